Context: an optimization exercise on an open-source flow, tuned for small area, a short achievable clock period and few clock cycles per item. The choices shown serve that exercise and are no tape-out recipe. At most, simulation tests tie the RTL to the original design; equivalence was not proved. Order is by start time. A run may have started before the one above it ended, and the first run may already hold edits. The series may have gaps, and a smaller design here may also do less where the tests do not look. Function not checked in runs 2 to 19, 21, 22, 29 to 31, 33 to 36 and 39: the RTL went through the layout flow alone. No activity file was given, so power comes from the tool's default toggle rates.

--- flow/run.sh ---
#!/bin/bash
# synth_recipe.tcl (not shown) runs the flow's synth.tcl, then flattens the netlist and writes it again
# the make line also repeats each setting of config.mk as NAME=value (left out here)
make -C /OpenROAD-flow-scripts/flow DESIGN_CONFIG=/design/flow/config.mk WORK_HOME=/design/flow/orfs CLKGATE_MAP_FILE= SYNTH_SCRIPT=/design/flow/synth_recipe.tcl finish
--- flow/config.mk ---
export PLATFORM = sky130hd
export DESIGN_NAME = fp_sqrt
export DESIGN_NICKNAME = fp_sqrt
export VERILOG_FILES = /design/flow/design.v
export SDC_FILE = /design/flow/constraint.sdc
export NUM_CORES = 4
export LEC_CHECK = 0
export CAP_MARGIN = 20
export CORE_MARGIN = 2
export CORE_UTILIZATION = 40
export SLEW_MARGIN = 20
--- flow/constraint.sdc ---
create_clock -name core_clock -period 11.0 [get_ports {clk}]
set_input_delay 2.2000 -clock core_clock [delete_from_list [all_inputs] [get_ports {clk}]]
set_output_delay 2.2000 -clock core_clock [all_outputs]
set_load 0.01 [all_outputs]
--- flow/design.v ---
module integer_sqrt #(parameter WIDTH = 32, parameter CYCLES = 14)(stall, clk, data_in, quotient, remainder, ready);
    output reg signed [WIDTH-1: 0] quotient;
    output reg signed [WIDTH-1: 0] remainder;
    output reg ready;
    input wire unsigned [WIDTH-1: 0] data_in;
    input clk;
    input stall;
    parameter s_IDLE = 1'b0;
    parameter s_CALC = 1'b1;
    reg unsigned [6:0] c;
    reg state;
    reg signed [WIDTH-1: 0] q;
    reg signed [WIDTH-1: 0] rem;
    reg rdy;
    always @(posedge clk) begin
        q = quotient;
        rem = remainder;
        rdy = ready;
        if(stall == 1)begin
            state = s_IDLE;
            q = 0;
            rem = 0;
            rdy = 0;
            c = CYCLES;
        end 
        case(state)
            s_IDLE:
                begin
                    if(rdy == 1) begin
                        state = s_IDLE;
                    end
                    else begin
                        state = s_CALC;
                    end
                end
            s_CALC:
                begin
                    if (rem >= 0) begin                                                        
                        rem = (rem << 2) | ((data_in >> (c << 1)) & 3);
                        rem = rem - ((q << 2) | 1);
                    end
                    else begin
                        rem = (rem << 2) | ((data_in >> (c + 1)) & 3);
                        rem = rem + ((q << 2) | 3);
                    end
                    if (rem >= 0) begin                                                        
                        q = ((q << 1) | 1);
                    end
                    else begin
                        q = (q << 1);
                    end
                    if (rem < 0) begin                                                        
                        rem = rem + ((q << 1) | 1);
                    end
                    if (c == 0) begin
                        rdy = 1;
                        state = s_IDLE;
                    end
                    c = c - 1;
                end
        endcase
        quotient <= q;
        remainder <= rem;
        ready <= rdy;
    end
endmodule
module fp_sqrt(reset, clk, i_sign, i_exp, i_frac, ready, o_sign, o_exp, o_frac);
    parameter WIDTH = 64;
    parameter EXP_WIDTH = 11;
    parameter FRAC_WIDTH = 52;
    parameter BIAS = 1023;
    parameter CYCLES = 28;
input reset;
input clk;
input i_sign;
input wire unsigned [EXP_WIDTH-1: 0] i_exp;
input wire unsigned [FRAC_WIDTH-1: 0] i_frac;
output reg ready;
output reg o_sign;
output reg unsigned [EXP_WIDTH-1: 0] o_exp;
output reg unsigned [FRAC_WIDTH-1: 0] o_frac;
reg unsigned [WIDTH-1: 0] temp_frac;
wire unsigned [WIDTH-1: 0] temp_frac2;
reg stall;
wire signed [WIDTH-1: 0] remainder;
wire r;
parameter s_IDLE = 2'b00;
parameter s_INIT = 2'b01;
parameter s_CALC = 2'b10;
reg[1:0] state;
defparam rooter.CYCLES = CYCLES;
defparam rooter.WIDTH = WIDTH;
integer_sqrt rooter(stall, clk, temp_frac, temp_frac2, remainder, r);
always @(posedge clk) begin
    if(reset == 1'b1) begin
        state = s_IDLE;
        ready = 1'b0;
        o_sign = 1'b0;
        o_exp = 0;
        o_frac = 0;
        stall <= 1;
    end
    case(state)
        s_IDLE: begin
            if(ready == 1)begin
                state = s_IDLE;
            end
            else begin
                state = s_INIT;
            end
        end
        s_INIT: begin
            o_sign = i_sign;
            o_exp[EXP_WIDTH-1: 0] = (i_exp >> 1) + (BIAS >> 1) + i_exp[0];
            if(i_exp[0] == 1'b0) begin
                    temp_frac[4:0] <= 0;
                    temp_frac[56:5] <= i_frac[51:0];
                    temp_frac[57] <= 1;
                    temp_frac[63:58] <= 0;
            end
            else begin
                    temp_frac[3:0] <= 0;
                    temp_frac[55:4] <= i_frac[51:0];
                    temp_frac[56] <= 1;
                    temp_frac[63:57] <= 0;
            end
            stall <= 0;                                          
            state = s_CALC;
        end
        s_CALC: begin
            if(r == 1'b1) begin
                ready = 1'b1;
                    o_frac[23:0] = 0;
                    o_frac[51:24] = temp_frac2[27:0];
                state = s_IDLE;
            end 
        end
    endcase
end
endmodule
==> results.py, run 1 <==
metrics = {
    "outcome": {
        "status": "complete, no violations",
    },
    "route": {
        "drt_first_iter_violations": 2158,
        "drc": 0,
        "viasPerCell": 6.09,
        "wl_per_cell_um": 22.4,
        "vias": 23900,
        "dr.pass1.iters": 10,
        "ant_nets": 0,
        "routed_wl_um": 87700,
    },
    "die": {
        "initial_core_util": 0.404,
        "dieWidth_um": 248,
        "num_rows": 89,
        "num_io_pins": 131,
        "die_area_um2": 61300,
        "core_area_um2": 58800,
        "die_y_um": 248,
    },
    "global_routing": {
        "grt_max_degree": 85,
        "grt_pass1_wl_um": 136000,
        "antenna_found_initial": 0,
        "grt_pass1_vias": 23000,
        "grt-ovfl-total": 0,
        "grt_usage": 0.282,
    },
    "clocking": {
        "cts_hold_buf": 0,
        "cts_max_level": 2,
        "path_clk_slew_ns": 0.06,
        "clock_latency_ns": 0.59,
        "cts.sinks": 256,
        "cts_root_buf": "clkbuf_16",
        "ctsResizeCount": 0,
        "numCtsBuffers": 35,
        "cts_tree": "built",
        "post_cts_buffers": 0,
        "cts_max_path_buffers": 3,
    },
    "pwr": {
        "p_int_mw": 3.16,
        "seqPwrFrac": 0.189,
        "peakVddDrop_mv": 0.178,
        "p_sw_mw": 2.93,
        "swShare": 0.481,
        "clkPwrFrac": 0.204,
        "powerDensity_nw_per_um2": 229,
        "comb_power_share": 0.608,
        "cellLeakagePower_nw": 11.3,
    },
    "setup_path": {
        "critPathArrivalTime_ns": 9.84,
        "r2r_cells": 29,
        "max_stage_delay_ns": 0.79,
        "r2r-start": "stall",
        "path_class": "reg2reg",
        "rrSetupSlack_ns": 1.61,
        "r2r-end": "rooter.remainder[56]",
        "crit_path_end_kind": "flop",
        "slowest_stage": "inv_2",
        "required_ns": 11.45,
        "crit_fanout": 65,
        "startpoint_type": "flop",
    },
    "hold_path": {
        "whs_endpoint": "o_frac[19]",
        "min_from": "o_frac[19]",
        "hold_depth": 1,
        "hold_class": "reg2reg",
    },
    "synth": {
        "syn_area_per_cell_um2": 7.62,
        "synth_cell_types": 102,
        "synth_ff_type": "dfxtp_1",
        "seq_area_frac_synth": 0.244,
        "synth_area_um2": 23700,
        "synth_edf_count": 66,
        "ys.warnings.count": 2,
        "syn_inst": 3114,
        "ys_ff_latch": 256,
        "async_flop_share": 0,
    },
    "timing": {
        "rsz0062_at_grt": "no",
        "timing.slew.headroom": 0.255,
        "hold_viol": 0,
        "setup_viol": 0,
        "period_share": 0.854,
        "fin_skew_ns": 0.0382,
        "max_freq_ghz": 0.106,
        "period_needed_ns": 9.39,
        "final.setup.tns_ns": 0,
        "worst_slew_pin_slew_ns": 1.11,
        "finalMaxSlewViolations": 0,
    },
    "layout": {
        "mostFrequentLayoutCell": "nand2_1",
        "stdcell_area_um2": 26600,
        "syn_to_final_growth_pct": 11.9,
        "fillers": 5994,
        "multiInputGateArea_um2": 16400,
        "seq_area_um2": 5800,
        "layout.nets": 3371,
        "final_cell_mix": "nand2_1, a21oi_1, o21ai_0, nor2_1, ha_1",
        "drive_gt1_frac": 0.0662,
    },
    "place": {
        "place.port_buffers": 130,
        "hpwlAfterDp_um": 68200,
        "postPlaceCellArea_um2": 25300,
        "gp_congestion": 0.981,
    },
    "run": {
        "maxCapViolations": 0,
    },
}
[kinds of logic (layout without fill, tap and decap cells)]
group / after synthesis / count (layout) / synth area share
AOI/OAI and AO/OA: 1036 / 1036 / 0.282
xor gates and xnor gates: 128 / 128 / 0.0476
adders and majority gates: 189 / 189 / 0.100
buffers and inverters: 369 / 398 / 0.0682
DFF: 256 / 256 / 0.244
muxes: 108 / 108 / 0.0510
other: 0 / 1 / 0
and+or+nand+nor: 1028 / 1028 / 0.207
[sequential cells by signal (all words and copies together), names as in the netlist]
signal            cells
rooter.c              7
o_exp                11
rooter.remainder     63
state                 2
rooter.state          1
o_frac               52
rooter.data_in       54
stall                 1
ready                 1
rooter.ready          1
rooter.quotient      62
o_sign                1
[cell usage after synthesis (8+ instances only)]
cell type    n  share of area
a211oi_1    33          0.010
a21boi_0    10         0.0032
a21o_1      77          0.024
a21oi_1    299          0.063
a221o_1     19         0.0080
a221oi_1    12         0.0044
a22oi_1      9         0.0028
a311oi_1    31          0.011
a31oi_1     34         0.0090
a41oi_1      9         0.0033
and2_1      45          0.012
and3_1      19         0.0050
buf_1       13         0.0021
buf_2        8         0.0017
buf_4        8         0.0025
buf_6       22          0.010
clkbuf_1   141          0.022
dfxtp_1    190           0.16
edfxtp_1    66          0.084
ha_1       188          0.099
inv_1      167          0.026
mux2_2      61          0.029
mux2i_1     41          0.017
nand2_1    370          0.059
nand2b_1    22         0.0058
nand3_1     46         0.0097
nand4_1     56          0.015
nor2_1     218          0.034
nor2b_1     90          0.024
nor3_1      48          0.010
nor3b_1      9         0.0028
nor4_1      47          0.012
o211ai_1    28         0.0089
o21a_1      22         0.0070
o21ai_0    236          0.050
o21bai_1    58          0.018
o22ai_1     12         0.0032
o31ai_1     42          0.013
or2_2       10         0.0026
or3_1       17         0.0045
xnor2_1     96          0.035
xor2_1      31          0.011
[metal layers]
| layer | global-route usage | wire length [µm] | up-vias |
|---|---|---|---|
| li1 | - | - | 11300 |
| met1 | 0.376 | 39000 | 11500 |
| met2 | 0.461 | 39900 | 951 |
| met3 | 0.0408 | 5660 | 151 |
| met4 | 0.103 | 3140 | 0 |
| met5 | 0 | 0 | - |
[cell type report]
class | count | area share
Inverter | 174 | 0.0247
Tap cell | 773 | 0.0364
Antenna cell | 1 | 0.0000943
Multi-Input combinational cell | 2489 | 0.616
Timing Repair Buffer | 160 | 0.0573
Clock buffer | 45 | 0.0363
Clock inverter | 19 | 0.0106
Sequential cell | 256 | 0.218
[power by group through the flow]
| stage | combinational (mW) | clock (mW) | sequential, mW |
|---|---|---|---|
| global route | 3.99 | 1.30 | 1.16 |
| floorplan | 2.66 | 0 | 1.12 |
| CTS | 3.63 | 1.26 | 1.15 |
| detailed placement | 3.61 | 0 | 1.16 |
| global placement | 3.63 | 0 | 1.16 |
| finish | 3.70 | 1.24 | 1.15 |
[worst max-delay path by stage]
| stage | slack, ns | endpoint | start |
|---|---|---|---|
| after detailed placement | 1.84 | rooter.remainder[56] | stall |
| after floorplan | 3.57 | rooter.remainder[56] | stall |
| after global routing | 0.92 | rooter.remainder[56] | stall |
| final | 1.61 | rooter.remainder[56] | stall |
| after CTS | 1.74 | rooter.remainder[56] | stall |
| after global placement | 1.77 | rooter.remainder[54] | rooter.c[1] |
[worst max-delay path: cells and delay by family, from the launching register on]
kind,cells,cell delay (ns)
compound gates,12,3.74
simple gates,9,2.00
buf+inv,4,1.55
fa+ha+maj,2,0.93
flops,1,0.58
xor+xnor,2,0.34
[per-stage QoR]
step / total power [mW] / setup slack, ns / util / hold slack [ns] / instances
2_1_floorplan: 3.77 / 3.57 / - / 0.415 / 3114
3_3_place_gp: 4.79 / 1.77 / 0.430 / 0.442 / 3852
3_5_place_dp: 4.77 / 1.84 / 0.430 / 0.444 / 3852
4_1_cts: 6.04 / 1.74 / 0.451 / 0.459 / 3916
5_1_grt: 6.45 / 0.920 / 0.452 / 0.475 / 3916
6_report: 6.08 / 1.61 / 0.452 / 0.458 / 3917
Testbench counts, summed over its fixed seeds: cycles 61,440, items 1,920.
==> run 2: changes to the inputs <==
==> flow/design.v (replaced) <==
module integer_sqrt #(parameter K = 1) (clk, start, odd, frac, root, done);
    input clk;
    input start;
    input odd;
    input [51:0] frac;
    output [27:0] root;
    output done;
    localparam C  = 28 / K;          
    localparam CW = $clog2(C + 1);
    reg [28:0] q;                    
    reg signed [30:0] rem;           
    reg [CW-1:0] cnt;                
    reg [2*K-1:0] p;                 
    assign root = q[27:0];
    assign done = q[28];
    wire [56:0] fe = {frac, 5'd0};
    function [2*K-1:0] window;
        input [CW-1:0] c;
        input e0;
        reg [2*K:0] w;
        integer i;
        begin
            w = 0;
            for (i = 0; i < C; i = i + 1)
                if (c == i) w = fe[56 - 2*i*K -: 2*K+1];
            window = e0 ? w[2*K:1] : w[2*K-1:0];
        end
    endfunction
    reg signed [30:0] r;
    reg [28:0] qq;
    reg signed [30:0] t;
    integer s;
    always @(*) begin
        r = rem;
        qq = q;
        for (s = 0; s < K; s = s + 1) begin
            if (!r[30])
                t = {r[28:0], p[2*K-1-2*s -: 2]} - {qq[27:0], 2'b01};
            else
                t = {r[28:0], p[2*K-1-2*s -: 2]} + {qq[27:0], 2'b11};
            qq = {qq[27:0], ~t[30]};
            r = t;
        end
    end
    always @(posedge clk) begin
        if (start) begin
            q   <= 29'd1;
            rem <= odd ? 31'd0 : {29'd0, frac[51], ~frac[51]};
            cnt <= 1;
            p   <= window(0, odd);
        end else begin
            if (!q[28]) q <= qq;
            rem <= r;
            cnt <= cnt + 1'b1;
            p   <= window(cnt, odd);
        end
    end
endmodule
module fp_sqrt(reset, clk, i_sign, i_exp, i_frac, ready, o_sign, o_exp, o_frac);
    input reset;
    input clk;
    input i_sign;
    input wire [10:0] i_exp;
    input wire [51:0] i_frac;
    output wire ready;
    output reg o_sign;
    output reg [10:0] o_exp;
    output wire [51:0] o_frac;
    wire [27:0] root;
    always @(posedge clk) begin
        if (reset) begin
            o_sign <= i_sign;
            o_exp  <= (i_exp >> 1) + 11'd511 + i_exp[0];
        end
    end
    integer_sqrt rooter(.clk(clk), .start(reset), .odd(i_exp[0]), .frac(i_frac),
                        .root(root), .done(ready));
    assign o_frac = {root, 24'd0};
endmodule
==> results.py, run 2 <==
metrics = {
    "outcome": {
        "status": "complete, no violations",
    },
    "pwr": {
        "cellLeakagePower_nw": 2.55,
        "seqPwrFrac": 0.230,
        "p_int_uw": 987,
        "powerDensity_nw_per_um2": 239,
        "comb_power_share": 0.574,
        "clkPwrFrac": 0.196,
        "p_sw_uw": 646,
        "swShare": 0.395,
        "peakVddDrop_mv": 0.144,
    },
    "setup_path": {
        "r2r-start": "rooter.cnt[1]",
        "cp_cell_sequence": "clkdlybuf4s50_1",
        "crit_fanout": 33,
        "crit_path_end_kind": "primary output",
        "max_stage_delay_ns": 0.98,
        "crit_path_start": "rooter.q[28]",
        "crit_family": "flip-flops",
        "slowest_stage": "dfxtp_2",
        "required_ns": 8.80,
        "worst-path-buf-inv": 1,
        "path_class": "reg2out",
        "startpoint_type": "flop",
        "critPathArrivalTime_ns": 2.04,
    },
    "clocking": {
        "path_clk_slew_ns": 0.06,
        "cts_hold_buf": 0,
        "ctsResizeCount": 0,
        "post_cts_buffers": 0,
        "cts_root_buf": "clkbuf_16",
        "clock_latency_ns": 0.34,
        "numCtsBuffers": 9,
        "cts.sinks": 78,
        "cts_tree": "built",
        "cts_max_path_buffers": 2,
        "cts_max_level": 3,
    },
    "timing": {
        "worst_slew_pin_slew_ns": 0.987,
        "timing.slew.headroom": 0.342,
        "hold_viol": 0,
        "final.setup.tns_ns": 0,
        "period_needed_ns": 4.24,
        "setup_viol": 0,
        "finalMaxSlewViolations": 0,
        "period_share": 0.385,
        "fin_skew_ns": 0.00631,
        "rsz0062_at_grt": "no",
        "max_freq_ghz": 0.236,
    },
    "synth": {
        "seq_area_frac_synth": 0.299,
        "synth_top_area_share": 0.235,
        "synth_cell_types": 62,
        "ys.warnings.count": 2,
        "synth_edf_count": 12,
        "syn_area_per_cell_um2": 8.23,
        "ys_ff_latch": 78,
        "yosysTopAreaCell": "dfxtp_1",
        "yosysMostFrequentCell": "nor2_1",
        "synth_ff_type": "dfxtp_1",
        "synth_area_um2": 5630,
        "synthTopCellsByCount": "nor2_1, dfxtp_1, buf_4",
        "syn_inst": 684,
        "async_flop_share": 0,
        "synth.area.top_cells": "dfxtp_1, ha_1, buf_4",
    },
    "die": {
        "num_io_pins": 131,
        "die_y_um": 123,
        "die_area_um2": 15000,
        "core_area_um2": 13800,
        "num_rows": 43,
        "initial_core_util": 0.407,
        "dieWidth_um": 123,
    },
    "layout": {
        "stdcell_area_um2": 6820,
        "final_cell_mix": "clkdlybuf4s50_1, nor2_1, dfxtp_1, xnor2_1, a21oi_1",
        "fin_cells": 928,
        "syn_to_final_growth_pct": 21.2,
        "largest_reg_flops": 30,
        "largest-register": "rooter.rem",
        "layout.nets": 845,
        "n_antenna_cell": 0,
        "drive_gt1_frac": 0.0307,
        "mostFrequentLayoutCell": "clkdlybuf4s50_1",
    },
    "global_routing": {
        "antenna_found_initial": 0,
        "grt-ovfl-total": 0,
        "grt_pass1_wl_um": 22100,
        "grt_max_degree": 84,
        "grt_pass1_vias": 4581,
        "grt_usage": 0.184,
    },
    "place": {
        "dp_cells": 912,
        "gp_congestion": 0.831,
        "hpwlAfterDp_um": 9740,
        "place.port_buffers": 106,
        "postPlaceCellArea_um2": 6510,
    },
    "route": {
        "dr.pass1.iters": 5,
        "ant_nets": 0,
        "viasPerCell": 5.31,
        "routed_wl_um": 13500,
        "wl_per_cell_um": 14.6,
        "drt_first_iter_violations": 385,
        "drc": 0,
        "vias": 4932,
    },
    "hold_path": {
        "min_from": "rooter.cnt[0]",
        "hold_class": "reg2reg",
    },
    "run": {
        "maxCapViolations": 0,
    },
}
-- run 2: cell count changes after synthesis, sizes merged, moves of 119 or more --
cell / change
a21oi: -259
o21ai: -206
clkbuf: -119
nand2: -334
nor2: -134
inv: -150
dfxtp: -124
ha: -152
-- run 2: per-layer routing --
layer  part of all wire  track usage  vias to the layer above
met1               0.47        0.249                     2282
met3              0.077       0.0534                       10
met4             0.0066       0.0517                        0
met5                  0            0                        -
met2               0.45        0.285                      177
li1                   -            -                     2463
-- run 2: cells by family after synthesis --
group                    share of synthesized area
buffers and inverters                        0.106
other                                     0.000666
multiplexers                                0.0535
XOR/XNOR                                    0.0902
AND/OR/NAND/NOR                              0.187
AO/OA/AOI/OAI                                0.184
adder cells (fa/ha/maj)                     0.0800
flip-flops                                   0.299
-- run 2: worst paths after layout --
| kind | to | slack [ns] | cells after the start |
|---|---|---|---|
| worst max register to register | rooter.p[1] | 7.48 | 11 |
| worst min register to register | rooter.cnt[0] | 0.46 | 1 |
| worst min-delay path | rooter.cnt[0] | 0.46 | 1 |
| worst max-delay path | ready | 6.76 | 1 |
-- run 2: per-stage QoR --
| step | setup WS, ns | utilization | total power [mW] | hold WS, ns |
|---|---|---|---|---|
| 2_1_floorplan | 7.34 | - | 1.13 | 0.404 |
| 3_3_place_gp | 6.62 | 0.471 | 1.30 | 0.422 |
| 3_5_place_dp | 6.61 | 0.471 | 1.31 | 0.438 |
| 4_1_cts | 6.70 | 0.494 | 1.65 | 0.453 |
| 5_1_grt | 6.66 | 0.494 | 1.79 | 0.475 |
| 6_report | 6.76 | 0.494 | 1.63 | 0.455 |
-- run 2: power groups by stage --
stage | sequential, mW | combinational, mW | clock, mW
2_1_floorplan | 0.378 | 0.754 | 0
3_3_place_gp | 0.381 | 0.916 | 0
3_5_place_dp | 0.382 | 0.932 | 0
4_1_cts | 0.376 | 0.939 | 0.331
5_1_grt | 0.381 | 1.06 | 0.342
6_report | 0.375 | 0.937 | 0.321
-- run 2: final cells by class --
type                       instances  area [µm²]
fill                            1344        7000
clock buffer                      12         246
timing repair buffer             109        1080
clock inverter                     4        70.1
inverter                          21        78.8
multi-input combinational        524        3440
tap                              180         225
sequential                        78        1680
==> run 3: changes to the inputs <==
--- a/flow/design.v
+++ b/flow/design.v
@@ -74,5 +74,5 @@
         end
     end
-    integer_sqrt rooter(.clk(clk), .start(reset), .odd(i_exp[0]), .frac(i_frac),
+    integer_sqrt #(.K(2)) rooter(.clk(clk), .start(reset), .odd(i_exp[0]), .frac(i_frac),
                         .root(root), .done(ready));
     assign o_frac = {root, 24'd0};
==> results.py, run 3 <==
metrics = {
    "layout": {
        "stdcell_area_um2": 7980,
        "largest_reg_flops": 30,
        "final_cell_mix": "clkdlybuf4s50_1, nor2_1, xnor2_1, ha_1, dfxtp_1",
        "fin_util": 0.483,
        "mostFrequentLayoutCell": "clkdlybuf4s50_1",
        "largest-register": "rooter.rem",
        "seq_area_um2": 1700,
        "multiInputGateArea_um2": 4550,
        "syn_to_final_growth_pct": 18.2,
        "drive_gt1_frac": 0.0384,
        "layout.nets": 985,
        "fillers": 1629,
        "n_antenna_cell": 0,
    },
    "die": {
        "num_rows": 47,
        "dieWidth_um": 134,
        "num_io_pins": 131,
        "core_area_um2": 16500,
        "die_y_um": 134,
        "die_area_um2": 17900,
        "initial_core_util": 0.409,
    },
    "global_routing": {
        "grt_max_degree": 85,
        "grt_pass1_vias": 5456,
        "grt_usage": 0.187,
        "grt_pass1_wl_um": 27000,
        "grt-ovfl-total": 0,
        "antenna_found_initial": 0,
    },
    "synth": {
        "syn_inst": 790,
        "ys.warnings.count": 2,
        "yosysTopAreaCell": "dfxtp_1",
        "synthTopCellsByCount": "nor2_1, xnor2_1, dfxtp_1",
        "syn_area_per_cell_um2": 8.55,
        "ys_ff_latch": 79,
        "synth_edf_count": 12,
        "synth_area_um2": 6750,
        "synth_top_area_share": 0.199,
        "async_flop_share": 0,
        "synth_cell_types": 64,
        "yosysMostFrequentCell": "nor2_1",
        "synth_ff_type": "dfxtp_1",
        "synth.area.top_cells": "dfxtp_1, xnor2_1, ha_1",
        "seq_area_frac_synth": 0.252,
    },
    "timing": {
        "timing.slew.headroom": 0.339,
        "worst_slew_pin_slew_ns": 0.991,
        "max_freq_ghz": 0.144,
        "period_share": 0.633,
        "period_needed_ns": 6.97,
        "rsz0062_at_grt": "no",
        "hold_viol": 0,
        "fin_ws_ns": 4.03,
        "fin_skew_ns": 0.00581,
        "final.setup.tns_ns": 0,
        "finalMaxSlewViolations": 0,
        "setup_viol": 0,
    },
    "route": {
        "routed.top_layer": "met4",
        "routed_wl_um": 16300,
        "dr.pass1.iters": 4,
        "drt_first_iter_violations": 254,
        "dr_wl_met3_um": 978,
        "wl_met2_um": 7660,
        "viasPerCell": 5.18,
        "ant_nets": 0,
        "met1_length_um": 7510,
        "drc": 0,
        "vias": 5592,
        "wl_per_cell_um": 15.1,
    },
    "setup_path": {
        "cp_cell_sequence": "xnor2_1, ha_1, o211ai_1, a21oi_1, o41ai_4, o31ai_2, a211oi_2, o21ai_1, a31oi_1, xnor2_2, buf_4, xnor2_1, ha_1, a21o_1, a2111oi_2, a2111oi_0, a211oi_2, nor2b_1, or4b_4, a31oi_4, o21ai_1, xnor3_1, mux2i_1, nand2b_1",
        "crit_family": "compound AO/OA/AOI/OAI gates",
        "startpoint_type": "flop",
        "slowest_stage": "dfxtp_2",
        "critPathArrivalTime_ns": 7.20,
        "worst-path-buf-inv": 1,
        "crit_fanout": 29,
        "crit_path_end_kind": "flop",
        "path_class": "reg2reg",
        "required_ns": 11.23,
        "max_stage_delay_ns": 0.98,
    },
    "clocking": {
        "cts_tree": "built",
        "clock_latency_ns": 0.35,
        "cts_hold_buf": 0,
        "numCtsBuffers": 9,
        "post_cts_buffers": 0,
        "cts_max_path_buffers": 2,
        "cts.sinks": 79,
        "cts_max_level": 3,
        "cts_root_buf": "clkbuf_16",
        "ctsResizeCount": 0,
        "path_clk_slew_ns": 0.06,
    },
    "run": {
        "maxCapViolations": 0,
    },
    "hold_path": {
        "hold_class": "reg2reg",
    },
    "place": {
        "postPlaceCellArea_um2": 7700,
        "gp_congestion": 0.856,
        "dp_slack_ns": 4.03,
        "hpwlAfterDp_um": 12300,
        "place.port_buffers": 106,
    },
    "outcome": {
        "status": "complete, no violations",
    },
}
## run 3: area by class of cell
cell class | instances | area share
multi-input cells | 629 | 0.570
inverters | 27 | 0.0127
flip-flops and latches | 79 | 0.213
well taps | 220 | 0.0345
clock inverters | 6 | 0.00643
repair buffers | 108 | 0.134
clock buffers | 10 | 0.0287
## run 3: final timing paths
path	from	to	slack (ns)	cells past startpoint
setup / recovery	rooter.rem[30]	rooter.q[0]	4.03	24
hold / removal	rooter.cnt[0]	rooter.cnt[0]	0.45	1
setup reg to reg	rooter.rem[30]	rooter.q[0]	4.03	24
hold reg to reg	rooter.cnt[0]	rooter.cnt[0]	0.45	1
## run 3: cell families after synthesis
kind of cell,share of synthesized area
buffers and inverters,0.0880
adders and majority gates,0.120
AOI/OAI and AO/OA,0.213
other,0.000555
muxes,0.0415
and+or+nand+nor,0.128
xor gates and xnor gates,0.156
DFF,0.252
## run 3: metrics by stage
| stage | instances | hold slack, ns |
|---|---|---|
| detailed placement | 1063 | 0.444 |
| finish | 1079 | 0.455 |
| CTS | 1079 | 0.459 |
| floorplan | 813 | 0.416 |
| global placement | 1063 | 0.436 |
| global route | 1079 | 0.476 |
## run 3: routing by layer
metal | vias to the layer above | global-route usage
li1 | 2867 | -
met1 | 2579 | 0.235
met2 | 134 | 0.314
met3 | 12 | 0.0518
met4 | 0 | 0.0520
met5 | - | 0
Power of run 3 is not shown: default switching activity piles up to over one toggle a cycle in this logic, so the estimate is an artifact.
==> run 4: changes to the inputs <==
--- a/flow/design.v
+++ b/flow/design.v
@@ -1,3 +1,3 @@
-module integer_sqrt #(parameter K = 1) (clk, start, odd, frac, root, done);
+module integer_sqrt #(parameter K = 1, parameter S = 0) (clk, start, odd, frac, root, done);
     input clk;
     input start;
@@ -6,5 +6,5 @@
     output [27:0] root;
     output done;
-    localparam C  = 28 / K;          
+    localparam C  = (28 - S) / K;    
     localparam CW = $clog2(C + 1);
     reg [28:0] q;                    
@@ -14,17 +14,44 @@
     assign root = q[27:0];
     assign done = q[28];
-    wire [56:0] fe = {frac, 5'd0};
-    function [2*K-1:0] window;
+    function [2*K-1:0] fetch;
         input [CW-1:0] c;
         input e0;
-        reg [2*K:0] w;
-        integer i;
+        reg [K-1:0] ev;              
+        reg [K:0]   od;              
+        integer n, k, i;
         begin
-            w = 0;
-            for (i = 0; i < C; i = i + 1)
-                if (c == i) w = fe[56 - 2*i*K -: 2*K+1];
-            window = e0 ? w[2*K:1] : w[2*K-1:0];
+            ev = 0;
+            od = 0;
+            for (n = 0; n < C; n = n + 1)
+                if (c == n)
+                    for (k = 0; k <= K; k = k + 1) begin
+                        i = 25 - S - K*n - k;
+                        if (k < K && i >= 0) ev[K-1-k] = frac[2*i];
+                        if (i >= 0) od[K-k] = frac[2*i+1];
+                    end
+            for (k = 0; k < K; k = k + 1)
+                fetch[2*K-1-2*k -: 2] = e0 ? {od[K-k], ev[K-1-k]} : {ev[K-1-k], od[K-1-k]};
         end
     endfunction
+    localparam TW = 2*S + 2;
+    wire [TW-1:0] mtop = odd ? {2'b01, frac[51 -: 2*S]} : {1'b1, frac[51 -: 2*S+1]};
+    reg [S:0] r0;
+    reg [S+1:0] m0;
+    reg [S+3:0] tt;
+    integer u;
+    always @(*) begin
+        r0 = 1;
+        m0 = mtop[TW-1:TW-2] - 1'b1;
+        for (u = 0; u < S; u = u + 1) begin
+            tt = {m0, mtop[2*S-1-2*u -: 2]} - {r0, 2'b01};
+            if (!tt[S+3]) begin
+                m0 = tt;
+                r0 = {r0, 1'b1};
+            end else begin
+                m0 = {m0, mtop[2*S-1-2*u -: 2]};
+                r0 = {r0, 1'b0};
+            end
+        end
+    end
     reg signed [30:0] r;
     reg [28:0] qq;
@@ -45,13 +72,13 @@
     always @(posedge clk) begin
         if (start) begin
-            q   <= 29'd1;
-            rem <= odd ? 31'd0 : {29'd0, frac[51], ~frac[51]};
+            q   <= r0;
+            rem <= m0;
             cnt <= 1;
-            p   <= window(0, odd);
+            p   <= fetch(0, odd);
         end else begin
             if (!q[28]) q <= qq;
             rem <= r;
             cnt <= cnt + 1'b1;
-            p   <= window(cnt, odd);
+            p   <= fetch(cnt, odd);
         end
     end
@@ -74,6 +101,6 @@
         end
     end
-    integer_sqrt #(.K(2)) rooter(.clk(clk), .start(reset), .odd(i_exp[0]), .frac(i_frac),
-                        .root(root), .done(ready));
+    integer_sqrt #(.K(1), .S(2)) rooter(.clk(clk), .start(reset), .odd(i_exp[0]),
+                        .frac(i_frac), .root(root), .done(ready));
     assign o_frac = {root, 24'd0};
 endmodule
--- a/flow/config.mk
+++ b/flow/config.mk
@@ -6,6 +6,8 @@
 export NUM_CORES = 4
 export LEC_CHECK = 0
+export ABC_CLOCK_PERIOD_IN_PS = 2500
 export CAP_MARGIN = 20
 export CORE_MARGIN = 2
 export CORE_UTILIZATION = 40
+export SETUP_SLACK_MARGIN = 5
 export SLEW_MARGIN = 20
==> results.py, run 4 <==
metrics = {
    "timing": {
        "finalMaxSlewViolations": 0,
        "period_share": 0.419,
        "hold_viol": 0,
        "worst_slew_pin_slew_ns": 0.986,
        "setup_viol": 0,
        "final.setup.tns_ns": 0,
        "rsz0062_at_grt": "no",
        "max_freq_ghz": 0.217,
        "period_needed_ns": 4.60,
        "fin_ws_ns": 6.40,
        "timing.slew.headroom": 0.343,
        "fin_skew_ns": 0.00587,
    },
    "clocking": {
        "cts.sinks": 78,
        "ctsResizeCount": 0,
        "post_cts_buffers": 0,
        "clock_latency_ns": 0.34,
        "cts_max_level": 3,
        "path_clk_slew_ns": 0.06,
        "cts_max_path_buffers": 2,
        "cts_root_buf": "clkbuf_16",
        "cts_tree": "built",
        "cts_hold_buf": 0,
        "numCtsBuffers": 9,
    },
    "route": {
        "wl_per_cell_um": 14.6,
        "ant_nets": 0,
        "drt_first_iter_violations": 309,
        "viasPerCell": 5.33,
        "vias": 5028,
        "routed_wl_um": 13800,
        "dr.pass1.iters": 4,
        "drc": 0,
    },
    "layout": {
        "final_cell_mix": "clkdlybuf4s50_1, nor2_1, dfxtp_1, a21oi_1, xnor2_1",
        "stdcell_area_um2": 7100,
        "largest_reg_flops": 30,
        "syn_to_final_growth_pct": 25.5,
        "fillers": 1334,
        "n_antenna_cell": 0,
        "layout.nets": 863,
        "mostFrequentLayoutCell": "clkdlybuf4s50_1",
        "largest-register": "rooter.rem",
        "fin_cells": 944,
        "drive_gt1_frac": 0.0458,
        "fin_util": 0.514,
    },
    "synth": {
        "syn_area_per_cell_um2": 8.40,
        "synth_top_area_share": 0.223,
        "synth.area.top_cells": "dfxtp_1, ha_1, edfxtp_1",
        "seq_area_frac_synth": 0.302,
        "synth_cell_types": 73,
        "async_flop_share": 0,
        "ys_ff_latch": 78,
        "synth_area_um2": 5660,
        "ys.warnings.count": 137,
        "yosysTopAreaCell": "dfxtp_1",
        "synth_edf_count": 15,
        "syn_inst": 674,
        "yosysMostFrequentCell": "nor2_1",
        "synthTopCellsByCount": "nor2_1, dfxtp_1, a21oi_1",
        "synth_ff_type": "dfxtp_1",
    },
    "pwr": {
        "cellLeakagePower_nw": 2.73,
        "powerDensity_nw_per_um2": 242,
        "peakVddDrop_mv": 0.126,
    },
    "die": {
        "die_area_um2": 15100,
        "die_y_um": 123,
        "dieWidth_um": 123,
        "num_io_pins": 131,
        "num_rows": 43,
        "core_area_um2": 13800,
        "initial_core_util": 0.409,
    },
    "place": {
        "dp_cells": 928,
        "hpwlAfterDp_um": 10200,
        "dp_slack_ns": 6.03,
        "place.port_buffers": 106,
        "gp_congestion": 0.843,
        "postPlaceCellArea_um2": 6750,
    },
    "global_routing": {
        "grt-ovfl-total": 0,
        "grt_pass1_wl_um": 22600,
        "grt_usage": 0.188,
        "grt_pass1_vias": 4677,
        "antenna_found_initial": 0,
        "grt_max_degree": 93,
    },
    "setup_path": {
        "required_ns": 11.25,
        "critPathArrivalTime_ns": 4.85,
        "path_class": "in2reg",
        "cpMostUsedCell": "o21ai_0",
        "max_stage_delay_ns": 0.82,
        "crit_path_end_kind": "flop",
        "crit_fanout": 16,
        "cp_cell_sequence": "clkdlybuf4s50_1, inv_1, a21boi_0, ha_1, nand3b_1, o31ai_1, o21ai_0, o21ai_1, nor2_1, xnor2_1, o21ai_0, o32ai_1",
        "startpoint_type": "input pin",
        "slowest_stage": "clkdlybuf4s50_1",
    },
    "run": {
        "maxCapViolations": 0,
    },
    "hold_path": {
        "hold_class": "reg2reg",
    },
    "outcome": {
        "status": "complete, no violations",
    },
}
## run 4: cell types whose count changed in the layout (fill, tap and decap cells not counted), moves of 6 or more
cell	before	now
a21boi_0	0	6
a21o_1	30	11
a21oi_1	57	45
ha_1	65	38
nand2_1	25	39
nor2_1	96	81
nor3_1	9	17
nor3b_1	0	6
o21bai_1	9	2
xnor2_1	93	43
## run 4: path summary, 6_finish.rpt
| kind | start | to | slack (ns) | cells past startpoint |
|---|---|---|---|---|
| worst max-delay path | i_exp[0] | rooter.rem[2] | 6.40 | 12 |
| worst min-delay path | rooter.cnt[0] | rooter.cnt[0] | 0.44 | 1 |
| worst max register to register | rooter.rem[30] | rooter.rem[25] | 7.51 | 11 |
| worst min register to register | rooter.cnt[0] | rooter.cnt[0] | 0.44 | 1 |
## run 4: cells by family (layout without fill, tap and decap cells)
family	count (synthesis)	count (layout)	share of synthesized area
flip-flops	78	78	0.302
adder cells (fa/ha/maj)	38	38	0.0840
AND/OR/NAND/NOR	201	201	0.168
other	1	24	0.000662
multiplexers	34	34	0.0612
AO/OA/AOI/OAI	177	177	0.216
buffers and inverters	83	150	0.0720
XOR/XNOR	62	62	0.0959
## run 4: layout make-up
type / instances / area, µm² / share of cell area
inverters: 23 / 86.3 / 0.0122
clock buffers: 11 / 254 / 0.0358
well taps: 180 / 225 / 0.0317
flip-flops and latches: 78 / 1710 / 0.241
multi-input cells: 536 / 3630 / 0.511
clock inverters: 5 / 104 / 0.0146
repair buffers: 111 / 1090 / 0.154
## run 4: where the power goes
| group | switching (mW) | internal (mW) |
|---|---|---|
| logic | 0.526 | 0.452 |
| registers | 0.0312 | 0.357 |
| clock network | 0.116 | 0.235 |
| total | 0.674 | 1.04 |
## run 4: critical path, delay by kind of cell
kind / cells / cell delay, ns
XOR/XNOR: 1 / 0.15
buffers and inverters: 2 / 1.02
AO/OA/AOI/OAI: 6 / 1.05
AND/OR/NAND/NOR: 2 / 0.20
adder cells (fa/ha/maj): 1 / 0.23
## run 4: metrics by stage
step,power (mW),hold slack (ns)
5_1_grt,1.87,0.470
6_report,1.72,0.444
4_1_cts,1.73,0.446
3_3_place_gp,1.35,0.419
2_1_floorplan,1.17,0.404
3_5_place_dp,1.36,0.435
## run 4: layer usage
layer	global-route usage	share of wire
met3	0.0392	0.050
met4	0.0511	0.015
met2	0.319	0.48
met1	0.242	0.45
met5	0	0
==> run 5: changes to the inputs <==
--- a/flow/design.v
+++ b/flow/design.v
@@ -101,5 +101,5 @@
         end
     end
-    integer_sqrt #(.K(1), .S(2)) rooter(.clk(clk), .start(reset), .odd(i_exp[0]),
+    integer_sqrt #(.K(2), .S(2)) rooter(.clk(clk), .start(reset), .odd(i_exp[0]),
                         .frac(i_frac), .root(root), .done(ready));
     assign o_frac = {root, 24'd0};
--- a/flow/config.mk
+++ b/flow/config.mk
@@ -6,5 +6,5 @@
 export NUM_CORES = 4
 export LEC_CHECK = 0
-export ABC_CLOCK_PERIOD_IN_PS = 2500
+export ABC_CLOCK_PERIOD_IN_PS = 3500
 export CAP_MARGIN = 20
 export CORE_MARGIN = 2
==> results.py, run 5 <==
metrics = {
    "layout": {
        "n_antenna_cell": 0,
        "largest-register": "rooter.rem",
        "final_cell_mix": "clkdlybuf4s50_1, nor2_1, xnor2_1, a21oi_1, ha_1",
        "fillers": 1596,
        "largest_reg_flops": 30,
        "drive_gt1_frac": 0.0393,
        "layout.nets": 1018,
        "mostFrequentLayoutCell": "clkdlybuf4s50_1",
        "syn_to_final_growth_pct": 23.3,
    },
    "run": {
        "maxCapViolations": 0,
    },
    "place": {
        "place.port_buffers": 106,
        "hpwlAfterDp_um": 12800,
        "gp_congestion": 0.846,
    },
    "global_routing": {
        "grt_pass1_wl_um": 27300,
        "grt_usage": 0.188,
        "antenna_found_initial": 0,
        "grt_max_degree": 45,
        "grt_pass1_vias": 5456,
        "grt-ovfl-total": 0,
    },
    "setup_path": {
        "critPathArrivalTime_ns": 5.54,
        "cp_cell_sequence": "xnor2_1, ha_1, o211ai_2, a21oi_1, nor2_1, o31ai_4, a211oi_2, a21oi_1, xnor2_4, buf_12, buf_4, xnor2_1, ha_1, and2_1, and3_1, a221oi_1, nor2_1, a21oi_1, a31oi_1, xor2_1, xnor3_1, a31o_1",
        "crit_family": "compound AO/OA/AOI/OAI gates",
        "startpoint_type": "flop",
        "path_class": "reg2reg",
        "r2r-start": "rooter.q[1]",
        "cpMostUsedCell": "a21oi_1",
        "max_stage_delay_ns": 0.52,
        "crit_fanout": 18,
        "slowest_stage": "edfxtp_1",
        "required_ns": 11.09,
        "worst-path-buf-inv": 2,
        "crit_path_end_kind": "flop",
        "crit_path_start": "rooter.q[1]",
    },
    "synth": {
        "yosysTopAreaCell": "dfxtp_1",
        "synth_cell_types": 62,
        "synth_area_um2": 6700,
        "seq_area_frac_synth": 0.258,
        "synth_edf_count": 15,
        "synth_ff_type": "dfxtp_1",
        "synthTopCellsByCount": "nor2_1, xnor2_1, a21oi_1, ha_1, dfxtp_1",
        "syn_area_per_cell_um2": 8.38,
        "ys_ff_latch": 79,
        "async_flop_share": 0,
        "ys.warnings.count": 72,
        "synth.area.top_cells": "dfxtp_1, ha_1, xnor2_1",
        "synth_top_area_share": 0.191,
        "syn_inst": 799,
    },
    "clocking": {
        "numCtsBuffers": 9,
        "cts.sinks": 79,
        "cts_hold_buf": 0,
        "cts_max_path_buffers": 2,
        "cts_tree": "built",
        "cts_max_level": 3,
        "cts_root_buf": "clkbuf_16",
        "path_clk_slew_ns": 0.07,
        "clock_latency_ns": 0.35,
    },
    "route": {
        "drt_first_iter_violations": 277,
        "ant_nets": 0,
        "viasPerCell": 5.27,
        "wl_per_cell_um": 15.3,
        "routed_wl_um": 16900,
        "dr.pass1.iters": 4,
        "drc": 0,
        "vias": 5845,
    },
    "hold_path": {
        "min_from": "rooter.cnt[0]",
        "hold_class": "reg2reg",
    },
    "timing": {
        "fin_skew_ns": 0.0114,
        "finalMaxSlewViolations": 0,
        "max_freq_ghz": 0.184,
        "setup_viol": 0,
        "final.setup.tns_ns": 0,
        "rsz0062_at_grt": "no",
        "period_share": 0.495,
        "period_needed_ns": 5.45,
        "hold_viol": 0,
        "timing.slew.headroom": 0.374,
        "worst_slew_pin_slew_ns": 0.939,
    },
    "die": {
        "num_rows": 47,
        "initial_core_util": 0.407,
        "die_y_um": 133,
        "dieWidth_um": 133,
        "core_area_um2": 16500,
        "num_io_pins": 131,
        "die_area_um2": 17800,
    },
    "outcome": {
        "status": "complete, no violations",
    },
}
==> run 5: cell types whose count changed after synthesis, moves of 7 or more <==
cell and delta:
a221oi_1 +9, xor2_1 +13, ha_1 +29, nand2_1 +9, xnor2_1 +45, a21oi_1 +22, nor2_1 +7, inv_1 +9
==> run 5: metal layers <==
metal / track usage / routed length [µm] / up-vias
li1: - / - / 2960
met1: 0.239 / 7740 / 2710
met2: 0.322 / 8070 / 152
met3: 0.0358 / 832 / 23
met4: 0.0585 / 306 / 0
met5: 0 / 0 / -
==> run 5: area by class of cell <==
cell class,count,area [µm²],share of cell area
clock buffer,9,225,0.0273
timing repair buffer,112,1130,0.137
clock inverter,7,145,0.0176
multi-input combinational,652,4620,0.560
sequential,79,1740,0.210
inverter,31,116,0.0141
tap,220,275,0.0333
==> run 5: per-stage QoR <==
step,setup slack [ns],hold slack (ns),util,cells,area (µm²)
finish,5.55,0.449,0.501,1110,8260
global route,5.11,0.482,0.501,1110,8260
CTS,5.07,0.449,0.497,1106,8180
detailed placement,4.80,0.434,0.474,1090,7810
global placement,4.94,0.426,0.474,1090,7810
floorplan,5.33,0.404,-,822,6790
==> run 5: final timing paths <==
kind,slack [ns],depth (start not counted),to
worst max-delay path,5.55,22,rooter.q[0]
worst min-delay path,0.45,1,rooter.cnt[0]
worst max register to register,5.55,22,rooter.q[0]
worst min register to register,0.45,1,rooter.cnt[0]
==> run 5: cells by family after synthesis <==
family / share of synthesized area
other: 0.000560
DFF: 0.258
xor gates and xnor gates: 0.160
adders and majority gates: 0.125
AOI/OAI and AO/OA: 0.199
buffers and inverters: 0.0669
and+or+nand+nor: 0.141
muxes: 0.0478
==> run 5: timing repair <==
item                                   in CTS  in global routing
setup endpoints to repair                   3                  5
resized for setup                           1                  1
pin swaps                                   0                  1
endpoints found under the hold margin       0                  0
buffers inserted                            0                  4
==> run 5: worst register-to-register path, delay by kind of cell, from the launching register on <==
family          cells  cell delay, ns
flops               1            0.52
simple gates        4            0.59
buf+inv             2            0.47
xor+xnor            5            0.89
fa+ha+maj           2            0.75
compound gates      9            1.98
Power of run 5 is left out: the tool's default activity adds up to more than one toggle a clock period on the data nets, which glitch-free logic cannot reach.
==> run 6: changes to the inputs <==
--- a/flow/design.v
+++ b/flow/design.v
@@ -101,5 +101,5 @@
         end
     end
-    integer_sqrt #(.K(2), .S(2)) rooter(.clk(clk), .start(reset), .odd(i_exp[0]),
+    integer_sqrt #(.K(4), .S(4)) rooter(.clk(clk), .start(reset), .odd(i_exp[0]),
                         .frac(i_frac), .root(root), .done(ready));
     assign o_frac = {root, 24'd0};
--- a/flow/config.mk
+++ b/flow/config.mk
@@ -6,5 +6,5 @@
 export NUM_CORES = 4
 export LEC_CHECK = 0
-export ABC_CLOCK_PERIOD_IN_PS = 3500
+export ABC_CLOCK_PERIOD_IN_PS = 6000
 export CAP_MARGIN = 20
 export CORE_MARGIN = 2
==> results.py, run 6 <==
metrics = {
    "outcome": {
        "status": "complete, no violations",
    },
    "synth": {
        "synth_ff_type": "dfxtp_1",
        "synth_area_um2": 10400,
        "syn_area_per_cell_um2": 7.93,
        "yosysMostFrequentCell": "nor2_1",
        "synth_cell_types": 72,
        "synthTopCellsByCount": "nor2_1, ha_1, xnor2_1",
        "synth_top_area_share": 0.157,
        "ys_ff_latch": 82,
        "synth_edf_count": 17,
        "yosysTopAreaCell": "ha_1",
        "synth.area.top_cells": "ha_1, dfxtp_1, xnor2_1",
        "seq_area_frac_synth": 0.173,
        "syn_inst": 1317,
        "ys.warnings.count": 37,
        "async_flop_share": 0,
    },
    "place": {
        "hpwlAfterDp_um": 24600,
        "gp_congestion": 0.951,
        "postPlaceCellArea_um2": 12100,
        "place.port_buffers": 106,
        "dp_cells": 1739,
    },
    "route": {
        "viasPerCell": 5.55,
        "routed_wl_um": 34100,
        "ant_nets": 0,
        "vias": 10400,
        "drc": 0,
        "dr.pass1.iters": 5,
        "drt_first_iter_violations": 654,
        "wl_per_cell_um": 18.3,
    },
    "clocking": {
        "cts_max_level": 3,
        "numCtsBuffers": 9,
        "cts_max_path_buffers": 2,
        "clock_latency_ns": 0.37,
        "cts.sinks": 82,
        "cts_hold_buf": 0,
        "cts_tree": "built",
        "cts_root_buf": "clkbuf_16",
        "path_clk_slew_ns": 0.08,
    },
    "global_routing": {
        "grt_max_degree": 49,
        "grt_pass1_wl_um": 51600,
        "grt_usage": 0.233,
        "antenna_found_initial": 1,
        "grt_pass1_vias": 9824,
        "grt-ovfl-total": 0,
    },
    "setup_path": {
        "r2r-start": "rooter.rem[30]",
        "crit_path_end_kind": "flop",
        "required_ns": 11.12,
        "r2r_cells": 47,
        "r2r-end": "rooter.q[0]",
        "rrSetupSlack_ns": 0.90,
        "critPathArrivalTime_ns": 10.22,
        "max_stage_delay_ns": 0.44,
        "startpoint_type": "flop",
        "path_class": "reg2reg",
        "slowest_stage": "a221o_2",
        "crit_fanout": 9,
    },
    "timing": {
        "finalMaxSlewViolations": 0,
        "hold_viol": 0,
        "setup_viol": 0,
        "timing.slew.headroom": 0.307,
        "rsz0062_at_grt": "yes",
        "fin_skew_ns": 0.0106,
        "max_freq_ghz": 0.0990,
        "worst_slew_pin_slew_ns": 1.04,
        "period_needed_ns": 10.10,
        "period_share": 0.918,
    },
    "hold_path": {
        "min_from": "rooter.cnt[0]",
        "whs_endpoint": "rooter.cnt[0]",
        "hold_depth": 1,
        "hold_class": "reg2reg",
    },
    "layout": {
        "stdcell_area_um2": 14200,
        "fillers": 2376,
        "fin_cells": 1866,
        "drive_gt1_frac": 0.216,
        "n_antenna_cell": 0,
        "syn_to_final_growth_pct": 35.6,
        "largest-register": "rooter.rem",
        "final_cell_mix": "buf_4, nor2_1, xnor2_1, ha_1, clkdlybuf4s50_1",
        "largest_reg_flops": 30,
        "mostFrequentLayoutCell": "buf_4",
        "layout.nets": 1723,
    },
    "die": {
        "num_rows": 59,
        "num_io_pins": 131,
        "die_area_um2": 27400,
        "die_y_um": 166,
        "dieWidth_um": 166,
        "initial_core_util": 0.404,
        "core_area_um2": 25800,
    },
    "run": {
        "maxCapViolations": 0,
    },
}
run 6: cell types whose count changed after synthesis, moves of 16 or more:
cell     previous run  this run
xor2_1             32        97
ha_1               67       131
nor2_1             88       135
o21ai_0            29        76
a21oi_1            67       108
xnor2_1            88       129
nand2_1            48        85
a21o_1             17        42
buf_1               6        30
inv_1              30        46
run 6: what timing repair did:
| action | 4_1_cts | 5_1_grt |
|---|---|---|
| setup buffers | 49 | 57 |
| setup endpoints to repair | 33 | 33 |
| gates resized for setup | 84 | 99 |
| gates cloned | 4 | 1 |
| pin swaps | 66 | 90 |
run 6: worst max-delay path: cells and delay by family (launching register included):
kind / cells / cell delay, ns
and+or+nand+nor: 9 / 1.62
AOI/OAI and AO/OA: 18 / 3.50
adders and majority gates: 4 / 1.24
buffers and inverters: 7 / 1.25
xor gates and xnor gates: 9 / 1.78
DFF: 1 / 0.40
run 6: worst max-delay path by stage:
| stage | startpoint | end | slack [ns] | depth (start not counted) |
|---|---|---|---|---|
| 2_1_floorplan | rooter.rem[30] | rooter.q[0] | 1.01 | 50 |
| 3_3_place_gp | rooter.rem[30] | rooter.q[0] | 0.28 | 45 |
| 3_5_place_dp | rooter.rem[30] | rooter.q[0] | -0.03 | 43 |
| 4_1_cts | rooter.rem[30] | rooter.q[0] | 0.65 | 45 |
| 5_1_grt | rooter.rem[30] | rooter.q[0] | 0.55 | 49 |
| 6_report | rooter.rem[30] | rooter.q[0] | 0.90 | 47 |
run 6: final cells by class:
type                       instances  area, µm²  area share
timing repair buffer             259       2370       0.168
clock buffer                       9        225      0.0159
multi-input combinational       1127       9060       0.640
inverter                          47        181      0.0128
sequential                        82       1820       0.128
clock inverter                     7       86.3     0.00609
tap                              335        419      0.0296
run 6: kinds of logic (layout without fill, tap and decap cells):
logic type / count (synthesis) / after routing / synth area share
and+or+nand+nor: 335 / 335 / 0.148
adders and majority gates: 131 / 131 / 0.157
buffers and inverters: 131 / 322 / 0.0574
muxes: 44 / 44 / 0.0428
DFF: 82 / 82 / 0.173
AOI/OAI and AO/OA: 363 / 363 / 0.224
other: 1 / 24 / 0.000359
xor gates and xnor gates: 230 / 230 / 0.197
run 6: metrics by stage:
stage          hold slack [ns]  setup TNS, ns  utilization  worst slack [ns]
4_1_cts                  0.431              0        0.513             0.653
5_1_grt                  0.437              0        0.548             0.548
2_1_floorplan            0.392              0            -              1.01
6_report                 0.428              0        0.548             0.902
3_3_place_gp             0.405              0        0.469             0.280
3_5_place_dp             0.414        -0.0286        0.469           -0.0286
run 6: metal layers:
layer / GRT usage / part of all wire
met5: 0 / 0.00038
met4: 0.0934 / 0.035
met1: 0.303 / 0.44
met3: 0.0432 / 0.065
met2: 0.380 / 0.46
Power of run 6 is left out for the same reason.
==> run 7: changes to the inputs <==
--- a/flow/design.v
+++ b/flow/design.v
@@ -56,5 +56,6 @@
     reg signed [30:0] r;
     reg [28:0] qq;
-    reg signed [30:0] t;
+    reg [1:0] pp;
+    reg sg;
     integer s;
     always @(*) begin
@@ -62,10 +63,8 @@
         qq = q;
         for (s = 0; s < K; s = s + 1) begin
-            if (!r[30])
-                t = {r[28:0], p[2*K-1-2*s -: 2]} - {qq[27:0], 2'b01};
-            else
-                t = {r[28:0], p[2*K-1-2*s -: 2]} + {qq[27:0], 2'b11};
-            qq = {qq[27:0], ~t[30]};
-            r = t;
+            pp = p[2*K-1-2*s -: 2];
+            sg = r[30];
+            r = {r[28:0] + (qq ^ {29{~sg}}) + (pp != 2'b00), pp - 2'b01};
+            qq = {qq[27:0], ~r[30]};
         end
     end
@@ -101,5 +100,5 @@
         end
     end
-    integer_sqrt #(.K(4), .S(4)) rooter(.clk(clk), .start(reset), .odd(i_exp[0]),
+    integer_sqrt #(.K(1), .S(2)) rooter(.clk(clk), .start(reset), .odd(i_exp[0]),
                         .frac(i_frac), .root(root), .done(ready));
     assign o_frac = {root, 24'd0};
==> flow/flow/run.sh (new file) <==
#!/bin/bash
# The standard layout (standard.sh, standard synthesis unchanged) with
# two changes to how the layout is made: the port buffers use the smallest
# buffer cell, and timing repair aims for 8 ns of setup slack.
set -o pipefail
bash standard.sh "BUFFER_PORTS_ARGS=-buffer_cell sky130_fd_sc_hd__buf_1" SETUP_SLACK_MARGIN=8  finish > flow_make.log 2>&1
==> flow/standard.sh (new file) <==
#!/bin/bash
# synth_recipe.tcl (not shown) runs the flow's synth.tcl, then flattens the netlist and writes it again
# the make line also repeats each setting of config.mk as NAME=value (left out here)
make -C /OpenROAD-flow-scripts/flow DESIGN_CONFIG=/design/flow/config.mk WORK_HOME=/design/flow/orfs CLKGATE_MAP_FILE= SYNTH_SCRIPT=/design/flow/synth_recipe.tcl "${@:-finish}"
--- a/flow/config.mk
+++ b/flow/config.mk
@@ -6,5 +6,5 @@
 export NUM_CORES = 4
 export LEC_CHECK = 0
-export ABC_CLOCK_PERIOD_IN_PS = 6000
+export ABC_CLOCK_PERIOD_IN_PS = 2500
 export CAP_MARGIN = 20
 export CORE_MARGIN = 2
removed: flow/run.sh
==> results.py, run 7 <==
metrics = {
    "outcome": {
        "status": "complete, no violations",
    },
    "synth": {
        "synth_cell_types": 70,
        "seq_area_frac_synth": 0.304,
        "synth.area.top_cells": "dfxtp_1, ha_1, edfxtp_1",
        "yosysMostFrequentCell": "nor2_1",
        "synthTopCellsByCount": "nor2_1, dfxtp_1, nand2_1",
        "yosysTopAreaCell": "dfxtp_1",
        "syn_inst": 674,
        "synth_edf_count": 15,
        "synth_area_um2": 5630,
        "async_flop_share": 0,
        "syn_area_per_cell_um2": 8.35,
        "ys.warnings.count": 137,
        "synth_top_area_share": 0.224,
        "ys_ff_latch": 78,
        "synth_ff_type": "dfxtp_1",
    },
    "setup_path": {
        "critPathArrivalTime_ns": 3.73,
        "crit_path_end_kind": "flop",
        "required_ns": 11.26,
        "crit_fanout": 2,
        "startpoint_type": "input pin",
        "path_class": "in2reg",
    },
    "place": {
        "hpwlAfterDp_um": 10100,
        "postPlaceCellArea_um2": 6130,
        "place.port_buffers": 106,
        "gp_congestion": 0.883,
    },
    "layout": {
        "n_antenna_cell": 0,
        "layout.nets": 924,
        "largest_reg_flops": 30,
        "final_cell_mix": "nor2_1, buf_1, buf_4, nand2_1, buf_6",
        "stdcell_area_um2": 7730,
        "mostFrequentLayoutCell": "nor2_1",
        "largest-register": "rooter.rem",
        "drive_gt1_frac": 0.265,
        "syn_to_final_growth_pct": 37.4,
    },
    "timing": {
        "finalMaxSlewViolations": 0,
        "setup_viol": 0,
        "max_freq_ghz": 0.288,
        "hold-worst-slack_ns": 0.439,
        "period_needed_ns": 3.47,
        "rsz0062_at_grt": "yes",
        "final.setup.tns_ns": 0,
        "worst_slew_pin_slew_ns": 1.14,
        "hold_viol": 0,
        "fin_skew_ns": 0.00754,
        "period_share": 0.315,
        "timing.slew.headroom": 0.242,
    },
    "route": {
        "ant_nets": 0,
        "wl_per_cell_um": 16.1,
        "drc": 0,
        "vias": 5458,
        "drt_first_iter_violations": 294,
        "dr.pass1.iters": 5,
        "routed_wl_um": 16200,
        "viasPerCell": 5.44,
    },
    "global_routing": {
        "grt-ovfl-total": 0,
        "grt_max_degree": 43,
        "grt_pass1_vias": 5078,
        "antenna_found_initial": 0,
        "grt_pass1_wl_um": 24700,
        "grt_usage": 0.208,
    },
    "clocking": {
        "cts.sinks": 78,
        "path_clk_slew_ns": 0.05,
        "cts_max_path_buffers": 2,
        "cts_tree": "built",
        "cts_max_level": 3,
        "cts_root_buf": "clkbuf_16",
        "cts_hold_buf": 0,
        "clock_latency_ns": 0.34,
        "numCtsBuffers": 9,
    },
    "die": {
        "initial_core_util": 0.407,
        "dieWidth_um": 123,
        "die_y_um": 123,
        "num_io_pins": 131,
        "num_rows": 43,
        "core_area_um2": 13800,
        "die_area_um2": 15000,
    },
    "pwr": {
        "peakVddDrop_mv": 0.119,
        "cellLeakagePower_nw": 3.15,
        "powerDensity_nw_per_um2": 230,
    },
    "run": {
        "maxCapViolations": 0,
    },
    "hold_path": {
        "hold_class": "reg2reg",
    },
}
run 7: changes by cell type after synthesis, sizes merged, moves of 12 or more:
cell	change
a21o	-28
a21oi	-71
a31oi	-13
buf	-29
ha	-94
inv	-26
nand2	-35
nor2	-44
o21a	-15
o21ai	-43
o21bai	-12
xnor2	-91
xor2	-82
run 7: per-layer routing:
metal	share of wire	up-vias	GRT usage
met5	0	-	0
met2	0.49	184	0.339
li1	-	2651	-
met3	0.053	30	0.0409
met4	0.023	0	0.0833
met1	0.43	2593	0.270
run 7: critical path: stages:
cell and delay [ns]:
buf_6 0.07, nand2b_4 0.12, o31ai_4 0.08, a32oi_1 0.21, o221ai_1 0.17, a2111oi_2 0.37, o211ai_1 0.15, and3_1 0.20
o221ai_2 0.14
run 7: kinds of logic after synthesis:
family	count (synthesis)	synth area share
xor+xnor	57	0.0911
flops	78	0.304
other cells	1	0.000666
fa+ha+maj	39	0.0894
buf+inv	79	0.0696
mux	30	0.0536
compound gates	171	0.211
simple gates	219	0.180
run 7: worst paths after layout:
| kind | startpoint | end | slack (ns) | cells after the start |
|---|---|---|---|---|
| setup / recovery | i_frac[41] | rooter.p[1] | 7.53 | 9 |
| hold / removal | rooter.p[0] | rooter.rem[0] | 0.44 | 1 |
| setup reg to reg | rooter.cnt[0] | rooter.p[1] | 7.87 | 10 |
| hold reg to reg | rooter.p[0] | rooter.rem[0] | 0.44 | 1 |
run 7: stage by stage:
step | instances | setup WS [ns] | util | power [mW]
3_3_place_gp | 928 | 6.38 | 0.443 | 1.28
4_1_cts | 993 | 7.44 | 0.531 | 1.69
3_5_place_dp | 928 | 6.27 | 0.443 | 1.29
6_report | 1004 | 7.53 | 0.559 | 1.78
2_1_floorplan | 697 | 7.11 | - | 1.13
5_1_grt | 1004 | 7.43 | 0.559 | 1.92
run 7: what timing repair did:
action,4_1_cts,5_1_grt
gates resized for setup,144,66
setup buffers,45,10
pin swaps,27,23
setup endpoints to repair,88,67
gates cloned,4,1
run 7: cell type report:
type                            instances  area [µm²]
Tap cell                              180         225
Clock inverter                          5        65.1
Timing Repair Buffer                  169        1340
Sequential cell                        78        1760
Inverter                               21        85.1
Multi-Input combinational cell        540        4000
Fill cell                            1226        6090
Clock buffer                           11         253
run 7: report_power, final:
group / switching (mW) / internal (mW)
logic: 0.581 / 0.498
registers: 0.0294 / 0.356
clock network: 0.122 / 0.190
total: 0.733 / 1.04
==> run 8: changes to the inputs <==
--- a/flow/design.v
+++ b/flow/design.v
@@ -100,5 +100,5 @@
         end
     end
-    integer_sqrt #(.K(1), .S(2)) rooter(.clk(clk), .start(reset), .odd(i_exp[0]),
+    integer_sqrt #(.K(2), .S(2)) rooter(.clk(clk), .start(reset), .odd(i_exp[0]),
                         .frac(i_frac), .root(root), .done(ready));
     assign o_frac = {root, 24'd0};
==> flow/flow/run.sh (replaced) <==
#!/bin/bash
# The standard layout (standard.sh, standard synthesis unchanged) with
# two changes to how the layout is made: the port buffers use the smallest
# buffer cell, and timing repair aims for 7 ns of setup slack.
set -o pipefail
bash standard.sh "BUFFER_PORTS_ARGS=-buffer_cell sky130_fd_sc_hd__buf_1" SETUP_SLACK_MARGIN=7  finish > flow_make.log 2>&1
--- a/flow/config.mk
+++ b/flow/config.mk
@@ -6,5 +6,5 @@
 export NUM_CORES = 4
 export LEC_CHECK = 0
-export ABC_CLOCK_PERIOD_IN_PS = 2500
+export ABC_CLOCK_PERIOD_IN_PS = 3500
 export CAP_MARGIN = 20
 export CORE_MARGIN = 2
==> results.py, run 8 <==
metrics = {
    "synth": {
        "synth_top_area_share": 0.189,
        "async_flop_share": 0,
        "synth_ff_type": "dfxtp_1",
        "yosysTopAreaCell": "dfxtp_1",
        "synthTopCellsByCount": "xnor2_1, nor2_1, ha_1",
        "seq_area_frac_synth": 0.256,
        "ys_ff_latch": 79,
        "synth_edf_count": 15,
        "synth.area.top_cells": "dfxtp_1, xnor2_1, ha_1",
        "ys.warnings.count": 72,
        "syn_area_per_cell_um2": 8.39,
        "synth_cell_types": 67,
        "yosysMostFrequentCell": "xnor2_1",
        "syn_inst": 806,
        "synth_area_um2": 6770,
    },
    "setup_path": {
        "path_class": "reg2reg",
        "crit_fanout": 10,
        "slowest_stage": "edfxtp_1",
        "crit_family": "compound AO/OA/AOI/OAI gates",
        "max_stage_delay_ns": 0.46,
        "startpoint_type": "flop",
        "critPathArrivalTime_ns": 5.62,
        "cp_cell_sequence": "xnor2_2, fa_2, fa_2, a211oi_4, o211ai_2, a31oi_4, o31ai_4, a311o_1, a31oi_2, xnor2_2, buf_12, buf_12, xnor2_1, ha_1, inv_1, nor2_1, nand2_1, nor3_2, a21oi_2, a311o_1, o21ai_1, xnor3_1, a22o_1",
        "rrSetupSlack_ns": 5.49,
        "required_ns": 11.11,
        "r2r-start": "rooter.q[0]",
        "crit_path_end_kind": "flop",
        "r2r-end": "rooter.q[0]",
        "worst-path-buf-inv": 3,
        "r2r_cells": 23,
    },
    "layout": {
        "largest-register": "rooter.rem",
        "largest_reg_flops": 30,
        "drive_gt1_frac": 0.161,
        "fin_cells": 1168,
        "layout.nets": 1077,
        "n_antenna_cell": 0,
        "syn_to_final_growth_pct": 25.1,
        "stdcell_area_um2": 8460,
        "final_cell_mix": "buf_1, nor2_1, xnor2_1, dfxtp_1, ha_1",
        "mostFrequentLayoutCell": "buf_1",
    },
    "die": {
        "dieWidth_um": 134,
        "num_rows": 47,
        "num_io_pins": 131,
        "die_area_um2": 18000,
        "core_area_um2": 16600,
        "initial_core_util": 0.408,
        "die_y_um": 134,
    },
    "place": {
        "hpwlAfterDp_um": 12200,
        "gp_congestion": 0.855,
        "postPlaceCellArea_um2": 7380,
        "place.port_buffers": 106,
        "dp_cells": 1100,
        "dp_slack_ns": 4.50,
    },
    "clocking": {
        "numCtsBuffers": 9,
        "cts_max_level": 3,
        "clock_latency_ns": 0.36,
        "cts_hold_buf": 0,
        "path_clk_slew_ns": 0.06,
        "cts.sinks": 79,
        "cts_max_path_buffers": 2,
        "cts_tree": "built",
        "cts_root_buf": "clkbuf_16",
    },
    "global_routing": {
        "grt-ovfl-total": 0,
        "antenna_found_initial": 0,
        "grt_pass1_wl_um": 28100,
        "grt_pass1_vias": 5749,
        "grt_usage": 0.195,
        "grt_max_degree": 49,
    },
    "route": {
        "viasPerCell": 5.14,
        "dr.pass1.iters": 5,
        "vias": 6007,
        "wl_per_cell_um": 15.0,
        "drt_first_iter_violations": 212,
        "drc": 0,
        "routed_wl_um": 17500,
        "ant_nets": 0,
    },
    "timing": {
        "setup_viol": 0,
        "worst_slew_pin_slew_ns": 0.800,
        "period_needed_ns": 5.51,
        "max_freq_ghz": 0.182,
        "final.setup.tns_ns": 0,
        "timing.slew.headroom": 0.467,
        "finalMaxSlewViolations": 0,
        "rsz0062_at_grt": "yes",
        "hold_viol": 0,
        "fin_ws_ns": 5.49,
        "fin_skew_ns": 0.0102,
        "period_share": 0.501,
    },
    "hold_path": {
        "hold_depth": 1,
        "min_from": "rooter.cnt[0]",
        "hold_class": "reg2reg",
        "whs_endpoint": "rooter.cnt[0]",
    },
    "outcome": {
        "status": "complete, no violations",
    },
    "run": {
        "maxCapViolations": 0,
    },
}
[run 8: cell count changes in the layout (fill, tap and decap cells not counted), sizes merged, moves of 5 or more]
cell,delta
nor2b,-6
o22ai,-5
clkbuf,-9
xor2,+6
a31oi,+7
a21oi,+27
xnor2,+56
inv,+17
o21ai,+6
nand4,+6
o21bai,+5
ha,+28
[run 8: layer usage]
layer / up-vias / global-route usage / part of all wire
met5: - / 0 / 0
met4: 0 / 0.0749 / 0.027
met3: 34 / 0.0393 / 0.042
met2: 138 / 0.326 / 0.48
met1: 2749 / 0.248 / 0.45
li1: 3086 / - / -
[run 8: metrics by stage]
| stage | hold WS [ns] | util |
|---|---|---|
| after floorplan | 0.416 | - |
| after global placement | 0.435 | 0.445 |
| after detailed placement | 0.451 | 0.445 |
| after CTS | 0.461 | 0.492 |
| after global routing | 0.477 | 0.510 |
| final | 0.461 | 0.510 |
[run 8: how the worst max path moves through the flow]
stage | cells after the start | end | slack (ns) | start
floorplan | 23 | rooter.q[0] | 5.63 | rooter.q[0]
global placement | 23 | rooter.q[0] | 4.60 | rooter.rem[30]
detailed placement | 23 | rooter.q[0] | 4.50 | rooter.rem[30]
CTS | 23 | rooter.q[0] | 5.54 | rooter.q[0]
global route | 23 | rooter.q[0] | 5.23 | rooter.q[0]
finish | 23 | rooter.q[0] | 5.49 | rooter.q[0]
[run 8: timing repair]
item                                    CTS  global route
setup buffers                            34            16
resized for setup                        38            39
endpoints found under the setup margin   32            29
endpoints found under the hold margin     0             0
gates cloned                              2             0
pin swaps                                41            39
[run 8: kinds of logic (layout without fill, tap and decap cells)]
group                      count (synthesis)  count (layout)  share of synthesized area
AOI/OAI and AO/OA                        206             206                      0.204
xor gates and xnor gates                 119             119                      0.156
adders and majority gates                 68              68                      0.129
buffers and inverters                     91             210                     0.0666
DFF                                       79              79                      0.256
muxes                                     32              32                     0.0475
other                                      1              24                   0.000554
and+or+nand+nor                          210             210                      0.140
[run 8: cell type report]
class | instances | area [µm²]
multi-input cells | 659 | 5100
clock buffers | 9 | 225
repair buffers | 161 | 933
fillers | 1612 | 8120
clock inverters | 7 | 61.3
inverters | 33 | 126
flip-flops and latches | 79 | 1740
well taps | 220 | 275
[run 8: worst register-to-register path, stage by stage, from the launching register on]
cell and delay (ns):
edfxtp_1 0.46, xnor2_2 0.17, fa_2 0.35, fa_2 0.39, a211oi_4 0.28, o211ai_2 0.16
a31oi_4 0.28, o31ai_4 0.10, a311o_1 0.30, a31oi_2 0.17, xnor2_2 0.18, buf_12 0.18
buf_12 0.15, xnor2_1 0.08, ha_1 0.32, inv_1 0.06, nor2_1 0.21, nand2_1 0.16
nor3_2 0.20, a21oi_2 0.09, a311o_1 0.35, o21ai_1 0.15, xnor3_1 0.24, a22o_1 0.22
Power of run 8 is left out: the tool's default activity adds up to more than one toggle a clock period on the data nets, which glitch-free logic cannot reach.
==> run 9: changes to the inputs <==
--- a/flow/design.v
+++ b/flow/design.v
@@ -1,3 +1,3 @@
-module integer_sqrt #(parameter K = 1, parameter S = 0) (clk, start, odd, frac, root, done);
+module integer_sqrt #(parameter K = 1, parameter S = 1) (clk, start, odd, frac, root, done);
     input clk;
     input start;
@@ -9,5 +9,5 @@
     localparam CW = $clog2(C + 1);
     reg [28:0] q;                    
-    reg signed [30:0] rem;           
+    reg [29:0] rem;                  
     reg [CW-1:0] cnt;                
     reg [2*K-1:0] p;                 
@@ -54,19 +54,19 @@
         end
     end
-    reg signed [30:0] r;
-    reg [28:0] qq;
-    reg [1:0] pp;
-    reg sg;
-    integer s;
-    always @(*) begin
-        r = rem;
-        qq = q;
-        for (s = 0; s < K; s = s + 1) begin
-            pp = p[2*K-1-2*s -: 2];
-            sg = r[30];
-            r = {r[28:0] + (qq ^ {29{~sg}}) + (pp != 2'b00), pp - 2'b01};
-            qq = {qq[27:0], ~r[30]};
+    wire [29:0] rs [0:K];
+    wire [28:0] qs [0:K];
+    assign rs[0] = rem;
+    assign qs[0] = q;
+    genvar g;
+    generate
+        for (g = 0; g < K; g = g + 1) begin : step
+            wire [1:0] pp = p[2*K-1-2*g -: 2];
+            wire sg = rs[g][29];
+            wire [28:0] sum;
+            ksadd #(.N(29)) add(.a(rs[g][28:0]), .b(qs[g] ^ {29{~sg}}), .ci(pp != 2'b00), .s(sum));
+            assign rs[g+1] = {sum[28], sum[26:0], pp - 2'b01};
+            assign qs[g+1] = {qs[g][27:0], ~sum[28]};
         end
-    end
+    endgenerate
     always @(posedge clk) begin
         if (start) begin
@@ -76,10 +76,28 @@
             p   <= fetch(0, odd);
         end else begin
-            if (!q[28]) q <= qq;
-            rem <= r;
+            if (!q[28]) q <= qs[K];
+            rem <= rs[K];
             cnt <= cnt + 1'b1;
             p   <= fetch(cnt, odd);
         end
     end
+endmodule
+module ksadd #(parameter N = 29) (input [N-1:0] a, input [N-1:0] b, input ci, output [N-1:0] s);
+    wire [N-1:0] p0 = a ^ b;
+    reg [N-1:0] g, p, gn, pn;
+    integer i, d;
+    always @(*) begin
+        g = a & b; p = p0;
+        g[0] = g[0] | (p0[0] & ci);
+        for (d = 1; d < N; d = d * 2) begin
+            gn = g; pn = p;
+            for (i = d; i < N; i = i + 1) begin
+                gn[i] = g[i] | (p[i] & g[i-d]);
+                pn[i] = p[i] & p[i-d];
+            end
+            g = gn; p = pn;
+        end
+    end
+    assign s = p0 ^ {g[N-2:0], ci};
 endmodule
 module fp_sqrt(reset, clk, i_sign, i_exp, i_frac, ready, o_sign, o_exp, o_frac);
==> flow/flow/run.sh (replaced) <==
#!/bin/bash
# The standard layout (standard.sh, standard synthesis unchanged) with
# two changes to how the layout is made: the port buffers use the smallest
# buffer cell, and timing repair aims for 5 ns of setup slack.
set -o pipefail
bash standard.sh "BUFFER_PORTS_ARGS=-buffer_cell sky130_fd_sc_hd__buf_1" SETUP_SLACK_MARGIN=5  finish > flow_make.log 2>&1
--- a/flow/config.mk
+++ b/flow/config.mk
@@ -6,5 +6,5 @@
 export NUM_CORES = 4
 export LEC_CHECK = 0
-export ABC_CLOCK_PERIOD_IN_PS = 3500
+export ABC_CLOCK_PERIOD_IN_PS = 2500
 export CAP_MARGIN = 20
 export CORE_MARGIN = 2
==> results.py, run 9 <==
metrics = {
    "outcome": {
        "status": "complete, no violations",
    },
    "clocking": {
        "path_clk_slew_ns": 0.06,
        "cts_tree": "built",
        "cts_max_level": 3,
        "clock_latency_ns": 0.35,
        "cts.sinks": 79,
        "cts_max_path_buffers": 2,
        "numCtsBuffers": 9,
        "cts_root_buf": "clkbuf_16",
    },
    "setup_path": {
        "startpoint_type": "flop",
        "critPathArrivalTime_ns": 5.83,
        "worst-path-buf-inv": 1,
        "required_ns": 11.10,
        "crit_family": "compound AO/OA/AOI/OAI gates",
        "cp_cell_sequence": "xnor2_1, fa_1, fa_1, a211oi_1, o21ai_1, o211ai_1, buf_4, a211oi_2, o21ai_1, a31o_2, and3_4, xnor2_1, ha_1, nor2b_1, o31a_1, o311ai_1, nand3_1, a211oi_4, o31ai_1, xor2_1, xor2_1, a22o_1",
        "max_stage_delay_ns": 0.47,
        "crit_fanout": 6,
        "crit_path_end_kind": "flop",
        "slowest_stage": "fa_1",
        "path_class": "reg2reg",
    },
    "route": {
        "vias": 5780,
        "drc": 0,
        "dr.pass1.iters": 5,
        "routed_wl_um": 16400,
        "drt_first_iter_violations": 245,
        "ant_nets": 0,
        "wl_per_cell_um": 14.6,
        "viasPerCell": 5.14,
    },
    "timing": {
        "rsz0062_at_grt": "no",
        "hold_viol": 0,
        "fin_skew_ns": 0.00604,
        "max_freq_ghz": 0.175,
        "timing.slew.headroom": 0.296,
        "period_share": 0.521,
        "finalMaxSlewViolations": 0,
        "period_needed_ns": 5.73,
        "final.setup.tns_ns": 0,
        "setup_viol": 0,
        "worst_slew_pin_slew_ns": 1.06,
    },
    "global_routing": {
        "antenna_found_initial": 0,
        "grt-ovfl-total": 0,
        "grt_pass1_wl_um": 25900,
        "grt_max_degree": 93,
        "grt_usage": 0.179,
        "grt_pass1_vias": 5284,
    },
    "place": {
        "place.port_buffers": 106,
        "gp_congestion": 0.842,
        "hpwlAfterDp_um": 11800,
    },
    "layout": {
        "mostFrequentLayoutCell": "buf_1",
        "multiInputGateArea_um2": 4750,
        "drive_gt1_frac": 0.0808,
        "syn_to_final_growth_pct": 15.0,
        "largest_reg_flops": 30,
        "n_antenna_cell": 0,
        "seq_area_um2": 1740,
        "layout.nets": 1033,
        "final_cell_mix": "buf_1, nor2_1, xnor2_1, ha_1, dfxtp_1",
        "fillers": 1692,
        "largest-register": "rooter.rem",
    },
    "hold_path": {
        "hold_class": "reg2reg",
    },
    "synth": {
        "ys_ff_latch": 79,
        "ys.warnings.count": 143,
        "synth_top_area_share": 0.189,
        "yosysTopAreaCell": "dfxtp_1",
        "synth_cell_types": 66,
        "syn_inst": 784,
        "synth.area.top_cells": "dfxtp_1, ha_1, xnor2_1",
        "async_flop_share": 0,
        "syn_area_per_cell_um2": 8.63,
        "synthTopCellsByCount": "nor2_1, xnor2_1, ha_1",
        "synth_edf_count": 15,
        "synth_ff_type": "dfxtp_1",
        "synth_area_um2": 6760,
        "seq_area_frac_synth": 0.256,
        "yosysMostFrequentCell": "nor2_1",
    },
    "die": {
        "num_rows": 47,
        "dieWidth_um": 134,
        "die_area_um2": 18000,
        "core_area_um2": 16600,
        "die_y_um": 134,
        "initial_core_util": 0.408,
        "num_io_pins": 131,
    },
    "run": {
        "maxCapViolations": 0,
    },
}
run 9: cell types whose count changed in the layout (fill, tap and decap cells not counted), sizes merged, moves of 7 or more:
cell / delta
inv: -9
o21ai: -8
a31oi: -7
buf: -31
a21o: +17
xnor2: -12
run 9: cells by family (layout without fill, tap and decap cells):
| group | count (synthesis) | count (layout) | share of synthesized area |
|---|---|---|---|
| adder cells (fa/ha/maj) | 68 | 68 | 0.129 |
| XOR/XNOR | 108 | 108 | 0.140 |
| multiplexers | 44 | 44 | 0.0701 |
| AND/OR/NAND/NOR | 205 | 207 | 0.137 |
| buffers and inverters | 80 | 175 | 0.0611 |
| other | 1 | 24 | 0.000555 |
| AO/OA/AOI/OAI | 199 | 199 | 0.206 |
| flip-flops | 79 | 79 | 0.256 |
run 9: per-layer routing:
metal | vias to the layer above | wire, µm | GRT usage
met5 | - | 0 | 0
met1 | 2653 | 7740 | 0.233
met2 | 137 | 7740 | 0.302
li1 | 2972 | - | -
met4 | 0 | 265 | 0.0573
met3 | 18 | 668 | 0.0325
run 9: worst paths after layout:
path,start,endpoint,slack [ns],cells after the start
min,rooter.p[0],rooter.rem[0],0.45,1
max,rooter.q[0],rooter.q[0],5.27,22
min reg2reg,rooter.p[0],rooter.rem[0],0.45,1
max reg2reg,rooter.q[0],rooter.q[0],5.27,22
run 9: repair_timing:
item                                    CTS  global route
gates cloned                              1             1
buffers inserted                          2            19
endpoints found under the setup margin   22            11
pin swaps                                 0             7
gates resized for setup                   2             4
hold buffers                              0             0
hold endpoints to repair                  0             0
run 9: layout make-up:
cell class / instances / share of cell area
sequential: 79 / 0.223
clock inverter: 6 / 0.0109
tap: 220 / 0.0354
inverter: 30 / 0.0145
multi-input combinational: 650 / 0.612
clock buffer: 10 / 0.0294
timing repair buffer: 129 / 0.0748
run 9: stage by stage:
stage	area (µm²)	cells	worst slack, ns	utilization	hold WS, ns
3_3_place_gp	7240	1085	4.22	0.437	0.444
5_1_grt	7770	1124	4.93	0.469	0.479
6_report	7770	1124	5.27	0.469	0.448
4_1_cts	7590	1104	5.03	0.458	0.447
2_1_floorplan	6850	807	5.45	-	0.416
3_5_place_dp	7240	1085	4.12	0.437	0.439
Power of run 9 is left out for the same reason.
==> run 10: changes to the inputs <==
==> flow/flow/run.sh (replaced) <==
#!/bin/bash
# The standard layout (standard.sh, standard synthesis unchanged) with
# two changes to how the layout is made: the port buffers use the smallest
# buffer cell, and timing repair aims for 6.5 ns of setup slack.
set -o pipefail
bash standard.sh "BUFFER_PORTS_ARGS=-buffer_cell sky130_fd_sc_hd__buf_1" SETUP_SLACK_MARGIN=6.5  finish > flow_make.log 2>&1
==> results.py, run 10 <==
metrics = {
    "outcome": {
        "status": "complete, no violations",
    },
    "layout": {
        "largest-register": "rooter.rem",
        "layout.nets": 1059,
        "drive_gt1_frac": 0.167,
        "syn_to_final_growth_pct": 21.6,
        "largest_reg_flops": 30,
        "fin_util": 0.496,
        "n_antenna_cell": 0,
        "mostFrequentLayoutCell": "buf_1",
        "final_cell_mix": "buf_1, nor2_1, xnor2_1, dfxtp_1, ha_1",
        "fillers": 1629,
    },
    "route": {
        "drc": 0,
        "vias": 5967,
        "routed_wl_um": 16900,
        "ant_nets": 0,
        "dr.pass1.iters": 5,
        "drt_first_iter_violations": 276,
        "viasPerCell": 5.19,
        "wl_per_cell_um": 14.7,
    },
    "synth": {
        "yosysMostFrequentCell": "nor2_1",
        "syn_inst": 784,
        "syn_area_per_cell_um2": 8.63,
        "synth_ff_type": "dfxtp_1",
        "ys.warnings.count": 143,
        "synth.area.top_cells": "dfxtp_1, ha_1, xnor2_1",
        "yosysTopAreaCell": "dfxtp_1",
        "synthTopCellsByCount": "nor2_1, xnor2_1, ha_1",
        "synth_top_area_share": 0.189,
        "synth_cell_types": 66,
        "seq_area_frac_synth": 0.256,
        "synth_edf_count": 15,
        "ys_ff_latch": 79,
        "synth_area_um2": 6760,
        "async_flop_share": 0,
    },
    "setup_path": {
        "startpoint_type": "flop",
        "crit_path_end_kind": "flop",
        "crit_fanout": 7,
        "critPathArrivalTime_ns": 5.11,
        "required_ns": 11.10,
        "path_class": "reg2reg",
    },
    "global_routing": {
        "grt_pass1_wl_um": 27400,
        "gr-max-usage-layer": "met2",
        "grtUsageMet1": 0.247,
        "grt_max_degree": 93,
        "use_met3": 0.0272,
        "grt_use_met2": 0.323,
        "grt_pass1_vias": 5526,
        "grt_usage": 0.189,
        "grt-ovfl-total": 0,
        "antenna_found_initial": 0,
    },
    "timing": {
        "hold_viol": 0,
        "fin_ws_ns": 5.99,
        "worst_slew_pin_slew_ns": 1.04,
        "period_needed_ns": 5.01,
        "fin_skew_ns": 0.00891,
        "setup_viol": 0,
        "rsz0062_at_grt": "yes",
        "timing.slew.headroom": 0.304,
        "final.setup.tns_ns": 0,
        "finalMaxSlewViolations": 0,
        "max_freq_ghz": 0.200,
        "period_share": 0.455,
    },
    "die": {
        "core_area_um2": 16600,
        "dieWidth_um": 134,
        "initial_core_util": 0.408,
        "die_y_um": 134,
        "num_io_pins": 131,
        "die_area_um2": 18000,
        "num_rows": 47,
    },
    "place": {
        "gp_congestion": 0.875,
        "dp_slack_ns": 4.59,
        "place.port_buffers": 106,
        "hpwlAfterDp_um": 11800,
    },
    "clocking": {
        "cts_tree": "built",
        "cts_root_buf": "clkbuf_16",
        "path_clk_slew_ns": 0.06,
        "cts_max_path_buffers": 2,
        "numCtsBuffers": 9,
        "clock_latency_ns": 0.35,
        "cts.sinks": 79,
        "cts_max_level": 3,
    },
    "run": {
        "maxCapViolations": 0,
    },
    "hold_path": {
        "hold_class": "reg2reg",
    },
}
## run 10: logic make-up after synthesis
kind of cell,synth area share
mux,0.0701
flops,0.256
xor+xnor,0.140
buf+inv,0.0611
fa+ha+maj,0.129
other cells,0.000555
compound gates,0.206
simple gates,0.137
## run 10: critical path, stage by stage, from the launching register on
cell	delay, ns
edfxtp_1	0.43
xnor2_2	0.16
fa_2	0.35
fa_2	0.38
a211oi_2	0.22
o21ai_2	0.09
o211ai_1	0.15
buf_4	0.16
a211oi_4	0.06
o21ai_2	0.14
a31o_2	0.17
buf_4	0.10
buf_4	0.09
and3_4	0.27
xnor2_1	0.14
ha_2	0.32
o21ai_0	0.20
nor2_1	0.11
o311ai_2	0.10
nand3_2	0.15
a211oi_2	0.30
o31ai_1	0.11
xor2_1	0.16
xor2_1	0.18
a22o_1	0.20
## run 10: final cells by class
class	instances	area, µm²	share of cell area
Multi-Input combinational cell	649	5000	0.608
Clock inverter	7	50.0	0.00609
Sequential cell	79	1740	0.211
Clock buffer	9	225	0.0274
Inverter	30	113	0.0137
Timing Repair Buffer	156	821	0.0998
Tap cell	220	275	0.0335
## run 10: through the flow
| stage | hold slack [ns] | cells | instance area (µm²) |
|---|---|---|---|
| after global placement | 0.442 | 1085 | 7300 |
| final | 0.464 | 1150 | 8220 |
| after global routing | 0.495 | 1150 | 8220 |
| after floorplan | 0.416 | 807 | 6920 |
| after detailed placement | 0.451 | 1085 | 7300 |
| after CTS | 0.461 | 1130 | 7900 |
## run 10: layer usage
metal  up-vias  wire [µm]
li1       3040          -
met1      2777       7860
met2       133       8130
met3        17        662
met4         0        260
met5         -          0
## run 10: worst paths after layout
kind,depth (start not counted),startpoint,slack [ns],endpoint
max,24,rooter.q[0],5.99,rooter.q[0]
max reg2reg,24,rooter.q[0],5.99,rooter.q[0]
min reg2reg,1,rooter.cnt[0],0.46,rooter.cnt[0]
min,1,rooter.cnt[0],0.46,rooter.cnt[0]
## run 10: what timing repair did
item	4_1_cts	5_1_grt
resized for setup	19	39
gates cloned	1	0
endpoints found under the hold margin	0	0
pin swaps	36	38
setup endpoints to repair	28	24
hold buffers	0	0
setup buffers	28	20
Power of run 10 is left out for the same reason.
==> run 11: changes to the inputs <==
--- a/flow/design.v
+++ b/flow/design.v
@@ -118,5 +118,5 @@
         end
     end
-    integer_sqrt #(.K(2), .S(2)) rooter(.clk(clk), .start(reset), .odd(i_exp[0]),
+    integer_sqrt #(.K(1), .S(3)) rooter(.clk(clk), .start(reset), .odd(i_exp[0]),
                         .frac(i_frac), .root(root), .done(ready));
     assign o_frac = {root, 24'd0};
==> flow/flow/run.sh (replaced) <==
#!/bin/bash
# The standard layout (standard.sh, standard synthesis unchanged) with
# two changes to how the layout is made: the port buffers use the smallest
# buffer cell, and timing repair aims for 7.5 ns of setup slack.
set -o pipefail
bash standard.sh "BUFFER_PORTS_ARGS=-buffer_cell sky130_fd_sc_hd__buf_1" SETUP_SLACK_MARGIN=7.5  finish > flow_make.log 2>&1
==> results.py, run 11 <==
metrics = {
    "layout": {
        "largest-register": "rooter.rem",
        "final_cell_mix": "buf_1, nor2_1, dfxtp_1, xnor2_1, ha_1",
        "mostFrequentLayoutCell": "buf_1",
        "syn_to_final_growth_pct": 19.2,
        "drive_gt1_frac": 0.107,
        "largest_reg_flops": 30,
        "stdcell_area_um2": 6910,
        "n_antenna_cell": 0,
        "layout.nets": 893,
    },
    "timing": {
        "period_share": 0.413,
        "final.setup.tns_ns": 0,
        "timing.slew.headroom": 0.412,
        "worst_slew_pin_slew_ns": 0.883,
        "rsz0062_at_grt": "yes",
        "hold_viol": 0,
        "period_needed_ns": 4.55,
        "setup_viol": 0,
        "max_freq_ghz": 0.220,
        "fin_skew_ns": 0.00639,
        "finalMaxSlewViolations": 0,
    },
    "setup_path": {
        "critPathArrivalTime_ns": 4.64,
        "r2r_cells": 11,
        "required_ns": 11.10,
        "startpoint_type": "input pin",
        "r2r-end": "rooter.rem[29]",
        "path_class": "in2reg",
        "rrSetupSlack_ns": 7.72,
        "r2r-start": "rooter.q[0]",
        "crit_fanout": 5,
        "crit_path_end_kind": "flop",
    },
    "synth": {
        "yosysMostFrequentCell": "nor2_1",
        "ys_ff_latch": 78,
        "seq_area_frac_synth": 0.297,
        "synth_cell_types": 75,
        "synth.area.top_cells": "dfxtp_1, ha_1, edfxtp_1",
        "syn_inst": 677,
        "yosysTopAreaCell": "dfxtp_1",
        "synthTopCellsByCount": "nor2_1, dfxtp_1, xnor2_1",
        "synth_edf_count": 16,
        "ys.warnings.count": 263,
        "async_flop_share": 0,
        "syn_area_per_cell_um2": 8.57,
        "synth_top_area_share": 0.214,
        "synth_ff_type": "dfxtp_1",
        "synth_area_um2": 5800,
    },
    "pwr": {
        "seqPwrFrac": 0.231,
        "clkPwrFrac": 0.165,
        "p_int_uw": 995,
        "p_sw_uw": 690,
        "power_mw": 1.68,
        "peakVddDrop_mv": 0.120,
        "comb_power_share": 0.605,
        "powerDensity_nw_per_um2": 244,
        "swShare": 0.410,
        "cellLeakagePower_nw": 2.65,
    },
    "die": {
        "core_area_um2": 14400,
        "die_y_um": 124,
        "initial_core_util": 0.404,
        "dieWidth_um": 124,
        "die_area_um2": 15500,
        "num_rows": 44,
        "num_io_pins": 131,
    },
    "global_routing": {
        "grt_pass1_vias": 5006,
        "grt-ovfl-total": 0,
        "grt_max_degree": 81,
        "grt_pass1_wl_um": 23300,
        "antenna_found_initial": 0,
        "grt_usage": 0.180,
    },
    "clocking": {
        "path_clk_slew_ns": 0.05,
        "cts_root_buf": "clkbuf_16",
        "cts_max_level": 3,
        "cts_hold_buf": 0,
        "cts_max_path_buffers": 2,
        "cts.sinks": 78,
        "clock_latency_ns": 0.34,
        "numCtsBuffers": 9,
        "cts_tree": "built",
    },
    "route": {
        "drc": 0,
        "vias": 5095,
        "ant_nets": 0,
        "wl_per_cell_um": 14.2,
        "viasPerCell": 5.24,
        "drt_first_iter_violations": 288,
        "dr.pass1.iters": 5,
        "routed_wl_um": 13800,
    },
    "place": {
        "gp_congestion": 0.886,
        "place.port_buffers": 106,
        "postPlaceCellArea_um2": 6290,
        "hpwlAfterDp_um": 9900,
    },
    "hold_path": {
        "hold_class": "reg2reg",
        "min_from": "rooter.p[0]",
        "whs_endpoint": "rooter.rem[0]",
        "hold_depth": 1,
    },
    "run": {
        "maxCapViolations": 0,
    },
    "outcome": {
        "status": "complete, no violations",
    },
}
run 11: worst max-delay path by stage:
stage | endpoint | startpoint
finish | rooter.q[0] | i_exp[0]
global route | rooter.rem[2] | i_frac[50]
floorplan | rooter.rem[1] | i_exp[0]
global placement | rooter.rem[2] | i_exp[0]
CTS | rooter.rem[1] | i_exp[0]
detailed placement | rooter.rem[1] | i_exp[0]
run 11: kinds of logic after synthesis:
kind of cell | synth area share
buf+inv | 0.0720
flops | 0.297
xor+xnor | 0.0917
simple gates | 0.181
fa+ha+maj | 0.0953
compound gates | 0.191
other cells | 0.000646
mux | 0.0716
run 11: final cells by class:
type	instances	area [µm²]
fillers	1412	7450
multi-input cells	538	3940
flip-flops and latches	78	1720
repair buffers	127	643
clock buffers	14	264
well taps	184	230
inverters	30	113
clock inverters	1	5.00
run 11: power groups by stage:
| stage | Sequential, mW | Combinational [mW] | Clock [mW] |
|---|---|---|---|
| floorplan | 0.388 | 0.804 | 0 |
| global placement | 0.393 | 0.954 | 0 |
| detailed placement | 0.395 | 0.964 | 0 |
| CTS | 0.389 | 0.994 | 0.285 |
| global route | 0.395 | 1.15 | 0.296 |
| finish | 0.389 | 1.02 | 0.278 |
run 11: per-layer routing:
layer / global-route usage / wire length (µm)
met5: 0 / 0
met4: 0.0701 / 271
met3: 0.0378 / 614
met2: 0.299 / 6570
met1: 0.228 / 6350
run 11: timing repair:
item	CTS	global route
gates resized for setup	27	23
pin swaps	14	13
cloned	1	0
setup endpoints to repair	23	14
buffers inserted	12	3
run 11: worst max-delay path, stage by stage:
cell      delay [ns]
buf_12          0.09
mux2i_4         0.22
ha_2            0.20
inv_2           0.04
ha_4            0.15
or2_4           0.27
o211ai_4        0.22
o22ai_4         0.12
mux2i_2         0.18
ha_1            0.35
a21oi_4         0.18
o21ai_4         0.10
buf_4           0.16
a22o_1          0.16
run 11: through the flow:
stage | hold slack, ns | setup WS, ns | utilization | std cells
2_1_floorplan | 0.404 | 6.16 | - | 700
3_3_place_gp | 0.425 | 5.46 | 0.438 | 941
3_5_place_dp | 0.437 | 5.32 | 0.438 | 941
4_1_cts | 0.444 | 6.49 | 0.472 | 969
5_1_grt | 0.453 | 6.32 | 0.481 | 972
6_report | 0.440 | 6.45 | 0.481 | 972
==> run 12: changes to the inputs <==
--- a/flow/design.v
+++ b/flow/design.v
@@ -54,17 +54,23 @@
         end
     end
-    wire [29:0] rs [0:K];
-    wire [28:0] qs [0:K];
+    wire [29:0] rs [0:K/2];
+    wire [28:0] qs [0:K/2];
     assign rs[0] = rem;
     assign qs[0] = q;
     genvar g;
     generate
-        for (g = 0; g < K; g = g + 1) begin : step
-            wire [1:0] pp = p[2*K-1-2*g -: 2];
+        for (g = 0; g < K/2; g = g + 1) begin : stage
+            wire [1:0] p1 = p[2*K-1-4*g -: 2];
+            wire [1:0] p2 = p[2*K-3-4*g -: 2];
             wire sg = rs[g][29];
-            wire [28:0] sum;
-            ksadd #(.N(29)) add(.a(rs[g][28:0]), .b(qs[g] ^ {29{~sg}}), .ci(pp != 2'b00), .s(sum));
-            assign rs[g+1] = {sum[28], sum[26:0], pp - 2'b01};
-            assign qs[g+1] = {qs[g][27:0], ~sum[28]};
+            wire [28:0] qn = qs[g] ^ {29{~sg}};
+            wire [30:0] t1 = {rs[g][28:0], p1} + {qn, 2'b11};
+            wire [30:0] x = {rs[g][26:0], p1, p2};
+            wire [30:0] t2s = x + {qn, 3'b111};
+            wire [30:0] t2b = x + {qn, 4'b1111} + {qn, 3'b000};
+            wire s1 = t1[30];
+            wire [30:0] t2 = (s1 == sg) ? t2b : t2s;
+            assign rs[g+1] = {t2[30], t2[28:0]};
+            assign qs[g+1] = {qs[g][26:0], ~s1, ~t2[30]};
         end
     endgenerate
@@ -76,28 +82,10 @@
             p   <= fetch(0, odd);
         end else begin
-            if (!q[28]) q <= qs[K];
-            rem <= rs[K];
+            if (!q[28]) q <= qs[K/2];
+            rem <= rs[K/2];
             cnt <= cnt + 1'b1;
             p   <= fetch(cnt, odd);
         end
     end
-endmodule
-module ksadd #(parameter N = 29) (input [N-1:0] a, input [N-1:0] b, input ci, output [N-1:0] s);
-    wire [N-1:0] p0 = a ^ b;
-    reg [N-1:0] g, p, gn, pn;
-    integer i, d;
-    always @(*) begin
-        g = a & b; p = p0;
-        g[0] = g[0] | (p0[0] & ci);
-        for (d = 1; d < N; d = d * 2) begin
-            gn = g; pn = p;
-            for (i = d; i < N; i = i + 1) begin
-                gn[i] = g[i] | (p[i] & g[i-d]);
-                pn[i] = p[i] & p[i-d];
-            end
-            g = gn; p = pn;
-        end
-    end
-    assign s = p0 ^ {g[N-2:0], ci};
 endmodule
 module fp_sqrt(reset, clk, i_sign, i_exp, i_frac, ready, o_sign, o_exp, o_frac);
@@ -118,5 +106,5 @@
         end
     end
-    integer_sqrt #(.K(1), .S(3)) rooter(.clk(clk), .start(reset), .odd(i_exp[0]),
+    integer_sqrt #(.K(2), .S(2)) rooter(.clk(clk), .start(reset), .odd(i_exp[0]),
                         .frac(i_frac), .root(root), .done(ready));
     assign o_frac = {root, 24'd0};
==> results.py, run 12 <==
metrics = {
    "timing": {
        "finalMaxSlewViolations": 0,
        "period_share": 0.321,
        "period_needed_ns": 3.54,
        "rsz0062_at_grt": "yes",
        "fin_skew_ns": 0.0110,
        "hold_viol": 0,
        "setup_viol": 0,
        "worst_slew_pin_slew_ns": 0.797,
        "max_freq_ghz": 0.283,
        "timing.slew.headroom": 0.469,
        "final.setup.tns_ns": 0,
        "fin_ws_ns": 7.46,
    },
    "global_routing": {
        "grt_max_degree": 83,
        "antenna_found_initial": 0,
        "grt_pass1_vias": 7694,
        "grt-ovfl-total": 0,
        "grt_usage": 0.206,
        "grt_pass1_wl_um": 39700,
    },
    "setup_path": {
        "crit_family": "compound AO/OA/AOI/OAI gates",
        "path_class": "in2reg",
        "max_stage_delay_ns": 0.23,
        "worst-path-buf-inv": 1,
        "required_ns": 11.29,
        "startpoint_type": "input pin",
        "slowest_stage": "ha_4",
        "crit_fanout": 5,
        "cp_cell_sequence": "buf_12, nand2_4, a21boi_4, ha_4, a221oi_4, a2bb2oi_4, nand2_2, a21oi_2, o22ai_1, a211o_1, o21ai_1",
        "critical_path_depth": 11,
        "r2r_cells": 12,
        "critPathArrivalTime_ns": 3.83,
        "crit_path_end_kind": "flop",
    },
    "die": {
        "core_area_um2": 21700,
        "die_area_um2": 23200,
        "num_rows": 54,
        "initial_core_util": 0.406,
        "die_y_um": 152,
        "dieWidth_um": 152,
        "num_io_pins": 131,
    },
    "clocking": {
        "cts_root_buf": "clkbuf_16",
        "clock_latency_ns": 0.36,
        "cts_max_level": 3,
        "numCtsBuffers": 9,
        "path_clk_slew_ns": 0.07,
        "cts_hold_buf": 0,
        "cts_tree": "built",
        "cts.sinks": 79,
        "cts_max_path_buffers": 2,
    },
    "layout": {
        "n_antenna_cell": 0,
        "fillers": 2126,
        "drive_gt1_frac": 0.0974,
        "layout.nets": 1356,
        "final_cell_mix": "ha_1, buf_1, nor2_1, a21oi_1, nand2_1",
        "mostFrequentLayoutCell": "ha_1",
        "largest-register": "rooter.rem",
        "syn_to_final_growth_pct": 14.8,
        "largest_reg_flops": 30,
        "fin_util": 0.466,
    },
    "hold_path": {
        "hold_class": "reg2reg",
        "hold_depth": 1,
    },
    "synth": {
        "synthTopCellsByCount": "ha_1, nor2_1, a21oi_1",
        "seq_area_frac_synth": 0.197,
        "yosysTopAreaCell": "ha_1",
        "synth.area.top_cells": "ha_1, dfxtp_1, xnor2_1",
        "syn_area_per_cell_um2": 8.21,
        "synth_top_area_share": 0.173,
        "yosysMostFrequentCell": "ha_1",
        "syn_inst": 1073,
        "synth_edf_count": 15,
        "synth_ff_type": "dfxtp_1",
        "ys_ff_latch": 79,
        "async_flop_share": 0,
        "synth_cell_types": 90,
        "ys.warnings.count": 72,
        "synth_area_um2": 8810,
    },
    "run": {
        "maxCapViolations": 0,
    },
    "place": {
        "hpwlAfterDp_um": 18900,
        "dp_slack_ns": 6.53,
        "place.port_buffers": 106,
        "gp_congestion": 0.881,
    },
    "route": {
        "drc": 0,
        "drt_first_iter_violations": 616,
        "wl_per_cell_um": 17.2,
        "routed_wl_um": 25000,
        "viasPerCell": 5.69,
        "ant_nets": 0,
        "dr.pass1.iters": 5,
        "vias": 8262,
    },
    "outcome": {
        "status": "complete, no violations",
    },
}
run 12: changes by cell type after synthesis, moves of 13 or more:
cell,change
ha_1,+81
a21oi_1,+47
xor2_1,+35
nand2_1,+34
a21o_1,+29
nand3_1,+20
o21ai_0,+18
clkbuf_1,+14
xnor2_1,+13
run 12: per-layer routing:
layer,GRT usage,wire length [µm],vias to the layer above
met4,0.0538,465,0
met3,0.0282,1050,36
met2,0.342,11600,213
met1,0.282,11900,3903
li1,-,-,4110
met5,0,0,-
run 12: timing repair:
action,4_1_cts,5_1_grt
resized for setup,27,38
pin swaps,4,12
buffers inserted,6,11
gates cloned,0,1
endpoints found under the hold margin,0,0
endpoints found under the setup margin,34,22
run 12: worst register-to-register path, delay by kind of cell, from the launching register on:
| family | cells | cell delay [ns] |
|---|---|---|
| XOR/XNOR | 1 | 0.19 |
| AND/OR/NAND/NOR | 5 | 0.85 |
| flip-flops | 1 | 0.38 |
| buffers and inverters | 1 | 0.20 |
| AO/OA/AOI/OAI | 4 | 1.18 |
| adder cells (fa/ha/maj) | 1 | 0.46 |
run 12: stage by stage:
step,cell area (µm²),hold slack (ns),cells
3_3_place_gp,9380,0.422,1417
5_1_grt,10100,0.472,1451
4_1_cts,9820,0.447,1439
6_report,10100,0.447,1451
2_1_floorplan,9000,0.404,1096
3_5_place_dp,9380,0.429,1417
run 12: kinds of logic after synthesis:
logic type	count (synthesis)	share of synthesized area
buffers and inverters	104	0.0573
AND/OR/NAND/NOR	298	0.165
XOR/XNOR	106	0.105
flip-flops	79	0.197
AO/OA/AOI/OAI	322	0.251
multiplexers	38	0.0449
other	1	0.000426
adder cells (fa/ha/maj)	125	0.179
run 12: final cells by class:
cell class | count | area (µm²) | area share
inverter | 34 | 136 | 0.0135
tap | 280 | 350 | 0.0347
clock buffer | 9 | 225 | 0.0223
multi-input combinational | 913 | 6930 | 0.686
sequential | 79 | 1750 | 0.173
timing repair buffer | 129 | 648 | 0.0641
clock inverter | 7 | 68.8 | 0.00681
run 12: final timing paths:
| check | from | slack, ns | to |
|---|---|---|---|
| worst max-delay path | i_exp[0] | 7.46 | rooter.rem[2] |
| worst min-delay path | rooter.cnt[0] | 0.45 | rooter.cnt[0] |
| worst max register to register | rooter.rem[29] | 7.50 | rooter.q[0] |
| worst min register to register | rooter.cnt[0] | 0.45 | rooter.cnt[0] |
Power of run 12 is not shown: the default activity estimate is doubtful for this run.
==> run 13: changes to the inputs <==
==> flow/flow/run.sh (replaced) <==
#!/bin/bash
# The standard layout (standard.sh, standard synthesis unchanged) with
# two changes to how the layout is made: the port buffers use the smallest
# buffer cell, and timing repair aims for 6 ns of setup slack.
set -o pipefail
bash standard.sh "BUFFER_PORTS_ARGS=-buffer_cell sky130_fd_sc_hd__buf_1" SETUP_SLACK_MARGIN=6  finish > flow_make.log 2>&1
==> results.py, run 13 <==
metrics = {
    "synth": {
        "seq_area_frac_synth": 0.197,
        "synth_top_area_share": 0.173,
        "synth_ff_type": "dfxtp_1",
        "ys_ff_latch": 79,
        "synthSimpleGateAreaFrac": 0.165,
        "syn_inst": 1073,
        "synth_area_um2": 8810,
        "synth_fa_ha_area_frac": 0.179,
        "synthTopCellsByCount": "ha_1, nor2_1, a21oi_1",
        "yosysTopAreaCell": "ha_1",
        "syn_area_per_cell_um2": 8.21,
        "async_flop_share": 0,
        "synth.area.top_cells": "ha_1, dfxtp_1, xnor2_1",
        "synth_compound_area_frac": 0.251,
        "yosysMostFrequentCell": "ha_1",
        "synth_edf_count": 15,
        "synth_top_family_by_area": "compound AO/OA/AOI/OAI gates",
        "ys.warnings.count": 72,
        "synth_xor_xnor_area_share": 0.105,
        "synth_cell_types": 90,
        "synth_mux_area_frac": 0.0449,
    },
    "layout": {
        "largest_reg_flops": 30,
        "layout.nets": 1337,
        "n_antenna_cell": 0,
        "final_cell_mix": "ha_1, buf_1, nor2_1, a21oi_1, nand2_1",
        "multiInputGateArea_um2": 6660,
        "fillers": 2210,
        "largest-register": "rooter.rem",
        "mostFrequentLayoutCell": "ha_1",
        "seq_area_um2": 1730,
        "syn_to_final_growth_pct": 9.38,
        "drive_gt1_frac": 0.0382,
    },
    "timing": {
        "max_freq_ghz": 0.219,
        "rsz0062_at_grt": "no",
        "worst_slew_pin_slew_ns": 1.04,
        "hold_viol": 0,
        "setup_viol": 0,
        "fin_ws_ns": 6.43,
        "final.setup.tns_ns": 0,
        "timing.slew.headroom": 0.306,
        "period_needed_ns": 4.57,
        "finalMaxSlewViolations": 0,
        "fin_skew_ns": 0.0122,
        "period_share": 0.415,
    },
    "clocking": {
        "cts_root_buf": "clkbuf_16",
        "cts_hold_buf": 0,
        "ctsResizeCount": 0,
        "cts_max_path_buffers": 2,
        "cts.sinks": 79,
        "path_clk_slew_ns": 0.07,
        "cts_max_level": 3,
        "clock_latency_ns": 0.36,
        "numCtsBuffers": 9,
        "cts_tree": "built",
        "post_cts_buffers": 0,
    },
    "hold_path": {
        "hold_class": "reg2reg",
        "whs_endpoint": "rooter.cnt[0]",
        "hold_depth": 1,
        "min_from": "rooter.cnt[0]",
    },
    "setup_path": {
        "crit_fanout": 11,
        "r2r-start": "rooter.rem[29]",
        "worst-path-buf-inv": 2,
        "slowest_stage": "buf_1",
        "path_class": "in2reg",
        "startpoint_type": "input pin",
        "rrSetupSlack_ns": 6.92,
        "cp_cell_sequence": "buf_1, inv_1, a21boi_0, ha_1, a221oi_1, a2bb2oi_2, nand2_1, a21oi_1, o22ai_1, a211o_1, o21ai_1",
        "r2r_cells": 12,
        "r2r-end": "rooter.rem[11]",
        "crit_family": "compound AO/OA/AOI/OAI gates",
        "required_ns": 11.29,
        "crit_path_end_kind": "flop",
        "max_stage_delay_ns": 0.39,
        "critPathArrivalTime_ns": 4.85,
    },
    "global_routing": {
        "antenna_found_initial": 0,
        "grt_pass1_vias": 7780,
        "grt_usage": 0.208,
        "grt_pass1_wl_um": 40000,
        "grt_max_degree": 83,
        "grt-ovfl-total": 0,
    },
    "route": {
        "drc": 0,
        "wl_per_cell_um": 17.0,
        "dr.pass1.iters": 5,
        "routed_wl_um": 24400,
        "vias": 8197,
        "ant_nets": 0,
        "drt_first_iter_violations": 530,
        "viasPerCell": 5.72,
    },
    "die": {
        "die_area_um2": 23200,
        "num_rows": 54,
        "initial_core_util": 0.406,
        "num_io_pins": 131,
        "dieWidth_um": 152,
        "die_y_um": 152,
        "core_area_um2": 21700,
    },
    "place": {
        "hpwlAfterDp_um": 18500,
        "dp_slack_ns": 6.13,
        "gp_congestion": 0.882,
        "place.port_buffers": 106,
    },
    "run": {
        "maxCapViolations": 0,
    },
    "outcome": {
        "status": "complete, no violations",
    },
}
run 13: how the worst max path moves through the flow:
stage / from / end / slack [ns] / cells after the start
after detailed placement: i_exp[0] / rooter.rem[2] / 6.13 / 11
final: i_exp[0] / rooter.rem[2] / 6.43 / 11
after global placement: i_exp[0] / rooter.rem[2] / 6.24 / 11
after CTS: i_exp[0] / rooter.rem[2] / 6.50 / 11
after floorplan: i_exp[0] / rooter.rem[2] / 6.53 / 12
after global routing: i_exp[0] / rooter.rem[2] / 6.16 / 11
run 13: layout make-up:
| class | count | share of cell area |
|---|---|---|
| Sequential cell | 79 | 0.180 |
| Clock inverter | 7 | 0.0113 |
| Clock buffer | 9 | 0.0234 |
| Timing Repair Buffer | 110 | 0.0446 |
| Tap cell | 280 | 0.0364 |
| Inverter | 34 | 0.0133 |
| Multi-Input combinational cell | 913 | 0.691 |
run 13: metal layers:
metal | up-vias | global-route usage | wire, µm
met2 | 191 | 0.345 | 11300
li1 | 4067 | - | -
met4 | 0 | 0.0534 | 382
met5 | - | 0 | 0
met3 | 27 | 0.0230 | 985
met1 | 3912 | 0.289 | 11700
run 13: cells by family (layout without fill, tap and decap cells):
kind of cell	Yosys count	in the layout
adders and majority gates	125	125
xor gates and xnor gates	106	106
and+or+nand+nor	298	298
AOI/OAI and AO/OA	322	322
muxes	38	38
DFF	79	79
other	1	24
buffers and inverters	104	160
run 13: worst register-to-register path: stages, from the launching register on:
cell,delay (ns)
dfxtp_2,0.31
buf_4,0.47
xnor2_1,0.26
ha_1,0.37
a21oi_1,0.14
o21ai_1,0.21
nor4_2,0.43
o22ai_1,0.19
o21ai_2,0.21
nand2_1,0.46
buf_4,0.39
or3_1,0.38
a21oi_1,0.18
run 13: metrics by stage:
| stage | utilization | instance area, µm² | instances | hold slack (ns) |
|---|---|---|---|---|
| final | 0.444 | 9630 | 1432 | 0.453 |
| after global routing | 0.444 | 9630 | 1432 | 0.464 |
| after CTS | 0.444 | 9630 | 1432 | 0.451 |
| after detailed placement | 0.429 | 9300 | 1416 | 0.434 |
| after global placement | 0.429 | 9300 | 1416 | 0.424 |
| after floorplan | - | 8890 | 1096 | 0.404 |
Power of run 13 is not shown: the default activity estimate is doubtful for this run.
==> run 14: changes to the inputs <==
==> flow/flow/run.sh (replaced) <==
#!/bin/bash
# The standard layout (standard.sh, standard synthesis unchanged) with
# two changes to how the layout is made: the port buffers use the smallest
# buffer cell, and timing repair aims for 8 ns of setup slack.
set -o pipefail
bash standard.sh "BUFFER_PORTS_ARGS=-buffer_cell sky130_fd_sc_hd__buf_1" SETUP_SLACK_MARGIN=8  finish > flow_make.log 2>&1
==> results.py, run 14 <==
metrics = {
    "outcome": {
        "status": "complete, no violations",
    },
    "timing": {
        "timing.slew.headroom": 0.435,
        "period_needed_ns": 3.53,
        "finalMaxSlewViolations": 0,
        "setup_viol": 0,
        "rsz0062_at_grt": "yes",
        "hold_viol": 0,
        "max_freq_ghz": 0.283,
        "period_share": 0.321,
        "fin_ws_ns": 7.47,
        "fin_skew_ns": 0.0126,
        "final.setup.tns_ns": 0,
        "worst_slew_pin_slew_ns": 0.848,
    },
    "setup_path": {
        "r2r_cells": 11,
        "crit_path_start": "i_exp[0]",
        "r2r-start": "rooter.q[0]",
        "crit_fanout": 11,
        "r2r-end": "rooter.q[0]",
        "startpoint_type": "input pin",
        "crit_path_end_kind": "flop",
        "cp_cell_sequence": "buf_12, inv_6, a21boi_4, ha_4, o31a_1, a2bb2oi_4, buf_4, o21a_1, o211a_1",
        "rrSetupSlack_ns": 7.71,
        "path_class": "in2reg",
        "required_ns": 11.10,
        "slowest_stage": "o31a_1",
        "critPathArrivalTime_ns": 3.64,
        "max_stage_delay_ns": 0.28,
    },
    "hold_path": {
        "whs_endpoint": "rooter.cnt[0]",
        "min_from": "rooter.cnt[0]",
        "hold_depth": 1,
        "hold_class": "reg2reg",
    },
    "route": {
        "dr.pass1.iters": 5,
        "ant_nets": 0,
        "wl_per_cell_um": 18.8,
        "routed_wl_um": 29500,
        "drt_first_iter_violations": 535,
        "vias": 9040,
        "drc": 0,
        "viasPerCell": 5.77,
    },
    "layout": {
        "fillers": 1827,
        "largest_reg_flops": 30,
        "final_cell_mix": "buf_4, nor2_1, ha_1, nand2_1, buf_1",
        "largest-register": "rooter.rem",
        "layout.nets": 1472,
        "mostFrequentLayoutCell": "buf_4",
        "n_antenna_cell": 0,
        "fin_cells": 1567,
        "drive_gt1_frac": 0.336,
        "syn_to_final_growth_pct": 47.9,
    },
    "die": {
        "num_rows": 54,
        "dieWidth_um": 152,
        "die_y_um": 152,
        "initial_core_util": 0.406,
        "die_area_um2": 23200,
        "core_area_um2": 21700,
        "num_io_pins": 131,
    },
    "synth": {
        "async_flop_share": 0,
        "yosysTopAreaCell": "ha_1",
        "ys.warnings.count": 72,
        "synth_cell_types": 90,
        "ys_ff_latch": 79,
        "synth_edf_count": 15,
        "yosysMostFrequentCell": "ha_1",
        "synth_area_um2": 8810,
        "syn_area_per_cell_um2": 8.21,
        "synth_top_area_share": 0.173,
        "synth_ff_type": "dfxtp_1",
        "synthTopCellsByCount": "ha_1, nor2_1, a21oi_1",
        "syn_inst": 1073,
        "seq_area_frac_synth": 0.197,
        "synth.area.top_cells": "ha_1, dfxtp_1, xnor2_1",
    },
    "clocking": {
        "clock_latency_ns": 0.36,
        "cts.sinks": 79,
        "cts_root_buf": "clkbuf_16",
        "cts_max_path_buffers": 2,
        "path_clk_slew_ns": 0.06,
        "cts_hold_buf": 0,
        "numCtsBuffers": 9,
        "cts_tree": "built",
        "cts_max_level": 3,
    },
    "place": {
        "place.port_buffers": 106,
        "gp_congestion": 0.851,
        "dp_cells": 1417,
        "dp_slack_ns": 6.49,
        "hpwlAfterDp_um": 19000,
    },
    "global_routing": {
        "grt_max_degree": 37,
        "grt-ovfl-total": 0,
        "grt_usage": 0.236,
        "antenna_found_initial": 0,
        "grt_pass1_wl_um": 45100,
        "grt_pass1_vias": 8679,
    },
    "run": {
        "maxCapViolations": 0,
    },
}
run 14: cell types whose count changed in the layout (fill, tap and decap cells not counted), moves of 24 or more:
cell     previous run  this run
dfxtp_4             0        24
xnor2_1            59        30
buf_6               0        57
dfxtp_1            62        37
buf_4               4        90
buf_1             105        58
ha_1              122        82
ha_4                0        31
run 14: worst max-delay path by stage:
| stage | endpoint | slack (ns) |
|---|---|---|
| 5_1_grt | rooter.rem[2] | 7.40 |
| 4_1_cts | rooter.rem[2] | 7.48 |
| 2_1_floorplan | rooter.rem[2] | 7.09 |
| 3_5_place_dp | rooter.rem[2] | 6.49 |
| 6_report | rooter.q[0] | 7.47 |
| 3_3_place_gp | rooter.rem[2] | 6.52 |
run 14: through the flow:
| step | utilization | instance area [µm²] | hold slack (ns) |
|---|---|---|---|
| 3_3_place_gp | 0.437 | 9480 | 0.435 |
| 6_report | 0.601 | 13000 | 0.450 |
| 2_1_floorplan | - | 9170 | 0.404 |
| 4_1_cts | 0.549 | 11900 | 0.454 |
| 3_5_place_dp | 0.437 | 9480 | 0.442 |
| 5_1_grt | 0.601 | 13000 | 0.468 |
run 14: cell families (layout without fill, tap and decap cells):
family	after synthesis	after routing	share of synthesized area
other	1	24	0.000426
AND/OR/NAND/NOR	298	298	0.165
XOR/XNOR	106	106	0.105
multiplexers	38	38	0.0449
buffers and inverters	104	295	0.0573
flip-flops	79	79	0.197
adder cells (fa/ha/maj)	125	125	0.179
AO/OA/AOI/OAI	322	322	0.251
run 14: layout make-up:
type | count | area (µm²) | area share
Timing Repair Buffer | 245 | 2100 | 0.161
Tap cell | 280 | 350 | 0.0269
Clock buffer | 9 | 225 | 0.0173
Clock inverter | 7 | 121 | 0.00932
Multi-Input combinational cell | 913 | 8270 | 0.635
Sequential cell | 79 | 1830 | 0.140
Inverter | 34 | 136 | 0.0105
run 14: metal layers:
metal,share of wire,GRT usage
met1,0.44,0.304
met2,0.48,0.394
met3,0.055,0.0424
met4,0.030,0.0895
met5,0,0
run 14: what timing repair did:
| item | in CTS | in global routing |
|---|---|---|
| cloned | 3 | 2 |
| endpoints found under the setup margin | 118 | 85 |
| buffers inserted | 82 | 47 |
| resized for setup | 291 | 143 |
| pin swaps | 83 | 97 |
run 14: worst max-delay path: cells and delay by family:
| kind | cells | cell delay (ns) |
|---|---|---|
| buf+inv | 3 | 0.41 |
| fa+ha+maj | 1 | 0.17 |
| compound gates | 5 | 0.85 |
Power of run 14 is not shown: the default activity estimate is doubtful for this run.
==> run 15: changes to the inputs <==
==> flow/flow/run.sh (replaced) <==
#!/bin/bash
# The standard layout (standard.sh, standard synthesis unchanged) with
# two changes to how the layout is made: the port buffers use the smallest
# buffer cell, and timing repair aims for 8.5 ns of setup slack.
set -o pipefail
bash standard.sh "BUFFER_PORTS_ARGS=-buffer_cell sky130_fd_sc_hd__buf_1" SETUP_SLACK_MARGIN=8.5  finish > flow_make.log 2>&1
==> results.py, run 15 <==
metrics = {
    "outcome": {
        "status": "complete, no violations",
    },
    "layout": {
        "n_antenna_cell": 0,
        "largest_reg_flops": 30,
        "final_cell_mix": "buf_4, ha_1, nor2_1, nand2_1, buf_1",
        "stdcell_area_um2": 13400,
        "fin_cells": 1586,
        "layout.nets": 1491,
        "syn_to_final_growth_pct": 51.6,
        "drive_gt1_frac": 0.362,
        "largest-register": "rooter.rem",
        "mostFrequentLayoutCell": "buf_4",
    },
    "global_routing": {
        "antenna_found_initial": 0,
        "grt_usage": 0.249,
        "use_met3": 0.0356,
        "grt_pass1_wl_um": 47300,
        "gr-max-usage-layer": "met2",
        "grt_max_degree": 32,
        "grt-ovfl-total": 0,
        "grt_use_met2": 0.440,
        "grt_pass1_vias": 9110,
        "grtUsageMet1": 0.311,
    },
    "setup_path": {
        "cp_cell_sequence": "buf_12, inv_6, a21boi_4, ha_4, o31a_1, a2bb2oi_4, buf_4, o21a_1, o211a_1",
        "max_stage_delay_ns": 0.28,
        "crit_path_end_kind": "flop",
        "r2r-end": "rooter.q[0]",
        "startpoint_type": "input pin",
        "rrSetupSlack_ns": 7.62,
        "crit_fanout": 11,
        "worst-path-buf-inv": 3,
        "critPathArrivalTime_ns": 3.67,
        "slowest_stage": "o31a_1",
        "required_ns": 11.12,
        "r2r_cells": 13,
        "path_class": "in2reg",
        "crit_family": "compound AO/OA/AOI/OAI gates",
        "r2r-start": "rooter.rem[29]",
    },
    "timing": {
        "period_needed_ns": 3.56,
        "period_share": 0.323,
        "worst_slew_pin_slew_ns": 0.849,
        "setup_viol": 0,
        "fin_skew_ns": 0.0127,
        "hold_viol": 0,
        "fin_ws_ns": 7.44,
        "max_freq_ghz": 0.281,
        "final.setup.tns_ns": 0,
        "finalMaxSlewViolations": 0,
        "timing.slew.headroom": 0.434,
        "rsz0062_at_grt": "yes",
    },
    "route": {
        "drc": 0,
        "wl_per_cell_um": 19.5,
        "dr.pass1.iters": 5,
        "viasPerCell": 5.82,
        "vias": 9231,
        "ant_nets": 0,
        "drt_first_iter_violations": 594,
        "routed_wl_um": 30900,
    },
    "synth": {
        "synthTopCellsByCount": "ha_1, nor2_1, a21oi_1",
        "async_flop_share": 0,
        "ys.warnings.count": 72,
        "syn_area_per_cell_um2": 8.21,
        "syn_inst": 1073,
        "seq_area_frac_synth": 0.197,
        "synth_cell_types": 90,
        "yosysTopAreaCell": "ha_1",
        "synth_ff_type": "dfxtp_1",
        "synth_area_um2": 8810,
        "synth_top_area_share": 0.173,
        "synth_edf_count": 15,
        "synth.area.top_cells": "ha_1, dfxtp_1, xnor2_1",
        "ys_ff_latch": 79,
        "yosysMostFrequentCell": "ha_1",
    },
    "clocking": {
        "numCtsBuffers": 9,
        "cts_root_buf": "clkbuf_16",
        "clock_latency_ns": 0.36,
        "cts_hold_buf": 0,
        "cts_tree": "built",
        "path_clk_slew_ns": 0.07,
        "cts_max_path_buffers": 2,
        "cts.sinks": 79,
        "cts_max_level": 3,
    },
    "hold_path": {
        "hold_class": "reg2reg",
        "hold_depth": 1,
        "whs_endpoint": "rooter.cnt[0]",
        "min_from": "rooter.cnt[0]",
    },
    "die": {
        "initial_core_util": 0.406,
        "core_area_um2": 21700,
        "die_y_um": 152,
        "num_rows": 54,
        "die_area_um2": 23200,
        "dieWidth_um": 152,
        "num_io_pins": 131,
    },
    "run": {
        "maxCapViolations": 0,
    },
    "place": {
        "place.port_buffers": 106,
        "dp_cells": 1417,
        "postPlaceCellArea_um2": 9780,
        "gp_congestion": 0.877,
        "dp_slack_ns": 6.50,
        "hpwlAfterDp_um": 19200,
    },
}
[run 15: cells by family (layout without fill, tap and decap cells)]
logic type | after synthesis | count (layout) | share of synthesized area
AO/OA/AOI/OAI | 322 | 322 | 0.251
buffers and inverters | 104 | 314 | 0.0573
multiplexers | 38 | 38 | 0.0449
XOR/XNOR | 106 | 106 | 0.105
AND/OR/NAND/NOR | 298 | 298 | 0.165
other | 1 | 24 | 0.000426
flip-flops | 79 | 79 | 0.197
adder cells (fa/ha/maj) | 125 | 125 | 0.179
[run 15: worst max-delay path by stage]
stage | endpoint | cells past startpoint | slack [ns] | startpoint
final | rooter.q[0] | 9 | 7.44 | i_exp[0]
after global routing | rooter.rem[2] | 11 | 7.37 | i_frac[50]
after CTS | rooter.rem[2] | 11 | 7.49 | i_frac[50]
after detailed placement | rooter.rem[2] | 11 | 6.50 | i_exp[0]
after global placement | rooter.rem[2] | 11 | 6.55 | i_exp[0]
after floorplan | rooter.rem[2] | 12 | 7.09 | i_exp[0]
[run 15: through the flow]
| step | hold WS (ns) | utilization |
|---|---|---|
| global route | 0.474 | 0.616 |
| global placement | 0.424 | 0.451 |
| detailed placement | 0.445 | 0.451 |
| finish | 0.455 | 0.616 |
| floorplan | 0.404 | - |
| CTS | 0.462 | 0.578 |
[run 15: what timing repair did]
item / 4_1_cts / 5_1_grt
endpoints found under the setup margin: 118 / 96
cloned: 8 / 2
gates resized for setup: 275 / 106
setup buffers: 113 / 30
pin swaps: 71 / 71
[run 15: area by class of cell]
type	instances	area, µm²
Multi-Input combinational cell	913	8380
Clock inverter	7	70.1
Timing Repair inverter	1	16.3
Inverter	34	159
Tap cell	280	350
Sequential cell	79	1830
Fill cell	1744	8330
Clock buffer	9	225
Timing Repair Buffer	263	2330
[run 15: routing by layer]
layer,up-vias,share of wire
met5,-,0
met4,0,0.031
met3,76,0.055
met2,367,0.49
met1,4391,0.42
li1,4397,-
Power of run 15 is not shown: the default activity estimate is doubtful for this run.
==> run 16: changes to the inputs <==
--- a/flow/design.v
+++ b/flow/design.v
@@ -35,23 +35,30 @@
     endfunction
     localparam TW = 2*S + 2;
-    wire [TW-1:0] mtop = odd ? {2'b01, frac[51 -: 2*S]} : {1'b1, frac[51 -: 2*S+1]};
-    reg [S:0] r0;
-    reg [S+1:0] m0;
-    reg [S+3:0] tt;
-    integer u;
-    always @(*) begin
-        r0 = 1;
-        m0 = mtop[TW-1:TW-2] - 1'b1;
-        for (u = 0; u < S; u = u + 1) begin
-            tt = {m0, mtop[2*S-1-2*u -: 2]} - {r0, 2'b01};
-            if (!tt[S+3]) begin
-                m0 = tt;
-                r0 = {r0, 1'b1};
-            end else begin
-                m0 = {m0, mtop[2*S-1-2*u -: 2]};
-                r0 = {r0, 1'b0};
+    function [2*S+2:0] topsqrt;      
+        input [TW-1:0] mt;
+        reg [S:0] r;
+        reg [S+1:0] m;
+        reg [S+3:0] t;
+        integer u;
+        begin
+            r = 1;
+            m = mt[TW-1:TW-2] - 1'b1;
+            for (u = 0; u < S; u = u + 1) begin
+                t = {m, mt[2*S-1-2*u -: 2]} - {r, 2'b01};
+                if (!t[S+3]) begin
+                    m = t;
+                    r = {r, 1'b1};
+                end else begin
+                    m = {m, mt[2*S-1-2*u -: 2]};
+                    r = {r, 1'b0};
+                end
             end
+            topsqrt = {r, m};
         end
-    end
+    endfunction
+    wire [2*S+2:0] top_odd  = topsqrt({2'b01, frac[51 -: 2*S]});
+    wire [2*S+2:0] top_even = topsqrt({1'b1, frac[51 -: 2*S+1]});
+    wire [S:0] r0 = odd ? top_odd[2*S+2 -: S+1] : top_even[2*S+2 -: S+1];
+    wire [S+1:0] m0 = odd ? top_odd[S+1:0] : top_even[S+1:0];
     wire [29:0] rs [0:K/2];
     wire [28:0] qs [0:K/2];
==> flow/flow/run.sh (replaced) <==
#!/bin/bash
# The standard layout (standard.sh, standard synthesis unchanged) with
# two changes to how the layout is made: the port buffers use the smallest
# buffer cell, and timing repair aims for 8 ns of setup slack.
set -o pipefail
bash standard.sh "BUFFER_PORTS_ARGS=-buffer_cell sky130_fd_sc_hd__buf_1" SETUP_SLACK_MARGIN=8  finish > flow_make.log 2>&1
==> results.py, run 16 <==
metrics = {
    "synth": {
        "synthTopCellsByCount": "ha_1, nor2_1, a21oi_1",
        "synth_fa_ha_area_frac": 0.192,
        "seq_area_frac_synth": 0.205,
        "synthSimpleGateAreaFrac": 0.144,
        "synth_ff_type": "dfxtp_1",
        "syn_inst": 1016,
        "synth_cell_types": 69,
        "syn_area_per_cell_um2": 8.33,
        "synth_area_um2": 8470,
        "async_flop_share": 0,
        "synth_mux_area_frac": 0.0497,
        "synth_xor_xnor_area_share": 0.117,
        "ys.warnings.count": 72,
        "synth_edf_count": 15,
        "synth_top_family_by_area": "compound AO/OA/AOI/OAI gates",
        "synth_compound_area_frac": 0.235,
        "yosysMostFrequentCell": "ha_1",
        "synth_top_area_share": 0.186,
        "ys_ff_latch": 79,
        "synth.area.top_cells": "ha_1, dfxtp_1, xnor2_1",
        "yosysTopAreaCell": "ha_1",
    },
    "timing": {
        "period_share": 0.319,
        "max_freq_ghz": 0.285,
        "final.setup.tns_ns": 0,
        "rsz0062_at_grt": "yes",
        "hold_viol": 0,
        "worst_slew_pin_slew_ns": 0.732,
        "fin_skew_ns": 0.0124,
        "setup_viol": 0,
        "period_needed_ns": 3.51,
        "timing.slew.headroom": 0.512,
        "finalMaxSlewViolations": 0,
    },
    "clocking": {
        "numCtsBuffers": 9,
        "cts_tree": "built",
        "cts_max_level": 3,
        "cts_hold_buf": 0,
        "clock_latency_ns": 0.36,
        "path_clk_slew_ns": 0.07,
        "cts.sinks": 79,
        "cts_max_path_buffers": 2,
        "cts_root_buf": "clkbuf_16",
    },
    "layout": {
        "final_cell_mix": "ha_1, nor2_1, a21oi_1, buf_1, nand2_1",
        "largest-register": "rooter.rem",
        "drive_gt1_frac": 0.268,
        "fin_cells": 1451,
        "layout.nets": 1365,
        "stdcell_area_um2": 11500,
        "n_antenna_cell": 0,
        "largest_reg_flops": 30,
        "mostFrequentLayoutCell": "ha_1",
        "fin_util": 0.551,
        "syn_to_final_growth_pct": 36.0,
    },
    "setup_path": {
        "path_class": "in2reg",
        "crit_fanout": 2,
        "required_ns": 11.23,
        "crit_path_end_kind": "flop",
        "critPathArrivalTime_ns": 3.74,
        "startpoint_type": "input pin",
    },
    "global_routing": {
        "grtUsageMet1": 0.305,
        "grt_use_met2": 0.376,
        "grt_pass1_wl_um": 40200,
        "antenna_found_initial": 0,
        "grt_usage": 0.226,
        "grt_pass1_vias": 7696,
        "grt_max_degree": 75,
        "grt-ovfl-total": 0,
        "gr-max-usage-layer": "met2",
        "use_met3": 0.0338,
    },
    "route": {
        "wl_per_cell_um": 17.3,
        "drc": 0,
        "dr.pass1.iters": 5,
        "routed_wl_um": 25100,
        "drt_first_iter_violations": 486,
        "vias": 7997,
        "ant_nets": 0,
        "viasPerCell": 5.51,
    },
    "die": {
        "initial_core_util": 0.405,
        "die_area_um2": 22300,
        "num_rows": 53,
        "core_area_um2": 20900,
        "die_y_um": 149,
        "dieWidth_um": 149,
        "num_io_pins": 131,
    },
    "outcome": {
        "status": "complete, no violations",
    },
    "place": {
        "hpwlAfterDp_um": 17300,
        "postPlaceCellArea_um2": 9340,
        "gp_congestion": 0.881,
        "place.port_buffers": 106,
        "dp_cells": 1364,
    },
    "run": {
        "maxCapViolations": 0,
    },
    "hold_path": {
        "hold_class": "reg2reg",
    },
}
-- run 16: changes by cell type after synthesis, moves of 11 or more --
cell	change
nand3_1	-15
o21ai_0	+14
inv_1	+11
o21ai_1	-11
xnor2_1	+11
-- run 16: cells by family (layout without fill, tap and decap cells) --
logic type               Yosys count  in the layout
AO/OA/AOI/OAI                    297            298
XOR/XNOR                         113            113
adder cells (fa/ha/maj)          129            129
buffers and inverters            102            238
flip-flops                        79             79
multiplexers                      37             37
other                              1             24
AND/OR/NAND/NOR                  258            258
-- run 16: path summary, 6_finish.rpt --
path | startpoint | to | slack (ns) | cells past startpoint
setup / recovery | i_frac[39] | rooter.p[0] | 7.49 | 8
hold / removal | rooter.cnt[0] | rooter.cnt[0] | 0.45 | 1
setup reg to reg | rooter.rem[29] | rooter.q[0] | 7.50 | 13
hold reg to reg | rooter.cnt[0] | rooter.cnt[0] | 0.45 | 1
-- run 16: per-layer routing --
| layer | up-vias | share of wire |
|---|---|---|
| met5 | - | 0 |
| met4 | 0 | 0.019 |
| met3 | 30 | 0.048 |
| met2 | 225 | 0.48 |
| met1 | 3766 | 0.46 |
| li1 | 3976 | - |
-- run 16: layout make-up --
class	count	area (µm²)
Tap cell	275	344
Fill cell	1938	9370
Timing Repair Buffer	180	1540
Inverter	42	168
Clock buffer	9	225
Sequential cell	79	1830
Clock inverter	7	61.3
Multi-Input combinational cell	859	7350
-- run 16: worst max-delay path: stages --
cell and delay, ns:
buf_6 0.10, a221oi_2 0.23, o31ai_1 0.09, a222oi_1 0.31, o311ai_1 0.16, o21ai_1 0.10
o21ai_1 0.08, mux4_2 0.46
-- run 16: per-stage QoR --
| stage | worst slack (ns) | hold WS (ns) |
|---|---|---|
| 6_report | 7.49 | 0.446 |
| 5_1_grt | 7.38 | 0.474 |
| 4_1_cts | 7.48 | 0.450 |
| 3_5_place_dp | 6.45 | 0.431 |
| 3_3_place_gp | 6.52 | 0.426 |
| 2_1_floorplan | 7.39 | 0.404 |
-- run 16: timing repair --
item / CTS / global route
pin swaps: 46 / 25
gates resized for setup: 248 / 50
buffers inserted: 54 / 11
gates cloned: 6 / 0
endpoints found under the setup margin: 101 / 82
Power of run 16 is not shown: the default activity estimate is doubtful for this run.
==> run 17: changes to the inputs <==
==> flow/flow/run.sh (replaced) <==
#!/bin/bash
# The standard layout (standard.sh, standard synthesis unchanged) with
# two changes to how the layout is made: the port buffers use the smallest
# buffer cell, and timing repair aims for 7.5 ns of setup slack.
set -o pipefail
bash standard.sh "BUFFER_PORTS_ARGS=-buffer_cell sky130_fd_sc_hd__buf_1" SETUP_SLACK_MARGIN=7.5  finish > flow_make.log 2>&1
==> results.py, run 17 <==
metrics = {
    "synth": {
        "async_flop_share": 0,
        "syn_inst": 1016,
        "yosysTopAreaCell": "ha_1",
        "synthTopCellsByCount": "ha_1, nor2_1, a21oi_1",
        "synth_area_um2": 8470,
        "ys.warnings.count": 72,
        "yosysMostFrequentCell": "ha_1",
        "synth.area.top_cells": "ha_1, dfxtp_1, xnor2_1",
        "synth_edf_count": 15,
        "syn_area_per_cell_um2": 8.33,
        "synth_cell_types": 69,
        "ys_ff_latch": 79,
        "synth_top_area_share": 0.186,
        "seq_area_frac_synth": 0.205,
        "synth_ff_type": "dfxtp_1",
    },
    "route": {
        "drc": 0,
        "drt_first_iter_violations": 476,
        "routed_wl_um": 24000,
        "dr.pass1.iters": 8,
        "wl_per_cell_um": 17.1,
        "ant_nets": 0,
        "viasPerCell": 5.57,
        "vias": 7816,
    },
    "die": {
        "core_area_um2": 20900,
        "initial_core_util": 0.405,
        "dieWidth_um": 149,
        "die_area_um2": 22300,
        "num_rows": 53,
        "num_io_pins": 131,
        "die_y_um": 149,
    },
    "layout": {
        "stdcell_area_um2": 10100,
        "syn_to_final_growth_pct": 19.1,
        "layout.nets": 1318,
        "n_antenna_cell": 0,
        "final_cell_mix": "ha_1, buf_1, nor2_1, a21oi_1, nand2_1",
        "mostFrequentLayoutCell": "ha_1",
        "fillers": 2075,
        "drive_gt1_frac": 0.121,
        "largest_reg_flops": 30,
        "fin_util": 0.482,
        "largest-register": "rooter.rem",
    },
    "global_routing": {
        "grt_pass1_vias": 7313,
        "grt_max_degree": 53,
        "antenna_found_initial": 0,
        "grt-ovfl-total": 0,
        "grt_usage": 0.210,
        "grt_pass1_wl_um": 37300,
    },
    "run": {
        "maxCapViolations": 0,
    },
    "timing": {
        "worst_slew_pin_slew_ns": 0.724,
        "fin_ws_ns": 7.46,
        "final.setup.tns_ns": 0,
        "timing.slew.headroom": 0.517,
        "max_freq_ghz": 0.282,
        "fin_skew_ns": 0.0136,
        "finalMaxSlewViolations": 0,
        "period_needed_ns": 3.54,
        "rsz0062_at_grt": "yes",
        "hold_viol": 0,
        "setup_viol": 0,
        "period_share": 0.322,
    },
    "setup_path": {
        "required_ns": 11.24,
        "crit_fanout": 2,
        "path_class": "in2reg",
        "critPathArrivalTime_ns": 3.78,
        "crit_path_end_kind": "flop",
        "startpoint_type": "input pin",
    },
    "clocking": {
        "path_clk_slew_ns": 0.07,
        "cts.sinks": 79,
        "cts_hold_buf": 0,
        "cts_max_path_buffers": 2,
        "cts_tree": "built",
        "numCtsBuffers": 9,
        "cts_root_buf": "clkbuf_16",
        "clock_latency_ns": 0.36,
        "cts_max_level": 3,
    },
    "place": {
        "place.port_buffers": 106,
        "gp_congestion": 0.881,
        "dp_slack_ns": 6.75,
        "hpwlAfterDp_um": 17300,
        "postPlaceCellArea_um2": 9020,
    },
    "hold_path": {
        "hold_class": "reg2reg",
    },
    "outcome": {
        "status": "complete, no violations",
    },
}
[run 17: cell counts after synthesis]
No cell type changed its count.
[run 17: stage by stage]
step | hold slack, ns | cells
2_1_floorplan | 0.404 | 1039
3_3_place_gp | 0.427 | 1363
3_5_place_dp | 0.425 | 1363
4_1_cts | 0.442 | 1390
5_1_grt | 0.481 | 1404
6_report | 0.448 | 1404
[run 17: cell type report]
| cell class | count | area, µm² | share of cell area |
|---|---|---|---|
| clock buffers | 9 | 225 | 0.0223 |
| clock inverters | 7 | 85.1 | 0.00844 |
| inverters | 42 | 165 | 0.0164 |
| multi-input cells | 858 | 6800 | 0.675 |
| flip-flops and latches | 79 | 1740 | 0.173 |
| well taps | 275 | 344 | 0.0341 |
| repair buffers | 134 | 717 | 0.0711 |
[run 17: cells by family (layout without fill, tap and decap cells)]
| group | count (synthesis) | in the layout | synth area share |
|---|---|---|---|
| DFF | 79 | 79 | 0.205 |
| AOI/OAI and AO/OA | 297 | 297 | 0.235 |
| buffers and inverters | 102 | 192 | 0.0578 |
| and+or+nand+nor | 258 | 258 | 0.144 |
| other | 1 | 24 | 0.000443 |
| adders and majority gates | 129 | 129 | 0.192 |
| xor gates and xnor gates | 113 | 113 | 0.117 |
| muxes | 37 | 37 | 0.0497 |
[run 17: per-layer routing]
metal | wire, µm | global-route usage | up-vias
li1 | - | - | 3882
met1 | 10900 | 0.275 | 3659
met2 | 11200 | 0.352 | 235
met3 | 1140 | 0.0305 | 40
met4 | 681 | 0.0752 | 0
met5 | 0 | 0 | -
[run 17: worst max-delay path, cell delays in order]
cell,delay [ns]
buf_6,0.09
a221oi_2,0.24
o31ai_1,0.09
a222oi_1,0.40
o311ai_1,0.13
o21ai_1,0.09
o21ai_1,0.08
mux4_2,0.46
[run 17: final timing paths]
kind / start / end / slack, ns / cells past startpoint
hold reg to reg: rooter.cnt[0] / rooter.cnt[0] / 0.45 / 1
setup / recovery: i_frac[39] / rooter.p[0] / 7.46 / 8
setup reg to reg: rooter.q[0] / rooter.q[0] / 7.53 / 12
hold / removal: rooter.cnt[0] / rooter.cnt[0] / 0.45 / 1
[run 17: what timing repair did]
action / in CTS / in global routing
buffers inserted: 10 / 13
gates resized for setup: 41 / 65
endpoints found under the setup margin: 38 / 36
cloned: 1 / 1
pin swaps: 8 / 23
Power of run 17 is not shown: the default activity estimate is doubtful for this run.
==> run 18: changes to the inputs <==
==> flow/flow/run.sh (replaced) <==
#!/bin/bash
# The standard layout (standard.sh, standard synthesis unchanged) with
# two changes to how the layout is made: the port buffers use the smallest
# buffer cell, and timing repair aims for 7 ns of setup slack.
set -o pipefail
bash standard.sh "BUFFER_PORTS_ARGS=-buffer_cell sky130_fd_sc_hd__buf_1" SETUP_SLACK_MARGIN=7  finish > flow_make.log 2>&1
==> results.py, run 18 <==
metrics = {
    "outcome": {
        "status": "complete, no violations",
    },
    "timing": {
        "finalMaxSlewViolations": 0,
        "period_share": 0.349,
        "timing.slew.headroom": 0.309,
        "final.setup.tns_ns": 0,
        "worst_slew_pin_slew_ns": 1.04,
        "rsz0062_at_grt": "no",
        "hold_viol": 0,
        "max_freq_ghz": 0.261,
        "setup_viol": 0,
        "fin_skew_ns": 0.0112,
        "period_needed_ns": 3.83,
    },
    "clocking": {
        "cts_tree": "built",
        "cts_max_level": 3,
        "cts_root_buf": "clkbuf_16",
        "cts.sinks": 79,
        "numCtsBuffers": 9,
        "cts_max_path_buffers": 2,
        "path_clk_slew_ns": 0.07,
        "clock_latency_ns": 0.36,
        "cts_hold_buf": 0,
    },
    "layout": {
        "layout.nets": 1299,
        "fin_util": 0.449,
        "n_antenna_cell": 0,
        "syn_to_final_growth_pct": 10.8,
        "mostFrequentLayoutCell": "ha_1",
        "fillers": 2163,
        "final_cell_mix": "ha_1, buf_1, nor2_1, a21oi_1, xnor2_1",
        "multiInputGateArea_um2": 6360,
        "drive_gt1_frac": 0.0441,
        "largest-register": "rooter.rem",
        "largest_reg_flops": 30,
        "seq_area_um2": 1740,
    },
    "run": {
        "maxCapViolations": 0,
    },
    "route": {
        "drt_first_iter_violations": 478,
        "viasPerCell": 5.48,
        "vias": 7586,
        "routed_wl_um": 22500,
        "dr.pass1.iters": 5,
        "drc": 0,
        "ant_nets": 0,
        "wl_per_cell_um": 16.2,
    },
    "synth": {
        "synth_cell_types": 69,
        "ys.warnings.count": 72,
        "synth_top_area_share": 0.186,
        "synth_ff_type": "dfxtp_1",
        "synth_xor_xnor_area_share": 0.117,
        "synthTopCellsByCount": "ha_1, nor2_1, a21oi_1",
        "synth_edf_count": 15,
        "synth_compound_area_frac": 0.235,
        "synth_mux_area_frac": 0.0497,
        "syn_area_per_cell_um2": 8.33,
        "seq_area_frac_synth": 0.205,
        "yosysTopAreaCell": "ha_1",
        "async_flop_share": 0,
        "synth.area.top_cells": "ha_1, dfxtp_1, xnor2_1",
        "synth_area_um2": 8470,
        "synth_fa_ha_area_frac": 0.192,
        "yosysMostFrequentCell": "ha_1",
        "syn_inst": 1016,
        "ys_ff_latch": 79,
        "synthSimpleGateAreaFrac": 0.144,
        "synth_top_family_by_area": "compound AO/OA/AOI/OAI gates",
    },
    "setup_path": {
        "slowest_stage": "dfxtp_2",
        "required_ns": 8.80,
        "critPathArrivalTime_ns": 1.63,
        "crit_path_end_kind": "primary output",
        "crit_family": "flip-flops",
        "startpoint_type": "flop",
        "path_class": "reg2out",
        "worst-path-buf-inv": 1,
        "cp_cell_sequence": "buf_1",
        "max_stage_delay_ns": 1.01,
        "crit_fanout": 32,
    },
    "die": {
        "die_area_um2": 22300,
        "core_area_um2": 20900,
        "num_rows": 53,
        "num_io_pins": 131,
        "die_y_um": 149,
        "dieWidth_um": 149,
        "initial_core_util": 0.405,
    },
    "global_routing": {
        "grt_max_degree": 75,
        "grt_pass1_vias": 7221,
        "grt_pass1_wl_um": 36800,
        "grt-ovfl-total": 0,
        "antenna_found_initial": 0,
        "grt_usage": 0.205,
    },
    "place": {
        "hpwlAfterDp_um": 17300,
        "gp_congestion": 0.895,
        "place.port_buffers": 106,
    },
    "hold_path": {
        "hold_class": "reg2reg",
    },
}
-- run 18: changes by cell type in the layout (fill, tap and decap cells not counted), moves of 4 or more --
cell / change
xnor2_1: +19
buf_4: -16
o21ai_0: +15
xnor2_2: -15
o21ai_1: -11
buf_1: +8
ha_1: +7
a21oi_1: +5
a21oi_2: -5
ha_4: -5
buf_2: -4
xnor2_4: -4
-- run 18: logic make-up after synthesis --
kind of cell / count (synthesis)
flip-flops: 79
other: 1
adder cells (fa/ha/maj): 129
XOR/XNOR: 113
multiplexers: 37
AND/OR/NAND/NOR: 258
buffers and inverters: 102
AO/OA/AOI/OAI: 297
-- run 18: final cells by class --
class | count | share of cell area
Multi-Input combinational cell | 858 | 0.677
Sequential cell | 79 | 0.185
Timing Repair Buffer | 115 | 0.0515
Tap cell | 275 | 0.0367
Clock buffer | 9 | 0.0240
Inverter | 42 | 0.0168
Clock inverter | 7 | 0.00867
-- run 18: metrics by stage --
stage	hold WS [ns]	cells	worst slack [ns]	cell area, µm²
after floorplan	0.404	1039	7.17	8550
after global placement	0.424	1363	6.62	8990
after detailed placement	0.432	1363	6.52	8990
after CTS	0.449	1383	7.04	9350
after global routing	0.482	1385	7.00	9380
final	0.449	1385	7.17	9380
-- run 18: final timing paths --
check / end / slack, ns / cells after the start / start
max reg2reg: rooter.q[0] / 7.22 / 13 / rooter.rem[29]
min reg2reg: rooter.cnt[0] / 0.45 / 1 / rooter.cnt[0]
max: ready / 7.17 / 1 / rooter.q[28]
min: rooter.cnt[0] / 0.45 / 1 / rooter.cnt[0]
-- run 18: metal layers --
layer	vias up	part of all wire	global-route usage
li1	3834	-	-
met1	3539	0.47	0.274
met2	184	0.46	0.342
met3	29	0.045	0.0308
met4	0	0.021	0.0619
met5	-	0	0
-- run 18: what timing repair did --
| action | 4_1_cts | 5_1_grt |
|---|---|---|
| setup endpoints to repair | 30 | 23 |
| pin swaps | 0 | 1 |
| gates resized for setup | 5 | 5 |
| buffers inserted | 4 | 2 |
Power of run 18 is not shown: the default activity estimate is doubtful for this run.
==> run 19: changes to the inputs <==
==> flow/flow/run.sh (replaced) <==
#!/bin/bash
# The standard layout (standard.sh, standard synthesis unchanged) with
# two changes to how the layout is made: the port buffers use the smallest
# buffer cell, and timing repair aims for 7.5 ns of setup slack.
set -o pipefail
bash standard.sh "BUFFER_PORTS_ARGS=-buffer_cell sky130_fd_sc_hd__buf_1" SETUP_SLACK_MARGIN=7.5  finish > flow_make.log 2>&1
--- a/flow/config.mk
+++ b/flow/config.mk
@@ -9,5 +9,5 @@
 export CAP_MARGIN = 20
 export CORE_MARGIN = 2
-export CORE_UTILIZATION = 40
+export CORE_UTILIZATION = 60
 export SETUP_SLACK_MARGIN = 5
 export SLEW_MARGIN = 20
==> results.py, run 19 <==
metrics = {
    "layout": {
        "largest-register": "rooter.rem",
        "n_antenna_cell": 0,
        "final_cell_mix": "ha_1, buf_1, nor2_1, a21oi_1, nand2_1",
        "drive_gt1_frac": 0.130,
        "layout.nets": 1324,
        "mostFrequentLayoutCell": "ha_1",
        "fin_cells": 1315,
        "largest_reg_flops": 30,
        "syn_to_final_growth_pct": 18.4,
    },
    "route": {
        "dr.pass1.iters": 6,
        "routed_wl_um": 22300,
        "vias": 7760,
        "drt_first_iter_violations": 451,
        "wl_per_cell_um": 17.0,
        "ant_nets": 0,
        "viasPerCell": 5.90,
        "drc": 0,
    },
    "global_routing": {
        "grt_pass1_vias": 7155,
        "grt_pass1_wl_um": 34700,
        "antenna_found_initial": 0,
        "grt_max_degree": 76,
        "grt-ovfl-total": 0,
        "grt_usage": 0.291,
    },
    "clocking": {
        "cts_tree": "built",
        "clock_latency_ns": 0.35,
        "numCtsBuffers": 9,
        "cts_root_buf": "clkbuf_16",
        "cts_max_level": 3,
        "path_clk_slew_ns": 0.07,
        "cts_max_path_buffers": 2,
        "cts_hold_buf": 0,
        "cts.sinks": 79,
    },
    "synth": {
        "synth_xor_xnor_area_share": 0.117,
        "synth_edf_count": 15,
        "synth_mux_area_frac": 0.0497,
        "synth_top_area_share": 0.186,
        "syn_inst": 1016,
        "synthTopCellsByCount": "ha_1, nor2_1, a21oi_1",
        "synth_area_um2": 8470,
        "synth_fa_ha_area_frac": 0.192,
        "seq_area_frac_synth": 0.205,
        "synthSimpleGateAreaFrac": 0.144,
        "syn_area_per_cell_um2": 8.33,
        "synth_compound_area_frac": 0.235,
        "synth.area.top_cells": "ha_1, dfxtp_1, xnor2_1",
        "yosysMostFrequentCell": "ha_1",
        "synth_top_family_by_area": "compound AO/OA/AOI/OAI gates",
        "ys.warnings.count": 72,
        "yosysTopAreaCell": "ha_1",
        "ys_ff_latch": 79,
        "async_flop_share": 0,
        "synth_ff_type": "dfxtp_1",
        "synth_cell_types": 69,
    },
    "timing": {
        "period_share": 0.322,
        "setup_viol": 0,
        "finalMaxSlewViolations": 0,
        "worst_slew_pin_slew_ns": 0.759,
        "hold_viol": 0,
        "fin_skew_ns": 0.00739,
        "timing.slew.headroom": 0.489,
        "rsz0062_at_grt": "yes",
        "period_needed_ns": 3.55,
        "final.setup.tns_ns": 0,
        "max_freq_ghz": 0.282,
    },
    "die": {
        "num_rows": 43,
        "initial_core_util": 0.612,
        "dieWidth_um": 123,
        "num_io_pins": 131,
        "die_area_um2": 15100,
        "core_area_um2": 13800,
        "die_y_um": 123,
    },
    "place": {
        "hpwlAfterDp_um": 16100,
        "dp_cells": 1268,
        "place.port_buffers": 106,
        "gp_congestion": 0.934,
    },
    "run": {
        "maxCapViolations": 0,
    },
    "setup_path": {
        "startpoint_type": "input pin",
        "crit_path_end_kind": "flop",
        "critPathArrivalTime_ns": 3.77,
        "path_class": "in2reg",
        "required_ns": 11.23,
        "crit_fanout": 2,
    },
    "outcome": {
        "status": "complete, no violations",
    },
    "hold_path": {
        "hold_class": "reg2reg",
    },
}
-- run 19: cell counts after synthesis --
Identical to the previous run, type by type.
-- run 19: kinds of logic after synthesis --
kind of cell,after synthesis
adder cells (fa/ha/maj),129
other,1
AND/OR/NAND/NOR,258
AO/OA/AOI/OAI,297
buffers and inverters,102
multiplexers,37
flip-flops,79
XOR/XNOR,113
-- run 19: area by class of cell --
type | instances | area (µm²)
clock buffers | 9 | 225
well taps | 180 | 225
clock inverters | 7 | 86.3
repair buffers | 140 | 782
inverters | 42 | 171
multi-input cells | 858 | 6780
flip-flops and latches | 79 | 1750
fillers | 1141 | 3800
-- run 19: stage by stage --
step | worst slack, ns | util | instance area (µm²) | hold slack [ns]
2_1_floorplan | 7.38 | - | 8590 | 0.404
6_report | 7.45 | 0.725 | 10000 | 0.436
3_5_place_dp | 6.29 | 0.643 | 8900 | 0.419
4_1_cts | 7.41 | 0.683 | 9440 | 0.435
5_1_grt | 7.35 | 0.725 | 10000 | 0.466
3_3_place_gp | 6.38 | 0.643 | 8900 | 0.420
-- run 19: repair_timing --
item                                    4_1_cts  5_1_grt
buffers inserted                             10       20
endpoints found under the setup margin       42       26
gates resized for setup                      33       78
pin swaps                                     8       23
gates cloned                                  0        1
-- run 19: critical path, stage by stage --
cell and delay [ns]:
buf_6 0.09, buf_4 0.12, nor2b_1 0.10, a311oi_1 0.06
a21oi_1 0.15, o311ai_1 0.10, o21ai_1 0.11, a21oi_1 0.09
o22ai_1 0.20, o21ai_1 0.10, mux4_2 0.46
-- run 19: routing by layer --
layer,wire length (µm),track usage,up-vias,share of wire
met2,10800,0.496,244,0.48
met4,446,0.0841,0,0.020
met3,1170,0.0418,27,0.052
li1,-,-,3890,-
met5,0,0,-,0
met1,9940,0.380,3599,0.45
-- run 19: worst paths after layout --
path                        from            end  slack, ns  cells past startpoint
hold / removal     rooter.cnt[0]  rooter.cnt[0]       0.44                      1
hold reg to reg    rooter.cnt[0]  rooter.cnt[0]       0.44                      1
setup / recovery      i_frac[39]    rooter.p[3]       7.45                     11
setup reg to reg  rooter.rem[29]    rooter.q[0]       7.53                     12
Power of run 19 is not shown: the default activity estimate is doubtful for this run.
==> run 20: changes to the inputs <==
--- a/flow/design.v
+++ b/flow/design.v
@@ -7,5 +7,5 @@
     output done;
     localparam C  = (28 - S) / K;    
-    localparam CW = $clog2(C + 1);
+    localparam CW = (C < 16) ? 4 : 5;
     reg [28:0] q;                    
     reg [29:0] rem;                  
==> flow/flow/run.sh (replaced) <==
#!/bin/bash
# The standard layout (standard.sh, standard synthesis unchanged) with
# two changes to how the layout is made: the port buffers use the smallest
# buffer cell, and timing repair aims for 7 ns of setup slack.
set -o pipefail
bash standard.sh "BUFFER_PORTS_ARGS=-buffer_cell sky130_fd_sc_hd__buf_1" SETUP_SLACK_MARGIN=7  finish > flow_make.log 2>&1
--- a/flow/config.mk
+++ b/flow/config.mk
@@ -9,5 +9,5 @@
 export CAP_MARGIN = 20
 export CORE_MARGIN = 2
-export CORE_UTILIZATION = 60
+export CORE_UTILIZATION = 40
 export SETUP_SLACK_MARGIN = 5
 export SLEW_MARGIN = 20
==> results.py, run 20 <==
metrics = {
    "clocking": {
        "cts.sinks": 79,
        "cts_max_level": 3,
        "path_clk_slew_ns": 0.07,
        "cts_max_path_buffers": 2,
        "numCtsBuffers": 9,
        "cts_hold_buf": 0,
        "clock_latency_ns": 0.36,
        "cts_root_buf": "clkbuf_16",
        "cts_tree": "built",
    },
    "die": {
        "dieWidth_um": 149,
        "initial_core_util": 0.405,
        "num_io_pins": 131,
        "die_y_um": 149,
        "core_area_um2": 20900,
        "die_area_um2": 22300,
        "num_rows": 53,
    },
    "layout": {
        "n_antenna_cell": 0,
        "largest_reg_flops": 30,
        "seq_area_um2": 1740,
        "fin_cells": 1385,
        "fillers": 2163,
        "multiInputGateArea_um2": 6360,
        "mostFrequentLayoutCell": "ha_1",
        "syn_to_final_growth_pct": 10.8,
        "fin_util": 0.449,
        "drive_gt1_frac": 0.0441,
        "largest-register": "rooter.rem",
        "final_cell_mix": "ha_1, buf_1, nor2_1, a21oi_1, xnor2_1",
        "layout.nets": 1299,
    },
    "setup_path": {
        "r2r-start": "rooter.rem[29]",
        "worst-path-buf-inv": 1,
        "cp_cell_sequence": "buf_1",
        "rrSetupSlack_ns": 7.22,
        "path_class": "reg2out",
        "crit_path_end_kind": "primary output",
        "crit_fanout": 32,
        "crit_family": "flip-flops",
        "r2r_cells": 13,
        "slowest_stage": "dfxtp_2",
        "r2r-end": "rooter.q[0]",
        "startpoint_type": "flop",
        "required_ns": 8.80,
        "max_stage_delay_ns": 1.01,
        "critPathArrivalTime_ns": 1.63,
    },
    "synth": {
        "synth_cell_types": 69,
        "synth_edf_count": 15,
        "syn_inst": 1016,
        "synth_area_um2": 8470,
        "seq_area_frac_synth": 0.205,
        "synth_ff_type": "dfxtp_1",
        "async_flop_share": 0,
        "yosysTopAreaCell": "ha_1",
        "syn_area_per_cell_um2": 8.33,
        "yosysMostFrequentCell": "ha_1",
        "synth.area.top_cells": "ha_1, dfxtp_1, xnor2_1",
        "synth_top_area_share": 0.186,
        "ys.warnings.count": 72,
        "synthTopCellsByCount": "ha_1, nor2_1, a21oi_1",
        "ys_ff_latch": 79,
    },
    "route": {
        "dr.pass1.iters": 5,
        "drc": 0,
        "viasPerCell": 5.48,
        "wl_per_cell_um": 16.2,
        "ant_nets": 0,
        "routed_wl_um": 22500,
        "vias": 7586,
        "drt_first_iter_violations": 478,
    },
    "run": {
        "maxCapViolations": 0,
    },
    "timing": {
        "max_freq_ghz": 0.261,
        "fin_skew_ns": 0.0112,
        "setup_viol": 0,
        "worst_slew_pin_slew_ns": 1.04,
        "timing.slew.headroom": 0.309,
        "finalMaxSlewViolations": 0,
        "rsz0062_at_grt": "no",
        "period_share": 0.349,
        "final.setup.tns_ns": 0,
        "period_needed_ns": 3.83,
        "hold_viol": 0,
    },
    "place": {
        "gp_congestion": 0.895,
        "place.port_buffers": 106,
        "dp_cells": 1363,
        "hpwlAfterDp_um": 17300,
    },
    "global_routing": {
        "grt_usage": 0.205,
        "antenna_found_initial": 0,
        "grt_pass1_wl_um": 36800,
        "grt_max_degree": 75,
        "grt-ovfl-total": 0,
        "grt_pass1_vias": 7221,
    },
    "outcome": {
        "status": "complete, no violations",
    },
    "hold_path": {
        "hold_depth": 1,
        "hold_class": "reg2reg",
        "whs_endpoint": "rooter.cnt[0]",
        "min_from": "rooter.cnt[0]",
    },
}
==> run 20: changes by cell type in the layout (fill, tap and decap cells not counted), moves of 5 or more <==
cell | before | now
o21ai_1 | 15 | 6
o21ai_0 | 41 | 54
xnor2_1 | 53 | 69
dfxtp_2 | 6 | 1
xnor2_4 | 6 | 0
ha_1 | 118 | 126
buf_4 | 26 | 7
dfxtp_1 | 55 | 62
buf_1 | 97 | 105
inv_1 | 36 | 42
xnor2_2 | 11 | 1
==> run 20: worst max-delay path by stage <==
stage,slack [ns],start,depth (start not counted),end
after floorplan,7.17,rooter.rem[29],15,rooter.rem[27]
after global placement,6.62,rooter.rem[29],13,rooter.rem[27]
after detailed placement,6.52,rooter.rem[29],13,rooter.rem[27]
after CTS,7.04,rooter.rem[29],13,rooter.rem[27]
after global routing,7.00,rooter.rem[29],13,rooter.q[0]
final,7.17,rooter.q[28],1,ready
==> run 20: kinds of logic (layout without fill, tap and decap cells) <==
logic type / after synthesis / count (layout) / synth area share
AO/OA/AOI/OAI: 297 / 297 / 0.235
XOR/XNOR: 113 / 113 / 0.117
adder cells (fa/ha/maj): 129 / 129 / 0.192
buffers and inverters: 102 / 173 / 0.0578
flip-flops: 79 / 79 / 0.205
multiplexers: 37 / 37 / 0.0497
other: 1 / 24 / 0.000443
AND/OR/NAND/NOR: 258 / 258 / 0.144
==> run 20: repair_timing <==
action / in CTS / in global routing
setup endpoints to repair: 30 / 23
gates resized for setup: 5 / 5
setup buffers: 4 / 2
pin swaps: 0 / 1
gates cloned: 0 / 0
==> run 20: final cells by class <==
cell class	instances	share of cell area
inverters	42	0.0168
clock inverters	7	0.00867
clock buffers	9	0.0240
repair buffers	115	0.0515
flip-flops and latches	79	0.185
multi-input cells	858	0.677
well taps	275	0.0367
==> run 20: stage by stage <==
stage	cell area [µm²]	setup slack, ns	hold slack, ns
after floorplan	8550	7.17	0.404
after global placement	8990	6.62	0.424
after detailed placement	8990	6.52	0.432
after CTS	9350	7.04	0.449
after global routing	9380	7.00	0.482
final	9380	7.17	0.449
==> run 20: metal layers <==
| metal | track usage | wire [µm] | up-vias |
|---|---|---|---|
| li1 | - | - | 3834 |
| met1 | 0.274 | 10600 | 3539 |
| met2 | 0.342 | 10400 | 184 |
| met3 | 0.0308 | 1010 | 29 |
| met4 | 0.0619 | 474 | 0 |
| met5 | 0 | 0 | - |
Testbench counts for the RTL of run 20, summed over its fixed seeds: cycles 26,880, items 1,920.
Power of run 20 is not shown: the default activity estimate is doubtful for this run.
==> run 21: changes to the inputs <==
--- a/flow/design.v
+++ b/flow/design.v
@@ -9,9 +9,10 @@
     localparam CW = (C < 16) ? 4 : 5;
     reg [28:0] q;                    
+    reg rdy;                         
     reg [29:0] rem;                  
     reg [CW-1:0] cnt;                
     reg [2*K-1:0] p;                 
     assign root = q[27:0];
-    assign done = q[28];
+    assign done = rdy;
     function [2*K-1:0] fetch;
         input [CW-1:0] c;
@@ -85,4 +86,5 @@
         if (start) begin
             q   <= r0;
+            rdy <= 1'b0;
             rem <= m0;
             cnt <= 1;
@@ -90,4 +92,5 @@
         end else begin
             if (!q[28]) q <= qs[K/2];
+            rdy <= rdy | q[28-K];
             rem <= rs[K/2];
             cnt <= cnt + 1'b1;
==> flow/flow/run.sh (replaced) <==
#!/bin/bash
# The standard layout (standard.sh, standard synthesis unchanged) with
# two changes to how the layout is made: the port buffers use the smallest
# buffer cell, and timing repair aims for 7.5 ns of setup slack.
set -o pipefail
bash standard.sh "BUFFER_PORTS_ARGS=-buffer_cell sky130_fd_sc_hd__buf_1" SETUP_SLACK_MARGIN=7.5  finish > flow_make.log 2>&1
==> results.py, run 21 <==
metrics = {
    "outcome": {
        "status": "complete, no violations",
    },
    "timing": {
        "setup_viol": 0,
        "rsz0062_at_grt": "yes",
        "period_needed_ns": 3.57,
        "timing.slew.headroom": 0.331,
        "fin_skew_ns": 0.00921,
        "period_share": 0.324,
        "worst_slew_pin_slew_ns": 1.00,
        "final.setup.tns_ns": 0,
        "hold_viol": 0,
        "finalMaxSlewViolations": 0,
        "max_freq_ghz": 0.280,
    },
    "die": {
        "die_y_um": 150,
        "initial_core_util": 0.407,
        "dieWidth_um": 150,
        "num_io_pins": 131,
        "core_area_um2": 21000,
        "die_area_um2": 22500,
        "num_rows": 53,
    },
    "global_routing": {
        "antenna_found_initial": 0,
        "grt-ovfl-total": 0,
        "grt_pass1_wl_um": 37100,
        "grt_usage": 0.206,
        "grt_pass1_vias": 7417,
        "grt_max_degree": 44,
    },
    "layout": {
        "seq_area_um2": 1770,
        "largest_reg_flops": 30,
        "layout.nets": 1314,
        "final_cell_mix": "ha_1, buf_1, nor2_1, nand2_1, a21oi_1",
        "mostFrequentLayoutCell": "ha_1",
        "drive_gt1_frac": 0.130,
        "n_antenna_cell": 0,
        "largest-register": "rooter.rem",
        "stdcell_area_um2": 10100,
        "fin_util": 0.481,
        "fillers": 2076,
        "multiInputGateArea_um2": 6790,
        "syn_to_final_growth_pct": 18.1,
    },
    "synth": {
        "synth_fa_ha_area_frac": 0.191,
        "synthSimpleGateAreaFrac": 0.142,
        "ys.warnings.count": 72,
        "seq_area_frac_synth": 0.205,
        "yosysMostFrequentCell": "ha_1",
        "synth_xor_xnor_area_share": 0.119,
        "synth_ff_type": "dfxtp_1",
        "async_flop_share": 0,
        "syn_area_per_cell_um2": 8.24,
        "synth_cell_types": 75,
        "syn_inst": 1036,
        "synth_edf_count": 15,
        "ys_ff_latch": 80,
        "yosysTopAreaCell": "ha_1",
        "synth_area_um2": 8540,
        "synth_top_area_share": 0.185,
        "synthTopCellsByCount": "ha_1, nor2_1, a21oi_1",
        "synth_top_family_by_area": "compound AO/OA/AOI/OAI gates",
        "synth_mux_area_frac": 0.0422,
        "synth_compound_area_frac": 0.220,
        "synth.area.top_cells": "ha_1, dfxtp_1, xnor2_1",
    },
    "setup_path": {
        "startpoint_type": "flop",
        "path_class": "reg2reg",
        "rrSetupSlack_ns": 7.43,
        "r2r-start": "rooter.q[1]",
        "crit_fanout": 5,
        "critPathArrivalTime_ns": 3.67,
        "required_ns": 11.11,
        "max_stage_delay_ns": 0.42,
        "r2r-end": "rooter.q[0]",
        "cp_cell_sequence": "buf_4, xor2_1, ha_1, ha_4, a21o_1, a21oi_1, a21oi_2, o211ai_1, o31ai_4, a31oi_4, o311a_1, o32a_1, nor3b_1",
        "r2r_cells": 13,
        "crit_path_end_kind": "flop",
        "slowest_stage": "edfxtp_1",
        "crit_family": "compound AO/OA/AOI/OAI gates",
        "worst-path-buf-inv": 1,
        "critical_path_depth": 13,
    },
    "clocking": {
        "cts.sinks": 80,
        "cts_max_level": 3,
        "cts_tree": "built",
        "path_clk_slew_ns": 0.07,
        "clock_latency_ns": 0.35,
        "cts_root_buf": "clkbuf_16",
        "cts_max_path_buffers": 2,
        "numCtsBuffers": 9,
    },
    "hold_path": {
        "min_from": "rooter.cnt[0]",
        "whs_endpoint": "rooter.cnt[0]",
        "hold_depth": 1,
        "hold_class": "reg2reg",
    },
    "route": {
        "wl_per_cell_um": 16.5,
        "routed_wl_um": 23100,
        "vias": 7582,
        "viasPerCell": 5.42,
        "drc": 0,
        "ant_nets": 0,
        "dr.pass1.iters": 5,
        "drt_first_iter_violations": 392,
    },
    "place": {
        "place.port_buffers": 106,
        "gp_congestion": 0.851,
        "hpwlAfterDp_um": 16800,
        "postPlaceCellArea_um2": 8960,
    },
    "run": {
        "maxCapViolations": 0,
    },
}
run 21: what timing repair did:
action / CTS / global route
setup buffers: 10 / 16
pin swaps: 6 / 25
gates cloned: 2 / 1
hold buffers: 0 / 0
resized for setup: 51 / 50
setup endpoints to repair: 35 / 29
run 21: area by class of cell:
type	count	share of cell area
flip-flops and latches	80	0.175
clock inverters	7	0.00831
clock buffers	9	0.0223
repair buffers	137	0.0709
inverters	41	0.0159
well taps	275	0.0341
multi-input cells	851	0.673
run 21: worst max path at each step:
stage                       end  slack (ns)      startpoint
finish              rooter.q[0]        7.43     rooter.q[1]
global placement    rooter.q[0]        6.87  rooter.rem[29]
global route        rooter.q[0]        7.28  rooter.rem[29]
CTS                 rooter.q[0]        7.44  rooter.rem[29]
floorplan           rooter.q[0]        7.50      i_frac[49]
detailed placement  rooter.q[0]        6.80  rooter.rem[29]
run 21: per-layer routing:
layer	part of all wire	vias up	wire length, µm	global-route usage
li1	-	3845	-	-
met1	0.47	3551	10800	0.266
met2	0.48	168	11100	0.360
met3	0.040	18	927	0.0336
met4	0.012	0	281	0.0434
met5	0	-	0	0
run 21: cells by family (layout without fill, tap and decap cells):
group                      Yosys count  after routing
AOI/OAI and AO/OA                  285            285
and+or+nand+nor                    260            261
adders and majority gates          129            129
buffers and inverters              129            194
xor gates and xnor gates           116            116
DFF                                 80             80
muxes                               36             36
other                                1             24
run 21: stage by stage:
| step | setup slack [ns] | hold slack [ns] | instances |
|---|---|---|---|
| 5_1_grt | 7.28 | 0.459 | 1400 |
| 6_report | 7.43 | 0.445 | 1400 |
| 2_1_floorplan | 7.50 | 0.404 | 1059 |
| 3_3_place_gp | 6.87 | 0.421 | 1355 |
| 3_5_place_dp | 6.80 | 0.436 | 1355 |
| 4_1_cts | 7.44 | 0.451 | 1383 |
Power of run 21 is not shown: the default activity estimate is doubtful for this run.
==> run 22: changes to the inputs <==
--- a/flow/config.mk
+++ b/flow/config.mk
@@ -6,4 +6,5 @@
 export NUM_CORES = 4
 export LEC_CHECK = 0
+export ABC_AREA = 1
 export ABC_CLOCK_PERIOD_IN_PS = 2500
 export CAP_MARGIN = 20
==> results.py, run 22 <==
metrics = {
    "outcome": {
        "status": "complete, no violations",
    },
    "place": {
        "hpwlAfterDp_um": 21700,
        "place.port_buffers": 106,
        "dp_cells": 1741,
        "gp_congestion": 0.955,
        "postPlaceCellArea_um2": 9740,
    },
    "synth": {
        "yosysMostFrequentCell": "nand2_1",
        "synth_edf_count": 15,
        "synth_area_um2": 9320,
        "synth_top_area_share": 0.169,
        "async_flop_share": 0,
        "synth_cell_types": 44,
        "yosysTopAreaCell": "ha_1",
        "synthTopCellsByCount": "nand2_1, inv_1, nor2_1",
        "syn_area_per_cell_um2": 6.80,
        "syn_inst": 1372,
        "synth_ff_type": "dfxtp_1",
        "synth.area.top_cells": "ha_1, dfxtp_1, nand2_1",
        "ys.warnings.count": 72,
        "ys_ff_latch": 80,
        "seq_area_frac_synth": 0.188,
    },
    "route": {
        "dr.pass1.iters": 5,
        "viasPerCell": 5.17,
        "routed_wl_um": 27600,
        "wl_met2_um": 12700,
        "drc": 0,
        "wl_per_cell_um": 15.6,
        "ant_nets": 0,
        "dr_wl_met3_um": 1680,
        "vias": 9148,
        "routed.top_layer": "met4",
        "met1_length_um": 12600,
        "drt_first_iter_violations": 625,
    },
    "clocking": {
        "path_clk_slew_ns": 0.07,
        "cts_max_path_buffers": 2,
        "clock_latency_ns": 0.36,
        "cts_root_buf": "clkbuf_16",
        "cts_hold_buf": 0,
        "numCtsBuffers": 9,
        "cts_tree": "built",
        "cts.sinks": 80,
        "cts_max_level": 3,
    },
    "global_routing": {
        "grt_pass1_wl_um": 43800,
        "antenna_found_initial": 0,
        "grt_usage": 0.226,
        "grt_pass1_vias": 8765,
        "grt-ovfl-total": 0,
        "grt_max_degree": 32,
    },
    "die": {
        "num_io_pins": 131,
        "num_rows": 55,
        "core_area_um2": 22800,
        "die_y_um": 157,
        "initial_core_util": 0.409,
        "die_area_um2": 24500,
        "dieWidth_um": 157,
    },
    "layout": {
        "final_cell_mix": "nand2_1, nor2_1, inv_1, ha_1, buf_1",
        "layout.nets": 1647,
        "multiInputGateArea_um2": 6670,
        "drive_gt1_frac": 0.0439,
        "mostFrequentLayoutCell": "nand2_1",
        "syn_to_final_growth_pct": 10.2,
        "n_antenna_cell": 0,
        "fin_util": 0.451,
        "seq_area_um2": 1760,
        "fillers": 2462,
        "largest-register": "rooter.rem",
        "stdcell_area_um2": 10300,
        "largest_reg_flops": 30,
        "fin_cells": 1771,
    },
    "setup_path": {
        "crit_path_end_kind": "flop",
        "startpoint_type": "input pin",
        "crit_fanout": 8,
        "slowest_stage": "o21ai_0",
        "cpMostUsedCell": "nand2_1",
        "critPathArrivalTime_ns": 3.65,
        "required_ns": 11.24,
        "max_stage_delay_ns": 0.25,
        "path_class": "in2reg",
        "cp_cell_sequence": "clkbuf_4, clkinvlp_4, ha_2, inv_1, ha_1, inv_1, nand2_2, nand2_1, o21ai_0, o22ai_2, nand2_1, nand2_1",
    },
    "timing": {
        "period_needed_ns": 3.40,
        "final.setup.tns_ns": 0,
        "setup_viol": 0,
        "hold_viol": 0,
        "max_freq_ghz": 0.294,
        "rsz0062_at_grt": "yes",
        "fin_skew_ns": 0.0123,
        "timing.slew.headroom": 0.594,
        "period_share": 0.309,
        "finalMaxSlewViolations": 0,
        "worst_slew_pin_slew_ns": 0.604,
    },
    "run": {
        "maxCapViolations": 0,
    },
    "hold_path": {
        "hold_class": "reg2reg",
    },
}
## run 22: cell count changes after synthesis, sizes merged, moves of 12 or more
cell	before	now
nor2b	16	0
nor2	82	151
mux2i	36	0
clkbuf	22	10
nand2	78	267
xnor2	69	43
o21ai	46	90
a211oi	22	3
o22ai	7	25
xor2	47	69
inv	39	153
nand3	17	77
## run 22: worst paths after layout
kind | startpoint | endpoint | slack (ns) | cells past startpoint
hold reg to reg | rooter.cnt[0] | rooter.cnt[0] | 0.47 | 1
hold / removal | rooter.cnt[0] | rooter.cnt[0] | 0.47 | 1
setup reg to reg | rooter.rem[29] | rooter.rem[16] | 7.75 | 13
setup / recovery | i_frac[49] | rooter.rem[2] | 7.60 | 12
## run 22: worst max-delay path, delay by kind of cell
family | cells | cell delay (ns)
AO/OA/AOI/OAI | 2 | 0.36
adder cells (fa/ha/maj) | 2 | 0.37
buffers and inverters | 4 | 0.41
AND/OR/NAND/NOR | 4 | 0.31
## run 22: kinds of logic (layout without fill, tap and decap cells)
group                      Yosys count  after routing  synth area share
and+or+nand+nor                    546            546             0.246
AOI/OAI and AO/OA                  278            278             0.173
buffers and inverters              227            290             0.115
adders and majority gates          128            128             0.173
xor gates and xnor gates           112            112             0.105
DFF                                 80             80             0.188
other                                1             24          0.000402
## run 22: cell type report
cell class / count / area share
Clock buffer: 9 / 0.0219
Clock inverter: 7 / 0.00840
Inverter: 153 / 0.0578
Multi-Input combinational cell: 1088 / 0.649
Sequential cell: 80 / 0.171
Tap cell: 313 / 0.0381
Timing Repair Buffer: 118 / 0.0516
Timing Repair inverter: 3 / 0.00195
## run 22: through the flow
stage | worst slack (ns) | hold slack [ns]
CTS | 7.54 | 0.465
global placement | 6.09 | 0.445
finish | 7.60 | 0.469
floorplan | 7.50 | 0.413
global route | 7.46 | 0.483
detailed placement | 6.40 | 0.450
## run 22: timing repair
action,CTS,global route
cloned,2,1
resized for setup,10,18
pin swaps,0,2
buffers inserted,4,7
setup endpoints to repair,72,47
## run 22: metal layers
| layer | track usage | up-vias |
|---|---|---|
| li1 | - | 4670 |
| met5 | 0 | - |
| met2 | 0.381 | 264 |
| met1 | 0.300 | 4181 |
| met4 | 0.0655 | 0 |
| met3 | 0.0313 | 33 |
Power of run 22 is not shown: the default activity estimate is doubtful for this run.
==> run 23: changes to the inputs <==
--- a/flow/design.v
+++ b/flow/design.v
@@ -58,6 +58,17 @@
         end
     endfunction
-    wire [2*S+2:0] top_odd  = topsqrt({2'b01, frac[51 -: 2*S]});
-    wire [2*S+2:0] top_even = topsqrt({1'b1, frac[51 -: 2*S+1]});
+    wire [2*S+2:0] tab_odd  [0:(1 << 2*S) - 1];
+    wire [2*S+2:0] tab_even [0:(1 << 2*S+1) - 1];
+    genvar v;
+    generate
+        for (v = 0; v < (1 << 2*S); v = v + 1) begin : todd
+            assign tab_odd[v] = topsqrt({2'b01, v[2*S-1:0]});
+        end
+        for (v = 0; v < (1 << 2*S+1); v = v + 1) begin : teven
+            assign tab_even[v] = topsqrt({1'b1, v[2*S:0]});
+        end
+    endgenerate
+    wire [2*S+2:0] top_odd  = tab_odd[frac[51 -: 2*S]];
+    wire [2*S+2:0] top_even = tab_even[frac[51 -: 2*S+1]];
     wire [S:0] r0 = odd ? top_odd[2*S+2 -: S+1] : top_even[2*S+2 -: S+1];
     wire [S+1:0] m0 = odd ? top_odd[S+1:0] : top_even[S+1:0];
==> results.py, run 23 <==
metrics = {
    "outcome": {
        "status": "complete, no violations",
    },
    "run": {
        "maxCapViolations": 0,
    },
    "setup_path": {
        "crit_path_end_kind": "flop",
        "path_class": "in2reg",
        "crit_fanout": 14,
        "critPathArrivalTime_ns": 3.53,
        "startpoint_type": "input pin",
        "required_ns": 11.11,
        "r2r_cells": 14,
    },
    "layout": {
        "final_cell_mix": "nand2_1, nor2_1, inv_1, ha_1, buf_1",
        "mostFrequentLayoutCell": "nand2_1",
        "drive_gt1_frac": 0.0596,
        "fillers": 2421,
        "syn_to_final_growth_pct": 9.05,
        "largest_reg_flops": 30,
        "n_antenna_cell": 0,
        "largest-register": "rooter.rem",
        "layout.nets": 1575,
    },
    "synth": {
        "syn_inst": 1315,
        "seq_area_frac_synth": 0.190,
        "synth_area_um2": 9220,
        "synth_cell_types": 55,
        "yosysTopAreaCell": "ha_1",
        "synth_edf_count": 15,
        "async_flop_share": 0,
        "synth_top_area_share": 0.163,
        "synth_ff_type": "dfxtp_1",
        "syn_area_per_cell_um2": 7.01,
        "yosysMostFrequentCell": "nand2_1",
        "ys_ff_latch": 80,
        "synth.area.top_cells": "ha_1, dfxtp_1, nand2_1",
        "ys.warnings.count": 72,
        "synthTopCellsByCount": "nand2_1, nor2_1, inv_1",
    },
    "timing": {
        "period_needed_ns": 3.42,
        "finalMaxSlewViolations": 0,
        "max_freq_ghz": 0.293,
        "worst_slew_pin_slew_ns": 0.560,
        "hold_viol": 0,
        "setup_viol": 0,
        "rsz0062_at_grt": "yes",
        "period_share": 0.311,
        "timing.slew.headroom": 0.624,
        "fin_skew_ns": 0.0146,
        "final.setup.tns_ns": 0,
    },
    "clocking": {
        "cts_hold_buf": 0,
        "cts_max_level": 3,
        "cts_max_path_buffers": 2,
        "path_clk_slew_ns": 0.07,
        "cts.sinks": 80,
        "numCtsBuffers": 9,
        "cts_root_buf": "clkbuf_16",
        "clock_latency_ns": 0.36,
        "cts_tree": "built",
    },
    "route": {
        "routed_wl_um": 26100,
        "dr.pass1.iters": 5,
        "ant_nets": 0,
        "vias": 8712,
        "viasPerCell": 5.19,
        "drc": 0,
        "wl_per_cell_um": 15.6,
        "drt_first_iter_violations": 563,
    },
    "global_routing": {
        "grt_pass1_vias": 8329,
        "grt_max_degree": 37,
        "antenna_found_initial": 0,
        "grt-ovfl-total": 0,
        "grt_usage": 0.214,
        "grt_pass1_wl_um": 41700,
    },
    "hold_path": {
        "hold_depth": 1,
        "hold_class": "reg2reg",
    },
    "die": {
        "dieWidth_um": 156,
        "num_io_pins": 131,
        "die_y_um": 156,
        "num_rows": 55,
        "core_area_um2": 22600,
        "initial_core_util": 0.407,
        "die_area_um2": 24300,
    },
    "place": {
        "place.port_buffers": 106,
        "hpwlAfterDp_um": 20900,
        "gp_congestion": 0.922,
    },
}
## run 23: cell types whose count changed in the layout (fill, tap and decap cells not counted), sizes merged, moves of 6 or more
cell      delta
nand3       +13
a21oi        +6
nand2        -6
o21ai       -16
nand3b       -9
ha           -6
xor2         -6
nor2        -12
inv         -23
buf          -8
xnor2        +8
clkinvlp     -6
## run 23: path summary, 6_finish.rpt
check	from	endpoint	slack, ns
hold / removal	rooter.cnt[0]	rooter.cnt[0]	0.46
setup reg to reg	rooter.rem[29]	rooter.q[0]	7.66
setup / recovery	i_exp[0]	o_exp[8]	7.58
hold reg to reg	rooter.cnt[0]	rooter.cnt[0]	0.46
## run 23: through the flow
step / area [µm²] / hold WS (ns) / util / cells / setup slack [ns]
6_report: 10100 / 0.459 / 0.444 / 1677 / 7.58
5_1_grt: 10100 / 0.495 / 0.444 / 1677 / 7.47
4_1_cts: 9970 / 0.459 / 0.441 / 1674 / 7.44
3_5_place_dp: 9610 / 0.445 / 0.424 / 1658 / 5.64
3_3_place_gp: 9610 / 0.435 / 0.424 / 1658 / 5.69
2_1_floorplan: 9370 / 0.412 / - / 1338 / 7.35
## run 23: cells by family after synthesis
logic type,share of synthesized area
AND/OR/NAND/NOR,0.252
AO/OA/AOI/OAI,0.171
buffers and inverters,0.110
adder cells (fa/ha/maj),0.167
XOR/XNOR,0.110
flip-flops,0.190
other,0.000407
## run 23: worst max-delay path, cell delays in order
cell,delay (ns)
buf_4,0.18
inv_12,0.10
ha_4,0.14
ha_4,0.14
nand2_2,0.05
or3_4,0.38
nor2_4,0.12
inv_2,0.04
o21ai_1,0.11
nand2_1,0.06
## run 23: cell type report
cell class	count	area [µm²]	area share
Clock buffer	9	225	0.0224
Clock inverter	7	109	0.0108
Inverter	129	520	0.0518
Multi-Input combinational cell	1057	6630	0.659
Sequential cell	80	1760	0.175
Tap cell	285	357	0.0355
Timing Repair Buffer	109	452	0.0449
Timing Repair inverter	1	7.51	0.000747
## run 23: layer usage
metal | vias up | track usage | wire, µm
li1 | 4474 | - | -
met5 | - | 0 | 0
met4 | 0 | 0.0511 | 434
met1 | 3995 | 0.282 | 12000
met2 | 218 | 0.370 | 12400
met3 | 25 | 0.0300 | 1310
## run 23: repair_timing
item,in CTS,in global routing
gates cloned,0,2
resized for setup,9,11
endpoints found under the setup margin,68,50
setup buffers,0,1
pin swaps,0,2
Testbench counts for the RTL of run 23, summed over its fixed seeds: cycles 26,880, items 1,920.
Power of run 23 is not shown: the default activity estimate is doubtful for this run.
==> run 24: changes to the inputs <==
==> flow/flow/run.sh (replaced) <==
#!/bin/bash
# The standard layout (standard.sh, standard synthesis unchanged) with
# two changes to how the layout is made: the port buffers use the smallest
# buffer cell, and timing repair aims for 8 ns of setup slack.
set -o pipefail
bash standard.sh "BUFFER_PORTS_ARGS=-buffer_cell sky130_fd_sc_hd__buf_1" SETUP_SLACK_MARGIN=8  finish > flow_make.log 2>&1
==> results.py, run 24 <==
metrics = {
    "timing": {
        "timing.slew.headroom": 0.585,
        "worst_slew_pin_slew_ns": 0.622,
        "hold_viol": 0,
        "finalMaxSlewViolations": 0,
        "period_needed_ns": 3.22,
        "fin_skew_ns": 0.0116,
        "period_share": 0.293,
        "max_freq_ghz": 0.310,
        "final.setup.tns_ns": 0,
        "setup_viol": 0,
        "rsz0062_at_grt": "yes",
    },
    "synth": {
        "syn_inst": 1315,
        "synth_ff_type": "dfxtp_1",
        "synth_xor_xnor_area_share": 0.110,
        "ys.warnings.count": 72,
        "synth_mux_area_frac": 0,
        "synth_edf_count": 15,
        "synth_area_um2": 9220,
        "syn_area_per_cell_um2": 7.01,
        "synth_compound_area_frac": 0.171,
        "synth.area.top_cells": "ha_1, dfxtp_1, nand2_1",
        "synthTopCellsByCount": "nand2_1, nor2_1, inv_1",
        "synth_cell_types": 55,
        "synth_fa_ha_area_frac": 0.167,
        "async_flop_share": 0,
        "synth_top_area_share": 0.163,
        "synth_top_family_by_area": "simple AND/OR/NAND/NOR gates",
        "ys_ff_latch": 80,
        "yosysTopAreaCell": "ha_1",
        "seq_area_frac_synth": 0.190,
        "yosysMostFrequentCell": "nand2_1",
        "synthSimpleGateAreaFrac": 0.252,
    },
    "global_routing": {
        "grt-ovfl-total": 0,
        "antenna_found_initial": 0,
        "grt_usage": 0.241,
        "grt_pass1_vias": 9242,
        "grt_max_degree": 37,
        "grt_pass1_wl_um": 46500,
    },
    "layout": {
        "largest-register": "rooter.rem",
        "layout.nets": 1656,
        "fillers": 2241,
        "syn_to_final_growth_pct": 28.8,
        "n_antenna_cell": 0,
        "seq_area_um2": 1850,
        "mostFrequentLayoutCell": "nand2_1",
        "largest_reg_flops": 30,
        "drive_gt1_frac": 0.238,
        "final_cell_mix": "nand2_1, nor2_1, inv_1, ha_1, a21oi_1",
        "fin_util": 0.524,
        "multiInputGateArea_um2": 7340,
    },
    "clocking": {
        "cts_root_buf": "clkbuf_16",
        "path_clk_slew_ns": 0.07,
        "cts_tree": "built",
        "cts_hold_buf": 0,
        "cts.sinks": 80,
        "cts_max_path_buffers": 2,
        "cts_max_level": 3,
        "numCtsBuffers": 9,
        "clock_latency_ns": 0.36,
    },
    "place": {
        "gp_congestion": 0.928,
        "hpwlAfterDp_um": 21300,
        "place.port_buffers": 106,
    },
    "die": {
        "die_area_um2": 24300,
        "num_rows": 55,
        "num_io_pins": 131,
        "core_area_um2": 22600,
        "dieWidth_um": 156,
        "initial_core_util": 0.407,
        "die_y_um": 156,
    },
    "hold_path": {
        "whs_endpoint": "rooter.cnt[0]",
        "min_from": "rooter.cnt[0]",
        "hold_depth": 1,
        "hold_class": "reg2reg",
    },
    "route": {
        "vias": 9330,
        "dr.pass1.iters": 5,
        "wl_per_cell_um": 16.5,
        "viasPerCell": 5.31,
        "drt_first_iter_violations": 527,
        "routed_wl_um": 29100,
        "drc": 0,
        "ant_nets": 0,
    },
    "setup_path": {
        "crit_fanout": 2,
        "slowest_stage": "edfxtp_1",
        "path_class": "reg2out",
        "critPathArrivalTime_ns": 1.02,
        "rrSetupSlack_ns": 7.85,
        "r2r-end": "rooter.q[0]",
        "cp_cell_sequence": "buf_4, buf_6",
        "max_stage_delay_ns": 0.40,
        "crit_path_end_kind": "primary output",
        "crit_path_start": "rooter.q[1]",
        "required_ns": 8.80,
        "r2r-start": "rooter.q[2]",
        "r2r_cells": 19,
        "startpoint_type": "flop",
    },
    "run": {
        "maxCapViolations": 0,
    },
    "outcome": {
        "status": "complete, no violations",
    },
}
-- run 24: through the flow --
step | area (µm²) | setup WS, ns | hold WS, ns | std cells
after CTS | 11400 | 7.79 | 0.455 | 1743
after global routing | 11900 | 7.71 | 0.501 | 1758
after floorplan | 9410 | 7.36 | 0.412 | 1338
after global placement | 9630 | 6.91 | 0.438 | 1657
final | 11900 | 7.78 | 0.452 | 1758
after detailed placement | 9630 | 6.85 | 0.443 | 1657
-- run 24: logic make-up (layout without fill, tap and decap cells) --
kind of cell / Yosys count / count (layout)
fa+ha+maj: 122 / 122
xor+xnor: 114 / 114
compound gates: 262 / 262
flops: 80 / 80
other cells: 1 / 24
buf+inv: 202 / 335
simple gates: 534 / 536
-- run 24: worst max-delay path: cells and delay by family, from the launching register on --
kind / cells / cell delay, ns
buffers and inverters: 2 / 0.28
flip-flops: 1 / 0.40
-- run 24: how the worst max path moves through the flow --
stage                     slack [ns]  depth (start not counted)           to
after floorplan                 7.36                         10     o_exp[8]
after global placement          6.91                         10     o_exp[8]
after detailed placement        6.85                         10     o_exp[8]
after CTS                       7.79                          1   o_frac[26]
after global routing            7.71                         15  rooter.q[0]
final                           7.78                          2   o_frac[25]
-- run 24: metal layers --
layer,track usage,share of wire
met5,0,0
met4,0.113,0.037
met3,0.0317,0.054
met2,0.408,0.48
met1,0.304,0.43
-- run 24: cell type report --
class                      instances  area share
timing repair inverter             1    0.000632
tap                              285      0.0300
clock buffer                       9      0.0190
clock inverter                     7     0.00896
multi-input combinational       1058       0.618
sequential                        80       0.156
inverter                         129      0.0448
timing repair buffer             189       0.123
-- run 24: timing repair --
item / in CTS / in global routing
resized for setup: 225 / 97
gates cloned: 2 / 1
setup endpoints to repair: 120 / 81
pin swaps: 56 / 44
buffers inserted: 68 / 14
Power of run 24 is not shown: the default activity estimate is doubtful for this run.
==> run 25: changes to the inputs <==
--- a/flow/config.mk
+++ b/flow/config.mk
@@ -13,2 +13,3 @@
 export SETUP_SLACK_MARGIN = 5
 export SLEW_MARGIN = 20
+export TNS_END_PERCENT = 10
==> results.py, run 25 <==
metrics = {
    "synth": {
        "async_flop_share": 0,
        "synth_area_um2": 9220,
        "synth.area.top_cells": "ha_1, dfxtp_1, nand2_1",
        "seq_area_frac_synth": 0.190,
        "synth_top_area_share": 0.163,
        "synth_cell_types": 55,
        "synth_edf_count": 15,
        "ys.warnings.count": 72,
        "yosysMostFrequentCell": "nand2_1",
        "ys_ff_latch": 80,
        "synth_ff_type": "dfxtp_1",
        "syn_area_per_cell_um2": 7.01,
        "yosysTopAreaCell": "ha_1",
        "synthTopCellsByCount": "nand2_1, nor2_1, inv_1",
        "syn_inst": 1315,
    },
    "hold_path": {
        "hold_class": "reg2reg",
    },
    "timing": {
        "setup_viol": 0,
        "rsz0062_at_grt": "yes",
        "max_freq_ghz": 0.306,
        "period_needed_ns": 3.26,
        "period_share": 0.297,
        "hold_viol": 0,
        "finalMaxSlewViolations": 0,
        "final.setup.tns_ns": 0,
        "fin_skew_ns": 0.0122,
    },
    "outcome": {
        "status": "complete, no violations",
    },
    "global_routing": {
        "grt-ovfl-total": 0,
        "grt_pass1_vias": 8419,
        "grt_max_degree": 37,
        "antenna_found_initial": 0,
        "grt_usage": 0.217,
        "grt_pass1_wl_um": 42100,
    },
    "die": {
        "dieWidth_um": 156,
        "initial_core_util": 0.407,
        "core_area_um2": 22600,
        "die_y_um": 156,
        "num_io_pins": 131,
        "num_rows": 55,
        "die_area_um2": 24300,
    },
    "clocking": {
        "clock_latency_ns": 0.36,
        "cts.sinks": 80,
        "path_clk_slew_ns": 0.07,
        "cts_root_buf": "clkbuf_16",
        "cts_tree": "built",
        "cts_max_level": 3,
        "numCtsBuffers": 9,
        "cts_hold_buf": 0,
        "cts_max_path_buffers": 2,
    },
    "route": {
        "dr.pass1.iters": 5,
        "drt_first_iter_violations": 558,
        "wl_per_cell_um": 16.0,
        "drc": 0,
        "vias": 8943,
        "routed_wl_um": 27300,
        "ant_nets": 0,
        "viasPerCell": 5.24,
    },
    "layout": {
        "mostFrequentLayoutCell": "nand2_1",
        "fin_util": 0.481,
        "syn_to_final_growth_pct": 18.1,
        "final_cell_mix": "nand2_1, nor2_1, inv_1, ha_1, buf_1",
        "stdcell_area_um2": 10900,
        "layout.nets": 1605,
        "largest-register": "rooter.rem",
        "fillers": 2365,
        "drive_gt1_frac": 0.130,
        "largest_reg_flops": 30,
        "n_antenna_cell": 0,
    },
    "setup_path": {
        "critPathArrivalTime_ns": 3.38,
        "required_ns": 11.12,
        "startpoint_type": "input pin",
        "crit_fanout": 14,
        "path_class": "in2reg",
        "crit_path_end_kind": "flop",
    },
    "place": {
        "gp_congestion": 0.887,
        "hpwlAfterDp_um": 21100,
        "place.port_buffers": 106,
        "postPlaceCellArea_um2": 9620,
    },
    "run": {
        "maxCapViolations": 0,
    },
}
[run 25: cell counts after synthesis]
Identical to the previous run, type by type.
[run 25: cell families after synthesis]
kind of cell / count (synthesis) / synth area share
and+or+nand+nor: 534 / 0.252
other: 1 / 0.000407
AOI/OAI and AO/OA: 262 / 0.171
adders and majority gates: 122 / 0.167
DFF: 80 / 0.190
buffers and inverters: 202 / 0.110
xor gates and xnor gates: 114 / 0.110
[run 25: per-stage QoR]
step                      instances  hold slack (ns)  setup slack (ns)
final                          1707            0.457              7.74
after global routing           1707            0.470              7.68
after CTS                      1685            0.456              7.73
after detailed placement       1658            0.446              5.61
after global placement         1658            0.432              5.68
after floorplan                1338            0.412              7.35
[run 25: critical path: stages]
cell	delay [ns]
buf_8	0.13
inv_12	0.05
ha_4	0.13
ha_4	0.14
nand2_2	0.05
or3_4	0.35
nor2_4	0.10
inv_2	0.04
o21ai_1	0.12
nand2_1	0.06
[run 25: timing repair]
item | CTS | global route
cloned | 1 | 2
resized for setup | 28 | 94
setup endpoints to repair | 120 | 92
pin swaps | 3 | 16
setup buffers | 10 | 20
[run 25: area by class of cell]
type                            instances  area (µm²)  area share
Timing Repair inverter                  1        7.51    0.000690
Timing Repair Buffer                  138         761      0.0699
Tap cell                              285         357      0.0328
Multi-Input combinational cell       1058        7130       0.655
Sequential cell                        80        1770       0.162
Clock buffer                            9         225      0.0207
Clock inverter                          7         109      0.0100
Inverter                              129         534      0.0491
[run 25: worst paths after layout]
path,start,to,slack [ns],cells after the start
worst min-delay path,rooter.cnt[0],rooter.cnt[0],0.46,1
worst max register to register,rooter.q[2],rooter.q[0],7.97,15
worst min register to register,rooter.cnt[0],rooter.cnt[0],0.46,1
worst max-delay path,i_exp[0],o_exp[8],7.74,10
[run 25: per-layer routing]
layer,track usage,up-vias,routed length [µm]
met5,0,-,0
li1,-,4551,-
met3,0.0328,33,1440
met4,0.0384,0,504
met2,0.385,267,13200
met1,0.282,4092,12200
Power of run 25 is not shown: the default activity estimate is doubtful for this run.
==> run 26: changes to the inputs <==
==> flow/flow/run.sh (replaced) <==
#!/bin/bash
# The standard layout (standard.sh, standard synthesis unchanged) with
# two changes to how the layout is made: the port buffers use the smallest
# buffer cell, and timing repair aims for 7.75 ns of setup slack.
set -o pipefail
bash standard.sh "BUFFER_PORTS_ARGS=-buffer_cell sky130_fd_sc_hd__buf_1" SETUP_SLACK_MARGIN=7.75  finish > flow_make.log 2>&1
==> results.py, run 26 <==
metrics = {
    "global_routing": {
        "grt_max_degree": 37,
        "grt_pass1_wl_um": 42000,
        "grt_pass1_vias": 8347,
        "grt-ovfl-total": 0,
        "antenna_found_initial": 0,
        "grt_usage": 0.216,
    },
    "synth": {
        "synth_top_area_share": 0.163,
        "syn_inst": 1315,
        "ys.warnings.count": 72,
        "synth.area.top_cells": "ha_1, dfxtp_1, nand2_1",
        "yosysMostFrequentCell": "nand2_1",
        "async_flop_share": 0,
        "ys_ff_latch": 80,
        "synth_edf_count": 15,
        "synthTopCellsByCount": "nand2_1, nor2_1, inv_1",
        "synth_area_um2": 9220,
        "synth_ff_type": "dfxtp_1",
        "yosysTopAreaCell": "ha_1",
        "syn_area_per_cell_um2": 7.01,
        "seq_area_frac_synth": 0.190,
        "synth_cell_types": 55,
    },
    "outcome": {
        "status": "complete, no violations",
    },
    "layout": {
        "final_cell_mix": "nand2_1, nor2_1, inv_1, ha_1, buf_1",
        "largest_reg_flops": 30,
        "drive_gt1_frac": 0.0820,
        "largest-register": "rooter.rem",
        "mostFrequentLayoutCell": "nand2_1",
        "n_antenna_cell": 0,
        "syn_to_final_growth_pct": 11.7,
        "layout.nets": 1585,
    },
    "route": {
        "dr.pass1.iters": 5,
        "drc": 0,
        "wl_per_cell_um": 15.7,
        "viasPerCell": 5.19,
        "vias": 8756,
        "drt_first_iter_violations": 600,
        "routed_wl_um": 26400,
        "ant_nets": 0,
    },
    "timing": {
        "setup_viol": 0,
        "final.setup.tns_ns": 0,
        "hold_viol": 0,
        "worst_slew_pin_slew_ns": 0.509,
        "period_needed_ns": 3.26,
        "max_freq_ghz": 0.306,
        "rsz0062_at_grt": "yes",
        "period_share": 0.297,
        "fin_skew_ns": 0.0126,
        "timing.slew.headroom": 0.658,
        "finalMaxSlewViolations": 0,
    },
    "clocking": {
        "cts_root_buf": "clkbuf_16",
        "path_clk_slew_ns": 0.07,
        "cts.sinks": 80,
        "cts_hold_buf": 0,
        "cts_max_level": 3,
        "cts_tree": "built",
        "cts_max_path_buffers": 2,
        "clock_latency_ns": 0.36,
        "numCtsBuffers": 9,
    },
    "setup_path": {
        "crit_family": "flip-flops",
        "slowest_stage": "edfxtp_1",
        "worst-path-buf-inv": 1,
        "startpoint_type": "flop",
        "crit_path_start": "rooter.q[2]",
        "cp_cell_sequence": "buf_1",
        "required_ns": 8.80,
        "max_stage_delay_ns": 0.52,
        "path_class": "reg2out",
        "critPathArrivalTime_ns": 1.06,
        "r2r-start": "rooter.rem[29]",
        "crit_path_end_kind": "primary output",
        "crit_fanout": 5,
    },
    "hold_path": {
        "hold_class": "reg2reg",
        "min_from": "rooter.cnt[0]",
    },
    "run": {
        "maxCapViolations": 0,
    },
    "die": {
        "die_y_um": 156,
        "core_area_um2": 22600,
        "initial_core_util": 0.407,
        "num_io_pins": 131,
        "dieWidth_um": 156,
        "die_area_um2": 24300,
        "num_rows": 55,
    },
    "place": {
        "hpwlAfterDp_um": 20900,
        "gp_congestion": 0.922,
        "place.port_buffers": 106,
    },
}
run 26: cell counts after synthesis:
No cell type changed its count.
run 26: cell families after synthesis:
family,count (synthesis),synth area share
compound gates,262,0.171
xor+xnor,114,0.110
fa+ha+maj,122,0.167
buf+inv,202,0.110
flops,80,0.190
other cells,1,0.000407
simple gates,534,0.252
run 26: final cells by class:
type / instances / area, µm²
clock buffer: 9 / 225
multi-input combinational: 1057 / 6770
clock inverter: 7 / 109
tap: 285 / 357
timing repair buffer: 119 / 551
timing repair inverter: 1 / 7.51
sequential: 80 / 1760
fill: 2404 / 12300
inverter: 129 / 520
run 26: worst paths after layout:
| kind | to | slack [ns] | cells after the start |
|---|---|---|---|
| max | o_frac[26] | 7.74 | 1 |
| min | rooter.cnt[0] | 0.46 | 1 |
| max reg2reg | rooter.rem[16] | 7.82 | 15 |
| min reg2reg | rooter.cnt[0] | 0.46 | 1 |
run 26: metal layers:
layer / GRT usage / vias up / routed length [µm]
li1: - / 4487 / -
met1: 0.286 / 4010 / 12100
met2: 0.374 / 229 / 12500
met3: 0.0294 / 30 / 1300
met4: 0.0516 / 0 / 452
met5: 0 / - / 0
run 26: per-stage QoR:
| step | instance area [µm²] | hold WS (ns) | instances | setup slack, ns | util |
|---|---|---|---|---|---|
| 3_5_place_dp | 9610 | 0.445 | 1658 | 5.64 | 0.424 |
| 5_1_grt | 10300 | 0.495 | 1687 | 7.66 | 0.455 |
| 4_1_cts | 10000 | 0.459 | 1677 | 7.68 | 0.443 |
| 3_3_place_gp | 9610 | 0.435 | 1658 | 5.69 | 0.424 |
| 2_1_floorplan | 9370 | 0.412 | 1338 | 7.35 | - |
| 6_report | 10300 | 0.459 | 1687 | 7.74 | 0.455 |
run 26: what timing repair did:
item | CTS | global route
pin swaps | 1 | 9
setup buffers | 2 | 9
endpoints found under the setup margin | 78 | 41
cloned | 1 | 1
gates resized for setup | 19 | 38
Power of run 26 is not shown: the default activity estimate is doubtful for this run.
==> run 27: changes to the inputs <==
--- a/flow/config.mk
+++ b/flow/config.mk
@@ -11,5 +11,6 @@
 export CORE_MARGIN = 2
 export CORE_UTILIZATION = 40
+export CTS_BUF_LIST = sky130_fd_sc_hd__clkbuf_4 sky130_fd_sc_hd__clkbuf_8
 export SETUP_SLACK_MARGIN = 5
 export SLEW_MARGIN = 20
-export TNS_END_PERCENT = 10
+export TNS_END_PERCENT = 30
==> results.py, run 27 <==
metrics = {
    "timing": {
        "max_freq_ghz": 0.305,
        "setup_viol": 0,
        "rsz0062_at_grt": "yes",
        "final.setup.tns_ns": 0,
        "fin_skew_ns": 0.0237,
        "period_share": 0.298,
        "fin_ws_ns": 7.73,
        "hold-worst-slack_ns": 0.465,
        "finalMaxSlewViolations": 0,
        "hold_viol": 0,
        "period_needed_ns": 3.27,
    },
    "hold_path": {
        "min_from": "rooter.cnt[0]",
        "hold_class": "reg2reg",
    },
    "layout": {
        "layout.nets": 1586,
        "final_cell_mix": "nand2_1, nor2_1, inv_1, ha_1, buf_1",
        "drive_gt1_frac": 0.0898,
        "n_antenna_cell": 0,
        "largest_reg_flops": 30,
        "syn_to_final_growth_pct": 11.1,
        "mostFrequentLayoutCell": "nand2_1",
        "fin_util": 0.453,
        "largest-register": "rooter.rem",
    },
    "synth": {
        "ys.warnings.count": 72,
        "synth_edf_count": 15,
        "ys_ff_latch": 80,
        "synth_area_um2": 9220,
        "seq_area_frac_synth": 0.190,
        "syn_area_per_cell_um2": 7.01,
        "synth_top_area_share": 0.163,
        "synthTopCellsByCount": "nand2_1, nor2_1, inv_1",
        "yosysMostFrequentCell": "nand2_1",
        "synth_ff_type": "dfxtp_1",
        "synth_cell_types": 55,
        "yosysTopAreaCell": "ha_1",
        "synth.area.top_cells": "ha_1, dfxtp_1, nand2_1",
        "syn_inst": 1315,
        "async_flop_share": 0,
    },
    "die": {
        "die_area_um2": 24300,
        "num_io_pins": 131,
        "core_area_um2": 22600,
        "dieWidth_um": 156,
        "die_y_um": 156,
        "initial_core_util": 0.407,
        "num_rows": 55,
    },
    "route": {
        "dr.pass1.iters": 6,
        "drt_first_iter_violations": 635,
        "routed_wl_um": 26600,
        "ant_nets": 0,
        "drc": 0,
        "vias": 8825,
        "wl_per_cell_um": 15.7,
        "viasPerCell": 5.23,
    },
    "clocking": {
        "cts_max_level": 3,
        "numCtsBuffers": 9,
        "clock_latency_ns": 0.39,
        "cts.sinks": 80,
        "path_clk_slew_ns": 0.11,
        "cts_root_buf": "clkbuf_8",
        "cts_max_path_buffers": 2,
        "cts_tree": "built",
    },
    "setup_path": {
        "cp_cell_sequence": "buf_1",
        "crit_family": "flip-flops",
        "slowest_stage": "dfxtp_1",
        "required_ns": 8.80,
        "critPathArrivalTime_ns": 1.07,
        "rrSetupSlack_ns": 7.79,
        "crit_path_start": "rooter.q[16]",
        "path_class": "reg2out",
        "crit_fanout": 5,
        "crit_path_end_kind": "primary output",
        "r2r-start": "rooter.q[0]",
        "worst-path-buf-inv": 1,
        "max_stage_delay_ns": 0.50,
        "startpoint_type": "flop",
    },
    "place": {
        "place.port_buffers": 106,
        "hpwlAfterDp_um": 20900,
        "dp_slack_ns": 5.75,
        "gp_congestion": 0.903,
    },
    "outcome": {
        "status": "complete, no violations",
    },
    "global_routing": {
        "grt-ovfl-total": 0,
        "antenna_found_initial": 0,
        "grt_usage": 0.218,
        "grt_pass1_wl_um": 42200,
        "grt_pass1_vias": 8317,
        "grt_max_degree": 37,
    },
    "run": {
        "maxCapViolations": 0,
    },
}
==> run 27: layout make-up <==
class	count	area, µm²
repair inverters	1	7.51
inverters	129	515
well taps	285	357
multi-input cells	1056	6810
fillers	2369	12400
clock buffers	9	124
flip-flops and latches	80	1750
clock inverters	7	108
repair buffers	121	568
==> run 27: per-layer routing <==
metal  GRT usage  share of wire
met2       0.371           0.47
met5           0              0
met3      0.0364          0.058
met1       0.286           0.45
met4      0.0572          0.018
==> run 27: worst paths after layout <==
kind,cells after the start,endpoint
max,1,o_frac[40]
min,1,rooter.cnt[0]
max reg2reg,14,rooter.q[0]
min reg2reg,1,rooter.cnt[0]
==> run 27: cells by family after synthesis <==
logic type | after synthesis | share of synthesized area
flip-flops | 80 | 0.190
other | 1 | 0.000407
AND/OR/NAND/NOR | 534 | 0.252
AO/OA/AOI/OAI | 262 | 0.171
buffers and inverters | 202 | 0.110
XOR/XNOR | 114 | 0.110
adder cells (fa/ha/maj) | 122 | 0.167
==> run 27: per-stage QoR <==
| step | cells | area [µm²] |
|---|---|---|
| finish | 1688 | 10200 |
| global route | 1688 | 10200 |
| CTS | 1676 | 9920 |
| detailed placement | 1657 | 9620 |
| global placement | 1657 | 9620 |
| floorplan | 1338 | 9380 |
==> run 27: timing repair <==
| action | in CTS | in global routing |
|---|---|---|
| gates resized for setup | 18 | 44 |
| pin swaps | 0 | 9 |
| cloned | 1 | 1 |
| setup endpoints to repair | 89 | 75 |
| hold buffers | 0 | 0 |
| setup buffers | 2 | 11 |
| endpoints found under the hold margin | 0 | 0 |
Power of run 27 is not shown: the default activity estimate is doubtful for this run.
==> run 28: changes to the inputs <==
--- a/flow/config.mk
+++ b/flow/config.mk
@@ -11,5 +11,4 @@
 export CORE_MARGIN = 2
 export CORE_UTILIZATION = 40
-export CTS_BUF_LIST = sky130_fd_sc_hd__clkbuf_4 sky130_fd_sc_hd__clkbuf_8
 export SETUP_SLACK_MARGIN = 5
 export SLEW_MARGIN = 20
==> results.py, run 28 <==
metrics = {
    "outcome": {
        "status": "complete, no violations",
    },
    "setup_path": {
        "critPathArrivalTime_ns": 1.07,
        "slowest_stage": "edfxtp_1",
        "max_stage_delay_ns": 0.52,
        "cp_cell_sequence": "buf_6",
        "path_class": "reg2out",
        "r2r_cells": 14,
        "crit_path_end_kind": "primary output",
        "crit_family": "flip-flops",
        "crit_fanout": 4,
        "worst-path-buf-inv": 1,
        "required_ns": 8.80,
        "startpoint_type": "flop",
        "critical_path_depth": 1,
    },
    "global_routing": {
        "grt_usage": 0.219,
        "grt_pass1_wl_um": 42400,
        "grt_max_degree": 37,
        "grt_pass1_vias": 8345,
        "grt-ovfl-total": 0,
        "antenna_found_initial": 0,
    },
    "synth": {
        "syn_inst": 1315,
        "ys_ff_latch": 80,
        "async_flop_share": 0,
        "synthTopCellsByCount": "nand2_1, nor2_1, inv_1",
        "ys.warnings.count": 72,
        "synth_top_area_share": 0.163,
        "seq_area_frac_synth": 0.190,
        "syn_area_per_cell_um2": 7.01,
        "synth_ff_type": "dfxtp_1",
        "synth.area.top_cells": "ha_1, dfxtp_1, nand2_1",
        "yosysMostFrequentCell": "nand2_1",
        "synth_cell_types": 55,
        "yosysTopAreaCell": "ha_1",
        "synth_edf_count": 15,
        "synth_area_um2": 9220,
    },
    "clocking": {
        "cts_root_buf": "clkbuf_16",
        "numCtsBuffers": 9,
        "clock_latency_ns": 0.36,
        "cts_tree": "built",
        "path_clk_slew_ns": 0.08,
        "cts.sinks": 80,
        "cts_max_path_buffers": 2,
        "cts_max_level": 3,
    },
    "die": {
        "core_area_um2": 22600,
        "num_rows": 55,
        "die_y_um": 156,
        "dieWidth_um": 156,
        "num_io_pins": 131,
        "initial_core_util": 0.407,
        "die_area_um2": 24300,
    },
    "layout": {
        "drive_gt1_frac": 0.0814,
        "layout.nets": 1583,
        "largest-register": "rooter.rem",
        "seq_area_um2": 1750,
        "fillers": 2369,
        "fin_cells": 1685,
        "syn_to_final_growth_pct": 11.3,
        "largest_reg_flops": 30,
        "n_antenna_cell": 0,
        "mostFrequentLayoutCell": "nand2_1",
        "multiInputGateArea_um2": 6750,
        "final_cell_mix": "nand2_1, nor2_1, inv_1, ha_1, buf_1",
        "stdcell_area_um2": 10300,
    },
    "route": {
        "routed_wl_um": 26400,
        "drt_first_iter_violations": 720,
        "vias": 8865,
        "wl_per_cell_um": 15.7,
        "ant_nets": 0,
        "drc": 0,
        "viasPerCell": 5.26,
        "dr.pass1.iters": 5,
    },
    "timing": {
        "period_needed_ns": 3.27,
        "setup_viol": 0,
        "max_freq_ghz": 0.306,
        "hold_viol": 0,
        "period_share": 0.297,
        "rsz0062_at_grt": "yes",
        "final.setup.tns_ns": 0,
        "timing.slew.headroom": 0.654,
        "finalMaxSlewViolations": 0,
        "worst_slew_pin_slew_ns": 0.516,
        "fin_skew_ns": 0.0146,
    },
    "place": {
        "place.port_buffers": 106,
        "gp_congestion": 0.903,
        "dp_cells": 1657,
        "hpwlAfterDp_um": 20900,
        "postPlaceCellArea_um2": 9620,
    },
    "hold_path": {
        "hold_class": "reg2reg",
        "hold_depth": 1,
    },
    "run": {
        "maxCapViolations": 0,
    },
}
-- run 28: cell counts after synthesis --
Identical to the previous run, type by type.
-- run 28: path summary, 6_finish.rpt --
| check | slack [ns] | from | to |
|---|---|---|---|
| max | 7.73 | rooter.q[0] | o_frac[24] |
| max reg2reg | 7.79 | rooter.rem[29] | rooter.q[0] |
| min | 0.46 | rooter.cnt[0] | rooter.cnt[0] |
| min reg2reg | 0.46 | rooter.cnt[0] | rooter.cnt[0] |
-- run 28: what timing repair did --
action	4_1_cts	5_1_grt
buffers inserted	3	7
pin swaps	1	9
gates cloned	1	1
gates resized for setup	20	33
hold buffers	0	0
setup endpoints to repair	77	61
-- run 28: layout make-up --
cell class,count,area share
multi-input combinational,1056,0.658
clock inverter,7,0.0105
sequential,80,0.171
inverter,129,0.0502
clock buffer,9,0.0219
timing repair inverter,1,0.000731
timing repair buffer,118,0.0535
tap,285,0.0347
-- run 28: cell families after synthesis --
kind of cell | after synthesis | share of synthesized area
AO/OA/AOI/OAI | 262 | 0.171
flip-flops | 80 | 0.190
AND/OR/NAND/NOR | 534 | 0.252
other | 1 | 0.000407
XOR/XNOR | 114 | 0.110
buffers and inverters | 202 | 0.110
adder cells (fa/ha/maj) | 122 | 0.167
-- run 28: per-layer routing --
metal | wire length, µm | up-vias | share of wire | track usage
li1 | - | 4507 | - | -
met1 | 12100 | 4083 | 0.46 | 0.285
met2 | 12400 | 244 | 0.47 | 0.378
met3 | 1410 | 31 | 0.053 | 0.0358
met4 | 478 | 0 | 0.018 | 0.0537
met5 | 0 | - | 0 | 0
-- run 28: through the flow --
stage,setup slack (ns),hold WS [ns],utilization
global route,7.62,0.479,0.453
CTS,7.67,0.457,0.444
detailed placement,5.75,0.444,0.425
finish,7.73,0.459,0.453
global placement,5.79,0.433,0.425
floorplan,7.35,0.412,-
Power of run 28 is not shown: the default activity estimate is doubtful for this run.
==> run 29: changes to the inputs <==
--- a/flow/design.v
+++ b/flow/design.v
@@ -84,8 +84,13 @@
             wire sg = rs[g][29];
             wire [28:0] qn = qs[g] ^ {29{~sg}};
-            wire [30:0] t1 = {rs[g][28:0], p1} + {qn, 2'b11};
+            wire [30:0] t1, t2s, t2b;
+            pfadd #(31) a1(.a({rs[g][28:0], p1}), .b({qn, 2'b11}), .s(t1));
             wire [30:0] x = {rs[g][26:0], p1, p2};
-            wire [30:0] t2s = x + {qn, 3'b111};
-            wire [30:0] t2b = x + {qn, 4'b1111} + {qn, 3'b000};
+            pfadd #(31) a2(.a(x), .b({qn[27:0], 3'b111}), .s(t2s));
+            wire [30:0] ca = {qn[26:0], 4'b1111};
+            wire [30:0] cb = {qn[27:0], 3'b000};
+            wire [30:0] cs = x ^ ca ^ cb;
+            wire [30:0] cc = (x & ca) | (x & cb) | (ca & cb);
+            pfadd #(31) a3(.a(cs), .b({cc[29:0], 1'b0}), .s(t2b));
             wire s1 = t1[30];
             wire [30:0] t2 = (s1 == sg) ? t2b : t2s;
@@ -110,4 +115,28 @@
     end
 endmodule
+module pfadd #(parameter N = 31) (a, b, s);
+    input [N-1:0] a;
+    input [N-1:0] b;
+    output [N-1:0] s;
+    wire [N-1:0] p0 = a ^ b;
+    reg [N-1:0] g, p, gn, pn;
+    integer i, d;
+    always @(*) begin
+        g = a & b;
+        p = p0;
+        for (d = 1; d < N; d = d * 2) begin
+            gn = g;
+            pn = p;
+            for (i = 0; i < N; i = i + 1)
+                if (i & d) begin
+                    gn[i] = g[i] | (p[i] & g[(i & ~(d-1)) - 1]);
+                    pn[i] = p[i] & p[(i & ~(d-1)) - 1];
+                end
+            g = gn;
+            p = pn;
+        end
+    end
+    assign s = p0 ^ {g[N-2:0], 1'b0};
+endmodule
 module fp_sqrt(reset, clk, i_sign, i_exp, i_frac, ready, o_sign, o_exp, o_frac);
     input reset;
==> results.py, run 29 <==
metrics = {
    "synth": {
        "ys.warnings.count": 73,
        "synth_ff_type": "dfxtp_1",
        "synth_top_area_share": 0.154,
        "seq_area_frac_synth": 0.208,
        "yosysTopAreaCell": "dfxtp_1",
        "synth.area.top_cells": "dfxtp_1, ha_1, nand2_1",
        "ys_ff_latch": 80,
        "synth_cell_types": 45,
        "synth_edf_count": 15,
        "syn_inst": 1206,
        "synth_area_um2": 8420,
        "async_flop_share": 0,
        "synthTopCellsByCount": "nand2_1, inv_1, nor2_1",
        "yosysMostFrequentCell": "nand2_1",
        "syn_area_per_cell_um2": 6.99,
    },
    "layout": {
        "layout.nets": 1516,
        "multiInputGateArea_um2": 6610,
        "largest_reg_flops": 30,
        "syn_to_final_growth_pct": 26.8,
        "final_cell_mix": "nand2_1, inv_1, buf_1, nor2_1, nand3_1",
        "n_antenna_cell": 0,
        "drive_gt1_frac": 0.174,
        "fillers": 2005,
        "largest-register": "rooter.rem",
        "mostFrequentLayoutCell": "nand2_1",
        "seq_area_um2": 1760,
    },
    "die": {
        "num_io_pins": 131,
        "dieWidth_um": 149,
        "num_rows": 53,
        "initial_core_util": 0.405,
        "core_area_um2": 20800,
        "die_area_um2": 22200,
        "die_y_um": 149,
    },
    "timing": {
        "rsz0062_at_grt": "yes",
        "period_share": 0.307,
        "hold_viol": 0,
        "finalMaxSlewViolations": 0,
        "max_freq_ghz": 0.297,
        "timing.slew.headroom": 0.568,
        "period_needed_ns": 3.37,
        "final.setup.tns_ns": 0,
        "worst_slew_pin_slew_ns": 0.646,
        "setup_viol": 0,
        "fin_skew_ns": 0.00939,
    },
    "clocking": {
        "cts_root_buf": "clkbuf_16",
        "path_clk_slew_ns": 0.06,
        "cts_tree": "built",
        "cts.sinks": 80,
        "numCtsBuffers": 9,
        "clock_latency_ns": 0.36,
        "cts_max_level": 3,
        "cts_max_path_buffers": 2,
    },
    "route": {
        "viasPerCell": 4.92,
        "vias": 7979,
        "dr.pass1.iters": 7,
        "routed_wl_um": 23700,
        "drc": 0,
        "ant_nets": 0,
        "drt_first_iter_violations": 460,
        "wl_per_cell_um": 14.6,
    },
    "setup_path": {
        "r2r_cells": 16,
        "crit_path_end_kind": "primary output",
        "startpoint_type": "flop",
        "required_ns": 8.80,
        "rrSetupSlack_ns": 7.72,
        "path_class": "reg2out",
        "crit_fanout": 2,
        "r2r-end": "rooter.q[0]",
        "critPathArrivalTime_ns": 1.17,
        "r2r-start": "rooter.rem[29]",
    },
    "global_routing": {
        "grt-ovfl-total": 0,
        "grt_pass1_vias": 7450,
        "antenna_found_initial": 0,
        "grt_usage": 0.202,
        "grt_max_degree": 33,
        "grt_pass1_wl_um": 35900,
    },
    "outcome": {
        "status": "complete, no violations",
    },
    "hold_path": {
        "hold_class": "reg2reg",
        "hold_depth": 1,
        "whs_endpoint": "rooter.cnt[0]",
        "min_from": "rooter.cnt[0]",
    },
    "place": {
        "hpwlAfterDp_um": 16600,
        "gp_congestion": 0.874,
        "place.port_buffers": 106,
    },
    "run": {
        "maxCapViolations": 0,
    },
}
==> run 29: critical path, cell delays in order, from the launching register on <==
cell	delay, ns
edfxtp_1	0.49
buf_4	0.20
buf_1	0.13
==> run 29: cell families after synthesis <==
family,synth area share
DFF,0.208
adders and majority gates,0.179
AOI/OAI and AO/OA,0.131
and+or+nand+nor,0.261
buffers and inverters,0.136
xor gates and xnor gates,0.0853
other,0.000445
==> run 29: worst max path at each step <==
stage,startpoint,end,slack [ns]
global placement,rooter.rem[29],rooter.q[0],6.97
finish,rooter.q[1],o_frac[25],7.63
floorplan,i_exp[0],o_exp[10],7.71
global route,rooter.rem[29],rooter.rem[25],7.54
CTS,i_exp[0],o_exp[10],7.61
detailed placement,rooter.rem[29],rooter.q[0],6.90
==> run 29: area by class of cell <==
type | count | share of cell area
Multi-Input combinational cell | 912 | 0.619
Timing Repair Buffer | 165 | 0.0914
Clock inverter | 6 | 0.00633
Clock buffer | 10 | 0.0224
Tap cell | 275 | 0.0322
Timing Repair inverter | 1 | 0.000703
Inverter | 172 | 0.0635
Sequential cell | 80 | 0.164
==> run 29: routing by layer <==
layer | global-route usage | routed length (µm) | up-vias
li1 | - | - | 4099
met1 | 0.267 | 10500 | 3630
met2 | 0.343 | 11300 | 218
met3 | 0.0251 | 1300 | 32
met4 | 0.0671 | 529 | 0
met5 | 0 | 0 | -
==> run 29: through the flow <==
| step | hold WS [ns] | cells | util | setup WS [ns] | cell area, µm² |
|---|---|---|---|---|---|
| 6_report | 0.461 | 1621 | 0.513 | 7.63 | 10700 |
| 3_5_place_dp | 0.446 | 1544 | 0.428 | 6.90 | 8910 |
| 4_1_cts | 0.461 | 1587 | 0.478 | 7.61 | 9960 |
| 5_1_grt | 0.486 | 1621 | 0.513 | 7.54 | 10700 |
| 2_1_floorplan | 0.412 | 1229 | - | 7.71 | 8670 |
| 3_3_place_gp | 0.432 | 1544 | 0.428 | 6.97 | 8910 |
==> run 29: timing repair <==
item	CTS	global route
setup buffers	26	30
resized for setup	80	93
pin swaps	15	55
gates cloned	1	4
setup endpoints to repair	69	71
hold buffers	0	0
Power of run 29 is left out: the tool's default activity adds up to more than one toggle a clock period on the data nets, which glitch-free logic cannot reach.
==> run 30: changes to the inputs <==
--- a/flow/config.mk
+++ b/flow/config.mk
@@ -6,5 +6,4 @@
 export NUM_CORES = 4
 export LEC_CHECK = 0
-export ABC_AREA = 1
 export ABC_CLOCK_PERIOD_IN_PS = 2500
 export CAP_MARGIN = 20
==> results.py, run 30 <==
metrics = {
    "outcome": {
        "status": "complete, no violations",
    },
    "route": {
        "wl_met2_um": 11600,
        "viasPerCell": 5.41,
        "dr_wl_met3_um": 960,
        "drc": 0,
        "drt_first_iter_violations": 410,
        "met1_length_um": 10400,
        "dr.pass1.iters": 5,
        "routed_wl_um": 23800,
        "wl_per_cell_um": 17.3,
        "vias": 7443,
        "ant_nets": 0,
        "routed.top_layer": "met4",
    },
    "timing": {
        "timing.slew.headroom": 0.460,
        "max_freq_ghz": 0.290,
        "period_share": 0.314,
        "final.setup.tns_ns": 0,
        "rsz0062_at_grt": "yes",
        "hold_viol": 0,
        "worst_slew_pin_slew_ns": 0.809,
        "fin_skew_ns": 0.00587,
        "period_needed_ns": 3.45,
        "finalMaxSlewViolations": 0,
        "setup_viol": 0,
    },
    "global_routing": {
        "grt_pass1_vias": 7292,
        "grt_max_degree": 76,
        "grt_usage": 0.219,
        "grt_pass1_wl_um": 37800,
        "grt-ovfl-total": 0,
        "antenna_found_initial": 0,
    },
    "synth": {
        "async_flop_share": 0,
        "ys_ff_latch": 80,
        "yosysMostFrequentCell": "nor2_1",
        "synth_area_um2": 8150,
        "synth.area.top_cells": "dfxtp_1, ha_1, xnor2_1",
        "yosysTopAreaCell": "dfxtp_1",
        "syn_inst": 963,
        "syn_area_per_cell_um2": 8.46,
        "synthTopCellsByCount": "nor2_1, ha_1, dfxtp_1",
        "seq_area_frac_synth": 0.215,
        "synth_ff_type": "dfxtp_1",
        "synth_edf_count": 15,
        "synth_top_area_share": 0.160,
        "ys.warnings.count": 73,
        "synth_cell_types": 66,
    },
    "layout": {
        "mostFrequentLayoutCell": "buf_1",
        "largest-register": "rooter.rem",
        "drive_gt1_frac": 0.207,
        "layout.nets": 1276,
        "largest_reg_flops": 30,
        "fillers": 1821,
        "syn_to_final_growth_pct": 30.3,
        "final_cell_mix": "buf_1, nor2_1, dfxtp_1, ha_1, buf_4",
        "n_antenna_cell": 0,
    },
    "clocking": {
        "cts_max_level": 3,
        "cts_max_path_buffers": 2,
        "cts.sinks": 80,
        "numCtsBuffers": 9,
        "cts_hold_buf": 0,
        "clock_latency_ns": 0.36,
        "cts_root_buf": "clkbuf_16",
        "cts_tree": "built",
        "path_clk_slew_ns": 0.07,
    },
    "setup_path": {
        "r2r-end": "rooter.q[0]",
        "r2r-start": "rooter.rem[29]",
        "critPathArrivalTime_ns": 3.57,
        "slowest_stage": "fa_1",
        "required_ns": 11.12,
        "crit_path_end_kind": "flop",
        "cp_cell_sequence": "buf_12, buf_12, xnor2_4, fa_1, ha_4, a211oi_4, o21ai_2, a22oi_2, o21ai_2, or2_4, a211oi_2, xnor2_1, a211o_1",
        "crit_end": "rooter.q[0]",
        "path_class": "reg2reg",
        "r2r_cells": 13,
        "rrSetupSlack_ns": 7.55,
        "crit_path_start": "rooter.rem[29]",
        "max_stage_delay_ns": 0.49,
        "startpoint_type": "flop",
        "crit_fanout": 7,
    },
    "place": {
        "place.port_buffers": 106,
        "hpwlAfterDp_um": 16600,
        "gp_congestion": 0.857,
    },
    "die": {
        "core_area_um2": 20100,
        "num_rows": 52,
        "die_area_um2": 21500,
        "num_io_pins": 131,
        "dieWidth_um": 147,
        "initial_core_util": 0.405,
        "die_y_um": 147,
    },
    "hold_path": {
        "hold_class": "reg2reg",
    },
    "run": {
        "maxCapViolations": 0,
    },
}
[run 30: worst min path at each step]
stage / start / end / slack (ns) / cells past startpoint
finish: rooter.cnt[0] / rooter.cnt[0] / 0.44 / 1
global route: rooter.cnt[0] / rooter.cnt[0] / 0.47 / 1
CTS: rooter.cnt[0] / rooter.cnt[0] / 0.45 / 1
detailed placement: rooter.cnt[0] / rooter.cnt[0] / 0.43 / 1
global placement: rooter.cnt[0] / rooter.cnt[0] / 0.43 / 1
floorplan: rooter.cnt[0] / rooter.cnt[0] / 0.40 / 1
[run 30: critical path, delay by kind of cell (launching register included)]
kind            cells  cell delay [ns]
buf+inv             2             0.31
xor+xnor            2             0.35
flops               1             0.38
compound gates      6             1.12
fa+ha+maj           2             0.76
simple gates        1             0.27
[run 30: cells by family after synthesis]
family                     Yosys count  share of synthesized area
other                                1                   0.000460
xor gates and xnor gates           111                      0.123
AOI/OAI and AO/OA                  239                      0.192
muxes                               44                     0.0544
DFF                                 80                      0.215
buffers and inverters              125                     0.0831
adders and majority gates          113                      0.190
and+or+nand+nor                    250                      0.142
[run 30: cell type report]
class / count / area (µm²) / share of cell area
repair buffers: 183 / 1160 / 0.110
well taps: 270 / 338 / 0.0318
clock inverters: 7 / 70.1 / 0.00660
multi-input cells: 781 / 6880 / 0.648
inverters: 46 / 183 / 0.0172
flip-flops and latches: 80 / 1760 / 0.166
clock buffers: 9 / 225 / 0.0212
[run 30: stage by stage]
step	utilization	std cells	cell area, µm²	setup WS (ns)	hold slack, ns
3_3_place_gp	0.438	1286	8800	6.58	0.428
6_report	0.528	1376	10600	7.55	0.444
5_1_grt	0.528	1376	10600	7.45	0.471
3_5_place_dp	0.438	1286	8800	6.50	0.429
2_1_floorplan	-	986	8600	7.60	0.404
4_1_cts	0.513	1363	10300	7.62	0.446
[run 30: metal layers]
metal	up-vias	GRT usage
li1	3648	-
met1	3520	0.281
met2	223	0.369
met3	52	0.0311
met4	0	0.0951
met5	-	0
[run 30: what timing repair did]
item / in CTS / in global routing
cloned: 2 / 0
buffers inserted: 59 / 13
pin swaps: 46 / 24
endpoints found under the setup margin: 60 / 67
resized for setup: 115 / 31
Power of run 30 is left out for the same reason.
==> run 31: changes to the inputs <==
--- a/flow/design.v
+++ b/flow/design.v
@@ -85,5 +85,5 @@
             wire [28:0] qn = qs[g] ^ {29{~sg}};
             wire [30:0] t1, t2s, t2b;
-            pfadd #(31) a1(.a({rs[g][28:0], p1}), .b({qn, 2'b11}), .s(t1));
+            assign t1 = {rs[g][28:0], p1} + {qn, 2'b11};
             wire [30:0] x = {rs[g][26:0], p1, p2};
             pfadd #(31) a2(.a(x), .b({qn[27:0], 3'b111}), .s(t2s));
@@ -120,20 +120,19 @@
     output [N-1:0] s;
     wire [N-1:0] p0 = a ^ b;
-    reg [N-1:0] g, p, gn, pn;
+    reg [N-1:0] g, p;
     integer i, d;
     always @(*) begin
         g = a & b;
         p = p0;
-        for (d = 1; d < N; d = d * 2) begin
-            gn = g;
-            pn = p;
-            for (i = 0; i < N; i = i + 1)
-                if (i & d) begin
-                    gn[i] = g[i] | (p[i] & g[(i & ~(d-1)) - 1]);
-                    pn[i] = p[i] & p[(i & ~(d-1)) - 1];
-                end
-            g = gn;
-            p = pn;
-        end
+        for (d = 1; d < N; d = d * 2)
+            for (i = 2*d - 1; i < N; i = i + 2*d) begin
+                g[i] = g[i] | (p[i] & g[i-d]);
+                p[i] = p[i] & p[i-d];
+            end
+        for (d = 16; d >= 1; d = d / 2)
+            for (i = 3*d - 1; i < N; i = i + 2*d) begin
+                g[i] = g[i] | (p[i] & g[i-d]);
+                p[i] = p[i] & p[i-d];
+            end
     end
     assign s = p0 ^ {g[N-2:0], 1'b0};
--- a/flow/config.mk
+++ b/flow/config.mk
@@ -6,4 +6,5 @@
 export NUM_CORES = 4
 export LEC_CHECK = 0
+export ABC_AREA = 1
 export ABC_CLOCK_PERIOD_IN_PS = 2500
 export CAP_MARGIN = 20
==> results.py, run 31 <==
metrics = {
    "layout": {
        "largest-register": "rooter.rem",
        "layout.nets": 1448,
        "fin_util": 0.501,
        "fillers": 1974,
        "stdcell_area_um2": 10200,
        "drive_gt1_frac": 0.177,
        "final_cell_mix": "nand2_1, inv_1, buf_1, nor2_1, ha_1",
        "syn_to_final_growth_pct": 22.1,
        "mostFrequentLayoutCell": "nand2_1",
        "seq_area_um2": 1760,
        "largest_reg_flops": 30,
        "multiInputGateArea_um2": 6210,
        "n_antenna_cell": 0,
    },
    "synth": {
        "synth.area.top_cells": "dfxtp_1, ha_1, nand2_1",
        "synth_cell_types": 46,
        "seq_area_frac_synth": 0.210,
        "yosysTopAreaCell": "dfxtp_1",
        "synth_ff_type": "dfxtp_1",
        "yosysMostFrequentCell": "nand2_1",
        "syn_inst": 1125,
        "synth_edf_count": 15,
        "ys.warnings.count": 73,
        "synth_top_area_share": 0.156,
        "async_flop_share": 0,
        "synth_area_um2": 8350,
        "ys_ff_latch": 80,
        "synthTopCellsByCount": "nand2_1, inv_1, ha_1",
        "syn_area_per_cell_um2": 7.42,
    },
    "setup_path": {
        "crit_path_end_kind": "flop",
        "cp_cell_sequence": "buf_12, buf_6, nand2_1, nand2_4, ha_1, a21oi_1, nand2_1, ha_4, nand2_1, nand2_1, nand2_1, nand2_1, a21oi_2, nand2_4, inv_2, o21bai_1, a31o_2, fa_2, xor2_1, o21ai_1, nor2_1",
        "critical_path_depth": 21,
        "cpMostUsedCell": "nand2_1",
        "crit_family": "adder cells",
        "r2r-end": "rooter.rem[23]",
        "r2r-start": "rooter.rem[29]",
        "rrSetupSlack_ns": 7.65,
        "crit_fanout": 7,
        "startpoint_type": "flop",
        "slowest_stage": "dfxtp_4",
        "path_class": "reg2reg",
        "max_stage_delay_ns": 0.38,
        "r2r_cells": 21,
        "critPathArrivalTime_ns": 3.60,
        "worst-path-buf-inv": 3,
        "required_ns": 11.25,
    },
    "die": {
        "die_y_um": 148,
        "num_rows": 52,
        "initial_core_util": 0.410,
        "core_area_um2": 20400,
        "dieWidth_um": 148,
        "die_area_um2": 22000,
        "num_io_pins": 131,
    },
    "route": {
        "routed_wl_um": 22300,
        "wl_met2_um": 10800,
        "met1_length_um": 10000,
        "viasPerCell": 4.83,
        "routed.top_layer": "met4",
        "dr.pass1.iters": 5,
        "ant_nets": 0,
        "vias": 7352,
        "wl_per_cell_um": 14.6,
        "drt_first_iter_violations": 341,
        "dr_wl_met3_um": 1100,
        "drc": 0,
    },
    "global_routing": {
        "grt_max_degree": 38,
        "grt-ovfl-total": 0,
        "antenna_found_initial": 0,
        "grt_pass1_wl_um": 34700,
        "grt_usage": 0.198,
        "grt_pass1_vias": 7141,
    },
    "run": {
        "maxCapViolations": 0,
    },
    "place": {
        "dp_slack_ns": 7.01,
        "postPlaceCellArea_um2": 8910,
        "hpwlAfterDp_um": 16200,
        "gp_congestion": 0.842,
        "place.port_buffers": 106,
    },
    "hold_path": {
        "hold_class": "reg2reg",
        "hold_depth": 1,
        "min_from": "rooter.cnt[0]",
        "whs_endpoint": "rooter.cnt[0]",
    },
    "timing": {
        "max_freq_ghz": 0.298,
        "final.setup.tns_ns": 0,
        "hold_viol": 0,
        "setup_viol": 0,
        "timing.slew.headroom": 0.624,
        "fin_skew_ns": 0.0128,
        "fin_ws_ns": 7.65,
        "rsz0062_at_grt": "yes",
        "finalMaxSlewViolations": 0,
        "period_share": 0.305,
        "worst_slew_pin_slew_ns": 0.562,
        "period_needed_ns": 3.35,
    },
    "clocking": {
        "clock_latency_ns": 0.35,
        "cts_max_path_buffers": 2,
        "cts_max_level": 3,
        "cts_tree": "built",
        "path_clk_slew_ns": 0.07,
        "cts_root_buf": "clkbuf_16",
        "cts_hold_buf": 0,
        "cts.sinks": 80,
        "numCtsBuffers": 9,
    },
    "outcome": {
        "status": "complete, no violations",
    },
}
==> run 31: cell count changes after synthesis, moves of 25 or more <==
cell	change
nand2_1	+190
inv_1	+129
mux2i_1	-42
nand3_1	+39
xnor2_1	-33
o21ai_0	-32
fa_1	+26
nand2_2	+25
==> run 31: worst max path at each step <==
stage                              start        endpoint
after floorplan                 i_exp[0]       o_exp[10]
after global placement    rooter.rem[29]  rooter.rem[12]
after detailed placement  rooter.rem[29]   rooter.rem[3]
after CTS                          reset     rooter.q[1]
after global routing      rooter.rem[29]  rooter.rem[23]
final                     rooter.rem[29]  rooter.rem[23]
==> run 31: repair_timing <==
action,in CTS,in global routing
resized for setup,67,42
endpoints found under the hold margin,0,0
cloned,0,3
pin swaps,38,22
buffers inserted,31,16
setup endpoints to repair,70,68
==> run 31: logic make-up (layout without fill, tap and decap cells) <==
logic type      after synthesis  in the layout  synth area share
compound gates              137            137            0.0973
xor+xnor                     73             73            0.0766
fa+ha+maj                   135            135             0.243
buf+inv                     246            348             0.140
flops                        80             80             0.210
other cells                   1             24          0.000449
simple gates                453            455             0.233
==> run 31: worst register-to-register path, delay by kind of cell, from the launching register on <==
family | cells | cell delay [ns]
xor gates and xnor gates | 1 | 0.15
and+or+nand+nor | 9 | 0.77
AOI/OAI and AO/OA | 5 | 0.74
DFF | 1 | 0.38
buffers and inverters | 3 | 0.38
adders and majority gates | 3 | 0.82
==> run 31: metal layers <==
metal | track usage | vias up
li1 | - | 3742
met1 | 0.256 | 3386
met2 | 0.341 | 200
met3 | 0.0368 | 24
met4 | 0.0519 | 0
met5 | 0 | -
==> run 31: metrics by stage <==
stage	std cells	hold slack, ns
final	1522	0.453
after global routing	1522	0.482
after CTS	1503	0.457
after detailed placement	1456	0.440
after global placement	1456	0.432
after floorplan	1148	0.411
==> run 31: area by class of cell <==
| type | count | area share |
|---|---|---|
| Timing Repair Buffer | 155 | 0.0851 |
| Timing Repair inverter | 1 | 0.000736 |
| Clock buffer | 10 | 0.0225 |
| Clock inverter | 6 | 0.0106 |
| Sequential cell | 80 | 0.172 |
| Multi-Input combinational cell | 824 | 0.609 |
| Inverter | 176 | 0.0666 |
| Tap cell | 270 | 0.0331 |
Power of run 31 is not shown: the default activity estimate is doubtful for this run.
==> run 32: changes to the inputs <==
--- a/flow/design.v
+++ b/flow/design.v
@@ -84,13 +84,8 @@
             wire sg = rs[g][29];
             wire [28:0] qn = qs[g] ^ {29{~sg}};
-            wire [30:0] t1, t2s, t2b;
-            assign t1 = {rs[g][28:0], p1} + {qn, 2'b11};
+            wire [30:0] t1 = {rs[g][28:0], p1} + {qn, 2'b11};
             wire [30:0] x = {rs[g][26:0], p1, p2};
-            pfadd #(31) a2(.a(x), .b({qn[27:0], 3'b111}), .s(t2s));
-            wire [30:0] ca = {qn[26:0], 4'b1111};
-            wire [30:0] cb = {qn[27:0], 3'b000};
-            wire [30:0] cs = x ^ ca ^ cb;
-            wire [30:0] cc = (x & ca) | (x & cb) | (ca & cb);
-            pfadd #(31) a3(.a(cs), .b({cc[29:0], 1'b0}), .s(t2b));
+            wire [30:0] t2s = x + {qn, 3'b111};
+            wire [30:0] t2b = x + {qn, 4'b1111} + {qn, 3'b000};
             wire s1 = t1[30];
             wire [30:0] t2 = (s1 == sg) ? t2b : t2s;
@@ -115,27 +110,4 @@
     end
 endmodule
-module pfadd #(parameter N = 31) (a, b, s);
-    input [N-1:0] a;
-    input [N-1:0] b;
-    output [N-1:0] s;
-    wire [N-1:0] p0 = a ^ b;
-    reg [N-1:0] g, p;
-    integer i, d;
-    always @(*) begin
-        g = a & b;
-        p = p0;
-        for (d = 1; d < N; d = d * 2)
-            for (i = 2*d - 1; i < N; i = i + 2*d) begin
-                g[i] = g[i] | (p[i] & g[i-d]);
-                p[i] = p[i] & p[i-d];
-            end
-        for (d = 16; d >= 1; d = d / 2)
-            for (i = 3*d - 1; i < N; i = i + 2*d) begin
-                g[i] = g[i] | (p[i] & g[i-d]);
-                p[i] = p[i] & p[i-d];
-            end
-    end
-    assign s = p0 ^ {g[N-2:0], 1'b0};
-endmodule
 module fp_sqrt(reset, clk, i_sign, i_exp, i_frac, ready, o_sign, o_exp, o_frac);
     input reset;
--- a/flow/config.mk
+++ b/flow/config.mk
@@ -11,4 +11,5 @@
 export CORE_MARGIN = 2
 export CORE_UTILIZATION = 40
+export PLACE_DENSITY = 0.75
 export SETUP_SLACK_MARGIN = 5
 export SLEW_MARGIN = 20
==> results.py, run 32 <==
metrics = {
    "synth": {
        "ys_ff_latch": 80,
        "syn_area_per_cell_um2": 7.01,
        "seq_area_frac_synth": 0.190,
        "synth_ff_type": "dfxtp_1",
        "yosysTopAreaCell": "ha_1",
        "synthTopCellsByCount": "nand2_1, nor2_1, inv_1",
        "synth_top_area_share": 0.163,
        "ys.warnings.count": 72,
        "synth_cell_types": 55,
        "yosysMostFrequentCell": "nand2_1",
        "synth_area_um2": 9220,
        "syn_inst": 1315,
        "synth_edf_count": 15,
        "async_flop_share": 0,
        "synth.area.top_cells": "ha_1, dfxtp_1, nand2_1",
    },
    "setup_path": {
        "crit_fanout": 4,
        "crit_path_end_kind": "primary output",
        "critPathArrivalTime_ns": 1.09,
        "startpoint_type": "flop",
        "required_ns": 8.80,
        "path_class": "reg2out",
        "r2r_cells": 14,
    },
    "timing": {
        "period_share": 0.299,
        "timing.slew.headroom": 0.667,
        "fin_ws_ns": 7.71,
        "period_needed_ns": 3.29,
        "rsz0062_at_grt": "yes",
        "fin_skew_ns": 0.0120,
        "worst_slew_pin_slew_ns": 0.496,
        "final.setup.tns_ns": 0,
        "setup_viol": 0,
        "finalMaxSlewViolations": 0,
        "hold_viol": 0,
        "max_freq_ghz": 0.304,
    },
    "layout": {
        "n_antenna_cell": 0,
        "drive_gt1_frac": 0.101,
        "multiInputGateArea_um2": 6900,
        "layout.nets": 1590,
        "seq_area_um2": 1760,
        "largest_reg_flops": 30,
        "fin_cells": 1692,
        "fillers": 2265,
        "largest-register": "rooter.rem",
        "stdcell_area_um2": 10500,
        "mostFrequentLayoutCell": "nand2_1",
        "syn_to_final_growth_pct": 13.9,
        "final_cell_mix": "nand2_1, nor2_1, inv_1, ha_1, buf_1",
    },
    "place": {
        "dp_cells": 1657,
        "gp_congestion": 0.946,
        "place.port_buffers": 106,
        "postPlaceCellArea_um2": 9620,
        "hpwlAfterDp_um": 20600,
        "dp_slack_ns": 5.82,
    },
    "die": {
        "dieWidth_um": 156,
        "initial_core_util": 0.407,
        "die_area_um2": 24300,
        "core_area_um2": 22600,
        "num_rows": 55,
        "die_y_um": 156,
        "num_io_pins": 131,
    },
    "clocking": {
        "cts_tree": "built",
        "clock_latency_ns": 0.36,
        "cts_max_path_buffers": 2,
        "numCtsBuffers": 9,
        "cts_root_buf": "clkbuf_16",
        "path_clk_slew_ns": 0.07,
        "cts_max_level": 3,
        "cts.sinks": 80,
    },
    "global_routing": {
        "grt_pass1_vias": 8439,
        "grt_pass1_wl_um": 41500,
        "antenna_found_initial": 0,
        "grt_usage": 0.215,
        "grt_max_degree": 37,
        "grt-ovfl-total": 0,
    },
    "route": {
        "ant_nets": 0,
        "drc": 0,
        "dr.pass1.iters": 5,
        "vias": 9058,
        "viasPerCell": 5.35,
        "drt_first_iter_violations": 632,
        "wl_per_cell_um": 16.0,
        "routed_wl_um": 27100,
    },
    "outcome": {
        "status": "complete, no violations",
    },
    "run": {
        "maxCapViolations": 0,
    },
    "hold_path": {
        "hold_class": "reg2reg",
        "hold_depth": 1,
    },
}
## run 32: changes by cell type after synthesis, sizes merged, moves of 21 or more
cell	delta
a21oi	+48
xnor2	+21
o21ai	+41
a21o	+30
nor2	+39
inv	-48
fa	-43
nand3	+34
ha	+30
## run 32: critical path, cell delays in order (launching register included)
cell,delay (ns)
edfxtp_1,0.46
buf_6,0.16
buf_6,0.11
## run 32: path summary, 6_finish.rpt
| check | slack, ns | endpoint | startpoint |
|---|---|---|---|
| max | 7.71 | o_frac[25] | rooter.q[1] |
| min | 0.47 | rooter.cnt[0] | rooter.cnt[0] |
| max reg2reg | 7.86 | rooter.q[0] | rooter.rem[29] |
| min reg2reg | 0.47 | rooter.cnt[0] | rooter.cnt[0] |
## run 32: timing repair
action	in CTS	in global routing
pin swaps	2	14
gates cloned	1	3
hold buffers	0	0
gates resized for setup	25	58
setup endpoints to repair	77	35
setup buffers	7	8
## run 32: kinds of logic (layout without fill, tap and decap cells)
kind of cell | after synthesis | after routing | share of synthesized area
adder cells (fa/ha/maj) | 122 | 122 | 0.167
other | 1 | 24 | 0.000407
AO/OA/AOI/OAI | 262 | 262 | 0.171
XOR/XNOR | 114 | 114 | 0.110
AND/OR/NAND/NOR | 534 | 535 | 0.252
flip-flops | 80 | 80 | 0.190
buffers and inverters | 202 | 270 | 0.110
## run 32: through the flow
step            util  hold WS (ns)
3_5_place_dp   0.425         0.449
6_report       0.464         0.465
5_1_grt        0.464         0.491
2_1_floorplan      -         0.412
4_1_cts        0.446         0.464
3_3_place_gp   0.425         0.428
## run 32: area by class of cell
class                      count  share of cell area
tap                          285              0.0340
clock inverter                 7              0.0104
multi-input combinational   1057               0.657
clock buffer                   9              0.0215
timing repair inverter         1            0.000715
inverter                     129              0.0496
sequential                    80               0.168
timing repair buffer         124              0.0590
## run 32: metal layers
layer,vias up,part of all wire,track usage,routed length [µm]
li1,4514,-,-,-
met1,4152,0.44,0.279,11900
met2,342,0.46,0.363,12600
met3,50,0.071,0.0358,1920
met4,0,0.025,0.0703,691
met5,-,0,0,0
Testbench counts for the RTL of run 32, summed over its fixed seeds: cycles 26,880, items 1,920.
Power of run 32 is not shown: the default activity estimate is doubtful for this run.
==> run 33: changes to the inputs <==
--- a/flow/design.v
+++ b/flow/design.v
@@ -7,14 +7,14 @@
     output done;
     localparam C  = (28 - S) / K;    
-    localparam CW = (C < 16) ? 4 : 5;
+    localparam JW = (C + 1) / 2;     
     reg [28:0] q;                    
     reg rdy;                         
     reg [29:0] rem;                  
-    reg [CW-1:0] cnt;                
+    reg [JW-1:0] jc;                 
     reg [2*K-1:0] p;                 
     assign root = q[27:0];
     assign done = rdy;
     function [2*K-1:0] fetch;
-        input [CW-1:0] c;
+        input [C-1:0] c;             
         input e0;
         reg [K-1:0] ev;              
@@ -25,5 +25,5 @@
             od = 0;
             for (n = 0; n < C; n = n + 1)
-                if (c == n)
+                if (c[n])
                     for (k = 0; k <= K; k = k + 1) begin
                         i = 25 - S - K*n - k;
@@ -33,4 +33,19 @@
             for (k = 0; k < K; k = k + 1)
                 fetch[2*K-1-2*k -: 2] = e0 ? {od[K-k], ev[K-1-k]} : {ev[K-1-k], od[K-1-k]};
+        end
+    endfunction
+    function [C-1:0] jdec;
+        input [JW-1:0] j;
+        integer n;
+        begin
+            for (n = 0; n < C; n = n + 1)
+                if (n == 0)
+                    jdec[n] = ~j[0] & ~j[JW-1];
+                else if (n < JW)
+                    jdec[n] = j[n-1] & ~j[n];
+                else if (n == JW)
+                    jdec[n] = j[JW-1] & j[0];
+                else
+                    jdec[n] = ~j[n-JW-1] & j[n-JW];
         end
     endfunction
@@ -99,12 +114,12 @@
             rdy <= 1'b0;
             rem <= m0;
-            cnt <= 1;
-            p   <= fetch(0, odd);
+            jc  <= 1;
+            p   <= fetch(1, odd);
         end else begin
             if (!q[28]) q <= qs[K/2];
             rdy <= rdy | q[28-K];
             rem <= rs[K/2];
-            cnt <= cnt + 1'b1;
-            p   <= fetch(cnt, odd);
+            jc  <= {jc[JW-2:0], ~jc[JW-1]};
+            p   <= fetch(jdec(jc), odd);
         end
     end
--- a/flow/config.mk
+++ b/flow/config.mk
@@ -11,5 +11,4 @@
 export CORE_MARGIN = 2
 export CORE_UTILIZATION = 40
-export PLACE_DENSITY = 0.75
 export SETUP_SLACK_MARGIN = 5
 export SLEW_MARGIN = 20
==> results.py, run 33 <==
metrics = {
    "timing": {
        "finalMaxSlewViolations": 0,
        "fin_ws_ns": 7.67,
        "hold-worst-slack_ns": 0.451,
        "timing.slew.headroom": 0.648,
        "max_freq_ghz": 0.300,
        "final.setup.tns_ns": 0,
        "fin_skew_ns": 0.0157,
        "setup_viol": 0,
        "hold_viol": 0,
        "period_share": 0.303,
        "worst_slew_pin_slew_ns": 0.522,
        "period_needed_ns": 3.33,
        "rsz0062_at_grt": "yes",
    },
    "global_routing": {
        "grt-ovfl-total": 0,
        "grt_max_degree": 37,
        "grt_pass1_wl_um": 42000,
        "grt_usage": 0.220,
        "antenna_found_initial": 0,
        "grt_pass1_vias": 8200,
    },
    "route": {
        "ant_nets": 0,
        "dr_wl_met3_um": 1190,
        "wl_met2_um": 12600,
        "wl_per_cell_um": 15.8,
        "routed_wl_um": 27000,
        "viasPerCell": 5.15,
        "drt_first_iter_violations": 654,
        "routed.top_layer": "met4",
        "drc": 0,
        "dr.pass1.iters": 5,
        "vias": 8799,
        "met1_length_um": 12400,
    },
    "synth": {
        "async_flop_share": 0,
        "synth_ff_type": "dfxtp_1",
        "yosysMostFrequentCell": "nand2_1",
        "synthTopCellsByCount": "nand2_1, inv_1, ha_1, nor2_1, a21oi_1",
        "seq_area_frac_synth": 0.197,
        "synth_top_area_share": 0.158,
        "ys.warnings.count": 72,
        "syn_area_per_cell_um2": 6.93,
        "synth_edf_count": 15,
        "ys_ff_latch": 83,
        "syn_inst": 1326,
        "synth_area_um2": 9190,
        "synth_cell_types": 50,
        "synth.area.top_cells": "ha_1, dfxtp_1, nand2_1",
        "yosysTopAreaCell": "ha_1",
    },
    "layout": {
        "syn_to_final_growth_pct": 12.4,
        "stdcell_area_um2": 10300,
        "fillers": 2450,
        "drive_gt1_frac": 0.0696,
        "largest-register": "rooter.rem",
        "layout.nets": 1601,
        "largest_reg_flops": 30,
        "n_antenna_cell": 0,
        "final_cell_mix": "nand2_1, inv_1, ha_1, nor2_1, buf_1",
        "mostFrequentLayoutCell": "nand2_1",
    },
    "place": {
        "hpwlAfterDp_um": 20900,
        "postPlaceCellArea_um2": 9610,
        "gp_congestion": 0.909,
        "dp_slack_ns": 6.78,
        "place.port_buffers": 106,
    },
    "die": {
        "dieWidth_um": 156,
        "die_area_um2": 24200,
        "num_rows": 55,
        "die_y_um": 156,
        "initial_core_util": 0.407,
        "core_area_um2": 22600,
        "num_io_pins": 131,
    },
    "clocking": {
        "cts_hold_buf": 0,
        "path_clk_slew_ns": 0.07,
        "cts_tree": "built",
        "numCtsBuffers": 9,
        "cts_root_buf": "clkbuf_16",
        "cts_max_level": 3,
        "cts_max_path_buffers": 2,
        "cts.sinks": 83,
        "clock_latency_ns": 0.37,
    },
    "setup_path": {
        "r2r_cells": 15,
        "startpoint_type": "flop",
        "rrSetupSlack_ns": 7.81,
        "path_class": "reg2out",
        "crit_path_start": "rooter.q[0]",
        "crit_end": "o_frac[24]",
        "crit_path_end_kind": "primary output",
        "r2r-start": "rooter.rem[29]",
        "r2r-end": "rooter.q[0]",
        "crit_fanout": 2,
        "required_ns": 8.80,
        "critPathArrivalTime_ns": 1.13,
    },
    "run": {
        "maxCapViolations": 0,
    },
    "outcome": {
        "status": "complete, no violations",
    },
    "hold_path": {
        "hold_class": "reg2reg",
    },
}
run 33: critical path: stages, from the launching register on:
cell	delay, ns
edfxtp_1	0.40
buf_4	0.16
buf_6	0.11
buf_6	0.11
run 33: routing by layer:
layer  up-vias  global-route usage
met5         -                   0
met4         0              0.0834
met2       199               0.367
met3        37              0.0233
li1       4550                   -
met1      4013               0.293
run 33: metrics by stage:
stage                     std cells   util
final                          1707  0.457
after global routing           1707  0.457
after CTS                      1690  0.443
after detailed placement       1668  0.426
after global placement         1668  0.426
after floorplan                1349      -
run 33: cell type report:
| class | instances | area, µm² | area share |
|---|---|---|---|
| flip-flops and latches | 83 | 1810 | 0.176 |
| clock buffers | 9 | 225 | 0.0218 |
| repair inverters | 1 | 7.51 | 0.000727 |
| multi-input cells | 1038 | 6580 | 0.637 |
| well taps | 285 | 357 | 0.0345 |
| clock inverters | 7 | 51.3 | 0.00497 |
| inverters | 155 | 637 | 0.0617 |
| repair buffers | 129 | 656 | 0.0635 |
run 33: cell families (layout without fill, tap and decap cells):
| logic type | after synthesis | after routing | share of synthesized area |
|---|---|---|---|
| compound gates | 278 | 278 | 0.177 |
| xor+xnor | 118 | 118 | 0.113 |
| fa+ha+maj | 118 | 118 | 0.162 |
| buf+inv | 229 | 301 | 0.121 |
| flops | 83 | 83 | 0.197 |
| other cells | 1 | 24 | 0.000408 |
| simple gates | 499 | 500 | 0.230 |
run 33: repair_timing:
| action | 4_1_cts | 5_1_grt |
|---|---|---|
| setup buffers | 4 | 16 |
| cloned | 2 | 1 |
| pin swaps | 2 | 7 |
| gates resized for setup | 15 | 37 |
| setup endpoints to repair | 75 | 58 |
run 33: worst min path at each step:
stage	endpoint	start	cells past startpoint
6_report	rooter.jc[6]	rooter.jc[5]	2
5_1_grt	rooter.rdy	rooter.rdy	2
4_1_cts	rooter.jc[6]	rooter.jc[5]	2
3_5_place_dp	rooter.jc[6]	rooter.jc[5]	2
3_3_place_gp	rooter.jc[6]	rooter.jc[5]	2
2_1_floorplan	rooter.jc[0]	rooter.jc[6]	1
Power of run 33 is not shown: the default activity estimate is doubtful for this run.
==> run 34: changes to the inputs <==
==> flow/flow/run.sh (replaced) <==
#!/bin/bash
# The standard layout (standard.sh, standard synthesis unchanged) with
# two changes to how the layout is made: the port buffers use the smallest
# buffer cell, and timing repair aims for 7.9 ns of setup slack.
set -o pipefail
bash standard.sh "BUFFER_PORTS_ARGS=-buffer_cell sky130_fd_sc_hd__buf_1" SETUP_SLACK_MARGIN=7.9  finish > flow_make.log 2>&1
==> results.py, run 34 <==
metrics = {
    "timing": {
        "worst_slew_pin_slew_ns": 0.538,
        "fin_skew_ns": 0.00900,
        "timing.slew.headroom": 0.638,
        "max_freq_ghz": 0.304,
        "period_share": 0.299,
        "hold_viol": 0,
        "period_needed_ns": 3.29,
        "finalMaxSlewViolations": 0,
        "rsz0062_at_grt": "yes",
        "final.setup.tns_ns": 0,
        "setup_viol": 0,
    },
    "layout": {
        "layout.nets": 1618,
        "fin_cells": 1724,
        "n_antenna_cell": 0,
        "final_cell_mix": "nand2_1, inv_1, nor2_1, ha_1, buf_1",
        "largest-register": "rooter.rem",
        "mostFrequentLayoutCell": "nand2_1",
        "fin_util": 0.479,
        "drive_gt1_frac": 0.110,
        "largest_reg_flops": 30,
        "syn_to_final_growth_pct": 17.7,
    },
    "outcome": {
        "status": "complete, no violations",
    },
    "setup_path": {
        "crit_end": "o_exp[8]",
        "path_class": "in2reg",
        "critPathArrivalTime_ns": 3.40,
        "crit_path_start": "i_exp[0]",
        "crit_fanout": 2,
        "r2r_cells": 13,
        "r2r-end": "rooter.q[0]",
        "required_ns": 11.10,
        "rrSetupSlack_ns": 7.98,
        "startpoint_type": "input pin",
        "crit_path_end_kind": "flop",
        "r2r-start": "rooter.rem[29]",
    },
    "route": {
        "dr_wl_met3_um": 974,
        "wl_per_cell_um": 15.6,
        "routed_wl_um": 27000,
        "viasPerCell": 5.18,
        "met1_length_um": 12600,
        "routed.top_layer": "met4",
        "drc": 0,
        "drt_first_iter_violations": 598,
        "wl_met2_um": 12700,
        "vias": 8926,
        "ant_nets": 0,
        "dr.pass1.iters": 5,
    },
    "place": {
        "hpwlAfterDp_um": 20900,
        "dp_cells": 1668,
        "gp_congestion": 0.926,
        "place.port_buffers": 106,
    },
    "synth": {
        "synthTopCellsByCount": "nand2_1, inv_1, ha_1, nor2_1, a21oi_1",
        "synth_ff_type": "dfxtp_1",
        "async_flop_share": 0,
        "syn_area_per_cell_um2": 6.93,
        "syn_inst": 1326,
        "ys_ff_latch": 83,
        "synth_edf_count": 15,
        "synth.area.top_cells": "ha_1, dfxtp_1, nand2_1",
        "yosysMostFrequentCell": "nand2_1",
        "synth_area_um2": 9190,
        "synth_cell_types": 50,
        "seq_area_frac_synth": 0.197,
        "ys.warnings.count": 72,
        "synth_top_area_share": 0.158,
        "yosysTopAreaCell": "ha_1",
    },
    "die": {
        "dieWidth_um": 156,
        "num_rows": 55,
        "die_y_um": 156,
        "initial_core_util": 0.407,
        "die_area_um2": 24200,
        "num_io_pins": 131,
        "core_area_um2": 22600,
    },
    "clocking": {
        "cts_tree": "built",
        "clock_latency_ns": 0.35,
        "cts.sinks": 83,
        "cts_root_buf": "clkbuf_16",
        "path_clk_slew_ns": 0.07,
        "cts_max_path_buffers": 2,
        "cts_max_level": 3,
        "numCtsBuffers": 9,
    },
    "global_routing": {
        "grt_pass1_vias": 8332,
        "grt-ovfl-total": 0,
        "grt_usage": 0.218,
        "antenna_found_initial": 0,
        "grt_pass1_wl_um": 42100,
        "grt_max_degree": 37,
    },
    "hold_path": {
        "hold_depth": 2,
        "hold_class": "reg2reg",
    },
    "run": {
        "maxCapViolations": 0,
    },
}
## run 34: cell counts after synthesis
No cell type changed its count.
## run 34: metal layers
layer	up-vias	track usage
met5	-	0
met4	0	0.0747
met3	36	0.0261
met2	196	0.367
met1	4113	0.290
li1	4581	-
## run 34: how the worst min path moves through the flow
stage                      start      endpoint
detailed placement  rooter.jc[5]  rooter.jc[6]
global route          rooter.rdy    rooter.rdy
global placement    rooter.jc[5]  rooter.jc[6]
floorplan           rooter.jc[6]  rooter.jc[0]
finish              rooter.jc[5]  rooter.jc[6]
CTS                 rooter.jc[5]  rooter.jc[6]
## run 34: cell type report
class	instances	area, µm²
well taps	285	357
clock inverters	6	65.1
multi-input cells	1038	6900
fillers	2339	11800
flip-flops and latches	83	1820
repair inverters	1	7.51
inverters	155	649
repair buffers	146	782
clock buffers	10	229
## run 34: logic make-up (layout without fill, tap and decap cells)
group / after synthesis / count (layout) / synth area share
other: 1 / 24 / 0.000408
adder cells (fa/ha/maj): 118 / 118 / 0.162
buffers and inverters: 229 / 318 / 0.121
XOR/XNOR: 118 / 118 / 0.113
AO/OA/AOI/OAI: 278 / 278 / 0.177
flip-flops: 83 / 83 / 0.197
AND/OR/NAND/NOR: 499 / 500 / 0.230
## run 34: worst max-delay path, stage by stage
cell and delay (ns):
buf_12 0.12, clkinv_16 0.04, ha_4 0.13, ha_4 0.14, nand2_4 0.04, or3_4 0.38, nor2_4 0.12, inv_2 0.05
nor2_2 0.10, xor2_1 0.06
## run 34: metrics by stage
step	worst slack [ns]	hold slack [ns]	cell area, µm²
6_report	7.71	0.442	10800
3_5_place_dp	6.74	0.434	9610
5_1_grt	7.66	0.488	10800
2_1_floorplan	7.48	0.400	9360
3_3_place_gp	6.77	0.434	9610
4_1_cts	7.69	0.444	10100
## run 34: timing repair
action / 4_1_cts / 5_1_grt
endpoints found under the setup margin: 103 / 70
buffers inserted: 13 / 25
hold buffers: 0 / 0
gates resized for setup: 25 / 88
cloned: 1 / 1
pin swaps: 6 / 17
Power of run 34 is not shown: the default activity estimate is doubtful for this run.
==> run 35: changes to the inputs <==
--- a/flow/design.v
+++ b/flow/design.v
@@ -7,14 +7,14 @@
     output done;
     localparam C  = (28 - S) / K;    
-    localparam JW = (C + 1) / 2;     
+    localparam CW = (C < 16) ? 4 : 5;
     reg [28:0] q;                    
     reg rdy;                         
     reg [29:0] rem;                  
-    reg [JW-1:0] jc;                 
+    reg [CW-1:0] cnt;                
     reg [2*K-1:0] p;                 
     assign root = q[27:0];
     assign done = rdy;
     function [2*K-1:0] fetch;
-        input [C-1:0] c;             
+        input [CW-1:0] c;
         input e0;
         reg [K-1:0] ev;              
@@ -25,5 +25,5 @@
             od = 0;
             for (n = 0; n < C; n = n + 1)
-                if (c[n])
+                if (c == n)
                     for (k = 0; k <= K; k = k + 1) begin
                         i = 25 - S - K*n - k;
@@ -33,19 +33,4 @@
             for (k = 0; k < K; k = k + 1)
                 fetch[2*K-1-2*k -: 2] = e0 ? {od[K-k], ev[K-1-k]} : {ev[K-1-k], od[K-1-k]};
-        end
-    endfunction
-    function [C-1:0] jdec;
-        input [JW-1:0] j;
-        integer n;
-        begin
-            for (n = 0; n < C; n = n + 1)
-                if (n == 0)
-                    jdec[n] = ~j[0] & ~j[JW-1];
-                else if (n < JW)
-                    jdec[n] = j[n-1] & ~j[n];
-                else if (n == JW)
-                    jdec[n] = j[JW-1] & j[0];
-                else
-                    jdec[n] = ~j[n-JW-1] & j[n-JW];
         end
     endfunction
@@ -101,6 +86,12 @@
             wire [30:0] t1 = {rs[g][28:0], p1} + {qn, 2'b11};
             wire [30:0] x = {rs[g][26:0], p1, p2};
-            wire [30:0] t2s = x + {qn, 3'b111};
-            wire [30:0] t2b = x + {qn, 4'b1111} + {qn, 3'b000};
+            wire [30:0] a = {qn[27:0], 3'b111};
+            wire [30:0] b = {qn[26:0], 4'b1000};
+            wire [30:0] t2s = x + a;
+            wire [30:0] hp = x ^ a;
+            wire [30:0] hg = x & a;
+            wire [30:0] cs = hp ^ b;
+            wire [30:0] cc = hg | (hp & b);
+            wire [30:0] t2b = cs + {cc[29:0], 1'b0};
             wire s1 = t1[30];
             wire [30:0] t2 = (s1 == sg) ? t2b : t2s;
@@ -114,12 +105,12 @@
             rdy <= 1'b0;
             rem <= m0;
-            jc  <= 1;
-            p   <= fetch(1, odd);
+            cnt <= 1;
+            p   <= fetch(0, odd);
         end else begin
             if (!q[28]) q <= qs[K/2];
             rdy <= rdy | q[28-K];
             rem <= rs[K/2];
-            jc  <= {jc[JW-2:0], ~jc[JW-1]};
-            p   <= fetch(jdec(jc), odd);
+            cnt <= cnt + 1'b1;
+            p   <= fetch(cnt, odd);
         end
     end
==> flow/flow/run.sh (replaced) <==
#!/bin/bash
# The standard layout (standard.sh, standard synthesis unchanged) with
# two changes to how the layout is made: the port buffers use the smallest
# buffer cell, and timing repair aims for 7.75 ns of setup slack.
set -o pipefail
bash standard.sh "BUFFER_PORTS_ARGS=-buffer_cell sky130_fd_sc_hd__buf_1" SETUP_SLACK_MARGIN=7.75  finish > flow_make.log 2>&1
==> results.py, run 35 <==
metrics = {
    "timing": {
        "fin_ws_ns": 7.64,
        "hold-worst-slack_ns": 0.458,
        "max_freq_ghz": 0.297,
        "hold_viol": 0,
        "fin_skew_ns": 0.0122,
        "rsz0062_at_grt": "yes",
        "period_needed_ns": 3.36,
        "period_share": 0.306,
        "setup_viol": 0,
        "final.setup.tns_ns": 0,
        "timing.slew.headroom": 0.525,
        "worst_slew_pin_slew_ns": 0.713,
        "finalMaxSlewViolations": 0,
    },
    "synth": {
        "synth_top_area_share": 0.139,
        "syn_area_per_cell_um2": 6.72,
        "seq_area_frac_synth": 0.187,
        "async_flop_share": 0,
        "synth_ff_type": "dfxtp_1",
        "ys_ff_latch": 80,
        "synthTopCellsByCount": "nand2_1, inv_1, nor2_1",
        "synth_cell_types": 54,
        "yosysMostFrequentCell": "nand2_1",
        "yosysTopAreaCell": "dfxtp_1",
        "synth_area_um2": 9360,
        "synth_edf_count": 15,
        "synth.area.top_cells": "dfxtp_1, ha_1, nand2_1",
        "syn_inst": 1394,
        "ys.warnings.count": 72,
    },
    "route": {
        "routed_wl_um": 28800,
        "dr.pass1.iters": 5,
        "vias": 9154,
        "ant_nets": 0,
        "viasPerCell": 5.05,
        "drc": 0,
        "drt_first_iter_violations": 553,
        "wl_per_cell_um": 15.9,
    },
    "setup_path": {
        "required_ns": 11.30,
        "crit_fanout": 7,
        "path_class": "reg2reg",
        "critPathArrivalTime_ns": 3.66,
        "startpoint_type": "flop",
        "crit_path_end_kind": "flop",
    },
    "global_routing": {
        "grt_max_degree": 34,
        "grt-ovfl-total": 0,
        "grt_pass1_vias": 8870,
        "grt_usage": 0.229,
        "grt_pass1_wl_um": 44500,
        "antenna_found_initial": 0,
    },
    "run": {
        "maxCapViolations": 0,
    },
    "layout": {
        "drive_gt1_frac": 0.121,
        "layout.nets": 1681,
        "syn_to_final_growth_pct": 20.1,
        "mostFrequentLayoutCell": "nand2_1",
        "n_antenna_cell": 0,
        "largest_reg_flops": 30,
        "final_cell_mix": "nand2_1, inv_1, nor2_1, buf_1, ha_1",
        "largest-register": "rooter.rem",
    },
    "clocking": {
        "clock_latency_ns": 0.36,
        "cts_max_level": 3,
        "cts_max_path_buffers": 2,
        "cts_tree": "built",
        "numCtsBuffers": 9,
        "cts_root_buf": "clkbuf_16",
        "path_clk_slew_ns": 0.07,
        "cts.sinks": 80,
    },
    "place": {
        "place.port_buffers": 106,
        "gp_congestion": 1.01,
        "hpwlAfterDp_um": 22600,
        "dp_slack_ns": 6.68,
    },
    "die": {
        "num_io_pins": 131,
        "dieWidth_um": 157,
        "num_rows": 55,
        "initial_core_util": 0.411,
        "core_area_um2": 22800,
        "die_area_um2": 24600,
        "die_y_um": 157,
    },
    "outcome": {
        "status": "complete, no violations",
    },
    "hold_path": {
        "hold_class": "reg2reg",
    },
}
==> run 35: cell types whose count changed after synthesis, moves of 8 or more <==
cell     before  now
inv_1       151  249
xor2_1       66   58
ha_1        116   95
o21ai_0      71   62
xnor2_1      52   24
nand3_1      73   81
nand2_1     262  277
a21o_1       35   15
a21oi_1      90  101
fa_1          2   27
==> run 35: through the flow <==
stage                     cell area, µm²  cells  utilization
after floorplan                     9540   1417            -
after global placement              9840   1766        0.432
after detailed placement            9840   1766        0.432
after CTS                          10500   1792        0.461
after global routing               11200   1811        0.494
final                              11200   1811        0.494
==> run 35: final timing paths <==
| kind | startpoint | to | slack (ns) | cells after the start |
|---|---|---|---|---|
| worst max-delay path | rooter.rem[29] | rooter.rem[28] | 7.64 | 14 |
| worst min-delay path | rooter.cnt[0] | rooter.cnt[0] | 0.46 | 1 |
| worst min register to register | rooter.cnt[0] | rooter.cnt[0] | 0.46 | 1 |
| worst max register to register | rooter.rem[29] | rooter.rem[28] | 7.64 | 14 |
==> run 35: final cells by class <==
cell class                      count  area (µm²)
Clock buffer                        9         225
Timing Repair Buffer              137         737
Clock inverter                      7        72.6
Inverter                          251         966
Timing Repair inverter              1        7.51
Tap cell                          313         392
Sequential cell                    80        1760
Fill cell                        2325       11500
Multi-Input combinational cell   1013        7090
==> run 35: routing by layer <==
metal  track usage  wire (µm)  vias up
li1              -          -     4615
met1         0.306      12900     4192
met2         0.376      13200      295
met3        0.0319       1680       52
met4        0.0878        923        0
met5             0          0        -
==> run 35: worst max-delay path: stages (launching register included) <==
cell and delay (ns):
dfxtp_4 0.48, clkbuf_16 0.24, xor2_4 0.10, fa_1 0.54, inv_1 0.04, ha_1 0.36, nand2_1 0.10, nand2_1 0.12
a21oi_1 0.34, o221ai_1 0.25, a21oi_1 0.16, nand2_1 0.12, xor2_2 0.22, nand2_1 0.09, a21oi_2 0.13
==> run 35: what timing repair did <==
action	in CTS	in global routing
hold buffers	0	0
buffers inserted	9	16
pin swaps	3	17
endpoints found under the setup margin	70	48
gates resized for setup	50	107
cloned	1	3
==> run 35: kinds of logic (layout without fill, tap and decap cells) <==
family                     Yosys count  after routing  synth area share
adders and majority gates          122            122             0.185
and+or+nand+nor                    528            529             0.235
buffers and inverters              325            405             0.153
AOI/OAI and AO/OA                  254            254             0.159
xor gates and xnor gates            84             84            0.0802
other                                1             24          0.000401
DFF                                 80             80             0.187
Power of run 35 is left out: the tool's default activity adds up to more than one toggle a clock period on the data nets, which glitch-free logic cannot reach.
==> run 36: changes to the inputs <==
==> flow/flow/run.sh (replaced) <==
#!/bin/bash
# The standard layout (standard.sh, standard synthesis unchanged) with
# two changes to how the layout is made: the port buffers use the smallest
# buffer cell, and timing repair aims for 7.6 ns of setup slack.
set -o pipefail
bash standard.sh "BUFFER_PORTS_ARGS=-buffer_cell sky130_fd_sc_hd__buf_1" SETUP_SLACK_MARGIN=7.6  finish > flow_make.log 2>&1
==> results.py, run 36 <==
metrics = {
    "route": {
        "vias": 8968,
        "dr.pass1.iters": 5,
        "met1_length_um": 11800,
        "dr_wl_met3_um": 1240,
        "wl_per_cell_um": 15.1,
        "wl_met2_um": 13200,
        "routed.top_layer": "met4",
        "drt_first_iter_violations": 499,
        "ant_nets": 0,
        "routed_wl_um": 27200,
        "drc": 0,
        "viasPerCell": 4.97,
    },
    "clocking": {
        "numCtsBuffers": 9,
        "path_clk_slew_ns": 0.07,
        "clock_latency_ns": 0.35,
        "cts_root_buf": "clkbuf_16",
        "cts.sinks": 80,
        "cts_max_path_buffers": 2,
        "cts_tree": "built",
        "cts_max_level": 3,
    },
    "layout": {
        "drive_gt1_frac": 0.0859,
        "fillers": 2389,
        "final_cell_mix": "nand2_1, inv_1, nor2_1, buf_1, a21oi_1",
        "layout.nets": 1673,
        "mostFrequentLayoutCell": "nand2_1",
        "syn_to_final_growth_pct": 15.1,
        "n_antenna_cell": 0,
        "largest-register": "rooter.rem",
        "largest_reg_flops": 30,
    },
    "synth": {
        "synth_xor_xnor_area_share": 0.0802,
        "synth_top_family_by_area": "simple AND/OR/NAND/NOR gates",
        "seq_area_frac_synth": 0.187,
        "synth_top_area_share": 0.139,
        "synth_mux_area_frac": 0,
        "yosysMostFrequentCell": "nand2_1",
        "synthTopCellsByCount": "nand2_1, inv_1, nor2_1",
        "ys_ff_latch": 80,
        "async_flop_share": 0,
        "synth_area_um2": 9360,
        "synth_ff_type": "dfxtp_1",
        "syn_area_per_cell_um2": 6.72,
        "syn_inst": 1394,
        "synth_compound_area_frac": 0.159,
        "synth_fa_ha_area_frac": 0.185,
        "ys.warnings.count": 72,
        "synth_edf_count": 15,
        "yosysTopAreaCell": "dfxtp_1",
        "synthSimpleGateAreaFrac": 0.235,
        "synth_cell_types": 54,
        "synth.area.top_cells": "dfxtp_1, ha_1, nand2_1",
    },
    "hold_path": {
        "hold_class": "reg2reg",
    },
    "timing": {
        "period_share": 0.303,
        "setup_viol": 0,
        "timing.slew.headroom": 0.545,
        "period_needed_ns": 3.33,
        "fin_ws_ns": 7.67,
        "hold_viol": 0,
        "final.setup.tns_ns": 0,
        "max_freq_ghz": 0.300,
        "worst_slew_pin_slew_ns": 0.680,
        "fin_skew_ns": 0.0104,
        "rsz0062_at_grt": "yes",
        "finalMaxSlewViolations": 0,
    },
    "global_routing": {
        "grt_pass1_vias": 8606,
        "grt-ovfl-total": 0,
        "antenna_found_initial": 0,
        "grt_usage": 0.219,
        "grt_max_degree": 34,
        "grt_pass1_wl_um": 42600,
    },
    "place": {
        "hpwlAfterDp_um": 21700,
        "dp_slack_ns": 6.64,
        "gp_congestion": 0.953,
        "place.port_buffers": 106,
    },
    "run": {
        "maxCapViolations": 0,
    },
    "setup_path": {
        "required_ns": 11.11,
        "crit_fanout": 11,
        "crit_path_end_kind": "flop",
        "path_class": "in2reg",
        "critPathArrivalTime_ns": 3.45,
        "startpoint_type": "input pin",
    },
    "die": {
        "die_area_um2": 24600,
        "dieWidth_um": 157,
        "die_y_um": 157,
        "num_io_pins": 131,
        "num_rows": 55,
        "core_area_um2": 22800,
        "initial_core_util": 0.411,
    },
    "outcome": {
        "status": "complete, no violations",
    },
}
==> run 36: what timing repair did <==
| item | 4_1_cts | 5_1_grt |
|---|---|---|
| endpoints found under the setup margin | 65 | 56 |
| buffers inserted | 4 | 16 |
| pin swaps | 0 | 9 |
| gates cloned | 0 | 3 |
| resized for setup | 14 | 71 |
| hold buffers | 0 | 0 |
==> run 36: area by class of cell <==
class / instances / area (µm²) / area share
well taps: 313 / 392 / 0.0363
multi-input cells: 1013 / 6740 / 0.625
repair buffers: 129 / 638 / 0.0592
clock inverters: 7 / 71.3 / 0.00662
flip-flops and latches: 80 / 1760 / 0.163
clock buffers: 9 / 225 / 0.0209
inverters: 251 / 953 / 0.0884
repair inverters: 1 / 7.51 / 0.000696
==> run 36: final timing paths <==
path / start / endpoint / slack, ns / cells after the start
worst max-delay path: i_exp[0] / o_exp[9] / 7.67 / 8
worst min-delay path: rooter.cnt[0] / rooter.cnt[0] / 0.46 / 1
worst max register to register: rooter.rem[29] / rooter.q[0] / 7.71 / 17
worst min register to register: rooter.cnt[0] / rooter.cnt[0] / 0.46 / 1
==> run 36: worst max-delay path, cell delays in order <==
cell	delay [ns]
buf_1	0.42
inv_4	0.11
ha_4	0.20
nand2_1	0.11
nor3_2	0.06
nand3b_1	0.14
nor3_2	0.06
xor2_1	0.14
==> run 36: metal layers <==
| metal | track usage | vias up |
|---|---|---|
| li1 | - | 4598 |
| met1 | 0.270 | 4060 |
| met2 | 0.384 | 255 |
| met3 | 0.0295 | 55 |
| met4 | 0.0878 | 0 |
| met5 | 0 | - |
==> run 36: logic make-up after synthesis <==
logic type | count (synthesis)
adder cells (fa/ha/maj) | 122
AO/OA/AOI/OAI | 254
XOR/XNOR | 84
flip-flops | 80
AND/OR/NAND/NOR | 528
buffers and inverters | 325
other | 1
==> run 36: stage by stage <==
| step | cells | area [µm²] | hold WS, ns | util |
|---|---|---|---|---|
| CTS | 1784 | 10200 | 0.460 | 0.448 |
| global placement | 1764 | 9810 | 0.437 | 0.430 |
| finish | 1803 | 10800 | 0.458 | 0.473 |
| floorplan | 1417 | 9500 | 0.413 | - |
| global route | 1803 | 10800 | 0.475 | 0.473 |
| detailed placement | 1764 | 9810 | 0.450 | 0.430 |
Power of run 36 is left out for the same reason.
==> run 37: changes to the inputs <==
--- a/flow/design.v
+++ b/flow/design.v
@@ -86,12 +86,6 @@
             wire [30:0] t1 = {rs[g][28:0], p1} + {qn, 2'b11};
             wire [30:0] x = {rs[g][26:0], p1, p2};
-            wire [30:0] a = {qn[27:0], 3'b111};
-            wire [30:0] b = {qn[26:0], 4'b1000};
-            wire [30:0] t2s = x + a;
-            wire [30:0] hp = x ^ a;
-            wire [30:0] hg = x & a;
-            wire [30:0] cs = hp ^ b;
-            wire [30:0] cc = hg | (hp & b);
-            wire [30:0] t2b = cs + {cc[29:0], 1'b0};
+            wire [30:0] t2s = x + {qn, 3'b111};
+            wire [30:0] t2b = x + {qn, 4'b1111} + {qn, 3'b000};
             wire s1 = t1[30];
             wire [30:0] t2 = (s1 == sg) ? t2b : t2s;
==> flow/flow/run.sh (replaced) <==
#!/bin/bash
# The standard layout (standard.sh, standard synthesis unchanged) with
# two changes to how the layout is made: the port buffers use the smallest
# buffer cell, and timing repair aims for 7.75 ns of setup slack.
set -o pipefail
bash standard.sh "BUFFER_PORTS_ARGS=-buffer_cell sky130_fd_sc_hd__buf_1" SETUP_SLACK_MARGIN=7.75  finish > flow_make.log 2>&1
--- a/flow/config.mk
+++ b/flow/config.mk
@@ -11,4 +11,5 @@
 export CORE_MARGIN = 2
 export CORE_UTILIZATION = 40
+export GPL_ROUTABILITY_DRIVEN = 0
 export SETUP_SLACK_MARGIN = 5
 export SLEW_MARGIN = 20
==> results.py, run 37 <==
metrics = {
    "setup_path": {
        "r2r-end": "rooter.q[0]",
        "critPathArrivalTime_ns": 1.15,
        "worst-path-buf-inv": 1,
        "startpoint_type": "flop",
        "path_class": "reg2out",
        "crit_path_end_kind": "primary output",
        "slowest_stage": "edfxtp_1",
        "r2r-start": "rooter.rem[29]",
        "crit_path_start": "rooter.q[0]",
        "crit_fanout": 4,
        "r2r_cells": 14,
        "cp_cell_sequence": "buf_2",
        "max_stage_delay_ns": 0.57,
        "crit_end": "o_frac[24]",
        "rrSetupSlack_ns": 7.83,
        "crit_family": "flip-flops",
        "required_ns": 8.80,
        "critical_path_depth": 1,
    },
    "route": {
        "routed_wl_um": 26300,
        "ant_nets": 0,
        "vias": 8776,
        "wl_per_cell_um": 15.6,
        "drt_first_iter_violations": 499,
        "dr.pass1.iters": 5,
        "viasPerCell": 5.22,
        "drc": 0,
    },
    "synth": {
        "synth_area_um2": 9220,
        "ys.warnings.count": 72,
        "async_flop_share": 0,
        "yosysTopAreaCell": "ha_1",
        "synth_cell_types": 55,
        "syn_area_per_cell_um2": 7.01,
        "synth_top_area_share": 0.163,
        "syn_inst": 1315,
        "synthTopCellsByCount": "nand2_1, nor2_1, inv_1",
        "ys_ff_latch": 80,
        "synth.area.top_cells": "ha_1, dfxtp_1, nand2_1",
        "synth_ff_type": "dfxtp_1",
        "synth_edf_count": 15,
        "yosysMostFrequentCell": "nand2_1",
        "seq_area_frac_synth": 0.190,
    },
    "die": {
        "num_rows": 55,
        "core_area_um2": 22600,
        "dieWidth_um": 156,
        "die_area_um2": 24300,
        "initial_core_util": 0.407,
        "die_y_um": 156,
        "num_io_pins": 131,
    },
    "timing": {
        "finalMaxSlewViolations": 0,
        "period_share": 0.305,
        "hold_viol": 0,
        "hold-worst-slack_ns": 0.455,
        "period_needed_ns": 3.35,
        "rsz0062_at_grt": "yes",
        "setup_viol": 0,
        "worst_slew_pin_slew_ns": 0.508,
        "max_freq_ghz": 0.299,
        "fin_skew_ns": 0.0117,
        "final.setup.tns_ns": 0,
        "timing.slew.headroom": 0.659,
    },
    "clocking": {
        "cts.sinks": 80,
        "path_clk_slew_ns": 0.07,
        "cts_max_level": 3,
        "cts_root_buf": "clkbuf_16",
        "cts_tree": "built",
        "clock_latency_ns": 0.35,
        "numCtsBuffers": 9,
        "cts_hold_buf": 0,
        "cts_max_path_buffers": 2,
    },
    "outcome": {
        "status": "complete, no violations",
    },
    "global_routing": {
        "grt_max_degree": 37,
        "antenna_found_initial": 0,
        "grt-ovfl-total": 0,
        "grt_usage": 0.214,
        "grt_pass1_vias": 8294,
        "grt_pass1_wl_um": 41700,
    },
    "hold_path": {
        "min_from": "rooter.cnt[0]",
        "hold_class": "reg2reg",
    },
    "layout": {
        "stdcell_area_um2": 10200,
        "largest-register": "rooter.rem",
        "syn_to_final_growth_pct": 10.2,
        "n_antenna_cell": 0,
        "layout.nets": 1580,
        "mostFrequentLayoutCell": "nand2_1",
        "seq_area_um2": 1750,
        "drive_gt1_frac": 0.0723,
        "fillers": 2390,
        "largest_reg_flops": 30,
        "final_cell_mix": "nand2_1, nor2_1, inv_1, ha_1, buf_1",
        "multiInputGateArea_um2": 6730,
    },
    "place": {
        "postPlaceCellArea_um2": 9620,
        "place.port_buffers": 106,
        "hpwlAfterDp_um": 20700,
    },
    "run": {
        "maxCapViolations": 0,
    },
}
## run 37: cell count changes after synthesis, sizes merged, moves of 14 or more
cell	previous run	this run
fa	27	2
ha	95	120
nor2	125	139
nand2	282	260
xnor2	25	51
inv	251	127
a21o	15	36
## run 37: layer usage
metal | global-route usage | part of all wire | up-vias
li1 | - | - | 4486
met1 | 0.281 | 0.46 | 4064
met2 | 0.370 | 0.48 | 207
met3 | 0.0328 | 0.047 | 19
met4 | 0.0498 | 0.013 | 0
met5 | 0 | 0 | -
## run 37: kinds of logic (layout without fill, tap and decap cells)
| family | after synthesis | in the layout | share of synthesized area |
|---|---|---|---|
| AO/OA/AOI/OAI | 262 | 262 | 0.171 |
| flip-flops | 80 | 80 | 0.190 |
| other | 1 | 24 | 0.000407 |
| buffers and inverters | 202 | 261 | 0.110 |
| adder cells (fa/ha/maj) | 122 | 122 | 0.167 |
| AND/OR/NAND/NOR | 534 | 534 | 0.252 |
| XOR/XNOR | 114 | 114 | 0.110 |
## run 37: what timing repair did
action | CTS | global route
cloned | 1 | 1
resized for setup | 16 | 29
setup endpoints to repair | 77 | 67
pin swaps | 0 | 6
buffers inserted | 2 | 5
## run 37: worst min path at each step
stage / end / cells past startpoint
after CTS: rooter.cnt[0] / 1
after global placement: rooter.cnt[0] / 1
final: rooter.cnt[0] / 1
after detailed placement: rooter.cnt[0] / 1
after global routing: rooter.cnt[0] / 1
after floorplan: rooter.cnt[0] / 1
## run 37: stage by stage
stage	cells	setup WS, ns	utilization
final	1682	7.65	0.449
after global routing	1682	7.60	0.449
after CTS	1676	7.53	0.440
after detailed placement	1657	5.72	0.425
after global placement	1657	5.80	0.425
after floorplan	1338	7.35	-
## run 37: final cells by class
| cell class | count | area share |
|---|---|---|
| multi-input combinational | 1056 | 0.663 |
| sequential | 80 | 0.172 |
| timing repair buffer | 115 | 0.0508 |
| inverter | 129 | 0.0507 |
| tap | 285 | 0.0351 |
| clock buffer | 9 | 0.0222 |
| clock inverter | 7 | 0.00529 |
| timing repair inverter | 1 | 0.000739 |
Testbench counts for the RTL of run 37, summed over its fixed seeds: cycles 26,880, items 1,920.
Power of run 37 is not shown: the default activity estimate is doubtful for this run.
==> run 38: changes to the inputs <==
--- a/flow/config.mk
+++ b/flow/config.mk
@@ -11,5 +11,6 @@
 export CORE_MARGIN = 2
 export CORE_UTILIZATION = 40
-export GPL_ROUTABILITY_DRIVEN = 0
+export CTS_CLUSTER_DIAMETER = 100
+export CTS_CLUSTER_SIZE = 40
 export SETUP_SLACK_MARGIN = 5
 export SLEW_MARGIN = 20
==> results.py, run 38 <==
metrics = {
    "outcome": {
        "status": "complete, no violations",
    },
    "hold_path": {
        "hold_depth": 1,
        "hold_class": "reg2reg",
        "whs_endpoint": "rooter.cnt[0]",
        "min_from": "rooter.cnt[0]",
    },
    "clocking": {
        "clock_latency_ns": 0.36,
        "cts_max_level": 3,
        "cts_hold_buf": 0,
        "cts_max_path_buffers": 2,
        "path_clk_slew_ns": 0.08,
        "cts.sinks": 80,
        "cts_root_buf": "clkbuf_16",
        "cts_tree": "built",
        "numCtsBuffers": 9,
    },
    "synth": {
        "yosysMostFrequentCell": "nand2_1",
        "synth_ff_type": "dfxtp_1",
        "syn_inst": 1315,
        "syn_area_per_cell_um2": 7.01,
        "async_flop_share": 0,
        "synth_edf_count": 15,
        "ys.warnings.count": 72,
        "synth_top_area_share": 0.163,
        "synth.area.top_cells": "ha_1, dfxtp_1, nand2_1",
        "synth_area_um2": 9220,
        "synthTopCellsByCount": "nand2_1, nor2_1, inv_1",
        "synth_cell_types": 55,
        "yosysTopAreaCell": "ha_1",
        "seq_area_frac_synth": 0.190,
        "ys_ff_latch": 80,
    },
    "route": {
        "viasPerCell": 5.26,
        "drc": 0,
        "drt_first_iter_violations": 720,
        "dr.pass1.iters": 5,
        "vias": 8865,
        "routed_wl_um": 26400,
        "ant_nets": 0,
        "wl_per_cell_um": 15.7,
    },
    "layout": {
        "n_antenna_cell": 0,
        "final_cell_mix": "nand2_1, nor2_1, inv_1, ha_1, buf_1",
        "drive_gt1_frac": 0.0814,
        "syn_to_final_growth_pct": 11.3,
        "largest_reg_flops": 30,
        "layout.nets": 1583,
        "mostFrequentLayoutCell": "nand2_1",
        "fillers": 2369,
        "largest-register": "rooter.rem",
    },
    "global_routing": {
        "grt_max_degree": 37,
        "grt_pass1_vias": 8345,
        "antenna_found_initial": 0,
        "grt_usage": 0.219,
        "grt_pass1_wl_um": 42400,
        "grt-ovfl-total": 0,
    },
    "timing": {
        "period_share": 0.297,
        "period_needed_ns": 3.27,
        "rsz0062_at_grt": "yes",
        "fin_skew_ns": 0.0146,
        "final.setup.tns_ns": 0,
        "worst_slew_pin_slew_ns": 0.516,
        "timing.slew.headroom": 0.654,
        "hold_viol": 0,
        "fin_ws_ns": 7.73,
        "setup_viol": 0,
        "max_freq_ghz": 0.306,
        "finalMaxSlewViolations": 0,
    },
    "die": {
        "initial_core_util": 0.407,
        "die_y_um": 156,
        "num_rows": 55,
        "dieWidth_um": 156,
        "num_io_pins": 131,
        "core_area_um2": 22600,
        "die_area_um2": 24300,
    },
    "setup_path": {
        "critPathArrivalTime_ns": 1.07,
        "r2r-start": "rooter.rem[29]",
        "crit_fanout": 4,
        "slowest_stage": "edfxtp_1",
        "path_class": "reg2out",
        "r2r-end": "rooter.q[0]",
        "crit_path_end_kind": "primary output",
        "worst-path-buf-inv": 1,
        "cp_cell_sequence": "buf_6",
        "r2r_cells": 14,
        "crit_family": "flip-flops",
        "startpoint_type": "flop",
        "required_ns": 8.80,
        "rrSetupSlack_ns": 7.79,
        "max_stage_delay_ns": 0.52,
    },
    "place": {
        "dp_slack_ns": 5.75,
        "place.port_buffers": 106,
        "hpwlAfterDp_um": 20900,
        "gp_congestion": 0.903,
    },
    "run": {
        "maxCapViolations": 0,
    },
}
==> run 38: routing by layer <==
layer  vias to the layer above  track usage  share of wire
met5                         -            0              0
met4                         0       0.0537          0.018
met3                        31       0.0358          0.053
met2                       244        0.378           0.47
met1                      4083        0.285           0.46
li1                       4507            -              -
==> run 38: worst max path at each step <==
stage	from	to	slack, ns	depth (start not counted)
floorplan	i_exp[0]	o_exp[8]	7.35	10
global placement	reset	rooter.q[2]	5.79	3
finish	rooter.q[0]	o_frac[24]	7.73	1
global route	rooter.q[17]	rooter.q[0]	7.62	13
detailed placement	reset	rooter.q[2]	5.75	3
CTS	rooter.q[0]	o_frac[24]	7.67	1
==> run 38: kinds of logic after synthesis <==
group,after synthesis,share of synthesized area
and+or+nand+nor,534,0.252
AOI/OAI and AO/OA,262,0.171
xor gates and xnor gates,114,0.110
adders and majority gates,122,0.167
DFF,80,0.190
other,1,0.000407
buffers and inverters,202,0.110
==> run 38: what timing repair did <==
action | CTS | global route
setup endpoints to repair | 77 | 61
pin swaps | 1 | 9
buffers inserted | 3 | 7
cloned | 1 | 1
gates resized for setup | 20 | 33
==> run 38: final cells by class <==
type,count,area [µm²],share of cell area
flip-flops and latches,80,1750,0.171
clock inverters,7,108,0.0105
well taps,285,357,0.0347
inverters,129,515,0.0502
repair buffers,118,549,0.0535
repair inverters,1,7.51,0.000731
clock buffers,9,225,0.0219
multi-input cells,1056,6750,0.658
==> run 38: stage by stage <==
| step | area, µm² | std cells | utilization | hold slack [ns] |
|---|---|---|---|---|
| floorplan | 9380 | 1338 | - | 0.412 |
| global placement | 9620 | 1657 | 0.425 | 0.433 |
| detailed placement | 9620 | 1657 | 0.425 | 0.444 |
| CTS | 10000 | 1677 | 0.444 | 0.457 |
| global route | 10300 | 1685 | 0.453 | 0.479 |
| finish | 10300 | 1685 | 0.453 | 0.459 |
Power of run 38 is not shown: the default activity estimate is doubtful for this run.
==> run 39: changes to the inputs <==
--- a/flow/design.v
+++ b/flow/design.v
@@ -13,9 +13,12 @@
     reg [CW-1:0] cnt;                
     reg [2*K-1:0] p;                 
+    reg ob;                          
     assign root = q[27:0];
     assign done = rdy;
-    function [2*K-1:0] fetch;
+    function [2*K:0] fetch;          
         input [CW-1:0] c;
         input e0;
+        input first;                 
+        input oprev;                 
         reg [K-1:0] ev;              
         reg [K:0]   od;              
@@ -29,8 +32,10 @@
                         i = 25 - S - K*n - k;
                         if (k < K && i >= 0) ev[K-1-k] = frac[2*i];
-                        if (i >= 0) od[K-k] = frac[2*i+1];
+                        if (k > 0 && i >= 0) od[K-k] = frac[2*i+1];
                     end
+            od[K] = first ? frac[2*(25-S)+1] : oprev;
             for (k = 0; k < K; k = k + 1)
                 fetch[2*K-1-2*k -: 2] = e0 ? {od[K-k], ev[K-1-k]} : {ev[K-1-k], od[K-1-k]};
+            fetch[2*K] = od[0];
         end
     endfunction
@@ -100,5 +105,5 @@
             rem <= m0;
             cnt <= 1;
-            p   <= fetch(0, odd);
+            {ob, p} <= fetch(0, odd, 1'b1, 1'b0);
         end else begin
             if (!q[28]) q <= qs[K/2];
@@ -106,5 +111,5 @@
             rem <= rs[K/2];
             cnt <= cnt + 1'b1;
-            p   <= fetch(cnt, odd);
+            {ob, p} <= fetch(cnt, odd, 1'b0, ob);
         end
     end
--- a/flow/config.mk
+++ b/flow/config.mk
@@ -11,6 +11,4 @@
 export CORE_MARGIN = 2
 export CORE_UTILIZATION = 40
-export CTS_CLUSTER_DIAMETER = 100
-export CTS_CLUSTER_SIZE = 40
 export SETUP_SLACK_MARGIN = 5
 export SLEW_MARGIN = 20
==> results.py, run 39 <==
metrics = {
    "synth": {
        "syn_inst": 1315,
        "syn_area_per_cell_um2": 6.94,
        "synth_top_area_share": 0.165,
        "ys_ff_latch": 81,
        "async_flop_share": 0,
        "seq_area_frac_synth": 0.194,
        "ys.warnings.count": 72,
        "synth_edf_count": 15,
        "synth.area.top_cells": "ha_1, dfxtp_1, nand2_1",
        "yosysMostFrequentCell": "nand2_1",
        "yosysTopAreaCell": "ha_1",
        "synthTopCellsByCount": "nand2_1, nor2_1, inv_1",
        "synth_area_um2": 9130,
        "synth_cell_types": 50,
        "synth_ff_type": "dfxtp_1",
    },
    "global_routing": {
        "grtUsageMet1": 0.291,
        "grt_usage": 0.220,
        "grt_pass1_wl_um": 42100,
        "gr-max-usage-layer": "met2",
        "antenna_found_initial": 0,
        "grt_max_degree": 40,
        "use_met3": 0.0265,
        "grt_pass1_vias": 8284,
        "grt_use_met2": 0.376,
        "grt-ovfl-total": 0,
    },
    "layout": {
        "n_antenna_cell": 0,
        "stdcell_area_um2": 10500,
        "fin_util": 0.464,
        "final_cell_mix": "nand2_1, nor2_1, inv_1, ha_1, buf_1",
        "mostFrequentLayoutCell": "nand2_1",
        "largest_reg_flops": 30,
        "layout.nets": 1598,
        "syn_to_final_growth_pct": 14.5,
        "largest-register": "rooter.rem",
        "drive_gt1_frac": 0.0954,
    },
    "die": {
        "initial_core_util": 0.406,
        "core_area_um2": 22500,
        "dieWidth_um": 155,
        "die_y_um": 155,
        "die_area_um2": 24000,
        "num_rows": 55,
        "num_io_pins": 131,
    },
    "route": {
        "vias": 8832,
        "ant_nets": 0,
        "viasPerCell": 5.20,
        "wl_per_cell_um": 15.9,
        "drc": 0,
        "dr.pass1.iters": 5,
        "routed_wl_um": 27000,
        "drt_first_iter_violations": 678,
    },
    "clocking": {
        "numCtsBuffers": 9,
        "path_clk_slew_ns": 0.07,
        "cts_tree": "built",
        "cts_root_buf": "clkbuf_16",
        "cts_max_level": 3,
        "clock_latency_ns": 0.36,
        "cts.sinks": 81,
        "cts_max_path_buffers": 2,
    },
    "run": {
        "maxCapViolations": 0,
    },
    "timing": {
        "hold-worst-slack_ns": 0.473,
        "hold_viol": 0,
        "rsz0062_at_grt": "yes",
        "final.setup.tns_ns": 0,
        "max_freq_ghz": 0.295,
        "worst_slew_pin_slew_ns": 0.572,
        "period_needed_ns": 3.39,
        "period_share": 0.308,
        "fin_skew_ns": 0.00682,
        "finalMaxSlewViolations": 0,
        "timing.slew.headroom": 0.615,
        "setup_viol": 0,
    },
    "setup_path": {
        "max_stage_delay_ns": 0.51,
        "critPathArrivalTime_ns": 1.19,
        "worst-path-buf-inv": 2,
        "cp_cell_sequence": "buf_4, clkbuf_2",
        "required_ns": 8.80,
        "path_class": "reg2out",
        "crit_family": "flip-flops",
        "startpoint_type": "flop",
        "crit_fanout": 4,
        "slowest_stage": "edfxtp_1",
        "crit_path_end_kind": "primary output",
    },
    "outcome": {
        "status": "complete, no violations",
    },
    "place": {
        "gp_congestion": 0.945,
        "hpwlAfterDp_um": 20500,
        "postPlaceCellArea_um2": 9540,
        "place.port_buffers": 106,
    },
    "hold_path": {
        "hold_class": "reg2reg",
    },
}
==> run 39: cell count changes in the layout (fill, tap and decap cells not counted), moves of 12 or more <==
cell,previous run,this run
inv_1,119,136
nand2_1,250,238
xnor2_2,7,21
nand3_1,83,70
xnor2_1,44,28
==> run 39: area by class of cell <==
type	count	area [µm²]
fill	2317	12100
multi-input combinational	1042	6780
sequential	81	1780
timing repair buffer	132	678
inverter	142	562
tap	285	357
clock buffer	9	225
clock inverter	7	61.3
timing repair inverter	2	15.0
==> run 39: kinds of logic after synthesis <==
logic type                 share of synthesized area
and+or+nand+nor                                0.231
AOI/OAI and AO/OA                              0.177
buffers and inverters                          0.116
adders and majority gates                      0.169
xor gates and xnor gates                       0.112
DFF                                            0.194
other                                       0.000411
==> run 39: per-layer routing <==
metal / vias up / wire length, µm
met2: 228 / 12800
met3: 34 / 1370
met5: - / 0
li1: 4527 / -
met1: 4043 / 12200
met4: 0 / 631
==> run 39: path summary, 6_finish.rpt <==
| check | start | to | slack, ns | cells past startpoint |
|---|---|---|---|---|
| max reg2reg | rooter.q[1] | rooter.q[0] | 7.83 | 16 |
| max | rooter.q[1] | o_frac[25] | 7.61 | 2 |
| min | rooter.rdy | rooter.rdy | 0.47 | 2 |
| min reg2reg | rooter.rdy | rooter.rdy | 0.47 | 2 |
==> run 39: metrics by stage <==
stage                     std cells  setup slack (ns)
after floorplan                1338              7.35
after global placement         1658              6.23
after detailed placement       1658              6.22
after CTS                      1689              7.67
after global routing           1700              7.61
final                          1700              7.61
==> run 39: what timing repair did <==
| action | 4_1_cts | 5_1_grt |
|---|---|---|
| cloned | 2 | 2 |
| endpoints found under the setup margin | 72 | 51 |
| buffers inserted | 13 | 9 |
| hold buffers | 0 | 0 |
| resized for setup | 16 | 56 |
| pin swaps | 2 | 7 |
| hold endpoints to repair | 0 | 0 |
==> run 39: tightest hold or removal path, cell delays in order (launching register included) <==
cell and delay [ns]:
dfxtp_1 0.31, nor2_1 0.08, nor2_1 0.04
Power of run 39 is not shown: the default activity estimate is doubtful for this run.

port drivers added, routing unchanged:
No port has a modelled driver above. Below, the same layouts with a new extraction and two added sets of constraints.
Step 1 (the two cells are an assumption about what drives the block):
set clk [get_ports {clk}]
set_driving_cell -lib_cell sky130_fd_sc_hd__clkbuf_16 $clk
set_driving_cell -lib_cell sky130_fd_sc_hd__buf_2 [delete_from_list [all_inputs] $clk]
Step 2 moves the port delays by t, midway between the first and last clock arrival at a register: inputs arrive t later, outputs are due t later. That takes back most of the time a late clock gives input paths.
Slacks: no drivers / after step 1 / after step 2; pairs: no drivers / after step 1.
run | t (ns) | setup WS [ns] | clock arrival spread, ns
run 1 | 0.626 | 1.605 / 1.605 / 1.605 | 0.042 / 0.042
run 2 | 0.376 | 6.764 / 6.726 / 6.541 | 0.007 / 0.006
run 3 | 0.386 | 4.035 / 4.035 / 4.035 | 0.005 / 0.006
run 4 | 0.377 | 6.396 / 6.412 / 6.036 | 0.006 / 0.005
run 5 | 0.382 | 5.552 / 5.552 / 5.552 | 0.012 / 0.013
run 6 | 0.407 | 0.902 / 0.902 / 0.902 | 0.013 / 0.013
run 7 | 0.376 | 7.532 / 7.486 / 7.111 | 0.008 / 0.007
run 8 | 0.400 | 5.493 / 5.493 / 5.493 | 0.010 / 0.010
run 9 | 0.387 | 5.272 / 5.272 / 5.272 | 0.006 / 0.006
run 10 | 0.393 | 5.992 / 5.992 / 5.992 | 0.009 / 0.009
run 11 | 0.385 | 6.452 / 6.356 / 5.971 | 0.007 / 0.006
run 12 | 0.399 | 7.464 / 7.425 / 7.026 | 0.011 / 0.011
run 13 | 0.404 | 6.432 / 6.455 / 6.051 | 0.012 / 0.012
run 14 | 0.400 | 7.467 / 7.469 / 7.069 | 0.012 / 0.013
run 15 | 0.405 | 7.444 / 7.443 / 7.038 | 0.013 / 0.012
run 16 | 0.403 | 7.486 / 7.492 / 7.089 | 0.013 / 0.012
run 17 | 0.401 | 7.455 / 7.468 / 7.067 | 0.014 / 0.014
run 18 | 0.403 | 7.166 / 7.118 / 6.942 | 0.011 / 0.012
run 19 | 0.386 | 7.455 / 7.455 / 7.070 | 0.008 / 0.007
run 20 | 0.403 | 7.166 / 7.118 / 6.942 | 0.011 / 0.012
run 21 | 0.391 | 7.433 / 7.433 / 7.149 | 0.009 / 0.009
run 22 | 0.401 | 7.597 / 7.618 / 7.217 | 0.012 / 0.012
run 23 | 0.401 | 7.583 / 7.604 / 7.202 | 0.015 / 0.015
run 24 | 0.398 | 7.776 / 7.730 / 7.381 | 0.011 / 0.011
run 25 | 0.396 | 7.736 / 7.715 / 7.342 | 0.012 / 0.013
run 26 | 0.403 | 7.735 / 7.684 / 7.360 | 0.012 / 0.012
run 27 | 0.419 | 7.726 / 7.684 / 7.339 | 0.024 / 0.024
run 28 | 0.404 | 7.729 / 7.680 / 7.355 | 0.015 / 0.015
run 29 | 0.398 | 7.627 / 7.584 / 7.349 | 0.009 / 0.009
run 30 | 0.400 | 7.546 / 7.546 / 7.254 | 0.007 / 0.006
run 31 | 0.387 | 7.648 / 7.648 / 7.356 | 0.013 / 0.013
run 32 | 0.404 | 7.708 / 7.660 / 7.339 | 0.012 / 0.012
run 33 | 0.406 | 7.666 / 7.617 / 7.257 | 0.016 / 0.015
run 34 | 0.397 | 7.706 / 7.683 / 7.308 | 0.009 / 0.009
run 35 | 0.406 | 7.638 / 7.611 / 7.254 | 0.012 / 0.012
run 36 | 0.392 | 7.665 / 7.627 / 7.289 | 0.014 / 0.014
run 37 | 0.394 | 7.650 / 7.604 / 7.375 | 0.012 / 0.012
run 38 | 0.404 | 7.729 / 7.680 / 7.355 | 0.015 / 0.015
run 39 | 0.411 | 7.611 / 7.563 / 7.300 | 0.010 / 0.010
After both steps every run listed still meets setup and hold. For run 11, which loses most, drivers alone change the setup slack by -0.096 ns; drivers and shift together by -0.481 ns.
